Source: an optimization exercise on an open RTL-to-GDS flow (aim: small area, a short achievable clock period and few clock cycles per item). Production flows keep margins and buffers that such runs may drop. At most, simulation tests tie the RTL to the original design; equivalence was not proved. Runs are listed by start time; runs that overlapped did not see each other's results, and the first one shown may already differ from the original design. Not every run is shown, and edits may drop behaviour that the tests do not exercise. Function not checked in runs 3, 4, 10 to 13, 21 to 23, 26, 28 and 33 to 39: the RTL went through the layout flow alone.

===== design/flow/design.v =====
module B2BCD_IP #(parameter WIDTH = 4, parameter DIGIT = 2)(
    Binary_code,
    BCD_code
);
input  [WIDTH-1: 0]   Binary_code;
output [4*DIGIT-1: 0]    BCD_code;
wire [4*DIGIT-1: 0] shift_result [2:WIDTH-1];
wire [4*DIGIT-1: 0]   add_result [2:WIDTH-2];
genvar i, j;
generate
    for(i=2; i<WIDTH; i=i+1)begin : loop_shift
        if(i==2)begin
            assign shift_result[i] = {{(4*DIGIT-3){1'b0}}, Binary_code[WIDTH-1 : WIDTH-3]};
        end
        else begin
            assign shift_result[i] = {add_result[i-1][4*DIGIT-2: 0], Binary_code[WIDTH-i-1]};
        end   
    end
    for(i=2; i<WIDTH-1; i=i+1)begin : loop_add1
        for(j=0; j<DIGIT; j=j+1)begin
            assign add_result[i][4*j+3:4*j] = (shift_result[i][4*j+3:4*j] > 4)? shift_result[i][4*j+3:4*j] + 3 : shift_result[i][4*j+3:4*j]; 
        end      
    end
endgenerate
assign BCD_code = shift_result[WIDTH-1];
endmodule
module UT_TOP (
    clk, 
    rst_n, 
    in_valid, 
    in_time,
    out_valid, 
    out_display, 
    out_day
);
input        clk, rst_n, in_valid;
input [30:0] in_time;
output reg       out_valid;
output reg [3:0] out_display;
output reg [2:0] out_day;
reg  [3:0]  current_state, next_state;
parameter IDLE       = 4'd0  ;
parameter INPUT      = 4'd1  ;
parameter CAL_16YEAR = 4'd2  ;
parameter CAL_4YEAR  = 4'd3  ;
parameter CAL_YEAR   = 4'd4  ;
parameter CAL_MONTH  = 4'd5  ;
parameter CAL_DAY    = 4'd6  ;
parameter CAL_4HOUR  = 4'd7  ;
parameter CAL_HOUR   = 4'd8  ;
parameter CAL_15MIN  = 4'd9  ;
parameter CAL_MIN    = 4'd10 ;
parameter CAL_SEC    = 4'd11 ;
parameter OUT        = 4'd12 ;
parameter time_16years      = 31'd504921600;   
parameter time_4years       = 31'd126230400;   
parameter time_common_years = 31'd31536000;    
parameter time_leap_years   = 31'd31622400;    
parameter time_odd_month    = 31'd2678400;     
parameter time_even_month   = 31'd2592000;     
parameter time_leap_month   = 31'd2505600;     
parameter time_com_month    = 31'd2419200;     
parameter time_day          = 31'd86400;       
parameter time_4hour        = 31'd14400;       
parameter time_hour         = 31'd3600;        
parameter time_15minute     = 31'd900;         
parameter time_minute       = 31'd60;          
reg [3:0] counter;
reg [30:0] in_time_reg;
reg leap;
reg [10:0] year;
reg [3:0]  month;
reg [4:0]  day;
reg [4:0]  hour;
reg [5:0]  minute;
reg [5:0]  second;
wire [10:0] temp_year;
wire [3:0]  temp_month;
wire [2:0]  week;
reg  [10:0] Binary_code;
wire [15:0] BCD_code;
assign temp_year =  (month < 3)? year-1 : year;
assign temp_month = (month < 3)? month + 12 : month;
assign week = (day + 2*temp_month + 3*(temp_month + 1)/5 + temp_year + temp_year/4 - temp_year/100 + temp_year/400 + 1) % 7;
B2BCD_IP #(11, 4) I_B2BCD_IP ( .Binary_code(Binary_code), .BCD_code(BCD_code) );
always @(*)begin
    case (counter)
        0 : Binary_code = year; 
        1 : Binary_code = year;
        2 : Binary_code = year;
        3 : Binary_code = year;
        4 : Binary_code = {7'b0, month};
        5 : Binary_code = {7'b0, month};
        6 : Binary_code = {6'b0, day};
        7 : Binary_code = {6'b0, day};
        8 : Binary_code = {6'b0, hour};
        9 : Binary_code = {6'b0, hour};
        10: Binary_code = {5'b0, minute};
        11: Binary_code = {5'b0, minute};
        12: Binary_code = {5'b0, second};
        13: Binary_code = {5'b0, second};  
        default: Binary_code = year;
    endcase
end
always @(*) begin
    leap = (year[1:0] == 2'b00)? 1: 0;
end
always @(posedge clk or negedge rst_n) begin
    if(!rst_n)begin
        in_time_reg <= 0;
    end
    else if(in_valid)begin
        in_time_reg <= in_time;
    end
    else if(next_state == CAL_16YEAR)begin
        in_time_reg <= (in_time_reg < time_16years)? in_time_reg : in_time_reg - time_16years;
    end
    else if(next_state == CAL_4YEAR)begin
        in_time_reg <= (in_time_reg < time_4years)? in_time_reg : in_time_reg - time_4years;
    end
    else if(next_state == CAL_YEAR)begin
        if(leap)
            in_time_reg <= (in_time_reg < time_leap_years)? in_time_reg : in_time_reg - time_leap_years;
        else
            in_time_reg <= (in_time_reg < time_common_years)? in_time_reg : in_time_reg - time_common_years;
    end
    else if(next_state == CAL_MONTH)begin
        if(month == 2 && leap) 
            in_time_reg <= (in_time_reg < time_leap_month)? in_time_reg: in_time_reg - time_leap_month;
        else if(month == 2 && !leap) 
            in_time_reg <= (in_time_reg < time_com_month)? in_time_reg: in_time_reg - time_com_month;
        else if(month == 1 || month == 3 || month == 5  || month == 7 || month == 8 || month == 10 || month == 12) 
            in_time_reg <= (in_time_reg < time_odd_month)? in_time_reg: in_time_reg - time_odd_month;
        else 
            in_time_reg <= (in_time_reg < time_even_month)? in_time_reg: in_time_reg - time_even_month;
    end
    else if(next_state == CAL_DAY)begin
        in_time_reg <= (in_time_reg < time_day)? in_time_reg: in_time_reg - time_day;
    end
    else if(next_state == CAL_4HOUR)begin
        in_time_reg <= (in_time_reg < time_4hour)? in_time_reg: in_time_reg - time_4hour;
    end
    else if(next_state == CAL_HOUR)begin
        in_time_reg <= (in_time_reg < time_hour)? in_time_reg: in_time_reg - time_hour;
    end
    else if(next_state == CAL_15MIN)begin
        in_time_reg <= (in_time_reg < time_15minute)? in_time_reg: in_time_reg - time_15minute;
    end
    else if(next_state == CAL_MIN)begin
        in_time_reg <= (in_time_reg < time_minute)? in_time_reg: in_time_reg - time_minute;
    end
end
always @(posedge clk or negedge rst_n) begin
    if(!rst_n)begin
        year <= 'd1970;
    end
    else if(next_state == CAL_16YEAR)begin
        year <= (in_time_reg < time_16years)? year: year + 'd16;
    end
    else if(next_state == CAL_4YEAR)begin
        year <= (in_time_reg < time_4years)? year: year + 'd4;
    end
    else if(next_state == CAL_YEAR)begin
        if(leap)
            year <= (in_time_reg < time_leap_years)? year: year + 'd1;
        else
            year <= (in_time_reg < time_common_years)? year: year + 'd1;
    end
    else if(next_state == IDLE)begin
        year <= 'd1970;
    end
end
always @(posedge clk or negedge rst_n) begin
    if(!rst_n)begin
        month <= 'd1;
    end
    else if(next_state == CAL_MONTH)begin
        if(month == 2 && leap) 
            month <= (in_time_reg < time_leap_month)? month: month + 'd1;
        else if(month == 2 && !leap) 
            month <= (in_time_reg < time_com_month)? month: month + 'd1;
        else if(month == 1 || month == 3 || month == 5  || month == 7 || month == 8 || month == 10 || month == 12)
            month <= (in_time_reg < time_odd_month)? month: month + 'd1;
        else 
            month <= (in_time_reg < time_even_month)? month: month + 'd1;
    end
    else if(next_state == IDLE)begin
        month <= 'd1;
    end
end
always @(posedge clk or negedge rst_n) begin
    if(!rst_n)begin
        day <= 'd1;
    end
    else if(next_state == CAL_DAY)begin
        day <= (in_time_reg < time_day)? day : day + 'd1;
    end
    else if(next_state == IDLE)begin
        day <= 'd1;
    end
end
always @(posedge clk or negedge rst_n) begin
    if(!rst_n)begin
        hour <= 'd0;
    end
    else if(next_state == CAL_4HOUR)begin
        hour <= (in_time_reg < time_4hour)? hour : hour + 'd4;
    end
    else if(next_state == CAL_HOUR)begin
        hour <= (in_time_reg < time_hour)? hour : hour + 'd1;
    end
    else if(next_state == IDLE)begin
        hour <= 'd0;
    end
end
always @(posedge clk or negedge rst_n) begin
    if(!rst_n)begin
        minute <= 'd0;
    end
    else if(next_state == CAL_15MIN)begin
        minute <= (in_time_reg < time_15minute)? minute : minute + 'd15;
    end
    else if(next_state == CAL_MIN)begin
        minute <= (in_time_reg < time_minute)? minute : minute + 'd1;
    end
    else if(next_state == IDLE)begin
        minute <= 'd0;
    end
end
always @(*)begin
    second = in_time_reg[5:0];
end
always @(posedge clk or negedge rst_n) begin
    if(!rst_n)begin
        counter <= 'd0;
    end
    else if(next_state == OUT)begin
        counter <= counter + 1;
    end
    else if(next_state == IDLE)begin
        counter <= 'd0;
    end
end
always@(posedge clk or negedge rst_n)begin
    if(!rst_n)begin
        current_state <= IDLE;
    end
    else begin
        current_state <= next_state;
    end
end
always@(*)begin
    if(!rst_n)
        next_state = IDLE ;
    else begin
        case(current_state)
        IDLE:
            next_state = (!in_valid)? IDLE : INPUT;
        INPUT:
            next_state = CAL_16YEAR;
        CAL_16YEAR:
            next_state = (in_time_reg < time_16years)? CAL_4YEAR : CAL_16YEAR;
        CAL_4YEAR:
            next_state = (in_time_reg < time_4years)? CAL_YEAR : CAL_4YEAR;
        CAL_YEAR:begin
            if(leap) 
                next_state = (in_time_reg < time_leap_years)? CAL_MONTH : CAL_YEAR;
            else 
                next_state = (in_time_reg < time_common_years)? CAL_MONTH : CAL_YEAR;
        end
        CAL_MONTH:begin
            if(month == 2 && leap) 
                next_state = (in_time_reg < time_leap_month)? CAL_DAY : CAL_MONTH;
            else if(month == 2 && !leap) 
                next_state = (in_time_reg < time_com_month)? CAL_DAY : CAL_MONTH;
            else if(month == 1 || month == 3 || month == 5  || month == 7 || month == 8 || month == 10 || month == 12) 
                next_state = (in_time_reg < time_odd_month)? CAL_DAY : CAL_MONTH;
            else 
                next_state = (in_time_reg < time_even_month)? CAL_DAY : CAL_MONTH;
        end 
        CAL_DAY:
            next_state = (in_time_reg < time_day)? CAL_4HOUR : CAL_DAY;  
        CAL_4HOUR:
            next_state = (in_time_reg < time_4hour)? CAL_HOUR : CAL_4HOUR;
        CAL_HOUR:
            next_state = (in_time_reg < time_hour)? CAL_15MIN : CAL_HOUR;
        CAL_15MIN:
            next_state = (in_time_reg < time_15minute)? CAL_MIN : CAL_15MIN;
        CAL_MIN:
            next_state = (in_time_reg < time_minute)? OUT : CAL_MIN;
        OUT:
            next_state = (counter == 14)? IDLE : OUT;
        default :
            next_state = IDLE ;
        endcase
    end
end
always @(posedge clk or negedge rst_n) begin
    if (!rst_n) out_valid <= 'd0;
    else if(next_state == OUT) out_valid <= 'd1;
	else out_valid <= 'd0; 
end
always @(posedge clk or negedge rst_n) begin
	if (!rst_n) out_display <= 'd0;
    else if(next_state == OUT)begin
        case (counter)
            0 : out_display <= BCD_code[15:12];
            1 : out_display <= BCD_code[11:8];
            2 : out_display <= BCD_code[7:4];
            3 : out_display <= BCD_code[3:0];
            4 : out_display <= BCD_code[7:4];
            5 : out_display <= BCD_code[3:0];
            6 : out_display <= BCD_code[7:4];
            7 : out_display <= BCD_code[3:0];
            8 : out_display <= BCD_code[7:4];
            9 : out_display <= BCD_code[3:0];
            10: out_display <= BCD_code[7:4];
            11: out_display <= BCD_code[3:0];
            12: out_display <= BCD_code[7:4];
            13: out_display <= BCD_code[3:0];
        endcase
    end 
	else out_display <= 'd0;
end
always @(posedge clk or negedge rst_n) begin
	if (!rst_n) out_day <= 'd0;
    else if(next_state == OUT) out_day <= week;
	else out_day <= 'd0;
end
endmodule

===== design/flow/run.sh =====
#!/bin/bash
# synth_recipe.tcl (not shown) runs the flow's synth.tcl, then flattens the netlist and writes it again
# the make line also repeats each setting of config.mk as NAME=value (left out here)
make -C /OpenROAD-flow-scripts/flow DESIGN_CONFIG=/design/flow/config.mk WORK_HOME=/design/flow/orfs CLKGATE_MAP_FILE= SYNTH_SCRIPT=/design/flow/synth_recipe.tcl finish

===== design/flow/config.mk =====
export PLATFORM = sky130hd
export DESIGN_NAME = UT_TOP
export DESIGN_NICKNAME = UT_TOP
export VERILOG_FILES = /design/flow/design.v
export SDC_FILE = /design/flow/constraint.sdc
export NUM_CORES = 4
export LEC_CHECK = 0
export CAP_MARGIN = 20
export CORE_MARGIN = 2
export CORE_UTILIZATION = 40
export SLEW_MARGIN = 20

===== design/flow/constraint.sdc =====
create_clock -name core_clock -period 15.0 [get_ports {clk}]
set_input_delay 3.0000 -clock core_clock [delete_from_list [all_inputs] [get_ports {clk}]]
set_output_delay 3.0000 -clock core_clock [all_outputs]
set_load 0.01 [all_outputs]

==> results of run 1 <==
## cell type report
| class | count | area, um^2 | area share (%) |
|---|---|---|---|
| repair buffers | 156 | 1330 | 7.63 |
| inverters | 119 | 447 | 2.57 |
| well taps | 468 | 586 | 3.37 |
| flip-flops and latches | 78 | 1960 | 11.3 |
| multi-input cells | 1763 | 12700 | 73.3 |
| clock buffers | 10 | 229 | 1.32 |
| clock inverters | 6 | 86.3 | 0.497 |
## how the worst min path moves through the flow
stage / endpoint / slack, ps / depth (start not counted)
final: minute[5]$_DFFE_PN0P_ / 480 / 1
after global routing: minute[5]$_DFFE_PN0P_ / 520 / 1
after CTS: minute[5]$_DFFE_PN0P_ / 490 / 1
after detailed placement: minute[5]$_DFFE_PN0P_ / 470 / 1
after global placement: minute[5]$_DFFE_PN0P_ / 470 / 1
after floorplan: minute[5]$_DFFE_PN0P_ / 440 / 1
## metrics by stage
step                      hold WS, ps  TNS (ps)  cell area (um^2)  instances
final                             479         0             17400       2600
after global routing              517      -205             17400       2600
after CTS                         486         0             16500       2570
after detailed placement          474      -817             16000       2548
after global placement            470         0             16000       2548
after floorplan                   442         0             15000       2087
## routing by layer
layer	vias to the layer above	wire, um	track usage [%]
met2	615	23800	42.9
met3	142	2920	3.71
li1	7858	-	-
met5	-	0	0
met1	7864	21600	32.3
met4	0	1710	9.94
## cells in the final DEF, fill, tap and decap left out, types with 39 or more instances in the layout
cell type        synthesis  routed
a21oi_1                183     173
buf_4                    4     108
clkdlybuf4s50_1          0      39
dfrtp_1                 69      68
ha_1                   132     126
inv_1                  115     109
nand2_1                195     191
nand3_1                 80      77
nor2_1                 194     192
nor3_1                  64      58
o21ai_0                166     162
xnor2_1                 56      44
## Yosys cell counts, types with 19 or more instances
cell / n
a211oi_1: 22
and3_1: 27
xor2_1: 25
xnor2_1: 56
dfrtp_1: 69
nand2b_1: 23
inv_1: 115
nor4_1: 19
clkbuf_1: 108
nor2b_1: 23
fa_1: 23
o21ai_0: 166
a21o_1: 21
nand2_1: 195
o211ai_1: 24
a31oi_1: 42
a21oi_1: 183
o22ai_1: 37
nor2_1: 194
ha_1: 132
mux2i_1: 38
nand3_1: 80
nor3_1: 64
mux2_2: 19
## logic make-up after synthesis
family / count (synthesis) / share of synthesized area, %
xor gates and xnor gates: 81 / 4.77
and+or+nand+nor: 710 / 22.7
AOI/OAI and AO/OA: 752 / 34.1
adders and majority gates: 163 / 14.7
buffers and inverters: 246 / 6.53
DFF: 78 / 13.2
muxes: 57 / 4.00
## worst max-delay path: cells and delay by family (launching register included)
| family | cells | cell delay (ps) |
|---|---|---|
| fa+ha+maj | 12 | 3580 |
| compound gates | 23 | 4580 |
| buf+inv | 17 | 1840 |
| flops | 1 | 410 |
| xor+xnor | 1 | 180 |
| simple gates | 16 | 3100 |
| mux | 3 | 690 |
## timing repair
| item | in CTS | in global routing |
|---|---|---|
| resized for setup | 28 | 114 |
| buffers inserted | 6 | 30 |
| setup endpoints to repair | 3 | 3 |
| pin swaps | 9 | 47 |
==> results by group, run 1 <==
Yosys
  • Post-synthesis register bit count: 78
  • Area contributors post-synth: dfrtp_1 (12%), ha_1 (11%), a21oi_1 (6.2%), o21ai_0 (5.6%), nand2_1 (4.9%)
  • Post-Syn Area: 0.0149 mm^2
  • Yosys warning count: 2
  • Register area share after synthesis: 13.2%
  • Synth Flop Type: dfrtp_1
  • Synth area leader: dfrtp_1
  • Post-synth top area share: 11.6%
  • Syn Inst Count: 2087
  • Synth async-reset ratio: 100%
  • Post-synth EDFFs: 0
  • Distinct cells, synth: 101
  • Avg Cell Area, Syn: 7.13 um^2

Finish
  • Layout cells sized above 1: 15.1%
  • Fill count: 3686
  • Largest register FFs: 31
  • Core Util, Final: 47.5%
  • Layout Area Growth over Synthesis: 16.8%
  • Antenna cell count: 0
  • # nets final: 2316

CTS
  • CTS Sinks: 78
  • CTS H-tree lvls: 3
  • Post-CTS Hold Buffers: 0
  • CTS max path bufs: 2
  • Clk pin slew, worst setup/hold paths: 70 ps
  • Clk latency of the worst-skew pair: 370 ps
  • Clock buffer count from CTS: 9
  • TritonCTS clock tree: built
  • Clock Tree Root: clkbuf_16

Global route
  • Initial antenna violation count: 0
  • Global-route wire length before repair: 80400 um
  • Grt ovf: 0
  • Largest net degree at the start of global routing: 56
  • Number of global-route vias before repair: 15.6k
  • Total GRT Usage: 25.3%

Hold path
  • Worst hold start: minute[5]$_DFFE_PN0P_
  • Worst Hold Class: flip-flop to flip-flop

Route
  • Routed Antenna Nets: 0
  • Final Routed Wirelength: 50000 um
  • DRC viols: 0
  • Iteration-0 DRC count of the detailed router: 1385
  • Drt first pass iters: 6
  • Routed WL per cell: 19.2 um
  • Total number of vias: 16.5k
  • Via density: 6.34

STA
  • Crit path time final: 14510 ps
  • Final hold vios: 0
  • Final Slew Violations: 0
  • Peak Freq: 68.9 MHz
  • Setup violations, final: 0
  • Clock Skews: 8.28 ps
  • Rel. slew slack: 19.8%
  • Worst-Margin Slew: 1200 ps
  • Final worst path period share: 96.8%
  • Setup ws final: 486 ps

Critical path
  • Worst setup EP type: flip-flop
  • CP Launch Type: flip-flop
  • Crit Path Class: flip-flop to flip-flop
  • Most used cell, CP: inv_2
  • Worst reg2reg setup slack: 490 ps
  • Critical Path RT: 15260 ps
  • Critical Path Max Stage Delay: 590 ps
  • Worst r2r src: month[2]$_DFFE_PN0P_
  • Critical R2R Capture: out_day[2]$_DFF_PN0_
  • Critical Path AT: 14770 ps
  • Crit path max fanout: 6
  • Setup crit start: month[2]$_DFFE_PN0P_
  • Cells on worst reg2reg path: 72
  • Critical Path Sink: out_day[2]$_DFF_PN0_
  • Cell at the slowest stage of the critical path: or4_4

Die
  • Row count: 70
  • Die X: 197 um
  • Area of the core: 0.0366 mm^2
  • Die height: 197 um
  • IO Pins: 42
  • Initial core utilization: 40.6%
  • Full die area: 0.0387 mm^2

Placement
  • Port Buf Inserts: 41
  • DPL Wire Length: 36700 um
  • Routability cong.: 0.954
  • Pre-CTS setup slack: -324 ps

Run status
  • Status: timing/DRC/antenna clean

Flow run
  • Max Cap Viol: 0
Testbench counts, summed over its fixed seeds: cycles 132,079, items 2,400.
Power of run 1 is not shown: default switching activity piles up to over one toggle a cycle in this logic, so the estimate is an artifact.
==> inputs of run 2 (changes only) <==
==> design/flow/design.v (replaced) <==
module UT_TOP (
    clk,
    rst_n,
    in_valid,
    in_time,
    out_valid,
    out_display,
    out_day
);
input        clk, rst_n, in_valid;
input [30:0] in_time;
output reg       out_valid;
output reg [3:0] out_display;
output reg [2:0] out_day;
localparam STEPS = 4;
localparam MAIN  = 16;                
localparam NCYC  = (MAIN + 12) / STEPS;   
localparam LW    = MAIN + 7;          
reg [9:0]    R;
reg [LW-1:0] L;
reg [10:0]   R2;
reg [4:0]    C;
reg [2:0]    W;
reg          busy;
reg [4:0]    k;
reg [9:0]    r_s  [0:STEPS];
reg [LW-1:0] l_s  [0:STEPS];
reg [10:0]   r2_s [0:STEPS];
reg [4:0]    c_s  [0:STEPS];
reg [2:0]    w_s  [0:STEPS];
reg [10:0]   t, t2, kk;
reg [3:0]    w2;
reg          q, q2;
integer      i, g;
always @(*) begin
    r_s[0]  = R;
    l_s[0]  = L;
    r2_s[0] = R2;
    c_s[0]  = C;
    w_s[0]  = W;
    for (i = 0; i < STEPS; i = i + 1) begin
        g = k * STEPS + i;
        if (g < MAIN)          kk = 11'd675;
        else if (g < MAIN + 5) kk = 11'd900;
        else                   kk = 11'd960;
        t = {r_s[i], l_s[i][LW-1]};
        q = (t >= kk);
        r_s[i+1] = q ? (t - kk) : t[9:0];
        l_s[i+1] = {l_s[i][LW-2:0], q};
        if (g < MAIN) begin
            t2 = {r2_s[i][9:0], q};
            q2 = r2_s[i][10] | (t2 >= 11'd1461);
            r2_s[i+1] = q2 ? (t2 - 11'd1461) : t2;
            c_s[i+1]  = {c_s[i][3:0], q2};
            w2 = {w_s[i], q};
            w_s[i+1] = (w2 >= 4'd7) ? w2 - 4'd7 : w2[2:0];
        end else begin
            r2_s[i+1] = r2_s[i];
            c_s[i+1]  = c_s[i];
            w_s[i+1]  = w_s[i];
        end
    end
end
always @(posedge clk) begin
    if (in_valid) begin
        R  <= {{(10-(31-LW)){1'b0}}, in_time[30:LW]};
        L  <= in_time[LW-1:0];
        R2 <= 11'd0;
        C  <= 5'd0;
        W  <= 3'd0;
    end else if (busy && k < NCYC) begin
        R  <= r_s[STEPS];
        L  <= l_s[STEPS];
        R2 <= r2_s[STEPS];
        C  <= c_s[STEPS];
        W  <= w_s[STEPS];
    end
end
always @(posedge clk or negedge rst_n) begin
    if (!rst_n) begin
        busy <= 1'b0;
        k    <= 5'd0;
    end else if (in_valid) begin
        busy <= 1'b1;
        k    <= 5'd0;
    end else if (busy) begin
        k    <= k + 5'd1;
        if (k == MAIN / STEPS + 13) busy <= 1'b0;
    end
end
reg  [1:0] yc;
reg  [8:0] doy, doyn, mstart;
reg        leap, feb29;
reg  [7:0] yr;
reg  [6:0] yy;
reg        y20;
reg  [3:0] mon;
reg  [4:0] dom;
always @(*) begin
    if (R2 >= 11'd1096)      begin yc = 2'd3; doy = R2 - 11'd1096; end
    else if (R2 >= 11'd730)  begin yc = 2'd2; doy = R2 - 11'd730;  end
    else if (R2 >= 11'd365)  begin yc = 2'd1; doy = R2 - 11'd365;  end
    else                     begin yc = 2'd0; doy = R2[8:0];       end
    leap  = (yc == 2'd2);
    feb29 = leap && (doy == 9'd59);
    doyn  = (leap && doy > 9'd59) ? doy - 9'd1 : doy;
    yr    = {1'b0, C, 2'b00} + yc + 8'd70;
    y20   = (yr >= 8'd100);
    yy    = y20 ? yr - 8'd100 : yr;
    if      (doyn >= 9'd334) begin mon = 4'd12; mstart = 9'd334; end
    else if (doyn >= 9'd304) begin mon = 4'd11; mstart = 9'd304; end
    else if (doyn >= 9'd273) begin mon = 4'd10; mstart = 9'd273; end
    else if (doyn >= 9'd243) begin mon = 4'd9;  mstart = 9'd243; end
    else if (doyn >= 9'd212) begin mon = 4'd8;  mstart = 9'd212; end
    else if (doyn >= 9'd181) begin mon = 4'd7;  mstart = 9'd181; end
    else if (doyn >= 9'd151) begin mon = 4'd6;  mstart = 9'd151; end
    else if (doyn >= 9'd120) begin mon = 4'd5;  mstart = 9'd120; end
    else if (doyn >= 9'd90)  begin mon = 4'd4;  mstart = 9'd90;  end
    else if (doyn >= 9'd59)  begin mon = 4'd3;  mstart = 9'd59;  end
    else if (doyn >= 9'd31)  begin mon = 4'd2;  mstart = 9'd31;  end
    else                     begin mon = 4'd1;  mstart = 9'd0;   end
    dom = doyn - mstart + 9'd1;
    if (feb29) begin mon = 4'd2; dom = 5'd29; end
end
wire [4:0] hour = L[11:7];
wire [5:0] minute = L[6:1];
wire [5:0] second = (L[0] ? 6'd30 : 6'd0) + R[9:5];
function [7:0] bcd2;    
    input [6:0] b;
    reg [3:0] tn;
    begin
        if      (b >= 7'd90) tn = 4'd9;
        else if (b >= 7'd80) tn = 4'd8;
        else if (b >= 7'd70) tn = 4'd7;
        else if (b >= 7'd60) tn = 4'd6;
        else if (b >= 7'd50) tn = 4'd5;
        else if (b >= 7'd40) tn = 4'd4;
        else if (b >= 7'd30) tn = 4'd3;
        else if (b >= 7'd20) tn = 4'd2;
        else if (b >= 7'd10) tn = 4'd1;
        else                 tn = 4'd0;
        bcd2 = {tn, b[3:0] - tn[3:0] * 4'd10};
    end
endfunction
wire [7:0] yy_b  = bcd2(yy);
wire [7:0] mon_b = bcd2({3'd0, mon});
wire [7:0] dom_b = bcd2({2'd0, dom});
wire [7:0] hr_b  = bcd2({2'd0, hour});
wire [7:0] mi_b  = bcd2({1'd0, minute});
wire [7:0] se_b  = bcd2({1'd0, second});
reg [3:0] digit;
always @(*) begin
    case (k - MAIN / STEPS)
        5'd0:  digit = y20 ? 4'd2 : 4'd1;
        5'd1:  digit = y20 ? 4'd0 : 4'd9;
        5'd2:  digit = yy_b[7:4];
        5'd3:  digit = yy_b[3:0];
        5'd4:  digit = mon_b[7:4];
        5'd5:  digit = mon_b[3:0];
        5'd6:  digit = dom_b[7:4];
        5'd7:  digit = dom_b[3:0];
        5'd8:  digit = hr_b[7:4];
        5'd9:  digit = hr_b[3:0];
        5'd10: digit = mi_b[7:4];
        5'd11: digit = mi_b[3:0];
        5'd12: digit = se_b[7:4];
        default: digit = se_b[3:0];
    endcase
end
wire outing = busy && !in_valid && (k >= MAIN / STEPS);
wire [2:0] wday = (W >= 3'd3) ? W - 3'd3 : W + 3'd4;    
always @(posedge clk or negedge rst_n) begin
    if (!rst_n) begin
        out_valid   <= 1'b0;
        out_display <= 4'd0;
        out_day     <= 3'd0;
    end else if (outing) begin
        out_valid   <= 1'b1;
        out_display <= digit;
        out_day     <= wday;
    end else begin
        out_valid   <= 1'b0;
        out_display <= 4'd0;
        out_day     <= 3'd0;
    end
end
endmodule
==> results by group, run 2 <==
Yosys
  • Yosys warning count: 6 (+4)
  • Syn Inst Count: 1475 (-29%)
  • Avg Cell Area, Syn: 7.39 um^2 (+3.7%)
  • Post-synth EDFFs: 31 (+31)
  • Synth Flop Type: edfxtp_1
  • Synth area leader: ha_1
  • Top-count cell post-synth: nand2_1
  • Area contributors post-synth: ha_1 (9.3%), edfxtp_1 (8.5%), a21oi_1 (5.1%), nand2_1 (5.1%), nor2_1 (4.8%)
  • Post-synth top area share: 9.30% (-2.3 points)
  • Synth async-reset ratio: 21.2% (-79 points)
  • Distinct cells, synth: 106 (+5.0%)
  • Register area share after synthesis: 15.6% (+2.4 points)
  • Synth top cells by count: nand2_1 (147), nor2_1 (138), a21oi_1 (111), o21ai_0 (88), ha_1 (81)
  • Post-Syn Area: 0.0109 mm^2 (-27%)
  • Post-synthesis register bit count: 66 (-15%)

Global route
  • Initial antenna violation count: 0 (unchanged)
  • Largest net degree at the start of global routing: 80 (+43%)
  • Number of global-route vias before repair: 10.3k (-34%)
  • Grt ovf: 0 (unchanged)
  • Global-route wire length before repair: 55000 um (-32%)
  • Total GRT Usage: 23.8% (-1.5 points)

STA
  • Setup ws final: 2190 ps (+1710 ps)
  • Setup violations, final: 0 (unchanged)
  • Peak Freq: 78.1 MHz (+13%)
  • Rel. slew slack: 31.1% (+11 points)
  • Final Slew Violations: 0 (unchanged)
  • Crit path time final: 12810 ps (-1710 ps)
  • Final worst path period share: 85.4% (-11 points)
  • Final hold vios: 0 (unchanged)
  • RSZ-0062 raised after global routing: no
  • Clock Skews: 8.11 ps (-0.169 ps)
  • Worst-Margin Slew: 1030 ps (-173 ps)
  • Setup TNS: 0 ps (unchanged)

Route
  • Iteration-0 DRC count of the detailed router: 1078 (-22%)
  • Final Routed Wirelength: 34700 um (-31%)
  • Total number of vias: 11.3k (-32%)
  • DRC viols: 0 (unchanged)
  • Routed Antenna Nets: 0 (unchanged)
  • Via density: 6.21 (-2.0%)
  • Routed WL per cell: 19.2 um (-0.31%)
  • Drt first pass iters: 5 (-1)

Critical path
  • Most used cell, CP: ha_1
  • Critical Path Max Stage Delay: 630 ps (+40 ps)
  • Crit path max fanout: 32 (+26)
  • Cell at the slowest stage of the critical path: dfrtp_1
  • Cells on worst reg2reg path: 43 (-40%)
  • Worst reg2reg setup slack: 2190 ps (+1710 ps)
  • Critical R2R Capture: R2[1]$_SDFFE_PP0P_
  • Crit Path Class: flip-flop to flip-flop
  • Worst r2r src: k[2]$_DFFE_PN0P_
  • Worst setup EP type: flip-flop
  • CP Launch Type: flip-flop
  • Critical Path RT: 15200 ps (-60 ps)
  • Critical Path AT: 13000 ps (-1770 ps)

Placement
  • Port Buf Inserts: 41 (unchanged)
  • Routability cong.: 0.932 (-2.3%)
  • DPL Wire Length: 26500 um (-28%)
  • Pre-CTS setup slack: 2460 ps (+2780 ps)
  • Placed cell area: 0.0115 mm^2 (-28%)

CTS
  • Post-CTS setup buffer count: 0 (-6)
  • CTS Sinks: 66 (-15%)
  • Clk pin slew, worst setup/hold paths: 70 ps (about the same)
  • Clock buffer count from CTS: 9 (unchanged)
  • Post-CTS Hold Buffers: 0 (unchanged)
  • Clk latency of the worst-skew pair: 350 ps (-20 ps)
  • CTS H-tree lvls: 3 (unchanged)
  • CTS max path bufs: 2 (unchanged)
  • CTS resizes: 0 (-100%)
  • Clock Tree Root: clkbuf_16
  • TritonCTS clock tree: built

Hold path
  • Worst hold start: L[14]$_DFFE_PP_
  • Worst Hold Class: flip-flop to flip-flop
  • Hold path endpoint: L[18]$_DFFE_PP_
  • WHS Path Cells: 1 (unchanged)

Die
  • Area of the core: 0.0269 mm^2 (-27%)
  • IO Pins: 42 (unchanged)
  • Die height: 169 um (-14%)
  • Row count: 60 (-14%)
  • Initial core utilization: 40.6% (-0.074 points)
  • Die X: 169 um (-14%)
  • Full die area: 0.0286 mm^2 (-26%)

Finish
  • Final Instance Area: 0.0118 mm^2 (-32%)
  • Most frequent cells in the layout: nand2_1 (147), nor2_1 (138), a21oi_1 (111)
  • Most common cell after layout, fill and taps aside: nand2_1
  • Layout cells sized above 1: 8.36% (-6.7 points)
  • Fill count: 2729 (-26%)
  • Largest register FFs: 23 (-26%)
  • Core Util, Final: 43.9% (-3.5 points)
  • Area of the multi-input gates: 0.00858 mm^2 (-33%)
  • Layout Area Growth over Synthesis: 8.32%
  • Antenna cell count: 0 (unchanged)
  • # nets final: 1590 (-31%)
  • Register area: 0.00170 mm^2 (-13%)

Flow run
  • Max Cap Viol: 0 (unchanged)

Run status
  • Status: timing/DRC/antenna clean
==> run 2: changes by cell type in the layout (fill, tap and decap cells not counted), sizes merged, moves of 38 or more <==
cell	delta
nor2	-56
o21ai	-75
buf	-103
a21oi	-68
inv	-38
ha	-51
nand2	-47
dfrtp	-55
==> run 2: logic make-up after synthesis <==
logic type                 after synthesis  share of synthesized area (%)
and+or+nand+nor                        543                           24.6
adders and majority gates               93                           11.2
xor gates and xnor gates                81                           6.58
AOI/OAI and AO/OA                      493                           31.4
muxes                                   49                           4.89
buffers and inverters                  150                           5.74
DFF                                     66                           15.6
==> run 2: per-stage QoR <==
| step | std cells | hold WS [ps] |
|---|---|---|
| after floorplan | 1475 | 507 |
| after global placement | 1796 | 529 |
| after detailed placement | 1796 | 537 |
| after CTS | 1812 | 554 |
| after global routing | 1812 | 571 |
| final | 1812 | 553 |
==> run 2: routing by layer <==
layer	global-route usage, %	up-vias	part of all wire [%]
li1	-	5470	-
met3	2.57	43	6.5
met2	37.8	404	44
met4	5.83	0	1.6
met5	0	-	0
met1	34.4	5334	47
==> run 2: cell type report <==
type,instances,share of cell area (%)
Clock inverter,7,0.699
Clock buffer,9,1.91
Multi-Input combinational cell,1259,72.7
Tap cell,341,3.61
Inverter,76,2.44
Sequential cell,66,14.4
Timing Repair Buffer,54,4.26
==> run 2: worst max-delay path by stage <==
stage	from	end	slack [ps]	cells after the start
floorplan	k[3]$_DFFE_PN0P_	R2[1]$_SDFFE_PP0P_	4400	51
detailed placement	k[2]$_DFFE_PN0P_	R2[1]$_SDFFE_PP0P_	2460	43
global route	k[2]$_DFFE_PN0P_	R2[1]$_SDFFE_PP0P_	1300	43
finish	k[2]$_DFFE_PN0P_	R2[1]$_SDFFE_PP0P_	2190	43
CTS	k[2]$_DFFE_PN0P_	R2[1]$_SDFFE_PP0P_	2450	43
global placement	k[2]$_DFFE_PN0P_	R2[1]$_SDFFE_PP0P_	2820	43
==> run 2: worst max-delay path, delay by kind of cell, from the launching register on <==
| kind | cells | cell delay, ps |
|---|---|---|
| and+or+nand+nor | 12 | 3220 |
| AOI/OAI and AO/OA | 15 | 3760 |
| xor gates and xnor gates | 1 | 230 |
| DFF | 1 | 630 |
| muxes | 3 | 890 |
| adders and majority gates | 5 | 1670 |
| buffers and inverters | 7 | 2190 |
Testbench counts for the RTL of run 2, summed over its fixed seeds: cycles 48,000, items 2,400.
Power of run 2 is left out for the same reason.
==> inputs of run 3 (changes only) <==
==> design/flow/design.v (replaced) <==
module UT_TOP (
    clk,
    rst_n,
    in_valid,
    in_time,
    out_valid,
    out_display,
    out_day
);
input        clk, rst_n, in_valid;
input [30:0] in_time;
output reg       out_valid;
output reg [3:0] out_display;
output reg [2:0] out_day;
reg [9:0]  R;      
reg [22:0] L;      
reg [10:0] R2;     
reg [7:0]  B;      
reg [3:0]  C2;     
reg [2:0]  W;      
reg        y20;    
reg        jf;     
reg        busy;
reg [4:0]  k;      
wire main_ph  = (k <= 5'd8);
wire date_ph  = (k <= 5'd9);
wire mon_ph   = (k == 5'd10) || (k == 5'd11);
wire eng_en   = busy && (k <= 5'd14);
wire div2_en  = busy && (k <= 5'd11);
wire hr0 = (k == 5'd9) || (k == 5'd10) || (k == 5'd11);
wire hr1 = (k == 5'd9) || (k == 5'd10);
function [11:0] step;    
    input [10:0] t;
    input [1:0]  m;      
    begin
        case (m)
            2'd0: step = (t >= 11'd675) ? {1'b1, t - 11'd675} : {1'b0, t};
            2'd1: step = (t >= 11'd900) ? {1'b1, t - 11'd900} : {1'b0, t};
            default: step = (t >= 11'd960) ? {1'b1, t - 11'd960} : {1'b0, t};
        endcase
    end
endfunction
wire [1:0] m0 = main_ph ? 2'd0 : hr0 ? 2'd1 : 2'd2;
wire [1:0] m1 = main_ph ? 2'd0 : hr1 ? 2'd1 : 2'd2;
wire [11:0] s0 = step({R, L[22]}, m0);
wire [9:0]  r1 = s0[9:0];
wire [21:0] l1 = L[21:0];
wire [11:0] s1 = step({r1, l1[21]}, m1);
wire        q0 = s0[11];
wire        q1 = s1[11];
function [11:0] step2;   
    input [11:0] t;
    input        mon;
    begin
        if (mon) step2 = (t >= 12'd1958) ? {1'b1, t[10:0] - 11'd1958} : {1'b0, t[10:0]};
        else     step2 = (t >= 12'd1461) ? {1'b1, t[10:0] - 11'd1461} : {1'b0, t[10:0]};
    end
endfunction
wire [10:0] r2i = (k == 5'd10) ? {R2[10:2], 2'b01} : R2;
wire        b0  = main_ph ? q0 : (k == 5'd9) || (k == 5'd10);
wire        b1  = main_ph ? q1 : (k == 5'd9);
wire [11:0] u0  = step2({r2i, b0}, mon_ph);
wire [11:0] u1  = step2({u0[10:0], b1}, mon_ph);
function [5:0] dbl_lo;   
    input [3:0] d;
    input       q;
    integer i, j;
    reg [1:0] c;
    reg [3:0] o;
    begin
        dbl_lo = 6'd0;
        for (i = 0; i < 10; i = i + 1)
            for (j = 0; j < 2; j = j + 1) begin
                c = (2 * i + j + 4) / 10;
                o = (2 * i + j + 4) % 10;
                if (d == i && q == j) dbl_lo = {c, o};
            end
    end
endfunction
function [3:0] dbl_hi;
    input [3:0] d;
    input [1:0] c;
    integer i, j;
    begin
        dbl_hi = 4'd0;
        for (i = 0; i < 10; i = i + 1)
            for (j = 0; j < 3; j = j + 1)
                if (d == i && c == j)
                    dbl_hi = ((2 * i + j) % 10) & 15;
    end
endfunction
wire [5:0] bl0 = dbl_lo(B[3:0], u0[11]);
wire [3:0] bh0 = dbl_hi(B[7:4], bl0[5:4]);
wire [5:0] bl1 = dbl_lo(bl0[3:0], u1[11]);
wire [3:0] bh1 = dbl_hi(bh0, bl1[5:4]);
function [2:0] mod7x2;   
    input [2:0] w;
    input       b;
    integer i, j;
    begin
        mod7x2 = 3'd0;
        for (i = 0; i < 7; i = i + 1)
            for (j = 0; j < 2; j = j + 1)
                if (w == i && b == j) mod7x2 = ((2 * i + j) % 7) & 7;
    end
endfunction
wire [2:0] w2 = mod7x2(mod7x2(W, q0), q1);
always @(posedge clk) begin
    if (in_valid) begin
        R  <= {2'b00, in_time[30:23]};
        L  <= in_time[22:0];
        R2 <= 11'd1304;
        B  <= 8'h96;
        W  <= 3'd0;
    end else begin
        if (eng_en) begin
            R <= s1[9:0];
            L <= {l1[20:0], q0, q1};
        end
        if (div2_en) R2 <= u1[10:0];
        if (busy && main_ph) W <= w2;
        if (busy && date_ph) B <= {bh1, bl1[3:0]};
        if (busy && mon_ph)  C2 <= {C2[1:0], u0[11], u1[11]};
        if (busy && k == 5'd1) y20 <= ({R, L} >= 33'd946684800);
        if (busy && k == 5'd10) jf <= (R2 >= 11'd1224);
    end
end
always @(posedge clk or negedge rst_n) begin
    if (!rst_n) begin
        busy <= 1'b0;
        k    <= 5'd0;
    end else if (in_valid) begin
        busy <= 1'b1;
        k    <= 5'd1;
    end else if (busy) begin
        k    <= k + 5'd1;
        if (k == 5'd21) busy <= 1'b0;
    end
end
wire       jfc = (k == 5'd10) ? (R2 >= 11'd1224) : jf;
wire       yc  = jfc && (B[3:0] == 4'd9);
wire [3:0] yt  = yc ? ((B[7:4] == 4'd9) ? 4'd0 : B[7:4] + 4'd1) : B[7:4];
wire [3:0] yo  = yc ? 4'd0 : B[3:0] + jfc;
function [3:0] mtab;     
    input [3:0] m;
    integer i;
    begin
        mtab = 4'd0;
        for (i = 0; i < 12; i = i + 1)
            if (m == i) mtab = (i < 10 ? i + 3 : i - 9) & 15;
    end
endfunction
wire [4:0] dom  = R2[10:6] + 5'd1;
wire [4:0] hour = L[11:7];
wire [5:0] mnt  = L[6:1];
reg [5:0] fld;
always @(*) begin
    case (k)
        5'd12, 5'd13: fld = {2'd0, mtab(C2)};
        5'd14, 5'd15: fld = {1'd0, dom};
        5'd16, 5'd17: fld = {1'd0, hour};
        5'd18, 5'd19: fld = mnt;
        default:      fld = {1'd0, R[9:5]};    
    endcase
end
function [6:0] bcd;      
    input [5:0] x;
    integer i;
    reg [2:0] tn;
    reg [3:0] on;
    begin
        bcd = 7'd0;
        for (i = 0; i < 64; i = i + 1) begin
            tn = i / 10;
            on = i % 10;
            if (x == i) bcd = {tn, on};
        end
    end
endfunction
wire [6:0] fb = bcd(fld);
wire       s30 = (k == 5'd20) && L[0];
wire [2:0] ft = s30 ? fb[6:4] + 3'd3 : fb[6:4];
reg [3:0] digit;
always @(*) begin
    case (k)
        5'd8:    digit = y20 ? 4'd2 : 4'd1;
        5'd9:    digit = y20 ? 4'd0 : 4'd9;
        5'd10:   digit = yt;
        5'd11:   digit = yo;
        default: digit = k[0] ? fb[3:0] : {1'b0, ft};
    endcase
end
wire [2:0] wd   = (k == 5'd8) ? w2 : W;
wire [2:0] wday = (wd >= 3'd3) ? wd - 3'd3 : wd + 3'd4;
wire outing = busy && !in_valid && (k >= 5'd8);
always @(posedge clk or negedge rst_n) begin
    if (!rst_n) begin
        out_valid   <= 1'b0;
        out_display <= 4'd0;
        out_day     <= 3'd0;
    end else if (outing) begin
        out_valid   <= 1'b1;
        out_display <= digit;
        out_day     <= wday;
    end else begin
        out_valid   <= 1'b0;
        out_display <= 4'd0;
        out_day     <= 3'd0;
    end
end
endmodule
--- a/design/flow/config.mk
+++ b/design/flow/config.mk
@@ -6,4 +6,5 @@
 export NUM_CORES = 4
 export LEC_CHECK = 0
+export ABC_AREA = 1
 export CAP_MARGIN = 20
 export CORE_MARGIN = 2
==> results by group, run 3 <==
Run status
  • Status: timing/DRC/antenna clean

Yosys
  • Synth area leader: nand2_1
  • Area contributors post-synth: nand2_1 (19%), edfxtp_1 (12%), inv_1 (7.7%), nor2_1 (6.3%), nand3_1 (5.9%)
  • Synth Flop Type: edfxtp_1
  • Synth top cells by count: nand2_1 (458), inv_1 (189), nor2_1 (154), nand3_1 (109), o21ai_0 (78)
  • Yosys warning count: 1 (-5)
  • Synthesized-area fraction occupied by xor and xnor cells: 2.36% (-4.2 points)
  • Post-synth top area share: 18.6% (+9.3 points)
  • Synth async-reset ratio: 18.7% (-2.5 points)
  • Avg Cell Area, Syn: 6.03 um^2 (-18%)
  • Simple-gate share of the synthesized area: 44.8% (+20 points)
  • Synth Area in Adders: 4.60% (-6.6 points)
  • Post-Syn Area: 0.00924 mm^2 (-15%)
  • Mux contribution to synthesized area: 0% (-4.9 points)
  • Syn Inst Count: 1531 (+3.8%)
  • Post-synth EDFFs: 37 (+19%)
  • Post-synthesis register bit count: 75 (+14%)
  • Distinct cells, synth: 63 (-41%)
  • Synth Area in Compound Gates: 16.4% (-15 points)
  • Largest family of logic cells by synthesized area: simple AND/OR/NAND/NOR gates
  • Register area share after synthesis: 21.0% (+5.4 points)
  • Top-count cell post-synth: nand2_1

STA
  • Rel. slew slack: 47.2% (+16 points)
  • Final Slew Violations: 0 (unchanged)
  • Clock Skews: 13.6 ps (+5.51 ps)
  • Setup violations, final: 0 (unchanged)
  • Final hold vios: 0 (unchanged)
  • Peak Freq: 201 MHz (+160%)
  • Setup TNS: 0 ps (unchanged)
  • Worst-Margin Slew: 791 ps (-234 ps)
  • Setup ws final: 10030 ps (+7830 ps)
  • RSZ-0062 raised after global routing: no
  • Crit path time final: 4970 ps (-7830 ps)
  • Final worst path period share: 33.2% (-52 points)

Global route
  • Initial antenna violation count: 0 (unchanged)
  • Grt ovf: 0 (unchanged)
  • Global-route wire length before repair: 47000 um (-15%)
  • Largest net degree at the start of global routing: 71 (-11%)
  • Number of global-route vias before repair: 9327 (-9.3%)
  • Total GRT Usage: 24.1% (+0.30 points)

CTS
  • Clock buffer count from CTS: 9 (unchanged)
  • Post-CTS setup buffer count: 0 (unchanged)
  • CTS max path bufs: 2 (unchanged)
  • CTS H-tree lvls: 3 (unchanged)
  • TritonCTS clock tree: built
  • CTS Sinks: 75 (+14%)
  • Post-CTS Hold Buffers: 0 (unchanged)
  • Clk pin slew, worst setup/hold paths: 70 ps (about the same)
  • CTS resizes: 0 (unchanged)
  • Clock Tree Root: clkbuf_16
  • Clk latency of the worst-skew pair: 360 ps (about the same)

Critical path
  • Critical Path Max Stage Delay: 460 ps (-170 ps)
  • Critical Path RT: 15260 ps (+60 ps)
  • Critical Path AT: 5230 ps (-7770 ps)
  • Worst setup EP type: flip-flop
  • Setup crit start: k[0]$_DFFE_PN0P_
  • Cell at the slowest stage of the critical path: dfrtp_1
  • Worst r2r src: k[0]$_DFFE_PN0P_
  • Crit path max fanout: 34 (+6.3%)
  • Crit Path Class: flip-flop to flip-flop
  • CP Launch Type: flip-flop
  • Most used cell, CP: nand2_1

Die
  • Die height: 156 um (-7.8%)
  • Die X: 156 um (-7.8%)
  • Row count: 55 (-8.3%)
  • IO Pins: 42 (unchanged)
  • Full die area: 0.0243 mm^2 (-15%)
  • Initial core utilization: 40.8% (+0.25 points)
  • Area of the core: 0.0226 mm^2 (-16%)

Route
  • Drt first pass iters: 5 (unchanged)
  • Final Routed Wirelength: 29200 um (-16%)
  • Iteration-0 DRC count of the detailed router: 716 (-34%)
  • DRC viols: 0 (unchanged)
  • Routed met1 length: 13100 um (-21%)
  • Via density: 5.45 (-12%)
  • Max Used Layer: met4
  • Routed WL per cell: 15.9 um (-17%)
  • Routed wl met3: 1620 um (-29%)
  • Routed Antenna Nets: 0 (unchanged)
  • Total number of vias: 10.0k (-11%)
  • Routed wl met2: 13700 um (-11%)

Finish
  • Fill count: 2396 (-12%)
  • Most frequent cells in the layout: nand2_1 (458), inv_1 (189), nor2_1 (154)
  • Layout Area Growth over Synthesis: 9.86%
  • # nets final: 1619 (+1.8%)
  • Register area: 0.00194 mm^2 (+14%)
  • Area of the multi-input gates: 0.00630 mm^2 (-27%)
  • Antenna cell count: 0 (unchanged)
  • Largest register FFs: 23 (unchanged)
  • Most common cell after layout, fill and taps aside: nand2_1
  • Layout cells sized above 1: 8.61% (+0.25 points)

Placement
  • Routability cong.: 0.938 (+0.63%)
  • Port Buf Inserts: 41 (unchanged)
  • DPL Wire Length: 22800 um (-14%)
  • Pre-CTS setup slack: 9670 ps (+7220 ps)

Flow run
  • Max Cap Viol: 0 (unchanged)

Hold path
  • Worst Hold Class: flip-flop to flip-flop
  • Worst hold start: C2[0]$_DFFE_PP_
## run 3: worst paths after layout
check                                endpoint  slack, ps  cells after the start
setup / recovery           R2[0]$_SDFFE_PP0P_      10030                     26
setup reg to reg           R2[0]$_SDFFE_PP0P_      10030                     26
hold reg to reg               C2[2]$_DFFE_PP_        500                      0
hold / removal                C2[2]$_DFFE_PP_        500                      0
max in group asynchronous    k[3]$_DFFE_PN0P_      11470                      1
min in group asynchronous    k[4]$_DFFE_PN0P_       3070                      1
## run 3: layout make-up
cell class / count / area share [%]
repair buffers: 43 / 4.14
clock buffers: 9 / 2.22
well taps: 285 / 3.51
inverters: 218 / 8.12
clock inverters: 7 / 0.814
multi-input cells: 1204 / 62.1
flip-flops and latches: 75 / 19.1
## run 3: critical path, delay by kind of cell, from the launching register on
family / cells / cell delay, ps
simple gates: 16 / 2660
fa+ha+maj: 3 / 810
compound gates: 3 / 590
flops: 1 / 460
buf+inv: 4 / 340
## run 3: kinds of logic after synthesis
| logic type | after synthesis |
|---|---|
| AND/OR/NAND/NOR | 894 |
| AO/OA/AOI/OAI | 252 |
| adder cells (fa/ha/maj) | 34 |
| buffers and inverters | 252 |
| flip-flops | 75 |
| XOR/XNOR | 24 |
## run 3: metrics by stage
| stage | area [um^2] | utilization (%) | hold slack (ps) | cells |
|---|---|---|---|---|
| 3_3_place_gp | 9840 | 43.4 | 473 | 1825 |
| 3_5_place_dp | 9840 | 43.4 | 486 | 1825 |
| 4_1_cts | 10100 | 44.8 | 502 | 1841 |
| 5_1_grt | 10100 | 44.8 | 523 | 1841 |
| 2_1_floorplan | 9240 | - | 452 | 1531 |
| 6_report | 10100 | 44.8 | 502 | 1841 |
## run 3: per-layer routing
metal	track usage (%)	up-vias
met5	0	-
met4	8.17	0
met3	2.83	56
met2	40.7	296
met1	31.9	4598
li1	-	5091
Power of run 3 is not shown: the default activity estimate is doubtful for this run.
==> inputs of run 4 (changes only) <==
--- a/design/flow/config.mk
+++ b/design/flow/config.mk
@@ -6,5 +6,4 @@
 export NUM_CORES = 4
 export LEC_CHECK = 0
-export ABC_AREA = 1
 export CAP_MARGIN = 20
 export CORE_MARGIN = 2
==> results by group, run 4 <==
Hold path
  • Worst Hold Class: flip-flop to flip-flop

Critical path
  • Crit Path Class: flip-flop to flip-flop
  • Critical Path Max Stage Delay: 730 ps (+270 ps)
  • Critical R2R Capture: out_day[0]$_DFF_PN0_
  • Critical Path RT: 15240 ps (-20 ps)
  • Worst reg2reg setup slack: 8550 ps (-1480 ps)
  • Crit path max fanout: 12 (-65%)
  • Setup crit start: R[1]$_DFFE_PP_
  • Critical Path AT: 6690 ps (+1460 ps)
  • Most used cell, CP: ha_1
  • CP Launch Type: flip-flop
  • Cell at the slowest stage of the critical path: o31ai_2
  • Critical Path Sink: out_day[0]$_DFF_PN0_
  • Worst r2r src: R[1]$_DFFE_PP_
  • Critical Path, Cell by Cell: inv_1 -> ha_1 -> and2_1 -> a31oi_2 -> a211oi_2 -> a22oi_1 -> xnor2_1 -> inv_1 -> ha_1 -> nand2_1 -> nor3_1 -> nor4b_2 -> o31ai_2 -> o22ai_2 -> o2111a_1 -> a31oi_1 -> a41oi_1 -> or2_1 -> ha_1 -> ha_1 -> inv_1 -> o2111ai_2 -> nor4b_1 -> a31o_1
  • Cells on worst reg2reg path: 24 (-7.7%)
  • Worst setup EP type: flip-flop

CTS
  • Clock buffer count from CTS: 9 (unchanged)
  • TritonCTS clock tree: built
  • Clock Tree Root: clkbuf_16
  • Clk latency of the worst-skew pair: 350 ps (about the same)
  • CTS Sinks: 75 (unchanged)
  • CTS max path bufs: 2 (unchanged)
  • CTS resizes: 0 (unchanged)
  • Clk pin slew, worst setup/hold paths: 70 ps (about the same)
  • Post-CTS Hold Buffers: 0 (unchanged)
  • CTS H-tree lvls: 3 (unchanged)
  • Post-CTS setup buffer count: 0 (unchanged)

STA
  • Worst-Margin Slew: 1030 ps (+236 ps)
  • Crit path time final: 6450 ps (+1480 ps)
  • Setup TNS: 0 ps (unchanged)
  • Clock Skews: 10.3 ps (-3.30 ps)
  • Final hold vios: 0 (unchanged)
  • RSZ-0062 raised after global routing: no
  • Rel. slew slack: 31.0% (-16 points)
  • Final worst path period share: 43.0% (+9.8 points)
  • Final Slew Violations: 0 (unchanged)
  • Setup violations, final: 0 (unchanged)
  • Peak Freq: 155 MHz (-23%)

Placement
  • Port Buf Inserts: 41 (unchanged)
  • Placed cells: 1274 (-30%)
  • DPL Wire Length: 17700 um (-23%)
  • Routability cong.: 0.948 (+1.1%)

Yosys
  • Register area share after synthesis: 24.0% (+3.0 points)
  • Post-synthesis register bit count: 75 (unchanged)
  • Top-count cell post-synth: nand2_1
  • Distinct cells, synth: 111 (+76%)
  • Syn Inst Count: 1014 (-34%)
  • Area contributors post-synth: edfxtp_1 (14%), dfxtp_1 (5.9%), ha_1 (5.3%), a21oi_1 (4.4%), dfrtp_1 (4.3%)
  • Yosys warning count: 1 (unchanged)
  • Post-synth EDFFs: 37 (unchanged)
  • Synth top cells by count: nand2_1 (92), nor2_1 (89), a21oi_1 (72), o21ai_0 (66), inv_1 (43)
  • Synth async-reset ratio: 18.7% (unchanged)
  • Synth area leader: edfxtp_1
  • Synth Flop Type: edfxtp_1
  • Avg Cell Area, Syn: 7.99 um^2 (+32%)
  • Post-synth top area share: 13.7% (-4.9 points)
  • Post-Syn Area: 0.00810 mm^2 (-12%)

Route
  • Total number of vias: 7934 (-21%)
  • Drt first pass iters: 5 (unchanged)
  • Final Routed Wirelength: 23900 um (-18%)
  • Iteration-0 DRC count of the detailed router: 716 (unchanged)
  • DRC viols: 0 (unchanged)
  • Routed WL per cell: 18.5 um (+17%)
  • Routed Antenna Nets: 0 (unchanged)
  • Via density: 6.15 (+13%)

Finish
  • Most common cell after layout, fill and taps aside: nand2_1
  • Fill count: 2057 (-14%)
  • # nets final: 1083 (-33%)
  • Core Util, Final: 44.7% (-0.13 points)
  • Layout cells sized above 1: 10.6% (+2.0 points)
  • Layout Area Growth over Synthesis: 10.6%
  • Largest register FFs: 23 (unchanged)
  • Most frequent cells in the layout: nand2_1 (92), nor2_1 (89), a21oi_1 (72)
  • Non-Filler Instances: 1291 (-30%)

Global route
  • Total GRT Usage: 22.3% (-1.8 points)
  • Initial antenna violation count: 0 (unchanged)
  • Grt ovf: 0 (unchanged)
  • Largest net degree at the start of global routing: 41 (-42%)
  • Global-route wire length before repair: 39100 um (-17%)
  • Number of global-route vias before repair: 7442 (-20%)

Die
  • IO Pins: 42 (unchanged)
  • Initial core utilization: 40.4% (-0.39 points)
  • Row count: 52 (-5.5%)
  • Area of the core: 0.0200 mm^2 (-11%)
  • Die height: 146 um (-6.2%)
  • Die X: 146 um (-6.2%)
  • Full die area: 0.0214 mm^2 (-12%)

Run status
  • Status: timing/DRC/antenna clean

Flow run
  • Max Cap Viol: 0 (unchanged)
==> run 4: critical path, delay by kind of cell, from the launching register on <==
kind / cells / cell delay [ps]
compound gates: 10 / 3100
xor+xnor: 1 / 360
fa+ha+maj: 4 / 810
buf+inv: 3 / 440
flops: 1 / 470
simple gates: 6 / 1140
==> run 4: area by class of cell <==
class,count,area (um^2),share of cell area [%]
antenna,1,2.50,0.0279
inverter,44,165,1.84
multi-input combinational,838,5740,64.0
sequential,75,1940,21.7
tap,270,338,3.77
clock inverter,7,98.8,1.10
clock buffer,9,225,2.51
timing repair buffer,47,450,5.03
==> run 4: routing by layer <==
layer,global-route usage (%),routed length (um),up-vias
li1,-,-,3835
met1,29.1,10700,3776
met2,35.8,11000,271
met3,3.41,1220,52
met4,11.4,1060,0
met5,0,0,-
==> run 4: metrics by stage <==
| step | instance area (um^2) | hold slack [ps] | setup slack, ps |
|---|---|---|---|
| final | 8960 | 583 | 8550 |
| after CTS | 8950 | 580 | 8630 |
| after detailed placement | 8630 | 569 | 8680 |
| after global routing | 8950 | 594 | 7920 |
| after floorplan | 8100 | 532 | 9620 |
| after global placement | 8630 | 564 | 8880 |
==> run 4: worst min-delay path by stage <==
| stage | start | cells past startpoint | endpoint |
|---|---|---|---|
| 6_report | L[13]$_DFFE_PP_ | 1 | L[15]$_DFFE_PP_ |
| 5_1_grt | L[13]$_DFFE_PP_ | 1 | L[15]$_DFFE_PP_ |
| 4_1_cts | L[13]$_DFFE_PP_ | 1 | L[15]$_DFFE_PP_ |
| 3_5_place_dp | L[13]$_DFFE_PP_ | 1 | L[15]$_DFFE_PP_ |
| 3_3_place_gp | L[13]$_DFFE_PP_ | 1 | L[15]$_DFFE_PP_ |
| 2_1_floorplan | C2[1]$_DFFE_PP_ | 0 | C2[3]$_DFFE_PP_ |
==> run 4: cells by family after synthesis <==
kind of cell	after synthesis	synth area share, %
simple gates	363	23.0
buf+inv	101	5.21
flops	75	24.0
fa+ha+maj	35	5.38
compound gates	346	31.0
xor+xnor	49	5.48
mux	45	5.96
Power of run 4 is not shown: the default activity estimate is doubtful for this run.
==> inputs of run 5 (changes only) <==
==> design/flow/design.v (replaced) <==
module UT_TOP (
    clk,
    rst_n,
    in_valid,
    in_time,
    out_valid,
    out_display,
    out_day
);
input        clk, rst_n, in_valid;
input [30:0] in_time;
output reg       out_valid;
output reg [3:0] out_display;
output reg [2:0] out_day;
reg [9:0]  R;      
reg [22:0] L;      
reg [10:0] R2;     
reg [7:0]  B;      
reg [3:0]  C2;     
reg [2:0]  W;      
reg        y20;    
reg        jf;     
reg        busy;
reg [4:0]  k;      
function ge11;       
    input [10:0] t;
    input [10:0] K;
    reg   [15:0] g, e;
    integer i, w;
    begin
        for (i = 0; i < 16; i = i + 1) begin
            g[i] = (i < 11) ? (t[i] & ~K[i]) : 1'b0;
            e[i] = (i < 11) ? ~(t[i] ^ K[i]) : 1'b1;
        end
        for (w = 1; w < 16; w = w * 2)
            for (i = 0; i < 16; i = i + 2 * w) begin
                g[i] = g[i + w] | (e[i + w] & g[i]);
                e[i] = e[i + w] & e[i];
            end
        ge11 = g[0] | e[0];
    end
endfunction
function ge24;       
    input [23:0] t;
    input [23:0] K;
    reg   [31:0] g, e;
    integer i, w;
    begin
        for (i = 0; i < 32; i = i + 1) begin
            g[i] = (i < 24) ? (t[i] & ~K[i]) : 1'b0;
            e[i] = (i < 24) ? ~(t[i] ^ K[i]) : 1'b1;
        end
        for (w = 1; w < 32; w = w * 2)
            for (i = 0; i < 32; i = i + 2 * w) begin
                g[i] = g[i + w] | (e[i + w] & g[i]);
                e[i] = e[i + w] & e[i];
            end
        ge24 = g[0] | e[0];
    end
endfunction
function [3:0] dd;   
    input [3:0] d;
    integer i;
    reg [3:0] v;
    begin
        dd = 4'd0;
        for (i = 0; i < 16; i = i + 1) begin
            v = (i >= 5) ? i + 3 : i;
            if (d == i) dd = v;
        end
    end
endfunction
function [6:0] bcd;      
    input [5:0] x;
    integer i;
    reg [2:0] tn;
    reg [3:0] on;
    begin
        bcd = 7'd0;
        for (i = 0; i < 64; i = i + 1) begin
            tn = i / 10;
            on = i % 10;
            if (x == i) bcd = {tn, on};
        end
    end
endfunction
function [2:0] m7;       
    input [2:0] w;
    input       b;
    integer i;
    reg [2:0] v;
    begin
        m7 = 3'd0;
        for (i = 0; i < 7; i = i + 1) begin
            v = (2 * i + b) % 7;
            if (w == i) m7 = v;
        end
    end
endfunction
function [2:0] wmap;     
    input [2:0] w;
    integer i;
    reg [2:0] v;
    begin
        wmap = 3'd0;
        for (i = 0; i < 7; i = i + 1) begin
            v = (i + 4) % 7;
            if (w == i) wmap = v;
        end
    end
endfunction
reg  f1, f8, f9, f10, pm, h0, n0, h1, n1, mon;
wire k8  = f8;
wire k9  = f9;
wire k10 = f10;
wire k1  = f1;
wire [4:0] kn = busy ? k + 5'd1 : 5'd1;       
always @(posedge clk) begin
    f1  <= (kn == 5'd1);
    f8  <= (kn == 5'd8);
    f9  <= (kn == 5'd9);
    f10 <= (kn == 5'd10);
    pm  <= (kn <= 5'd8);
    h0  <= (kn == 5'd9) || (kn == 5'd10) || (kn == 5'd11);    
    n0  <= (kn == 5'd12) || (kn == 5'd13) || (kn == 5'd14);   
    h1  <= (kn == 5'd9) || (kn == 5'd10);                     
    n1  <= (kn >= 5'd11) && (kn <= 5'd14);                    
    mon <= (kn == 5'd10) || (kn == 5'd11);                    
end
function [10:0] step;    
    input [10:0] t;
    input        m, h, n;
    reg          q6, q9, q96;
    reg   [10:0] d6, d9, d96;
    begin
        q6  = ge11(t, 11'd675);
        q9  = ge11(t, 11'd900);
        q96 = ge11(t, 11'd960);
        d6  = t - 11'd675;
        d9  = t - 11'd900;
        d96 = t - 11'd960;
        if (m && q6)       step = {1'b1, d6[9:0]};
        else if (h && q9)  step = {1'b1, d9[9:0]};
        else if (n && q96) step = {1'b1, d96[9:0]};
        else               step = {1'b0, t[9:0]};
    end
endfunction
wire [10:0] s0 = step({R, L[22]}, pm, h0, n0);
wire [10:0] s1 = step({s0[9:0], L[21]}, pm, h1, n1);
wire        q0 = s0[10];
wire        q1 = s1[10];
function [11:0] step2;   
    input [11:0] t;
    input        mo;
    reg          qa, qb;
    reg   [11:0] da, db;
    begin
        qa = ge11(t[11:1], 11'd730) & (t[0] | ~(t[11:1] == 11'd730));    
        qb = ge11(t[11:1], 11'd979);                                      
        da = t - 12'd1461;
        db = t - 12'd1958;
        if (!mo && qa)     step2 = {1'b1, da[10:0]};
        else if (mo && qb) step2 = {1'b1, db[10:0]};
        else               step2 = {1'b0, t[10:0]};
    end
endfunction
wire [10:0] r2i = k10 ? {R2[10:2], 2'b01} : R2;
wire        b0  = pm ? q0 : (k9 || k10);
wire        b1  = pm ? q1 : k9;
wire [11:0] u0  = step2({r2i, b0}, mon);
wire [11:0] u1a = step2({u0[10:0], 1'b1}, mon);
wire [11:0] u1b = step2({u0[10:0], 1'b0}, mon);
wire [11:0] u1  = b1 ? u1a : u1b;
wire [7:0] bb0 = {dd(B[7:4]), dd(B[3:0])};
wire [7:0] bb1 = {bb0[6:0], u0[11]};
wire [7:0] bb2 = {dd(bb1[7:4]), dd(bb1[3:0])};
wire [7:0] bb3 = {bb2[6:0], u1[11]};
wire [2:0] wa = q0 ? m7(W, 1'b1) : m7(W, 1'b0);
wire [2:0] w2 = q1 ? m7(wa, 1'b1) : m7(wa, 1'b0);
always @(posedge clk) begin
    if (!busy) begin
        R  <= {2'b00, in_time[30:23]};
        L  <= in_time[22:0];
        R2 <= 11'd1304;
        B  <= 8'h09;
        W  <= 3'd0;
    end else begin
        if (pm || h0 || n0) begin
            R <= s1[9:0];
            L <= {L[20:0], q0, q1};
        end
        if (pm || k9 || mon) R2 <= u1[10:0];
        if (pm || k9) B <= bb3;
        if (pm) W <= w2;
        if (mon) C2 <= {C2[1:0], u0[11], u1[11]};
        if (k1) y20 <= ge24({R[7:0], L[22:7]}, 24'd7395975);
        if (k10) jf <= ge11(R2, 11'd1224);
    end
end
always @(posedge clk or negedge rst_n) begin
    if (!rst_n) begin
        busy <= 1'b0;
        k    <= 5'd0;
    end else if (in_valid) begin
        busy <= 1'b1;
        k    <= 5'd1;
    end else if (busy) begin
        k    <= k + 5'd1;
        if (k == 5'd21) busy <= 1'b0;
    end
end
wire       jfc = k10 ? ge11(R2, 11'd1224) : jf;
wire       yc  = jfc && (B[3:0] == 4'd9);
wire [3:0] yt  = !yc ? B[7:4] : (B[7:4] == 4'd9) ? 4'd0 : B[7:4] + 4'd1;
wire [3:0] yo  = !jfc ? B[3:0] : yc ? 4'd0 : B[3:0] + 4'd1;
reg [3:0] mt, mo;
always @(*) begin
    case (C2)
        4'd7, 4'd8, 4'd9: begin mt = 4'd1; mo = C2 - 4'd7; end
        4'd10, 4'd11:     begin mt = 4'd0; mo = C2 - 4'd9; end
        default:          begin mt = 4'd0; mo = C2 + 4'd3; end
    endcase
end
reg [5:0] fld;
always @(*) begin
    if (k[4:1] == 4'd7)      fld = {1'b0, R2[10:6]};    
    else if (k[4:1] == 4'd8) fld = {1'b0, L[11:7]};     
    else if (k[4:1] == 4'd9) fld = L[6:1];              
    else                     fld = {1'b0, R[9:5]};      
end
wire [6:0] fb   = bcd(fld);
wire       dinc = (k[4:1] == 4'd7);                      
wire       s30  = (k[4:1] == 4'd10) && L[0];             
wire       o9   = (fb[3:0] == 4'd9);
wire [3:0] fo   = !dinc ? fb[3:0] : o9 ? 4'd0 : fb[3:0] + 4'd1;
wire [3:0] ft   = (dinc && o9) ? fb[6:4] + 4'd1 : s30 ? fb[6:4] + 4'd3 : {1'b0, fb[6:4]};
reg [3:0] digit;
always @(*) begin
    case (k)
        5'd8:    digit = y20 ? 4'd2 : 4'd1;
        5'd9:    digit = y20 ? 4'd0 : 4'd9;
        5'd10:   digit = yt;
        5'd11:   digit = yo;
        5'd12:   digit = mt;
        5'd13:   digit = mo;
        default: digit = k[0] ? fo : ft;
    endcase
end
wire [2:0] wday   = k8 ? wmap(w2) : wmap(W);
wire       outing = busy && (k >= 5'd8);
always @(posedge clk or negedge rst_n) begin
    if (!rst_n) begin
        out_valid   <= 1'b0;
        out_display <= 4'd0;
        out_day     <= 3'd0;
    end else if (outing) begin
        out_valid   <= 1'b1;
        out_display <= digit;
        out_day     <= wday;
    end else begin
        out_valid   <= 1'b0;
        out_display <= 4'd0;
        out_day     <= 3'd0;
    end
end
endmodule
==> results by group, run 5 <==
Global route
  • GR Util met1: 29.0% (-0.12 points)
  • Grt ovf: 0 (unchanged)
  • Grt peak-use layer: met2
  • Initial antenna violation count: 0 (unchanged)
  • Total GRT Usage: 20.7% (-1.6 points)
  • M2 GR Usage: 32.9% (-2.9 points)
  • Number of global-route vias before repair: 7135 (-4.1%)
  • Largest net degree at the start of global routing: 65 (+59%)
  • M3 GR Usage: 3.25% (-0.16 points)
  • Global-route wire length before repair: 36500 um (-6.5%)

Die
  • IO Pins: 42 (unchanged)
  • Area of the core: 0.0200 mm^2 (unchanged)
  • Row count: 52 (unchanged)
  • Full die area: 0.0214 mm^2 (about the same)
  • Die height: 146 um (about the same)
  • Initial core utilization: 40.4% (about the same)
  • Die X: 146 um (about the same)

STA
  • Setup violations, final: 0 (unchanged)
  • Worst-Margin Slew: 1020 ps (-5.48 ps)
  • Final Slew Violations: 0 (unchanged)
  • Crit path time final: 5650 ps (-797 ps)
  • Rel. slew slack: 31.7% (+0.75 points)
  • Peak Freq: 177 MHz (+14%)
  • Clock Skews: 14.0 ps (+3.71 ps)
  • Final hold vios: 0 (unchanged)
  • Final worst path period share: 37.7% (-5.3 points)
  • Worst hold slack: 533 ps (-50.7 ps)
  • Setup TNS: 0 ps (unchanged)
  • RSZ-0062 raised after global routing: no

CTS
  • CTS H-tree lvls: 3 (unchanged)
  • Post-CTS setup buffer count: 0 (unchanged)
  • Clk pin slew, worst setup/hold paths: 70 ps (about the same)
  • Post-CTS Hold Buffers: 0 (unchanged)
  • Clock buffer count from CTS: 9 (unchanged)
  • CTS Sinks: 85 (+13%)
  • Clk latency of the worst-skew pair: 360 ps (about the same)
  • CTS max path bufs: 2 (unchanged)
  • Clock Tree Root: clkbuf_16
  • TritonCTS clock tree: built
  • CTS resizes: 0 (unchanged)

Hold path
  • Hold path endpoint: R2[1]$_SDFFE_PN0P_
  • Worst hold start: R2[1]$_SDFFE_PN0P_
  • WHS Path Cells: 2 (+1)
  • Worst Hold Class: flip-flop to flip-flop

Yosys
  • Synth Flop Type: edfxtp_1
  • Post-synth EDFFs: 37 (unchanged)
  • Register area share after synthesis: 26.4% (+2.5 points)
  • Post-synth top area share: 13.7% (about the same)
  • Area contributors post-synth: edfxtp_1 (14%), dfxtp_1 (8.4%), ha_1 (5.6%), a21oi_1 (4.8%), nand2_1 (4.6%)
  • Distinct cells, synth: 101 (-9.0%)
  • Synth async-reset ratio: 16.5% (-2.2 points)
  • Synth top cells by count: nand2_1 (100), nor2_1 (98), a21oi_1 (77), o21ai_0 (72)
  • Top-count cell post-synth: nand2_1
  • Yosys warning count: 1 (unchanged)
  • Synth area leader: edfxtp_1
  • Post-synthesis register bit count: 85 (+13%)
  • Avg Cell Area, Syn: 7.93 um^2 (-0.71%)
  • Syn Inst Count: 1022 (+0.79%)
  • Post-Syn Area: 0.00811 mm^2 (about the same)

Route
  • Routed WL per cell: 17.3 um (-6.5%)
  • Iteration-0 DRC count of the detailed router: 663 (-7.4%)
  • Drt first pass iters: 6 (+1)
  • Final Routed Wirelength: 22400 um (-6.3%)
  • Routed Antenna Nets: 0 (unchanged)
  • Total number of vias: 7671 (-3.3%)
  • Via density: 5.93 (-3.5%)
  • DRC viols: 0 (unchanged)

Run status
  • Status: timing/DRC/antenna clean

Critical path
  • Critical Path AT: 5890 ps (-800 ps)
  • Crit path max fanout: 22 (+10)
  • Critical R2R Capture: out_day[2]$_DFF_PN0_
  • Worst r2r src: R[1]$_DFFE_PP_
  • Cells on worst reg2reg path: 20 (-17%)
  • Critical Path RT: 15230 ps (about the same)
  • CP Launch Type: flip-flop
  • Worst setup EP type: flip-flop
  • Crit Path Class: flip-flop to flip-flop
  • Worst reg2reg setup slack: 9350 ps (+800 ps)

Finish
  • Fill count: 2055 (-0.097%)
  • Area of the multi-input gates: 0.00553 mm^2 (-3.7%)
  • Layout cells sized above 1: 8.40% (-2.2 points)
  • Layout Area Growth over Synthesis: 9.82%
  • Register area: 0.00214 mm^2 (+10%)
  • Most frequent cells in the layout: nand2_1 (100), nor2_1 (98), a21oi_1 (77)
  • Antenna cell count: 0 (-1)
  • Most common cell after layout, fill and taps aside: nand2_1
  • Largest register FFs: 23 (unchanged)
  • # nets final: 1089 (+0.55%)
  • Core Util, Final: 44.4% (-0.28 points)

Placement
  • DPL Wire Length: 16300 um (-7.8%)
  • Port Buf Inserts: 41 (unchanged)
  • Routability cong.: 0.930 (-1.9%)

Flow run
  • Max Cap Viol: 0 (unchanged)
==> run 5: area by class of cell <==
class / count / share of cell area, %
tap: 270 / 3.80
inverter: 48 / 2.02
clock buffer: 9 / 2.53
sequential: 85 / 24.1
multi-input combinational: 831 / 62.1
clock inverter: 7 / 0.633
timing repair buffer: 44 / 4.86
==> run 5: logic make-up (layout without fill, tap and decap cells) <==
| family | count (synthesis) | in the layout | share of synthesized area [%] |
|---|---|---|---|
| and+or+nand+nor | 377 | 377 | 23.3 |
| AOI/OAI and AO/OA | 333 | 333 | 29.1 |
| buffers and inverters | 106 | 108 | 5.40 |
| DFF | 85 | 85 | 26.4 |
| muxes | 43 | 43 | 5.73 |
| xor gates and xnor gates | 42 | 42 | 4.54 |
| adders and majority gates | 36 | 36 | 5.56 |
==> run 5: per-layer routing <==
| metal | up-vias | wire [um] |
|---|---|---|
| met5 | - | 0 |
| met4 | 0 | 384 |
| met3 | 39 | 1150 |
| met2 | 250 | 10000 |
| met1 | 3572 | 10800 |
| li1 | 3810 | - |
==> run 5: worst max-delay path by stage <==
stage                   startpoint                   end  slack, ps  depth (start not counted)
global route        R[2]$_DFFE_PP_        R[4]$_DFFE_PP_       8930                         20
global placement    R[1]$_DFFE_PP_  out_day[2]$_DFF_PN0_       9540                         20
CTS                 R[1]$_DFFE_PP_  out_day[0]$_DFF_PN0_       9410                         20
finish              R[1]$_DFFE_PP_  out_day[2]$_DFF_PN0_       9350                         20
detailed placement  R[1]$_DFFE_PP_     W[0]$_SDFFE_PN0P_       9430                         20
floorplan           R[1]$_DFFE_PP_        R[6]$_DFFE_PP_      10050                         21
==> run 5: metrics by stage <==
step	cells	setup slack [ps]	area, um^2
global route	1294	8930	8900
floorplan	1022	10050	8110
CTS	1294	9410	8900
finish	1294	9350	8900
detailed placement	1278	9430	8620
global placement	1278	9540	8620
==> run 5: worst max-delay path: stages, from the launching register on <==
cell and delay (ps):
edfxtp_1 450, inv_1 140, ha_1 240, or3b_1 450
a21boi_4 290, nor2_1 230, nor2_1 240, a22oi_1 120
xnor2_1 400, inv_1 120, ha_1 280, and3b_1 190
a41o_1 190, a311o_1 290, a211o_1 340, a21o_1 170
nand2_1 510, nand3_1 340, a21oi_1 270, o221a_2 210
nor4_1 40
Testbench counts for the RTL of run 5, summed over its fixed seeds: cycles 55,200, items 2,400.
Power of run 5 is not shown: the default activity estimate is doubtful for this run.
==> inputs of run 6 (changes only) <==
--- a/design/flow/config.mk
+++ b/design/flow/config.mk
@@ -6,4 +6,5 @@
 export NUM_CORES = 4
 export LEC_CHECK = 0
+export ABC_AREA = 1
 export CAP_MARGIN = 20
 export CORE_MARGIN = 2
==> results by group, run 6 <==
STA
  • Final Slew Violations: 0 (unchanged)
  • Final worst path period share: 31.0% (-6.7 points)
  • Final hold vios: 0 (unchanged)
  • Peak Freq: 215 MHz (+22%)
  • Setup TNS: 0 ps (unchanged)
  • Clock Skews: 12.8 ps (-1.23 ps)
  • Rel. slew slack: 46.4% (+15 points)
  • Crit path time final: 4640 ps (-1010 ps)
  • Worst-Margin Slew: 805 ps (-217 ps)
  • Setup violations, final: 0 (unchanged)
  • RSZ-0062 raised after global routing: no

Route
  • Routed Antenna Nets: 0 (unchanged)
  • DRC viols: 0 (unchanged)
  • Routed wl met3: 974 um (-15%)
  • Routed WL per cell: 13.8 um (-20%)
  • Max Used Layer: met4
  • Total number of vias: 8815 (+15%)
  • Via density: 5.13 (-13%)
  • Final Routed Wirelength: 23800 um (+6.1%)
  • Drt first pass iters: 6 (unchanged)
  • Routed wl met2: 10400 um (+4.0%)
  • Routed met1 length: 12000 um (+11%)
  • Iteration-0 DRC count of the detailed router: 683 (+3.0%)

CTS
  • TritonCTS clock tree: built
  • Post-CTS Hold Buffers: 0 (unchanged)
  • Clock buffer count from CTS: 9 (unchanged)
  • Post-CTS setup buffer count: 0 (unchanged)
  • CTS resizes: 0 (unchanged)
  • Clk pin slew, worst setup/hold paths: 60 ps (about the same)
  • Clk latency of the worst-skew pair: 360 ps (about the same)
  • CTS max path bufs: 2 (unchanged)
  • Clock Tree Root: clkbuf_16
  • CTS H-tree lvls: 3 (unchanged)
  • CTS Sinks: 85 (unchanged)

Finish
  • Most common cell after layout, fill and taps aside: nand2_1
  • Layout Area Growth over Synthesis: 10.0%
  • Fill count: 2277 (+11%)
  • Antenna cell count: 0 (unchanged)
  • Most frequent cells in the layout: nand2_1 (420), inv_1 (201), nor2_1 (125)
  • Largest register FFs: 23 (unchanged)
  • Layout cells sized above 1: 7.35% (-1.1 points)
  • # nets final: 1508 (+38%)

Global route
  • Global-route wire length before repair: 38600 um (+5.7%)
  • Total GRT Usage: 21.0% (+0.37 points)
  • Grt ovf: 0 (unchanged)
  • Number of global-route vias before repair: 7896 (+11%)
  • Initial antenna violation count: 0 (unchanged)
  • Largest net degree at the start of global routing: 50 (-23%)

Yosys
  • Synth top cells by count: nand2_1 (420), inv_1 (202), nor2_1 (125), nand3_1 (100), o21ai_0 (97)
  • Top-count cell post-synth: nand2_1
  • Synth area leader: nand2_1
  • Synth Flop Type: edfxtp_1
  • Syn Inst Count: 1414 (+38%)
  • Post-Syn Area: 0.00870 mm^2 (+7.4%)
  • Post-synth EDFFs: 37 (unchanged)
  • Distinct cells, synth: 60 (-41%)
  • Post-synth top area share: 18.1% (+4.4 points)
  • Yosys warning count: 1 (unchanged)
  • Area contributors post-synth: nand2_1 (18%), edfxtp_1 (13%), inv_1 (8.7%), dfxtp_1 (7.8%), nand3_1 (5.7%)
  • Register area share after synthesis: 24.6% (-1.8 points)
  • Avg Cell Area, Syn: 6.16 um^2 (-22%)
  • Synth async-reset ratio: 16.5% (unchanged)
  • Post-synthesis register bit count: 85 (unchanged)

Critical path
  • Critical Path Max Stage Delay: 470 ps (-40 ps)
  • Worst setup EP type: flip-flop
  • Most used cell, CP: nand2_1
  • Critical Path RT: 15090 ps (-140 ps)
  • Crit Path Class: flip-flop to flip-flop
  • Cell at the slowest stage of the critical path: edfxtp_1
  • Crit path max fanout: 15 (-32%)
  • CP Launch Type: flip-flop
  • Critical Path AT: 4730 ps (-1160 ps)

Placement
  • Routability cong.: 0.949 (+2.0%)
  • Port Buf Inserts: 41 (unchanged)
  • DPL Wire Length: 18300 um (+12%)

Die
  • Row count: 53 (+1.9%)
  • IO Pins: 42 (unchanged)
  • Die X: 152 um (+3.5%)
  • Full die area: 0.0230 mm^2 (+7.2%)
  • Area of the core: 0.0212 mm^2 (+5.9%)
  • Die height: 152 um (+3.5%)
  • Initial core utilization: 41.0% (+0.57 points)

Flow run
  • Max Cap Viol: 0 (unchanged)

Run status
  • Status: timing/DRC/antenna clean

Hold path
  • Worst Hold Class: flip-flop to flip-flop
run 6: cell count changes in the layout (fill, tap and decap cells not counted), sizes merged, moves of 11 or more:
cell	change
xnor2	-25
inv	+178
xor2	+30
mux2i	-16
nand2b	-14
nand2	+352
nor2	+36
o21ai	+35
and2	-12
a21o	-15
a21oi	-11
mux2	-27
nand3	+79
or3	-15
run 6: area by class of cell:
cell class                 instances  area (um^2)  area share [%]
clock buffer                      10          230            2.40
multi-input combinational       1075         5540            57.8
sequential                        85         2140            22.4
inverter                         223          842            8.79
timing repair buffer              44          433            4.52
clock inverter                     6         52.6           0.549
tap                              275          344            3.59
run 6: logic make-up after synthesis:
logic type | share of synthesized area [%]
compound gates | 15.6
simple gates | 38.0
flops | 24.6
xor+xnor | 4.73
buf+inv | 11.8
fa+ha+maj | 5.17
run 6: through the flow:
stage | utilization (%) | instances | setup WS [ps] | hold slack [ps] | area, um^2
2_1_floorplan | - | 1414 | 11370 | 449 | 8700
3_3_place_gp | 43.8 | 1702 | 10560 | 500 | 9300
3_5_place_dp | 43.8 | 1702 | 10410 | 499 | 9300
4_1_cts | 45.1 | 1718 | 10380 | 510 | 9580
5_1_grt | 45.1 | 1718 | 9940 | 548 | 9580
6_report | 45.1 | 1718 | 10360 | 512 | 9580
run 6: per-layer routing:
layer | up-vias | global-route usage (%)
met1 | 3980 | 31.1
met5 | - | 0
met2 | 202 | 32.6
met4 | 0 | 5.32
li1 | 4608 | -
met3 | 25 | 2.37
run 6: final timing paths:
path,start,cells after the start,to,slack (ps)
max,R[1]$_DFFE_PP_,25,R[4]$_DFFE_PP_,10360
min,f1$_DFF_P_,2,y20$_DFFE_PP_,510
max reg2reg,R[1]$_DFFE_PP_,25,R[4]$_DFFE_PP_,10360
min reg2reg,f1$_DFF_P_,2,y20$_DFFE_PP_,510
max in group asynchronous,rst_n,1,busy$_DFF_PN0_,11430
min in group asynchronous,rst_n,1,out_day[1]$_DFF_PN0_,3090
run 6: critical path: cells and delay by family, from the launching register on:
kind / cells / cell delay (ps)
DFF: 1 / 470
buffers and inverters: 4 / 480
AOI/OAI and AO/OA: 5 / 440
xor gates and xnor gates: 2 / 550
and+or+nand+nor: 12 / 1960
adders and majority gates: 2 / 460
Power of run 6 is not shown: the default activity estimate is doubtful for this run.
==> inputs of run 7 (changes only) <==
==> design/flow/flow/run.sh (new file) <==
#!/bin/bash
# The standard layout, with timing repair aiming at 10.5 ns of setup slack
# (a 4.5 ns cycle) instead of 0; the clock and constraints stay the design's.
set -o pipefail
bash standard.sh SETUP_SLACK_MARGIN=10.5 finish > standard.log 2>&1
==> design/flow/standard.sh (new file) <==
#!/bin/bash
# synth_recipe.tcl (not shown) runs the flow's synth.tcl, then flattens the netlist and writes it again
# the make line also repeats each setting of config.mk as NAME=value (left out here)
make -C /OpenROAD-flow-scripts/flow DESIGN_CONFIG=/design/flow/config.mk WORK_HOME=/design/flow/orfs CLKGATE_MAP_FILE= SYNTH_SCRIPT=/design/flow/synth_recipe.tcl "${@:-finish}"
removed: design/flow/run.sh
==> results by group, run 7 <==
Critical path
  • CP Launch Type: flip-flop
  • Setup crit start: out_day[1]$_DFF_PN0_
  • Critical Path RT: 12000 ps (-3090 ps)
  • Critical Path Max Stage Delay: 530 ps (+60 ps)
  • Worst setup EP type: primary output
  • CP bufs+invs: 1 (-3)
  • Crit path max fanout: 1 (-14)
  • Cells on worst reg2reg path: 28 (+12%)
  • Critical Path Sink: out_day[1]
  • Top delay family on crit path: buffers and inverters
  • Worst r2r src: R[5]$_DFFE_PP_
  • Critical R2R Capture: B[0]$_SDFFE_PN1P_
  • Critical Path AT: 1230 ps (-3500 ps)
  • WP depth: 1 (-96%)
  • Crit Path Class: flip-flop to primary output
  • Worst reg2reg setup slack: 10860 ps (+500 ps)
  • Critical Path, Cell by Cell: clkdlybuf4s50_1
  • Cell at the slowest stage of the critical path: clkdlybuf4s50_1

Run status
  • Status: timing/DRC/antenna clean

CTS
  • Clk latency of the worst-skew pair: 360 ps (about the same)
  • CTS Sinks: 85 (unchanged)
  • TritonCTS clock tree: built
  • Clock Tree Root: clkbuf_16
  • CTS max path bufs: 2 (unchanged)
  • CTS H-tree lvls: 3 (unchanged)
  • Post-CTS Hold Buffers: 0 (unchanged)
  • Clock buffer count from CTS: 9 (unchanged)
  • Clk pin slew, worst setup/hold paths: 70 ps (about the same)

Global route
  • Number of global-route vias before repair: 7911 (+0.19%)
  • Initial antenna violation count: 0 (unchanged)
  • Total GRT Usage: 21.1% (+0.044 points)
  • Grt ovf: 0 (unchanged)
  • Global-route wire length before repair: 38700 um (+0.21%)
  • Largest net degree at the start of global routing: 50 (unchanged)

Die
  • Full die area: 0.0230 mm^2 (unchanged)
  • IO Pins: 42 (unchanged)
  • Die height: 152 um (unchanged)
  • Initial core utilization: 41.0% (unchanged)
  • Area of the core: 0.0212 mm^2 (unchanged)
  • Die X: 152 um (unchanged)
  • Row count: 53 (unchanged)

STA
  • Setup violations, final: 0 (unchanged)
  • Peak Freq: 237 MHz (+9.8%)
  • Final worst path period share: 28.2% (-2.8 points)
  • Clock Skews: 11.8 ps (-0.954 ps)
  • Setup TNS: 0 ps (unchanged)
  • Final Slew Violations: 0 (unchanged)
  • RSZ-0062 raised after global routing: no
  • Rel. slew slack: 44.8% (-1.6 points)
  • Final hold vios: 0 (unchanged)
  • Worst hold slack: 513 ps (+0.198 ps)
  • Worst-Margin Slew: 828 ps (+23.3 ps)
  • Crit path time final: 4230 ps (-416 ps)

Finish
  • # nets final: 1524 (+1.1%)
  • Most common cell after layout, fill and taps aside: nand2_1
  • Area of the multi-input gates: 0.00558 mm^2 (+0.75%)
  • Antenna cell count: 0 (unchanged)
  • Layout Area Growth over Synthesis: 11.9%
  • Fill count: 2265 (-0.53%)
  • Layout cells sized above 1: 8.84% (+1.5 points)
  • Most frequent cells in the layout: nand2_1 (419), inv_1 (199), nor2_1 (124)
  • Register area: 0.00214 mm^2 (unchanged)
  • Largest register FFs: 23 (unchanged)

Yosys
  • Top-count cell post-synth: nand2_1
  • Post-Syn Area: 0.00870 mm^2 (unchanged)
  • Post-synth EDFFs: 37 (unchanged)
  • Synth Flop Type: edfxtp_1
  • Area contributors post-synth: nand2_1 (18%), edfxtp_1 (13%), inv_1 (8.7%), dfxtp_1 (7.8%), nand3_1 (5.7%)
  • Syn Inst Count: 1414 (unchanged)
  • Distinct cells, synth: 60 (unchanged)
  • Post-synthesis register bit count: 85 (unchanged)
  • Register area share after synthesis: 24.6% (unchanged)
  • Avg Cell Area, Syn: 6.16 um^2 (unchanged)
  • Yosys warning count: 1 (unchanged)
  • Post-synth top area share: 18.1% (unchanged)
  • Synth area leader: nand2_1
  • Synth async-reset ratio: 16.5% (unchanged)
  • Synth top cells by count: nand2_1 (420), inv_1 (202), nor2_1 (125), nand3_1 (100), o21ai_0 (97)

Route
  • Via density: 5.14 (+0.17%)
  • Routed WL per cell: 13.9 um (+0.34%)
  • DRC viols: 0 (unchanged)
  • Total number of vias: 8912 (+1.1%)
  • Iteration-0 DRC count of the detailed router: 665 (-2.6%)
  • Drt first pass iters: 5 (-1)
  • Final Routed Wirelength: 24100 um (+1.3%)
  • Routed Antenna Nets: 0 (unchanged)

Hold path
  • Worst Hold Class: flip-flop to flip-flop

Flow run
  • Max Cap Viol: 0 (unchanged)

Placement
  • Routability cong.: 0.949 (unchanged)
  • DPL Wire Length: 18300 um (unchanged)
  • Port Buf Inserts: 41 (unchanged)
run 7: cell counts after synthesis:
Identical to the previous run, type by type.
run 7: kinds of logic after synthesis:
| family | count (synthesis) | share of synthesized area [%] |
|---|---|---|
| flip-flops | 85 | 24.6 |
| adder cells (fa/ha/maj) | 36 | 5.17 |
| XOR/XNOR | 47 | 4.73 |
| buffers and inverters | 254 | 11.8 |
| AO/OA/AOI/OAI | 237 | 15.6 |
| AND/OR/NAND/NOR | 755 | 38.0 |
run 7: what timing repair did:
item                                    in CTS  in global routing
endpoints found under the setup margin       7                 22
resized for setup                            1                 10
pin swaps                                    1                  1
hold endpoints to repair                     0                  0
setup buffers                                2                 14
run 7: area by class of cell:
cell class                      instances  share of cell area (%)
Multi-Input combinational cell       1075                    57.2
Sequential cell                        85                    22.0
Inverter                              223                    8.68
Timing Repair Buffer                   60                    5.68
Tap cell                              275                    3.53
Clock buffer                           10                    2.36
Clock inverter                          6                   0.539
run 7: worst min path at each step:
stage,start,endpoint,depth (start not counted)
after floorplan,busy$_DFF_PN0_,jf$_DFFE_PP_,0
after global placement,f1$_DFF_P_,y20$_DFFE_PP_,2
after detailed placement,R2[0]$_SDFFE_PN0P_,R2[0]$_SDFFE_PN0P_,2
after CTS,R2[0]$_SDFFE_PN0P_,R2[0]$_SDFFE_PN0P_,2
after global routing,f1$_DFF_P_,y20$_DFFE_PP_,2
final,f1$_DFF_P_,y20$_DFFE_PP_,2
run 7: worst reg2reg max path: cells and delay by family (launching register included):
kind / cells / cell delay [ps]
adders and majority gates: 2 / 480
xor gates and xnor gates: 1 / 180
buffers and inverters: 6 / 760
and+or+nand+nor: 14 / 1490
AOI/OAI and AO/OA: 5 / 700
DFF: 1 / 430
run 7: metal layers:
layer	vias to the layer above	track usage, %	wire (um)
met5	-	0	0
met4	0	5.32	341
met3	24	2.37	1050
met2	231	32.8	10600
met1	4010	31.1	12100
li1	4647	-	-
run 7: per-stage QoR:
step	util, %	instance area, um^2	cells	worst slack (ps)
final	45.9	9740	1734	10770
after detailed placement	43.8	9300	1702	10410
after CTS	45.2	9600	1720	10570
after floorplan	-	8700	1414	11370
after global routing	45.9	9740	1734	10520
after global placement	43.8	9300	1702	10560
Power of run 7 is not shown: the default activity estimate is doubtful for this run.
==> inputs of run 8 (changes only) <==
==> design/flow/flow/run.sh (replaced) <==
#!/bin/bash
# The standard layout, with timing repair aiming at 11.2 ns of setup slack
# (a 3.8000000000000007 ns cycle) instead of 0; the clock and constraints stay the design's.
set -o pipefail
bash standard.sh SETUP_SLACK_MARGIN=11.2 finish > standard.log 2>&1
==> results by group, run 8 <==
Run status
  • Status: timing/DRC/antenna clean

Critical path
  • Top delay family on crit path: flip-flops
  • Critical Path Max Stage Delay: 380 ps (-150 ps)
  • Crit Path Class: flip-flop to primary output
  • Critical Path AT: 870 ps (-360 ps)
  • Cell at the slowest stage of the critical path: dfrtp_1
  • Critical Path RT: 12000 ps (about the same)
  • CP Launch Type: flip-flop
  • CP bufs+invs: 1 (unchanged)
  • Critical Path, Cell by Cell: buf_2
  • Crit path max fanout: 1 (unchanged)
  • Worst setup EP type: primary output

CTS
  • TritonCTS clock tree: built
  • Clk latency of the worst-skew pair: 360 ps (about the same)
  • Post-CTS Hold Buffers: 0 (unchanged)
  • CTS Sinks: 85 (unchanged)
  • Clock Tree Root: clkbuf_16
  • CTS H-tree lvls: 3 (unchanged)
  • Clk pin slew, worst setup/hold paths: 70 ps (about the same)
  • Clock buffer count from CTS: 9 (unchanged)
  • CTS max path bufs: 2 (unchanged)

Yosys
  • Area contributors post-synth: nand2_1 (18%), edfxtp_1 (13%), inv_1 (8.7%), dfxtp_1 (7.8%), nand3_1 (5.7%)
  • Synth top cells by count: nand2_1 (420), inv_1 (202), nor2_1 (125), nand3_1 (100), o21ai_0 (97)
  • Synth Area in Adders: 5.17% (unchanged)
  • Largest family of logic cells by synthesized area: simple AND/OR/NAND/NOR gates
  • Top-count cell post-synth: nand2_1
  • Synth Area in Compound Gates: 15.6% (unchanged)
  • Simple-gate share of the synthesized area: 38.0% (unchanged)
  • Synth area leader: nand2_1
  • Avg Cell Area, Syn: 6.16 um^2 (unchanged)
  • Post-Syn Area: 0.00870 mm^2 (unchanged)
  • Distinct cells, synth: 60 (unchanged)
  • Mux contribution to synthesized area: 0% (unchanged)
  • Syn Inst Count: 1414 (unchanged)
  • Yosys warning count: 1 (unchanged)
  • Synthesized-area fraction occupied by xor and xnor cells: 4.73% (unchanged)
  • Post-synth top area share: 18.1% (unchanged)
  • Post-synthesis register bit count: 85 (unchanged)
  • Synth Flop Type: edfxtp_1
  • Post-synth EDFFs: 37 (unchanged)
  • Register area share after synthesis: 24.6% (unchanged)
  • Synth async-reset ratio: 16.5% (unchanged)

STA
  • Rel. slew slack: 48.8% (+4.0 points)
  • Worst-Margin Slew: 765 ps (-62.6 ps)
  • Final hold vios: 0 (unchanged)
  • Peak Freq: 259 MHz (+9.3%)
  • Final worst path period share: 25.8% (-2.4 points)
  • Crit path time final: 3870 ps (-360 ps)
  • Worst hold slack: 512 ps (-0.572 ps)
  • Clock Skews: 9.13 ps (-2.71 ps)
  • Setup TNS: 0 ps (unchanged)
  • Final Slew Violations: 0 (unchanged)
  • RSZ-0062 raised after global routing: yes
  • Setup violations, final: 0 (unchanged)

Finish
  • Largest register FFs: 23 (unchanged)
  • Layout cells sized above 1: 16.0% (+7.2 points)
  • Most common cell after layout, fill and taps aside: nand2_1
  • Core Util, Final: 48.8% (+2.9 points)
  • Layout Area Growth over Synthesis: 19.0%
  • Antenna cell count: 0 (unchanged)
  • Non-Filler Instances: 1778 (+2.5%)
  • Most frequent cells in the layout: nand2_1 (407), inv_1 (186), nor2_1 (116)
  • # nets final: 1568 (+2.9%)

Die
  • Area of the core: 0.0212 mm^2 (unchanged)
  • Initial core utilization: 41.0% (unchanged)
  • IO Pins: 42 (unchanged)
  • Row count: 53 (unchanged)
  • Die X: 152 um (unchanged)
  • Full die area: 0.0230 mm^2 (unchanged)
  • Die height: 152 um (unchanged)

Route
  • Routed Antenna Nets: 0 (unchanged)
  • Total number of vias: 9195 (+3.2%)
  • Routed WL per cell: 14.3 um (+3.0%)
  • DRC viols: 0 (unchanged)
  • Via density: 5.17 (+0.62%)
  • Final Routed Wirelength: 25400 um (+5.7%)
  • Drt first pass iters: 5 (unchanged)
  • Iteration-0 DRC count of the detailed router: 794 (+19%)

Global route
  • Number of global-route vias before repair: 8264 (+4.5%)
  • Total GRT Usage: 21.8% (+0.78 points)
  • Initial antenna violation count: 0 (unchanged)
  • Largest net degree at the start of global routing: 50 (unchanged)
  • Global-route wire length before repair: 40100 um (+3.6%)
  • Grt ovf: 0 (unchanged)

Placement
  • Routability cong.: 0.949 (unchanged)
  • Placed cells: 1702 (unchanged)
  • Port Buf Inserts: 41 (unchanged)
  • DPL Wire Length: 18300 um (unchanged)

Flow run
  • Max Cap Viol: 0 (unchanged)

Hold path
  • Worst Hold Class: flip-flop to flip-flop
-- run 8: cell count changes in the layout (fill, tap and decap cells not counted), sizes merged --
cell | before | now
clkdlybuf4s50 | 41 | 33
clkinvlp | 1 | 0
nand3 | 110 | 111
nand2 | 452 | 453
buf | 19 | 68
inv | 225 | 227
-- run 8: cells by family (layout without fill, tap and decap cells) --
logic type               after synthesis  after routing
AO/OA/AOI/OAI                        237            237
XOR/XNOR                              47             47
adder cells (fa/ha/maj)               36             36
buffers and inverters                254            341
flip-flops                            85             85
AND/OR/NAND/NOR                      755            757
-- run 8: final cells by class --
cell class / instances / area (um^2)
fill: 2200 / 10900
clock buffer: 10 / 230
inverter: 223 / 852
multi-input combinational: 1077 / 5900
timing repair buffer: 101 / 836
timing repair inverter: 1 / 3.75
clock inverter: 6 / 52.6
sequential: 85 / 2150
tap: 275 / 344
-- run 8: worst reg2reg max path, delay by kind of cell (launching register included) --
kind / cells / cell delay (ps)
adders and majority gates: 2 / 410
and+or+nand+nor: 21 / 2130
DFF: 1 / 530
xor gates and xnor gates: 1 / 150
buffers and inverters: 4 / 330
AOI/OAI and AO/OA: 1 / 170
-- run 8: per-stage QoR --
step	area [um^2]	setup WS [ps]
after floorplan	8700	11370
after global placement	9300	10560
after detailed placement	9300	10410
after CTS	9970	11120
after global routing	10400	10980
final	10400	11130
-- run 8: per-layer routing --
layer | vias to the layer above | GRT usage [%] | wire length [um]
met1 | 4160 | 31.2 | 12300
li1 | 4742 | - | -
met2 | 247 | 34.5 | 11300
met3 | 46 | 2.60 | 1310
met5 | - | 0 | 0
met4 | 0 | 6.85 | 517
-- run 8: worst paths after layout --
kind,startpoint,end,slack (ps),cells after the start
setup / recovery,out_day[1]$_DFF_PN0_,out_day[1],11130,1
hold / removal,f1$_DFF_P_,y20$_DFFE_PP_,510,2
setup reg to reg,R[6]$_DFFE_PP_,R2[10]$_SDFFE_PN1P_,11190,29
hold reg to reg,f1$_DFF_P_,y20$_DFFE_PP_,510,2
max in group asynchronous,rst_n,k[1]$_DFFE_PN0P_,11370,1
min in group asynchronous,rst_n,out_display[3]$_DFF_PN0_,3090,1
-- run 8: timing repair --
item / CTS / global route
pin swaps: 26 / 38
endpoints found under the setup margin: 38 / 36
gates cloned: 3 / 0
gates resized for setup: 77 / 59
setup buffers: 33 / 24
Power of run 8 is not shown: the default activity estimate is doubtful for this run.
==> inputs of run 9 (changes only) <==
==> design/flow/flow/run.sh (replaced) <==
#!/bin/bash
# The standard layout, with timing repair aiming at 11.2 ns of setup slack
# instead of 0; the clock and the constraints stay the design's.
set -o pipefail
bash standard.sh SETUP_SLACK_MARGIN=11.2 finish > standard.log 2>&1
--- a/design/flow/config.mk
+++ b/design/flow/config.mk
@@ -9,4 +9,4 @@
 export CAP_MARGIN = 20
 export CORE_MARGIN = 2
-export CORE_UTILIZATION = 40
+export CORE_UTILIZATION = 65
 export SLEW_MARGIN = 20
==> results by group, run 9 <==
Yosys
  • Post-synth EDFFs: 37 (unchanged)
  • Synth async-reset ratio: 16.5% (unchanged)
  • Top-count cell post-synth: nand2_1
  • Yosys warning count: 1 (unchanged)
  • Syn Inst Count: 1414 (unchanged)
  • Register area share after synthesis: 24.6% (unchanged)
  • Synth area leader: nand2_1
  • Post-synth top area share: 18.1% (unchanged)
  • Synth top cells by count: nand2_1 (420), inv_1 (202), nor2_1 (125), nand3_1 (100), o21ai_0 (97)
  • Area contributors post-synth: nand2_1 (18%), edfxtp_1 (13%), inv_1 (8.7%), dfxtp_1 (7.8%), nand3_1 (5.7%)
  • Post-Syn Area: 0.00870 mm^2 (unchanged)
  • Synth Flop Type: edfxtp_1
  • Distinct cells, synth: 60 (unchanged)
  • Avg Cell Area, Syn: 6.16 um^2 (unchanged)
  • Post-synthesis register bit count: 85 (unchanged)

Route
  • DRC viols: 0 (unchanged)
  • Routed Antenna Nets: 0 (unchanged)
  • Iteration-0 DRC count of the detailed router: 1236 (+56%)
  • Routed WL per cell: 16.4 um (+15%)
  • Drt first pass iters: 6 (+1)
  • Via density: 5.92 (+15%)
  • Total number of vias: 10.0k (+9.2%)
  • Final Routed Wirelength: 27800 um (+9.3%)

CTS
  • Post-CTS Hold Buffers: 0 (unchanged)
  • Clock Tree Root: clkbuf_16
  • Clk pin slew, worst setup/hold paths: 70 ps (about the same)
  • CTS H-tree lvls: 3 (unchanged)
  • CTS Sinks: 85 (unchanged)
  • Clk latency of the worst-skew pair: 360 ps (about the same)
  • TritonCTS clock tree: built
  • Clock buffer count from CTS: 9 (unchanged)
  • CTS max path bufs: 2 (unchanged)

Run status
  • Status: timing/DRC/antenna clean

Die
  • Full die area: 0.0143 mm^2 (-38%)
  • Area of the core: 0.0131 mm^2 (-38%)
  • Die height: 120 um (-21%)
  • IO Pins: 42 (unchanged)
  • Initial core utilization: 66.3% (+25 points)
  • Die X: 120 um (-21%)
  • Row count: 42 (-21%)

STA
  • Setup TNS: 0 ps (unchanged)
  • Final worst path period share: 26.4% (+0.65 points)
  • Worst-Margin Slew: 778 ps (+12.2 ps)
  • Final hold vios: 0 (unchanged)
  • Clock Skews: 11.4 ps (+2.25 ps)
  • RSZ-0062 raised after global routing: yes
  • Crit path time final: 3970 ps (+98.1 ps)
  • Setup violations, final: 0 (unchanged)
  • Final Slew Violations: 0 (unchanged)
  • Rel. slew slack: 48.0% (-0.81 points)
  • Peak Freq: 252 MHz (-2.5%)

Finish
  • # nets final: 1584 (+1.0%)
  • Core Util, Final: 80.5% (+32 points)
  • Largest register FFs: 23 (unchanged)
  • Most frequent cells in the layout: nand2_1 (401), inv_1 (187), nor2_1 (117)
  • Most common cell after layout, fill and taps aside: nand2_1
  • Non-Filler Instances: 1695 (-4.7%)
  • Layout cells sized above 1: 18.2% (+2.2 points)
  • Antenna cell count: 0 (unchanged)
  • Layout Area Growth over Synthesis: 21.5%
  • Final Instance Area: 0.0106 mm^2 (+2.1%)
  • Fill count: 943 (-57%)

Critical path
  • Cell at the slowest stage of the critical path: edfxtp_1
  • Crit path max fanout: 7 (+6)
  • Critical Path Max Stage Delay: 460 ps (+80 ps)
  • Worst setup EP type: flip-flop
  • CP Launch Type: flip-flop
  • Critical Path AT: 4220 ps (+3350 ps)
  • Crit Path Class: flip-flop to flip-flop
  • Most used cell, CP: nand2_1
  • Critical Path RT: 15250 ps (+3250 ps)

Global route
  • Total GRT Usage: 36.0% (+14 points)
  • Largest net degree at the start of global routing: 59 (+18%)
  • Global-route wire length before repair: 41700 um (+4.0%)
  • Initial antenna violation count: 0 (unchanged)
  • Grt ovf: 0 (unchanged)
  • Number of global-route vias before repair: 8883 (+7.5%)

Flow run
  • Max Cap Viol: 0 (unchanged)

Hold path
  • Worst Hold Class: flip-flop to flip-flop

Placement
  • Routability cong.: 0.991 (+4.4%)
  • Placed cells: 1603 (-5.8%)
  • DPL Wire Length: 18200 um (-0.75%)
  • Placed cell area: 0.00917 mm^2 (-1.3%)
  • Port Buf Inserts: 41 (unchanged)
==> run 9: cell counts after synthesis <==
Identical to the previous run, type by type.
==> run 9: layer usage <==
metal,vias to the layer above,part of all wire [%],wire (um),GRT usage (%)
met5,-,0,0,0
met4,0,4.9,1360,15.1
met3,142,8.9,2480,5.13
met2,651,46,12800,60.3
met1,4482,40,11100,46.5
li1,4762,-,-,-
==> run 9: worst max-delay path: cells and delay by family (launching register included) <==
family | cells | cell delay [ps]
adders and majority gates | 2 | 280
buffers and inverters | 7 | 750
DFF | 1 | 460
xor gates and xnor gates | 1 | 140
and+or+nand+nor | 17 | 1820
AOI/OAI and AO/OA | 3 | 420
==> run 9: cells by family (layout without fill, tap and decap cells) <==
logic type	Yosys count	count (layout)	share of synthesized area [%]
AOI/OAI and AO/OA	237	237	15.6
xor gates and xnor gates	47	47	4.73
adders and majority gates	36	36	5.17
buffers and inverters	254	357	11.8
DFF	85	85	24.6
and+or+nand+nor	755	757	38.0
==> run 9: through the flow <==
step,hold slack [ps],worst slack [ps]
finish,525,11030
global route,549,10880
CTS,528,11130
detailed placement,508,10400
global placement,492,10550
floorplan,449,11370
==> run 9: final timing paths <==
path | start | end | slack, ps | cells past startpoint
max | R[0]$_DFFE_PP_ | R2[4]$_SDFFE_PN1P_ | 11030 | 30
min | f1$_DFF_P_ | y20$_DFFE_PP_ | 520 | 2
max reg2reg | R[0]$_DFFE_PP_ | R2[4]$_SDFFE_PN1P_ | 11030 | 30
min reg2reg | f1$_DFF_P_ | y20$_DFFE_PP_ | 520 | 2
max in group asynchronous | rst_n | k[2]$_DFFE_PN0P_ | 11520 | 1
min in group asynchronous | rst_n | out_display[2]$_DFF_PN0_ | 3030 | 1
==> run 9: final cells by class <==
class                           instances  area (um^2)  share of cell area, %
Clock buffer                           12          269                   2.54
Clock inverter                          4         52.6                  0.497
Sequential cell                        85         2150                   20.3
Inverter                              223          870                   8.22
Multi-Input combinational cell       1077         6000                   56.7
Timing Repair Buffer                  117         1010                   9.59
Timing Repair inverter                  1         7.51                 0.0710
Tap cell                              176          220                   2.08
==> run 9: timing repair <==
action,in CTS,in global routing
setup endpoints to repair,38,38
pin swaps,29,47
gates resized for setup,90,85
buffers inserted,40,33
gates cloned,3,0
Power of run 9 is not shown: default switching activity piles up to over one toggle a cycle in this logic, so the estimate is an artifact.
==> inputs of run 10 (changes only) <==
--- a/design/flow/design.v
+++ b/design/flow/design.v
@@ -169,7 +169,5 @@
 wire        b1  = pm ? q1 : k9;
 wire [11:0] u0  = step2({r2i, b0}, mon);
-wire [11:0] u1a = step2({u0[10:0], 1'b1}, mon);
-wire [11:0] u1b = step2({u0[10:0], 1'b0}, mon);
-wire [11:0] u1  = b1 ? u1a : u1b;
+wire [11:0] u1  = step2({u0[10:0], b1}, mon);
 wire [7:0] bb0 = {dd(B[7:4]), dd(B[3:0])};
 wire [7:0] bb1 = {bb0[6:0], u0[11]};
--- a/design/flow/config.mk
+++ b/design/flow/config.mk
@@ -9,4 +9,4 @@
 export CAP_MARGIN = 20
 export CORE_MARGIN = 2
-export CORE_UTILIZATION = 65
+export CORE_UTILIZATION = 40
 export SLEW_MARGIN = 20
==> results by group, run 10 <==
Route
  • Final Routed Wirelength: 26100 um (-6.1%)
  • DRC viols: 0 (unchanged)
  • Routed wl met2: 12100 um (-5.2%)
  • Routed met1 length: 12300 um (+11%)
  • Routed Antenna Nets: 0 (unchanged)
  • Max Used Layer: met4
  • Drt first pass iters: 5 (-1)
  • Via density: 5.27 (-11%)
  • Routed WL per cell: 14.8 um (-9.8%)
  • Iteration-0 DRC count of the detailed router: 718 (-42%)
  • Routed wl met3: 1190 um (-52%)
  • Total number of vias: 9296 (-7.4%)

Global route
  • Initial antenna violation count: 0 (unchanged)
  • Largest net degree at the start of global routing: 57 (-3.4%)
  • Number of global-route vias before repair: 8404 (-5.4%)
  • Grt ovf: 0 (unchanged)
  • Total GRT Usage: 22.2% (-14 points)
  • Global-route wire length before repair: 40900 um (-2.1%)

Critical path
  • Critical R2R Capture: R2[10]$_SDFFE_PN1P_
  • Cell at the slowest stage of the critical path: dfrtp_1
  • Top delay family on crit path: flip-flops
  • CP Launch Type: flip-flop
  • CP bufs+invs: 1 (-6)
  • Worst r2r src: R[5]$_DFFE_PP_
  • Worst setup EP type: primary output
  • Crit Path Class: flip-flop to primary output
  • Cells on worst reg2reg path: 30 (unchanged)
  • Critical Path RT: 12000 ps (-3250 ps)
  • Worst reg2reg setup slack: 11250 ps (+220 ps)
  • Critical Path AT: 860 ps (-3360 ps)
  • Critical Path, Cell by Cell: buf_2
  • Crit path max fanout: 1 (-6)
  • Critical Path Max Stage Delay: 370 ps (-90 ps)

Finish
  • Most frequent cells in the layout: nand2_1 (388), inv_1 (182), nand3_1 (123)
  • # nets final: 1554 (-1.9%)
  • Area of the multi-input gates: 0.00598 mm^2 (-0.33%)
  • Largest register FFs: 23 (unchanged)
  • Fill count: 2140 (+130%)
  • Layout cells sized above 1: 17.0% (-1.3 points)
  • Most common cell after layout, fill and taps aside: nand2_1
  • Register area: 0.00214 mm^2 (-0.12%)
  • Layout Area Growth over Synthesis: 21.8%
  • Antenna cell count: 0 (unchanged)
  • Non-Filler Instances: 1765 (+4.1%)
  • Final Instance Area: 0.0105 mm^2 (-0.40%)

Die
  • Row count: 53 (+26%)
  • Initial core utilization: 40.9% (-25 points)
  • Die height: 151 um (+26%)
  • Die X: 151 um (+26%)
  • Area of the core: 0.0212 mm^2 (+61%)
  • Full die area: 0.0228 mm^2 (+59%)
  • IO Pins: 42 (unchanged)

Yosys
  • Synth Flop Type: edfxtp_1
  • Synth top cells by count: nand2_1 (408), inv_1 (198), nand3_1 (126), nor2_1 (104), o21ai_0 (104)
  • Distinct cells, synth: 59 (-1.7%)
  • Avg Cell Area, Syn: 6.20 um^2 (+0.63%)
  • Syn Inst Count: 1397 (-1.2%)
  • Register area share after synthesis: 24.8% (+0.14 points)
  • Synth area leader: nand2_1
  • Post-synthesis register bit count: 85 (unchanged)
  • Area contributors post-synth: nand2_1 (18%), edfxtp_1 (13%), inv_1 (8.6%), dfxtp_1 (7.9%), nand3_1 (7.3%)
  • Synth async-reset ratio: 16.5% (unchanged)
  • Post-synth EDFFs: 37 (unchanged)
  • Post-synth top area share: 17.7% (-0.42 points)
  • Yosys warning count: 1 (unchanged)
  • Post-Syn Area: 0.00865 mm^2 (-0.57%)
  • Top-count cell post-synth: nand2_1

Placement
  • Placed cells: 1684 (+5.1%)
  • Pre-CTS setup slack: 10590 ps (+193 ps)
  • Port Buf Inserts: 41 (unchanged)
  • Routability cong.: 0.950 (-4.1%)
  • DPL Wire Length: 18500 um (+1.7%)
  • Placed cell area: 0.00926 mm^2 (+0.97%)

STA
  • Peak Freq: 259 MHz (+2.7%)
  • Setup violations, final: 0 (unchanged)
  • Final hold vios: 0 (unchanged)
  • Rel. slew slack: 38.9% (-9.1 points)
  • Clock Skews: 7.59 ps (-3.79 ps)
  • Setup TNS: 0 ps (unchanged)
  • Setup ws final: 11140 ps (+105 ps)
  • RSZ-0062 raised after global routing: yes
  • Final worst path period share: 25.7% (-0.70 points)
  • Worst-Margin Slew: 917 ps (+140 ps)
  • Crit path time final: 3860 ps (-105 ps)
  • Final Slew Violations: 0 (unchanged)

CTS
  • CTS Sinks: 85 (unchanged)
  • CTS max path bufs: 2 (unchanged)
  • TritonCTS clock tree: built
  • Clk pin slew, worst setup/hold paths: 70 ps (about the same)
  • Clock buffer count from CTS: 9 (unchanged)
  • CTS H-tree lvls: 3 (unchanged)
  • Clock Tree Root: clkbuf_16
  • Clk latency of the worst-skew pair: 350 ps (about the same)

Hold path
  • WHS Path Cells: 1 (-1)
  • Worst hold start: f8$_DFF_P_
  • Worst Hold Class: flip-flop to flip-flop
  • Hold path endpoint: out_day[0]$_DFF_PN0_

Flow run
  • Max Cap Viol: 0 (unchanged)

Run status
  • Status: timing/DRC/antenna clean
==> run 10: through the flow <==
step / hold slack, ps / utilization, %
after floorplan: 446 / -
after global placement: 496 / 43.8
after detailed placement: 486 / 43.8
after CTS: 513 / 46.5
after global routing: 543 / 49.8
final: 512 / 49.8
==> run 10: worst max path at each step <==
stage | startpoint | end | slack [ps] | cells past startpoint
6_report | out_day[2]$_DFF_PN0_ | out_day[2] | 11140 | 1
2_1_floorplan | R[1]$_DFFE_PP_ | R2[10]$_SDFFE_PN1P_ | 11360 | 34
4_1_cts | out_day[1]$_DFF_PN0_ | out_day[1] | 11130 | 1
3_3_place_gp | R[5]$_DFFE_PP_ | C2[0]$_DFFE_PP_ | 10720 | 25
5_1_grt | R[2]$_DFFE_PP_ | R2[10]$_SDFFE_PN1P_ | 11050 | 34
3_5_place_dp | R[5]$_DFFE_PP_ | R2[7]$_SDFFE_PN0P_ | 10590 | 29
==> run 10: cells by family after synthesis <==
| logic type | Yosys count | share of synthesized area (%) |
|---|---|---|
| AO/OA/AOI/OAI | 228 | 15.0 |
| XOR/XNOR | 55 | 5.57 |
| flip-flops | 85 | 24.8 |
| adder cells (fa/ha/maj) | 35 | 5.06 |
| AND/OR/NAND/NOR | 739 | 37.9 |
| multiplexers | 1 | 0.116 |
| buffers and inverters | 254 | 11.6 |
==> run 10: final cells by class <==
| class | count | area share (%) |
|---|---|---|
| clock buffers | 11 | 2.51 |
| clock inverters | 5 | 0.606 |
| inverters | 222 | 8.09 |
| multi-input cells | 1060 | 56.7 |
| flip-flops and latches | 85 | 20.4 |
| well taps | 275 | 3.27 |
| repair buffers | 107 | 8.44 |
==> run 10: what timing repair did <==
action | 4_1_cts | 5_1_grt
endpoints found under the setup margin | 38 | 37
pin swaps | 7 | 49
hold buffers | 0 | 0
cloned | 0 | 2
gates resized for setup | 72 | 85
setup buffers | 22 | 41
==> run 10: layer usage <==
layer | global-route usage, % | up-vias
met5 | 0 | -
met4 | 5.98 | 0
met3 | 2.47 | 37
met2 | 36.9 | 288
met1 | 30.6 | 4272
li1 | - | 4699
Power of run 10 is not shown: the default activity estimate is doubtful for this run.
==> inputs of run 11 (changes only) <==
--- a/design/flow/design.v
+++ b/design/flow/design.v
@@ -71,18 +71,4 @@
     end
 endfunction
-function [6:0] bcd;      
-    input [5:0] x;
-    integer i;
-    reg [2:0] tn;
-    reg [3:0] on;
-    begin
-        bcd = 7'd0;
-        for (i = 0; i < 64; i = i + 1) begin
-            tn = i / 10;
-            on = i % 10;
-            if (x == i) bcd = {tn, on};
-        end
-    end
-endfunction
 function [2:0] m7;       
     input [2:0] w;
@@ -169,5 +155,7 @@
 wire        b1  = pm ? q1 : k9;
 wire [11:0] u0  = step2({r2i, b0}, mon);
-wire [11:0] u1  = step2({u0[10:0], b1}, mon);
+wire [11:0] u1a = step2({u0[10:0], 1'b1}, mon);
+wire [11:0] u1b = step2({u0[10:0], 1'b0}, mon);
+wire [11:0] u1  = b1 ? u1a : u1b;
 wire [7:0] bb0 = {dd(B[7:4]), dd(B[3:0])};
 wire [7:0] bb1 = {bb0[6:0], u0[11]};
@@ -210,14 +198,18 @@
 wire       jfc = k10 ? ge11(R2, 11'd1224) : jf;
 wire       yc  = jfc && (B[3:0] == 4'd9);
-wire [3:0] yt  = !yc ? B[7:4] : (B[7:4] == 4'd9) ? 4'd0 : B[7:4] + 4'd1;
-wire [3:0] yo  = !jfc ? B[3:0] : yc ? 4'd0 : B[3:0] + 4'd1;
-reg [3:0] mt, mo;
-always @(*) begin
-    case (C2)
-        4'd7, 4'd8, 4'd9: begin mt = 4'd1; mo = C2 - 4'd7; end
-        4'd10, 4'd11:     begin mt = 4'd0; mo = C2 - 4'd9; end
-        default:          begin mt = 4'd0; mo = C2 + 4'd3; end
-    endcase
-end
+wire [3:0] yt  = yc ? inc10(B[7:4]) : B[7:4];
+wire [3:0] yo  = jfc ? inc10(B[3:0]) : B[3:0];
+function [3:0] inc10;    
+    input [3:0] d;
+    begin
+        inc10 = (d == 4'd9) ? 4'd0 : {d[3] | (d[2] & d[1] & d[0]),
+                                     d[2] ^ (d[1] & d[0]),
+                                     d[1] ^ d[0],
+                                     ~d[0]};
+    end
+endfunction
+wire       mt = (C2 == 4'd7) || (C2 == 4'd8) || (C2 == 4'd9);
+wire [3:0] mo = (C2 == 4'd7) ? 4'd0 : (C2 == 4'd8) || (C2 == 4'd10) ? 4'd1 :
+                (C2 == 4'd9) || (C2 == 4'd11) ? 4'd2 : C2 + 4'd3;
 reg [5:0] fld;
 always @(*) begin
@@ -227,10 +219,19 @@
     else                     fld = {1'b0, R[9:5]};      
 end
-wire [6:0] fb   = bcd(fld);
+wire [3:0] dA   = dd({1'b0, fld[5:3]});
+wire [3:0] dB   = dd({dA[2:0], fld[2]});
+wire [3:0] dC   = dd({dB[2:0], fld[1]});
+wire [6:0] fb   = {dA[3], dB[3], dC[3], dC[2:0], fld[0]};
 wire       dinc = (k[4:1] == 4'd7);                      
 wire       s30  = (k[4:1] == 4'd10) && L[0];             
 wire       o9   = (fb[3:0] == 4'd9);
-wire [3:0] fo   = !dinc ? fb[3:0] : o9 ? 4'd0 : fb[3:0] + 4'd1;
-wire [3:0] ft   = (dinc && o9) ? fb[6:4] + 4'd1 : s30 ? fb[6:4] + 4'd3 : {1'b0, fb[6:4]};
+wire [3:0] fo   = dinc ? inc10(fb[3:0]) : fb[3:0];
+wire       tp1  = dinc && o9;                           
+reg  [2:0] ft;
+always @(*) begin
+    if (tp1)                ft = (fb[5:4] == 2'd0) ? 3'd1 : (fb[5:4] == 2'd1) ? 3'd2 : 3'd3;
+    else if (s30)           ft = (fb[5:4] == 2'd0) ? 3'd3 : (fb[5:4] == 2'd1) ? 3'd4 : 3'd5;
+    else                    ft = fb[6:4];
+end
 reg [3:0] digit;
 always @(*) begin
@@ -240,7 +241,7 @@
         5'd10:   digit = yt;
         5'd11:   digit = yo;
-        5'd12:   digit = mt;
+        5'd12:   digit = {3'b000, mt};
         5'd13:   digit = mo;
-        default: digit = k[0] ? fo : ft;
+        default: digit = k[0] ? fo : {1'b0, ft};
     endcase
 end
==> results by group, run 11 <==
Run status
  • Status: timing/DRC/antenna clean

Global route
  • Number of global-route vias before repair: 7616 (-9.4%)
  • Global-route wire length before repair: 37700 um (-7.6%)
  • Initial antenna violation count: 0 (unchanged)
  • Grt ovf: 0 (unchanged)
  • Largest net degree at the start of global routing: 60 (+5.3%)
  • Total GRT Usage: 22.9% (+0.73 points)

Critical path
  • Top delay family on crit path: flip-flops
  • Crit Path Class: flip-flop to primary output
  • CP bufs+invs: 1 (unchanged)
  • Critical Path, Cell by Cell: buf_2
  • Worst setup EP type: primary output
  • Cell at the slowest stage of the critical path: dfrtp_1
  • Critical Path AT: 860 ps (about the same)
  • CP Launch Type: flip-flop
  • Critical Path RT: 12000 ps (about the same)
  • Crit path max fanout: 1 (unchanged)
  • Critical Path Max Stage Delay: 370 ps (about the same)

Die
  • Initial core utilization: 40.7% (-0.21 points)
  • Area of the core: 0.0194 mm^2 (-8.3%)
  • Die height: 145 um (-4.4%)
  • IO Pins: 42 (unchanged)
  • Row count: 51 (-3.8%)
  • Die X: 145 um (-4.4%)
  • Full die area: 0.0209 mm^2 (-8.5%)

Yosys
  • Synth async-reset ratio: 16.5% (unchanged)
  • Top-count cell post-synth: nand2_1
  • Syn Inst Count: 1202 (-14%)
  • Register area share after synthesis: 27.1% (+2.4 points)
  • Post-Syn Area: 0.00790 mm^2 (-8.8%)
  • Synth Flop Type: edfxtp_1
  • Area contributors post-synth: nand2_1 (15%), edfxtp_1 (14%), dfxtp_1 (8.6%), inv_1 (7.9%), o21ai_0 (6.4%)
  • Post-synth top area share: 15.1% (-2.6 points)
  • Avg Cell Area, Syn: 6.57 um^2 (+6.0%)
  • Distinct cells, synth: 62 (+5.1%)
  • Post-synthesis register bit count: 85 (unchanged)
  • Yosys warning count: 1 (unchanged)
  • Synth area leader: nand2_1
  • Synth top cells by count: nand2_1 (317), inv_1 (166), o21ai_0 (101), nor2_1 (91), nand3_1 (82)
  • Post-synth EDFFs: 37 (unchanged)

Route
  • Routed Antenna Nets: 0 (unchanged)
  • Drt first pass iters: 5 (unchanged)
  • Routed wl met2: 11600 um (-4.7%)
  • Final Routed Wirelength: 24400 um (-6.7%)
  • Max Used Layer: met4
  • Routed WL per cell: 15.5 um (+4.9%)
  • Iteration-0 DRC count of the detailed router: 602 (-16%)
  • Routed met1 length: 11100 um (-10%)
  • DRC viols: 0 (unchanged)
  • Total number of vias: 8261 (-11%)
  • Via density: 5.26 (about the same)
  • Routed wl met3: 1090 um (-8.2%)

Placement
  • Placed cells: 1484 (-12%)
  • Routability cong.: 0.994 (+4.6%)
  • DPL Wire Length: 17500 um (-5.2%)
  • Port Buf Inserts: 41 (unchanged)

Finish
  • Non-Filler Instances: 1570 (-11%)
  • Layout cells sized above 1: 20.0% (+3.0 points)
  • Antenna cell count: 0 (unchanged)
  • Layout Area Growth over Synthesis: 24.4%
  • Most common cell after layout, fill and taps aside: nand2_1
  • Most frequent cells in the layout: nand2_1 (300), inv_1 (148), o21ai_0 (90)
  • # nets final: 1366 (-12%)
  • Largest register FFs: 23 (unchanged)
  • Core Util, Final: 50.7% (+0.84 points)

CTS
  • CTS Sinks: 85 (unchanged)
  • Clock Tree Root: clkbuf_16
  • Clk pin slew, worst setup/hold paths: 60 ps (about the same)
  • Clock buffer count from CTS: 9 (unchanged)
  • TritonCTS clock tree: built
  • Clk latency of the worst-skew pair: 360 ps (about the same)
  • CTS max path bufs: 2 (unchanged)
  • Post-CTS Hold Buffers: 0 (unchanged)
  • CTS H-tree lvls: 3 (unchanged)

STA
  • Crit path time final: 3860 ps (-3.70 ps)
  • Final worst path period share: 25.7% (about the same)
  • Setup violations, final: 0 (unchanged)
  • Peak Freq: 259 MHz (about the same)
  • Setup TNS: 0 ps (unchanged)
  • Final Slew Violations: 0 (unchanged)
  • Worst-Margin Slew: 640 ps (-277 ps)
  • Clock Skews: 10.4 ps (+2.85 ps)
  • RSZ-0062 raised after global routing: yes
  • Final hold vios: 0 (unchanged)
  • Rel. slew slack: 57.3% (+18 points)

Flow run
  • Max Cap Viol: 0 (unchanged)

Hold path
  • Worst Hold Class: flip-flop to flip-flop
-- run 11: cell types whose count changed in the layout (fill, tap and decap cells not counted), moves of 6 or more --
cell,previous run,this run
nor2_1,97,86
nor2_2,12,5
nand2_1,388,300
o21ai_1,8,22
xor2_1,47,36
inv_1,182,148
nand4_1,19,13
o21ai_0,100,90
nand3_1,123,73
o22ai_1,1,8
-- run 11: through the flow --
stage          area (um^2)  worst slack (ps)  hold WS, ps
2_1_floorplan         7900             11410          449
3_3_place_gp          8500             10510          507
3_5_place_dp          8500             10560          520
4_1_cts               9130             11120          529
5_1_grt               9830             10990          534
6_report              9830             11140          523
-- run 11: cells by family (layout without fill, tap and decap cells) --
family / Yosys count / after routing / share of synthesized area [%]
compound gates: 241 / 241 / 17.9
xor+xnor: 43 / 43 / 4.86
flops: 85 / 85 / 27.1
fa+ha+maj: 32 / 32 / 5.07
buf+inv: 214 / 317 / 11.1
simple gates: 587 / 587 / 34.0
-- run 11: worst paths after layout --
check / from / depth (start not counted) / slack, ps / endpoint
max: out_display[1]$_DFF_PN0_ / 1 / 11140 / out_display[1]
min in group asynchronous: rst_n / 1 / 3020 / out_day[1]$_DFF_PN0_
max reg2reg: R[6]$_DFFE_PP_ / 28 / 11150 / R2[4]$_SDFFE_PN1P_
min: f1$_DFF_P_ / 2 / 520 / y20$_DFFE_PP_
max in group asynchronous: rst_n / 1 / 11540 / k[1]$_DFFE_PN0P_
min reg2reg: f1$_DFF_P_ / 2 / 520 / y20$_DFFE_PP_
-- run 11: final cells by class --
class                           instances  area (um^2)
Tap cell                              265          332
Timing Repair Buffer                  114          970
Sequential cell                        85         2140
Fill cell                            1946         9570
Multi-Input combinational cell        903         5320
Clock inverter                          6          111
Inverter                              187          726
Clock buffer                           10          229
-- run 11: metal layers --
| layer | vias up | global-route usage, % |
|---|---|---|
| li1 | 4150 | - |
| met1 | 3811 | 30.0 |
| met3 | 48 | 3.61 |
| met4 | 0 | 6.29 |
| met2 | 252 | 39.3 |
| met5 | - | 0 |
-- run 11: what timing repair did --
action / CTS / global route
setup endpoints to repair: 32 / 36
resized for setup: 68 / 96
buffers inserted: 28 / 42
hold endpoints to repair: 0 / 0
gates cloned: 0 / 0
pin swaps: 16 / 58
Power of run 11 is not shown: default switching activity piles up to over one toggle a cycle in this logic, so the estimate is an artifact.
==> inputs of run 12 (changes only) <==
--- a/design/flow/design.v
+++ b/design/flow/design.v
@@ -117,17 +117,10 @@
     input [10:0] t;
     input        m, h, n;
-    reg          q6, q9, q96;
-    reg   [10:0] d6, d9, d96;
-    begin
-        q6  = ge11(t, 11'd675);
-        q9  = ge11(t, 11'd900);
-        q96 = ge11(t, 11'd960);
-        d6  = t - 11'd675;
-        d9  = t - 11'd900;
-        d96 = t - 11'd960;
-        if (m && q6)       step = {1'b1, d6[9:0]};
-        else if (h && q9)  step = {1'b1, d9[9:0]};
-        else if (n && q96) step = {1'b1, d96[9:0]};
-        else               step = {1'b0, t[9:0]};
+    reg   [10:0] kk;
+    reg   [11:0] d;
+    begin
+        kk = ({11{m}} & 11'd675) | ({11{h}} & 11'd900) | ({11{n}} & 11'd960);
+        d  = {1'b0, t} - {1'b0, kk};
+        step = d[11] ? {1'b0, t[9:0]} : {1'b1, d[9:0]};
     end
 endfunction
@@ -139,14 +132,8 @@
     input [11:0] t;
     input        mo;
-    reg          qa, qb;
-    reg   [11:0] da, db;
-    begin
-        qa = ge11(t[11:1], 11'd730) & (t[0] | ~(t[11:1] == 11'd730));    
-        qb = ge11(t[11:1], 11'd979);                                      
-        da = t - 12'd1461;
-        db = t - 12'd1958;
-        if (!mo && qa)     step2 = {1'b1, da[10:0]};
-        else if (mo && qb) step2 = {1'b1, db[10:0]};
-        else               step2 = {1'b0, t[10:0]};
+    reg   [12:0] d;
+    begin
+        d = {1'b0, t} - (mo ? 13'd1958 : 13'd1461);
+        step2 = d[12] ? {1'b0, t[10:0]} : {1'b1, d[10:0]};
     end
 endfunction
==> results by group, run 12 <==
Die
  • IO Pins: 42 (unchanged)
  • Full die area: 0.0203 mm^2 (-2.6%)
  • Area of the core: 0.0188 mm^2 (-3.3%)
  • Initial core utilization: 41.0% (+0.25 points)
  • Die X: 143 um (-1.3%)
  • Die height: 143 um (-1.3%)
  • Row count: 50 (-2.0%)

Critical path
  • Critical R2R Capture: R2[8]$_SDFFE_PN1P_
  • CP Launch Type: flip-flop
  • Worst setup EP type: flip-flop
  • Critical Path RT: 15290 ps (+3290 ps)
  • Critical Path AT: 4530 ps (+3670 ps)
  • Worst reg2reg setup slack: 10760 ps (-390 ps)
  • Most used cell, CP: nand2_1
  • Crit path max fanout: 4 (+3)
  • Critical Path Max Stage Delay: 390 ps (+20 ps)
  • Worst r2r src: pm$_DFF_P_
  • Crit Path Class: flip-flop to flip-flop
  • Cell at the slowest stage of the critical path: dfxtp_4
  • Cells on worst reg2reg path: 32 (+14%)

Finish
  • Most frequent cells in the layout: nand2_1 (346), inv_1 (154), nand3_1 (98)
  • Layout cells sized above 1: 19.4% (-0.63 points)
  • Register area: 0.00215 mm^2 (+0.29%)
  • # nets final: 1365 (-0.073%)
  • Antenna cell count: 0 (unchanged)
  • Largest register FFs: 23 (unchanged)
  • Most common cell after layout, fill and taps aside: nand2_1
  • Area of the multi-input gates: 0.00535 mm^2 (+0.68%)
  • Layout Area Growth over Synthesis: 25.9%
  • Fill count: 1873 (-3.8%)

Route
  • Routed Antenna Nets: 0 (unchanged)
  • DRC viols: 0 (unchanged)
  • Total number of vias: 8036 (-2.7%)
  • Via density: 5.25 (-0.18%)
  • Final Routed Wirelength: 23100 um (-5.1%)
  • Iteration-0 DRC count of the detailed router: 695 (+15%)
  • Routed WL per cell: 15.1 um (-2.6%)
  • Drt first pass iters: 5 (unchanged)

Hold path
  • Hold path endpoint: out_day[2]$_DFF_PN0_
  • WHS Path Cells: 1 (-1)
  • Worst Hold Class: flip-flop to flip-flop
  • Worst hold start: f8$_DFF_P_

CTS
  • Clk latency of the worst-skew pair: 360 ps (about the same)
  • CTS Sinks: 85 (unchanged)
  • CTS H-tree lvls: 3 (unchanged)
  • TritonCTS clock tree: built
  • Clock Tree Root: clkbuf_16
  • Clock buffer count from CTS: 9 (unchanged)
  • Clk pin slew, worst setup/hold paths: 60 ps (about the same)
  • CTS max path bufs: 2 (unchanged)

Global route
  • Total GRT Usage: 22.6% (-0.33 points)
  • Global-route wire length before repair: 36600 um (-3.1%)
  • Initial antenna violation count: 0 (unchanged)
  • Grt ovf: 0 (unchanged)
  • Largest net degree at the start of global routing: 53 (-12%)
  • Number of global-route vias before repair: 7266 (-4.6%)

Yosys
  • Syn Inst Count: 1202 (unchanged)
  • Register area share after synthesis: 27.9% (+0.74 points)
  • Yosys warning count: 1 (unchanged)
  • Avg Cell Area, Syn: 6.39 um^2 (-2.7%)
  • Synth Flop Type: edfxtp_1
  • Area contributors post-synth: nand2_1 (18%), edfxtp_1 (14%), dfxtp_1 (8.9%), inv_1 (8.2%), nand3_1 (6.9%)
  • Post-synth top area share: 18.4% (+3.3 points)
  • Synth top cells by count: nand2_1 (376), inv_1 (168), nand3_1 (106), nor2_1 (98), o21ai_0 (75)
  • Post-synthesis register bit count: 85 (unchanged)
  • Post-Syn Area: 0.00769 mm^2 (-2.7%)
  • Top-count cell post-synth: nand2_1
  • Post-synth EDFFs: 37 (unchanged)
  • Synth async-reset ratio: 16.5% (unchanged)
  • Distinct cells, synth: 52 (-16%)
  • Synth area leader: nand2_1

STA
  • Peak Freq: 236 MHz (-9.0%)
  • Rel. slew slack: 49.0% (-8.3 points)
  • Setup violations, final: 0 (unchanged)
  • Final worst path period share: 28.2% (+2.5 points)
  • Final hold vios: 0 (unchanged)
  • Worst hold slack: 464 ps (-58.4 ps)
  • Clock Skews: 11.4 ps (+0.921 ps)
  • RSZ-0062 raised after global routing: yes
  • Crit path time final: 4240 ps (+380 ps)
  • Setup TNS: 0 ps (unchanged)
  • Final Slew Violations: 0 (unchanged)
  • Worst-Margin Slew: 759 ps (+119 ps)

Placement
  • Port Buf Inserts: 41 (unchanged)
  • DPL Wire Length: 16200 um (-7.7%)
  • Routability cong.: 0.918 (-7.6%)

Run status
  • Status: timing/DRC/antenna clean

Flow run
  • Max Cap Viol: 0 (unchanged)
-- run 12: through the flow --
stage	cell area, um^2	utilization, %	std cells	worst slack, ps
5_1_grt	9680	51.6	1530	10570
6_report	9680	51.6	1530	10760
4_1_cts	9180	48.9	1504	10790
3_5_place_dp	8350	44.5	1453	9940
2_1_floorplan	7780	-	1202	10580
3_3_place_gp	8350	44.5	1453	10040
-- run 12: how the worst max path moves through the flow --
| stage | slack [ps] | from | endpoint | depth (start not counted) |
|---|---|---|---|---|
| floorplan | 10580 | pm$_DFF_P_ | R2[0]$_SDFFE_PN0P_ | 34 |
| global placement | 10040 | pm$_DFF_P_ | R2[2]$_SDFFE_PN0P_ | 32 |
| detailed placement | 9940 | pm$_DFF_P_ | R2[2]$_SDFFE_PN0P_ | 32 |
| CTS | 10790 | pm$_DFF_P_ | R2[7]$_SDFFE_PN0P_ | 32 |
| global route | 10570 | pm$_DFF_P_ | R2[10]$_SDFFE_PN1P_ | 32 |
| finish | 10760 | pm$_DFF_P_ | R2[8]$_SDFFE_PN1P_ | 32 |
-- run 12: logic make-up (layout without fill, tap and decap cells) --
| family | Yosys count | after routing | share of synthesized area, % |
|---|---|---|---|
| xor+xnor | 32 | 32 | 3.65 |
| buf+inv | 211 | 302 | 10.9 |
| compound gates | 185 | 185 | 14.1 |
| flops | 85 | 85 | 27.9 |
| fa+ha+maj | 40 | 40 | 6.71 |
| simple gates | 649 | 652 | 36.8 |
-- run 12: layer usage --
metal / share of wire [%] / global-route usage (%) / up-vias / routed length, um
met4: 1.4 / 5.05 / 0 / 324
met2: 45 / 35.2 / 266 / 10400
met5: 0 / 0 / - / 0
li1: - / - / 4088 / -
met1: 48 / 33.4 / 3652 / 11100
met3: 5.5 / 2.88 / 30 / 1280
-- run 12: what timing repair did --
item                       CTS  global route
hold buffers                 0             0
resized for setup          107            77
pin swaps                   37            27
gates cloned                 3             0
setup endpoints to repair   38            38
buffers inserted            32            26
-- run 12: worst max-delay path, delay by kind of cell (launching register included) --
family	cells	cell delay [ps]
flip-flops	1	390
AND/OR/NAND/NOR	18	1660
buffers and inverters	5	280
XOR/XNOR	2	330
adder cells (fa/ha/maj)	4	1150
AO/OA/AOI/OAI	3	360
-- run 12: layout make-up --
cell class / instances / share of cell area, %
Multi-Input combinational cell: 909 / 55.3
Sequential cell: 85 / 22.2
Timing Repair Buffer: 102 / 8.98
Inverter: 184 / 7.57
Tap cell: 234 / 3.02
Clock buffer: 12 / 2.58
Clock inverter: 4 / 0.336
Power of run 12 is left out for the same reason.
==> inputs of run 13 (changes only) <==
--- a/design/flow/design.v
+++ b/design/flow/design.v
@@ -117,10 +117,17 @@
     input [10:0] t;
     input        m, h, n;
-    reg   [10:0] kk;
-    reg   [11:0] d;
-    begin
-        kk = ({11{m}} & 11'd675) | ({11{h}} & 11'd900) | ({11{n}} & 11'd960);
-        d  = {1'b0, t} - {1'b0, kk};
-        step = d[11] ? {1'b0, t[9:0]} : {1'b1, d[9:0]};
+    reg          q6, q9, q96;
+    reg   [10:0] d6, d9, d96;
+    begin
+        q6  = ge11(t, 11'd675);
+        q9  = ge11(t, 11'd900);
+        q96 = ge11(t, 11'd960);
+        d6  = t - 11'd675;
+        d9  = t - 11'd900;
+        d96 = t - 11'd960;
+        if (m && q6)       step = {1'b1, d6[9:0]};
+        else if (h && q9)  step = {1'b1, d9[9:0]};
+        else if (n && q96) step = {1'b1, d96[9:0]};
+        else               step = {1'b0, t[9:0]};
     end
 endfunction
@@ -132,8 +139,14 @@
     input [11:0] t;
     input        mo;
-    reg   [12:0] d;
-    begin
-        d = {1'b0, t} - (mo ? 13'd1958 : 13'd1461);
-        step2 = d[12] ? {1'b0, t[10:0]} : {1'b1, d[10:0]};
+    reg          qa, qb;
+    reg   [11:0] da, db;
+    begin
+        qa = ge11(t[11:1], 11'd730) & (t[0] | ~(t[11:1] == 11'd730));    
+        qb = ge11(t[11:1], 11'd979);                                      
+        da = t - 12'd1461;
+        db = t - 12'd1958;
+        if (!mo && qa)     step2 = {1'b1, da[10:0]};
+        else if (mo && qb) step2 = {1'b1, db[10:0]};
+        else               step2 = {1'b0, t[10:0]};
     end
 endfunction
==> design/flow/flow/run.sh (replaced) <==
#!/bin/bash
# The standard layout, with timing repair aiming at 11.5 ns of setup slack
# instead of 0; the clock and the constraints stay the design's.
set -o pipefail
bash standard.sh SETUP_SLACK_MARGIN=11.5 finish > standard.log 2>&1
==> results by group, run 13 <==
Run status
  • Status: timing/DRC/antenna clean

Route
  • Routed Antenna Nets: 0 (unchanged)
  • DRC viols: 0 (unchanged)
  • Iteration-0 DRC count of the detailed router: 544 (-22%)
  • Final Routed Wirelength: 25700 um (+11%)
  • Total number of vias: 8536 (+6.2%)
  • Via density: 5.28 (+0.57%)
  • Drt first pass iters: 5 (unchanged)
  • Routed WL per cell: 15.9 um (+5.0%)

CTS
  • CTS Sinks: 85 (unchanged)
  • Clk pin slew, worst setup/hold paths: 70 ps (about the same)
  • CTS max path bufs: 2 (unchanged)
  • Clk latency of the worst-skew pair: 350 ps (about the same)
  • CTS H-tree lvls: 3 (unchanged)
  • Clock buffer count from CTS: 9 (unchanged)
  • TritonCTS clock tree: built
  • Clock Tree Root: clkbuf_16

Die
  • Row count: 51 (+2.0%)
  • IO Pins: 42 (unchanged)
  • Die X: 145 um (+1.3%)
  • Initial core utilization: 40.7% (-0.25 points)
  • Full die area: 0.0209 mm^2 (+2.7%)
  • Die height: 145 um (+1.3%)
  • Area of the core: 0.0194 mm^2 (+3.4%)

Finish
  • # nets final: 1412 (+3.4%)
  • Layout cells sized above 1: 28.2% (+8.8 points)
  • Antenna cell count: 0 (unchanged)
  • Register area: 0.00215 mm^2 (unchanged)
  • Layout Area Growth over Synthesis: 34.9%
  • Largest register FFs: 23 (unchanged)
  • Area of the multi-input gates: 0.00575 mm^2 (+7.4%)
  • Most common cell after layout, fill and taps aside: nand2_1
  • Most frequent cells in the layout: nand2_1 (284), inv_1 (139), buf_4 (97)
  • Fill count: 1818 (-2.9%)
  • Core Util, Final: 54.9% (+3.3 points)
  • Final Instance Area: 0.0107 mm^2 (+10%)

STA
  • Setup TNS: 0 ps (unchanged)
  • Setup violations, final: 0 (unchanged)
  • Final hold vios: 0 (unchanged)
  • Crit path time final: 3850 ps (-385 ps)
  • RSZ-0062 raised after global routing: yes
  • Setup ws final: 11150 ps (+385 ps)
  • Final Slew Violations: 0 (unchanged)
  • Worst-Margin Slew: 632 ps (-127 ps)
  • Clock Skews: 9.30 ps (-2.06 ps)
  • Rel. slew slack: 57.8% (+8.8 points)
  • Final worst path period share: 25.7% (-2.6 points)
  • Peak Freq: 260 MHz (+10%)

Yosys
  • Top-count cell post-synth: nand2_1
  • Syn Inst Count: 1202 (unchanged)
  • Post-synthesis register bit count: 85 (unchanged)
  • Synth area leader: nand2_1
  • Area contributors post-synth: nand2_1 (15%), edfxtp_1 (14%), dfxtp_1 (8.6%), inv_1 (7.9%), o21ai_0 (6.4%)
  • Post-synth top area share: 15.1% (-3.3 points)
  • Distinct cells, synth: 62 (+19%)
  • Avg Cell Area, Syn: 6.57 um^2 (+2.7%)
  • Synth top cells by count: nand2_1 (317), inv_1 (166), o21ai_0 (101), nor2_1 (91), nand3_1 (82)
  • Synth async-reset ratio: 16.5% (unchanged)
  • Yosys warning count: 1 (unchanged)
  • Register area share after synthesis: 27.1% (-0.74 points)
  • Post-synth EDFFs: 37 (unchanged)
  • Synth Flop Type: edfxtp_1
  • Post-Syn Area: 0.00790 mm^2 (+2.7%)

Placement
  • Placed cell area: 0.00850 mm^2 (+1.8%)
  • Port Buf Inserts: 41 (unchanged)
  • DPL Wire Length: 17500 um (+7.9%)
  • Routability cong.: 0.946 (+3.0%)
  • Pre-CTS setup slack: 10660 ps (+713 ps)

Global route
  • Largest net degree at the start of global routing: 51 (-3.8%)
  • Grt ovf: 0 (unchanged)
  • Grt peak-use layer: met2
  • Initial antenna violation count: 1 (+1)
  • Number of global-route vias before repair: 8186 (+13%)
  • M2 GR Usage: 41.8% (+6.6 points)
  • Total GRT Usage: 23.9% (+1.3 points)
  • Global-route wire length before repair: 39500 um (+8.0%)
  • M3 GR Usage: 2.98% (+0.096 points)
  • GR Util met1: 29.6% (-3.8 points)

Flow run
  • Max Cap Viol: 0 (unchanged)

Critical path
  • Top delay family on crit path: flip-flops
  • Worst setup EP type: primary output
  • Cell at the slowest stage of the critical path: dfrtp_1
  • CP Launch Type: flip-flop
  • Cells on worst reg2reg path: 27 (-16%)
  • Crit path max fanout: 1 (-3)
  • Critical Path RT: 12000 ps (-3290 ps)
  • Critical Path AT: 850 ps (-3680 ps)
  • Crit Path Class: flip-flop to primary output
  • CP bufs+invs: 1 (-4)
  • Critical Path Max Stage Delay: 360 ps (-30 ps)
  • WP depth: 1 (-97%)
  • Critical Path, Cell by Cell: buf_2

Hold path
  • WHS Path Cells: 2 (+1)
  • Worst Hold Class: flip-flop to flip-flop
-- run 13: cell count changes in the layout (fill, tap and decap cells not counted), moves of 8 or more --
cell / change
nand3_1: -31
buf_4: +47
inv_1: -15
inv_2: +15
nand2_4: +14
a21oi_2: +10
o21ai_1: +23
nand2_1: -62
xor2_1: +8
nor2_1: -11
-- run 13: repair_timing --
action | CTS | global route
setup buffers | 63 | 51
gates resized for setup | 153 | 159
gates cloned | 2 | 0
pin swaps | 69 | 89
hold buffers | 0 | 0
endpoints found under the setup margin | 39 | 66
hold endpoints to repair | 0 | 0
-- run 13: kinds of logic after synthesis --
| group | share of synthesized area [%] |
|---|---|
| fa+ha+maj | 5.07 |
| compound gates | 17.9 |
| flops | 27.1 |
| buf+inv | 11.1 |
| xor+xnor | 4.86 |
| simple gates | 34.0 |
-- run 13: final cells by class --
type	instances	share of cell area, %
Multi-Input combinational cell	905	54.0
Sequential cell	85	20.2
Clock inverter	4	0.435
Inverter	187	7.04
Clock buffer	12	2.42
Timing Repair Buffer	158	12.8
Tap cell	265	3.11
-- run 13: final timing paths --
| kind | start | endpoint | slack, ps |
|---|---|---|---|
| worst max-delay path | out_day[2]$_DFF_PN0_ | out_day[2] | 11150 |
| min in group asynchronous | rst_n | out_day[2]$_DFF_PN0_ | 2650 |
| worst max register to register | R[0]$_DFFE_PP_ | R2[4]$_SDFFE_PN1P_ | 11260 |
| max in group asynchronous | rst_n | k[2]$_DFFE_PN0P_ | 11900 |
| worst min register to register | f1$_DFF_P_ | y20$_DFFE_PP_ | 540 |
| worst min-delay path | f1$_DFF_P_ | y20$_DFFE_PP_ | 540 |
-- run 13: metal layers --
| metal | vias up | wire, um | share of wire (%) |
|---|---|---|---|
| met2 | 234 | 12500 | 49 |
| met4 | 2 | 893 | 3.5 |
| li1 | 4255 | - | - |
| met3 | 68 | 1210 | 4.7 |
| met1 | 3977 | 11000 | 43 |
| met5 | - | 15 | 0.058 |
-- run 13: stage by stage --
stage | hold WS (ps) | cells
2_1_floorplan | 449 | 1202
3_3_place_gp | 513 | 1484
3_5_place_dp | 532 | 1484
4_1_cts | 539 | 1565
5_1_grt | 548 | 1616
6_report | 538 | 1616
Power of run 13 is left out for the same reason.
==> inputs of run 14 (changes only) <==
--- a/design/flow/design.v
+++ b/design/flow/design.v
@@ -71,27 +71,16 @@
     end
 endfunction
-function [2:0] m7;       
+function [2:0] w4;       
     input [2:0] w;
-    input       b;
-    integer i;
+    input       a, b;
+    integer i, j;
     reg [2:0] v;
     begin
-        m7 = 3'd0;
-        for (i = 0; i < 7; i = i + 1) begin
-            v = (2 * i + b) % 7;
-            if (w == i) m7 = v;
-        end
-    end
-endfunction
-function [2:0] wmap;     
-    input [2:0] w;
-    integer i;
-    reg [2:0] v;
-    begin
-        wmap = 3'd0;
-        for (i = 0; i < 7; i = i + 1) begin
-            v = (i + 4) % 7;
-            if (w == i) wmap = v;
-        end
+        w4 = 3'd0;
+        for (i = 0; i < 7; i = i + 1)
+            for (j = 0; j < 4; j = j + 1) begin
+                v = (4 * i + j + 9) % 7;
+                if (w == i && {a, b} == j) w4 = v;
+            end
     end
 endfunction
@@ -162,6 +151,5 @@
 wire [7:0] bb2 = {dd(bb1[7:4]), dd(bb1[3:0])};
 wire [7:0] bb3 = {bb2[6:0], u1[11]};
-wire [2:0] wa = q0 ? m7(W, 1'b1) : m7(W, 1'b0);
-wire [2:0] w2 = q1 ? m7(wa, 1'b1) : m7(wa, 1'b0);
+wire [2:0] w2 = w4(W, q0, q1);
 always @(posedge clk) begin
     if (!busy) begin
@@ -170,5 +158,5 @@
         R2 <= 11'd1304;
         B  <= 8'h09;
-        W  <= 3'd0;
+        W  <= 3'd4;
     end else begin
         if (pm || h0 || n0) begin
@@ -246,5 +234,5 @@
     endcase
 end
-wire [2:0] wday   = k8 ? wmap(w2) : wmap(W);
+wire [2:0] wday   = k8 ? w2 : W;
 wire       outing = busy && (k >= 5'd8);
 always @(posedge clk or negedge rst_n) begin
==> design/flow/flow/run.sh (replaced) <==
#!/bin/bash
# The standard layout, with timing repair aiming at 11.2 ns of setup slack
# instead of 0; the clock and the constraints stay the design's.
set -o pipefail
bash standard.sh SETUP_SLACK_MARGIN=11.2 finish > standard.log 2>&1
==> results by group, run 14 <==
Run status
  • Status: timing/DRC/antenna clean

Global route
  • Largest net degree at the start of global routing: 58 (+14%)
  • Global-route wire length before repair: 37700 um (-4.5%)
  • Total GRT Usage: 21.6% (-2.3 points)
  • Number of global-route vias before repair: 7644 (-6.6%)
  • Grt ovf: 0 (unchanged)
  • Initial antenna violation count: 0 (-1)

CTS
  • CTS max path bufs: 2 (unchanged)
  • Clock buffer count from CTS: 9 (unchanged)
  • CTS Sinks: 85 (unchanged)
  • Post-CTS Hold Buffers: 0 (unchanged)
  • TritonCTS clock tree: built
  • Clk pin slew, worst setup/hold paths: 70 ps (about the same)
  • Clk latency of the worst-skew pair: 360 ps (about the same)
  • CTS H-tree lvls: 3 (unchanged)
  • Clock Tree Root: clkbuf_16

Die
  • Die height: 146 um (+0.88%)
  • Die X: 146 um (+0.88%)
  • Area of the core: 0.0196 mm^2 (+0.99%)
  • Initial core utilization: 41.0% (+0.34 points)
  • Row count: 51 (unchanged)
  • IO Pins: 42 (unchanged)
  • Full die area: 0.0213 mm^2 (+1.8%)

Route
  • Via density: 5.29 (about the same)
  • Final Routed Wirelength: 24400 um (-4.7%)
  • DRC viols: 0 (unchanged)
  • Total number of vias: 8391 (-1.7%)
  • Routed WL per cell: 15.4 um (-3.0%)
  • Drt first pass iters: 5 (unchanged)
  • Iteration-0 DRC count of the detailed router: 688 (+26%)
  • Routed Antenna Nets: 0 (unchanged)

STA
  • Worst-Margin Slew: 721 ps (+89.0 ps)
  • Setup violations, final: 0 (unchanged)
  • Rel. slew slack: 51.5% (-6.3 points)
  • Final worst path period share: 25.8% (+0.11 points)
  • Peak Freq: 259 MHz (-0.43%)
  • Clock Skews: 9.86 ps (+0.560 ps)
  • Final hold vios: 0 (unchanged)
  • Crit path time final: 3870 ps (+16.4 ps)
  • Final Slew Violations: 0 (unchanged)
  • RSZ-0062 raised after global routing: yes
  • Worst hold slack: 528 ps (-10.8 ps)
  • Setup TNS: 0 ps (unchanged)

Placement
  • Routability cong.: 0.936 (-1.1%)
  • Placed cells: 1506 (+1.5%)
  • DPL Wire Length: 17400 um (-0.37%)
  • Placed cell area: 0.00859 mm^2 (+1.1%)
  • Port Buf Inserts: 41 (unchanged)

Finish
  • Antenna cell count: 0 (unchanged)
  • Largest register FFs: 23 (unchanged)
  • Non-Filler Instances: 1587 (-1.8%)
  • Layout cells sized above 1: 20.4% (-7.8 points)
  • Most frequent cells in the layout: nand2_1 (328), inv_1 (133), nor2_1 (87)
  • Layout Area Growth over Synthesis: 22.4%
  • # nets final: 1384 (-2.0%)
  • Most common cell after layout, fill and taps aside: nand2_1
  • Final Instance Area: 0.00984 mm^2 (-7.6%)

Critical path
  • Worst setup EP type: primary output
  • Critical Path RT: 12000 ps (about the same)
  • Worst r2r src: R[0]$_DFFE_PP_
  • Critical Path Max Stage Delay: 370 ps (about the same)
  • CP Launch Type: flip-flop
  • Cells on worst reg2reg path: 27 (unchanged)
  • Top delay family on crit path: flip-flops
  • CP bufs+invs: 1 (unchanged)
  • Crit path max fanout: 1 (unchanged)
  • Cell at the slowest stage of the critical path: dfrtp_1
  • Crit Path Class: flip-flop to primary output
  • Setup crit start: out_display[1]$_DFF_PN0_
  • Critical Path, Cell by Cell: buf_2
  • Worst reg2reg setup slack: 11220 ps (-40 ps)
  • Critical Path AT: 870 ps (+20 ps)
  • Critical R2R Capture: R2[9]$_SDFFE_PN0P_

Yosys
  • Post-synth top area share: 16.1% (+1.0 points)
  • Synth Flop Type: edfxtp_1
  • Synth top cells by count: nand2_1 (345), inv_1 (149), nor2_1 (102), o21ai_0 (91), nand3_1 (71)
  • Synth area leader: nand2_1
  • Syn Inst Count: 1231 (+2.4%)
  • Avg Cell Area, Syn: 6.53 um^2 (-0.58%)
  • Post-Syn Area: 0.00804 mm^2 (+1.8%)
  • Post-synthesis register bit count: 85 (unchanged)
  • Register area share after synthesis: 26.6% (-0.49 points)
  • Yosys warning count: 1 (unchanged)
  • Post-synth EDFFs: 37 (unchanged)
  • Area contributors post-synth: nand2_1 (16%), edfxtp_1 (14%), dfxtp_1 (8.5%), inv_1 (7.0%), o21ai_0 (5.7%)
  • Distinct cells, synth: 59 (-4.8%)
  • Top-count cell post-synth: nand2_1
  • Synth async-reset ratio: 16.5% (unchanged)

Hold path
  • Worst hold start: f1$_DFF_P_
  • Hold path endpoint: y20$_DFFE_PP_
  • Worst Hold Class: flip-flop to flip-flop
  • WHS Path Cells: 2 (unchanged)

Flow run
  • Max Cap Viol: 0 (unchanged)
run 14: cell types whose count changed in the layout (fill, tap and decap cells not counted), sizes merged, moves of 8 or more:
cell,change
nand2,+29
nor2,+17
inv,-11
o21ai,-8
buf,-53
run 14: what timing repair did:
action,in CTS,in global routing
resized for setup,63,110
setup endpoints to repair,38,35
buffers inserted,10,51
cloned,1,3
pin swaps,6,50
run 14: area by class of cell:
| class | instances | area (um^2) |
|---|---|---|
| clock buffer | 9 | 225 |
| clock inverter | 7 | 56.3 |
| fill | 1916 | 9750 |
| inverter | 167 | 649 |
| multi-input combinational | 949 | 5540 |
| sequential | 85 | 2150 |
| tap | 265 | 332 |
| timing repair buffer | 105 | 893 |
run 14: logic make-up after synthesis:
family / share of synthesized area, %
AND/OR/NAND/NOR: 35.8
AO/OA/AOI/OAI: 16.5
buffers and inverters: 10.5
flip-flops: 26.6
XOR/XNOR: 5.45
adder cells (fa/ha/maj): 5.14
run 14: worst max-delay path by stage:
stage | endpoint | slack (ps) | depth (start not counted)
finish | out_display[1] | 11130 | 1
global route | R2[9]$_SDFFE_PN0P_ | 11020 | 27
CTS | out_display[1] | 11120 | 1
detailed placement | C2[0]$_DFFE_PP_ | 10570 | 25
global placement | out_day[2]$_DFF_PN0_ | 10640 | 29
floorplan | R2[3]$_SDFFE_PN1P_ | 11410 | 25
run 14: metrics by stage:
step / setup WS, ps / util (%)
after floorplan: 11410 / -
after global placement: 10640 / 43.9
after detailed placement: 10570 / 43.9
after CTS: 11120 / 46.0
after global routing: 11020 / 50.3
final: 11130 / 50.3
run 14: layer usage:
layer | up-vias | wire length, um | track usage, %
met3 | 39 | 1580 | 4.86
met2 | 268 | 10900 | 34.3
met4 | 0 | 544 | 5.64
li1 | 4232 | - | -
met5 | - | 0 | 0
met1 | 3852 | 11400 | 29.7
Testbench counts for the RTL of run 14, summed over its fixed seeds: cycles 55,200, items 2,400.
Power of run 14 is left out for the same reason.
==> inputs of run 15 (changes only) <==
==> design/flow/flow/run.sh (replaced) <==
#!/bin/bash
# The standard layout, with timing repair aiming at 10.9 ns of setup slack
# instead of 0; the clock and the constraints stay the design's.
set -o pipefail
bash standard.sh SETUP_SLACK_MARGIN=10.9 finish > standard.log 2>&1
==> results by group, run 15 <==
Global route
  • Initial antenna violation count: 0 (unchanged)
  • Total GRT Usage: 21.3% (-0.29 points)
  • Largest net degree at the start of global routing: 58 (unchanged)
  • Grt ovf: 0 (unchanged)
  • Global-route wire length before repair: 37200 um (-1.3%)
  • Number of global-route vias before repair: 7522 (-1.6%)

Yosys
  • Post-synth EDFFs: 37 (unchanged)
  • Distinct cells, synth: 59 (unchanged)
  • Post-synthesis register bit count: 85 (unchanged)
  • Yosys warning count: 1 (unchanged)
  • Synth Flop Type: edfxtp_1
  • Synth area leader: nand2_1
  • Synth top cells by count: nand2_1 (345), inv_1 (149), nor2_1 (102), o21ai_0 (91), nand3_1 (71)
  • Post-Syn Area: 0.00804 mm^2 (unchanged)
  • Post-synth top area share: 16.1% (unchanged)
  • Synth async-reset ratio: 16.5% (unchanged)
  • Syn Inst Count: 1231 (unchanged)
  • Area contributors post-synth: nand2_1 (16%), edfxtp_1 (14%), dfxtp_1 (8.5%), inv_1 (7.0%), o21ai_0 (5.7%)
  • Top-count cell post-synth: nand2_1
  • Register area share after synthesis: 26.6% (unchanged)
  • Avg Cell Area, Syn: 6.53 um^2 (unchanged)

Finish
  • Largest register FFs: 23 (unchanged)
  • Core Util, Final: 47.0% (-3.3 points)
  • Layout cells sized above 1: 12.5% (-8.0 points)
  • Most common cell after layout, fill and taps aside: nand2_1
  • Most frequent cells in the layout: nand2_1 (343), inv_1 (140), nor2_1 (96)
  • Layout Area Growth over Synthesis: 14.4%
  • Final Instance Area: 0.00920 mm^2 (-6.6%)
  • # nets final: 1338 (-3.3%)
  • Antenna cell count: 0 (unchanged)

CTS
  • Clock Tree Root: clkbuf_16
  • CTS max path bufs: 2 (unchanged)
  • Post-CTS Hold Buffers: 0 (unchanged)
  • Clock buffer count from CTS: 9 (unchanged)
  • CTS Sinks: 85 (unchanged)
  • Clk latency of the worst-skew pair: 360 ps (about the same)
  • TritonCTS clock tree: built
  • Clk pin slew, worst setup/hold paths: 70 ps (about the same)
  • CTS H-tree lvls: 3 (unchanged)

Critical path
  • Critical Path AT: 1010 ps (+140 ps)
  • Worst r2r src: R[6]$_DFFE_PP_
  • CP bufs+invs: 1 (unchanged)
  • Worst setup EP type: primary output
  • Setup crit start: out_display[1]$_DFF_PN0_
  • Crit Path Class: flip-flop to primary output
  • Crit path max fanout: 1 (unchanged)
  • Critical Path RT: 12000 ps (about the same)
  • Critical Path Max Stage Delay: 370 ps (about the same)
  • Cell at the slowest stage of the critical path: dfrtp_1
  • Critical Path, Cell by Cell: dlygate4sd2_1
  • CP Launch Type: flip-flop
  • Top delay family on crit path: flip-flops

STA
  • Final worst path period share: 26.7% (+0.94 points)
  • Worst-Margin Slew: 726 ps (+4.36 ps)
  • RSZ-0062 raised after global routing: no
  • Final Slew Violations: 0 (unchanged)
  • Rel. slew slack: 51.6% (+0.087 points)
  • Clock Skews: 10.9 ps (+1.01 ps)
  • Peak Freq: 249 MHz (-3.5%)
  • Setup TNS: 0 ps (unchanged)
  • Crit path time final: 4010 ps (+141 ps)
  • Final hold vios: 0 (unchanged)
  • Setup violations, final: 0 (unchanged)

Hold path
  • Worst Hold Class: flip-flop to flip-flop
  • Worst hold start: f1$_DFF_P_

Placement
  • Port Buf Inserts: 41 (unchanged)
  • DPL Wire Length: 17400 um (unchanged)
  • Routability cong.: 0.936 (unchanged)
  • Placed cell area: 0.00859 mm^2 (unchanged)

Flow run
  • Max Cap Viol: 0 (unchanged)

Route
  • Drt first pass iters: 5 (unchanged)
  • Routed Antenna Nets: 0 (unchanged)
  • Via density: 5.25 (-0.68%)
  • Total number of vias: 8092 (-3.6%)
  • Iteration-0 DRC count of the detailed router: 716 (+4.1%)
  • Routed WL per cell: 15.1 um (-2.2%)
  • Final Routed Wirelength: 23200 um (-5.1%)
  • DRC viols: 0 (unchanged)

Die
  • IO Pins: 42 (unchanged)
  • Full die area: 0.0213 mm^2 (unchanged)
  • Die X: 146 um (unchanged)
  • Area of the core: 0.0196 mm^2 (unchanged)
  • Row count: 51 (unchanged)
  • Die height: 146 um (unchanged)
  • Initial core utilization: 41.0% (unchanged)

Run status
  • Status: timing/DRC/antenna clean
[run 15: metal layers]
layer / GRT usage, % / vias up / routed length (um)
li1: - / 4136 / -
met2: 33.6 / 237 / 10200
met5: 0 / - / 0
met1: 29.6 / 3693 / 11200
met4: 5.20 / 0 / 325
met3: 4.92 / 26 / 1550
[run 15: kinds of logic after synthesis]
group / count (synthesis) / share of synthesized area (%)
xor+xnor: 50 / 5.45
simple gates: 638 / 35.8
flops: 85 / 26.6
fa+ha+maj: 33 / 5.14
buf+inv: 201 / 10.5
compound gates: 224 / 16.5
[run 15: path summary, 6_finish.rpt]
check / endpoint / slack [ps] / depth (start not counted)
min in group asynchronous: out_display[1]$_DFF_PN0_ / 3040 / 1
hold reg to reg: y20$_DFFE_PP_ / 530 / 2
setup reg to reg: R2[0]$_SDFFE_PN0P_ / 11070 / 25
setup / recovery: out_display[1] / 10990 / 1
hold / removal: y20$_DFFE_PP_ / 530 / 2
max in group asynchronous: busy$_DFF_PN0_ / 11520 / 1
[run 15: worst register-to-register path, cell delays in order, from the launching register on]
cell and delay, ps:
edfxtp_1 490, ha_1 270, nand2_1 60, o21bai_2 200, nand2_2 120, nand2_4 110, nand4_4 150, and2_1 180
inv_1 60, ha_1 230, o21ai_4 210, o21ai_2 90, o21ai_1 180, xor2_1 180, nand2_1 110, nand2_4 130
inv_2 60, nor2_1 110, nand4_1 120, nor2_2 150, nor2_4 80, nand3_4 130, buf_4 120, nand2_1 60
a21oi_1 170, nor2_1 60
[run 15: what timing repair did]
action,in CTS,in global routing
gates cloned,0,2
pin swaps,0,7
resized for setup,17,42
endpoints found under the setup margin,33,24
setup buffers,4,13
[run 15: stage by stage]
step	instances	hold slack [ps]	setup WS, ps
6_report	1541	526	10990
5_1_grt	1541	568	10880
4_1_cts	1526	533	10900
3_5_place_dp	1506	526	10570
3_3_place_gp	1506	495	10640
2_1_floorplan	1231	471	11410
[run 15: area by class of cell]
type | count | area (um^2)
Fill cell | 2000 | 10400
Multi-Input combinational cell | 947 | 5240
Sequential cell | 85 | 2140
Inverter | 167 | 633
Timing Repair Buffer | 61 | 563
Tap cell | 265 | 332
Clock buffer | 9 | 225
Clock inverter | 7 | 56.3
Power of run 15 is left out for the same reason.
==> inputs of run 16 (changes only) <==
--- a/design/flow/design.v
+++ b/design/flow/design.v
@@ -14,5 +14,5 @@
 output reg [2:0] out_day;
 reg [9:0]  R;      
-reg [22:0] L;      
+reg [21:0] L;      
 reg [10:0] R2;     
 reg [7:0]  B;      
@@ -71,4 +71,13 @@
     end
 endfunction
+function [3:0] inc10;    
+    input [3:0] d;
+    begin
+        inc10 = (d == 4'd9) ? 4'd0 : {d[3] | (d[2] & d[1] & d[0]),
+                                     d[2] ^ (d[1] & d[0]),
+                                     d[1] ^ d[0],
+                                     ~d[0]};
+    end
+endfunction
 function [2:0] w4;       
     input [2:0] w;
@@ -85,20 +94,32 @@
     end
 endfunction
-reg  f1, f8, f9, f10, pm, h0, n0, h1, n1, mon;
-wire k8  = f8;
-wire k9  = f9;
-wire k10 = f10;
-wire k1  = f1;
+function [2:0] w1;       
+    input [2:0] w;
+    input       a;
+    integer i, j;
+    reg [2:0] v;
+    begin
+        w1 = 3'd0;
+        for (i = 0; i < 7; i = i + 1)
+            for (j = 0; j < 2; j = j + 1) begin
+                v = (2 * i + j + 3) % 7;
+                if (w == i && a == j) w1 = v;
+            end
+    end
+endfunction
+reg  pm0, pm1, h0, n0, h1, n1, mon;           
+wire k1  = (k == 5'd1);
+wire k8  = (k == 5'd8);
+wire k9  = (k == 5'd9);
+wire k10 = (k == 5'd10);
+wire k11 = (k == 5'd11);
 wire [4:0] kn = busy ? k + 5'd1 : 5'd1;       
 always @(posedge clk) begin
-    f1  <= (kn == 5'd1);
-    f8  <= (kn == 5'd8);
-    f9  <= (kn == 5'd9);
-    f10 <= (kn == 5'd10);
-    pm  <= (kn <= 5'd8);
-    h0  <= (kn == 5'd9) || (kn == 5'd10) || (kn == 5'd11);    
-    n0  <= (kn == 5'd12) || (kn == 5'd13) || (kn == 5'd14);   
-    h1  <= (kn == 5'd9) || (kn == 5'd10);                     
-    n1  <= (kn >= 5'd11) && (kn <= 5'd14);                    
+    pm0 <= (kn <= 5'd8);                                      
+    pm1 <= (kn <= 5'd7);                                      
+    h0  <= (kn == 5'd9) || (kn == 5'd10);                     
+    h1  <= (kn == 5'd8) || (kn == 5'd9) || (kn == 5'd10);     
+    n0  <= (kn >= 5'd11) && (kn <= 5'd13);                    
+    n1  <= (kn >= 5'd11) && (kn <= 5'd13);
     mon <= (kn == 5'd10) || (kn == 5'd11);                    
 end
@@ -121,6 +142,6 @@
     end
 endfunction
-wire [10:0] s0 = step({R, L[22]}, pm, h0, n0);
-wire [10:0] s1 = step({s0[9:0], L[21]}, pm, h1, n1);
+wire [10:0] s0 = step({R, L[21]}, pm0, h0, n0);
+wire [10:0] s1 = step({s0[9:0], L[20]}, pm1, h1, n1);
 wire        q0 = s0[10];
 wire        q1 = s1[10];
@@ -140,33 +161,33 @@
     end
 endfunction
+wire        b0  = k1 ? 1'b0 : (pm0 && !k9) ? L[0] : (k9 || k10);
+wire        b1  = pm0 ? q0 : k9;
 wire [10:0] r2i = k10 ? {R2[10:2], 2'b01} : R2;
-wire        b0  = pm ? q0 : (k9 || k10);
-wire        b1  = pm ? q1 : k9;
 wire [11:0] u0  = step2({r2i, b0}, mon);
-wire [11:0] u1a = step2({u0[10:0], 1'b1}, mon);
-wire [11:0] u1b = step2({u0[10:0], 1'b0}, mon);
-wire [11:0] u1  = b1 ? u1a : u1b;
+wire [11:0] u1  = step2({u0[10:0], b1}, mon);
 wire [7:0] bb0 = {dd(B[7:4]), dd(B[3:0])};
 wire [7:0] bb1 = {bb0[6:0], u0[11]};
 wire [7:0] bb2 = {dd(bb1[7:4]), dd(bb1[3:0])};
 wire [7:0] bb3 = {bb2[6:0], u1[11]};
-wire [2:0] w2 = w4(W, q0, q1);
+wire [2:0] w2 = k8 ? w1(W, q0) : w4(W, q0, q1);
 always @(posedge clk) begin
     if (!busy) begin
-        R  <= {2'b00, in_time[30:23]};
-        L  <= in_time[22:0];
+        R  <= {1'b0, in_time[30:22]};
+        L  <= in_time[21:0];
         R2 <= 11'd1304;
         B  <= 8'h09;
         W  <= 3'd4;
     end else begin
-        if (pm || h0 || n0) begin
+        if (pm0 || h0 || n0) begin
             R <= s1[9:0];
-            L <= {L[20:0], q0, q1};
-        end
-        if (pm || k9 || mon) R2 <= u1[10:0];
-        if (pm || k9) B <= bb3;
-        if (pm) W <= w2;
+            L <= {L[19:0], q0, q1};
+        end
+        if (pm0 || k9 || mon) begin
+            R2 <= u1[10:0];
+            if (!mon) B <= bb3;
+        end
+        if (pm0) W <= w2;
         if (mon) C2 <= {C2[1:0], u0[11], u1[11]};
-        if (k1) y20 <= ge24({R[7:0], L[22:7]}, 24'd7395975);
+        if (k1) y20 <= ge24({R[8:0], L[21:7]}, 24'd7395975);
         if (k10) jf <= ge11(R2, 11'd1224);
     end
@@ -188,13 +209,4 @@
 wire [3:0] yt  = yc ? inc10(B[7:4]) : B[7:4];
 wire [3:0] yo  = jfc ? inc10(B[3:0]) : B[3:0];
-function [3:0] inc10;    
-    input [3:0] d;
-    begin
-        inc10 = (d == 4'd9) ? 4'd0 : {d[3] | (d[2] & d[1] & d[0]),
-                                     d[2] ^ (d[1] & d[0]),
-                                     d[1] ^ d[0],
-                                     ~d[0]};
-    end
-endfunction
 wire       mt = (C2 == 4'd7) || (C2 == 4'd8) || (C2 == 4'd9);
 wire [3:0] mo = (C2 == 4'd7) ? 4'd0 : (C2 == 4'd8) || (C2 == 4'd10) ? 4'd1 :
@@ -203,7 +215,7 @@
 always @(*) begin
     if (k[4:1] == 4'd7)      fld = {1'b0, R2[10:6]};    
-    else if (k[4:1] == 4'd8) fld = {1'b0, L[11:7]};     
-    else if (k[4:1] == 4'd9) fld = L[6:1];              
-    else                     fld = {1'b0, R[9:5]};      
+    else if (k[4:1] == 4'd8) fld = {1'b0, L[10:6]};     
+    else if (k[4:1] == 4'd9) fld = L[5:0];              
+    else                     fld = R[9:4];              
 end
 wire [3:0] dA   = dd({1'b0, fld[5:3]});
@@ -212,14 +224,7 @@
 wire [6:0] fb   = {dA[3], dB[3], dC[3], dC[2:0], fld[0]};
 wire       dinc = (k[4:1] == 4'd7);                      
-wire       s30  = (k[4:1] == 4'd10) && L[0];             
-wire       o9   = (fb[3:0] == 4'd9);
 wire [3:0] fo   = dinc ? inc10(fb[3:0]) : fb[3:0];
-wire       tp1  = dinc && o9;                           
-reg  [2:0] ft;
-always @(*) begin
-    if (tp1)                ft = (fb[5:4] == 2'd0) ? 3'd1 : (fb[5:4] == 2'd1) ? 3'd2 : 3'd3;
-    else if (s30)           ft = (fb[5:4] == 2'd0) ? 3'd3 : (fb[5:4] == 2'd1) ? 3'd4 : 3'd5;
-    else                    ft = fb[6:4];
-end
+wire       tp1  = dinc && (fb[3:0] == 4'd9);            
+wire [2:0] ft   = !tp1 ? fb[6:4] : (fb[5:4] == 2'd0) ? 3'd1 : (fb[5:4] == 2'd1) ? 3'd2 : 3'd3;
 reg [3:0] digit;
 always @(*) begin
==> design/flow/flow/run.sh (replaced) <==
#!/bin/bash
# The standard layout, with timing repair aiming at 11.2 ns of setup slack
# instead of 0; the clock and the constraints stay the design's.
set -o pipefail
bash standard.sh SETUP_SLACK_MARGIN=11.2 finish > standard.log 2>&1
==> results by group, run 16 <==
STA
  • Clock Skews: 7.03 ps (-3.84 ps)
  • Worst-Margin Slew: 664 ps (-61.7 ps)
  • RSZ-0062 raised after global routing: yes
  • Crit path time final: 3840 ps (-170 ps)
  • Peak Freq: 261 MHz (+4.4%)
  • Rel. slew slack: 55.6% (+4.1 points)
  • Setup TNS: 0 ps (unchanged)
  • Final Slew Violations: 0 (unchanged)
  • Setup violations, final: 0 (unchanged)
  • Final worst path period share: 25.6% (-1.1 points)
  • Final hold vios: 0 (unchanged)

Finish
  • # nets final: 1378 (+3.0%)
  • Most frequent cells in the layout: nand2_1 (388), inv_1 (150), o21ai_0 (97)
  • Final Instance Area: 0.00932 mm^2 (+1.3%)
  • Layout cells sized above 1: 15.7% (+3.2 points)
  • Most common cell after layout, fill and taps aside: nand2_1
  • Largest register FFs: 22 (-4.3%)
  • Layout Area Growth over Synthesis: 19.3%
  • Antenna cell count: 0 (unchanged)

Die
  • Die X: 144 um (-1.4%)
  • Die height: 144 um (-1.4%)
  • Area of the core: 0.0193 mm^2 (-1.3%)
  • Full die area: 0.0207 mm^2 (-2.8%)
  • Row count: 51 (unchanged)
  • IO Pins: 42 (unchanged)
  • Initial core utilization: 40.4% (-0.64 points)

Yosys
  • Synthesized-area fraction occupied by xor and xnor cells: 5.37% (-0.081 points)
  • Register area share after synthesis: 26.1% (-0.50 points)
  • Yosys warning count: 1 (unchanged)
  • Post-synth EDFFs: 37 (unchanged)
  • Syn Inst Count: 1245 (+1.1%)
  • Simple-gate share of the synthesized area: 36.3% (+0.48 points)
  • Avg Cell Area, Syn: 6.28 um^2 (-3.9%)
  • Mux contribution to synthesized area: 0% (unchanged)
  • Synth Area in Compound Gates: 16.1% (-0.34 points)
  • Post-synth top area share: 19.3% (+3.2 points)
  • Area contributors post-synth: nand2_1 (19%), edfxtp_1 (14%), inv_1 (7.8%), dfxtp_1 (7.4%), o21ai_0 (6.5%)
  • Synth area leader: nand2_1
  • Top-count cell post-synth: nand2_1
  • Synth async-reset ratio: 17.5% (+1.0 points)
  • Synth Flop Type: edfxtp_1
  • Post-synthesis register bit count: 80 (-5.9%)
  • Post-Syn Area: 0.00781 mm^2 (-2.8%)
  • Distinct cells, synth: 58 (-1.7%)
  • Largest family of logic cells by synthesized area: simple AND/OR/NAND/NOR gates
  • Synth Area in Adders: 4.96% (-0.17 points)
  • Synth top cells by count: nand2_1 (402), inv_1 (163), o21ai_0 (101), nor2_1 (88), nand3_1 (82)

Placement
  • Placed cell area: 0.00841 mm^2 (-2.2%)
  • Routability cong.: 0.892 (-4.6%)
  • DPL Wire Length: 15700 um (-9.5%)
  • Port Buf Inserts: 41 (unchanged)

CTS
  • CTS Sinks: 80 (-5.9%)
  • Clk pin slew, worst setup/hold paths: 60 ps (about the same)
  • Clk latency of the worst-skew pair: 350 ps (about the same)
  • Clock buffer count from CTS: 9 (unchanged)
  • TritonCTS clock tree: built
  • CTS max path bufs: 2 (unchanged)
  • Clock Tree Root: clkbuf_16
  • CTS H-tree lvls: 3 (unchanged)

Critical path
  • CP bufs+invs: 1 (unchanged)
  • Critical Path, Cell by Cell: buf_2
  • Critical Path AT: 840 ps (-170 ps)
  • Critical Path RT: 12000 ps (about the same)
  • Worst setup EP type: primary output
  • Crit path max fanout: 1 (unchanged)
  • Cell at the slowest stage of the critical path: dfrtp_1
  • Crit Path Class: flip-flop to primary output
  • CP Launch Type: flip-flop
  • Top delay family on crit path: flip-flops
  • Critical Path Max Stage Delay: 360 ps (about the same)

Route
  • DRC viols: 0 (unchanged)
  • Total number of vias: 8010 (-1.0%)
  • Iteration-0 DRC count of the detailed router: 592 (-17%)
  • Routed WL per cell: 13.8 um (-8.6%)
  • Drt first pass iters: 5 (unchanged)
  • Final Routed Wirelength: 21800 um (-6.1%)
  • Routed Antenna Nets: 0 (unchanged)
  • Via density: 5.06 (-3.6%)

Hold path
  • Worst Hold Class: flip-flop to flip-flop

Global route
  • Largest net degree at the start of global routing: 54 (-6.9%)
  • Initial antenna violation count: 0 (unchanged)
  • Grt ovf: 0 (unchanged)
  • Total GRT Usage: 21.1% (-0.27 points)
  • Global-route wire length before repair: 35200 um (-5.6%)
  • Number of global-route vias before repair: 7376 (-1.9%)

Flow run
  • Max Cap Viol: 0 (unchanged)

Run status
  • Status: timing/DRC/antenna clean
==> run 16: changes by cell type in the layout (fill, tap and decap cells not counted), sizes merged, moves of 8 or more <==
| cell | previous run | this run |
|---|---|---|
| buf | 20 | 54 |
| nand4 | 22 | 13 |
| nor3 | 23 | 9 |
| nor2 | 117 | 104 |
| dlygate4sd2 | 8 | 0 |
| inv | 168 | 181 |
| nand2 | 380 | 424 |
==> run 16: area by class of cell <==
cell class	count	area, um^2
clock buffer	9	225
clock inverter	7	61.3
fill	1992	10000
inverter	182	703
multi-input combinational	953	5210
sequential	80	2050
tap	265	332
timing repair buffer	87	738
==> run 16: logic make-up after synthesis <==
family	count (synthesis)
simple gates	650
compound gates	222
buf+inv	215
xor+xnor	47
fa+ha+maj	31
flops	80
==> run 16: layer usage <==
layer  global-route usage (%)  up-vias  part of all wire, %
li1                         -     4162                    -
met1                     26.9     3639                   46
met5                        0        -                    0
met3                     2.47       38                  2.7
met4                     6.40        0                  2.2
met2                     37.2      171                   49
==> run 16: timing repair <==
action,CTS,global route
endpoints found under the setup margin,35,39
pin swaps,6,24
cloned,1,2
setup buffers,5,37
hold buffers,0,0
gates resized for setup,56,71
endpoints found under the hold margin,0,0
==> run 16: final timing paths <==
path / startpoint / slack (ps) / to / cells past startpoint
min in group asynchronous: rst_n / 3040 / out_day[1]$_DFF_PN0_ / 1
max reg2reg: k[0]$_DFFE_PN0P_ / 11340 / R2[5]$_SDFFE_PN0P_ / 27
max in group asynchronous: rst_n / 11530 / k[4]$_DFFE_PN0P_ / 1
max: out_day[2]$_DFF_PN0_ / 11160 / out_day[2] / 1
min reg2reg: B[7]$_SDFFE_PN0P_ / 500 / B[7]$_SDFFE_PN0P_ / 2
min: B[7]$_SDFFE_PN0P_ / 500 / B[7]$_SDFFE_PN0P_ / 2
==> run 16: through the flow <==
step / hold slack [ps] / setup slack (ps) / util [%] / std cells
6_report: 498 / 11160 / 48.2 / 1583
5_1_grt: 531 / 11110 / 48.2 / 1583
4_1_cts: 509 / 11150 / 45.4 / 1544
3_5_place_dp: 500 / 10340 / 43.5 / 1522
3_3_place_gp: 499 / 10400 / 43.5 / 1522
2_1_floorplan: 449 / 11280 / - / 1245
Testbench counts for the RTL of run 16, summed over its fixed seeds: cycles 55,200, items 2,400.
Power of run 16 is not shown: the default activity estimate is doubtful for this run.
==> inputs of run 17 (changes only) <==
==> design/flow/flow/run.sh (replaced) <==
#!/bin/bash
# The standard layout, with timing repair aiming at 11.0 ns of setup slack
# instead of 0; the clock and the constraints stay the design's.
set -o pipefail
bash standard.sh SETUP_SLACK_MARGIN=11.0 finish > standard.log 2>&1
==> results by group, run 17 <==
Run status
  • Status: timing/DRC/antenna clean

Critical path
  • Cell at the slowest stage of the critical path: dfrtp_1
  • Top delay family on crit path: flip-flops
  • Critical Path AT: 940 ps (+100 ps)
  • Critical Path Max Stage Delay: 360 ps (about the same)
  • Critical Path, Cell by Cell: clkdlybuf4s15_1
  • Worst setup EP type: primary output
  • CP Launch Type: flip-flop
  • Crit Path Class: flip-flop to primary output
  • CP bufs+invs: 1 (unchanged)
  • Critical Path RT: 12000 ps (about the same)
  • Crit path max fanout: 1 (unchanged)

STA
  • Worst-Margin Slew: 657 ps (-6.41 ps)
  • Final Slew Violations: 0 (unchanged)
  • Crit path time final: 3940 ps (+100 ps)
  • Clock Skews: 6.20 ps (-0.830 ps)
  • Peak Freq: 254 MHz (-2.6%)
  • Rel. slew slack: 56.1% (+0.43 points)
  • Final worst path period share: 26.3% (+0.67 points)
  • RSZ-0062 raised after global routing: yes
  • Final hold vios: 0 (unchanged)
  • Setup violations, final: 0 (unchanged)
  • Setup TNS: 0 ps (unchanged)

Yosys
  • Avg Cell Area, Syn: 6.28 um^2 (unchanged)
  • Post-Syn Area: 0.00781 mm^2 (unchanged)
  • Register area share after synthesis: 26.1% (unchanged)
  • Post-synthesis register bit count: 80 (unchanged)
  • Synth async-reset ratio: 17.5% (unchanged)
  • Syn Inst Count: 1245 (unchanged)
  • Synth top cells by count: nand2_1 (402), inv_1 (163), o21ai_0 (101), nor2_1 (88), nand3_1 (82)
  • Area contributors post-synth: nand2_1 (19%), edfxtp_1 (14%), inv_1 (7.8%), dfxtp_1 (7.4%), o21ai_0 (6.5%)
  • Top-count cell post-synth: nand2_1
  • Post-synth EDFFs: 37 (unchanged)
  • Yosys warning count: 1 (unchanged)
  • Synth Flop Type: edfxtp_1
  • Synth area leader: nand2_1
  • Distinct cells, synth: 58 (unchanged)
  • Post-synth top area share: 19.3% (unchanged)

CTS
  • CTS max path bufs: 2 (unchanged)
  • CTS Sinks: 80 (unchanged)
  • Clk pin slew, worst setup/hold paths: 60 ps (about the same)
  • Clk latency of the worst-skew pair: 350 ps (about the same)
  • Clock buffer count from CTS: 9 (unchanged)
  • Clock Tree Root: clkbuf_16
  • CTS H-tree lvls: 3 (unchanged)
  • TritonCTS clock tree: built
  • Post-CTS Hold Buffers: 0 (unchanged)

Finish
  • Most frequent cells in the layout: nand2_1 (395), inv_1 (158), o21ai_0 (97)
  • Largest register FFs: 22 (unchanged)
  • Layout cells sized above 1: 11.6% (-4.1 points)
  • # nets final: 1361 (-1.2%)
  • Fill count: 2033 (+2.1%)
  • Layout Area Growth over Synthesis: 16.2%
  • Most common cell after layout, fill and taps aside: nand2_1
  • Non-Filler Instances: 1566 (-1.1%)
  • Antenna cell count: 0 (unchanged)

Die
  • Area of the core: 0.0193 mm^2 (unchanged)
  • IO Pins: 42 (unchanged)
  • Die height: 144 um (unchanged)
  • Row count: 51 (unchanged)
  • Initial core utilization: 40.4% (unchanged)
  • Full die area: 0.0207 mm^2 (unchanged)
  • Die X: 144 um (unchanged)

Placement
  • Port Buf Inserts: 41 (unchanged)
  • DPL Wire Length: 15700 um (unchanged)
  • Placed cells: 1522 (unchanged)
  • Routability cong.: 0.892 (unchanged)

Global route
  • Number of global-route vias before repair: 7400 (+0.33%)
  • Initial antenna violation count: 0 (unchanged)
  • Total GRT Usage: 21.1% (+0.062 points)
  • Global-route wire length before repair: 35300 um (+0.26%)
  • Grt ovf: 0 (unchanged)
  • Largest net degree at the start of global routing: 54 (unchanged)

Route
  • Routed WL per cell: 13.8 um (about the same)
  • Iteration-0 DRC count of the detailed router: 623 (+5.2%)
  • Via density: 5.00 (-1.1%)
  • DRC viols: 0 (unchanged)
  • Final Routed Wirelength: 21600 um (-1.0%)
  • Drt first pass iters: 5 (unchanged)
  • Routed Antenna Nets: 0 (unchanged)
  • Total number of vias: 7836 (-2.2%)

Flow run
  • Max Cap Viol: 0 (unchanged)

Hold path
  • Worst Hold Class: flip-flop to flip-flop
-- run 17: final cells by class --
| class | instances | area [um^2] | share of cell area [%] |
|---|---|---|---|
| clock inverter | 7 | 61.3 | 0.675 |
| timing repair buffer | 70 | 628 | 6.92 |
| tap | 265 | 332 | 3.65 |
| inverter | 182 | 702 | 7.73 |
| clock buffer | 9 | 225 | 2.48 |
| multi-input combinational | 953 | 5080 | 56.0 |
| sequential | 80 | 2050 | 22.5 |
-- run 17: cell families (layout without fill, tap and decap cells) --
group	Yosys count	after routing	synth area share, %
compound gates	222	222	16.1
flops	80	80	26.1
simple gates	650	653	36.3
xor+xnor	47	47	5.37
buf+inv	215	268	11.1
fa+ha+maj	31	31	4.96
-- run 17: path summary, 6_finish.rpt --
path | from | to | slack [ps] | depth (start not counted)
setup reg to reg | k[0]$_DFFE_PN0P_ | R2[5]$_SDFFE_PN0P_ | 11190 | 28
min in group asynchronous | rst_n | out_day[1]$_DFF_PN0_ | 3040 | 1
hold / removal | B[7]$_SDFFE_PN0P_ | B[7]$_SDFFE_PN0P_ | 500 | 2
max in group asynchronous | rst_n | k[1]$_DFFE_PN0P_ | 11530 | 1
setup / recovery | out_day[2]$_DFF_PN0_ | out_day[2] | 11060 | 1
hold reg to reg | B[7]$_SDFFE_PN0P_ | B[7]$_SDFFE_PN0P_ | 500 | 2
-- run 17: what timing repair did --
action / 4_1_cts / 5_1_grt
endpoints found under the setup margin: 34 / 36
cloned: 2 / 1
pin swaps: 5 / 10
resized for setup: 26 / 40
buffers inserted: 4 / 21
-- run 17: routing by layer --
metal	up-vias	part of all wire [%]	track usage, %
met5	-	0	0
met4	0	2.1	7.02
met3	35	2.7	2.43
met2	141	49	37.2
met1	3546	46	26.8
li1	4114	-	-
-- run 17: metrics by stage --
step                      area [um^2]  util (%)  setup WS (ps)  hold slack (ps)
after floorplan                  7810         -          11280              449
after global placement           8410      43.5          10400              499
after detailed placement         8410      43.5          10340              500
after CTS                        8790      45.5          11000              509
after global routing             9080      46.9          10970              531
final                            9080      46.9          11060              499
Power of run 17 is not shown: the default activity estimate is doubtful for this run.
==> inputs of run 18 (changes only) <==
==> design/flow/flow/run.sh (replaced) <==
#!/bin/bash
# The standard layout, with timing repair aiming at 10.9 ns of setup slack
# instead of 0; the clock and the constraints stay the design's.
set -o pipefail
bash standard.sh SETUP_SLACK_MARGIN=10.9 finish > standard.log 2>&1
--- a/design/flow/config.mk
+++ b/design/flow/config.mk
@@ -6,5 +6,4 @@
 export NUM_CORES = 4
 export LEC_CHECK = 0
-export ABC_AREA = 1
 export CAP_MARGIN = 20
 export CORE_MARGIN = 2
==> results by group, run 18 <==
Run status
  • Status: timing/DRC/antenna clean

Finish
  • Layout cells sized above 1: 25.1% (+13 points)
  • Most common cell after layout, fill and taps aside: buf_4
  • Antenna cell count: 0 (unchanged)
  • Layout Area Growth over Synthesis: 28.2%
  • Fill count: 1656 (-19%)
  • Most frequent cells in the layout: buf_4 (77), nand2_1 (75), nor2_1 (74)
  • Largest register FFs: 22 (unchanged)
  • # nets final: 1068 (-22%)

Yosys
  • Register area share after synthesis: 27.4% (+1.2 points)
  • Post-synth EDFFs: 37 (unchanged)
  • Synth async-reset ratio: 17.5% (unchanged)
  • Syn Inst Count: 938 (-25%)
  • Yosys warning count: 1 (unchanged)
  • Post-synth top area share: 14.9% (-4.4 points)
  • Post-Syn Area: 0.00746 mm^2 (-4.5%)
  • Synth top cells by count: nor2_1 (80), nand2_1 (77), a21oi_1 (72), o21ai_0 (70), clkbuf_1 (53)
  • Distinct cells, synth: 86 (+48%)
  • Top-count cell post-synth: nor2_1
  • Avg Cell Area, Syn: 7.95 um^2 (+27%)
  • Area contributors post-synth: edfxtp_1 (15%), dfxtp_1 (7.8%), ha_1 (5.2%), xnor2_1 (4.9%), a21oi_1 (4.8%)
  • Post-synthesis register bit count: 80 (unchanged)
  • Synth area leader: edfxtp_1
  • Synth Flop Type: edfxtp_1

STA
  • Final hold vios: 0 (unchanged)
  • Setup violations, final: 0 (unchanged)
  • Peak Freq: 226 MHz (-11%)
  • Clock Skews: 11.8 ps (+5.61 ps)
  • Setup TNS: 0 ps (unchanged)
  • Crit path time final: 4420 ps (+482 ps)
  • Final Slew Violations: 0 (unchanged)
  • Rel. slew slack: 30.7% (-25 points)
  • Worst-Margin Slew: 1040 ps (+381 ps)
  • Final worst path period share: 29.5% (+3.2 points)
  • RSZ-0062 raised after global routing: yes

Critical path
  • Worst setup EP type: flip-flop
  • CP Launch Type: flip-flop
  • Cells on worst reg2reg path: 20 (-29%)
  • Cell at the slowest stage of the critical path: or4_4
  • Most used cell, CP: ha_4
  • Crit Path Class: flip-flop to flip-flop
  • Critical Path, Cell by Cell: clkinv_4 -> ha_4 -> nand4bb_4 -> and2_4 -> ha_4 -> or4_4 -> a41oi_4 -> nor2b_4 -> nor4_4 -> o22ai_2 -> ha_4 -> nand2_2 -> a2111o_1 -> a311oi_4 -> buf_4 -> o21ai_4 -> nor3_2 -> nor4_4 -> mux2i_1 -> a31oi_1
  • Worst reg2reg setup slack: 10580 ps (-610 ps)
  • Critical Path Max Stage Delay: 540 ps (+180 ps)
  • Critical Path RT: 15200 ps (+3200 ps)
  • Critical Path AT: 4620 ps (+3680 ps)
  • Critical R2R Capture: R2[8]$_SDFFE_PN1P_
  • Worst r2r src: k[0]$_DFFE_PN0P_
  • Crit path max fanout: 4 (+3)

Placement
  • Routability cong.: 0.931 (+4.3%)
  • Port Buf Inserts: 41 (unchanged)
  • DPL Wire Length: 15000 um (-4.6%)

CTS
  • CTS max path bufs: 2 (unchanged)
  • CTS H-tree lvls: 3 (unchanged)
  • Post-CTS Hold Buffers: 0 (unchanged)
  • TritonCTS clock tree: built
  • Clk latency of the worst-skew pair: 360 ps (about the same)
  • Clock Tree Root: clkbuf_16
  • CTS Sinks: 80 (unchanged)
  • Clock buffer count from CTS: 9 (unchanged)
  • Clk pin slew, worst setup/hold paths: 70 ps (about the same)

Global route
  • Initial antenna violation count: 0 (unchanged)
  • Global-route wire length before repair: 36200 um (+2.8%)
  • Grt ovf: 0 (unchanged)
  • Largest net degree at the start of global routing: 62 (+15%)
  • Total GRT Usage: 22.6% (+1.5 points)
  • Number of global-route vias before repair: 7014 (-5.2%)

Route
  • Total number of vias: 7494 (-4.4%)
  • Via density: 6.06 (+21%)
  • Routed WL per cell: 18.8 um (+37%)
  • Drt first pass iters: 5 (unchanged)
  • Iteration-0 DRC count of the detailed router: 676 (+8.5%)
  • Final Routed Wirelength: 23200 um (+7.9%)
  • DRC viols: 0 (unchanged)
  • Routed Antenna Nets: 0 (unchanged)

Die
  • Initial core utilization: 41.1% (+0.71 points)
  • Area of the core: 0.0181 mm^2 (-6.1%)
  • Row count: 49 (-3.9%)
  • IO Pins: 42 (unchanged)
  • Die height: 141 um (-2.2%)
  • Die X: 141 um (-2.2%)
  • Full die area: 0.0198 mm^2 (-4.4%)

Hold path
  • WHS Path Cells: 0 (-2)
  • Worst Hold Class: flip-flop to flip-flop
  • Hold path endpoint: C2[3]$_DFFE_PP_
  • Worst hold start: C2[1]$_DFFE_PP_

Flow run
  • Max Cap Viol: 0 (unchanged)
[run 18: changes by cell type after synthesis, sizes merged, moves of 30 or more]
cell	change
inv	-136
mux2	+30
clkbuf	+37
nand3	-61
xnor2	+39
o21ai	-40
nand2	-346
[run 18: worst max path at each step]
stage / start / endpoint / depth (start not counted)
finish: k[0]$_DFFE_PN0P_ / R2[8]$_SDFFE_PN1P_ / 20
global route: k[0]$_DFFE_PN0P_ / R2[9]$_SDFFE_PN0P_ / 20
CTS: k[0]$_DFFE_PN0P_ / R2[8]$_SDFFE_PN1P_ / 20
detailed placement: k[1]$_DFFE_PN0P_ / R2[8]$_SDFFE_PN1P_ / 16
global placement: k[1]$_DFFE_PN0P_ / R2[8]$_SDFFE_PN1P_ / 16
floorplan: k[0]$_DFFE_PN0P_ / R2[8]$_SDFFE_PN1P_ / 21
[run 18: metrics by stage]
stage,cells,worst slack (ps),utilization [%],area (um^2),hold slack [ps]
2_1_floorplan,938,10660,-,7660,449
3_3_place_gp,1145,9960,44.7,8110,539
3_5_place_dp,1145,9870,44.7,8110,553
4_1_cts,1212,10630,50.0,9070,571
5_1_grt,1237,10360,52.7,9560,594
6_report,1237,10580,52.7,9560,571
[run 18: critical path: cells and delay by family (launching register included)]
family	cells	cell delay, ps
simple gates	8	1510
compound gates	6	1450
fa+ha+maj	3	460
flops	1	430
buf+inv	2	260
mux	1	160
[run 18: cell type report]
class,count,area [um^2],area share [%]
Clock buffer,12,289,3.02
Clock inverter,4,53.8,0.563
Inverter,44,176,1.84
Multi-Input combinational cell,745,5670,59.3
Sequential cell,80,2050,21.4
Tap cell,229,287,3.00
Timing Repair Buffer,123,1030,10.8
[run 18: metal layers]
layer / wire length [um] / vias to the layer above / track usage, % / share of wire, %
met5: 0 / - / 0 / 0
met4: 484 / 0 / 6.95 / 2.1
met3: 986 / 41 / 3.80 / 4.2
met2: 11500 / 210 / 38.8 / 49
met1: 10300 / 3633 / 29.3 / 44
li1: - / 3610 / - / -
[run 18: what timing repair did]
action	in CTS	in global routing
endpoints found under the setup margin	35	29
setup buffers	50	25
cloned	1	0
gates resized for setup	60	72
pin swaps	31	26
[run 18: cell families after synthesis]
group                    Yosys count  share of synthesized area (%)
buffers and inverters            114                           6.00
AND/OR/NAND/NOR                  313                           21.2
XOR/XNOR                          60                           7.04
flip-flops                        80                           27.4
multiplexers                      39                           5.74
AO/OA/AOI/OAI                    301                           27.4
adder cells (fa/ha/maj)           31                           5.20
Power of run 18 is not shown: the default activity estimate is doubtful for this run.
==> inputs of run 19 (changes only) <==
--- a/design/flow/config.mk
+++ b/design/flow/config.mk
@@ -6,4 +6,5 @@
 export NUM_CORES = 4
 export LEC_CHECK = 0
+export ABC_AREA = 1
 export CAP_MARGIN = 20
 export CORE_MARGIN = 2
==> results by group, run 19 <==
Finish
  • Layout Area Growth over Synthesis: 14.4%
  • Most frequent cells in the layout: nand2_1 (399), inv_1 (160), o21ai_0 (98)
  • Largest register FFs: 22 (unchanged)
  • Fill count: 2046 (+24%)
  • Layout cells sized above 1: 10.1% (-15 points)
  • Most common cell after layout, fill and taps aside: nand2_1
  • Non-Filler Instances: 1557 (+26%)
  • Register area: 0.00204 mm^2 (-0.24%)
  • # nets final: 1352 (+27%)
  • Area of the multi-input gates: 0.00502 mm^2 (-12%)
  • Antenna cell count: 0 (unchanged)

CTS
  • Clock Tree Root: clkbuf_16
  • CTS max path bufs: 2 (unchanged)
  • Clock buffer count from CTS: 9 (unchanged)
  • Post-CTS Hold Buffers: 0 (unchanged)
  • Clk latency of the worst-skew pair: 350 ps (about the same)
  • CTS Sinks: 80 (unchanged)
  • CTS H-tree lvls: 3 (unchanged)
  • Clk pin slew, worst setup/hold paths: 60 ps (about the same)
  • TritonCTS clock tree: built

Hold path
  • WHS Path Cells: 2 (+2)
  • Worst hold start: B[7]$_SDFFE_PN0P_
  • Worst Hold Class: flip-flop to flip-flop
  • Hold path endpoint: B[7]$_SDFFE_PN0P_

STA
  • Final worst path period share: 26.6% (-2.9 points)
  • Clock Skews: 5.31 ps (-6.50 ps)
  • Final Slew Violations: 0 (unchanged)
  • Worst hold slack: 499 ps (-72.0 ps)
  • Final hold vios: 0 (unchanged)
  • Setup TNS: 0 ps (unchanged)
  • RSZ-0062 raised after global routing: no
  • Peak Freq: 251 MHz (+11%)
  • Setup violations, final: 0 (unchanged)
  • Worst-Margin Slew: 661 ps (-377 ps)
  • Crit path time final: 3980 ps (-438 ps)
  • Rel. slew slack: 55.8% (+25 points)

Yosys
  • Area contributors post-synth: nand2_1 (19%), edfxtp_1 (14%), inv_1 (7.8%), dfxtp_1 (7.4%), o21ai_0 (6.5%)
  • Post-synth top area share: 19.3% (+4.4 points)
  • Yosys warning count: 1 (unchanged)
  • Post-synth EDFFs: 37 (unchanged)
  • Synth top cells by count: nand2_1 (402), inv_1 (163), o21ai_0 (101), nor2_1 (88), nand3_1 (82)
  • Distinct cells, synth: 58 (-33%)
  • Synth async-reset ratio: 17.5% (unchanged)
  • Syn Inst Count: 1245 (+33%)
  • Register area share after synthesis: 26.1% (-1.2 points)
  • Top-count cell post-synth: nand2_1
  • Synth Flop Type: edfxtp_1
  • Synth area leader: nand2_1
  • Avg Cell Area, Syn: 6.28 um^2 (-21%)
  • Post-synthesis register bit count: 80 (unchanged)
  • Post-Syn Area: 0.00781 mm^2 (+4.7%)

Route
  • Routed Antenna Nets: 0 (unchanged)
  • Iteration-0 DRC count of the detailed router: 572 (-15%)
  • Final Routed Wirelength: 21200 um (-8.8%)
  • Total number of vias: 7795 (+4.0%)
  • Routed WL per cell: 13.6 um (-28%)
  • DRC viols: 0 (unchanged)
  • Drt first pass iters: 5 (unchanged)
  • Via density: 5.01 (-17%)

Critical path
  • Worst setup EP type: primary output
  • Critical Path, Cell by Cell: dlygate4sd2_1
  • Worst reg2reg setup slack: 11150 ps (+570 ps)
  • Crit path max fanout: 1 (-3)
  • Critical Path AT: 980 ps (-3640 ps)
  • Critical Path RT: 12000 ps (-3200 ps)
  • CP bufs+invs: 1 (-1)
  • Worst r2r src: k[0]$_DFFE_PN0P_
  • Cell at the slowest stage of the critical path: dfrtp_1
  • Critical R2R Capture: C2[0]$_DFFE_PP_
  • Crit Path Class: flip-flop to primary output
  • Cells on worst reg2reg path: 21 (+5.0%)
  • Critical Path Max Stage Delay: 360 ps (-180 ps)
  • Top delay family on crit path: flip-flops
  • CP Launch Type: flip-flop

Flow run
  • Max Cap Viol: 0 (unchanged)

Placement
  • DPL Wire Length: 15700 um (+4.8%)
  • Placed cells: 1522 (+33%)
  • Routability cong.: 0.892 (-4.2%)
  • Port Buf Inserts: 41 (unchanged)

Die
  • Full die area: 0.0207 mm^2 (+4.6%)
  • Area of the core: 0.0193 mm^2 (+6.5%)
  • IO Pins: 42 (unchanged)
  • Initial core utilization: 40.4% (-0.71 points)
  • Row count: 51 (+4.1%)
  • Die X: 144 um (+2.3%)
  • Die height: 144 um (+2.3%)

Global route
  • Largest net degree at the start of global routing: 54 (-13%)
  • Initial antenna violation count: 0 (unchanged)
  • Global-route wire length before repair: 34900 um (-3.7%)
  • Number of global-route vias before repair: 7313 (+4.3%)
  • Grt ovf: 0 (unchanged)
  • Total GRT Usage: 20.9% (-1.7 points)

Run status
  • Status: timing/DRC/antenna clean
[run 19: repair_timing]
action | CTS | global route
gates resized for setup | 19 | 22
setup buffers | 2 | 16
cloned | 1 | 0
endpoints found under the setup margin | 31 | 28
pin swaps | 3 | 7
[run 19: worst max path at each step]
stage	cells past startpoint	end	slack [ps]	startpoint
after global placement	28	R2[5]$_SDFFE_PN0P_	10400	k[0]$_DFFE_PN0P_
after CTS	29	R2[4]$_SDFFE_PN1P_	10930	k[0]$_DFFE_PN0P_
after global routing	26	W[1]$_SDFFE_PN0P_	10870	R[2]$_DFFE_PP_
final	1	out_day[2]	11020	out_day[2]$_DFF_PN0_
after detailed placement	28	R2[5]$_SDFFE_PN0P_	10340	k[0]$_DFFE_PN0P_
after floorplan	25	C2[0]$_DFFE_PP_	11280	k[0]$_DFFE_PN0P_
[run 19: through the flow]
stage / setup WS [ps] / area, um^2 / utilization, %
final: 11020 / 8940 / 46.2
after global routing: 10870 / 8940 / 46.2
after CTS: 10930 / 8740 / 45.2
after detailed placement: 10340 / 8410 / 43.5
after global placement: 10400 / 8410 / 43.5
after floorplan: 11280 / 7810 / -
[run 19: area by class of cell]
type	count	share of cell area, %
timing repair buffer	63	6.33
clock buffer	9	2.52
multi-input combinational	951	56.1
inverter	182	7.79
tap	265	3.71
clock inverter	7	0.686
sequential	80	22.9
[run 19: per-layer routing]
metal	vias up	global-route usage, %	wire length (um)	part of all wire (%)
li1	4091	-	-	-
met1	3532	26.8	9940	47
met2	145	36.8	10300	49
met3	27	2.33	534	2.5
met4	0	6.45	387	1.8
met5	-	0	0	0
[run 19: cells by family after synthesis]
logic type	count (synthesis)	synth area share, %
AO/OA/AOI/OAI	222	16.1
XOR/XNOR	47	5.37
adder cells (fa/ha/maj)	31	4.96
buffers and inverters	215	11.1
flip-flops	80	26.1
AND/OR/NAND/NOR	650	36.3
[run 19: tightest hold or removal path, cell delays in order, from the launching register on]
cell,delay (ps)
dfxtp_1,330
nand2_1,70
a21oi_1,50
Power of run 19 is not shown: the default activity estimate is doubtful for this run.
==> inputs of run 20 (changes only) <==
--- a/design/flow/config.mk
+++ b/design/flow/config.mk
@@ -10,3 +10,4 @@
 export CORE_MARGIN = 2
 export CORE_UTILIZATION = 40
+export GPL_TIMING_DRIVEN = 1
 export SLEW_MARGIN = 20
==> results by group, run 20 <==
Global route
  • Largest net degree at the start of global routing: 54 (unchanged)
  • Total GRT Usage: 20.9% (unchanged)
  • Initial antenna violation count: 0 (unchanged)
  • Number of global-route vias before repair: 7313 (unchanged)
  • Global-route wire length before repair: 34900 um (unchanged)
  • Grt ovf: 0 (unchanged)

Critical path
  • Critical Path, Cell by Cell: dlygate4sd2_1
  • Crit Path Class: flip-flop to primary output
  • Critical Path AT: 980 ps (about the same)
  • Critical Path Max Stage Delay: 360 ps (about the same)
  • CP bufs+invs: 1 (unchanged)
  • Critical Path RT: 12000 ps (about the same)
  • Cell at the slowest stage of the critical path: dfrtp_1
  • CP Launch Type: flip-flop
  • Top delay family on crit path: flip-flops
  • Crit path max fanout: 1 (unchanged)
  • Worst setup EP type: primary output

STA
  • Final worst path period share: 26.6% (unchanged)
  • Setup TNS: 0 ps (unchanged)
  • RSZ-0062 raised after global routing: no
  • Worst-Margin Slew: 661 ps (unchanged)
  • Crit path time final: 3980 ps (unchanged)
  • Clock Skews: 5.31 ps (unchanged)
  • Peak Freq: 251 MHz (unchanged)
  • Final Slew Violations: 0 (unchanged)
  • Setup violations, final: 0 (unchanged)
  • Final hold vios: 0 (unchanged)
  • Rel. slew slack: 55.8% (unchanged)

Finish
  • Most frequent cells in the layout: nand2_1 (399), inv_1 (160), o21ai_0 (98)
  • Layout Area Growth over Synthesis: 14.4% (unchanged)
  • Non-Filler Instances: 1557 (unchanged)
  • Antenna cell count: 0 (unchanged)
  • Most common cell after layout, fill and taps aside: nand2_1
  • # nets final: 1352 (unchanged)
  • Largest register FFs: 22 (unchanged)
  • Layout cells sized above 1: 10.1% (unchanged)

Route
  • DRC viols: 0 (unchanged)
  • Routed WL per cell: 13.6 um (unchanged)
  • Via density: 5.01 (unchanged)
  • Drt first pass iters: 5 (unchanged)
  • Routed Antenna Nets: 0 (unchanged)
  • Iteration-0 DRC count of the detailed router: 572 (unchanged)
  • Total number of vias: 7795 (unchanged)
  • Final Routed Wirelength: 21200 um (unchanged)

CTS
  • CTS Sinks: 80 (unchanged)
  • Post-CTS Hold Buffers: 0 (unchanged)
  • Clock buffer count from CTS: 9 (unchanged)
  • Clk latency of the worst-skew pair: 350 ps (about the same)
  • TritonCTS clock tree: built
  • Clk pin slew, worst setup/hold paths: 60 ps (about the same)
  • CTS H-tree lvls: 3 (unchanged)
  • CTS max path bufs: 2 (unchanged)
  • Clock Tree Root: clkbuf_16

Yosys
  • Yosys warning count: 1 (unchanged)
  • Synth area leader: nand2_1
  • Avg Cell Area, Syn: 6.28 um^2 (unchanged)
  • Synth async-reset ratio: 17.5% (unchanged)
  • Area contributors post-synth: nand2_1 (19%), edfxtp_1 (14%), inv_1 (7.8%), dfxtp_1 (7.4%), o21ai_0 (6.5%)
  • Top-count cell post-synth: nand2_1
  • Post-synthesis register bit count: 80 (unchanged)
  • Synth Flop Type: edfxtp_1
  • Post-Syn Area: 0.00781 mm^2 (unchanged)
  • Syn Inst Count: 1245 (unchanged)
  • Register area share after synthesis: 26.1% (unchanged)
  • Post-synth top area share: 19.3% (unchanged)
  • Synth top cells by count: nand2_1 (402), inv_1 (163), o21ai_0 (101), nor2_1 (88), nand3_1 (82)
  • Post-synth EDFFs: 37 (unchanged)
  • Distinct cells, synth: 58 (unchanged)

Run status
  • Status: timing/DRC/antenna clean

Placement
  • Placed cells: 1522 (unchanged)
  • Routability cong.: 0.892 (unchanged)
  • DPL Wire Length: 15700 um (unchanged)
  • Port Buf Inserts: 41 (unchanged)

Die
  • Area of the core: 0.0193 mm^2 (unchanged)
  • Row count: 51 (unchanged)
  • Die height: 144 um (unchanged)
  • Initial core utilization: 40.4% (unchanged)
  • Die X: 144 um (unchanged)
  • Full die area: 0.0207 mm^2 (unchanged)
  • IO Pins: 42 (unchanged)

Flow run
  • Max Cap Viol: 0 (unchanged)

Hold path
  • Worst Hold Class: flip-flop to flip-flop
[run 20: worst reg2reg max path, stage by stage (launching register included)]
cell and delay (ps):
dfrtp_2 420, inv_2 120, ha_1 170, nand2_2 90, nor2_8 200, nor2_4 70
ha_1 250, inv_1 120, nand3_2 130, a21boi_2 170, nand2_1 80, nand2_2 150
inv_4 110, nand2_1 80, nand3_1 110, o21ai_4 140, ha_1 210, nor3b_2 220
nand3_2 150, nor2_4 200, nand3b_4 260, nand2_1 120
[run 20: final cells by class]
type / instances / area, um^2
sequential: 80 / 2040
fill: 2046 / 10400
timing repair buffer: 63 / 566
clock buffer: 9 / 225
multi-input combinational: 951 / 5020
tap: 265 / 332
clock inverter: 7 / 61.3
inverter: 182 / 697
[run 20: worst paths after layout]
check	startpoint	to	slack (ps)	cells past startpoint
worst max-delay path	out_day[2]$_DFF_PN0_	out_day[2]	11020	1
worst min-delay path	B[7]$_SDFFE_PN0P_	B[7]$_SDFFE_PN0P_	500	2
worst max register to register	k[0]$_DFFE_PN0P_	C2[0]$_DFFE_PP_	11150	21
worst min register to register	B[7]$_SDFFE_PN0P_	B[7]$_SDFFE_PN0P_	500	2
max in group asynchronous	rst_n	k[0]$_DFFE_PN0P_	11520	1
min in group asynchronous	rst_n	out_day[1]$_DFF_PN0_	3040	1
[run 20: through the flow]
step / worst slack, ps / hold slack (ps) / area, um^2 / utilization (%)
2_1_floorplan: 11280 / 449 / 7810 / -
3_3_place_gp: 10400 / 499 / 8410 / 43.5
3_5_place_dp: 10340 / 500 / 8410 / 43.5
4_1_cts: 10930 / 509 / 8740 / 45.2
5_1_grt: 10870 / 531 / 8940 / 46.2
6_report: 11020 / 499 / 8940 / 46.2
[run 20: logic make-up (layout without fill, tap and decap cells)]
group / Yosys count / after routing / synth area share, %
XOR/XNOR: 47 / 47 / 5.37
adder cells (fa/ha/maj): 31 / 31 / 4.96
buffers and inverters: 215 / 261 / 11.1
flip-flops: 80 / 80 / 26.1
AO/OA/AOI/OAI: 222 / 222 / 16.1
AND/OR/NAND/NOR: 650 / 651 / 36.3
[run 20: routing by layer]
metal,wire (um),vias to the layer above,part of all wire [%],global-route usage [%]
met4,387,0,1.8,6.45
met2,10300,145,49,36.8
met3,534,27,2.5,2.33
met5,0,-,0,0
li1,-,4091,-,-
met1,9940,3532,47,26.8
[run 20: repair_timing]
item / in CTS / in global routing
resized for setup: 19 / 22
buffers inserted: 2 / 16
endpoints found under the setup margin: 31 / 28
pin swaps: 3 / 7
cloned: 1 / 0
Power of run 20 is not shown: the default activity estimate is doubtful for this run.
==> inputs of run 21 (changes only) <==
--- a/design/flow/design.v
+++ b/design/flow/design.v
@@ -59,51 +59,38 @@
     end
 endfunction
-function [3:0] dd;   
-    input [3:0] d;
-    integer i;
-    reg [3:0] v;
-    begin
-        dd = 4'd0;
-        for (i = 0; i < 16; i = i + 1) begin
-            v = (i >= 5) ? i + 3 : i;
-            if (d == i) dd = v;
-        end
-    end
-endfunction
-function [3:0] inc10;    
-    input [3:0] d;
-    begin
-        inc10 = (d == 4'd9) ? 4'd0 : {d[3] | (d[2] & d[1] & d[0]),
-                                     d[2] ^ (d[1] & d[0]),
-                                     d[1] ^ d[0],
-                                     ~d[0]};
-    end
-endfunction
-function [2:0] w4;       
-    input [2:0] w;
+function [3:0] dd;
+    input [3:0] d;      
+    begin
+        dd[0] = (~d[3] & ~d[2] & d[0]) | (d[2] & d[1] & ~d[0]) | (d[3] & ~d[0]);
+        dd[1] = (~d[2] & d[1]) | (d[1] & d[0]) | (d[3] & ~d[0]);
+        dd[2] = (d[2] & ~d[1] & ~d[0]) | (d[3] & d[0]);
+        dd[3] = (d[2] & d[0]) | (d[2] & d[1]) | (d[3]);
+    end
+endfunction
+function [3:0] inc10;
+    input [3:0] d;      
+    begin
+        inc10[0] = (~d[0]);
+        inc10[1] = (~d[3] & ~d[1] & d[0]) | (d[1] & ~d[0]);
+        inc10[2] = (~d[2] & d[1] & d[0]) | (d[2] & ~d[1]) | (d[2] & ~d[0]);
+        inc10[3] = (d[2] & d[1] & d[0]) | (d[3] & ~d[0]);
+    end
+endfunction
+function [2:0] w4;
+    input [2:0] w;      
     input       a, b;
-    integer i, j;
-    reg [2:0] v;
-    begin
-        w4 = 3'd0;
-        for (i = 0; i < 7; i = i + 1)
-            for (j = 0; j < 4; j = j + 1) begin
-                v = (4 * i + j + 9) % 7;
-                if (w == i && {a, b} == j) w4 = v;
-            end
-    end
-endfunction
-function [2:0] w1;       
-    input [2:0] w;
+    begin
+        w4[0] = (~w[2] & ~w[1] & ~w[0] & b) | (~w[1] & w[0] & a & ~b) | (~w[2] & w[1] & ~w[0] & ~b) | (w[1] & w[0] & b) | (~w[1] & ~w[0] & ~a & b) | (w[2] & w[0] & ~b) | (w[2] & w[1] & a & b) | (w[2] & w[1] & ~a & ~b);
+        w4[1] = (~w[2] & ~w[1] & ~w[0] & ~a) | (~w[2] & ~w[1] & ~a & ~b) | (~w[2] & w[0] & a & b) | (~w[2] & ~w[0] & ~a & ~b) | (~w[2] & w[1] & a & b) | (w[1] & w[0] & a) | (w[2] & ~w[1] & a & ~b) | (w[2] & w[0] & ~a & b) | (w[2] & w[1] & ~a & b);
+        w4[2] = (~w[2] & ~w[0] & a) | (~w[2] & ~w[1] & w[0] & ~a & ~b) | (w[2] & ~w[0] & ~a) | (w[2] & w[0] & a & b) | (w[1] & ~w[0] & ~a & b) | (~w[1] & ~w[0] & a & ~b);
+    end
+endfunction
+function [2:0] w1;
+    input [2:0] w;      
     input       a;
-    integer i, j;
-    reg [2:0] v;
-    begin
-        w1 = 3'd0;
-        for (i = 0; i < 7; i = i + 1)
-            for (j = 0; j < 2; j = j + 1) begin
-                v = (2 * i + j + 3) % 7;
-                if (w == i && a == j) w1 = v;
-            end
+    begin
+        w1[0] = (~w[2] & ~w[1] & ~a) | (~w[2] & w[1] & a) | (w[2] & ~w[1] & ~w[0] & a) | (w[2] & w[1] & ~a);
+        w1[1] = (~w[2] & ~w[1] & ~w[0] & ~a) | (~w[2] & w[0] & a) | (w[1] & w[0]) | (w[2] & w[0] & ~a) | (w[2] & w[1] & a);
+        w1[2] = (~w[2] & ~w[1] & a) | (w[2] & ~w[1] & ~w[0]) | (~w[1] & w[0] & ~a);
     end
 endfunction
@@ -209,7 +196,17 @@
 wire [3:0] yt  = yc ? inc10(B[7:4]) : B[7:4];
 wire [3:0] yo  = jfc ? inc10(B[3:0]) : B[3:0];
-wire       mt = (C2 == 4'd7) || (C2 == 4'd8) || (C2 == 4'd9);
-wire [3:0] mo = (C2 == 4'd7) ? 4'd0 : (C2 == 4'd8) || (C2 == 4'd10) ? 4'd1 :
-                (C2 == 4'd9) || (C2 == 4'd11) ? 4'd2 : C2 + 4'd3;
+function [4:0] mbcd;
+    input [3:0] m;      
+    begin
+        mbcd[0] = (~m[0]);
+        mbcd[1] = (~m[3] & ~m[1] & ~m[0]) | (~m[2] & m[1] & m[0]) | (m[3] & m[0]);
+        mbcd[2] = (~m[3] & ~m[2] & m[0]) | (~m[3] & ~m[2] & m[1]) | (m[2] & ~m[1] & ~m[0]);
+        mbcd[3] = (m[2] & ~m[1] & m[0]) | (m[2] & m[1] & ~m[0]);
+        mbcd[4] = (m[2] & m[1] & m[0]) | (m[3] & ~m[1]);
+    end
+endfunction
+wire [4:0] mb = mbcd(C2);
+wire       mt = mb[4];
+wire [3:0] mo = mb[3:0];
 reg [5:0] fld;
 always @(*) begin
==> design/flow/flow/run.sh (replaced) <==
#!/bin/bash
# The standard layout, with timing repair aiming at 10.9 ns of setup slack
# instead of 0, and the port buffers made with buf_4 cells; the clock and the
# constraints stay the design's.
set -o pipefail
bash standard.sh SETUP_SLACK_MARGIN=10.9 "BUFFER_PORTS_ARGS=-buffer_cell sky130_fd_sc_hd__buf_4" finish > standard.log 2>&1
--- a/design/flow/config.mk
+++ b/design/flow/config.mk
@@ -10,4 +10,3 @@
 export CORE_MARGIN = 2
 export CORE_UTILIZATION = 40
-export GPL_TIMING_DRIVEN = 1
 export SLEW_MARGIN = 20
==> results by group, run 21 <==
Yosys
  • Top-count cell post-synth: nand2_1
  • Post-synth EDFFs: 37 (unchanged)
  • Syn Inst Count: 1251 (+0.48%)
  • Distinct cells, synth: 50 (-14%)
  • Synth async-reset ratio: 17.5% (unchanged)
  • Area contributors post-synth: nand2_1 (21%), edfxtp_1 (14%), dfxtp_1 (7.6%), inv_1 (7.4%), nand3_1 (6.8%)
  • Yosys warning count: 1 (unchanged)
  • Synth top cells by count: nand2_1 (437), inv_1 (152), nand3_1 (105), nor2_1 (90), o21ai_0 (76)
  • Synth Flop Type: edfxtp_1
  • Post-synthesis register bit count: 80 (unchanged)
  • Register area share after synthesis: 26.6% (+0.46 points)
  • Avg Cell Area, Syn: 6.14 um^2 (-2.2%)
  • Post-synth top area share: 21.4% (+2.1 points)
  • Synth area leader: nand2_1
  • Post-Syn Area: 0.00768 mm^2 (-1.7%)

STA
  • Rel. slew slack: 52.7% (-3.1 points)
  • Crit path time final: 3860 ps (-119 ps)
  • Worst hold slack: 521 ps (+21.4 ps)
  • Worst-Margin Slew: 704 ps (+42.8 ps)
  • Final hold vios: 0 (unchanged)
  • Setup TNS: 0 ps (unchanged)
  • Peak Freq: 259 MHz (+3.1%)
  • Clock Skews: 8.72 ps (+3.40 ps)
  • Setup ws final: 11140 ps (+119 ps)
  • Final Slew Violations: 0 (unchanged)
  • Final worst path period share: 25.8% (-0.79 points)
  • Setup violations, final: 0 (unchanged)
  • RSZ-0062 raised after global routing: yes

Finish
  • Layout cells sized above 1: 14.2% (+4.1 points)
  • Most frequent cells in the layout: nand2_1 (435), inv_1 (149), nand3_1 (103)
  • Antenna cell count: 0 (unchanged)
  • Most common cell after layout, fill and taps aside: nand2_1
  • Largest register FFs: 22 (unchanged)
  • Fill count: 1999 (-2.3%)
  • # nets final: 1355 (+0.22%)
  • Layout Area Growth over Synthesis: 14.0%

Critical path
  • Cells on worst reg2reg path: 27 (+29%)
  • Top delay family on crit path: flip-flops
  • Critical Path RT: 12000 ps (about the same)
  • Worst reg2reg setup slack: 11190 ps (+40 ps)
  • Worst setup EP type: primary output
  • Crit Path Class: flip-flop to primary output
  • CP Launch Type: flip-flop
  • Critical R2R Capture: B[0]$_SDFFE_PN1P_
  • Critical Path, Cell by Cell: buf_4
  • Critical Path AT: 860 ps (-120 ps)
  • Crit path max fanout: 1 (unchanged)
  • Critical Path Max Stage Delay: 380 ps (+20 ps)
  • Setup crit start: out_display[3]$_DFF_PN0_
  • Critical Path Sink: out_display[3]
  • Cell at the slowest stage of the critical path: dfrtp_1
  • Worst r2r src: k[0]$_DFFE_PN0P_
  • CP bufs+invs: 1 (unchanged)
  • WP depth: 1 (unchanged)

Global route
  • Global-route wire length before repair: 36700 um (+5.2%)
  • Number of global-route vias before repair: 7389 (+1.0%)
  • Largest net degree at the start of global routing: 47 (-13%)
  • Grt ovf: 0 (unchanged)
  • Total GRT Usage: 22.4% (+1.5 points)
  • Initial antenna violation count: 1 (+1)

CTS
  • CTS max path bufs: 2 (unchanged)
  • Post-CTS Hold Buffers: 0 (unchanged)
  • CTS Sinks: 80 (unchanged)
  • TritonCTS clock tree: built
  • Clock Tree Root: clkbuf_16
  • Clk pin slew, worst setup/hold paths: 60 ps (about the same)
  • Clk latency of the worst-skew pair: 350 ps (about the same)
  • CTS H-tree lvls: 3 (unchanged)
  • Clock buffer count from CTS: 9 (unchanged)

Die
  • IO Pins: 42 (unchanged)
  • Full die area: 0.0203 mm^2 (-1.7%)
  • Initial core utilization: 40.9% (+0.50 points)
  • Die X: 143 um (-0.85%)
  • Die height: 143 um (-0.85%)
  • Row count: 50 (-2.0%)
  • Area of the core: 0.0188 mm^2 (-2.9%)

Placement
  • Pre-CTS setup slack: 10500 ps (+164 ps)
  • Port Buf Inserts: 41 (unchanged)
  • DPL Wire Length: 16900 um (+7.5%)
  • Routability cong.: 0.890 (-0.32%)

Route
  • Drt first pass iters: 5 (unchanged)
  • Final Routed Wirelength: 22300 um (+5.1%)
  • DRC viols: 0 (unchanged)
  • Routed WL per cell: 14.5 um (+6.4%)
  • Via density: 5.27 (+5.3%)
  • Iteration-0 DRC count of the detailed router: 659 (+15%)
  • Total number of vias: 8104 (+4.0%)
  • Routed Antenna Nets: 0 (unchanged)

Hold path
  • Worst Hold Class: flip-flop to flip-flop
  • WHS Path Cells: 2 (unchanged)

Flow run
  • Max Cap Viol: 0 (unchanged)

Run status
  • Status: timing/DRC/antenna clean
[run 21: changes by cell type after synthesis, sizes merged, moves of 4 or more]
cell / change
nor3: +12
o22ai: -5
or2: -5
xor2: -11
a21oi: -4
inv: -9
nand3: +24
nand2: +46
a31oi: -4
o21ai: -18
nand3b: -4
ha: -8
[run 21: worst min-delay path by stage]
| stage | start | end |
|---|---|---|
| 2_1_floorplan | busy$_DFF_PN0_ | jf$_DFFE_PP_ |
| 4_1_cts | R[9]$_SDFFE_PN0P_ | R[9]$_SDFFE_PN0P_ |
| 6_report | R[9]$_SDFFE_PN0P_ | R[9]$_SDFFE_PN0P_ |
| 5_1_grt | R[9]$_SDFFE_PN0P_ | R[9]$_SDFFE_PN0P_ |
| 3_5_place_dp | R[9]$_SDFFE_PN0P_ | R[9]$_SDFFE_PN0P_ |
| 3_3_place_gp | R[9]$_SDFFE_PN0P_ | R[9]$_SDFFE_PN0P_ |
[run 21: final cells by class]
cell class                 instances  area, um^2  share of cell area, %
multi-input combinational        964        4880                   55.8
sequential                        80        2050                   23.4
inverter                         173         667                   7.62
timing repair buffer              70         538                   6.15
tap                              234         293                   3.34
clock buffer                       9         225                   2.57
clock inverter                     7         104                   1.19
[run 21: logic make-up after synthesis]
kind of cell	after synthesis	synth area share, %
compound gates	186	13.9
flops	80	26.6
simple gates	720	40.8
fa+ha+maj	23	3.75
xor+xnor	35	3.99
buf+inv	207	11.0
[run 21: metal layers]
layer	up-vias	global-route usage, %	wire, um
met3	36	2.73	1160
met1	3699	31.9	10800
met2	251	35.3	9920
li1	4116	-	-
met5	-	0	10
met4	2	6.93	410
[run 21: through the flow]
stage	cell area [um^2]	utilization, %	std cells
2_1_floorplan	7680	-	1251
3_3_place_gp	8120	43.3	1496
3_5_place_dp	8120	43.3	1496
4_1_cts	8470	45.1	1513
5_1_grt	8750	46.6	1537
6_report	8750	46.6	1537
[run 21: what timing repair did]
| action | CTS | global route |
|---|---|---|
| gates resized for setup | 7 | 24 |
| setup buffers | 1 | 24 |
| setup endpoints to repair | 27 | 27 |
| gates cloned | 0 | 0 |
| pin swaps | 1 | 4 |
Power of run 21 is not shown: the default activity estimate is doubtful for this run.
==> inputs of run 22 (changes only) <==
==> design/flow/flow/run.sh (replaced) <==
#!/bin/bash
# The standard layout, with timing repair aiming at 11.2 ns of setup slack
# instead of 0, and the port buffers made with buf_4 cells; the clock and the
# constraints stay the design's.
set -o pipefail
bash standard.sh SETUP_SLACK_MARGIN=11.2 "BUFFER_PORTS_ARGS=-buffer_cell sky130_fd_sc_hd__buf_4" finish > standard.log 2>&1
==> results by group, run 22 <==
Global route
  • Initial antenna violation count: 0 (-1)
  • Global-route wire length before repair: 35800 um (-2.4%)
  • Grt ovf: 0 (unchanged)
  • Number of global-route vias before repair: 7244 (-2.0%)
  • Largest net degree at the start of global routing: 47 (unchanged)
  • Total GRT Usage: 22.0% (-0.40 points)

STA
  • Crit path time final: 3860 ps (-6.00 ps)
  • Final worst path period share: 25.7% (-0.040 points)
  • Peak Freq: 259 MHz (+0.15%)
  • Rel. slew slack: 29.5% (-23 points)
  • RSZ-0062 raised after global routing: yes
  • Final hold vios: 0 (unchanged)
  • Setup violations, final: 0 (unchanged)
  • Worst-Margin Slew: 1050 ps (+344 ps)
  • Setup TNS: 0 ps (unchanged)
  • Clock Skews: 8.04 ps (-0.677 ps)
  • Final Slew Violations: 0 (unchanged)

Route
  • Drt first pass iters: 7 (+2)
  • Routed WL per cell: 14.6 um (+0.76%)
  • Iteration-0 DRC count of the detailed router: 575 (-13%)
  • Via density: 5.30 (+0.43%)
  • DRC viols: 0 (unchanged)
  • Routed Antenna Nets: 0 (unchanged)
  • Total number of vias: 8155 (+0.63%)
  • Final Routed Wirelength: 22500 um (+0.95%)

Die
  • Die X: 143 um (unchanged)
  • IO Pins: 42 (unchanged)
  • Die height: 143 um (unchanged)
  • Area of the core: 0.0188 mm^2 (unchanged)
  • Initial core utilization: 40.9% (unchanged)
  • Row count: 50 (unchanged)
  • Full die area: 0.0203 mm^2 (unchanged)

Yosys
  • Yosys warning count: 1 (unchanged)
  • Avg Cell Area, Syn: 6.14 um^2 (unchanged)
  • Synth top cells by count: nand2_1 (437), inv_1 (152), nand3_1 (105), nor2_1 (90), o21ai_0 (76)
  • Syn Inst Count: 1251 (unchanged)
  • Post-Syn Area: 0.00768 mm^2 (unchanged)
  • Synth Flop Type: edfxtp_1
  • Synth async-reset ratio: 17.5% (unchanged)
  • Distinct cells, synth: 50 (unchanged)
  • Top-count cell post-synth: nand2_1
  • Register area share after synthesis: 26.6% (unchanged)
  • Synth area leader: nand2_1
  • Post-synth top area share: 21.4% (unchanged)
  • Post-synth EDFFs: 37 (unchanged)
  • Post-synthesis register bit count: 80 (unchanged)
  • Area contributors post-synth: nand2_1 (21%), edfxtp_1 (14%), dfxtp_1 (7.6%), inv_1 (7.4%), nand3_1 (6.8%)

Critical path
  • Critical Path Max Stage Delay: 380 ps (about the same)
  • Top delay family on crit path: flip-flops
  • Critical Path RT: 12000 ps (about the same)
  • Cell at the slowest stage of the critical path: dfrtp_1
  • Worst reg2reg setup slack: 11360 ps (+170 ps)
  • Cells on worst reg2reg path: 26 (-3.7%)
  • Setup crit start: out_display[0]$_DFF_PN0_
  • CP Launch Type: flip-flop
  • Worst setup EP type: primary output
  • Crit path max fanout: 1 (unchanged)
  • WP depth: 1 (unchanged)
  • Worst r2r src: L[21]$_DFFE_PP_
  • Crit Path Class: flip-flop to primary output
  • Critical Path, Cell by Cell: buf_6
  • CP bufs+invs: 1 (unchanged)
  • Critical Path AT: 860 ps (about the same)

CTS
  • TritonCTS clock tree: built
  • Clk pin slew, worst setup/hold paths: 70 ps (about the same)
  • Clk latency of the worst-skew pair: 350 ps (about the same)
  • Clock Tree Root: clkbuf_16
  • CTS H-tree lvls: 3 (unchanged)
  • CTS Sinks: 80 (unchanged)
  • Clock buffer count from CTS: 9 (unchanged)
  • CTS max path bufs: 2 (unchanged)

Placement
  • Routability cong.: 0.915 (+2.9%)
  • DPL Wire Length: 16700 um (-1.5%)
  • Port Buf Inserts: 41 (unchanged)
  • Placed cells: 1496 (unchanged)

Finish
  • Layout Area Growth over Synthesis: 15.3%
  • Most frequent cells in the layout: nand2_1 (432), inv_1 (146), nand3_1 (103)
  • Most common cell after layout, fill and taps aside: nand2_1
  • Largest register FFs: 22 (unchanged)
  • Non-Filler Instances: 1540 (+0.20%)
  • # nets final: 1358 (+0.22%)
  • Layout cells sized above 1: 15.5% (+1.3 points)
  • Antenna cell count: 0 (unchanged)

Flow run
  • Max Cap Viol: 0 (unchanged)

Hold path
  • Worst hold start: R[9]$_SDFFE_PN0P_
  • WHS Path Cells: 2 (unchanged)
  • Worst Hold Class: flip-flop to flip-flop

Run status
  • Status: timing/DRC/antenna clean
## run 22: cell counts after synthesis
Identical to the previous run, type by type.
## run 22: layout make-up
type	instances	area, um^2
clock buffer	10	239
clock inverter	6	50.0
fill	1973	9910
inverter	173	673
multi-input combinational	966	4990
sequential	80	2050
tap	234	293
timing repair buffer	71	563
## run 22: logic make-up after synthesis
group,synth area share (%)
DFF,26.6
adders and majority gates,3.75
xor gates and xnor gates,3.99
buffers and inverters,11.0
AOI/OAI and AO/OA,13.9
and+or+nand+nor,40.8
## run 22: per-layer routing
layer	part of all wire, %	wire length, um	global-route usage (%)
met1	48	10700	31.2
met2	44	9910	34.2
met3	6.0	1340	2.99
met4	2.2	502	7.50
met5	0	0	0
## run 22: what timing repair did
item | 4_1_cts | 5_1_grt
setup buffers | 8 | 18
cloned | 0 | 2
endpoints found under the hold margin | 0 | 0
resized for setup | 22 | 44
pin swaps | 2 | 6
endpoints found under the setup margin | 35 | 35
hold buffers | 0 | 0
## run 22: worst paths after layout
kind / endpoint
min in group asynchronous: out_day[1]$_DFF_PN0_
min: R[9]$_SDFFE_PN0P_
max in group asynchronous: busy$_DFF_PN0_
max: out_display[0]
max reg2reg: R[0]$_DFFE_PP_
min reg2reg: R[9]$_SDFFE_PN0P_
## run 22: metrics by stage
stage                     worst slack [ps]  utilization (%)  area, um^2  hold slack [ps]
after global placement               10520             43.3        8120              513
final                                11140             47.2        8850              532
after global routing                 11120             47.2        8850              549
after CTS                            11130             45.5        8530              520
after floorplan                      11220                -        7680              470
after detailed placement             10490             43.3        8120              510
Power of run 22 is not shown: the default activity estimate is doubtful for this run.
==> inputs of run 23 (changes only) <==
--- a/design/flow/design.v
+++ b/design/flow/design.v
@@ -133,17 +133,37 @@
 wire        q0 = s0[10];
 wire        q1 = s1[10];
+function [11:0] rstep2;
+    input [11:0] t;
+    input [11:0] kk;
+    reg   [12:0] g, p;    
+    reg   [12:0] b;       
+    integer i, lvl, j;
+    reg   [12:0] G, P;
+    begin
+        for (i = 0; i < 12; i = i + 1) begin
+            g[i] = ~t[i] & kk[i];
+            p[i] = ~(t[i] ^ kk[i]);
+        end
+        g[12] = 1'b0; p[12] = 1'b0;
+        G = g; P = p;
+        for (lvl = 1; lvl < 16; lvl = lvl * 2)
+            for (i = 0; i < 12; i = i + 1)
+                if ((i / lvl) % 2 == 1) begin
+                    j = (i / lvl) * lvl - 1;
+                    G[i] = G[i] | (P[i] & G[j]);
+                    P[i] = P[i] & P[j];
+                end
+        b[0] = 1'b0;
+        for (i = 1; i < 13; i = i + 1) b[i] = G[i - 1];
+        rstep2[11] = ~b[12];
+        for (i = 0; i < 11; i = i + 1)
+            rstep2[i] = t[i] ^ (rstep2[11] & (kk[i] ^ b[i]));
+    end
+endfunction
 function [11:0] step2;   
     input [11:0] t;
     input        mo;
-    reg          qa, qb;
-    reg   [11:0] da, db;
-    begin
-        qa = ge11(t[11:1], 11'd730) & (t[0] | ~(t[11:1] == 11'd730));    
-        qb = ge11(t[11:1], 11'd979);                                      
-        da = t - 12'd1461;
-        db = t - 12'd1958;
-        if (!mo && qa)     step2 = {1'b1, da[10:0]};
-        else if (mo && qb) step2 = {1'b1, db[10:0]};
-        else               step2 = {1'b0, t[10:0]};
+    begin
+        step2 = rstep2(t, mo ? 12'd1958 : 12'd1461);
     end
 endfunction
==> design/flow/flow/run.sh (replaced) <==
#!/bin/bash
# The standard layout, with timing repair aiming at 11.0 ns of setup slack
# instead of 0, and the port buffers made with buf_4 cells; the clock and the
# constraints stay the design's.
set -o pipefail
bash standard.sh SETUP_SLACK_MARGIN=11.0 "BUFFER_PORTS_ARGS=-buffer_cell sky130_fd_sc_hd__buf_4" finish > standard.log 2>&1
==> results by group, run 23 <==
Run status
  • Status: timing/DRC/antenna clean

STA
  • Setup violations, final: 0 (unchanged)
  • Final hold vios: 0 (unchanged)
  • Peak Freq: 259 MHz (about the same)
  • Setup TNS: 0 ps (unchanged)
  • Final worst path period share: 25.7% (about the same)
  • Worst-Margin Slew: 935 ps (-113 ps)
  • Rel. slew slack: 37.1% (+7.6 points)
  • Crit path time final: 3860 ps (+1.80 ps)
  • Clock Skews: 7.86 ps (-0.176 ps)
  • Final Slew Violations: 0 (unchanged)
  • RSZ-0062 raised after global routing: no

Die
  • IO Pins: 42 (unchanged)
  • Area of the core: 0.0166 mm^2 (-11%)
  • Die X: 135 um (-5.5%)
  • Full die area: 0.0182 mm^2 (-11%)
  • Row count: 47 (-6.0%)
  • Die height: 135 um (-5.5%)
  • Initial core utilization: 41.1% (+0.19 points)

CTS
  • Clk pin slew, worst setup/hold paths: 60 ps (about the same)
  • TritonCTS clock tree: built
  • Clock buffer count from CTS: 9 (unchanged)
  • CTS Sinks: 80 (unchanged)
  • CTS H-tree lvls: 3 (unchanged)
  • CTS max path bufs: 2 (unchanged)
  • Post-CTS Hold Buffers: 0 (unchanged)
  • Clock Tree Root: clkbuf_16
  • Clk latency of the worst-skew pair: 350 ps (about the same)

Critical path
  • Worst reg2reg setup slack: 11240 ps (-120 ps)
  • Worst setup EP type: primary output
  • Crit path max fanout: 1 (unchanged)
  • Critical Path Max Stage Delay: 370 ps (about the same)
  • Critical Path AT: 860 ps (about the same)
  • CP bufs+invs: 1 (unchanged)
  • Top delay family on crit path: flip-flops
  • Critical Path, Cell by Cell: buf_4
  • Critical R2R Capture: R[5]$_DFFE_PP_
  • Cell at the slowest stage of the critical path: dfrtp_1
  • Crit Path Class: flip-flop to primary output
  • CP Launch Type: flip-flop
  • Cells on worst reg2reg path: 25 (-3.8%)
  • Worst r2r src: R[5]$_DFFE_PP_
  • Critical Path RT: 12000 ps (about the same)

Route
  • Total number of vias: 6782 (-17%)
  • Iteration-0 DRC count of the detailed router: 423 (-26%)
  • Drt first pass iters: 5 (-2)
  • Via density: 5.14 (-3.0%)
  • Routed WL per cell: 14.3 um (-2.0%)
  • Routed Antenna Nets: 0 (unchanged)
  • DRC viols: 0 (unchanged)
  • Final Routed Wirelength: 18900 um (-16%)

Placement
  • DPL Wire Length: 13700 um (-18%)
  • Port Buf Inserts: 41 (unchanged)
  • Routability cong.: 0.900 (-1.6%)

Hold path
  • Worst hold start: W[2]$_SDFFE_PN1P_
  • Hold path endpoint: W[2]$_SDFFE_PN1P_
  • WHS Path Cells: 2 (unchanged)
  • Worst Hold Class: flip-flop to flip-flop

Yosys
  • Yosys warning count: 1 (unchanged)
  • Post-synthesis register bit count: 80 (unchanged)
  • Top-count cell post-synth: nand2_1
  • Post-synth EDFFs: 37 (unchanged)
  • Synth top cells by count: nand2_1 (297), inv_1 (148), nor2_1 (86), o21ai_0 (69), nand3_1 (67)
  • Post-Syn Area: 0.00684 mm^2 (-11%)
  • Area contributors post-synth: nand2_1 (16%), edfxtp_1 (16%), dfxtp_1 (8.5%), inv_1 (8.1%), dfrtp_1 (5.1%)
  • Register area share after synthesis: 29.9% (+3.3 points)
  • Synth Flop Type: edfxtp_1
  • Avg Cell Area, Syn: 6.59 um^2 (+7.4%)
  • Syn Inst Count: 1038 (-17%)
  • Post-synth top area share: 16.3% (-5.1 points)
  • Distinct cells, synth: 60 (+20%)
  • Synth async-reset ratio: 17.5% (unchanged)
  • Synth area leader: nand2_1

Global route
  • Global-route wire length before repair: 30400 um (-15%)
  • Number of global-route vias before repair: 6272 (-13%)
  • Total GRT Usage: 21.0% (-0.97 points)
  • Largest net degree at the start of global routing: 55 (+17%)
  • Initial antenna violation count: 0 (unchanged)
  • Grt ovf: 0 (unchanged)

Finish
  • # nets final: 1151 (-15%)
  • Layout cells sized above 1: 15.3% (-0.19 points)
  • Largest register FFs: 22 (unchanged)
  • Antenna cell count: 0 (unchanged)
  • Layout Area Growth over Synthesis: 16.3%
  • Most common cell after layout, fill and taps aside: nand2_1
  • Fill count: 1703 (-14%)
  • Most frequent cells in the layout: nand2_1 (295), inv_1 (143), nor2_1 (84)

Flow run
  • Max Cap Viol: 0 (unchanged)
-- run 23: cell count changes after synthesis, sizes merged, moves of 4 or more --
cell / before / now
nand2: 469 / 315
nand3: 111 / 72
inv: 170 / 157
buf: 20 / 10
xor2: 33 / 24
a31oi: 9 / 15
o21ai: 99 / 93
nor2: 100 / 95
nand4: 14 / 18
-- run 23: worst max-delay path by stage --
stage | start | end | cells past startpoint
after floorplan | k[0]$_DFFE_PN0P_ | R2[1]$_SDFFE_PN0P_ | 31
final | out_display[3]$_DFF_PN0_ | out_display[3] | 1
after global routing | k[0]$_DFFE_PN0P_ | R2[1]$_SDFFE_PN0P_ | 30
after detailed placement | k[0]$_DFFE_PN0P_ | R2[7]$_SDFFE_PN0P_ | 30
after global placement | k[0]$_DFFE_PN0P_ | R2[5]$_SDFFE_PN0P_ | 30
after CTS | mon$_DFF_P_ | R2[1]$_SDFFE_PN0P_ | 22
-- run 23: repair_timing --
item | CTS | global route
gates resized for setup | 6 | 32
endpoints found under the setup margin | 14 | 26
pin swaps | 1 | 8
setup buffers | 2 | 24
cloned | 0 | 1
endpoints found under the hold margin | 0 | 0
-- run 23: layer usage --
layer  track usage (%)  vias to the layer above  part of all wire (%)
met5                 0                        -                     0
met4              7.19                        0                   2.0
met3              3.57                       36                   4.5
met2              33.3                      175                    45
met1              29.0                     3058                    49
li1                  -                     3513                     -
-- run 23: cell type report --
class	count	area, um^2	share of cell area [%]
Clock buffer	13	250	3.15
Multi-Input combinational cell	773	4180	52.6
Inverter	161	629	7.92
Timing Repair Buffer	70	526	6.61
Sequential cell	80	2050	25.7
Clock inverter	3	42.5	0.535
Tap cell	220	275	3.46
-- run 23: kinds of logic after synthesis --
family          share of synthesized area [%]
xor+xnor                                 3.31
flops                                    29.9
fa+ha+maj                                4.02
buf+inv                                  10.8
simple gates                             35.4
compound gates                           16.6
-- run 23: through the flow --
stage	worst slack (ps)	hold WS, ps	area (um^2)	util, %	instances
after floorplan	11100	449	6840	-	1038
after global routing	10990	556	7950	47.8	1320
final	11140	500	7950	47.8	1320
after detailed placement	10620	488	7310	44.0	1277
after global placement	10740	477	7310	44.0	1277
after CTS	11000	504	7630	45.9	1295
Power of run 23 is not shown: the default activity estimate is doubtful for this run.
==> inputs of run 24 (changes only) <==
--- a/design/flow/design.v
+++ b/design/flow/design.v
@@ -111,20 +111,37 @@
     mon <= (kn == 5'd10) || (kn == 5'd11);                    
 end
+function [10:0] rstep;
+    input [10:0] t;
+    input [10:0] kk;
+    reg   [11:0] g, p;    
+    reg   [11:0] b;       
+    integer i, lvl, j;
+    reg   [11:0] G, P;
+    begin
+        for (i = 0; i < 11; i = i + 1) begin
+            g[i] = ~t[i] & kk[i];
+            p[i] = ~(t[i] ^ kk[i]);
+        end
+        g[11] = 1'b0; p[11] = 1'b0;
+        G = g; P = p;
+        for (lvl = 1; lvl < 16; lvl = lvl * 2)
+            for (i = 0; i < 11; i = i + 1)
+                if ((i / lvl) % 2 == 1) begin
+                    j = (i / lvl) * lvl - 1;
+                    G[i] = G[i] | (P[i] & G[j]);
+                    P[i] = P[i] & P[j];
+                end
+        b[0] = 1'b0;
+        for (i = 1; i < 12; i = i + 1) b[i] = G[i - 1];
+        rstep[10] = ~b[11];
+        for (i = 0; i < 10; i = i + 1)
+            rstep[i] = t[i] ^ (rstep[10] & (kk[i] ^ b[i]));
+    end
+endfunction
 function [10:0] step;    
     input [10:0] t;
     input        m, h, n;
-    reg          q6, q9, q96;
-    reg   [10:0] d6, d9, d96;
-    begin
-        q6  = ge11(t, 11'd675);
-        q9  = ge11(t, 11'd900);
-        q96 = ge11(t, 11'd960);
-        d6  = t - 11'd675;
-        d9  = t - 11'd900;
-        d96 = t - 11'd960;
-        if (m && q6)       step = {1'b1, d6[9:0]};
-        else if (h && q9)  step = {1'b1, d9[9:0]};
-        else if (n && q96) step = {1'b1, d96[9:0]};
-        else               step = {1'b0, t[9:0]};
+    begin
+        step = rstep(t, ({11{m}} & 11'd675) | ({11{h}} & 11'd900) | ({11{n}} & 11'd960));
     end
 endfunction
==> results by group, run 24 <==
Die
  • IO Pins: 42 (unchanged)
  • Die height: 129 um (-4.1%)
  • Initial core utilization: 41.1% (+0.045 points)
  • Area of the core: 0.0153 mm^2 (-8.3%)
  • Die X: 129 um (-4.1%)
  • Full die area: 0.0167 mm^2 (-8.0%)
  • Row count: 45 (-4.3%)

STA
  • Clock Skews: 7.01 ps (-0.850 ps)
  • Setup TNS: 0 ps (unchanged)
  • Final Slew Violations: 0 (unchanged)
  • Rel. slew slack: 55.0% (+18 points)
  • Peak Freq: 259 MHz (+0.10%)
  • Crit path time final: 3860 ps (-4.00 ps)
  • Setup violations, final: 0 (unchanged)
  • Worst-Margin Slew: 670 ps (-265 ps)
  • RSZ-0062 raised after global routing: no
  • Final worst path period share: 25.7% (-0.027 points)
  • Final hold vios: 0 (unchanged)

Finish
  • Most common cell after layout, fill and taps aside: nand2_1
  • Most frequent cells in the layout: nand2_1 (237), inv_1 (130), nand3_1 (74), buf_4 (74), nor2_1 (63)
  • Layout cells sized above 1: 17.9% (+2.7 points)
  • Largest register FFs: 22 (unchanged)
  • Antenna cell count: 0 (unchanged)
  • # nets final: 1044 (-9.3%)
  • Layout Area Growth over Synthesis: 20.8%

Yosys
  • Synthesized-area fraction occupied by xor and xnor cells: 3.33% (+0.017 points)
  • Mux contribution to synthesized area: 0% (unchanged)
  • Largest family of logic cells by synthesized area: simple AND/OR/NAND/NOR gates
  • Post-synthesis register bit count: 80 (unchanged)
  • Synth Area in Adders: 4.58% (+0.56 points)
  • Post-synth top area share: 17.7% (+1.4 points)
  • Yosys warning count: 1 (unchanged)
  • Syn Inst Count: 924 (-11%)
  • Top-count cell post-synth: nand2_1
  • Register area share after synthesis: 32.5% (+2.7 points)
  • Synth top cells by count: nand2_1 (242), inv_1 (134), nand3_1 (77), nor2_1 (72), o21ai_0 (60)
  • Synth area leader: edfxtp_1
  • Post-Syn Area: 0.00628 mm^2 (-8.2%)
  • Synth async-reset ratio: 17.5% (unchanged)
  • Area contributors post-synth: edfxtp_1 (18%), nand2_1 (14%), dfxtp_1 (9.2%), inv_1 (8.0%), nand3_1 (6.1%)
  • Avg Cell Area, Syn: 6.79 um^2 (+3.1%)
  • Post-synth EDFFs: 37 (unchanged)
  • Synth Flop Type: edfxtp_1
  • Simple-gate share of the synthesized area: 32.0% (-3.4 points)
  • Distinct cells, synth: 52 (-13%)
  • Synth Area in Compound Gates: 16.7% (+0.052 points)

Route
  • Routed WL per cell: 13.8 um (-3.5%)
  • Final Routed Wirelength: 16600 um (-12%)
  • Iteration-0 DRC count of the detailed router: 487 (+15%)
  • DRC viols: 0 (unchanged)
  • Routed Antenna Nets: 0 (unchanged)
  • Via density: 5.10 (-0.66%)
  • Total number of vias: 6140 (-9.5%)
  • Drt first pass iters: 5 (unchanged)

Placement
  • DPL Wire Length: 11700 um (-15%)
  • Routability cong.: 0.877 (-2.6%)
  • Port Buf Inserts: 41 (unchanged)

Critical path
  • CP bufs+invs: 1 (unchanged)
  • Cell at the slowest stage of the critical path: dfrtp_1
  • Cells on worst reg2reg path: 25 (unchanged)
  • Critical Path AT: 860 ps (about the same)
  • Crit path max fanout: 1 (unchanged)
  • WP depth: 1 (unchanged)
  • Top delay family on crit path: flip-flops
  • Critical Path Max Stage Delay: 370 ps (about the same)
  • Crit Path Class: flip-flop to primary output
  • Worst reg2reg setup slack: 11190 ps (-50 ps)
  • Critical Path, Cell by Cell: buf_4
  • Worst setup EP type: primary output
  • Critical Path RT: 12000 ps (about the same)
  • CP Launch Type: flip-flop

CTS
  • CTS max path bufs: 2 (unchanged)
  • CTS Sinks: 80 (unchanged)
  • Clock buffer count from CTS: 9 (unchanged)
  • Clock Tree Root: clkbuf_16
  • Clk pin slew, worst setup/hold paths: 60 ps (about the same)
  • TritonCTS clock tree: built
  • Post-CTS Hold Buffers: 0 (unchanged)
  • Clk latency of the worst-skew pair: 350 ps (about the same)
  • CTS H-tree lvls: 3 (unchanged)

Hold path
  • WHS Path Cells: 2 (unchanged)
  • Worst Hold Class: flip-flop to flip-flop

Global route
  • Largest net degree at the start of global routing: 52 (-5.5%)
  • Initial antenna violation count: 0 (unchanged)
  • Grt ovf: 0 (unchanged)
  • Number of global-route vias before repair: 5574 (-11%)
  • Global-route wire length before repair: 26700 um (-12%)
  • Total GRT Usage: 19.9% (-1.1 points)

Flow run
  • Max Cap Viol: 0 (unchanged)

Run status
  • Status: timing/DRC/antenna clean
run 24: changes by cell type in the layout (fill, tap and decap cells not counted), moves of 8 or more:
cell / delta
nand2_1: -58
o21ai_0: -10
nor2_1: -21
xor2_1: -8
inv_1: -13
run 24: layout make-up:
cell class	instances	area [um^2]
Fill cell	1537	7680
Multi-Input combinational cell	671	3750
Sequential cell	80	2050
Timing Repair Buffer	77	607
Inverter	148	572
Tap cell	211	264
Clock buffer	10	229
Clock inverter	6	108
run 24: path summary, 6_finish.rpt:
kind,from,end
setup reg to reg,n0$_DFF_P_,R[8]$_DFFE_PP_
hold reg to reg,R2[4]$_SDFFE_PN1P_,R2[4]$_SDFFE_PN1P_
min in group asynchronous,rst_n,out_day[2]$_DFF_PN0_
max in group asynchronous,rst_n,k[0]$_DFFE_PN0P_
setup / recovery,out_day[0]$_DFF_PN0_,out_day[0]
hold / removal,R2[4]$_SDFFE_PN1P_,R2[4]$_SDFFE_PN1P_
run 24: repair_timing:
item,4_1_cts,5_1_grt
pin swaps,9,15
setup buffers,17,16
resized for setup,19,40
endpoints found under the setup margin,27,27
endpoints found under the hold margin,0,0
run 24: worst register-to-register path: stages (launching register included):
cell      delay [ps]
dfxtp_4          350
nor2_4           110
inv_2             60
nor2_4           110
inv_2             70
ha_4             230
nand2_2           80
inv_1             50
a221oi_2         200
nand2_1           90
buf_4            150
a21boi_4         200
nand3_2          110
xor2_2           160
inv_1             80
ha_1             310
nand2_1           70
inv_1             60
a221oi_2         270
o21ai_2          110
buf_4            150
buf_4            130
xor2_1           180
inv_1             60
nand3_1           70
a31oi_1           70
run 24: routing by layer:
metal  global-route usage [%]  vias up  wire length [um]
met5                        0        -                 0
met4                     6.59        0               288
met3                     2.56       23               652
met2                     30.5      143              7330
met1                     29.1     2797              8330
li1                         -     3177                 -
run 24: stage by stage:
stage               worst slack (ps)  utilization [%]  hold slack (ps)  instances  area [um^2]
floorplan                      11070                -              463        924         6280
global placement               10410             44.2              493       1154         6740
detailed placement             10230             44.2              483       1154         6740
CTS                            10990             47.8              498       1187         7300
global route                   10940             49.7              533       1203         7580
finish                         11140             49.7              493       1203         7580
run 24: cell families after synthesis:
| family | after synthesis |
|---|---|
| flip-flops | 80 |
| adder cells (fa/ha/maj) | 23 |
| AND/OR/NAND/NOR | 450 |
| AO/OA/AOI/OAI | 175 |
| XOR/XNOR | 23 |
| buffers and inverters | 173 |
Testbench counts for the RTL of run 24, summed over its fixed seeds: cycles 55,200, items 2,400.
Power of run 24 is not shown: the default activity estimate is doubtful for this run.
==> inputs of run 25 (changes only) <==
==> design/flow/flow/run.sh (replaced) <==
#!/bin/bash
# The standard layout, with timing repair aiming at 10.8 ns of setup slack
# instead of 0, and the port buffers made with buf_4 cells; the clock and the
# constraints stay the design's.
set -o pipefail
bash standard.sh SETUP_SLACK_MARGIN=10.8 "BUFFER_PORTS_ARGS=-buffer_cell sky130_fd_sc_hd__buf_4" finish > standard.log 2>&1
==> results by group, run 25 <==
Yosys
  • Post-synth top area share: 17.7% (unchanged)
  • Synth async-reset ratio: 17.5% (unchanged)
  • Register area share after synthesis: 32.5% (unchanged)
  • Synth top cells by count: nand2_1 (242), inv_1 (134), nand3_1 (77), nor2_1 (72), o21ai_0 (60)
  • Syn Inst Count: 924 (unchanged)
  • Synth area leader: edfxtp_1
  • Post-synthesis register bit count: 80 (unchanged)
  • Distinct cells, synth: 52 (unchanged)
  • Synth Flop Type: edfxtp_1
  • Area contributors post-synth: edfxtp_1 (18%), nand2_1 (14%), dfxtp_1 (9.2%), inv_1 (8.0%), nand3_1 (6.1%)
  • Avg Cell Area, Syn: 6.79 um^2 (unchanged)
  • Post-synth EDFFs: 37 (unchanged)
  • Post-Syn Area: 0.00628 mm^2 (unchanged)
  • Top-count cell post-synth: nand2_1
  • Yosys warning count: 1 (unchanged)

Finish
  • # nets final: 1030 (-1.3%)
  • Most common cell after layout, fill and taps aside: nand2_1
  • Core Util, Final: 48.6% (-1.1 points)
  • Antenna cell count: 0 (unchanged)
  • Layout cells sized above 1: 15.5% (-2.4 points)
  • Non-Filler Instances: 1189 (-1.2%)
  • Largest register FFs: 22 (unchanged)
  • Layout Area Growth over Synthesis: 18.2%
  • Most frequent cells in the layout: nand2_1 (238), inv_1 (131), nand3_1 (74)
  • Fill count: 1543 (+0.39%)

STA
  • Worst-Margin Slew: 663 ps (-6.16 ps)
  • Worst hold slack: 493 ps (+0.0340 ps)
  • RSZ-0062 raised after global routing: yes
  • Rel. slew slack: 55.4% (+0.41 points)
  • Peak Freq: 252 MHz (-2.9%)
  • Clock Skews: 7.13 ps (+0.112 ps)
  • Setup violations, final: 0 (unchanged)
  • Setup TNS: 0 ps (unchanged)
  • Final worst path period share: 26.5% (+0.78 points)
  • Final hold vios: 0 (unchanged)
  • Final Slew Violations: 0 (unchanged)
  • Crit path time final: 3970 ps (+117 ps)

Critical path
  • Critical Path AT: 4050 ps (+3190 ps)
  • CP Launch Type: flip-flop
  • Cell at the slowest stage of the critical path: dfxtp_4
  • Most used cell, CP: inv_1
  • Setup crit start: n0$_DFF_P_
  • Crit Path Class: flip-flop to flip-flop
  • Worst r2r src: n0$_DFF_P_
  • Critical Path Max Stage Delay: 370 ps (about the same)
  • Critical Path RT: 15080 ps (+3080 ps)
  • Worst setup EP type: flip-flop
  • Cells on worst reg2reg path: 25 (unchanged)
  • Crit path max fanout: 13 (+12)

Route
  • Routed Antenna Nets: 0 (unchanged)
  • Final Routed Wirelength: 16200 um (-2.3%)
  • Total number of vias: 6053 (-1.4%)
  • Routed WL per cell: 13.6 um (-1.1%)
  • Via density: 5.09 (-0.26%)
  • Iteration-0 DRC count of the detailed router: 415 (-15%)
  • Drt first pass iters: 6 (+1)
  • DRC viols: 0 (unchanged)

Global route
  • Number of global-route vias before repair: 5509 (-1.2%)
  • Grt ovf: 0 (unchanged)
  • Largest net degree at the start of global routing: 52 (unchanged)
  • Total GRT Usage: 19.7% (-0.23 points)
  • Initial antenna violation count: 0 (unchanged)
  • Global-route wire length before repair: 26400 um (-1.2%)

Die
  • Full die area: 0.0167 mm^2 (unchanged)
  • IO Pins: 42 (unchanged)
  • Row count: 45 (unchanged)
  • Initial core utilization: 41.1% (unchanged)
  • Area of the core: 0.0153 mm^2 (unchanged)
  • Die X: 129 um (unchanged)
  • Die height: 129 um (unchanged)

CTS
  • CTS H-tree lvls: 3 (unchanged)
  • CTS max path bufs: 2 (unchanged)
  • CTS Sinks: 80 (unchanged)
  • Clk pin slew, worst setup/hold paths: 60 ps (about the same)
  • TritonCTS clock tree: built
  • Clock buffer count from CTS: 9 (unchanged)
  • Post-CTS Hold Buffers: 0 (unchanged)
  • Clock Tree Root: clkbuf_16
  • Clk latency of the worst-skew pair: 350 ps (about the same)

Hold path
  • Worst hold start: R2[4]$_SDFFE_PN1P_
  • WHS Path Cells: 2 (unchanged)
  • Worst Hold Class: flip-flop to flip-flop

Flow run
  • Max Cap Viol: 0 (unchanged)

Run status
  • Status: timing/DRC/antenna clean

Placement
  • Routability cong.: 0.877 (unchanged)
  • DPL Wire Length: 11700 um (unchanged)
  • Placed cells: 1154 (unchanged)
  • Port Buf Inserts: 41 (unchanged)
## run 25: cell counts after synthesis
Identical to the previous run, type by type.
## run 25: cells by family (layout without fill, tap and decap cells)
group | after synthesis | in the layout | synth area share [%]
xor+xnor | 23 | 23 | 3.33
buf+inv | 173 | 227 | 10.9
flops | 80 | 80 | 32.5
simple gates | 450 | 450 | 32.0
compound gates | 175 | 175 | 16.7
fa+ha+maj | 23 | 23 | 4.58
## run 25: path summary, 6_finish.rpt
kind | to | slack, ps
max | R[1]$_DFFE_PP_ | 11030
min | R2[4]$_SDFFE_PN1P_ | 490
max reg2reg | R[1]$_DFFE_PP_ | 11030
min reg2reg | R2[4]$_SDFFE_PN1P_ | 490
max in group asynchronous | k[0]$_DFFE_PN0P_ | 12330
min in group asynchronous | out_day[2]$_DFF_PN0_ | 2490
## run 25: final cells by class
| type | instances | area [um^2] | area share, % |
|---|---|---|---|
| clock buffers | 10 | 229 | 3.09 |
| clock inverters | 6 | 108 | 1.45 |
| inverters | 148 | 574 | 7.74 |
| multi-input cells | 671 | 3710 | 50.0 |
| flip-flops and latches | 80 | 2050 | 27.6 |
| well taps | 211 | 264 | 3.56 |
| repair buffers | 63 | 489 | 6.59 |
## run 25: worst max-delay path, delay by kind of cell (launching register included)
family	cells	cell delay [ps]
simple gates	9	990
buf+inv	7	590
fa+ha+maj	2	510
flops	1	370
compound gates	5	900
xor+xnor	2	340
## run 25: through the flow
stage / setup slack [ps] / cell area (um^2)
floorplan: 11070 / 6280
global placement: 10410 / 6740
detailed placement: 10230 / 6740
CTS: 10760 / 7190
global route: 10700 / 7420
finish: 11030 / 7420
## run 25: routing by layer
layer | part of all wire [%] | global-route usage [%] | vias up
met5 | 0 | 0 | -
met1 | 50 | 29.0 | 2734
li1 | - | - | 3162
met2 | 44 | 30.0 | 137
met4 | 1.6 | 6.46 | 0
met3 | 4.0 | 2.52 | 20
## run 25: repair_timing
item / in CTS / in global routing
gates resized for setup: 12 / 32
pin swaps: 4 / 9
setup buffers: 7 / 12
setup endpoints to repair: 26 / 27
Power of run 25 is not shown: the default activity estimate is doubtful for this run.
==> inputs of run 26 (changes only) <==
--- a/design/flow/design.v
+++ b/design/flow/design.v
@@ -116,5 +116,5 @@
     reg   [11:0] g, p;    
     reg   [11:0] b;       
-    integer i, lvl, j;
+    integer i;
     reg   [11:0] G, P;
     begin
@@ -125,11 +125,8 @@
         g[11] = 1'b0; p[11] = 1'b0;
         G = g; P = p;
-        for (lvl = 1; lvl < 16; lvl = lvl * 2)
-            for (i = 0; i < 11; i = i + 1)
-                if ((i / lvl) % 2 == 1) begin
-                    j = (i / lvl) * lvl - 1;
-                    G[i] = G[i] | (P[i] & G[j]);
-                    P[i] = P[i] & P[j];
-                end
+        for (i = 1; i < 11; i = i + 1) begin
+            G[i] = G[i] | (P[i] & G[i - 1]);
+            P[i] = P[i] & P[i - 1];
+        end
         b[0] = 1'b0;
         for (i = 1; i < 12; i = i + 1) b[i] = G[i - 1];
@@ -155,5 +152,5 @@
     reg   [12:0] g, p;    
     reg   [12:0] b;       
-    integer i, lvl, j;
+    integer i;
     reg   [12:0] G, P;
     begin
@@ -164,11 +161,8 @@
         g[12] = 1'b0; p[12] = 1'b0;
         G = g; P = p;
-        for (lvl = 1; lvl < 16; lvl = lvl * 2)
-            for (i = 0; i < 12; i = i + 1)
-                if ((i / lvl) % 2 == 1) begin
-                    j = (i / lvl) * lvl - 1;
-                    G[i] = G[i] | (P[i] & G[j]);
-                    P[i] = P[i] & P[j];
-                end
+        for (i = 1; i < 12; i = i + 1) begin
+            G[i] = G[i] | (P[i] & G[i - 1]);
+            P[i] = P[i] & P[i - 1];
+        end
         b[0] = 1'b0;
         for (i = 1; i < 13; i = i + 1) b[i] = G[i - 1];
==> design/flow/flow/run.sh (replaced) <==
#!/bin/bash
# The standard layout, with timing repair aiming at 11.0 ns of setup slack
# instead of 0, and the port buffers made with buf_4 cells; the clock and the
# constraints stay the design's.
set -o pipefail
bash standard.sh SETUP_SLACK_MARGIN=11.0 "BUFFER_PORTS_ARGS=-buffer_cell sky130_fd_sc_hd__buf_4" finish > standard.log 2>&1
==> results by group, run 26 <==
Run status
  • Status: timing/DRC/antenna clean

CTS
  • Clk latency of the worst-skew pair: 340 ps (about the same)
  • CTS Sinks: 80 (unchanged)
  • Clock Tree Root: clkbuf_16
  • TritonCTS clock tree: built
  • Clock buffer count from CTS: 9 (unchanged)
  • CTS max path bufs: 2 (unchanged)
  • Clk pin slew, worst setup/hold paths: 60 ps (about the same)
  • CTS H-tree lvls: 3 (unchanged)
  • Post-CTS Hold Buffers: 0 (unchanged)

Critical path
  • WP depth: 32 (+28%)
  • Worst setup EP type: flip-flop
  • Crit Path Class: flip-flop to flip-flop
  • CP bufs+invs: 11 (+4)
  • Worst r2r src: R[0]$_DFFE_PP_
  • Setup crit start: R[0]$_DFFE_PP_
  • Most used cell, CP: buf_4
  • Critical Path RT: 15100 ps (+20 ps)
  • CP Launch Type: flip-flop
  • Critical Path AT: 4130 ps (+80 ps)
  • Critical R2R Capture: R[7]$_DFFE_PP_
  • Cells on worst reg2reg path: 32 (+28%)
  • Critical Path Max Stage Delay: 360 ps (about the same)
  • Critical Path Sink: R[7]$_DFFE_PP_
  • Top delay family on crit path: buffers and inverters
  • Crit path max fanout: 7 (-6)
  • Cell at the slowest stage of the critical path: edfxtp_1
  • Worst reg2reg setup slack: 10970 ps (-60 ps)

Global route
  • Grt ovf: 0 (unchanged)
  • Total GRT Usage: 19.6% (-0.10 points)
  • Initial antenna violation count: 0 (unchanged)
  • Number of global-route vias before repair: 5300 (-3.8%)
  • Largest net degree at the start of global routing: 54 (+3.8%)
  • Global-route wire length before repair: 25700 um (-2.5%)

Finish
  • Largest register FFs: 22 (unchanged)
  • Fill count: 1538 (-0.32%)
  • Most frequent cells in the layout: nand2_1 (213), inv_1 (136), buf_4 (88)
  • Layout Area Growth over Synthesis: 23.4%
  • # nets final: 1026 (-0.39%)
  • Register area: 0.00205 mm^2 (about the same)
  • Most common cell after layout, fill and taps aside: nand2_1
  • Antenna cell count: 0 (unchanged)
  • Layout cells sized above 1: 22.3% (+6.7 points)
  • Area of the multi-input gates: 0.00372 mm^2 (+0.27%)

Yosys
  • Synth top cells by count: nand2_1 (230), inv_1 (141), nor2_1 (71), nand3_1 (70), o21ai_0 (51)
  • Post-synth EDFFs: 37 (unchanged)
  • Syn Inst Count: 887 (-4.0%)
  • Distinct cells, synth: 55 (+5.8%)
  • Post-Syn Area: 0.00615 mm^2 (-2.1%)
  • Synth area leader: edfxtp_1
  • Area contributors post-synth: edfxtp_1 (18%), nand2_1 (14%), dfxtp_1 (9.4%), inv_1 (8.6%), dfrtp_1 (5.7%)
  • Post-synth top area share: 18.1% (+0.37 points)
  • Synth Flop Type: edfxtp_1
  • Post-synthesis register bit count: 80 (unchanged)
  • Synth async-reset ratio: 17.5% (unchanged)
  • Yosys warning count: 1 (unchanged)
  • Top-count cell post-synth: nand2_1
  • Register area share after synthesis: 33.2% (+0.69 points)
  • Avg Cell Area, Syn: 6.93 um^2 (+2.0%)

Die
  • Full die area: 0.0164 mm^2 (-2.0%)
  • IO Pins: 42 (unchanged)
  • Die height: 128 um (-1.0%)
  • Area of the core: 0.0151 mm^2 (-1.1%)
  • Die X: 128 um (-1.0%)
  • Row count: 45 (unchanged)
  • Initial core utilization: 40.7% (-0.40 points)

STA
  • Clock Skews: 5.99 ps (-1.14 ps)
  • Setup violations, final: 0 (unchanged)
  • Rel. slew slack: 40.5% (-15 points)
  • Final Slew Violations: 0 (unchanged)
  • Final worst path period share: 26.9% (+0.41 points)
  • Crit path time final: 4030 ps (+61.4 ps)
  • Setup TNS: 0 ps (unchanged)
  • Peak Freq: 248 MHz (-1.5%)
  • Worst-Margin Slew: 884 ps (+221 ps)
  • RSZ-0062 raised after global routing: yes
  • Final hold vios: 0 (unchanged)

Route
  • DRC viols: 0 (unchanged)
  • Total number of vias: 5918 (-2.2%)
  • Final Routed Wirelength: 16100 um (-0.75%)
  • Iteration-0 DRC count of the detailed router: 503 (+21%)
  • Routed WL per cell: 13.9 um (+1.6%)
  • Drt first pass iters: 5 (-1)
  • Routed Antenna Nets: 0 (unchanged)
  • Via density: 5.09 (about the same)

Placement
  • Port Buf Inserts: 41 (unchanged)
  • Routability cong.: 0.864 (-1.5%)
  • DPL Wire Length: 10900 um (-6.3%)

Flow run
  • Max Cap Viol: 0 (unchanged)

Hold path
  • Worst Hold Class: flip-flop to flip-flop
==> run 26: changes by cell type after synthesis, sizes merged, moves of 5 or more <==
| cell | delta |
|---|---|
| xor2 | +7 |
| o21ai | -17 |
| a21oi | -9 |
| nand2 | +6 |
| o22ai | -5 |
| o21bai | -5 |
| nand4 | -8 |
==> run 26: logic make-up after synthesis <==
group / after synthesis / synth area share (%)
flops: 80 / 33.2
fa+ha+maj: 23 / 4.68
xor+xnor: 28 / 3.99
compound gates: 137 / 13.1
buf+inv: 173 / 11.2
simple gates: 446 / 33.8
==> run 26: worst min-delay path by stage <==
stage,startpoint,endpoint,slack [ps],cells past startpoint
floorplan,R2[8]$_SDFFE_PN1P_,R2[8]$_SDFFE_PN1P_,440,2
global placement,R2[8]$_SDFFE_PN1P_,R2[8]$_SDFFE_PN1P_,460,2
detailed placement,R2[8]$_SDFFE_PN1P_,R2[8]$_SDFFE_PN1P_,460,2
CTS,R2[8]$_SDFFE_PN1P_,R2[8]$_SDFFE_PN1P_,480,2
global route,R2[8]$_SDFFE_PN1P_,R2[8]$_SDFFE_PN1P_,530,2
finish,R2[8]$_SDFFE_PN1P_,R2[8]$_SDFFE_PN1P_,470,2
==> run 26: timing repair <==
item                                   4_1_cts  5_1_grt
cloned                                       1        2
endpoints found under the hold margin        0        0
pin swaps                                   10       29
gates resized for setup                     23       43
setup endpoints to repair                   27       27
buffers inserted                            22       24
==> run 26: final cells by class <==
| class | instances | share of cell area [%] |
|---|---|---|
| multi-input cells | 637 | 49.0 |
| flip-flops and latches | 80 | 27.0 |
| repair buffers | 91 | 9.15 |
| inverters | 150 | 7.50 |
| well taps | 188 | 3.10 |
| clock buffers | 10 | 3.02 |
| clock inverters | 6 | 1.20 |
==> run 26: per-stage QoR <==
stage	hold slack, ps	setup slack (ps)	cells	area (um^2)	utilization (%)
after floorplan	442	11020	887	6160	-
after detailed placement	459	10370	1097	6610	43.8
after global placement	458	10480	1097	6610	43.8
after CTS	476	11000	1136	7200	47.7
final	472	10970	1162	7590	50.3
after global routing	532	10720	1162	7590	50.3
==> run 26: worst register-to-register path: cells and delay by family (launching register included) <==
family	cells	cell delay, ps
adder cells (fa/ha/maj)	2	550
flip-flops	1	360
XOR/XNOR	2	320
AND/OR/NAND/NOR	17	1260
buffers and inverters	11	1290
==> run 26: per-layer routing <==
layer | track usage [%] | share of wire (%) | up-vias
met1 | 27.9 | 49 | 2715
li1 | - | - | 3042
met2 | 31.1 | 45 | 137
met4 | 5.95 | 1.9 | 0
met5 | 0 | 0 | -
met3 | 2.63 | 4.3 | 24
Power of run 26 is not shown: the default activity estimate is doubtful for this run.
==> inputs of run 27 (changes only) <==
--- a/design/flow/design.v
+++ b/design/flow/design.v
@@ -116,5 +116,5 @@
     reg   [11:0] g, p;    
     reg   [11:0] b;       
-    integer i;
+    integer i, lvl, j;
     reg   [11:0] G, P;
     begin
@@ -125,8 +125,11 @@
         g[11] = 1'b0; p[11] = 1'b0;
         G = g; P = p;
-        for (i = 1; i < 11; i = i + 1) begin
-            G[i] = G[i] | (P[i] & G[i - 1]);
-            P[i] = P[i] & P[i - 1];
-        end
+        for (lvl = 1; lvl < 16; lvl = lvl * 2)
+            for (i = 0; i < 11; i = i + 1)
+                if ((i / lvl) % 2 == 1) begin
+                    j = (i / lvl) * lvl - 1;
+                    G[i] = G[i] | (P[i] & G[j]);
+                    P[i] = P[i] & P[j];
+                end
         b[0] = 1'b0;
         for (i = 1; i < 12; i = i + 1) b[i] = G[i - 1];
@@ -152,5 +155,5 @@
     reg   [12:0] g, p;    
     reg   [12:0] b;       
-    integer i;
+    integer i, lvl, j;
     reg   [12:0] G, P;
     begin
@@ -161,8 +164,11 @@
         g[12] = 1'b0; p[12] = 1'b0;
         G = g; P = p;
-        for (i = 1; i < 12; i = i + 1) begin
-            G[i] = G[i] | (P[i] & G[i - 1]);
-            P[i] = P[i] & P[i - 1];
-        end
+        for (lvl = 1; lvl < 16; lvl = lvl * 2)
+            for (i = 0; i < 12; i = i + 1)
+                if ((i / lvl) % 2 == 1) begin
+                    j = (i / lvl) * lvl - 1;
+                    G[i] = G[i] | (P[i] & G[j]);
+                    P[i] = P[i] & P[j];
+                end
         b[0] = 1'b0;
         for (i = 1; i < 13; i = i + 1) b[i] = G[i - 1];
==> design/flow/flow/run.sh (replaced) <==
#!/bin/bash
# The standard layout, with timing repair aiming at 11.2 ns of setup slack
# instead of 0, and the port buffers made with buf_4 cells; the clock and the
# constraints stay the design's.
set -o pipefail
bash standard.sh SETUP_SLACK_MARGIN=11.2 "BUFFER_PORTS_ARGS=-buffer_cell sky130_fd_sc_hd__buf_4" finish > standard.log 2>&1
==> results by group, run 27 <==
Yosys
  • Synthesized-area fraction occupied by xor and xnor cells: 3.33% (-0.66 points)
  • Syn Inst Count: 924 (+4.2%)
  • Post-synthesis register bit count: 80 (unchanged)
  • Post-synth EDFFs: 37 (unchanged)
  • Area contributors post-synth: edfxtp_1 (18%), nand2_1 (14%), dfxtp_1 (9.2%), inv_1 (8.0%), nand3_1 (6.1%)
  • Synth Area in Adders: 4.58% (-0.097 points)
  • Post-synth top area share: 17.7% (-0.37 points)
  • Post-Syn Area: 0.00628 mm^2 (+2.1%)
  • Synth async-reset ratio: 17.5% (unchanged)
  • Top-count cell post-synth: nand2_1
  • Synth Flop Type: edfxtp_1
  • Avg Cell Area, Syn: 6.79 um^2 (-2.0%)
  • Largest family of logic cells by synthesized area: simple AND/OR/NAND/NOR gates
  • Mux contribution to synthesized area: 0% (unchanged)
  • Simple-gate share of the synthesized area: 32.0% (-1.8 points)
  • Synth top cells by count: nand2_1 (242), inv_1 (134), nand3_1 (77), nor2_1 (72), o21ai_0 (60)
  • Distinct cells, synth: 52 (-5.5%)
  • Yosys warning count: 1 (unchanged)
  • Synth area leader: edfxtp_1
  • Synth Area in Compound Gates: 16.7% (+3.5 points)
  • Register area share after synthesis: 32.5% (-0.69 points)

STA
  • Setup violations, final: 0 (unchanged)
  • Setup TNS: 0 ps (unchanged)
  • RSZ-0062 raised after global routing: yes
  • Clock Skews: 5.19 ps (-0.801 ps)
  • Peak Freq: 260 MHz (+5.0%)
  • Final worst path period share: 25.6% (-1.3 points)
  • Crit path time final: 3840 ps (-192 ps)
  • Final hold vios: 0 (unchanged)
  • Final Slew Violations: 0 (unchanged)
  • Rel. slew slack: 35.8% (-4.7 points)
  • Worst hold slack: 512 ps (+39.9 ps)
  • Worst-Margin Slew: 957 ps (+73.3 ps)
  • Setup ws final: 11160 ps (+192 ps)

Critical path
  • Crit Path Class: flip-flop to primary output
  • CP bufs+invs: 1 (-10)
  • Critical Path AT: 840 ps (-3290 ps)
  • Critical Path Max Stage Delay: 370 ps (about the same)
  • Top delay family on crit path: flip-flops
  • Crit path max fanout: 1 (-6)
  • Critical Path RT: 12000 ps (-3100 ps)
  • CP Launch Type: flip-flop
  • Critical Path, Cell by Cell: buf_6
  • Cell at the slowest stage of the critical path: dfrtp_1
  • Worst setup EP type: primary output

Placement
  • Port Buf Inserts: 41 (unchanged)
  • Routability cong.: 0.887 (+2.6%)
  • DPL Wire Length: 11900 um (+8.7%)
  • Pre-CTS setup slack: 10380 ps (+7.30 ps)

CTS
  • CTS max path bufs: 2 (unchanged)
  • Post-CTS Hold Buffers: 0 (unchanged)
  • Clk latency of the worst-skew pair: 360 ps (+20 ps)
  • Clock buffer count from CTS: 9 (unchanged)
  • TritonCTS clock tree: built
  • CTS H-tree lvls: 3 (unchanged)
  • Clk pin slew, worst setup/hold paths: 60 ps (about the same)
  • CTS Sinks: 80 (unchanged)
  • Clock Tree Root: clkbuf_16

Route
  • Drt first pass iters: 5 (unchanged)
  • Via density: 5.17 (+1.5%)
  • Total number of vias: 6351 (+7.3%)
  • DRC viols: 0 (unchanged)
  • Routed Antenna Nets: 0 (unchanged)
  • Routed WL per cell: 14.1 um (+1.5%)
  • Final Routed Wirelength: 17300 um (+7.3%)
  • Iteration-0 DRC count of the detailed router: 526 (+4.6%)

Finish
  • Area of the multi-input gates: 0.00389 mm^2 (+4.6%)
  • Most frequent cells in the layout: nand2_1 (231), inv_1 (123), buf_4 (87)
  • Layout Area Growth over Synthesis: 26.3%
  • # nets final: 1070 (+4.3%)
  • Fill count: 1490 (-3.1%)
  • Antenna cell count: 0 (unchanged)
  • Register area: 0.00206 mm^2 (+0.30%)
  • Layout cells sized above 1: 22.4% (+0.12 points)
  • Most common cell after layout, fill and taps aside: nand2_1
  • Largest register FFs: 22 (unchanged)

Die
  • Area of the core: 0.0153 mm^2 (+1.1%)
  • Initial core utilization: 41.1% (+0.40 points)
  • Die X: 129 um (+1.0%)
  • IO Pins: 42 (unchanged)
  • Full die area: 0.0167 mm^2 (+2.1%)
  • Row count: 45 (unchanged)
  • Die height: 129 um (+1.0%)

Global route
  • Total GRT Usage: 21.1% (+1.5 points)
  • Grt ovf: 0 (unchanged)
  • Initial antenna violation count: 0 (unchanged)
  • Largest net degree at the start of global routing: 52 (-3.7%)
  • Number of global-route vias before repair: 5873 (+11%)
  • Global-route wire length before repair: 28000 um (+8.7%)

Hold path
  • Worst Hold Class: flip-flop to flip-flop

Run status
  • Status: timing/DRC/antenna clean

Flow run
  • Max Cap Viol: 0 (unchanged)
-- run 27: cell count changes after synthesis, sizes merged, moves of 5 or more --
cell / previous run / this run
a21oi: 40 / 49
nand2: 259 / 253
nand4: 4 / 12
o21ai: 54 / 71
o21bai: 1 / 6
o22ai: 3 / 8
xor2: 28 / 21
-- run 27: final cells by class --
cell class,instances,area share [%]
Tap cell,211,3.33
Multi-Input combinational cell,672,49.1
Timing Repair inverter,1,0.0789
Sequential cell,80,26.0
Clock buffer,13,3.60
Timing Repair Buffer,101,10.5
Clock inverter,3,0.253
Inverter,148,7.25
-- run 27: repair_timing --
action | CTS | global route
pin swaps | 14 | 49
endpoints found under the setup margin | 35 | 35
setup buffers | 31 | 26
hold endpoints to repair | 0 | 0
gates cloned | 2 | 0
resized for setup | 45 | 60
-- run 27: cells by family (layout without fill, tap and decap cells) --
logic type                 Yosys count  after routing
buffers and inverters              173            266
DFF                                 80             80
adders and majority gates           23             23
xor gates and xnor gates            23             23
AOI/OAI and AO/OA                  175            175
and+or+nand+nor                    450            451
-- run 27: worst paths after layout --
check                                              start                        to  slack [ps]  depth (start not counted)
worst min register to register        R2[4]$_SDFFE_PN1P_        R2[4]$_SDFFE_PN1P_         510                          2
worst max-delay path            out_display[2]$_DFF_PN0_            out_display[2]       11160                          1
worst max register to register                n0$_DFF_P_            R[1]$_DFFE_PP_       11170                         28
min in group asynchronous                          rst_n  out_display[0]$_DFF_PN0_        2480                          1
max in group asynchronous                          rst_n          k[0]$_DFFE_PN0P_       12350                          1
worst min-delay path                  R2[4]$_SDFFE_PN1P_        R2[4]$_SDFFE_PN1P_         510                          2
-- run 27: per-layer routing --
metal | GRT usage (%) | routed length, um
met3 | 3.06 | 747
met2 | 32.9 | 7620
met5 | 0 | 0
met4 | 8.89 | 386
met1 | 29.4 | 8530
-- run 27: through the flow --
step	std cells	area (um^2)	util (%)
2_1_floorplan	924	6290	-
3_3_place_gp	1154	6750	44.3
3_5_place_dp	1154	6750	44.3
4_1_cts	1203	7490	49.1
5_1_grt	1229	7930	51.9
6_report	1229	7930	51.9
Testbench counts for the RTL of run 27, summed over its fixed seeds: cycles 55,200, items 2,400.
Power of run 27 is not shown: the default activity estimate is doubtful for this run.
==> inputs of run 28 (changes only) <==
--- a/design/flow/design.v
+++ b/design/flow/design.v
@@ -77,4 +77,26 @@
     end
 endfunction
+function [5:0] bq_lo;
+    input [3:0] o;      
+    input       a, b;
+    begin
+        bq_lo[0] = (b);
+        bq_lo[1] = (~o[3] & ~o[2] & ~o[1] & a) | (~o[2] & o[1] & o[0] & ~a) | (o[2] & ~o[1] & ~o[0] & ~a) | (o[2] & o[1] & ~o[0] & a) | (o[3] & ~a) | (o[2] & ~o[1] & o[0] & a);
+        bq_lo[2] = (o[2] & ~o[0] & ~a) | (o[2] & o[1] & ~o[0]) | (o[3] & ~o[0] & a) | (~o[2] & ~o[1] & o[0] & ~a) | (~o[3] & ~o[2] & o[0] & a);
+        bq_lo[3] = (~o[2] & o[1] & ~o[0] & ~a) | (o[2] & ~o[1] & ~o[0] & a) | (o[2] & o[1] & o[0] & ~a) | (o[3] & o[0] & a);
+        bq_lo[4] = (~o[2] & o[1] & a) | (~o[2] & o[1] & o[0]) | (o[2] & ~o[1] & ~o[0]) | (o[1] & o[0] & a) | (o[3]);
+        bq_lo[5] = (o[2] & o[0]) | (o[2] & o[1]) | (o[3]);
+    end
+endfunction
+function [3:0] bq_hi;
+    input [3:0] t;      
+    input [1:0] c;
+    begin
+        bq_hi[0] = (c[0]);
+        bq_hi[1] = (~t[3] & ~t[2] & ~t[1] & c[1]) | (~t[2] & t[1] & t[0] & ~c[1]) | (t[2] & ~t[1] & ~t[0] & ~c[1]) | (t[2] & t[1] & ~t[0] & c[1]) | (t[3] & ~c[1]) | (t[2] & ~t[1] & t[0] & c[1]);
+        bq_hi[2] = (t[2] & ~t[0] & ~c[1]) | (t[2] & t[1] & ~t[0]) | (t[3] & ~t[0] & c[1]) | (~t[2] & ~t[1] & t[0] & ~c[1]) | (~t[3] & ~t[2] & t[0] & c[1]);
+        bq_hi[3] = (~t[2] & t[1] & ~t[0] & ~c[1]) | (t[2] & ~t[1] & ~t[0] & c[1]) | (t[2] & t[1] & t[0] & ~c[1]) | (t[3] & t[0] & c[1]);
+    end
+endfunction
 function [2:0] w4;
     input [2:0] w;      
@@ -95,5 +117,5 @@
     end
 endfunction
-reg  pm0, pm1, h0, n0, h1, n1, mon;           
+reg  pm0, pm1, h0, h1, n, mon;                
 wire k1  = (k == 5'd1);
 wire k8  = (k == 5'd8);
@@ -107,6 +129,5 @@
     h0  <= (kn == 5'd9) || (kn == 5'd10);                     
     h1  <= (kn == 5'd8) || (kn == 5'd9) || (kn == 5'd10);     
-    n0  <= (kn >= 5'd11) && (kn <= 5'd13);                    
-    n1  <= (kn >= 5'd11) && (kn <= 5'd13);
+    n   <= (kn >= 5'd11) && (kn <= 5'd13);                    
     mon <= (kn == 5'd10) || (kn == 5'd11);                    
 end
@@ -146,6 +167,6 @@
     end
 endfunction
-wire [10:0] s0 = step({R, L[21]}, pm0, h0, n0);
-wire [10:0] s1 = step({s0[9:0], L[20]}, pm1, h1, n1);
+wire [10:0] s0 = step({R, L[21]}, pm0, h0, n);
+wire [10:0] s1 = step({s0[9:0], L[20]}, pm1, h1, n);
 wire        q0 = s0[10];
 wire        q1 = s1[10];
@@ -190,8 +211,6 @@
 wire [11:0] u0  = step2({r2i, b0}, mon);
 wire [11:0] u1  = step2({u0[10:0], b1}, mon);
-wire [7:0] bb0 = {dd(B[7:4]), dd(B[3:0])};
-wire [7:0] bb1 = {bb0[6:0], u0[11]};
-wire [7:0] bb2 = {dd(bb1[7:4]), dd(bb1[3:0])};
-wire [7:0] bb3 = {bb2[6:0], u1[11]};
+wire [5:0] blo = bq_lo(B[3:0], u0[11], u1[11]);
+wire [7:0] bb3 = {bq_hi(B[7:4], blo[5:4]), blo[3:0]};
 wire [2:0] w2 = k8 ? w1(W, q0) : w4(W, q0, q1);
 always @(posedge clk) begin
@@ -203,5 +222,5 @@
         W  <= 3'd4;
     end else begin
-        if (pm0 || h0 || n0) begin
+        if (pm0 || h0 || n) begin
             R <= s1[9:0];
             L <= {L[19:0], q0, q1};
==> design/flow/flow/run.sh (replaced) <==
#!/bin/bash
# The standard layout, with timing repair aiming at 11.0 ns of setup slack
# instead of 0, and the port buffers made with buf_4 cells; the clock and the
# constraints stay the design's.
set -o pipefail
bash standard.sh SETUP_SLACK_MARGIN=11.0 "BUFFER_PORTS_ARGS=-buffer_cell sky130_fd_sc_hd__buf_4" finish > standard.log 2>&1
==> results by group, run 28 <==
Run status
  • Status: timing/DRC/antenna clean

Placement
  • Port Buf Inserts: 41 (unchanged)
  • Routability cong.: 0.890 (+0.39%)
  • Placed cell area: 0.00686 mm^2 (+1.6%)
  • DPL Wire Length: 12500 um (+5.7%)

Die
  • Area of the core: 0.0158 mm^2 (+3.4%)
  • Die height: 131 um (+0.97%)
  • Die X: 131 um (+0.97%)
  • IO Pins: 42 (unchanged)
  • Full die area: 0.0170 mm^2 (+2.0%)
  • Row count: 46 (+2.2%)
  • Initial core utilization: 40.6% (-0.53 points)

STA
  • Final hold vios: 0 (unchanged)
  • Final Slew Violations: 0 (unchanged)
  • Clock Skews: 9.07 ps (+3.88 ps)
  • RSZ-0062 raised after global routing: no
  • Peak Freq: 259 MHz (-0.41%)
  • Setup TNS: 0 ps (unchanged)
  • Rel. slew slack: 37.9% (+2.1 points)
  • Crit path time final: 3860 ps (+15.8 ps)
  • Setup violations, final: 0 (unchanged)
  • Worst-Margin Slew: 923 ps (-34.3 ps)
  • Final worst path period share: 25.7% (+0.11 points)

Route
  • DRC viols: 0 (unchanged)
  • Final Routed Wirelength: 17800 um (+2.7%)
  • Via density: 5.15 (-0.33%)
  • Iteration-0 DRC count of the detailed router: 409 (-22%)
  • Total number of vias: 6320 (-0.49%)
  • Routed Antenna Nets: 0 (unchanged)
  • Routed WL per cell: 14.5 um (+2.9%)
  • Drt first pass iters: 5 (unchanged)

Hold path
  • Worst hold start: R2[4]$_SDFFE_PN1P_
  • Worst Hold Class: flip-flop to flip-flop

Yosys
  • Mux contribution to synthesized area: 0% (unchanged)
  • Post-Syn Area: 0.00640 mm^2 (+2.0%)
  • Synth Area in Compound Gates: 16.3% (-0.41 points)
  • Syn Inst Count: 936 (+1.3%)
  • Top-count cell post-synth: nand2_1
  • Post-synth top area share: 17.4% (-0.35 points)
  • Synth area leader: edfxtp_1
  • Distinct cells, synth: 56 (+7.7%)
  • Synth async-reset ratio: 17.5% (unchanged)
  • Register area share after synthesis: 31.9% (-0.64 points)
  • Area contributors post-synth: edfxtp_1 (17%), nand2_1 (14%), dfxtp_1 (9.1%), inv_1 (7.8%), nand3_1 (6.4%)
  • Synth Area in Adders: 4.49% (-0.090 points)
  • Yosys warning count: 1 (unchanged)
  • Simple-gate share of the synthesized area: 33.5% (+1.6 points)
  • Largest family of logic cells by synthesized area: simple AND/OR/NAND/NOR gates
  • Synthesized-area fraction occupied by xor and xnor cells: 3.13% (-0.20 points)
  • Avg Cell Area, Syn: 6.84 um^2 (+0.71%)
  • Post-synth EDFFs: 37 (unchanged)
  • Synth Flop Type: edfxtp_1
  • Synth top cells by count: nand2_1 (245), inv_1 (133), nand3_1 (82), nor2_1 (75), o21ai_0 (64)
  • Post-synthesis register bit count: 80 (unchanged)

Critical path
  • Critical Path AT: 860 ps (+20 ps)
  • Setup crit start: out_display[1]$_DFF_PN0_
  • Critical Path RT: 12000 ps (about the same)
  • Cell at the slowest stage of the critical path: dfrtp_1
  • Crit path max fanout: 1 (unchanged)
  • Worst setup EP type: primary output
  • Crit Path Class: flip-flop to primary output
  • CP Launch Type: flip-flop
  • Critical Path, Cell by Cell: buf_4
  • Critical Path Max Stage Delay: 370 ps (about the same)
  • Top delay family on crit path: flip-flops
  • CP bufs+invs: 1 (unchanged)
  • Worst r2r src: n$_DFF_P_

Global route
  • Global-route wire length before repair: 28300 um (+1.3%)
  • Grt ovf: 0 (unchanged)
  • Total GRT Usage: 21.2% (+0.038 points)
  • Largest net degree at the start of global routing: 55 (+5.8%)
  • Initial antenna violation count: 0 (unchanged)
  • Number of global-route vias before repair: 5756 (-2.0%)

Finish
  • Antenna cell count: 0 (unchanged)
  • Most frequent cells in the layout: nand2_1 (241), inv_1 (129), nand3_1 (81), buf_4 (81), nor2_1 (70)
  • Final Instance Area: 0.00770 mm^2 (-2.9%)
  • Layout cells sized above 1: 19.0% (-3.4 points)
  • Largest register FFs: 22 (unchanged)
  • # nets final: 1063 (-0.65%)
  • Most common cell after layout, fill and taps aside: nand2_1
  • Layout Area Growth over Synthesis: 20.2%

CTS
  • Clk pin slew, worst setup/hold paths: 60 ps (about the same)
  • CTS Sinks: 80 (unchanged)
  • Clk latency of the worst-skew pair: 360 ps (about the same)
  • Clock Tree Root: clkbuf_16
  • Clock buffer count from CTS: 9 (unchanged)
  • CTS max path bufs: 2 (unchanged)
  • CTS H-tree lvls: 3 (unchanged)
  • TritonCTS clock tree: built

Flow run
  • Max Cap Viol: 0 (unchanged)
-- run 28: cells by family (layout without fill, tap and decap cells) --
logic type	after synthesis	count (layout)
compound gates	170	170
buf+inv	168	242
fa+ha+maj	23	23
flops	80	80
xor+xnor	22	22
simple gates	473	474
-- run 28: worst paths after layout --
path                                        to  slack [ps]  depth (start not counted)
setup / recovery                out_display[1]       11140                          1
hold / removal              R2[4]$_SDFFE_PN1P_         510                          2
setup reg to reg                R[2]$_DFFE_PP_       11200                         25
hold reg to reg             R2[4]$_SDFFE_PN1P_         510                          2
max in group asynchronous       busy$_DFF_PN0_       12340                          1
min in group asynchronous  out_valid$_DFF_PN0_        2480                          1
-- run 28: area by class of cell --
cell class | instances | area (um^2)
multi-input cells | 689 | 3890
fillers | 1654 | 8070
clock inverters | 6 | 36.3
flip-flops and latches | 80 | 2050
clock buffers | 10 | 229
well taps | 216 | 270
inverters | 143 | 566
repair buffers | 83 | 648
-- run 28: metal layers --
metal / global-route usage [%] / up-vias / part of all wire, %
li1: - / 3254 / -
met2: 31.9 / 157 / 43
met1: 30.4 / 2876 / 49
met4: 7.76 / 0 / 2.6
met5: 0 / - / 0
met3: 3.87 / 33 / 5.3
-- run 28: tightest hold or removal path, cell delays in order (launching register included) --
cell	delay [ps]
dfxtp_1	320
nand2_1	70
nand3_1	70
-- run 28: repair_timing --
| item | CTS | global route |
|---|---|---|
| buffers inserted | 17 | 22 |
| setup endpoints to repair | 27 | 27 |
| cloned | 0 | 1 |
| pin swaps | 7 | 17 |
| hold buffers | 0 | 0 |
| resized for setup | 25 | 35 |
-- run 28: through the flow --
step,setup WS [ps],util (%),std cells,hold WS (ps)
final,11140,48.8,1227,514
after global routing,10940,48.8,1227,522
after CTS,11000,46.6,1204,506
after detailed placement,10230,43.5,1171,493
after global placement,10340,43.5,1171,491
after floorplan,11040,-,936,449
Power of run 28 is not shown: the default activity estimate is doubtful for this run.
==> inputs of run 29 (changes only) <==
==> design/flow/design.v: back to that of run 24 <==
==> design/flow/flow/run.sh (replaced) <==
#!/bin/bash
# The standard layout, with timing repair aiming at 11.0 ns of setup slack
# instead of 0, and the port buffers made with buf_2 cells; the clock and the
# constraints stay the design's.
set -o pipefail
bash standard.sh SETUP_SLACK_MARGIN=11.0 "BUFFER_PORTS_ARGS=-buffer_cell sky130_fd_sc_hd__buf_2" finish > standard.log 2>&1
==> results by group, run 29 <==
Route
  • Total number of vias: 6138 (-2.9%)
  • Iteration-0 DRC count of the detailed router: 483 (+18%)
  • Final Routed Wirelength: 16600 um (-6.7%)
  • Routed Antenna Nets: 0 (unchanged)
  • Drt first pass iters: 5 (unchanged)
  • Routed WL per cell: 13.7 um (-5.3%)
  • Via density: 5.08 (-1.4%)
  • DRC viols: 0 (unchanged)

Critical path
  • Critical R2R Capture: R[1]$_DFFE_PP_
  • Critical Path AT: 860 ps (about the same)
  • CP Launch Type: flip-flop
  • Cells on worst reg2reg path: 25 (unchanged)
  • Crit Path Class: flip-flop to primary output
  • Crit path max fanout: 1 (unchanged)
  • Cell at the slowest stage of the critical path: dfrtp_1
  • Worst r2r src: n0$_DFF_P_
  • Critical Path RT: 12000 ps (about the same)
  • Worst reg2reg setup slack: 11200 ps (about the same)
  • CP bufs+invs: 1 (unchanged)
  • Critical Path, Cell by Cell: buf_2
  • Critical Path Max Stage Delay: 370 ps (about the same)
  • Worst setup EP type: primary output
  • Setup crit start: out_day[2]$_DFF_PN0_
  • Top delay family on crit path: flip-flops

Yosys
  • Yosys warning count: 1 (unchanged)
  • Synth Flop Type: edfxtp_1
  • Synth area leader: edfxtp_1
  • Post-Syn Area: 0.00628 mm^2 (-2.0%)
  • Area contributors post-synth: edfxtp_1 (18%), nand2_1 (14%), dfxtp_1 (9.2%), inv_1 (8.0%), nand3_1 (6.1%)
  • Post-synth top area share: 17.7% (+0.35 points)
  • Syn Inst Count: 924 (-1.3%)
  • Synth top cells by count: nand2_1 (242), inv_1 (134), nand3_1 (77), nor2_1 (72), o21ai_0 (60)
  • Post-synthesis register bit count: 80 (unchanged)
  • Distinct cells, synth: 52 (-7.1%)
  • Synth async-reset ratio: 17.5% (unchanged)
  • Register area share after synthesis: 32.5% (+0.64 points)
  • Top-count cell post-synth: nand2_1
  • Post-synth EDFFs: 37 (unchanged)
  • Avg Cell Area, Syn: 6.79 um^2 (-0.70%)

Finish
  • Area of the multi-input gates: 0.00378 mm^2 (-3.0%)
  • Most common cell after layout, fill and taps aside: nand2_1
  • Register area: 0.00205 mm^2 (-0.18%)
  • # nets final: 1049 (-1.3%)
  • Fill count: 1548 (-6.4%)
  • Most frequent cells in the layout: nand2_1 (234), inv_1 (130), nand3_1 (74)
  • Layout cells sized above 1: 18.2% (-0.84 points)
  • Final Instance Area: 0.00748 mm^2 (-2.8%)
  • Layout Area Growth over Synthesis: 19.2%
  • Largest register FFs: 22 (unchanged)
  • Antenna cell count: 0 (unchanged)

CTS
  • CTS H-tree lvls: 3 (unchanged)
  • Clk latency of the worst-skew pair: 350 ps (about the same)
  • CTS max path bufs: 2 (unchanged)
  • Clk pin slew, worst setup/hold paths: 60 ps (about the same)
  • TritonCTS clock tree: built
  • Clock Tree Root: clkbuf_16
  • CTS Sinks: 80 (unchanged)
  • Clock buffer count from CTS: 9 (unchanged)

Hold path
  • Worst Hold Class: flip-flop to flip-flop
  • Hold path endpoint: R2[4]$_SDFFE_PN1P_
  • Worst hold start: R2[4]$_SDFFE_PN1P_
  • WHS Path Cells: 2 (unchanged)

STA
  • Worst-Margin Slew: 636 ps (-287 ps)
  • Final hold vios: 0 (unchanged)
  • Final Slew Violations: 0 (unchanged)
  • Final worst path period share: 25.7% (about the same)
  • Rel. slew slack: 57.3% (+19 points)
  • Setup TNS: 0 ps (unchanged)
  • RSZ-0062 raised after global routing: no
  • Peak Freq: 259 MHz (about the same)
  • Crit path time final: 3860 ps (+0.400 ps)
  • Setup violations, final: 0 (unchanged)
  • Clock Skews: 8.09 ps (-0.973 ps)

Die
  • Initial core utilization: 41.1% (+0.53 points)
  • IO Pins: 42 (unchanged)
  • Area of the core: 0.0153 mm^2 (-3.2%)
  • Row count: 45 (-2.2%)
  • Die height: 129 um (-0.96%)
  • Full die area: 0.0167 mm^2 (-1.9%)
  • Die X: 129 um (-0.96%)

Global route
  • Grt ovf: 0 (unchanged)
  • Global-route wire length before repair: 27400 um (-3.4%)
  • Initial antenna violation count: 0 (unchanged)
  • Total GRT Usage: 20.6% (-0.63 points)
  • Largest net degree at the start of global routing: 52 (-5.5%)
  • Number of global-route vias before repair: 5703 (-0.92%)

Run status
  • Status: timing/DRC/antenna clean

Placement
  • Placed cell area: 0.00664 mm^2 (-3.2%)
  • DPL Wire Length: 11700 um (-7.1%)
  • Routability cong.: 0.866 (-2.7%)
  • Port Buf Inserts: 41 (unchanged)

Flow run
  • Max Cap Viol: 0 (unchanged)
-- run 29: cell types whose count changed after synthesis, sizes merged, moves of 5 or more --
cell,change
nor2,-9
o22ai,+5
nand2,-9
nand3,-6
-- run 29: per-layer routing --
| metal | track usage, % | vias up | wire (um) |
|---|---|---|---|
| li1 | - | 3190 | - |
| met1 | 29.7 | 2749 | 8100 |
| met2 | 31.0 | 172 | 7210 |
| met3 | 2.93 | 27 | 875 |
| met4 | 8.06 | 0 | 368 |
| met5 | 0 | - | 0 |
-- run 29: cell families after synthesis --
kind of cell | Yosys count | share of synthesized area (%)
buffers and inverters | 173 | 10.9
XOR/XNOR | 23 | 3.33
AO/OA/AOI/OAI | 175 | 16.7
adder cells (fa/ha/maj) | 23 | 4.58
AND/OR/NAND/NOR | 450 | 32.0
flip-flops | 80 | 32.5
-- run 29: how the worst max path moves through the flow --
stage,endpoint,cells past startpoint,slack [ps]
2_1_floorplan,R[7]$_DFFE_PP_,25,11070
3_3_place_gp,R[1]$_DFFE_PP_,24,10420
3_5_place_dp,R[1]$_DFFE_PP_,24,10240
4_1_cts,R[1]$_DFFE_PP_,22,11000
5_1_grt,W[1]$_SDFFE_PN0P_,25,10980
6_report,out_day[2],1,11140
-- run 29: through the flow --
step,std cells,setup slack [ps],util (%),hold slack [ps]
floorplan,924,11070,-,463
CTS,1188,11000,46.9,510
global route,1208,10980,49.0,540
finish,1208,11140,49.0,509
global placement,1154,10420,43.5,490
detailed placement,1154,10240,43.5,490
-- run 29: cell type report --
cell class              instances  area share [%]
flip-flops and latches         80            27.4
multi-input cells             672            50.5
clock inverters                 3           0.568
repair buffers                 81            7.09
well taps                     211            3.53
inverters                     148            7.71
clock buffers                  13            3.21
-- run 29: repair_timing --
item,in CTS,in global routing
setup buffers,17,20
pin swaps,10,18
setup endpoints to repair,27,27
cloned,1,0
hold buffers,0,0
resized for setup,28,35
Testbench counts for the RTL of run 29, summed over its fixed seeds: cycles 55,200, items 2,400.
Power of run 29 is not shown: the default activity estimate is doubtful for this run.
==> inputs of run 30 (changes only) <==
==> design/flow/flow/run.sh (replaced) <==
#!/bin/bash
# The standard layout, with timing repair aiming at 11.0 ns of setup slack
# instead of 0, and the port buffers made with buf_1 cells; placement not routability driven.
# The clock and the constraints stay the design's.
set -o pipefail
bash standard.sh SETUP_SLACK_MARGIN=11.0 "BUFFER_PORTS_ARGS=-buffer_cell sky130_fd_sc_hd__buf_1"  finish > standard.log 2>&1
--- a/design/flow/config.mk
+++ b/design/flow/config.mk
@@ -10,3 +10,4 @@
 export CORE_MARGIN = 2
 export CORE_UTILIZATION = 40
+export GPL_ROUTABILITY_DRIVEN = 0
 export SLEW_MARGIN = 20
==> results by group, run 30 <==
Critical path
  • Worst setup EP type: primary output
  • CP Launch Type: flip-flop
  • Cell at the slowest stage of the critical path: dfrtp_1
  • Cells on worst reg2reg path: 23 (-8.0%)
  • Critical R2R Capture: R[1]$_DFFE_PP_
  • Worst reg2reg setup slack: 11200 ps (about the same)
  • Critical Path, Cell by Cell: buf_1
  • Worst r2r src: h0$_DFF_P_
  • Crit Path Class: flip-flop to primary output
  • CP bufs+invs: 1 (unchanged)
  • Setup crit start: out_day[2]$_DFF_PN0_
  • Critical Path AT: 840 ps (-20 ps)
  • Crit path max fanout: 1 (unchanged)
  • Critical Path RT: 12000 ps (about the same)
  • Critical Path Max Stage Delay: 360 ps (about the same)
  • Top delay family on crit path: flip-flops

Route
  • Routed WL per cell: 13.6 um (-0.89%)
  • Total number of vias: 6189 (+0.83%)
  • Via density: 5.14 (+1.1%)
  • Drt first pass iters: 5 (unchanged)
  • Routed Antenna Nets: 0 (unchanged)
  • Iteration-0 DRC count of the detailed router: 528 (+9.3%)
  • DRC viols: 0 (unchanged)
  • Final Routed Wirelength: 16400 um (-1.1%)

Yosys
  • Top-count cell post-synth: nand2_1
  • Mux contribution to synthesized area: 0% (unchanged)
  • Synth area leader: edfxtp_1
  • Synth Area in Adders: 4.58% (unchanged)
  • Synth top cells by count: nand2_1 (242), inv_1 (134), nand3_1 (77), nor2_1 (72), o21ai_0 (60)
  • Post-Syn Area: 0.00628 mm^2 (unchanged)
  • Distinct cells, synth: 52 (unchanged)
  • Area contributors post-synth: edfxtp_1 (18%), nand2_1 (14%), dfxtp_1 (9.2%), inv_1 (8.0%), nand3_1 (6.1%)
  • Register area share after synthesis: 32.5% (unchanged)
  • Synth Flop Type: edfxtp_1
  • Yosys warning count: 1 (unchanged)
  • Post-synth top area share: 17.7% (unchanged)
  • Synthesized-area fraction occupied by xor and xnor cells: 3.33% (unchanged)
  • Simple-gate share of the synthesized area: 32.0% (unchanged)
  • Synth Area in Compound Gates: 16.7% (unchanged)
  • Avg Cell Area, Syn: 6.79 um^2 (unchanged)
  • Post-synth EDFFs: 37 (unchanged)
  • Post-synthesis register bit count: 80 (unchanged)
  • Synth async-reset ratio: 17.5% (unchanged)
  • Largest family of logic cells by synthesized area: simple AND/OR/NAND/NOR gates
  • Syn Inst Count: 924 (unchanged)

Die
  • Row count: 45 (unchanged)
  • Die height: 129 um (unchanged)
  • Area of the core: 0.0153 mm^2 (unchanged)
  • IO Pins: 42 (unchanged)
  • Die X: 129 um (unchanged)
  • Initial core utilization: 41.1% (unchanged)
  • Full die area: 0.0167 mm^2 (unchanged)

STA
  • Final hold vios: 0 (unchanged)
  • Peak Freq: 261 MHz (+0.53%)
  • Final worst path period share: 25.6% (-0.14 points)
  • Setup TNS: 0 ps (unchanged)
  • Final Slew Violations: 0 (unchanged)
  • Rel. slew slack: 50.0% (-7.2 points)
  • Worst-Margin Slew: 750 ps (+113 ps)
  • Clock Skews: 9.46 ps (+1.36 ps)
  • Crit path time final: 3840 ps (-20.5 ps)
  • Setup violations, final: 0 (unchanged)
  • RSZ-0062 raised after global routing: no

Global route
  • Grt ovf: 0 (unchanged)
  • Initial antenna violation count: 0 (unchanged)
  • Global-route wire length before repair: 27000 um (-1.5%)
  • Total GRT Usage: 20.2% (-0.33 points)
  • Largest net degree at the start of global routing: 52 (unchanged)
  • Number of global-route vias before repair: 5542 (-2.8%)

Finish
  • Most frequent cells in the layout: nand2_1 (235), inv_1 (130), nand3_1 (75)
  • Fill count: 1571 (+1.5%)
  • Most common cell after layout, fill and taps aside: nand2_1
  • Core Util, Final: 48.3% (-0.75 points)
  • Area of the multi-input gates: 0.00372 mm^2 (-1.5%)
  • Register area: 0.00205 mm^2 (+0.24%)
  • # nets final: 1046 (-0.29%)
  • Layout cells sized above 1: 13.5% (-4.7 points)
  • Largest register FFs: 22 (unchanged)
  • Antenna cell count: 0 (unchanged)
  • Layout Area Growth over Synthesis: 17.4%

Hold path
  • Worst Hold Class: flip-flop to flip-flop
  • Worst hold start: R2[4]$_SDFFE_PN1P_
  • WHS Path Cells: 2 (unchanged)
  • Hold path endpoint: R2[4]$_SDFFE_PN1P_

CTS
  • Post-CTS Hold Buffers: 0 (unchanged)
  • CTS H-tree lvls: 3 (unchanged)
  • Clock buffer count from CTS: 9 (unchanged)
  • CTS max path bufs: 2 (unchanged)
  • TritonCTS clock tree: built
  • Clk pin slew, worst setup/hold paths: 70 ps (about the same)
  • Clock Tree Root: clkbuf_16
  • Clk latency of the worst-skew pair: 350 ps (about the same)
  • CTS Sinks: 80 (unchanged)

Flow run
  • Max Cap Viol: 0 (unchanged)

Run status
  • Status: timing/DRC/antenna clean

Placement
  • DPL Wire Length: 11700 um (about the same)
  • Port Buf Inserts: 41 (unchanged)
run 30: cell counts after synthesis:
Identical to the previous run, type by type.
run 30: how the worst max path moves through the flow:
stage	slack [ps]	endpoint	depth (start not counted)
3_3_place_gp	10410	R[1]$_DFFE_PP_	24
3_5_place_dp	10220	R[1]$_DFFE_PP_	24
5_1_grt	10900	R[1]$_DFFE_PP_	23
4_1_cts	10990	R[1]$_DFFE_PP_	24
6_report	11160	out_day[2]	1
2_1_floorplan	11070	R[7]$_DFFE_PP_	25
run 30: cell families (layout without fill, tap and decap cells):
| kind of cell | after synthesis | count (layout) |
|---|---|---|
| AND/OR/NAND/NOR | 450 | 450 |
| AO/OA/AOI/OAI | 175 | 175 |
| buffers and inverters | 173 | 243 |
| flip-flops | 80 | 80 |
| adder cells (fa/ha/maj) | 23 | 23 |
| XOR/XNOR | 23 | 23 |
run 30: metrics by stage:
| stage | instances | hold WS (ps) | setup slack (ps) | area, um^2 |
|---|---|---|---|---|
| 2_1_floorplan | 924 | 463 | 11070 | 6280 |
| 3_3_place_gp | 1154 | 487 | 10410 | 6590 |
| 3_5_place_dp | 1154 | 487 | 10220 | 6590 |
| 4_1_cts | 1184 | 507 | 10990 | 7070 |
| 5_1_grt | 1205 | 519 | 10900 | 7370 |
| 6_report | 1205 | 502 | 11160 | 7370 |
run 30: timing repair:
item                       in CTS  in global routing
gates resized for setup        22                 35
buffers inserted               14                 21
cloned                          0                  0
pin swaps                       7                 17
setup endpoints to repair      27                 27
run 30: metal layers:
metal  track usage [%]  vias to the layer above  part of all wire (%)
met4              7.42                        0                   2.1
met3              2.85                       25                   4.8
met1              29.4                     2819                    50
li1                  -                     3193                     -
met5                 0                        -                     0
met2              30.5                      152                    43
run 30: area by class of cell:
class                   instances  area share [%]
flip-flops and latches         80            27.9
clock buffers                  12            3.63
multi-input cells             671            50.5
well taps                     211            3.58
repair buffers                 79            6.18
clock inverters                 4           0.340
inverters                     148            7.86
Power of run 30 is not shown: the default activity estimate is doubtful for this run.
==> inputs of run 31 (changes only) <==
==> design/flow/flow/run.sh (replaced) <==
#!/bin/bash
# The standard layout, with timing repair aiming at 11.0 ns of setup slack
# instead of 0, and the port buffers made with buf_1 cells; no gate cloning in repair.
# The clock and the constraints stay the design's.
set -o pipefail
bash standard.sh SETUP_SLACK_MARGIN=11.0 "BUFFER_PORTS_ARGS=-buffer_cell sky130_fd_sc_hd__buf_1" SKIP_GATE_CLONING=1 finish > standard.log 2>&1
--- a/design/flow/config.mk
+++ b/design/flow/config.mk
@@ -10,4 +10,3 @@
 export CORE_MARGIN = 2
 export CORE_UTILIZATION = 40
-export GPL_ROUTABILITY_DRIVEN = 0
 export SLEW_MARGIN = 20
==> results by group, run 31 <==
Run status
  • Status: timing/DRC/antenna clean

CTS
  • CTS max path bufs: 2 (unchanged)
  • CTS H-tree lvls: 3 (unchanged)
  • Clk latency of the worst-skew pair: 350 ps (about the same)
  • CTS Sinks: 80 (unchanged)
  • Clk pin slew, worst setup/hold paths: 70 ps (about the same)
  • TritonCTS clock tree: built
  • Clock Tree Root: clkbuf_16
  • Post-CTS Hold Buffers: 0 (unchanged)
  • Clock buffer count from CTS: 9 (unchanged)

Yosys
  • Syn Inst Count: 924 (unchanged)
  • Synth top cells by count: nand2_1 (242), inv_1 (134), nand3_1 (77), nor2_1 (72), o21ai_0 (60)
  • Synth Area in Adders: 4.58% (unchanged)
  • Synth area leader: edfxtp_1
  • Post-Syn Area: 0.00628 mm^2 (unchanged)
  • Largest family of logic cells by synthesized area: simple AND/OR/NAND/NOR gates
  • Simple-gate share of the synthesized area: 32.0% (unchanged)
  • Synthesized-area fraction occupied by xor and xnor cells: 3.33% (unchanged)
  • Top-count cell post-synth: nand2_1
  • Post-synthesis register bit count: 80 (unchanged)
  • Distinct cells, synth: 52 (unchanged)
  • Avg Cell Area, Syn: 6.79 um^2 (unchanged)
  • Post-synth top area share: 17.7% (unchanged)
  • Register area share after synthesis: 32.5% (unchanged)
  • Post-synth EDFFs: 37 (unchanged)
  • Synth Flop Type: edfxtp_1
  • Area contributors post-synth: edfxtp_1 (18%), nand2_1 (14%), dfxtp_1 (9.2%), inv_1 (8.0%), nand3_1 (6.1%)
  • Yosys warning count: 1 (unchanged)
  • Synth Area in Compound Gates: 16.7% (unchanged)
  • Synth async-reset ratio: 17.5% (unchanged)
  • Mux contribution to synthesized area: 0% (unchanged)

Route
  • Total number of vias: 6190 (+0.016%)
  • Drt first pass iters: 5 (unchanged)
  • Final Routed Wirelength: 16500 um (+0.93%)
  • Routed WL per cell: 13.7 um (+0.76%)
  • Routed Antenna Nets: 0 (unchanged)
  • Iteration-0 DRC count of the detailed router: 520 (-1.5%)
  • Via density: 5.13 (-0.15%)
  • DRC viols: 0 (unchanged)

STA
  • Peak Freq: 261 MHz (about the same)
  • Setup TNS: 0 ps (unchanged)
  • Rel. slew slack: 50.3% (+0.26 points)
  • Clock Skews: 7.63 ps (-1.82 ps)
  • Final hold vios: 0 (unchanged)
  • Worst-Margin Slew: 746 ps (-3.87 ps)
  • RSZ-0062 raised after global routing: no
  • Setup violations, final: 0 (unchanged)
  • Crit path time final: 3840 ps (+0.400 ps)
  • Final worst path period share: 25.6% (about the same)
  • Final Slew Violations: 0 (unchanged)

Die
  • IO Pins: 42 (unchanged)
  • Die height: 129 um (unchanged)
  • Full die area: 0.0167 mm^2 (unchanged)
  • Row count: 45 (unchanged)
  • Initial core utilization: 41.1% (unchanged)
  • Die X: 129 um (unchanged)
  • Area of the core: 0.0153 mm^2 (unchanged)

Finish
  • Largest register FFs: 22 (unchanged)
  • Layout Area Growth over Synthesis: 17.7%
  • Most common cell after layout, fill and taps aside: nand2_1
  • Antenna cell count: 0 (unchanged)
  • # nets final: 1048 (+0.19%)
  • Most frequent cells in the layout: nand2_1 (235), inv_1 (129), nand3_1 (75)
  • Core Util, Final: 48.4% (+0.12 points)
  • Layout cells sized above 1: 13.8% (+0.27 points)

Placement
  • Port Buf Inserts: 41 (unchanged)
  • Routability cong.: 0.865
  • DPL Wire Length: 11700 um (unchanged)

Critical path
  • Critical Path AT: 840 ps (about the same)
  • Critical Path Max Stage Delay: 360 ps (about the same)
  • Crit Path Class: flip-flop to primary output
  • Worst setup EP type: primary output
  • Top delay family on crit path: flip-flops
  • Critical Path RT: 12000 ps (about the same)
  • CP Launch Type: flip-flop
  • Cell at the slowest stage of the critical path: dfrtp_1
  • Crit path max fanout: 1 (unchanged)
  • CP bufs+invs: 1 (unchanged)
  • Critical Path, Cell by Cell: buf_1

Global route
  • Number of global-route vias before repair: 5542 (unchanged)
  • Largest net degree at the start of global routing: 52 (unchanged)
  • Initial antenna violation count: 0 (unchanged)
  • Total GRT Usage: 20.2% (unchanged)
  • Grt ovf: 0 (unchanged)
  • Global-route wire length before repair: 27000 um (unchanged)

Flow run
  • Max Cap Viol: 0 (unchanged)

Hold path
  • Worst Hold Class: flip-flop to flip-flop
run 31: cell types whose count changed in the layout (fill, tap and decap cells not counted), sizes merged:
cell,change
buf,+2
run 31: kinds of logic (layout without fill, tap and decap cells):
| kind of cell | after synthesis | after routing |
|---|---|---|
| XOR/XNOR | 23 | 23 |
| AND/OR/NAND/NOR | 450 | 450 |
| buffers and inverters | 173 | 245 |
| AO/OA/AOI/OAI | 175 | 175 |
| flip-flops | 80 | 80 |
| adder cells (fa/ha/maj) | 23 | 23 |
run 31: worst paths after layout:
kind	start	end	slack (ps)	cells after the start
max	out_day[2]$_DFF_PN0_	out_day[2]	11160	1
min	R2[4]$_SDFFE_PN1P_	R2[4]$_SDFFE_PN1P_	500	2
max reg2reg	h0$_DFF_P_	R[1]$_DFFE_PP_	11180	23
min reg2reg	R2[4]$_SDFFE_PN1P_	R2[4]$_SDFFE_PN1P_	500	2
max in group asynchronous	rst_n	k[1]$_DFFE_PN0P_	11790	1
min in group asynchronous	rst_n	out_valid$_DFF_PN0_	2690	1
run 31: worst reg2reg max path: cells and delay by family, from the launching register on:
family / cells / cell delay, ps
buf+inv: 7 / 670
simple gates: 8 / 980
xor+xnor: 3 / 530
compound gates: 3 / 490
flops: 1 / 360
fa+ha+maj: 2 / 540
run 31: through the flow:
| stage | cells | setup slack [ps] | hold WS [ps] | area [um^2] |
|---|---|---|---|---|
| finish | 1207 | 11160 | 504 | 7390 |
| CTS | 1184 | 10990 | 507 | 7070 |
| global route | 1207 | 10900 | 519 | 7390 |
| global placement | 1154 | 10410 | 487 | 6590 |
| floorplan | 924 | 11070 | 463 | 6280 |
| detailed placement | 1154 | 10220 | 487 | 6590 |
run 31: area by class of cell:
type,count,area [um^2]
fill,1566,7870
multi-input combinational,671,3720
sequential,80,2050
inverter,148,579
timing repair buffer,81,474
clock buffer,12,268
tap,211,264
clock inverter,4,25.0
run 31: repair_timing:
item                                    4_1_cts  5_1_grt
gates resized for setup                      22       38
pin swaps                                     7       18
buffers inserted                             14       23
endpoints found under the hold margin         0        0
cloned                                        0        0
endpoints found under the setup margin       27       27
run 31: metal layers:
layer | GRT usage [%] | wire length, um | vias up
met2 | 30.5 | 7200 | 159
li1 | - | - | 3192
met3 | 2.85 | 762 | 24
met1 | 29.4 | 8220 | 2815
met4 | 7.42 | 342 | 0
met5 | 0 | 0 | -
Power of run 31 is not shown: the default activity estimate is doubtful for this run.
==> inputs of run 32 (changes only) <==
==> design/flow/flow/run.sh (replaced) <==
#!/bin/bash
# The standard layout, with timing repair aiming at 11.0 ns of setup slack
# instead of 0, and the port buffers made with buf_1 cells; the clock and the
# constraints stay the design's.
set -o pipefail
bash standard.sh SETUP_SLACK_MARGIN=11.0 "BUFFER_PORTS_ARGS=-buffer_cell sky130_fd_sc_hd__buf_1" finish > standard.log 2>&1
==> results by group, run 32 <==
Die
  • IO Pins: 42 (unchanged)
  • Area of the core: 0.0153 mm^2 (unchanged)
  • Full die area: 0.0167 mm^2 (unchanged)
  • Row count: 45 (unchanged)
  • Die height: 129 um (unchanged)
  • Die X: 129 um (unchanged)
  • Initial core utilization: 41.1% (unchanged)

Critical path
  • Worst reg2reg setup slack: 11200 ps (+20 ps)
  • Worst setup EP type: primary output
  • Critical Path Sink: out_day[2]
  • Critical R2R Capture: R[1]$_DFFE_PP_
  • Critical Path RT: 12000 ps (about the same)
  • Critical Path Max Stage Delay: 360 ps (about the same)
  • Cells on worst reg2reg path: 23 (unchanged)
  • Top delay family on crit path: flip-flops
  • Critical Path AT: 840 ps (about the same)
  • Setup crit start: out_day[2]$_DFF_PN0_
  • Worst r2r src: h0$_DFF_P_
  • Cell at the slowest stage of the critical path: dfrtp_1
  • WP depth: 1 (unchanged)
  • Critical Path, Cell by Cell: buf_1
  • Crit path max fanout: 1 (unchanged)
  • Crit Path Class: flip-flop to primary output
  • CP bufs+invs: 1 (unchanged)
  • CP Launch Type: flip-flop

STA
  • Setup TNS: 0 ps (unchanged)
  • Worst-Margin Slew: 750 ps (+3.87 ps)
  • Rel. slew slack: 50.0% (-0.26 points)
  • Crit path time final: 3840 ps (-0.400 ps)
  • Final hold vios: 0 (unchanged)
  • Clock Skews: 9.46 ps (+1.82 ps)
  • Final worst path period share: 25.6% (about the same)
  • Setup violations, final: 0 (unchanged)
  • Peak Freq: 261 MHz (about the same)
  • Final Slew Violations: 0 (unchanged)
  • RSZ-0062 raised after global routing: no

Finish
  • Area of the multi-input gates: 0.00372 mm^2 (unchanged)
  • Register area: 0.00205 mm^2 (unchanged)
  • # nets final: 1046 (-0.19%)
  • Most frequent cells in the layout: nand2_1 (235), inv_1 (130), nand3_1 (75)
  • Most common cell after layout, fill and taps aside: nand2_1
  • Layout cells sized above 1: 13.5% (-0.27 points)
  • Layout Area Growth over Synthesis: 17.4%
  • Antenna cell count: 0 (unchanged)
  • Fill count: 1571 (+0.32%)
  • Largest register FFs: 22 (unchanged)

Yosys
  • Register area share after synthesis: 32.5% (unchanged)
  • Post-synth top area share: 17.7% (unchanged)
  • Post-synthesis register bit count: 80 (unchanged)
  • Distinct cells, synth: 52 (unchanged)
  • Synth area leader: edfxtp_1
  • Mux contribution to synthesized area: 0% (unchanged)
  • Simple-gate share of the synthesized area: 32.0% (unchanged)
  • Synthesized-area fraction occupied by xor and xnor cells: 3.33% (unchanged)
  • Syn Inst Count: 924 (unchanged)
  • Synth Area in Adders: 4.58% (unchanged)
  • Post-synth EDFFs: 37 (unchanged)
  • Synth Flop Type: edfxtp_1
  • Avg Cell Area, Syn: 6.79 um^2 (unchanged)
  • Top-count cell post-synth: nand2_1
  • Largest family of logic cells by synthesized area: simple AND/OR/NAND/NOR gates
  • Synth async-reset ratio: 17.5% (unchanged)
  • Synth top cells by count: nand2_1 (242), inv_1 (134), nand3_1 (77), nor2_1 (72), o21ai_0 (60)
  • Area contributors post-synth: edfxtp_1 (18%), nand2_1 (14%), dfxtp_1 (9.2%), inv_1 (8.0%), nand3_1 (6.1%)
  • Yosys warning count: 1 (unchanged)
  • Post-Syn Area: 0.00628 mm^2 (unchanged)
  • Synth Area in Compound Gates: 16.7% (unchanged)

CTS
  • Clock buffer count from CTS: 9 (unchanged)
  • Clock Tree Root: clkbuf_16
  • TritonCTS clock tree: built
  • Clk pin slew, worst setup/hold paths: 70 ps (about the same)
  • Clk latency of the worst-skew pair: 350 ps (about the same)
  • CTS H-tree lvls: 3 (unchanged)
  • CTS Sinks: 80 (unchanged)
  • CTS max path bufs: 2 (unchanged)
  • Post-CTS Hold Buffers: 0 (unchanged)

Placement
  • Port Buf Inserts: 41 (unchanged)
  • DPL Wire Length: 11700 um (unchanged)
  • Routability cong.: 0.865 (unchanged)

Global route
  • Total GRT Usage: 20.2% (unchanged)
  • Global-route wire length before repair: 27000 um (unchanged)
  • Number of global-route vias before repair: 5542 (unchanged)
  • Initial antenna violation count: 0 (unchanged)
  • Grt ovf: 0 (unchanged)
  • Largest net degree at the start of global routing: 52 (unchanged)

Route
  • Via density: 5.14 (+0.15%)
  • Routed WL per cell: 13.6 um (-0.76%)
  • Iteration-0 DRC count of the detailed router: 528 (+1.5%)
  • Routed Antenna Nets: 0 (unchanged)
  • DRC viols: 0 (unchanged)
  • Drt first pass iters: 5 (unchanged)
  • Final Routed Wirelength: 16400 um (-0.92%)
  • Total number of vias: 6189 (-0.016%)

Hold path
  • Worst Hold Class: flip-flop to flip-flop

Flow run
  • Max Cap Viol: 0 (unchanged)

Run status
  • Status: timing/DRC/antenna clean
[run 32: through the flow]
step	hold slack (ps)	instances	setup WS [ps]	utilization [%]	cell area, um^2
2_1_floorplan	463	924	11070	-	6280
3_3_place_gp	487	1154	10410	43.2	6590
3_5_place_dp	487	1154	10220	43.2	6590
4_1_cts	507	1184	10990	46.4	7070
5_1_grt	519	1205	10900	48.3	7370
6_report	502	1205	11160	48.3	7370
[run 32: logic make-up (layout without fill, tap and decap cells)]
kind of cell             after synthesis  after routing
AND/OR/NAND/NOR                      450            450
AO/OA/AOI/OAI                        175            175
buffers and inverters                173            243
flip-flops                            80             80
adder cells (fa/ha/maj)               23             23
XOR/XNOR                              23             23
[run 32: cell type report]
class                           count  share of cell area [%]
Multi-Input combinational cell    671                    50.5
Clock buffer                       12                    3.63
Tap cell                          211                    3.58
Clock inverter                      4                   0.340
Inverter                          148                    7.86
Sequential cell                    80                    27.9
Timing Repair Buffer               79                    6.18
[run 32: routing by layer]
layer	routed length [um]	part of all wire, %	GRT usage (%)	vias up
li1	-	-	-	3193
met2	7100	43	30.5	152
met1	8140	50	29.4	2819
met4	350	2.1	7.42	0
met3	783	4.8	2.85	25
met5	0	0	0	-
[run 32: worst register-to-register path: stages (launching register included)]
cell and delay [ps]:
dfxtp_4 360, nor2_4 130, inv_2 60, nor2_4 140, inv_2 80, ha_4 220, nand2_1 80, inv_1 60
a221oi_2 250, nand2_2 130, buf_4 160, buf_4 130, xor2_1 150, nor2_2 120, xor2_1 200, inv_1 90
ha_1 320, a21oi_1 170, or2_1 180, nand2_4 110, clkinv_8 90, nand3_1 100, xor2_1 180, o21ai_1 60
[run 32: what timing repair did]
action                     in CTS  in global routing
gates resized for setup        22                 35
pin swaps                       7                 17
buffers inserted               14                 21
setup endpoints to repair      27                 27
[run 32: worst min-delay path by stage]
stage	cells after the start	from	slack [ps]	endpoint
2_1_floorplan	2	R2[4]$_SDFFE_PN1P_	460	R2[4]$_SDFFE_PN1P_
3_3_place_gp	2	R2[4]$_SDFFE_PN1P_	490	R2[4]$_SDFFE_PN1P_
3_5_place_dp	2	R2[4]$_SDFFE_PN1P_	490	R2[4]$_SDFFE_PN1P_
4_1_cts	2	R2[4]$_SDFFE_PN1P_	510	R2[4]$_SDFFE_PN1P_
5_1_grt	2	R2[4]$_SDFFE_PN1P_	520	R2[4]$_SDFFE_PN1P_
6_report	2	R2[4]$_SDFFE_PN1P_	500	R2[4]$_SDFFE_PN1P_
Power of run 32 is not shown: the default activity estimate is doubtful for this run.
==> inputs of run 33 (changes only) <==
==> design/flow/design.v: back to that of run 28 <==
==> results by group, run 33 <==
Die
  • Initial core utilization: 40.6% (-0.53 points)
  • Area of the core: 0.0158 mm^2 (+3.4%)
  • IO Pins: 42 (unchanged)
  • Full die area: 0.0170 mm^2 (+2.0%)
  • Row count: 46 (+2.2%)
  • Die X: 131 um (+0.97%)
  • Die height: 131 um (+0.97%)

CTS
  • CTS max path bufs: 2 (unchanged)
  • Clock Tree Root: clkbuf_16
  • Post-CTS Hold Buffers: 0 (unchanged)
  • TritonCTS clock tree: built
  • Clk pin slew, worst setup/hold paths: 60 ps (about the same)
  • Clk latency of the worst-skew pair: 350 ps (about the same)
  • Clock buffer count from CTS: 9 (unchanged)
  • CTS Sinks: 80 (unchanged)
  • CTS H-tree lvls: 3 (unchanged)

Critical path
  • Cell at the slowest stage of the critical path: dfxtp_4
  • Critical Path AT: 4120 ps (+3280 ps)
  • Critical Path Max Stage Delay: 350 ps (about the same)
  • Critical Path RT: 15280 ps (+3280 ps)
  • Most used cell, CP: nand2_1
  • Crit path max fanout: 10 (+9)
  • Crit Path Class: flip-flop to flip-flop
  • CP Launch Type: flip-flop
  • Worst setup EP type: flip-flop

Flow run
  • Max Cap Viol: 0 (unchanged)

Yosys
  • Avg Cell Area, Syn: 6.84 um^2 (+0.71%)
  • Syn Inst Count: 936 (+1.3%)
  • Yosys warning count: 1 (unchanged)
  • Synth Flop Type: edfxtp_1
  • Synth async-reset ratio: 17.5% (unchanged)
  • Top-count cell post-synth: nand2_1
  • Register area share after synthesis: 31.9% (-0.64 points)
  • Synth top cells by count: nand2_1 (245), inv_1 (133), nand3_1 (82), nor2_1 (75), o21ai_0 (64)
  • Post-synthesis register bit count: 80 (unchanged)
  • Area contributors post-synth: edfxtp_1 (17%), nand2_1 (14%), dfxtp_1 (9.1%), inv_1 (7.8%), nand3_1 (6.4%)
  • Post-Syn Area: 0.00640 mm^2 (+2.0%)
  • Distinct cells, synth: 56 (+7.7%)
  • Post-synth top area share: 17.4% (-0.35 points)
  • Post-synth EDFFs: 37 (unchanged)
  • Synth area leader: edfxtp_1

STA
  • Setup TNS: 0 ps (unchanged)
  • Final Slew Violations: 0 (unchanged)
  • Worst hold slack: 504 ps (+1.86 ps)
  • Clock Skews: 8.97 ps (-0.491 ps)
  • Final worst path period share: 25.6% (about the same)
  • Rel. slew slack: 29.6% (-20 points)
  • Peak Freq: 260 MHz (about the same)
  • RSZ-0062 raised after global routing: no
  • Worst-Margin Slew: 1060 ps (+307 ps)
  • Setup violations, final: 0 (unchanged)
  • Final hold vios: 0 (unchanged)
  • Crit path time final: 3840 ps (+1.30 ps)

Global route
  • Number of global-route vias before repair: 5577 (+0.63%)
  • Global-route wire length before repair: 27500 um (+2.0%)
  • Initial antenna violation count: 0 (unchanged)
  • Total GRT Usage: 20.5% (+0.24 points)
  • Largest net degree at the start of global routing: 55 (+5.8%)
  • Grt ovf: 0 (unchanged)

Route
  • Routed WL per cell: 14.1 um (+3.6%)
  • Iteration-0 DRC count of the detailed router: 455 (-14%)
  • DRC viols: 0 (unchanged)
  • Drt first pass iters: 5 (unchanged)
  • Final Routed Wirelength: 17100 um (+4.5%)
  • Via density: 5.13 (-0.22%)
  • Routed Antenna Nets: 0 (unchanged)
  • Total number of vias: 6232 (+0.69%)

Placement
  • DPL Wire Length: 12100 um (+3.6%)
  • Routability cong.: 0.904 (+4.6%)
  • Port Buf Inserts: 41 (unchanged)

Finish
  • # nets final: 1052 (+0.57%)
  • Largest register FFs: 22 (unchanged)
  • Most common cell after layout, fill and taps aside: nand2_1
  • Most frequent cells in the layout: nand2_1 (241), inv_1 (129), nand3_1 (80)
  • Antenna cell count: 0 (unchanged)
  • Core Util, Final: 47.5% (-0.75 points)
  • Layout Area Growth over Synthesis: 17.1%
  • Layout cells sized above 1: 13.9% (+0.42 points)

Hold path
  • Worst Hold Class: flip-flop to flip-flop

Run status
  • Status: timing/DRC/antenna clean
-- run 33: worst paths after layout --
kind,startpoint,endpoint,slack [ps],depth (start not counted)
worst max-delay path,n$_DFF_P_,W[1]$_SDFFE_PN0P_,11160,29
worst min-delay path,R2[4]$_SDFFE_PN1P_,R2[4]$_SDFFE_PN1P_,500,2
worst max register to register,n$_DFF_P_,W[1]$_SDFFE_PN0P_,11160,29
worst min register to register,R2[4]$_SDFFE_PN1P_,R2[4]$_SDFFE_PN1P_,500,2
max in group asynchronous,rst_n,busy$_DFF_PN0_,11790,1
min in group asynchronous,rst_n,out_day[2]$_DFF_PN0_,2690,1
-- run 33: critical path, delay by kind of cell (launching register included) --
family	cells	cell delay, ps
adder cells (fa/ha/maj)	2	510
AO/OA/AOI/OAI	3	620
flip-flops	1	350
AND/OR/NAND/NOR	14	1360
buffers and inverters	9	750
XOR/XNOR	1	160
-- run 33: cells by family (layout without fill, tap and decap cells) --
group           Yosys count  after routing  share of synthesized area (%)
xor+xnor                 22             22                           3.13
flops                    80             80                           31.9
fa+ha+maj                23             23                           4.49
compound gates          170            170                           16.3
buf+inv                 168            231                           10.7
simple gates            473            474                           33.5
-- run 33: layout make-up --
| cell class | instances | area (um^2) |
|---|---|---|
| sequential | 80 | 2050 |
| inverter | 143 | 566 |
| multi-input combinational | 689 | 3890 |
| clock inverter | 7 | 95.1 |
| clock buffer | 9 | 225 |
| tap | 216 | 270 |
| fill | 1636 | 8270 |
| timing repair buffer | 72 | 394 |
-- run 33: repair_timing --
action,4_1_cts,5_1_grt
cloned,1,0
resized for setup,27,37
hold endpoints to repair,0,0
pin swaps,5,13
setup buffers,10,19
setup endpoints to repair,27,27
-- run 33: metrics by stage --
| stage | instances | instance area, um^2 | setup WS [ps] |
|---|---|---|---|
| 4_1_cts | 1197 | 7200 | 11010 |
| 2_1_floorplan | 936 | 6400 | 11040 |
| 3_5_place_dp | 1170 | 6700 | 10260 |
| 6_report | 1216 | 7500 | 11160 |
| 5_1_grt | 1216 | 7500 | 10960 |
| 3_3_place_gp | 1170 | 6700 | 10390 |
-- run 33: per-layer routing --
layer / wire length, um / share of wire (%) / GRT usage [%]
met4: 230 / 1.3 / 5.44
met3: 892 / 5.2 / 3.99
met2: 7480 / 44 / 31.1
met5: 0 / 0 / 0
met1: 8510 / 50 / 29.8
Power of run 33 is not shown: the default activity estimate is doubtful for this run.
==> inputs of run 34 (changes only) <==
--- a/design/flow/design.v
+++ b/design/flow/design.v
@@ -222,16 +222,20 @@
         W  <= 3'd4;
     end else begin
+        R[3:0]   <= s1[3:0];
+        L[21:11] <= L[19:9];
+        R2[5:0]  <= u1[5:0];
         if (pm0 || h0 || n) begin
-            R <= s1[9:0];
-            L <= {L[19:0], q0, q1};
+            R[9:4]  <= s1[9:4];                   
+            L[10:0] <= {L[8:0], q0, q1};          
         end
+        B[7:4] <= bb3[7:4];                       
         if (pm0 || k9 || mon) begin
-            R2 <= u1[10:0];
-            if (!mon) B <= bb3;
+            R2[10:6] <= u1[10:6];                 
+            if (!mon) B[3:0] <= bb3[3:0];
         end
         if (pm0) W <= w2;
         if (mon) C2 <= {C2[1:0], u0[11], u1[11]};
         if (k1) y20 <= ge24({R[8:0], L[21:7]}, 24'd7395975);
-        if (k10) jf <= ge11(R2, 11'd1224);
+        jf <= ge11(R2, 11'd1224);                 
     end
 end
==> results by group, run 34 <==
Run status
  • Status: timing/DRC/antenna clean

STA
  • Clock Skews: 8.26 ps (-0.706 ps)
  • Final worst path period share: 25.8% (+0.21 points)
  • Setup violations, final: 0 (unchanged)
  • Rel. slew slack: 50.3% (+21 points)
  • Worst-Margin Slew: 740 ps (-317 ps)
  • Crit path time final: 3870 ps (+30.9 ps)
  • Setup TNS: 0 ps (unchanged)
  • Peak Freq: 258 MHz (-0.80%)
  • RSZ-0062 raised after global routing: yes
  • Final Slew Violations: 0 (unchanged)
  • Final hold vios: 0 (unchanged)

Yosys
  • Post-synth top area share: 15.5% (-1.9 points)
  • Syn Inst Count: 909 (-2.9%)
  • Synth Flop Type: dfxtp_1
  • Synth async-reset ratio: 17.5% (unchanged)
  • Distinct cells, synth: 51 (-8.9%)
  • Post-Syn Area: 0.00599 mm^2 (-6.5%)
  • Yosys warning count: 1 (unchanged)
  • Avg Cell Area, Syn: 6.58 um^2 (-3.7%)
  • Synth top cells by count: nand2_1 (247), inv_1 (132), nor2_1 (77), nand3_1 (74), o21ai_0 (58)
  • Synth area leader: nand2_1
  • Post-synthesis register bit count: 80 (unchanged)
  • Register area share after synthesis: 31.6% (-0.28 points)
  • Top-count cell post-synth: nand2_1
  • Post-synth EDFFs: 22 (-41%)
  • Area contributors post-synth: nand2_1 (15%), dfxtp_1 (15%), edfxtp_1 (11%), inv_1 (8.3%), nand3_1 (6.2%)

CTS
  • TritonCTS clock tree: built
  • Clk latency of the worst-skew pair: 350 ps (about the same)
  • CTS H-tree lvls: 3 (unchanged)
  • Post-CTS Hold Buffers: 0 (unchanged)
  • Clk pin slew, worst setup/hold paths: 60 ps (about the same)
  • CTS max path bufs: 2 (unchanged)
  • CTS Sinks: 80 (unchanged)
  • Clock buffer count from CTS: 9 (unchanged)
  • Clock Tree Root: clkbuf_16

Die
  • IO Pins: 42 (unchanged)
  • Die height: 126 um (-3.2%)
  • Initial core utilization: 41.0% (+0.42 points)
  • Row count: 44 (-4.3%)
  • Area of the core: 0.0146 mm^2 (-7.5%)
  • Die X: 126 um (-3.2%)
  • Full die area: 0.0160 mm^2 (-6.3%)

Route
  • Routed WL per cell: 13.5 um (-4.1%)
  • Iteration-0 DRC count of the detailed router: 448 (-1.5%)
  • Routed Antenna Nets: 0 (unchanged)
  • DRC viols: 0 (unchanged)
  • Via density: 5.08 (-0.94%)
  • Final Routed Wirelength: 15700 um (-8.4%)
  • Total number of vias: 5894 (-5.4%)
  • Drt first pass iters: 4 (-1)

Flow run
  • Max Cap Viol: 0 (unchanged)

Finish
  • # nets final: 1029 (-2.2%)
  • Register area: 0.00190 mm^2 (-7.3%)
  • Layout Area Growth over Synthesis: 17.4%
  • Core Util, Final: 48.2% (+0.63 points)
  • Most common cell after layout, fill and taps aside: nand2_1
  • Antenna cell count: 0 (unchanged)
  • Largest register FFs: 22 (unchanged)
  • Layout cells sized above 1: 12.6% (-1.3 points)
  • Most frequent cells in the layout: nand2_1 (245), inv_1 (129), nand3_1 (72)
  • Final Instance Area: 0.00703 mm^2 (-6.3%)
  • Fill count: 1498 (-8.4%)
  • Area of the multi-input gates: 0.00362 mm^2 (-7.0%)

Global route
  • Number of global-route vias before repair: 5391 (-3.3%)
  • Global-route wire length before repair: 25900 um (-5.8%)
  • Total GRT Usage: 19.9% (-0.58 points)
  • Grt ovf: 0 (unchanged)
  • Initial antenna violation count: 0 (unchanged)
  • Largest net degree at the start of global routing: 50 (-9.1%)

Placement
  • DPL Wire Length: 11300 um (-6.6%)
  • Placed cell area: 0.00629 mm^2 (-6.1%)
  • Routability cong.: 0.888 (-1.8%)
  • Port Buf Inserts: 41 (unchanged)

Hold path
  • WHS Path Cells: 2 (unchanged)
  • Worst hold start: L[19]$_DFF_P_
  • Worst Hold Class: flip-flop to flip-flop
  • Hold path endpoint: L[21]$_DFF_P_

Critical path
  • Critical Path AT: 3960 ps (-160 ps)
  • Critical Path RT: 15090 ps (-190 ps)
  • Cells on worst reg2reg path: 26 (-10%)
  • Crit Path Class: flip-flop to flip-flop
  • Crit path max fanout: 8 (-2)
  • Worst reg2reg setup slack: 11130 ps (-30 ps)
  • CP Launch Type: flip-flop
  • Worst setup EP type: flip-flop
  • Critical R2R Capture: R[5]$_DFFE_PP_
  • Worst r2r src: n$_DFF_P_
[run 34: layout make-up]
cell class	count	area share, %
clock buffer	12	3.97
clock inverter	4	0.676
inverter	140	7.87
multi-input combinational	670	51.5
sequential	80	27.1
tap	184	3.28
timing repair buffer	71	5.62
[run 34: how the worst max path moves through the flow]
stage               from  cells past startpoint  slack [ps]             end
5_1_grt        n$_DFF_P_                     26       10900  R[5]$_DFFE_PP_
4_1_cts        n$_DFF_P_                     26       10980  R[5]$_DFFE_PP_
3_5_place_dp   n$_DFF_P_                     26       10480  R[5]$_DFFE_PP_
3_3_place_gp   n$_DFF_P_                     26       10630  R[5]$_DFFE_PP_
2_1_floorplan  n$_DFF_P_                     26       11100  R[6]$_DFFE_PP_
6_report       n$_DFF_P_                     26       11130  R[5]$_DFFE_PP_
[run 34: repair_timing]
action,in CTS,in global routing
buffers inserted,6,22
pin swaps,2,17
resized for setup,16,35
cloned,0,1
setup endpoints to repair,27,27
[run 34: stage by stage]
step / setup WS (ps) / hold WS (ps) / cells
after global routing: 10900 / 478 / 1161
after detailed placement: 10480 / 441 / 1116
after CTS: 10980 / 449 / 1138
final: 11130 / 447 / 1161
after floorplan: 11100 / 426 / 909
after global placement: 10630 / 442 / 1116
[run 34: kinds of logic (layout without fill, tap and decap cells)]
family	after synthesis	after routing	synth area share, %
adder cells (fa/ha/maj)	23	23	4.81
AND/OR/NAND/NOR	464	465	34.2
XOR/XNOR	23	23	3.37
flip-flops	80	80	31.6
AO/OA/AOI/OAI	159	159	15.5
buffers and inverters	160	227	10.5
[run 34: routing by layer]
metal / share of wire [%] / vias to the layer above / track usage, %
li1: - / 3103 / -
met4: 1.5 / 0 / 6.01
met5: 0 / - / 0
met3: 5.0 / 16 / 4.30
met1: 51 / 2618 / 28.6
met2: 43 / 157 / 29.9
[run 34: worst max-delay path, cell delays in order (launching register included)]
cell and delay [ps]:
dfxtp_4 360, nor2_4 130, inv_2 60, nor2_4 160, inv_2 80, ha_1 290, nand2_1 90, inv_1 40
a221oi_1 230, nand2_1 130, nand2_2 120, nand2_4 80, inv_8 90, nand3_1 120, xor2_2 190, inv_1 100
ha_4 230, nand2_1 60, inv_1 70, a221oi_2 280, nand2_2 130, nand2_4 130, nand2_8 90, clkinv_8 80
nand2_2 60, xnor2_2 130, o21ai_1 70
Power of run 34 is not shown: the default activity estimate is doubtful for this run.
==> inputs of run 35 (changes only) <==
==> design/flow/flow/run.sh (replaced) <==
#!/bin/bash
# The standard layout, with timing repair aiming at 10.9 ns of setup slack
# instead of 0, and the port buffers made with buf_1 cells; the clock and the
# constraints stay the design's.
set -o pipefail
bash standard.sh SETUP_SLACK_MARGIN=10.9 "BUFFER_PORTS_ARGS=-buffer_cell sky130_fd_sc_hd__buf_1" finish > standard.log 2>&1
==> results by group, run 35 <==
Route
  • Via density: 5.07 (about the same)
  • Routed WL per cell: 13.4 um (-0.96%)
  • DRC viols: 0 (unchanged)
  • Iteration-0 DRC count of the detailed router: 415 (-7.4%)
  • Drt first pass iters: 5 (+1)
  • Total number of vias: 5884 (-0.17%)
  • Routed Antenna Nets: 0 (unchanged)
  • Final Routed Wirelength: 15500 um (-1.0%)

Die
  • IO Pins: 42 (unchanged)
  • Die height: 126 um (unchanged)
  • Row count: 44 (unchanged)
  • Die X: 126 um (unchanged)
  • Initial core utilization: 41.0% (unchanged)
  • Area of the core: 0.0146 mm^2 (unchanged)
  • Full die area: 0.0160 mm^2 (unchanged)

STA
  • Final hold vios: 0 (unchanged)
  • Setup violations, final: 0 (unchanged)
  • Peak Freq: 253 MHz (-2.0%)
  • RSZ-0062 raised after global routing: no
  • Rel. slew slack: 49.0% (-1.3 points)
  • Crit path time final: 3950 ps (+77.4 ps)
  • Clock Skews: 9.93 ps (+1.67 ps)
  • Final worst path period share: 26.3% (+0.52 points)
  • Worst-Margin Slew: 759 ps (+19.9 ps)
  • Setup TNS: 0 ps (unchanged)
  • Setup ws final: 11050 ps (-77.4 ps)
  • Final Slew Violations: 0 (unchanged)

Global route
  • Grt ovf: 0 (unchanged)
  • Global-route wire length before repair: 25800 um (-0.42%)
  • Number of global-route vias before repair: 5355 (-0.67%)
  • Largest net degree at the start of global routing: 50 (unchanged)
  • Total GRT Usage: 19.8% (-0.080 points)
  • Initial antenna violation count: 0 (unchanged)

Placement
  • Pre-CTS setup slack: 10480 ps (unchanged)
  • DPL Wire Length: 11300 um (unchanged)
  • Port Buf Inserts: 41 (unchanged)
  • Routability cong.: 0.888 (unchanged)

Yosys
  • Register area share after synthesis: 31.6% (unchanged)
  • Post-synth top area share: 15.5% (unchanged)
  • Synth Flop Type: dfxtp_1
  • Synth area leader: nand2_1
  • Top-count cell post-synth: nand2_1
  • Distinct cells, synth: 51 (unchanged)
  • Post-synth EDFFs: 22 (unchanged)
  • Post-Syn Area: 0.00599 mm^2 (unchanged)
  • Area contributors post-synth: nand2_1 (15%), dfxtp_1 (15%), edfxtp_1 (11%), inv_1 (8.3%), nand3_1 (6.2%)
  • Avg Cell Area, Syn: 6.58 um^2 (unchanged)
  • Synth async-reset ratio: 17.5% (unchanged)
  • Post-synthesis register bit count: 80 (unchanged)
  • Synth top cells by count: nand2_1 (247), inv_1 (132), nor2_1 (77), nand3_1 (74), o21ai_0 (58)
  • Yosys warning count: 1 (unchanged)
  • Syn Inst Count: 909 (unchanged)

CTS
  • Clk latency of the worst-skew pair: 350 ps (about the same)
  • CTS H-tree lvls: 3 (unchanged)
  • Post-CTS Hold Buffers: 0 (unchanged)
  • CTS max path bufs: 2 (unchanged)
  • Clock Tree Root: clkbuf_16
  • TritonCTS clock tree: built
  • Clk pin slew, worst setup/hold paths: 70 ps (about the same)
  • Clock buffer count from CTS: 9 (unchanged)
  • CTS Sinks: 80 (unchanged)

Critical path
  • Critical Path RT: 15090 ps (about the same)
  • Critical Path AT: 4040 ps (+80 ps)
  • Crit Path Class: flip-flop to flip-flop
  • Cell at the slowest stage of the critical path: dfxtp_4
  • Crit path max fanout: 8 (unchanged)
  • Worst setup EP type: flip-flop
  • CP bufs+invs: 7 (unchanged)
  • Top delay family on crit path: simple AND/OR/NAND/NOR gates
  • CP Launch Type: flip-flop
  • Critical Path Max Stage Delay: 370 ps (about the same)

Finish
  • Layout cells sized above 1: 12.1% (-0.50 points)
  • Antenna cell count: 0 (unchanged)
  • Area of the multi-input gates: 0.00358 mm^2 (-1.1%)
  • Most frequent cells in the layout: nand2_1 (245), inv_1 (129), nand3_1 (73)
  • Fill count: 1501 (+0.20%)
  • Register area: 0.00191 mm^2 (+0.13%)
  • Largest register FFs: 22 (unchanged)
  • # nets final: 1028 (-0.097%)
  • Layout Area Growth over Synthesis: 16.5%
  • Most common cell after layout, fill and taps aside: nand2_1

Run status
  • Status: timing/DRC/antenna clean

Flow run
  • Max Cap Viol: 0 (unchanged)

Hold path
  • Worst Hold Class: flip-flop to flip-flop
[run 35: cell counts after synthesis]
No cell type changed its count.
[run 35: cell families (layout without fill, tap and decap cells)]
group / Yosys count / after routing / share of synthesized area (%)
buffers and inverters: 160 / 226 / 10.5
AND/OR/NAND/NOR: 464 / 465 / 34.2
AO/OA/AOI/OAI: 159 / 159 / 15.5
adder cells (fa/ha/maj): 23 / 23 / 4.81
XOR/XNOR: 23 / 23 / 3.37
flip-flops: 80 / 80 / 31.6
[run 35: metrics by stage]
step	cells	utilization, %	cell area (um^2)	hold slack, ps
4_1_cts	1136	45.9	6700	449
5_1_grt	1160	47.8	6980	478
6_report	1160	47.8	6980	444
3_5_place_dp	1116	43.1	6290	441
2_1_floorplan	909	-	5990	426
3_3_place_gp	1116	43.1	6290	442
[run 35: final timing paths]
| check | from | endpoint | slack, ps | cells past startpoint |
|---|---|---|---|---|
| setup / recovery | h0$_DFF_P_ | R[5]$_DFFE_PP_ | 11050 | 26 |
| hold / removal | L[19]$_DFF_P_ | L[21]$_DFF_P_ | 440 | 2 |
| setup reg to reg | h0$_DFF_P_ | R[5]$_DFFE_PP_ | 11050 | 26 |
| hold reg to reg | L[19]$_DFF_P_ | L[21]$_DFF_P_ | 440 | 2 |
| max in group asynchronous | rst_n | busy$_DFF_PN0_ | 11800 | 1 |
| min in group asynchronous | rst_n | out_day[1]$_DFF_PN0_ | 2690 | 1 |
[run 35: repair_timing]
action | 4_1_cts | 5_1_grt
buffers inserted | 4 | 23
resized for setup | 12 | 30
setup endpoints to repair | 25 | 27
cloned | 0 | 1
pin swaps | 1 | 14
[run 35: area by class of cell]
class,count,area share [%]
Inverter,140,7.82
Sequential cell,80,27.3
Clock buffer,12,4.00
Tap cell,184,3.30
Multi-Input combinational cell,670,51.3
Clock inverter,4,0.682
Timing Repair Buffer,70,5.56
[run 35: tightest hold or removal path: cells and delay by family (launching register included)]
kind	cells	cell delay (ps)
and+or+nand+nor	2	100
DFF	1	310
[run 35: layer usage]
layer / routed length, um / global-route usage, % / part of all wire (%)
met1: 7830 / 28.5 / 51
met2: 6630 / 29.9 / 43
met5: 0 / 0 / 0
met4: 207 / 5.69 / 1.3
met3: 834 / 4.30 / 5.4
Power of run 35 is not shown: the default activity estimate is doubtful for this run.
==> inputs of run 36 (changes only) <==
==> design/flow/flow/run.sh (replaced) <==
#!/bin/bash
# The standard layout, with timing repair aiming at 11.1 ns of setup slack
# instead of 0, and the port buffers made with buf_1 cells; the clock and the
# constraints stay the design's.
set -o pipefail
bash standard.sh SETUP_SLACK_MARGIN=11.1 "BUFFER_PORTS_ARGS=-buffer_cell sky130_fd_sc_hd__buf_1" finish > standard.log 2>&1
==> results by group, run 36 <==
Yosys
  • Avg Cell Area, Syn: 6.58 um^2 (unchanged)
  • Syn Inst Count: 909 (unchanged)
  • Area contributors post-synth: nand2_1 (15%), dfxtp_1 (15%), edfxtp_1 (11%), inv_1 (8.3%), nand3_1 (6.2%)
  • Post-synthesis register bit count: 80 (unchanged)
  • Distinct cells, synth: 51 (unchanged)
  • Top-count cell post-synth: nand2_1
  • Yosys warning count: 1 (unchanged)
  • Synth area leader: nand2_1
  • Synth top cells by count: nand2_1 (247), inv_1 (132), nor2_1 (77), nand3_1 (74), o21ai_0 (58)
  • Synth async-reset ratio: 17.5% (unchanged)
  • Synth Flop Type: dfxtp_1
  • Post-synth top area share: 15.5% (unchanged)
  • Register area share after synthesis: 31.6% (unchanged)
  • Post-synth EDFFs: 22 (unchanged)
  • Post-Syn Area: 0.00599 mm^2 (unchanged)

Critical path
  • CP Launch Type: flip-flop
  • Worst r2r src: n$_DFF_P_
  • Crit Path Class: flip-flop to primary output
  • Worst reg2reg setup slack: 11280 ps (+230 ps)
  • Worst setup EP type: primary output
  • CP bufs+invs: 1 (-6)
  • Top delay family on crit path: flip-flops
  • Critical Path RT: 12000 ps (-3090 ps)
  • Critical Path Max Stage Delay: 360 ps (about the same)
  • Critical R2R Capture: R[5]$_DFFE_PP_
  • Critical Path AT: 830 ps (-3210 ps)
  • Crit path max fanout: 1 (-7)
  • Critical Path, Cell by Cell: buf_1
  • Cell at the slowest stage of the critical path: dfrtp_1
  • Cells on worst reg2reg path: 25 (-3.8%)

Hold path
  • Hold path endpoint: L[19]$_DFF_P_
  • Worst Hold Class: flip-flop to flip-flop
  • Worst hold start: L[17]$_DFF_P_
  • WHS Path Cells: 2 (unchanged)

Placement
  • Port Buf Inserts: 41 (unchanged)
  • Pre-CTS setup slack: 10500 ps (+19.6 ps)
  • DPL Wire Length: 11200 um (-0.71%)
  • Placed cells: 1116 (unchanged)
  • Routability cong.: 0.880 (-0.84%)

Finish
  • Register area: 0.00190 mm^2 (-0.20%)
  • # nets final: 1029 (+0.097%)
  • Largest register FFs: 22 (unchanged)
  • Area of the multi-input gates: 0.00369 mm^2 (+3.1%)
  • Antenna cell count: 0 (unchanged)
  • Most common cell after layout, fill and taps aside: nand2_1
  • Fill count: 1466 (-2.3%)
  • Most frequent cells in the layout: nand2_1 (244), inv_1 (128), nand3_1 (72)
  • Layout cells sized above 1: 13.5% (+1.4 points)
  • Non-Filler Instances: 1161 (+0.086%)
  • Layout Area Growth over Synthesis: 18.9%

STA
  • Final worst path period share: 25.5% (-0.79 points)
  • Peak Freq: 261 MHz (+3.1%)
  • Clock Skews: 8.81 ps (-1.12 ps)
  • Setup TNS: 0 ps (unchanged)
  • Final Slew Violations: 0 (unchanged)
  • Final hold vios: 0 (unchanged)
  • Setup ws final: 11170 ps (+118 ps)
  • RSZ-0062 raised after global routing: no
  • Worst-Margin Slew: 742 ps (-16.9 ps)
  • Rel. slew slack: 50.5% (+1.5 points)
  • Setup violations, final: 0 (unchanged)
  • Crit path time final: 3830 ps (-118 ps)

Die
  • Area of the core: 0.0146 mm^2 (unchanged)
  • Full die area: 0.0160 mm^2 (unchanged)
  • Die X: 126 um (unchanged)
  • Initial core utilization: 41.0% (unchanged)
  • IO Pins: 42 (unchanged)
  • Row count: 44 (unchanged)
  • Die height: 126 um (unchanged)

CTS
  • Post-CTS Hold Buffers: 0 (unchanged)
  • Clk pin slew, worst setup/hold paths: 60 ps (about the same)
  • Clock buffer count from CTS: 9 (unchanged)
  • CTS H-tree lvls: 3 (unchanged)
  • TritonCTS clock tree: built
  • Clk latency of the worst-skew pair: 350 ps (about the same)
  • CTS Sinks: 80 (unchanged)
  • Clock Tree Root: clkbuf_16
  • CTS max path bufs: 2 (unchanged)

Route
  • DRC viols: 0 (unchanged)
  • Drt first pass iters: 6 (+1)
  • Routed WL per cell: 13.6 um (+1.5%)
  • Via density: 5.13 (+1.1%)
  • Iteration-0 DRC count of the detailed router: 460 (+11%)
  • Final Routed Wirelength: 15700 um (+1.6%)
  • Total number of vias: 5951 (+1.1%)
  • Routed Antenna Nets: 0 (unchanged)

Global route
  • Largest net degree at the start of global routing: 50 (unchanged)
  • Number of global-route vias before repair: 5402 (+0.88%)
  • Initial antenna violation count: 0 (unchanged)
  • Total GRT Usage: 20.0% (+0.18 points)
  • Grt ovf: 0 (unchanged)
  • Global-route wire length before repair: 26100 um (+1.3%)

Flow run
  • Max Cap Viol: 0 (unchanged)

Run status
  • Status: timing/DRC/antenna clean
-- run 36: repair_timing --
item	CTS	global route
pin swaps	5	14
resized for setup	22	40
setup endpoints to repair	27	27
setup buffers	17	12
-- run 36: layout make-up --
cell class / count / area share (%)
Multi-Input combinational cell: 669 / 51.9
Sequential cell: 80 / 26.7
Inverter: 140 / 7.66
Timing Repair Buffer: 72 / 5.71
Tap cell: 184 / 3.23
Clock buffer: 9 / 3.16
Clock inverter: 7 / 1.65
-- run 36: tightest hold or removal path, stage by stage, from the launching register on --
cell,delay (ps)
dfxtp_1,310
nand2_1,60
nand2_1,50
-- run 36: cell families after synthesis --
group	share of synthesized area, %
AOI/OAI and AO/OA	15.5
buffers and inverters	10.5
DFF	31.6
and+or+nand+nor	34.2
xor gates and xnor gates	3.37
adders and majority gates	4.81
-- run 36: stage by stage --
step           hold WS [ps]  area (um^2)  util [%]
2_1_floorplan           426         5990         -
5_1_grt                 483         7120      48.8
4_1_cts                 455         6850      47.0
6_report                454         7120      48.8
3_5_place_dp            443         6290      43.1
3_3_place_gp            443         6290      43.1
-- run 36: worst max path at each step --
stage / from / slack (ps) / depth (start not counted) / to
2_1_floorplan: n$_DFF_P_ / 11180 / 26 / R[6]$_DFFE_PP_
3_3_place_gp: n$_DFF_P_ / 10600 / 26 / R[5]$_DFFE_PP_
3_5_place_dp: n$_DFF_P_ / 10500 / 26 / R[5]$_DFFE_PP_
4_1_cts: n$_DFF_P_ / 11090 / 25 / R[5]$_DFFE_PP_
5_1_grt: mon$_DFF_P_ / 11070 / 21 / R2[9]$_SDFFE_PN0P_
6_report: out_display[2]$_DFF_PN0_ / 11170 / 1 / out_display[2]
-- run 36: layer usage --
layer  vias up  wire length (um)  GRT usage (%)
met2       142              6840           30.6
met5         -                 0              0
li1       3092                 -              -
met3        11               763           3.80
met4         0               172           4.78
met1      2706              7970           29.2
Power of run 36 is not shown: the default activity estimate is doubtful for this run.
==> inputs of run 37 (changes only) <==
==> design/flow/flow/run.sh (replaced) <==
#!/bin/bash
# The standard layout, with timing repair aiming at 11.2 ns of setup slack
# instead of 0, and the port buffers made with buf_1 cells; the clock and the
# constraints stay the design's.
set -o pipefail
bash standard.sh SETUP_SLACK_MARGIN=11.2 "BUFFER_PORTS_ARGS=-buffer_cell sky130_fd_sc_hd__buf_1" finish > standard.log 2>&1
==> results by group, run 37 <==
Critical path
  • Critical Path AT: 830 ps (about the same)
  • Cells on worst reg2reg path: 28 (+12%)
  • Worst setup EP type: primary output
  • Critical Path Max Stage Delay: 370 ps (about the same)
  • Critical R2R Capture: W[2]$_SDFFE_PN1P_
  • Worst reg2reg setup slack: 11290 ps (about the same)
  • Critical Path, Cell by Cell: clkbuf_2
  • Crit path max fanout: 1 (unchanged)
  • Cell at the slowest stage of the critical path: dfrtp_1
  • Worst r2r src: n$_DFF_P_
  • Top delay family on crit path: flip-flops
  • Crit Path Class: flip-flop to primary output
  • Critical Path RT: 12000 ps (about the same)
  • CP Launch Type: flip-flop
  • CP bufs+invs: 1 (unchanged)

STA
  • Rel. slew slack: 51.6% (+1.1 points)
  • Setup TNS: 0 ps (unchanged)
  • Crit path time final: 3830 ps (+4.30 ps)
  • Peak Freq: 261 MHz (-0.11%)
  • Final worst path period share: 25.6% (+0.029 points)
  • Clock Skews: 9.75 ps (+0.945 ps)
  • Final hold vios: 0 (unchanged)
  • RSZ-0062 raised after global routing: yes
  • Setup violations, final: 0 (unchanged)
  • Worst-Margin Slew: 726 ps (-16.4 ps)
  • Final Slew Violations: 0 (unchanged)

Yosys
  • Synth async-reset ratio: 17.5% (unchanged)
  • Register area share after synthesis: 31.6% (unchanged)
  • Yosys warning count: 1 (unchanged)
  • Mux contribution to synthesized area: 0% (unchanged)
  • Area contributors post-synth: nand2_1 (15%), dfxtp_1 (15%), edfxtp_1 (11%), inv_1 (8.3%), nand3_1 (6.2%)
  • Synth Flop Type: dfxtp_1
  • Avg Cell Area, Syn: 6.58 um^2 (unchanged)
  • Synth Area in Compound Gates: 15.5% (unchanged)
  • Largest family of logic cells by synthesized area: simple AND/OR/NAND/NOR gates
  • Post-synthesis register bit count: 80 (unchanged)
  • Synthesized-area fraction occupied by xor and xnor cells: 3.37% (unchanged)
  • Distinct cells, synth: 51 (unchanged)
  • Post-synth EDFFs: 22 (unchanged)
  • Syn Inst Count: 909 (unchanged)
  • Simple-gate share of the synthesized area: 34.2% (unchanged)
  • Post-synth top area share: 15.5% (unchanged)
  • Synth Area in Adders: 4.81% (unchanged)
  • Post-Syn Area: 0.00599 mm^2 (unchanged)
  • Top-count cell post-synth: nand2_1
  • Synth top cells by count: nand2_1 (247), inv_1 (132), nor2_1 (77), nand3_1 (74), o21ai_0 (58)
  • Synth area leader: nand2_1

Hold path
  • Worst Hold Class: flip-flop to flip-flop
  • WHS Path Cells: 2 (unchanged)
  • Worst hold start: L[14]$_DFF_P_
  • Hold path endpoint: L[16]$_DFF_P_

Die
  • Full die area: 0.0160 mm^2 (unchanged)
  • IO Pins: 42 (unchanged)
  • Initial core utilization: 41.0% (unchanged)
  • Row count: 44 (unchanged)
  • Die height: 126 um (unchanged)
  • Die X: 126 um (unchanged)
  • Area of the core: 0.0146 mm^2 (unchanged)

Flow run
  • Max Cap Viol: 0 (unchanged)

CTS
  • TritonCTS clock tree: built
  • Clock Tree Root: clkbuf_16
  • Clk latency of the worst-skew pair: 360 ps (about the same)
  • Clk pin slew, worst setup/hold paths: 60 ps (about the same)
  • CTS Sinks: 80 (unchanged)
  • CTS H-tree lvls: 3 (unchanged)
  • Post-CTS Hold Buffers: 0 (unchanged)
  • Clock buffer count from CTS: 9 (unchanged)
  • CTS max path bufs: 2 (unchanged)

Finish
  • Layout Area Growth over Synthesis: 21.6%
  • Antenna cell count: 0 (unchanged)
  • Most frequent cells in the layout: nand2_1 (244), inv_1 (128), nand3_1 (70)
  • Layout cells sized above 1: 16.4% (+2.9 points)
  • Largest register FFs: 22 (unchanged)
  • Most common cell after layout, fill and taps aside: nand2_1
  • # nets final: 1043 (+1.4%)
  • Fill count: 1406 (-4.1%)

Route
  • Routed Antenna Nets: 0 (unchanged)
  • Iteration-0 DRC count of the detailed router: 443 (-3.7%)
  • Final Routed Wirelength: 16200 um (+2.9%)
  • Via density: 5.12 (-0.13%)
  • DRC viols: 0 (unchanged)
  • Drt first pass iters: 5 (-1)
  • Routed WL per cell: 13.8 um (+1.7%)
  • Total number of vias: 6015 (+1.1%)

Placement
  • DPL Wire Length: 11200 um (about the same)
  • Port Buf Inserts: 41 (unchanged)
  • Routability cong.: 0.857 (-2.7%)

Global route
  • Global-route wire length before repair: 26100 um (about the same)
  • Total GRT Usage: 20.1% (+0.18 points)
  • Initial antenna violation count: 0 (unchanged)
  • Largest net degree at the start of global routing: 50 (unchanged)
  • Grt ovf: 0 (unchanged)
  • Number of global-route vias before repair: 5452 (+0.93%)

Run status
  • Status: timing/DRC/antenna clean
run 37: worst reg2reg max path: cells and delay by family, from the launching register on:
family	cells	cell delay, ps
buffers and inverters	7	570
flip-flops	1	360
XOR/XNOR	1	200
adder cells (fa/ha/maj)	2	510
AO/OA/AOI/OAI	3	430
AND/OR/NAND/NOR	15	1540
run 37: worst max path at each step:
stage | start | end | slack, ps | depth (start not counted)
3_5_place_dp | n$_DFF_P_ | R[5]$_DFFE_PP_ | 10550 | 26
6_report | out_display[1]$_DFF_PN0_ | out_display[1] | 11170 | 1
5_1_grt | n$_DFF_P_ | R[7]$_DFFE_PP_ | 11060 | 23
4_1_cts | out_display[1]$_DFF_PN0_ | out_display[1] | 11150 | 1
2_1_floorplan | k[0]$_DFFE_PN0P_ | R2[4]$_SDFF_PN1_ | 11210 | 29
3_3_place_gp | n$_DFF_P_ | R[5]$_DFFE_PP_ | 10620 | 26
run 37: final cells by class:
| class | count | area (um^2) | share of cell area, % |
|---|---|---|---|
| clock inverters | 7 | 93.8 | 1.29 |
| multi-input cells | 670 | 3760 | 51.7 |
| well taps | 184 | 230 | 3.16 |
| flip-flops and latches | 80 | 1910 | 26.2 |
| clock buffers | 9 | 225 | 3.10 |
| repair buffers | 85 | 510 | 7.02 |
| inverters | 140 | 548 | 7.53 |
run 37: logic make-up (layout without fill, tap and decap cells):
family,after synthesis,count (layout)
xor+xnor,23,23
fa+ha+maj,23,23
simple gates,464,465
flops,80,80
compound gates,159,159
buf+inv,160,241
run 37: repair_timing:
| item | 4_1_cts | 5_1_grt |
|---|---|---|
| gates cloned | 1 | 0 |
| setup buffers | 24 | 18 |
| hold endpoints to repair | 0 | 0 |
| endpoints found under the setup margin | 35 | 35 |
| pin swaps | 11 | 18 |
| resized for setup | 39 | 44 |
run 37: metal layers:
layer / wire, um / track usage, %
met1: 8000 / 29.1
met5: 0 / 0
met4: 178 / 5.04
met2: 7060 / 30.3
met3: 969 / 4.93
run 37: metrics by stage:
stage               util [%]  hold WS, ps  instances  cell area, um^2  setup slack (ps)
CTS                     47.5          457       1157             6940             11150
detailed placement      43.1          444       1116             6290             10550
global placement        43.1          440       1116             6290             10620
global route            49.9          477       1175             7280             11060
floorplan                  -          426        909             5990             11210
finish                  49.9          455       1175             7280             11170
Power of run 37 is not shown: the default activity estimate is doubtful for this run.
==> inputs of run 38 (changes only) <==
==> design/flow/flow/run.sh (replaced) <==
#!/bin/bash
# The standard layout, with timing repair aiming at 11.1 ns of setup slack
# instead of 0, and the port buffers made with buf_1 cells; the clock and the
# constraints stay the design's.
set -o pipefail
bash standard.sh SETUP_SLACK_MARGIN=11.1 "BUFFER_PORTS_ARGS=-buffer_cell sky130_fd_sc_hd__buf_1" finish > standard.log 2>&1
--- a/design/flow/config.mk
+++ b/design/flow/config.mk
@@ -10,3 +10,5 @@
 export CORE_MARGIN = 2
 export CORE_UTILIZATION = 40
+export CTS_CLUSTER_DIAMETER = 200
+export CTS_CLUSTER_SIZE = 30
 export SLEW_MARGIN = 20
==> results by group, run 38 <==
STA
  • Setup violations, final: 0 (unchanged)
  • Final Slew Violations: 0 (unchanged)
  • Worst-Margin Slew: 742 ps (+16.4 ps)
  • RSZ-0062 raised after global routing: no
  • Final worst path period share: 25.5% (-0.029 points)
  • Final hold vios: 0 (unchanged)
  • Clock Skews: 8.81 ps (-0.945 ps)
  • Crit path time final: 3830 ps (-4.30 ps)
  • Worst hold slack: 454 ps (-0.420 ps)
  • Setup TNS: 0 ps (unchanged)
  • Rel. slew slack: 50.5% (-1.1 points)
  • Peak Freq: 261 MHz (+0.11%)

Yosys
  • Register area share after synthesis: 31.6% (unchanged)
  • Synth Flop Type: dfxtp_1
  • Top-count cell post-synth: nand2_1
  • Synth async-reset ratio: 17.5% (unchanged)
  • Avg Cell Area, Syn: 6.58 um^2 (unchanged)
  • Post-synth top area share: 15.5% (unchanged)
  • Area contributors post-synth: nand2_1 (15%), dfxtp_1 (15%), edfxtp_1 (11%), inv_1 (8.3%), nand3_1 (6.2%)
  • Post-synthesis register bit count: 80 (unchanged)
  • Synth top cells by count: nand2_1 (247), inv_1 (132), nor2_1 (77), nand3_1 (74), o21ai_0 (58)
  • Synth area leader: nand2_1
  • Syn Inst Count: 909 (unchanged)
  • Yosys warning count: 1 (unchanged)
  • Post-Syn Area: 0.00599 mm^2 (unchanged)
  • Distinct cells, synth: 51 (unchanged)
  • Post-synth EDFFs: 22 (unchanged)

Finish
  • Layout Area Growth over Synthesis: 18.9%
  • Most common cell after layout, fill and taps aside: nand2_1
  • Layout cells sized above 1: 13.5% (-2.9 points)
  • Most frequent cells in the layout: nand2_1 (244), inv_1 (128), nand3_1 (72)
  • # nets final: 1029 (-1.3%)
  • Largest register FFs: 22 (unchanged)
  • Final Instance Area: 0.00712 mm^2 (-2.2%)
  • Core Util, Final: 48.8% (-1.1 points)
  • Antenna cell count: 0 (unchanged)

Critical path
  • Cell at the slowest stage of the critical path: dfrtp_1
  • Worst setup EP type: primary output
  • Critical Path RT: 12000 ps (about the same)
  • Cells on worst reg2reg path: 25 (-11%)
  • CP bufs+invs: 1 (unchanged)
  • Critical Path Max Stage Delay: 360 ps (about the same)
  • Critical Path AT: 830 ps (about the same)
  • Crit path max fanout: 1 (unchanged)
  • CP Launch Type: flip-flop
  • Critical Path, Cell by Cell: buf_1
  • WP depth: 1 (unchanged)
  • Crit Path Class: flip-flop to primary output
  • Top delay family on crit path: flip-flops

CTS
  • CTS max path bufs: 2 (unchanged)
  • Clk pin slew, worst setup/hold paths: 60 ps (about the same)
  • CTS H-tree lvls: 3 (unchanged)
  • Clk latency of the worst-skew pair: 350 ps (about the same)
  • TritonCTS clock tree: built
  • CTS Sinks: 80 (unchanged)
  • Clock buffer count from CTS: 9 (unchanged)
  • Post-CTS Hold Buffers: 0 (unchanged)
  • Clock Tree Root: clkbuf_16

Global route
  • Grt peak-use layer: met2
  • GR Util met1: 29.2% (+0.068 points)
  • Grt ovf: 0 (unchanged)
  • Number of global-route vias before repair: 5402 (-0.92%)
  • M2 GR Usage: 30.6% (+0.28 points)
  • Largest net degree at the start of global routing: 50 (unchanged)
  • Initial antenna violation count: 0 (unchanged)
  • Global-route wire length before repair: 26100 um (about the same)
  • Total GRT Usage: 20.0% (-0.18 points)
  • M3 GR Usage: 3.80% (-1.1 points)

Route
  • Routed Antenna Nets: 0 (unchanged)
  • Iteration-0 DRC count of the detailed router: 460 (+3.8%)
  • Drt first pass iters: 6 (+1)
  • Routed WL per cell: 13.6 um (-1.7%)
  • Via density: 5.13 (+0.13%)
  • Total number of vias: 5951 (-1.1%)
  • DRC viols: 0 (unchanged)
  • Final Routed Wirelength: 15700 um (-2.9%)

Die
  • Initial core utilization: 41.0% (unchanged)
  • Area of the core: 0.0146 mm^2 (unchanged)
  • Row count: 44 (unchanged)
  • IO Pins: 42 (unchanged)
  • Die X: 126 um (unchanged)
  • Die height: 126 um (unchanged)
  • Full die area: 0.0160 mm^2 (unchanged)

Placement
  • Routability cong.: 0.880 (+2.8%)
  • Placed cell area: 0.00629 mm^2 (about the same)
  • Port Buf Inserts: 41 (unchanged)
  • DPL Wire Length: 11200 um (about the same)

Hold path
  • Worst Hold Class: flip-flop to flip-flop
  • WHS Path Cells: 2 (unchanged)

Flow run
  • Max Cap Viol: 0 (unchanged)

Run status
  • Status: timing/DRC/antenna clean
-- run 38: final timing paths --
kind,from,endpoint,slack [ps]
setup / recovery,out_display[2]$_DFF_PN0_,out_display[2],11170
hold / removal,L[17]$_DFF_P_,L[19]$_DFF_P_,450
setup reg to reg,n$_DFF_P_,R[5]$_DFFE_PP_,11280
hold reg to reg,L[17]$_DFF_P_,L[19]$_DFF_P_,450
min in group asynchronous,rst_n,k[1]$_DFFE_PN0P_,2690
max in group asynchronous,rst_n,busy$_DFF_PN0_,11790
-- run 38: through the flow --
step | setup WS, ps | std cells
final | 11170 | 1161
after global routing | 11070 | 1161
after CTS | 11090 | 1149
after detailed placement | 10500 | 1116
after global placement | 10600 | 1116
after floorplan | 11180 | 909
-- run 38: cell type report --
cell class                      count  area (um^2)
Multi-Input combinational cell    669         3690
Tap cell                          184          230
Clock inverter                      7          118
Timing Repair Buffer               72          407
Clock buffer                        9          225
Sequential cell                    80         1900
Fill cell                        1466         7470
Inverter                          140          546
-- run 38: what timing repair did --
action                     in CTS  in global routing
setup endpoints to repair      27                 27
resized for setup              22                 40
pin swaps                       5                 14
setup buffers                  17                 12
gates cloned                    0                  0
-- run 38: routing by layer --
layer | up-vias | wire length, um
met4 | 0 | 172
met5 | - | 0
li1 | 3092 | -
met1 | 2706 | 7970
met3 | 11 | 763
met2 | 142 | 6840
-- run 38: cells by family (layout without fill, tap and decap cells) --
logic type | Yosys count | after routing | share of synthesized area, %
AOI/OAI and AO/OA | 159 | 159 | 15.5
xor gates and xnor gates | 23 | 23 | 3.37
adders and majority gates | 23 | 23 | 4.81
buffers and inverters | 160 | 228 | 10.5
DFF | 80 | 80 | 31.6
and+or+nand+nor | 464 | 464 | 34.2
Power of run 38 is not shown: the default activity estimate is doubtful for this run.
==> inputs of run 39 (changes only) <==
--- a/design/flow/design.v
+++ b/design/flow/design.v
@@ -20,5 +20,4 @@
 reg [2:0]  W;      
 reg        y20;    
-reg        jf;     
 reg        busy;
 reg [4:0]  k;      
@@ -99,13 +98,4 @@
     end
 endfunction
-function [2:0] w4;
-    input [2:0] w;      
-    input       a, b;
-    begin
-        w4[0] = (~w[2] & ~w[1] & ~w[0] & b) | (~w[1] & w[0] & a & ~b) | (~w[2] & w[1] & ~w[0] & ~b) | (w[1] & w[0] & b) | (~w[1] & ~w[0] & ~a & b) | (w[2] & w[0] & ~b) | (w[2] & w[1] & a & b) | (w[2] & w[1] & ~a & ~b);
-        w4[1] = (~w[2] & ~w[1] & ~w[0] & ~a) | (~w[2] & ~w[1] & ~a & ~b) | (~w[2] & w[0] & a & b) | (~w[2] & ~w[0] & ~a & ~b) | (~w[2] & w[1] & a & b) | (w[1] & w[0] & a) | (w[2] & ~w[1] & a & ~b) | (w[2] & w[0] & ~a & b) | (w[2] & w[1] & ~a & b);
-        w4[2] = (~w[2] & ~w[0] & a) | (~w[2] & ~w[1] & w[0] & ~a & ~b) | (w[2] & ~w[0] & ~a) | (w[2] & w[0] & a & b) | (w[1] & ~w[0] & ~a & b) | (~w[1] & ~w[0] & a & ~b);
-    end
-endfunction
 function [2:0] w1;
     input [2:0] w;      
@@ -213,5 +203,6 @@
 wire [5:0] blo = bq_lo(B[3:0], u0[11], u1[11]);
 wire [7:0] bb3 = {bq_hi(B[7:4], blo[5:4]), blo[3:0]};
-wire [2:0] w2 = k8 ? w1(W, q0) : w4(W, q0, q1);
+wire [2:0] wa = w1(W, q0);
+wire [2:0] w2 = k8 ? wa : w1(wa, q1);
 always @(posedge clk) begin
     if (!busy) begin
@@ -233,27 +224,21 @@
             R2[10:6] <= u1[10:6];                 
             if (!mon) B[3:0] <= bb3[3:0];
+            else if (k10) B[3:0] <= yo;          
         end
         if (pm0) W <= w2;
         if (mon) C2 <= {C2[1:0], u0[11], u1[11]};
         if (k1) y20 <= ge24({R[8:0], L[21:7]}, 24'd7395975);
-        jf <= ge11(R2, 11'd1224);                 
     end
 end
 always @(posedge clk or negedge rst_n) begin
-    if (!rst_n) begin
-        busy <= 1'b0;
-        k    <= 5'd0;
-    end else if (in_valid) begin
-        busy <= 1'b1;
-        k    <= 5'd1;
-    end else if (busy) begin
-        k    <= k + 5'd1;
-        if (k == 5'd21) busy <= 1'b0;
-    end
+    if (!rst_n)                 busy <= 1'b0;
+    else if (in_valid)          busy <= 1'b1;
+    else if (busy && k == 5'd21) busy <= 1'b0;
 end
-wire       jfc = k10 ? ge11(R2, 11'd1224) : jf;
-wire       yc  = jfc && (B[3:0] == 4'd9);
+always @(posedge clk) k <= kn;
+wire       jf  = ge11(R2, 11'd1224);
+wire       yc  = jf && (B[3:0] == 4'd9);
 wire [3:0] yt  = yc ? inc10(B[7:4]) : B[7:4];
-wire [3:0] yo  = jfc ? inc10(B[3:0]) : B[3:0];
+wire [3:0] yo  = jf ? inc10(B[3:0]) : B[3:0];
 function [4:0] mbcd;
     input [3:0] m;      
@@ -290,5 +275,5 @@
         5'd9:    digit = y20 ? 4'd0 : 4'd9;
         5'd10:   digit = yt;
-        5'd11:   digit = yo;
+        5'd11:   digit = B[3:0];
         5'd12:   digit = {3'b000, mt};
         5'd13:   digit = mo;
--- a/design/flow/config.mk
+++ b/design/flow/config.mk
@@ -10,5 +10,3 @@
 export CORE_MARGIN = 2
 export CORE_UTILIZATION = 40
-export CTS_CLUSTER_DIAMETER = 200
-export CTS_CLUSTER_SIZE = 30
 export SLEW_MARGIN = 20
==> results by group, run 39 <==
Run status
  • Status: timing/DRC/antenna clean

Global route
  • Number of global-route vias before repair: 5250 (-2.8%)
  • Initial antenna violation count: 0 (unchanged)
  • Largest net degree at the start of global routing: 53 (+6.0%)
  • Global-route wire length before repair: 25800 um (-1.2%)
  • Grt ovf: 0 (unchanged)
  • Total GRT Usage: 20.3% (+0.32 points)

Finish
  • # nets final: 1027 (-0.19%)
  • Fill count: 1473 (+0.48%)
  • Most common cell after layout, fill and taps aside: nand2_1
  • Layout cells sized above 1: 14.2% (+0.64 points)
  • Most frequent cells in the layout: nand2_1 (233), inv_1 (129), nand3_1 (79)
  • Layout Area Growth over Synthesis: 19.6%
  • Largest register FFs: 22 (unchanged)
  • Antenna cell count: 0 (unchanged)

CTS
  • Clock buffer count from CTS: 9 (unchanged)
  • TritonCTS clock tree: built
  • CTS Sinks: 79 (-1.3%)
  • CTS H-tree lvls: 3 (unchanged)
  • Clk pin slew, worst setup/hold paths: 70 ps (about the same)
  • Clk latency of the worst-skew pair: 350 ps (about the same)
  • CTS max path bufs: 2 (unchanged)
  • Clock Tree Root: clkbuf_16

Placement
  • Port Buf Inserts: 41 (unchanged)
  • Pre-CTS setup slack: 10400 ps (-107 ps)
  • DPL Wire Length: 11500 um (+2.9%)
  • Routability cong.: 0.909 (+3.3%)

Critical path
  • Cells on worst reg2reg path: 26 (+4.0%)
  • Critical Path AT: 850 ps (+20 ps)
  • CP Launch Type: flip-flop
  • Critical Path, Cell by Cell: buf_1
  • Crit path max fanout: 1 (unchanged)
  • Worst setup EP type: primary output
  • Cell at the slowest stage of the critical path: dfrtp_1
  • Critical Path Max Stage Delay: 370 ps (about the same)
  • CP bufs+invs: 1 (unchanged)
  • WP depth: 1 (unchanged)
  • Crit Path Class: flip-flop to primary output
  • Critical Path RT: 12000 ps (about the same)
  • Top delay family on crit path: flip-flops

Die
  • Area of the core: 0.0144 mm^2 (-1.1%)
  • Initial core utilization: 40.6% (-0.47 points)
  • Row count: 44 (unchanged)
  • Full die area: 0.0156 mm^2 (-2.2%)
  • Die height: 125 um (-1.1%)
  • Die X: 125 um (-1.1%)
  • IO Pins: 42 (unchanged)

STA
  • Worst hold slack: 455 ps (+0.827 ps)
  • Peak Freq: 260 MHz (-0.43%)
  • Final Slew Violations: 0 (unchanged)
  • Rel. slew slack: 44.8% (-5.7 points)
  • Worst-Margin Slew: 822 ps (+79.9 ps)
  • Setup TNS: 0 ps (unchanged)
  • RSZ-0062 raised after global routing: yes
  • Setup violations, final: 0 (unchanged)
  • Crit path time final: 3850 ps (+16.3 ps)
  • Setup ws final: 11150 ps (-16.3 ps)
  • Final hold vios: 0 (unchanged)
  • Final worst path period share: 25.6% (+0.11 points)
  • Clock Skews: 8.99 ps (+0.179 ps)

Yosys
  • Post-Syn Area: 0.00585 mm^2 (-2.3%)
  • Synth Flop Type: dfxtp_1
  • Synth area leader: dfxtp_1
  • Post-synth EDFFs: 21 (-4.5%)
  • Distinct cells, synth: 50 (-2.0%)
  • Post-synthesis register bit count: 79 (-1.3%)
  • Syn Inst Count: 891 (-2.0%)
  • Synth top cells by count: nand2_1 (241), inv_1 (133), nand3_1 (82), nor2_1 (75), dfxtp_1 (49)
  • Area contributors post-synth: dfxtp_1 (17%), nand2_1 (15%), edfxtp_1 (11%), inv_1 (8.5%), nand3_1 (7.0%)
  • Top-count cell post-synth: nand2_1
  • Yosys warning count: 1 (unchanged)
  • Register area share after synthesis: 31.4% (-0.21 points)
  • Synth async-reset ratio: 11.4% (-6.1 points)
  • Post-synth top area share: 16.8% (+1.3 points)
  • Avg Cell Area, Syn: 6.57 um^2 (-0.28%)

Route
  • Drt first pass iters: 5 (-1)
  • Routed Antenna Nets: 0 (unchanged)
  • Iteration-0 DRC count of the detailed router: 408 (-11%)
  • Final Routed Wirelength: 16000 um (+1.4%)
  • Routed WL per cell: 13.8 um (+1.6%)
  • Via density: 5.03 (-1.9%)
  • Total number of vias: 5829 (-2.1%)
  • DRC viols: 0 (unchanged)

Hold path
  • WHS Path Cells: 2 (unchanged)
  • Worst Hold Class: flip-flop to flip-flop

Flow run
  • Max Cap Viol: 0 (unchanged)
-- run 39: cell types whose count changed in the layout (fill, tap and decap cells not counted), moves of 4 or more --
cell,change
o21ai_0,-14
buf_4,+13
nand2_1,-11
nand3_1,+7
o21bai_1,+6
nor3_1,+5
a211oi_1,-4
nand4_1,-4
-- run 39: worst paths after layout --
kind	slack [ps]	startpoint	to
min reg2reg	460	L[17]$_DFF_P_	L[19]$_DFF_P_
min	460	L[17]$_DFF_P_	L[19]$_DFF_P_
max reg2reg	11250	h0$_DFF_P_	R[7]$_DFFE_PP_
max in group asynchronous	11950	rst_n	out_display[1]$_DFF_PN0_
min in group asynchronous	2640	rst_n	out_valid$_DFF_PN0_
max	11150	out_valid$_DFF_PN0_	out_valid
-- run 39: what timing repair did --
action,4_1_cts,5_1_grt
buffers inserted,14,26
endpoints found under the setup margin,27,26
pin swaps,11,26
cloned,0,1
resized for setup,27,24
hold buffers,0,0
-- run 39: layout make-up --
type / count / area [um^2] / area share (%)
clock buffers: 9 / 225 / 3.22
clock inverters: 7 / 60.1 / 0.858
inverters: 143 / 553 / 7.90
multi-input cells: 653 / 3570 / 51.1
flip-flops and latches: 79 / 1850 / 26.5
well taps: 184 / 230 / 3.29
repair buffers: 84 / 502 / 7.17
-- run 39: per-layer routing --
metal  part of all wire, %  track usage, %  up-vias
li1                      -               -     3075
met1                    48            28.1     2596
met2                    46            32.7      133
met3                   4.2            3.77       25
met4                   2.0            5.62        0
met5                     0               0        -
-- run 39: through the flow --
step	instances	util, %	cell area (um^2)
2_1_floorplan	891	-	5870
3_3_place_gp	1102	42.9	6190
3_5_place_dp	1102	42.9	6190
4_1_cts	1132	46.3	6680
5_1_grt	1159	48.5	7000
6_report	1159	48.5	7000
-- run 39: logic make-up (layout without fill, tap and decap cells) --
family,after synthesis,after routing,synth area share (%)
AO/OA/AOI/OAI,150,150,15.2
XOR/XNOR,23,23,3.44
adder cells (fa/ha/maj),23,23,4.92
buffers and inverters,160,243,10.6
flip-flops,79,79,31.4
AND/OR/NAND/NOR,456,457,34.5
Power of run 39 is left out: the tool's default activity adds up to more than one toggle a clock period on the data nets, which glitch-free logic cannot reach.
==> inputs of run 40 (changes only) <==
--- a/design/flow/design.v
+++ b/design/flow/design.v
@@ -20,4 +20,5 @@
 reg [2:0]  W;      
 reg        y20;    
+reg        jf;     
 reg        busy;
 reg [4:0]  k;      
@@ -98,4 +99,13 @@
     end
 endfunction
+function [2:0] w4;
+    input [2:0] w;      
+    input       a, b;
+    begin
+        w4[0] = (~w[2] & ~w[1] & ~w[0] & b) | (~w[1] & w[0] & a & ~b) | (~w[2] & w[1] & ~w[0] & ~b) | (w[1] & w[0] & b) | (~w[1] & ~w[0] & ~a & b) | (w[2] & w[0] & ~b) | (w[2] & w[1] & a & b) | (w[2] & w[1] & ~a & ~b);
+        w4[1] = (~w[2] & ~w[1] & ~w[0] & ~a) | (~w[2] & ~w[1] & ~a & ~b) | (~w[2] & w[0] & a & b) | (~w[2] & ~w[0] & ~a & ~b) | (~w[2] & w[1] & a & b) | (w[1] & w[0] & a) | (w[2] & ~w[1] & a & ~b) | (w[2] & w[0] & ~a & b) | (w[2] & w[1] & ~a & b);
+        w4[2] = (~w[2] & ~w[0] & a) | (~w[2] & ~w[1] & w[0] & ~a & ~b) | (w[2] & ~w[0] & ~a) | (w[2] & w[0] & a & b) | (w[1] & ~w[0] & ~a & b) | (~w[1] & ~w[0] & a & ~b);
+    end
+endfunction
 function [2:0] w1;
     input [2:0] w;      
@@ -203,6 +213,5 @@
 wire [5:0] blo = bq_lo(B[3:0], u0[11], u1[11]);
 wire [7:0] bb3 = {bq_hi(B[7:4], blo[5:4]), blo[3:0]};
-wire [2:0] wa = w1(W, q0);
-wire [2:0] w2 = k8 ? wa : w1(wa, q1);
+wire [2:0] w2 = k8 ? w1(W, q0) : w4(W, q0, q1);
 always @(posedge clk) begin
     if (!busy) begin
@@ -224,9 +233,9 @@
             R2[10:6] <= u1[10:6];                 
             if (!mon) B[3:0] <= bb3[3:0];
-            else if (k10) B[3:0] <= yo;          
         end
         if (pm0) W <= w2;
         if (mon) C2 <= {C2[1:0], u0[11], u1[11]};
         if (k1) y20 <= ge24({R[8:0], L[21:7]}, 24'd7395975);
+        jf <= ge11(R2, 11'd1224);                 
     end
 end
@@ -237,8 +246,8 @@
 end
 always @(posedge clk) k <= kn;
-wire       jf  = ge11(R2, 11'd1224);
-wire       yc  = jf && (B[3:0] == 4'd9);
+wire       jfc = k10 ? ge11(R2, 11'd1224) : jf;
+wire       yc  = jfc && (B[3:0] == 4'd9);
 wire [3:0] yt  = yc ? inc10(B[7:4]) : B[7:4];
-wire [3:0] yo  = jf ? inc10(B[3:0]) : B[3:0];
+wire [3:0] yo  = jfc ? inc10(B[3:0]) : B[3:0];
 function [4:0] mbcd;
     input [3:0] m;      
@@ -275,5 +284,5 @@
         5'd9:    digit = y20 ? 4'd0 : 4'd9;
         5'd10:   digit = yt;
-        5'd11:   digit = B[3:0];
+        5'd11:   digit = yo;
         5'd12:   digit = {3'b000, mt};
         5'd13:   digit = mo;
==> results by group, run 40 <==
CTS
  • Clock Tree Root: clkbuf_16
  • CTS max path bufs: 2 (unchanged)
  • Clock buffer count from CTS: 9 (unchanged)
  • Clk latency of the worst-skew pair: 360 ps (about the same)
  • CTS H-tree lvls: 3 (unchanged)
  • Clk pin slew, worst setup/hold paths: 70 ps (about the same)
  • Post-CTS Hold Buffers: 0 (unchanged)
  • CTS Sinks: 80 (+1.3%)
  • TritonCTS clock tree: built

Route
  • Routed wl met2: 6530 um (-11%)
  • Max Used Layer: met4
  • DRC viols: 0 (unchanged)
  • Final Routed Wirelength: 15700 um (-1.8%)
  • Via density: 5.15 (+2.3%)
  • Routed Antenna Nets: 0 (unchanged)
  • Routed wl met3: 879 um (+31%)
  • Total number of vias: 5862 (+0.57%)
  • Drt first pass iters: 7 (+2)
  • Routed met1 length: 7810 um (+2.1%)
  • Iteration-0 DRC count of the detailed router: 412 (+0.98%)
  • Routed WL per cell: 13.8 um (about the same)

Placement
  • Port Buf Inserts: 41 (unchanged)
  • DPL Wire Length: 11400 um (-0.91%)
  • Routability cong.: 0.912 (+0.24%)
  • Placed cell area: 0.00625 mm^2 (+1.0%)

Finish
  • Antenna cell count: 0 (unchanged)
  • Final Instance Area: 0.00693 mm^2 (-1.0%)
  • # nets final: 1007 (-1.9%)
  • Most common cell after layout, fill and taps aside: nand2_1
  • Register area: 0.00188 mm^2 (+1.3%)
  • Fill count: 1492 (+1.3%)
  • Largest register FFs: 22 (unchanged)
  • Core Util, Final: 47.8% (-0.68 points)
  • Area of the multi-input gates: 0.00360 mm^2 (+0.77%)
  • Layout Area Growth over Synthesis: 17.0%
  • Most frequent cells in the layout: nand2_1 (219), inv_1 (134), nor2_1 (80)
  • Layout cells sized above 1: 12.0% (-2.1 points)

Yosys
  • Post-synthesis register bit count: 80 (+1.3%)
  • Distinct cells, synth: 52 (+4.0%)
  • Synth async-reset ratio: 11.3% (-0.14 points)
  • Synth top cells by count: nand2_1 (224), inv_1 (136), nor2_1 (89), nand3_1 (67), o21ai_0 (54)
  • Avg Cell Area, Syn: 6.65 um^2 (+1.3%)
  • Synth Flop Type: dfxtp_1
  • Area contributors post-synth: dfxtp_1 (17%), nand2_1 (14%), edfxtp_1 (11%), inv_1 (8.6%), nand3_1 (5.7%)
  • Post-synth top area share: 16.6% (-0.20 points)
  • Register area share after synthesis: 31.5% (+0.14 points)
  • Yosys warning count: 1 (unchanged)
  • Top-count cell post-synth: nand2_1
  • Synth area leader: dfxtp_1
  • Post-Syn Area: 0.00592 mm^2 (+1.2%)
  • Post-synth EDFFs: 22 (+4.8%)
  • Syn Inst Count: 890 (-0.11%)

Die
  • Area of the core: 0.0145 mm^2 (+0.38%)
  • Initial core utilization: 40.9% (+0.33 points)
  • Full die area: 0.0158 mm^2 (+1.2%)
  • Die X: 126 um (+0.58%)
  • Die height: 126 um (+0.58%)
  • Row count: 44 (unchanged)
  • IO Pins: 42 (unchanged)

Hold path
  • Hold path endpoint: L[21]$_DFF_P_
  • Worst hold start: L[19]$_DFF_P_
  • WHS Path Cells: 2 (unchanged)
  • Worst Hold Class: flip-flop to flip-flop

Critical path
  • Worst setup EP type: primary output
  • WP depth: 1 (unchanged)
  • Worst r2r src: n$_DFF_P_
  • Critical Path, Cell by Cell: buf_1
  • Cell at the slowest stage of the critical path: dfrtp_1
  • Critical Path Max Stage Delay: 360 ps (about the same)
  • Cells on worst reg2reg path: 25 (-3.8%)
  • Critical Path RT: 12000 ps (about the same)
  • Crit Path Class: flip-flop to primary output
  • Crit path max fanout: 1 (unchanged)
  • Critical R2R Capture: R[6]$_DFFE_PP_
  • CP bufs+invs: 1 (unchanged)
  • Worst reg2reg setup slack: 11310 ps (+60 ps)
  • CP Launch Type: flip-flop
  • Top delay family on crit path: flip-flops
  • Critical Path AT: 850 ps (about the same)

Global route
  • Number of global-route vias before repair: 5423 (+3.3%)
  • Largest net degree at the start of global routing: 44 (-17%)
  • Total GRT Usage: 20.3% (about the same)
  • Initial antenna violation count: 0 (unchanged)
  • Global-route wire length before repair: 26000 um (+0.77%)
  • Grt ovf: 0 (unchanged)

STA
  • Final Slew Violations: 0 (unchanged)
  • RSZ-0062 raised after global routing: no
  • Peak Freq: 260 MHz (about the same)
  • Final worst path period share: 25.6% (about the same)
  • Final hold vios: 0 (unchanged)
  • Setup violations, final: 0 (unchanged)
  • Crit path time final: 3850 ps (-0.800 ps)
  • Rel. slew slack: 46.5% (+1.7 points)
  • Worst-Margin Slew: 797 ps (-25.5 ps)
  • Setup TNS: 0 ps (unchanged)
  • Clock Skews: 11.5 ps (+2.47 ps)

Flow run
  • Max Cap Viol: 0 (unchanged)

Run status
  • Status: timing/DRC/antenna clean
run 40: cell count changes in the layout (fill, tap and decap cells not counted), sizes merged, moves of 8 or more:
cell / change
buf: -22
nand3: -15
nand2: -14
nor2: +8
o21ai: +8
run 40: what timing repair did:
action	4_1_cts	5_1_grt
setup buffers	4	15
gates resized for setup	18	33
endpoints found under the setup margin	26	27
gates cloned	0	1
pin swaps	3	12
run 40: per-stage QoR:
stage                     hold slack [ps]  instances  setup slack (ps)
after floorplan                       426        890             11100
after CTS                             455       1123             11070
final                                 453       1139             11150
after detailed placement              442       1103             10600
after global placement                438       1103             10780
after global routing                  470       1139             11060
run 40: worst max path at each step:
| stage | start | endpoint | slack [ps] |
|---|---|---|---|
| 2_1_floorplan | n$_DFF_P_ | R[6]$_DFFE_PP_ | 11100 |
| 3_3_place_gp | n$_DFF_P_ | R[5]$_DFFE_PP_ | 10780 |
| 3_5_place_dp | n$_DFF_P_ | R[5]$_DFFE_PP_ | 10600 |
| 4_1_cts | n$_DFF_P_ | R[5]$_DFFE_PP_ | 11070 |
| 5_1_grt | n$_DFF_P_ | R[7]$_DFFE_PP_ | 11060 |
| 6_report | out_day[0]$_DFF_PN0_ | out_day[0] | 11150 |
run 40: layer usage:
metal,vias up,GRT usage [%]
met1,2616,28.6
met5,-,0
met3,33,3.53
met2,171,30.0
li1,3042,-
met4,0,10.0
run 40: area by class of cell:
cell class                 instances  share of cell area, %
multi-input combinational        650                   52.0
sequential                        80                   27.1
inverter                         147                   8.20
timing repair buffer              62                   4.50
tap                              184                   3.32
clock buffer                      10                   3.31
clock inverter                     6                   1.55
run 40: cells by family after synthesis:
logic type | Yosys count | share of synthesized area (%)
XOR/XNOR | 23 | 3.40
AND/OR/NAND/NOR | 442 | 33.2
flip-flops | 80 | 31.5
buffers and inverters | 161 | 10.5
AO/OA/AOI/OAI | 161 | 16.5
adder cells (fa/ha/maj) | 23 | 4.86
Testbench counts for the RTL of run 40, summed over its fixed seeds: cycles 55,200, items 2,400.
Power of run 40 is left out for the same reason.
==> inputs of run 41 (changes only) <==
--- a/design/flow/config.mk
+++ b/design/flow/config.mk
@@ -6,5 +6,4 @@
 export NUM_CORES = 4
 export LEC_CHECK = 0
-export ABC_AREA = 1
 export CAP_MARGIN = 20
 export CORE_MARGIN = 2
==> results by group, run 41 <==
Die
  • IO Pins: 42 (unchanged)
  • Area of the core: 0.0152 mm^2 (+5.0%)
  • Initial core utilization: 41.0% (+0.12 points)
  • Die height: 129 um (+2.5%)
  • Row count: 45 (+2.3%)
  • Full die area: 0.0166 mm^2 (+5.1%)
  • Die X: 129 um (+2.5%)

STA
  • Final Slew Violations: 0 (unchanged)
  • Crit path time final: 4310 ps (+466 ps)
  • Rel. slew slack: 40.3% (-6.2 points)
  • Clock Skews: 11.1 ps (-0.303 ps)
  • Setup violations, final: 0 (unchanged)
  • Final worst path period share: 28.7% (+3.1 points)
  • RSZ-0062 raised after global routing: yes
  • Final hold vios: 0 (unchanged)
  • Worst-Margin Slew: 896 ps (+99.3 ps)
  • Peak Freq: 232 MHz (-11%)
  • Setup TNS: 0 ps (unchanged)

Global route
  • M2 GR Usage: 34.5% (+4.5 points)
  • Number of global-route vias before repair: 5682 (+4.8%)
  • M3 GR Usage: 3.45% (-0.075 points)
  • Total GRT Usage: 21.3% (+1.0 points)
  • GR Util met1: 29.9% (+1.3 points)
  • Global-route wire length before repair: 28200 um (+8.3%)
  • Initial antenna violation count: 0 (unchanged)
  • Grt peak-use layer: met2
  • Grt ovf: 0 (unchanged)
  • Largest net degree at the start of global routing: 67 (+52%)

Critical path
  • Critical Path RT: 15230 ps (+3230 ps)
  • Worst setup EP type: flip-flop
  • Critical Path, Cell by Cell: or2_4 -> nor2_4 -> inv_4 -> ha_4 -> a211oi_2 -> o32a_1 -> and2_4 -> buf_4 -> nand3_1 -> xnor2_2 -> ha_1 -> a21o_4 -> nand3_1 -> o211ai_1 -> a31o_2 -> a21oi_4 -> buf_4 -> or3_4 -> a32oi_2 -> nor3_2 -> a311o_1
  • CP Launch Type: flip-flop
  • Crit path max fanout: 4 (+3)
  • Critical Path Max Stage Delay: 360 ps (about the same)
  • Crit Path Class: flip-flop to flip-flop
  • Cell at the slowest stage of the critical path: dfxtp_4
  • Critical Path AT: 4540 ps (+3690 ps)

Finish
  • Final Instance Area: 0.00775 mm^2 (+12%)
  • Most common cell after layout, fill and taps aside: nand2_1
  • # nets final: 892 (-11%)
  • Layout Area Growth over Synthesis: 24.4%
  • Largest register FFs: 22 (unchanged)
  • Non-Filler Instances: 1028 (-9.7%)
  • Most frequent cells in the layout: nand2_1 (78), nor2_1 (69), buf_4 (48)
  • Antenna cell count: 0 (unchanged)
  • Layout cells sized above 1: 24.5% (+12 points)

Route
  • Final Routed Wirelength: 17800 um (+14%)
  • Total number of vias: 6007 (+2.5%)
  • DRC viols: 0 (unchanged)
  • Routed WL per cell: 17.3 um (+26%)
  • Routed Antenna Nets: 0 (unchanged)
  • Iteration-0 DRC count of the detailed router: 373 (-9.5%)
  • Via density: 5.84 (+14%)
  • Drt first pass iters: 5 (-2)

Yosys
  • Synth async-reset ratio: 11.3% (unchanged)
  • Avg Cell Area, Syn: 8.09 um^2 (+22%)
  • Post-synth top area share: 15.7% (-0.83 points)
  • Synth area leader: dfxtp_1
  • Syn Inst Count: 771 (-13%)
  • Top-count cell post-synth: nand2_1
  • Post-synth EDFFs: 22 (unchanged)
  • Post-synthesis register bit count: 80 (unchanged)
  • Register area share after synthesis: 29.9% (-1.6 points)
  • Distinct cells, synth: 81 (+56%)
  • Yosys warning count: 1 (unchanged)
  • Area contributors post-synth: dfxtp_1 (16%), edfxtp_1 (11%), mux2_2 (5.8%), xnor2_1 (5.2%), nand2_1 (5.0%)
  • Post-Syn Area: 0.00623 mm^2 (+5.3%)
  • Synth top cells by count: nand2_1 (83), nor2_1 (80), a21oi_1 (52), dfxtp_1 (49), o21ai_0 (44)
  • Synth Flop Type: dfxtp_1

Placement
  • DPL Wire Length: 12200 um (+7.2%)
  • Placed cells: 959 (-13%)
  • Port Buf Inserts: 41 (unchanged)
  • Routability cong.: 0.884 (-3.0%)
  • Placed cell area: 0.00668 mm^2 (+6.9%)

CTS
  • TritonCTS clock tree: built
  • CTS max path bufs: 2 (unchanged)
  • Clock buffer count from CTS: 9 (unchanged)
  • CTS Sinks: 80 (unchanged)
  • Clk latency of the worst-skew pair: 350 ps (about the same)
  • Clk pin slew, worst setup/hold paths: 70 ps (about the same)
  • CTS H-tree lvls: 3 (unchanged)
  • Clock Tree Root: clkbuf_16
  • Post-CTS Hold Buffers: 0 (unchanged)

Run status
  • Status: timing/DRC/antenna clean

Hold path
  • Worst Hold Class: flip-flop to flip-flop

Flow run
  • Max Cap Viol: 0 (unchanged)
-- run 41: cell types whose count changed after synthesis, moves of 13 or more --
| cell | previous run | this run |
|---|---|---|
| nand2_1 | 224 | 83 |
| nand3_1 | 67 | 20 |
| and2_1 | 1 | 14 |
| xnor2_1 | 4 | 37 |
| inv_1 | 136 | 30 |
| clkbuf_1 | 11 | 34 |
| mux2_2 | 0 | 32 |
-- run 41: final cells by class --
| type | instances | area [um^2] |
|---|---|---|
| well taps | 188 | 235 |
| multi-input cells | 617 | 4550 |
| inverters | 33 | 155 |
| repair buffers | 94 | 581 |
| flip-flops and latches | 80 | 1890 |
| clock buffers | 10 | 229 |
| fillers | 1451 | 7450 |
| clock inverters | 6 | 115 |
-- run 41: per-layer routing --
metal,up-vias,wire (um)
met3,24,714
met2,172,8270
met1,2872,8580
met5,-,0
met4,0,247
li1,2939,-
-- run 41: timing repair --
action                                  CTS  global route
buffers inserted                         39            13
gates resized for setup                  35            38
pin swaps                                33            26
cloned                                    1             0
endpoints found under the setup margin   27            28
-- run 41: logic make-up after synthesis --
kind of cell    share of synthesized area (%)
compound gates                           22.3
xor+xnor                                 7.59
fa+ha+maj                                4.94
buf+inv                                  4.76
flops                                    29.9
mux                                      7.06
simple gates                             23.4
-- run 41: path summary, 6_finish.rpt --
kind	slack (ps)	from	depth (start not counted)	to
max	10690	h0$_DFF_P_	21	W[0]$_SDFFE_PN0P_
min	480	L[17]$_DFF_P_	1	L[19]$_DFF_P_
max reg2reg	10690	h0$_DFF_P_	21	W[0]$_SDFFE_PN0P_
min reg2reg	480	L[17]$_DFF_P_	1	L[19]$_DFF_P_
max in group asynchronous	12090	rst_n	1	busy$_DFFE_PN0P_
min in group asynchronous	2570	rst_n	1	out_display[0]$_DFF_PN0_
-- run 41: worst max-delay path: cells and delay by family, from the launching register on --
kind	cells	cell delay, ps
AO/OA/AOI/OAI	8	1650
AND/OR/NAND/NOR	7	1200
adder cells (fa/ha/maj)	2	470
flip-flops	1	360
buffers and inverters	3	340
XOR/XNOR	1	180
-- run 41: stage by stage --
stage	hold WS [ps]	setup WS (ps)	utilization, %
final	484	10690	51.0
after floorplan	456	10820	-
after global placement	466	9640	43.9
after CTS	489	10700	49.2
after detailed placement	474	9540	43.9
after global routing	503	10530	51.0
Power of run 41 is left out for the same reason.
==> inputs of run 42 (changes only) <==
--- a/design/flow/config.mk
+++ b/design/flow/config.mk
@@ -6,6 +6,8 @@
 export NUM_CORES = 4
 export LEC_CHECK = 0
+export ABC_AREA = 1
 export CAP_MARGIN = 20
 export CORE_MARGIN = 2
 export CORE_UTILIZATION = 40
+export CTS_BUF_LIST = sky130_fd_sc_hd__clkbuf_8 sky130_fd_sc_hd__clkbuf_16
 export SLEW_MARGIN = 20
==> results by group, run 42 <==
Run status
  • Status: timing/DRC/antenna clean

Hold path
  • Worst Hold Class: flip-flop to flip-flop
  • Worst hold start: L[19]$_DFF_P_
  • Hold path endpoint: L[21]$_DFF_P_
  • WHS Path Cells: 2 (+1)

Critical path
  • Worst setup EP type: primary output
  • Cells on worst reg2reg path: 25 (+19%)
  • Crit path max fanout: 1 (-3)
  • Top delay family on crit path: flip-flops
  • CP bufs+invs: 1 (-2)
  • CP Launch Type: flip-flop
  • Critical Path AT: 840 ps (-3700 ps)
  • Critical Path RT: 12000 ps (-3230 ps)
  • Crit Path Class: flip-flop to primary output
  • Cell at the slowest stage of the critical path: dfrtp_1
  • Critical Path, Cell by Cell: buf_1
  • Critical R2R Capture: R[6]$_DFFE_PP_
  • Critical Path Max Stage Delay: 360 ps (about the same)
  • WP depth: 1 (-95%)
  • Worst reg2reg setup slack: 11310 ps (+620 ps)
  • Worst r2r src: n$_DFF_P_

Route
  • Iteration-0 DRC count of the detailed router: 420 (+13%)
  • Routed WL per cell: 13.8 um (-21%)
  • Total number of vias: 5882 (-2.1%)
  • DRC viols: 0 (unchanged)
  • Via density: 5.16 (-12%)
  • Drt first pass iters: 7 (+2)
  • Routed Antenna Nets: 0 (unchanged)
  • Final Routed Wirelength: 15700 um (-12%)

STA
  • Rel. slew slack: 46.3% (+6.0 points)
  • Final hold vios: 0 (unchanged)
  • Crit path time final: 3840 ps (-466 ps)
  • RSZ-0062 raised after global routing: no
  • Final Slew Violations: 0 (unchanged)
  • Peak Freq: 260 MHz (+12%)
  • Setup TNS: 0 ps (unchanged)
  • Worst-Margin Slew: 800 ps (-96.2 ps)
  • Clock Skews: 11.2 ps (+0.0556 ps)
  • Worst hold slack: 453 ps (-31.5 ps)
  • Setup violations, final: 0 (unchanged)
  • Final worst path period share: 25.6% (-3.1 points)

Yosys
  • Post-Syn Area: 0.00592 mm^2 (-5.0%)
  • Yosys warning count: 1 (unchanged)
  • Post-synth top area share: 16.6% (+0.83 points)
  • Post-synthesis register bit count: 80 (unchanged)
  • Distinct cells, synth: 52 (-36%)
  • Synth Flop Type: dfxtp_1
  • Synth async-reset ratio: 11.3% (unchanged)
  • Synth area leader: dfxtp_1
  • Syn Inst Count: 890 (+15%)
  • Register area share after synthesis: 31.5% (+1.6 points)
  • Post-synth EDFFs: 22 (unchanged)
  • Top-count cell post-synth: nand2_1
  • Area contributors post-synth: dfxtp_1 (17%), nand2_1 (14%), edfxtp_1 (11%), inv_1 (8.6%), nand3_1 (5.7%)
  • Avg Cell Area, Syn: 6.65 um^2 (-18%)
  • Synth top cells by count: nand2_1 (224), inv_1 (136), nor2_1 (89), nand3_1 (67), o21ai_0 (54)

Placement
  • Placed cells: 1103 (+15%)
  • DPL Wire Length: 11400 um (-6.7%)
  • Routability cong.: 0.912 (+3.1%)
  • Port Buf Inserts: 41 (unchanged)

CTS
  • Clock buffer count from CTS: 9 (unchanged)
  • CTS max path bufs: 2 (unchanged)
  • Clk pin slew, worst setup/hold paths: 70 ps (about the same)
  • Clock Tree Root: clkbuf_16
  • Post-CTS Hold Buffers: 0 (unchanged)
  • CTS Sinks: 80 (unchanged)
  • TritonCTS clock tree: built
  • Clk latency of the worst-skew pair: 360 ps (about the same)
  • CTS H-tree lvls: 3 (unchanged)

Global route
  • Global-route wire length before repair: 26000 um (-7.7%)
  • Grt ovf: 0 (unchanged)
  • Grt peak-use layer: met2
  • M2 GR Usage: 30.0% (-4.5 points)
  • Largest net degree at the start of global routing: 44 (-34%)
  • Number of global-route vias before repair: 5423 (-4.6%)
  • Total GRT Usage: 20.3% (-1.0 points)
  • M3 GR Usage: 3.53% (+0.075 points)
  • GR Util met1: 28.6% (-1.3 points)
  • Initial antenna violation count: 0 (unchanged)

Die
  • IO Pins: 42 (unchanged)
  • Full die area: 0.0158 mm^2 (-4.9%)
  • Row count: 44 (-2.2%)
  • Initial core utilization: 40.9% (-0.12 points)
  • Die height: 126 um (-2.5%)
  • Die X: 126 um (-2.5%)
  • Area of the core: 0.0145 mm^2 (-4.8%)

Finish
  • Most common cell after layout, fill and taps aside: nand2_1
  • Layout cells sized above 1: 12.0% (-12 points)
  • # nets final: 1007 (+13%)
  • Layout Area Growth over Synthesis: 17.0%
  • Fill count: 1492 (+2.8%)
  • Most frequent cells in the layout: nand2_1 (219), inv_1 (135), nor2_1 (80)
  • Non-Filler Instances: 1139 (+11%)
  • Register area: 0.00188 mm^2 (-0.79%)
  • Largest register FFs: 22 (unchanged)
  • Antenna cell count: 0 (unchanged)
  • Area of the multi-input gates: 0.00360 mm^2 (-21%)

Flow run
  • Max Cap Viol: 0 (unchanged)
-- run 42: changes by cell type in the layout (fill, tap and decap cells not counted), sizes merged, moves of 16 or more --
cell	change
mux2	-32
and2	-16
o21ai	+17
buf	-31
inv	+114
nand2	+156
xnor2	-33
nand3	+53
-- run 42: timing repair --
item | 4_1_cts | 5_1_grt
buffers inserted | 4 | 15
cloned | 0 | 1
pin swaps | 3 | 12
setup endpoints to repair | 26 | 27
resized for setup | 18 | 33
-- run 42: worst max-delay path by stage --
stage                          from             end  slack [ps]
2_1_floorplan             n$_DFF_P_  R[6]$_DFFE_PP_       11100
3_3_place_gp              n$_DFF_P_  R[5]$_DFFE_PP_       10780
3_5_place_dp              n$_DFF_P_  R[5]$_DFFE_PP_       10600
4_1_cts                   n$_DFF_P_  R[5]$_DFFE_PP_       11070
5_1_grt                   n$_DFF_P_  R[7]$_DFFE_PP_       11060
6_report       out_day[0]$_DFF_PN0_      out_day[0]       11160
-- run 42: kinds of logic (layout without fill, tap and decap cells) --
group	Yosys count	after routing	synth area share, %
and+or+nand+nor	442	442	33.2
AOI/OAI and AO/OA	161	162	16.5
buffers and inverters	161	225	10.5
DFF	80	80	31.5
adders and majority gates	23	23	4.86
xor gates and xnor gates	23	23	3.40
-- run 42: layout make-up --
class / instances / area share, %
clock buffers: 9 / 3.25
clock inverters: 7 / 1.61
inverters: 147 / 8.20
multi-input cells: 650 / 52.0
flip-flops and latches: 80 / 27.1
well taps: 184 / 3.32
repair buffers: 62 / 4.50
-- run 42: through the flow --
step	utilization [%]	instance area (um^2)	setup WS [ps]
6_report	47.8	6930	11160
5_1_grt	47.8	6930	11060
4_1_cts	46.2	6690	11070
3_5_place_dp	43.2	6250	10600
3_3_place_gp	43.2	6250	10780
2_1_floorplan	-	5920	11100
-- run 42: routing by layer --
layer | vias up | wire length [um]
li1 | 3043 | -
met1 | 2631 | 7790
met2 | 174 | 6520
met3 | 34 | 896
met4 | 0 | 474
met5 | - | 0
Power of run 42 is left out for the same reason.
==> inputs of run 43 (changes only) <==
==> design/flow/flow/run.sh (replaced) <==
#!/bin/bash
# The standard layout, with timing repair aiming at 11.2 ns of setup slack
# instead of 0, and the port buffers made with buf_1 cells; the clock and the
# constraints stay the design's.
set -o pipefail
bash standard.sh SETUP_SLACK_MARGIN=11.2 "BUFFER_PORTS_ARGS=-buffer_cell sky130_fd_sc_hd__buf_1" finish > standard.log 2>&1
--- a/design/flow/config.mk
+++ b/design/flow/config.mk
@@ -10,4 +10,4 @@
 export CORE_MARGIN = 2
 export CORE_UTILIZATION = 40
-export CTS_BUF_LIST = sky130_fd_sc_hd__clkbuf_8 sky130_fd_sc_hd__clkbuf_16
+export CTS_BUF_LIST = sky130_fd_sc_hd__clkbuf_8
 export SLEW_MARGIN = 20
==> results by group, run 43 <==
Run status
  • Status: timing/DRC/antenna clean

Placement
  • Port Buf Inserts: 41 (unchanged)
  • Placed cells: 1103 (unchanged)
  • DPL Wire Length: 11400 um (-0.55%)
  • Routability cong.: 0.858 (-5.9%)

CTS
  • CTS H-tree lvls: 3 (unchanged)
  • Clock buffer count from CTS: 9 (unchanged)
  • CTS Sinks: 80 (unchanged)
  • TritonCTS clock tree: built
  • Clk pin slew, worst setup/hold paths: 100 ps (+30 ps)
  • Post-CTS Hold Buffers: 0 (unchanged)
  • CTS max path bufs: 2 (unchanged)
  • Clock Tree Root: clkbuf_8
  • Clk latency of the worst-skew pair: 380 ps (+20 ps)

Global route
  • Number of global-route vias before repair: 5476 (+0.98%)
  • Initial antenna violation count: 0 (unchanged)
  • Grt ovf: 0 (unchanged)
  • Global-route wire length before repair: 25900 um (-0.58%)
  • Grt peak-use layer: met2
  • Total GRT Usage: 19.9% (-0.38 points)
  • M2 GR Usage: 30.8% (+0.83 points)
  • GR Util met1: 28.6% (-0.053 points)
  • M3 GR Usage: 2.72% (-0.81 points)
  • Largest net degree at the start of global routing: 44 (unchanged)

Die
  • Row count: 44 (unchanged)
  • Area of the core: 0.0145 mm^2 (unchanged)
  • Die height: 126 um (unchanged)
  • Die X: 126 um (unchanged)
  • Initial core utilization: 40.9% (unchanged)
  • IO Pins: 42 (unchanged)
  • Full die area: 0.0158 mm^2 (unchanged)

Route
  • DRC viols: 0 (unchanged)
  • Routed WL per cell: 13.7 um (-0.32%)
  • Drt first pass iters: 5 (-2)
  • Via density: 5.16 (-0.14%)
  • Total number of vias: 5910 (+0.48%)
  • Final Routed Wirelength: 15700 um (+0.29%)
  • Iteration-0 DRC count of the detailed router: 463 (+10%)
  • Routed Antenna Nets: 0 (unchanged)

STA
  • Worst hold slack: 456 ps (+3.18 ps)
  • RSZ-0062 raised after global routing: yes
  • Setup violations, final: 0 (unchanged)
  • Final Slew Violations: 0 (unchanged)
  • Crit path time final: 3860 ps (+18.2 ps)
  • Rel. slew slack: 42.4% (-3.8 points)
  • Peak Freq: 259 MHz (-0.47%)
  • Final hold vios: 0 (unchanged)
  • Worst-Margin Slew: 857 ps (+56.9 ps)
  • Clock Skews: 16.5 ps (+5.25 ps)
  • Setup TNS: 0 ps (unchanged)
  • Final worst path period share: 25.8% (+0.12 points)

Yosys
  • Distinct cells, synth: 52 (unchanged)
  • Synth async-reset ratio: 11.3% (unchanged)
  • Avg Cell Area, Syn: 6.65 um^2 (unchanged)
  • Yosys warning count: 1 (unchanged)
  • Post-synth EDFFs: 22 (unchanged)
  • Synth top cells by count: nand2_1 (224), inv_1 (136), nor2_1 (89), nand3_1 (67), o21ai_0 (54)
  • Syn Inst Count: 890 (unchanged)
  • Area contributors post-synth: dfxtp_1 (17%), nand2_1 (14%), edfxtp_1 (11%), inv_1 (8.6%), nand3_1 (5.7%)
  • Post-synth top area share: 16.6% (unchanged)
  • Post-synthesis register bit count: 80 (unchanged)
  • Register area share after synthesis: 31.5% (unchanged)
  • Post-Syn Area: 0.00592 mm^2 (unchanged)
  • Synth Flop Type: dfxtp_1
  • Synth area leader: dfxtp_1
  • Top-count cell post-synth: nand2_1

Finish
  • Layout Area Growth over Synthesis: 16.0%
  • Core Util, Final: 47.5% (-0.39 points)
  • Non-Filler Instances: 1146 (+0.61%)
  • Most common cell after layout, fill and taps aside: nand2_1
  • Largest register FFs: 22 (unchanged)
  • Layout cells sized above 1: 13.8% (+1.8 points)
  • # nets final: 1014 (+0.70%)
  • Most frequent cells in the layout: nand2_1 (220), inv_1 (133), nor2_1 (80)
  • Antenna cell count: 0 (unchanged)

Critical path
  • Critical Path Max Stage Delay: 370 ps (about the same)
  • Crit path max fanout: 1 (unchanged)
  • Crit Path Class: flip-flop to primary output
  • CP bufs+invs: 1 (unchanged)
  • Top delay family on crit path: flip-flops
  • Critical Path RT: 12000 ps (about the same)
  • CP Launch Type: flip-flop
  • Critical Path, Cell by Cell: clkbuf_2
  • Critical Path AT: 860 ps (+20 ps)
  • Cell at the slowest stage of the critical path: dfrtp_1
  • Worst setup EP type: primary output

Flow run
  • Max Cap Viol: 0 (unchanged)

Hold path
  • Worst Hold Class: flip-flop to flip-flop
[run 43: logic make-up after synthesis]
family	Yosys count	synth area share [%]
adder cells (fa/ha/maj)	23	4.86
XOR/XNOR	23	3.40
buffers and inverters	161	10.5
AND/OR/NAND/NOR	442	33.2
AO/OA/AOI/OAI	161	16.5
flip-flops	80	31.5
[run 43: worst paths after layout]
check | startpoint | slack, ps | cells after the start | to
min in group asynchronous | rst_n | 2530 | 1 | out_day[2]$_DFF_PN0_
worst max register to register | h0$_DFF_P_ | 11400 | 26 | R[5]$_DFFE_PP_
worst max-delay path | out_day[0]$_DFF_PN0_ | 11140 | 1 | out_day[0]
worst min-delay path | L[14]$_DFF_P_ | 460 | 2 | L[16]$_DFF_P_
worst min register to register | L[14]$_DFF_P_ | 460 | 2 | L[16]$_DFF_P_
max in group asynchronous | rst_n | 12140 | 1 | busy$_DFFE_PN0P_
[run 43: area by class of cell]
type	instances	area (um^2)
clock buffers	9	124
clock inverters	7	62.6
fillers	1506	7610
inverters	147	571
multi-input cells	649	3600
flip-flops and latches	80	1880
well taps	184	230
repair buffers	70	402
[run 43: stage by stage]
| stage | setup slack (ps) | area (um^2) |
|---|---|---|
| global route | 11090 | 6870 |
| detailed placement | 10720 | 6260 |
| global placement | 10810 | 6260 |
| finish | 11140 | 6870 |
| floorplan | 11220 | 5930 |
| CTS | 11110 | 6620 |
[run 43: repair_timing]
| action | in CTS | in global routing |
|---|---|---|
| pin swaps | 5 | 15 |
| gates resized for setup | 21 | 43 |
| setup buffers | 11 | 16 |
| setup endpoints to repair | 35 | 35 |
[run 43: per-layer routing]
metal / wire, um / share of wire, %
met1: 7920 / 50
met5: 0 / 0
met3: 719 / 4.6
met2: 6780 / 43
met4: 313 / 2.0
Power of run 43 is left out for the same reason.
==> inputs of run 44 (changes only) <==
==> design/flow/flow/run.sh (replaced) <==
#!/bin/bash
# The standard layout, with timing repair aiming at 11.1 ns of setup slack
# instead of 0, and the port buffers made with buf_1 cells; the clock and the
# constraints stay the design's.
set -o pipefail
bash standard.sh SETUP_SLACK_MARGIN=11.1 "BUFFER_PORTS_ARGS=-buffer_cell sky130_fd_sc_hd__buf_1" finish > standard.log 2>&1
==> results by group, run 44 <==
Run status
  • Status: timing/DRC/antenna clean

STA
  • Worst-Margin Slew: 800 ps (-56.5 ps)
  • Setup violations, final: 0 (unchanged)
  • Clock Skews: 11.9 ps (-4.52 ps)
  • Final hold vios: 0 (unchanged)
  • Peak Freq: 259 MHz (about the same)
  • Setup TNS: 0 ps (unchanged)
  • Final worst path period share: 25.7% (about the same)
  • Crit path time final: 3860 ps (-2.30 ps)
  • Final Slew Violations: 0 (unchanged)
  • Rel. slew slack: 46.2% (+3.8 points)
  • Worst hold slack: 456 ps (-0.0720 ps)
  • RSZ-0062 raised after global routing: yes

Yosys
  • Post-synth EDFFs: 22 (unchanged)
  • Synth async-reset ratio: 11.3% (unchanged)
  • Post-synth top area share: 16.6% (unchanged)
  • Top-count cell post-synth: nand2_1
  • Synth Flop Type: dfxtp_1
  • Register area share after synthesis: 31.5% (unchanged)
  • Avg Cell Area, Syn: 6.65 um^2 (unchanged)
  • Synth top cells by count: nand2_1 (224), inv_1 (136), nor2_1 (89), nand3_1 (67), o21ai_0 (54)
  • Distinct cells, synth: 52 (unchanged)
  • Syn Inst Count: 890 (unchanged)
  • Synth area leader: dfxtp_1
  • Area contributors post-synth: dfxtp_1 (17%), nand2_1 (14%), edfxtp_1 (11%), inv_1 (8.6%), nand3_1 (5.7%)
  • Yosys warning count: 1 (unchanged)
  • Post-Syn Area: 0.00592 mm^2 (unchanged)
  • Post-synthesis register bit count: 80 (unchanged)

Route
  • Via density: 5.17 (+0.30%)
  • Final Routed Wirelength: 15700 um (-0.15%)
  • Routed Antenna Nets: 0 (unchanged)
  • Iteration-0 DRC count of the detailed router: 452 (-2.4%)
  • Drt first pass iters: 5 (unchanged)
  • Total number of vias: 5881 (-0.49%)
  • DRC viols: 0 (unchanged)
  • Routed WL per cell: 13.8 um (+0.64%)

Critical path
  • Setup crit start: out_day[0]$_DFF_PN0_
  • Cells on worst reg2reg path: 25 (-3.8%)
  • Critical Path Max Stage Delay: 370 ps (about the same)
  • Top delay family on crit path: flip-flops
  • Crit Path Class: flip-flop to primary output
  • Critical R2R Capture: R[6]$_DFFE_PP_
  • Worst reg2reg setup slack: 11320 ps (-80 ps)
  • WP depth: 1 (unchanged)
  • CP Launch Type: flip-flop
  • Critical Path, Cell by Cell: clkbuf_2
  • Critical Path AT: 860 ps (about the same)
  • Worst setup EP type: primary output
  • Cell at the slowest stage of the critical path: dfrtp_1
  • Crit path max fanout: 1 (unchanged)
  • Worst r2r src: n$_DFF_P_
  • Critical Path Sink: out_day[0]
  • Critical Path RT: 12000 ps (about the same)
  • CP bufs+invs: 1 (unchanged)

Finish
  • Final Instance Area: 0.00683 mm^2 (-0.62%)
  • Most frequent cells in the layout: nand2_1 (218), inv_1 (133), nor2_1 (80)
  • Largest register FFs: 22 (unchanged)
  • Layout cells sized above 1: 12.5% (-1.3 points)
  • Antenna cell count: 0 (unchanged)
  • Layout Area Growth over Synthesis: 15.3%
  • Most common cell after layout, fill and taps aside: nand2_1
  • Core Util, Final: 47.2% (-0.29 points)
  • # nets final: 1005 (-0.89%)

CTS
  • Clock Tree Root: clkbuf_8
  • TritonCTS clock tree: built
  • Clk latency of the worst-skew pair: 370 ps (about the same)
  • Post-CTS Hold Buffers: 0 (unchanged)
  • Clk pin slew, worst setup/hold paths: 90 ps (about the same)
  • CTS H-tree lvls: 3 (unchanged)
  • CTS max path bufs: 2 (unchanged)
  • Clock buffer count from CTS: 9 (unchanged)
  • CTS Sinks: 80 (unchanged)

Die
  • Die height: 126 um (unchanged)
  • Die X: 126 um (unchanged)
  • Initial core utilization: 40.9% (unchanged)
  • Row count: 44 (unchanged)
  • IO Pins: 42 (unchanged)
  • Full die area: 0.0158 mm^2 (unchanged)
  • Area of the core: 0.0145 mm^2 (unchanged)

Global route
  • Number of global-route vias before repair: 5428 (-0.88%)
  • Initial antenna violation count: 0 (unchanged)
  • Largest net degree at the start of global routing: 44 (unchanged)
  • Grt ovf: 0 (unchanged)
  • Global-route wire length before repair: 25900 um (+0.27%)
  • Total GRT Usage: 20.1% (+0.18 points)

Placement
  • Port Buf Inserts: 41 (unchanged)
  • Routability cong.: 0.912 (+6.2%)
  • DPL Wire Length: 11400 um (+0.55%)
  • Placed cell area: 0.00625 mm^2 (-0.12%)

Flow run
  • Max Cap Viol: 0 (unchanged)

Hold path
  • Worst Hold Class: flip-flop to flip-flop
-- run 44: cell counts after synthesis --
Identical to the previous run, type by type.
-- run 44: cells by family after synthesis --
kind of cell / share of synthesized area, %
AOI/OAI and AO/OA: 16.5
xor gates and xnor gates: 3.40
adders and majority gates: 4.86
and+or+nand+nor: 33.2
buffers and inverters: 10.5
DFF: 31.5
-- run 44: layer usage --
layer,track usage (%),wire length [um],up-vias
met2,30.3,6660,185
met3,3.48,964,34
met5,0,0,-
met4,8.17,405,0
li1,-,-,3050
met1,28.6,7680,2612
-- run 44: worst min path at each step --
stage                  startpoint            end  slack [ps]  depth (start not counted)
floorplan           L[19]$_DFF_P_  L[21]$_DFF_P_         430                          2
global placement    L[19]$_DFF_P_  L[21]$_DFF_P_         440                          2
detailed placement  L[17]$_DFF_P_  L[19]$_DFF_P_         440                          2
CTS                 L[19]$_DFF_P_  L[21]$_DFF_P_         460                          2
global route        L[17]$_DFF_P_  L[19]$_DFF_P_         470                          2
finish              L[19]$_DFF_P_  L[21]$_DFF_P_         460                          2
-- run 44: metrics by stage --
step	worst slack [ps]	std cells
after floorplan	11100	890
after global placement	10780	1103
after detailed placement	10600	1103
after CTS	11070	1123
after global routing	11060	1137
final	11140	1137
-- run 44: final cells by class --
cell class	instances	area, um^2
Clock buffer	9	124
Clock inverter	7	111
Fill cell	1502	7650
Inverter	147	567
Multi-Input combinational cell	650	3620
Sequential cell	80	1880
Tap cell	184	230
Timing Repair Buffer	60	300
-- run 44: repair_timing --
item / in CTS / in global routing
resized for setup: 18 / 40
cloned: 0 / 1
pin swaps: 3 / 10
setup buffers: 4 / 13
setup endpoints to repair: 26 / 30
Power of run 44 is left out for the same reason.
==> inputs of run 45 (changes only) <==
==> design/flow/flow/run.sh (replaced) <==
#!/bin/bash
# The standard layout, with timing repair aiming at 11.1 ns of setup slack
# instead of 0, and the port buffers made with buf_1 cells; repair only resizes and swaps gates.
# The clock and the constraints stay the design's.
set -o pipefail
bash standard.sh SETUP_SLACK_MARGIN=11.1 "BUFFER_PORTS_ARGS=-buffer_cell sky130_fd_sc_hd__buf_1" SETUP_MOVE_SEQUENCE=unbuffer,sizeup,swap finish > standard.log 2>&1
==> results by group, run 45 <==
Global route
  • Grt ovf: 0 (unchanged)
  • Global-route wire length before repair: 25900 um (about the same)
  • Total GRT Usage: 20.1% (about the same)
  • Initial antenna violation count: 0 (unchanged)
  • Number of global-route vias before repair: 5417 (-0.20%)
  • Largest net degree at the start of global routing: 44 (unchanged)

Finish
  • Core Util, Final: 48.1% (+0.96 points)
  • Largest register FFs: 22 (unchanged)
  • Layout Area Growth over Synthesis: 17.7%
  • Most common cell after layout, fill and taps aside: nand2_1
  • # nets final: 987 (-1.8%)
  • Antenna cell count: 0 (unchanged)
  • Non-Filler Instances: 1119 (-1.6%)
  • Most frequent cells in the layout: nand2_1 (215), inv_1 (128), nor2_1 (80)
  • Layout cells sized above 1: 13.5% (+0.99 points)

Route
  • Final Routed Wirelength: 15800 um (+0.66%)
  • Routed WL per cell: 14.1 um (+2.3%)
  • Via density: 5.21 (+0.81%)
  • Iteration-0 DRC count of the detailed router: 454 (+0.44%)
  • Routed Antenna Nets: 0 (unchanged)
  • DRC viols: 0 (unchanged)
  • Drt first pass iters: 4 (-1)
  • Total number of vias: 5835 (-0.78%)

Yosys
  • Post-synth EDFFs: 22 (unchanged)
  • Yosys warning count: 1 (unchanged)
  • Distinct cells, synth: 52 (unchanged)
  • Register area share after synthesis: 31.5% (unchanged)
  • Post-synth top area share: 16.6% (unchanged)
  • Avg Cell Area, Syn: 6.65 um^2 (unchanged)
  • Post-synthesis register bit count: 80 (unchanged)
  • Synth Area in Compound Gates: 16.5% (unchanged)
  • Mux contribution to synthesized area: 0% (unchanged)
  • Simple-gate share of the synthesized area: 33.2% (unchanged)
  • Top-count cell post-synth: nand2_1
  • Synth top cells by count: nand2_1 (224), inv_1 (136), nor2_1 (89), nand3_1 (67), o21ai_0 (54)
  • Synthesized-area fraction occupied by xor and xnor cells: 3.40% (unchanged)
  • Synth Flop Type: dfxtp_1
  • Post-Syn Area: 0.00592 mm^2 (unchanged)
  • Syn Inst Count: 890 (unchanged)
  • Largest family of logic cells by synthesized area: simple AND/OR/NAND/NOR gates
  • Synth async-reset ratio: 11.3% (unchanged)
  • Synth Area in Adders: 4.86% (unchanged)
  • Area contributors post-synth: dfxtp_1 (17%), nand2_1 (14%), edfxtp_1 (11%), inv_1 (8.6%), nand3_1 (5.7%)
  • Synth area leader: dfxtp_1

CTS
  • Clk latency of the worst-skew pair: 380 ps (about the same)
  • Clk pin slew, worst setup/hold paths: 90 ps (about the same)
  • CTS Sinks: 80 (unchanged)
  • TritonCTS clock tree: built
  • CTS max path bufs: 2 (unchanged)
  • Post-CTS Hold Buffers: 0 (unchanged)
  • Clock Tree Root: clkbuf_8
  • CTS H-tree lvls: 3 (unchanged)
  • Clock buffer count from CTS: 9 (unchanged)

Critical path
  • Critical Path Max Stage Delay: 370 ps (about the same)
  • Top delay family on crit path: flip-flops
  • Cell at the slowest stage of the critical path: dfrtp_1
  • Worst setup EP type: primary output
  • Crit path max fanout: 1 (unchanged)
  • Cells on worst reg2reg path: 26 (+4.0%)
  • Critical Path, Cell by Cell: clkbuf_2
  • CP bufs+invs: 1 (unchanged)
  • Critical Path RT: 12000 ps (about the same)
  • CP Launch Type: flip-flop
  • Critical Path AT: 860 ps (about the same)
  • Crit Path Class: flip-flop to primary output
  • WP depth: 1 (unchanged)

STA
  • Worst-Margin Slew: 792 ps (-8.03 ps)
  • RSZ-0062 raised after global routing: yes
  • Clock Skews: 13.6 ps (+1.71 ps)
  • Final Slew Violations: 0 (unchanged)
  • Rel. slew slack: 46.8% (+0.54 points)
  • Final worst path period share: 25.8% (+0.028 points)
  • Setup violations, final: 0 (unchanged)
  • Setup TNS: 0 ps (unchanged)
  • Final hold vios: 0 (unchanged)
  • Crit path time final: 3860 ps (+4.20 ps)
  • Worst hold slack: 456 ps (+0.265 ps)
  • Peak Freq: 259 MHz (-0.11%)

Placement
  • Routability cong.: 0.912 (unchanged)
  • DPL Wire Length: 11400 um (unchanged)
  • Port Buf Inserts: 41 (unchanged)
  • Placed cells: 1103 (unchanged)

Die
  • Full die area: 0.0158 mm^2 (unchanged)
  • Row count: 44 (unchanged)
  • IO Pins: 42 (unchanged)
  • Area of the core: 0.0145 mm^2 (unchanged)
  • Die height: 126 um (unchanged)
  • Initial core utilization: 40.9% (unchanged)
  • Die X: 126 um (unchanged)

Hold path
  • WHS Path Cells: 2 (unchanged)
  • Worst Hold Class: flip-flop to flip-flop

Run status
  • Status: timing/DRC/antenna clean

Flow run
  • Max Cap Viol: 0 (unchanged)
==> run 45: cell counts after synthesis <==
Identical to the previous run, type by type.
==> run 45: what timing repair did <==
item | in CTS | in global routing
buffers inserted | 0 | 0
endpoints found under the hold margin | 0 | 0
setup endpoints to repair | 26 | 30
pin swaps | 10 | 31
resized for setup | 28 | 83
==> run 45: kinds of logic after synthesis <==
group                      Yosys count
AOI/OAI and AO/OA                  161
buffers and inverters              161
and+or+nand+nor                    442
adders and majority gates           23
xor gates and xnor gates            23
DFF                                 80
==> run 45: layout make-up <==
type                    count  area (um^2)
clock inverters             7          111
well taps                 184          230
flip-flops and latches     80         1890
multi-input cells         649         3850
fillers                  1469         7510
inverters                 147          588
repair buffers             43          173
clock buffers               9          124
==> run 45: path summary, 6_finish.rpt <==
kind / slack, ps / startpoint / endpoint
max reg2reg: 11290 / n$_DFF_P_ / R[5]$_DFFE_PP_
min: 460 / L[19]$_DFF_P_ / L[21]$_DFF_P_
max in group asynchronous: 12150 / rst_n / out_display[1]$_DFF_PN0_
min in group asynchronous: 2530 / rst_n / out_day[2]$_DFF_PN0_
max: 11140 / out_day[0]$_DFF_PN0_ / out_day[0]
min reg2reg: 460 / L[19]$_DFF_P_ / L[21]$_DFF_P_
==> run 45: metal layers <==
layer,part of all wire (%),GRT usage [%],wire (um),vias up
li1,-,-,-,3003
met1,50,28.6,7840,2646
met2,43,30.6,6820,156
met3,4.7,3.48,751,30
met4,2.5,7.71,403,0
met5,0,0,0,-
==> run 45: stage by stage <==
stage | instance area, um^2 | setup WS, ps
global placement | 6250 | 10780
global route | 6970 | 11040
finish | 6970 | 11140
floorplan | 5920 | 11100
CTS | 6600 | 11070
detailed placement | 6250 | 10600
Power of run 45 is left out for the same reason.
==> inputs of run 46 (changes only) <==
--- a/design/flow/design.v
+++ b/design/flow/design.v
@@ -99,13 +99,4 @@
     end
 endfunction
-function [2:0] w4;
-    input [2:0] w;      
-    input       a, b;
-    begin
-        w4[0] = (~w[2] & ~w[1] & ~w[0] & b) | (~w[1] & w[0] & a & ~b) | (~w[2] & w[1] & ~w[0] & ~b) | (w[1] & w[0] & b) | (~w[1] & ~w[0] & ~a & b) | (w[2] & w[0] & ~b) | (w[2] & w[1] & a & b) | (w[2] & w[1] & ~a & ~b);
-        w4[1] = (~w[2] & ~w[1] & ~w[0] & ~a) | (~w[2] & ~w[1] & ~a & ~b) | (~w[2] & w[0] & a & b) | (~w[2] & ~w[0] & ~a & ~b) | (~w[2] & w[1] & a & b) | (w[1] & w[0] & a) | (w[2] & ~w[1] & a & ~b) | (w[2] & w[0] & ~a & b) | (w[2] & w[1] & ~a & b);
-        w4[2] = (~w[2] & ~w[0] & a) | (~w[2] & ~w[1] & w[0] & ~a & ~b) | (w[2] & ~w[0] & ~a) | (w[2] & w[0] & a & b) | (w[1] & ~w[0] & ~a & b) | (~w[1] & ~w[0] & a & ~b);
-    end
-endfunction
 function [2:0] w1;
     input [2:0] w;      
@@ -213,5 +204,6 @@
 wire [5:0] blo = bq_lo(B[3:0], u0[11], u1[11]);
 wire [7:0] bb3 = {bq_hi(B[7:4], blo[5:4]), blo[3:0]};
-wire [2:0] w2 = k8 ? w1(W, q0) : w4(W, q0, q1);
+wire [2:0] wa = w1(W, q0);
+wire [2:0] w2 = k8 ? wa : w1(wa, q1);
 always @(posedge clk) begin
     if (!busy) begin
==> design/flow/flow/run.sh (replaced) <==
#!/bin/bash
# The standard layout, with timing repair aiming at 11.1 ns of setup slack
# instead of 0, and the port buffers made with buf_1 cells; the clock and the
# constraints stay the design's.
set -o pipefail
bash standard.sh SETUP_SLACK_MARGIN=11.1 "BUFFER_PORTS_ARGS=-buffer_cell sky130_fd_sc_hd__buf_1" finish > standard.log 2>&1
==> results by group, run 46 <==
Yosys
  • Largest family of logic cells by synthesized area: simple AND/OR/NAND/NOR gates
  • Avg Cell Area, Syn: 6.64 um^2 (-0.24%)
  • Register area share after synthesis: 31.8% (+0.26 points)
  • Post-synth EDFFs: 22 (unchanged)
  • Synth async-reset ratio: 11.3% (unchanged)
  • Mux contribution to synthesized area: 0% (unchanged)
  • Post-synthesis register bit count: 80 (unchanged)
  • Synth Flop Type: dfxtp_1
  • Syn Inst Count: 885 (-0.56%)
  • Distinct cells, synth: 54 (+3.8%)
  • Simple-gate share of the synthesized area: 34.3% (+1.1 points)
  • Post-Syn Area: 0.00587 mm^2 (-0.80%)
  • Top-count cell post-synth: nand2_1
  • Yosys warning count: 1 (unchanged)
  • Area contributors post-synth: dfxtp_1 (17%), nand2_1 (16%), edfxtp_1 (11%), inv_1 (7.9%), nand3_1 (6.4%)
  • Synthesized-area fraction occupied by xor and xnor cells: 3.83% (+0.43 points)
  • Synth area leader: dfxtp_1
  • Synth top cells by count: nand2_1 (244), inv_1 (123), nor2_1 (77), nand3_1 (75), o21ai_0 (63)
  • Synth Area in Adders: 4.90% (+0.039 points)
  • Synth Area in Compound Gates: 15.4% (-1.1 points)
  • Post-synth top area share: 16.7% (+0.13 points)

Route
  • DRC viols: 0 (unchanged)
  • Final Routed Wirelength: 15000 um (-5.2%)
  • Drt first pass iters: 5 (+1)
  • Iteration-0 DRC count of the detailed router: 363 (-20%)
  • Total number of vias: 5692 (-2.5%)
  • Routed Antenna Nets: 0 (unchanged)
  • Via density: 4.99 (-4.3%)
  • Routed met1 length: 7830 um (-0.15%)
  • Routed WL per cell: 13.1 um (-7.0%)
  • Routed wl met3: 470 um (-37%)
  • Routed wl met2: 6490 um (-4.8%)
  • Max Used Layer: met4

Die
  • Area of the core: 0.0144 mm^2 (-0.38%)
  • Initial core utilization: 40.7% (-0.17 points)
  • Full die area: 0.0157 mm^2 (-0.78%)
  • Die X: 125 um (-0.39%)
  • IO Pins: 42 (unchanged)
  • Row count: 44 (unchanged)
  • Die height: 125 um (-0.39%)

Finish
  • Layout cells sized above 1: 13.7% (+0.21 points)
  • Largest register FFs: 22 (unchanged)
  • Core Util, Final: 47.5% (-0.65 points)
  • Non-Filler Instances: 1141 (+2.0%)
  • # nets final: 1009 (+2.2%)
  • Layout Area Growth over Synthesis: 16.6%
  • Most common cell after layout, fill and taps aside: nand2_1
  • Antenna cell count: 0 (unchanged)
  • Most frequent cells in the layout: nand2_1 (237), inv_1 (120), nor2_1 (73)
  • Final Instance Area: 0.00685 mm^2 (-1.7%)
  • Fill count: 1504 (+2.4%)

STA
  • Final worst path period share: 25.7% (-0.11 points)
  • Setup violations, final: 0 (unchanged)
  • Crit path time final: 3850 ps (-17.1 ps)
  • Setup TNS: 0 ps (unchanged)
  • Final Slew Violations: 0 (unchanged)
  • RSZ-0062 raised after global routing: yes
  • Worst-Margin Slew: 724 ps (-68.1 ps)
  • Rel. slew slack: 51.6% (+4.8 points)
  • Final hold vios: 0 (unchanged)
  • Clock Skews: 17.9 ps (+4.29 ps)
  • Peak Freq: 260 MHz (+0.45%)

Critical path
  • Critical Path RT: 12000 ps (about the same)
  • Critical R2R Capture: R[7]$_DFFE_PP_
  • Critical Path, Cell by Cell: buf_1
  • Worst setup EP type: primary output
  • CP Launch Type: flip-flop
  • Setup crit start: out_display[1]$_DFF_PN0_
  • Cells on worst reg2reg path: 26 (unchanged)
  • WP depth: 1 (unchanged)
  • Crit path max fanout: 1 (unchanged)
  • CP bufs+invs: 1 (unchanged)
  • Worst r2r src: h0$_DFF_P_
  • Critical Path Sink: out_display[1]
  • Crit Path Class: flip-flop to primary output
  • Cell at the slowest stage of the critical path: dfrtp_1
  • Worst reg2reg setup slack: 11250 ps (-40 ps)
  • Top delay family on crit path: flip-flops
  • Critical Path AT: 850 ps (about the same)
  • Critical Path Max Stage Delay: 360 ps (about the same)

Flow run
  • Max Cap Viol: 0 (unchanged)

Placement
  • DPL Wire Length: 10900 um (-4.8%)
  • Placed cell area: 0.00620 mm^2 (-0.84%)
  • Routability cong.: 0.854 (-6.3%)
  • Port Buf Inserts: 41 (unchanged)
  • Placed cells: 1097 (-0.54%)

CTS
  • TritonCTS clock tree: built
  • CTS Sinks: 80 (unchanged)
  • Clk latency of the worst-skew pair: 380 ps (about the same)
  • Clock Tree Root: clkbuf_8
  • CTS H-tree lvls: 3 (unchanged)
  • CTS max path bufs: 2 (unchanged)
  • Clk pin slew, worst setup/hold paths: 80 ps (about the same)
  • Clock buffer count from CTS: 9 (unchanged)

Global route
  • Grt ovf: 0 (unchanged)
  • Initial antenna violation count: 0 (unchanged)
  • Total GRT Usage: 19.0% (-1.1 points)
  • Largest net degree at the start of global routing: 51 (+16%)
  • Global-route wire length before repair: 24500 um (-5.7%)
  • Number of global-route vias before repair: 5082 (-6.2%)

Hold path
  • Worst Hold Class: flip-flop to flip-flop
  • Worst hold start: L[19]$_DFF_P_

Run status
  • Status: timing/DRC/antenna clean
==> run 46: cell count changes after synthesis, sizes merged, moves of 6 or more <==
| cell | before | now |
|---|---|---|
| nand2 | 239 | 258 |
| inv | 146 | 132 |
| a21oi | 49 | 38 |
| nand3 | 73 | 83 |
| nor2 | 91 | 82 |
| o21ai | 64 | 70 |
==> run 46: how the worst min path moves through the flow <==
| stage | end | depth (start not counted) |
|---|---|---|
| after CTS | L[21]$_DFF_P_ | 2 |
| after global placement | L[21]$_DFF_P_ | 2 |
| after global routing | L[21]$_DFF_P_ | 2 |
| final | L[21]$_DFF_P_ | 2 |
| after detailed placement | L[21]$_DFF_P_ | 2 |
| after floorplan | L[16]$_DFF_P_ | 2 |
==> run 46: cell type report <==
class	count	area, um^2	share of cell area (%)
Clock buffer	10	138	2.01
Clock inverter	6	58.8	0.859
Inverter	133	513	7.49
Multi-Input combinational cell	658	3640	53.1
Sequential cell	80	1880	27.5
Tap cell	184	230	3.36
Timing Repair Buffer	70	387	5.65
==> run 46: layer usage <==
metal  vias up  global-route usage, %
met1      2546                   27.7
li1       3035                      -
met5         -                      0
met4         0                   5.23
met3        15                   3.85
met2        96                   28.5
==> run 46: kinds of logic (layout without fill, tap and decap cells) <==
kind of cell / count (synthesis) / after routing
adders and majority gates: 23 / 23
DFF: 80 / 80
buffers and inverters: 148 / 219
xor gates and xnor gates: 24 / 24
and+or+nand+nor: 458 / 459
AOI/OAI and AO/OA: 152 / 152
==> run 46: per-stage QoR <==
stage	hold WS (ps)	setup WS [ps]
floorplan	425	11130
global placement	440	10370
detailed placement	443	10290
CTS	457	11120
global route	482	10990
finish	453	11150
==> run 46: timing repair <==
action                     4_1_cts  5_1_grt
pin swaps                        8       23
hold buffers                     0        0
gates cloned                     0        1
setup endpoints to repair       27       29
setup buffers                   10       17
resized for setup               30       31
Testbench counts for the RTL of run 46, summed over its fixed seeds: cycles 55,200, items 2,400.
Power of run 46 is left out for the same reason.
==> inputs of run 47 (changes only) <==
--- a/design/flow/config.mk
+++ b/design/flow/config.mk
@@ -11,3 +11,4 @@
 export CORE_UTILIZATION = 40
 export CTS_BUF_LIST = sky130_fd_sc_hd__clkbuf_8
+export PLACE_DENSITY = 0.4
 export SLEW_MARGIN = 20
==> results by group, run 47 <==
Run status
  • Status: timing/DRC/antenna clean

Route
  • DRC viols: 0 (unchanged)
  • Final Routed Wirelength: 16700 um (+12%)
  • Total number of vias: 5916 (+3.9%)
  • Via density: 5.15 (+3.3%)
  • Routed WL per cell: 14.6 um (+11%)
  • Iteration-0 DRC count of the detailed router: 292 (-20%)
  • Drt first pass iters: 4 (-1)
  • Routed Antenna Nets: 0 (unchanged)

Critical path
  • CP bufs+invs: 1 (unchanged)
  • Critical Path RT: 12000 ps (about the same)
  • Worst setup EP type: primary output
  • Crit Path Class: flip-flop to primary output
  • Cell at the slowest stage of the critical path: dfrtp_1
  • Crit path max fanout: 1 (unchanged)
  • Critical Path Max Stage Delay: 370 ps (about the same)
  • Top delay family on crit path: flip-flops
  • Critical Path, Cell by Cell: clkbuf_2
  • CP Launch Type: flip-flop
  • Critical Path AT: 860 ps (about the same)

Finish
  • Layout Area Growth over Synthesis: 19.9%
  • Non-Filler Instances: 1148 (+0.61%)
  • Final Instance Area: 0.00704 mm^2 (+2.9%)
  • Core Util, Final: 48.8% (+1.4 points)
  • Fill count: 1482 (-1.5%)
  • Largest register FFs: 22 (unchanged)
  • # nets final: 1016 (+0.69%)
  • Layout cells sized above 1: 15.7% (+2.0 points)
  • Most frequent cells in the layout: nand2_1 (234), inv_1 (121), nor2_1 (71)
  • Most common cell after layout, fill and taps aside: nand2_1
  • Antenna cell count: 0 (unchanged)

Placement
  • Port Buf Inserts: 41 (unchanged)
  • Routability cong.: 0.852 (-0.25%)
  • Placed cell area: 0.00621 mm^2 (+0.12%)
  • Placed cells: 1098 (+0.091%)
  • DPL Wire Length: 12300 um (+13%)

STA
  • Final hold vios: 0 (unchanged)
  • Worst-Margin Slew: 787 ps (+63.2 ps)
  • Setup violations, final: 0 (unchanged)
  • Final worst path period share: 25.8% (+0.11 points)
  • Crit path time final: 3860 ps (+16.7 ps)
  • RSZ-0062 raised after global routing: yes
  • Rel. slew slack: 47.4% (-4.2 points)
  • Final Slew Violations: 0 (unchanged)
  • Setup TNS: 0 ps (unchanged)
  • Clock Skews: 16.5 ps (-1.45 ps)
  • Peak Freq: 259 MHz (-0.43%)

Yosys
  • Synth top cells by count: nand2_1 (244), inv_1 (123), nor2_1 (77), nand3_1 (75), o21ai_0 (63)
  • Register area share after synthesis: 31.8% (unchanged)
  • Area contributors post-synth: dfxtp_1 (17%), nand2_1 (16%), edfxtp_1 (11%), inv_1 (7.9%), nand3_1 (6.4%)
  • Syn Inst Count: 885 (unchanged)
  • Avg Cell Area, Syn: 6.64 um^2 (unchanged)
  • Synth Flop Type: dfxtp_1
  • Post-synth top area share: 16.7% (unchanged)
  • Distinct cells, synth: 54 (unchanged)
  • Top-count cell post-synth: nand2_1
  • Synth async-reset ratio: 11.3% (unchanged)
  • Yosys warning count: 1 (unchanged)
  • Post-synth EDFFs: 22 (unchanged)
  • Post-synthesis register bit count: 80 (unchanged)
  • Post-Syn Area: 0.00587 mm^2 (unchanged)
  • Synth area leader: dfxtp_1

CTS
  • Clk latency of the worst-skew pair: 370 ps (about the same)
  • CTS H-tree lvls: 3 (unchanged)
  • CTS max path bufs: 2 (unchanged)
  • TritonCTS clock tree: built
  • CTS Sinks: 80 (unchanged)
  • Clock buffer count from CTS: 9 (unchanged)
  • Clk pin slew, worst setup/hold paths: 90 ps (about the same)
  • Clock Tree Root: clkbuf_8

Die
  • Full die area: 0.0157 mm^2 (unchanged)
  • IO Pins: 42 (unchanged)
  • Die height: 125 um (unchanged)
  • Initial core utilization: 40.7% (unchanged)
  • Row count: 44 (unchanged)
  • Die X: 125 um (unchanged)
  • Area of the core: 0.0144 mm^2 (unchanged)

Global route
  • Total GRT Usage: 21.4% (+2.4 points)
  • Number of global-route vias before repair: 5662 (+11%)
  • Global-route wire length before repair: 27300 um (+12%)
  • Largest net degree at the start of global routing: 50 (-2.0%)
  • Grt ovf: 0 (unchanged)
  • Initial antenna violation count: 0 (unchanged)

Hold path
  • Worst Hold Class: flip-flop to flip-flop

Flow run
  • Max Cap Viol: 0 (unchanged)
==> run 47: cell counts after synthesis <==
No cell type changed its count.
==> run 47: worst register-to-register path: stages, from the launching register on <==
cell and delay (ps):
dfxtp_4 360, nor2_4 110, inv_2 60, nor2_4 110, inv_4 60, ha_4 220
nand2_2 70, inv_1 50, a221oi_2 240, nand2_2 120, nand2_4 130, nand3_4 120
xor2_4 190, ha_4 280, a31o_4 150, a21o_1 130, nand4_1 160, o21ai_1 240
nand2_1 110, nand3_1 110, nand3_2 90, or2_1 250, nand3_2 60, nand2_1 50
==> run 47: cells by family (layout without fill, tap and decap cells) <==
family / Yosys count / count (layout) / share of synthesized area, %
DFF: 80 / 80 / 31.8
and+or+nand+nor: 458 / 459 / 34.3
adders and majority gates: 23 / 23 / 4.90
buffers and inverters: 148 / 226 / 9.76
AOI/OAI and AO/OA: 152 / 152 / 15.4
xor gates and xnor gates: 24 / 24 / 3.83
==> run 47: area by class of cell <==
type	instances	area [um^2]	share of cell area (%)
sequential	80	1880	26.8
multi-input combinational	658	3750	53.2
timing repair buffer	77	440	6.25
inverter	133	520	7.39
clock buffer	10	138	1.95
clock inverter	6	81.3	1.15
tap	184	230	3.27
==> run 47: worst paths after layout <==
path | slack, ps | to | start | depth (start not counted)
setup / recovery | 11140 | out_valid | out_valid$_DFF_PN0_ | 1
hold / removal | 470 | L[21]$_DFF_P_ | L[19]$_DFF_P_ | 2
setup reg to reg | 11290 | R[7]$_DFFE_PP_ | h0$_DFF_P_ | 23
hold reg to reg | 470 | L[21]$_DFF_P_ | L[19]$_DFF_P_ | 2
max in group asynchronous | 12100 | out_display[3]$_DFF_PN0_ | rst_n | 1
min in group asynchronous | 2560 | busy$_DFFE_PN0P_ | rst_n | 1
==> run 47: stage by stage <==
step | worst slack [ps] | hold slack, ps
floorplan | 11130 | 425
finish | 11140 | 466
CTS | 11100 | 470
detailed placement | 10210 | 451
global placement | 10340 | 439
global route | 11070 | 485
==> run 47: metal layers <==
layer	vias to the layer above	track usage, %	wire length [um]
li1	3038	-	-
met5	-	0	0
met4	0	10.9	566
met2	119	36.5	8150
met3	36	2.91	562
met1	2723	26.4	7450
==> run 47: timing repair <==
item,CTS,global route
endpoints found under the setup margin,27,29
endpoints found under the hold margin,0,0
pin swaps,12,22
setup buffers,15,18
cloned,0,1
hold buffers,0,0
gates resized for setup,34,48
Power of run 47 is left out for the same reason.
==> inputs of run 48 (changes only) <==
--- a/design/flow/config.mk
+++ b/design/flow/config.mk
@@ -11,4 +11,4 @@
 export CORE_UTILIZATION = 40
 export CTS_BUF_LIST = sky130_fd_sc_hd__clkbuf_8
-export PLACE_DENSITY = 0.4
+export PLACE_DENSITY = 0.8
 export SLEW_MARGIN = 20
==> results by group, run 48 <==
Finish
  • Most common cell after layout, fill and taps aside: nand2_1
  • Layout Area Growth over Synthesis: 15.5%
  • Most frequent cells in the layout: nand2_1 (240), inv_1 (120), nor2_1 (74)
  • # nets final: 1005 (-1.1%)
  • Largest register FFs: 22 (unchanged)
  • Layout cells sized above 1: 12.9% (-2.8 points)
  • Final Instance Area: 0.00678 mm^2 (-3.7%)
  • Antenna cell count: 0 (unchanged)
  • Fill count: 1409 (-4.9%)

Route
  • Drt first pass iters: 6 (+2)
  • Iteration-0 DRC count of the detailed router: 350 (+20%)
  • Final Routed Wirelength: 15100 um (-9.7%)
  • DRC viols: 0 (unchanged)
  • Routed Antenna Nets: 0 (unchanged)
  • Routed WL per cell: 13.3 um (-8.8%)
  • Total number of vias: 5970 (+0.91%)
  • Via density: 5.25 (+1.9%)

Global route
  • Global-route wire length before repair: 24300 um (-11%)
  • Grt ovf: 0 (unchanged)
  • Initial antenna violation count: 0 (unchanged)
  • Number of global-route vias before repair: 5313 (-6.2%)
  • Largest net degree at the start of global routing: 50 (unchanged)
  • Total GRT Usage: 18.8% (-2.6 points)

Critical path
  • Critical Path AT: 880 ps (+20 ps)
  • Top delay family on crit path: flip-flops
  • Critical Path, Cell by Cell: clkbuf_2
  • Crit Path Class: flip-flop to primary output
  • Critical Path RT: 12000 ps (about the same)
  • Crit path max fanout: 1 (unchanged)
  • Critical Path Max Stage Delay: 380 ps (about the same)
  • Cell at the slowest stage of the critical path: dfrtp_1
  • CP Launch Type: flip-flop
  • Worst setup EP type: primary output
  • CP bufs+invs: 1 (unchanged)

Placement
  • Port Buf Inserts: 41 (unchanged)
  • Routability cong.: 0.900 (+5.6%)
  • DPL Wire Length: 10800 um (-12%)
  • Placed cell area: 0.00620 mm^2 (-0.12%)

STA
  • Crit path time final: 3880 ps (+13.7 ps)
  • Final Slew Violations: 0 (unchanged)
  • Peak Freq: 258 MHz (-0.35%)
  • Setup violations, final: 0 (unchanged)
  • RSZ-0062 raised after global routing: yes
  • Final worst path period share: 25.9% (+0.091 points)
  • Setup TNS: 0 ps (unchanged)
  • Worst-Margin Slew: 792 ps (+4.56 ps)
  • Final hold vios: 0 (unchanged)
  • Clock Skews: 15.8 ps (-0.664 ps)
  • Rel. slew slack: 47.1% (-0.30 points)

Die
  • Initial core utilization: 40.7% (unchanged)
  • Die height: 125 um (unchanged)
  • Die X: 125 um (unchanged)
  • IO Pins: 42 (unchanged)
  • Area of the core: 0.0144 mm^2 (unchanged)
  • Full die area: 0.0157 mm^2 (unchanged)
  • Row count: 44 (unchanged)

Yosys
  • Post-synth top area share: 16.7% (unchanged)
  • Post-synth EDFFs: 22 (unchanged)
  • Area contributors post-synth: dfxtp_1 (17%), nand2_1 (16%), edfxtp_1 (11%), inv_1 (7.9%), nand3_1 (6.4%)
  • Distinct cells, synth: 54 (unchanged)
  • Synth async-reset ratio: 11.3% (unchanged)
  • Post-synthesis register bit count: 80 (unchanged)
  • Synth Flop Type: dfxtp_1
  • Register area share after synthesis: 31.8% (unchanged)
  • Yosys warning count: 1 (unchanged)
  • Post-Syn Area: 0.00587 mm^2 (unchanged)
  • Syn Inst Count: 885 (unchanged)
  • Synth area leader: dfxtp_1
  • Avg Cell Area, Syn: 6.64 um^2 (unchanged)
  • Top-count cell post-synth: nand2_1
  • Synth top cells by count: nand2_1 (244), inv_1 (123), nor2_1 (77), nand3_1 (75), o21ai_0 (63)

CTS
  • Clock buffer count from CTS: 9 (unchanged)
  • CTS Sinks: 80 (unchanged)
  • CTS max path bufs: 2 (unchanged)
  • Post-CTS Hold Buffers: 0 (unchanged)
  • TritonCTS clock tree: built
  • Clk pin slew, worst setup/hold paths: 100 ps (about the same)
  • Clock Tree Root: clkbuf_8
  • Clk latency of the worst-skew pair: 380 ps (about the same)
  • CTS H-tree lvls: 3 (unchanged)

Hold path
  • Worst Hold Class: flip-flop to flip-flop

Run status
  • Status: timing/DRC/antenna clean

Flow run
  • Max Cap Viol: 0 (unchanged)
==> run 48: cell count changes in the layout (fill, tap and decap cells not counted), moves of 3 or more <==
cell and change:
nor2_1 +3, nand2_2 -5, nor2_2 -3, clkinv_4 +3
nand3_4 -3, buf_4 -10, nand2_1 +6
==> run 48: cells by family (layout without fill, tap and decap cells) <==
logic type | Yosys count | count (layout) | synth area share [%]
DFF | 80 | 80 | 31.8
buffers and inverters | 148 | 215 | 9.76
xor gates and xnor gates | 24 | 24 | 3.83
adders and majority gates | 23 | 23 | 4.90
AOI/OAI and AO/OA | 152 | 152 | 15.4
and+or+nand+nor | 458 | 459 | 34.3
==> run 48: final timing paths <==
kind                                      start              endpoint  slack [ps]  cells after the start
max                        out_day[1]$_DFF_PN0_            out_day[1]       11120                      1
min                               L[19]$_DFF_P_         L[21]$_DFF_P_         440                      2
max reg2reg                          h0$_DFF_P_        R[7]$_DFFE_PP_       11260                     26
min reg2reg                       L[19]$_DFF_P_         L[21]$_DFF_P_         440                      2
max in group asynchronous                 rst_n      busy$_DFFE_PN0P_       12160                      1
min in group asynchronous                 rst_n  out_day[0]$_DFF_PN0_        2530                      1
==> run 48: area by class of cell <==
type / instances / area, um^2 / area share [%]
clock inverter: 6 / 76.3 / 1.13
clock buffer: 10 / 138 / 2.03
sequential: 80 / 1880 / 27.8
timing repair buffer: 66 / 345 / 5.09
multi-input combinational: 658 / 3600 / 53.0
inverter: 133 / 513 / 7.56
tap: 184 / 230 / 3.39
==> run 48: routing by layer <==
layer	wire length, um	global-route usage (%)
met5	0	0
met4	461	7.91
met3	799	2.44
met2	6720	30.4
met1	7120	25.4
==> run 48: timing repair <==
item                       CTS  global route
setup buffers                5            18
resized for setup           19            33
setup endpoints to repair   27            29
gates cloned                 0             1
pin swaps                    3            13
==> run 48: metrics by stage <==
stage	hold slack [ps]	setup slack, ps	cells	util [%]
floorplan	425	11130	885	-
global placement	434	10740	1097	43.0
detailed placement	440	10550	1097	43.0
CTS	448	11080	1118	45.2
global route	475	11010	1137	47.0
finish	441	11120	1137	47.0
Power of run 48 is left out for the same reason.
==> inputs of run 49 (changes only) <==
==> design/flow/run.sh (new file) <==
#!/bin/bash
# synth_recipe.tcl (not shown) runs the flow's synth.tcl, then flattens the netlist and writes it again
# the make line also repeats each setting of config.mk as NAME=value (left out here)
make -C /OpenROAD-flow-scripts/flow DESIGN_CONFIG=/design/flow/config.mk WORK_HOME=/design/flow/orfs CLKGATE_MAP_FILE= SYNTH_SCRIPT=/design/flow/synth_recipe.tcl finish
--- a/design/flow/config.mk
+++ b/design/flow/config.mk
@@ -12,3 +12,4 @@
 export CTS_BUF_LIST = sky130_fd_sc_hd__clkbuf_8
 export PLACE_DENSITY = 0.8
+export SETUP_SLACK_MARGIN = 5
 export SLEW_MARGIN = 20
removed: design/flow/flow/run.sh
removed: design/flow/standard.sh
==> results by group, run 49 <==
Run status
  • Status: timing/DRC/antenna clean

CTS
  • Clock Tree Root: clkbuf_8
  • TritonCTS clock tree: built
  • CTS Sinks: 80 (unchanged)
  • CTS max path bufs: 2 (unchanged)
  • Post-CTS Hold Buffers: 0 (unchanged)
  • Clock buffer count from CTS: 9 (unchanged)
  • Clk latency of the worst-skew pair: 370 ps (about the same)
  • Clk pin slew, worst setup/hold paths: 90 ps (about the same)
  • Post-CTS setup buffer count: 0 (-5)
  • CTS resizes: 0 (-19)
  • CTS H-tree lvls: 3 (unchanged)

Yosys
  • Avg Cell Area, Syn: 6.64 um^2 (unchanged)
  • Synth top cells by count: nand2_1 (244), inv_1 (123), nor2_1 (77), nand3_1 (75), o21ai_0 (63)
  • Register area share after synthesis: 31.8% (unchanged)
  • Distinct cells, synth: 54 (unchanged)
  • Top-count cell post-synth: nand2_1
  • Syn Inst Count: 885 (unchanged)
  • Post-synth top area share: 16.7% (unchanged)
  • Synth Flop Type: dfxtp_1
  • Synth area leader: dfxtp_1
  • Area contributors post-synth: dfxtp_1 (17%), nand2_1 (16%), edfxtp_1 (11%), inv_1 (7.9%), nand3_1 (6.4%)
  • Post-Syn Area: 0.00587 mm^2 (unchanged)
  • Yosys warning count: 1 (unchanged)
  • Post-synthesis register bit count: 80 (unchanged)
  • Synth async-reset ratio: 11.3% (unchanged)
  • Post-synth EDFFs: 22 (unchanged)

Route
  • Via density: 5.12 (-2.4%)
  • Iteration-0 DRC count of the detailed router: 356 (+1.7%)
  • Total number of vias: 5704 (-4.5%)
  • Final Routed Wirelength: 14100 um (-6.9%)
  • DRC viols: 0 (unchanged)
  • Routed Antenna Nets: 0 (unchanged)
  • Drt first pass iters: 5 (-1)
  • Routed WL per cell: 12.6 um (-4.9%)

Placement
  • Port Buf Inserts: 41 (unchanged)
  • Placed cell area: 0.00645 mm^2 (+4.1%)
  • Routability cong.: 0.917 (+1.9%)
  • DPL Wire Length: 10700 um (-0.62%)
  • Placed cells: 1097 (unchanged)

Critical path
  • CP Launch Type: flip-flop
  • Crit Path Class: flip-flop to flip-flop
  • Critical Path AT: 4640 ps (+3760 ps)
  • Critical Path Max Stage Delay: 500 ps (+120 ps)
  • Cell at the slowest stage of the critical path: o21ai_0
  • Crit path max fanout: 10 (+9)
  • CP bufs+invs: 4 (+3)
  • Top delay family on crit path: simple AND/OR/NAND/NOR gates
  • Critical Path RT: 15130 ps (+3130 ps)
  • Worst setup EP type: flip-flop
  • Most used cell, CP: nand2_1
  • Critical Path, Cell by Cell: nor2_1 -> inv_1 -> nor2_1 -> inv_1 -> ha_1 -> nand2_1 -> inv_1 -> o21ai_0 -> nand3_1 -> xor2_1 -> ha_1 -> a31o_2 -> nand3_1 -> nand2_1 -> nand2_1 -> nand2_1 -> nand2_1 -> nand2_2 -> inv_2 -> nand3_1 -> or2_1 -> nand3_1 -> nand2_1

STA
  • Final Slew Violations: 0 (unchanged)
  • Rel. slew slack: 50.1% (+3.0 points)
  • Final worst path period share: 30.1% (+4.2 points)
  • Clock Skews: 14.3 ps (-1.48 ps)
  • Crit path time final: 4510 ps (+635 ps)
  • Setup violations, final: 0 (unchanged)
  • Final hold vios: 0 (unchanged)
  • Peak Freq: 222 MHz (-14%)
  • RSZ-0062 raised after global routing: no
  • Worst-Margin Slew: 729 ps (-62.7 ps)
  • Worst hold slack: 458 ps (+16.9 ps)
  • Setup TNS: 0 ps (unchanged)

Finish
  • Most common cell after layout, fill and taps aside: nand2_1
  • Final Instance Area: 0.00666 mm^2 (-1.9%)
  • Antenna cell count: 0 (unchanged)
  • Layout Area Growth over Synthesis: 13.3%
  • Fill count: 1487 (+5.5%)
  • Most frequent cells in the layout: nand2_1 (244), inv_1 (123), nor2_1 (77)
  • Layout cells sized above 1: 7.21% (-5.7 points)
  • Non-Filler Instances: 1113 (-2.1%)
  • Area of the multi-input gates: 0.00343 mm^2 (-4.6%)
  • # nets final: 981 (-2.4%)
  • Register area: 0.00187 mm^2 (-0.86%)
  • Largest register FFs: 22 (unchanged)

Die
  • Initial core utilization: 40.7% (unchanged)
  • Full die area: 0.0157 mm^2 (unchanged)
  • Die height: 125 um (unchanged)
  • Row count: 44 (unchanged)
  • Die X: 125 um (unchanged)
  • Area of the core: 0.0144 mm^2 (unchanged)
  • IO Pins: 42 (unchanged)

Global route
  • Global-route wire length before repair: 24200 um (-0.43%)
  • Number of global-route vias before repair: 5326 (+0.24%)
  • Initial antenna violation count: 0 (unchanged)
  • Total GRT Usage: 18.5% (-0.28 points)
  • Grt ovf: 0 (unchanged)
  • Largest net degree at the start of global routing: 51 (+2.0%)

Flow run
  • Max Cap Viol: 0 (unchanged)

Hold path
  • Worst Hold Class: flip-flop to flip-flop
run 49: cell types whose count changed in the layout (fill, tap and decap cells not counted), moves of 4 or more:
cell             previous run  this run
clkdlybuf4s50_1             0        41
buf_1                      38         0
buf_4                      25         2
dfxtp_1                    44        49
xor2_1                     12        17
xor2_2                      7         2
dfxtp_4                     4         0
nand2_1                   240       244
nand2_4                     5         1
run 49: kinds of logic (layout without fill, tap and decap cells):
group / after synthesis / count (layout) / synth area share (%)
XOR/XNOR: 24 / 24 / 3.83
AND/OR/NAND/NOR: 458 / 458 / 34.3
flip-flops: 80 / 80 / 31.8
AO/OA/AOI/OAI: 152 / 152 / 15.4
adder cells (fa/ha/maj): 23 / 23 / 4.90
buffers and inverters: 148 / 192 / 9.76
run 49: cell type report:
type	instances	area share (%)
Multi-Input combinational cell	657	51.6
Clock inverter	7	1.17
Sequential cell	80	28.0
Inverter	133	7.50
Timing Repair Buffer	43	6.39
Clock buffer	9	1.86
Tap cell	184	3.46
run 49: path summary, 6_finish.rpt:
path                                from                  endpoint  slack [ps]  cells after the start
max                            n$_DFF_P_            R[7]$_DFFE_PP_       10490                     23
min                        L[11]$_DFF_P_             L[13]$_DFF_P_         460                      2
max reg2reg                    n$_DFF_P_            R[7]$_DFFE_PP_       10490                     23
min reg2reg                L[11]$_DFF_P_             L[13]$_DFF_P_         460                      2
max in group asynchronous          rst_n  out_display[1]$_DFF_PN0_       11810                      1
min in group asynchronous          rst_n       out_valid$_DFF_PN0_        2910                      1
run 49: layer usage:
metal	up-vias	track usage, %	wire length, um
met4	0	6.08	269
li1	2988	-	-
met1	2538	25.4	6750
met2	154	30.1	6290
met5	-	0	0
met3	24	2.74	746
run 49: through the flow:
stage               utilization (%)  worst slack, ps
floorplan                         -            11130
global placement               44.8            10740
detailed placement             44.8            10610
CTS                            46.1            10570
global route                   46.1            10040
finish                         46.1            10490
run 49: worst register-to-register path: cells and delay by family, from the launching register on:
kind / cells / cell delay (ps)
simple gates: 14 / 1770
fa+ha+maj: 2 / 580
xor+xnor: 1 / 280
flops: 1 / 380
compound gates: 2 / 770
buf+inv: 4 / 440
Power of run 49 is left out for the same reason.
==> inputs of run 50 (changes only) <==
==> design/flow/flow/run.sh (new file) <==
#!/bin/bash
# The standard layout, with timing repair aiming at 11.1 ns of setup slack
# instead of 0, and the port buffers made with buf_1 cells, without the buffers that synthesis put in; the clock and the
# constraints stay the design's.
set -o pipefail
bash standard.sh SETUP_SLACK_MARGIN=11.1 "BUFFER_PORTS_ARGS=-buffer_cell sky130_fd_sc_hd__buf_1" REMOVE_ABC_BUFFERS=1 finish > standard.log 2>&1
==> design/flow/standard.sh (new file) <==
#!/bin/bash
# synth_recipe.tcl (not shown) runs the flow's synth.tcl, then flattens the netlist and writes it again
# the make line also repeats each setting of config.mk as NAME=value (left out here)
make -C /OpenROAD-flow-scripts/flow DESIGN_CONFIG=/design/flow/config.mk WORK_HOME=/design/flow/orfs CLKGATE_MAP_FILE= SYNTH_SCRIPT=/design/flow/synth_recipe.tcl "${@:-finish}"
--- a/design/flow/config.mk
+++ b/design/flow/config.mk
@@ -12,4 +12,3 @@
 export CTS_BUF_LIST = sky130_fd_sc_hd__clkbuf_8
 export PLACE_DENSITY = 0.8
-export SETUP_SLACK_MARGIN = 5
 export SLEW_MARGIN = 20
removed: design/flow/run.sh
==> results by group, run 50 <==
Yosys
  • Top-count cell post-synth: nand2_1
  • Synth async-reset ratio: 11.3% (unchanged)
  • Post-synthesis register bit count: 80 (unchanged)
  • Register area share after synthesis: 31.8% (unchanged)
  • Area contributors post-synth: dfxtp_1 (17%), nand2_1 (16%), edfxtp_1 (11%), inv_1 (7.9%), nand3_1 (6.4%)
  • Syn Inst Count: 885 (unchanged)
  • Post-Syn Area: 0.00587 mm^2 (unchanged)
  • Yosys warning count: 1 (unchanged)
  • Distinct cells, synth: 54 (unchanged)
  • Avg Cell Area, Syn: 6.64 um^2 (unchanged)
  • Post-synth EDFFs: 22 (unchanged)
  • Post-synth top area share: 16.7% (unchanged)
  • Synth Flop Type: dfxtp_1
  • Synth top cells by count: nand2_1 (244), inv_1 (123), nor2_1 (77), nand3_1 (75), o21ai_0 (63)
  • Synth area leader: dfxtp_1

Global route
  • M3 GR Usage: 2.10% (-0.64 points)
  • Largest net degree at the start of global routing: 50 (-2.0%)
  • M2 GR Usage: 32.2% (+2.2 points)
  • Initial antenna violation count: 0 (unchanged)
  • Number of global-route vias before repair: 5435 (+2.0%)
  • Grt ovf: 0 (unchanged)
  • Global-route wire length before repair: 24400 um (+0.85%)
  • GR Util met1: 24.1% (-1.3 points)
  • Total GRT Usage: 18.6% (+0.055 points)
  • Grt peak-use layer: met2

Placement
  • DPL Wire Length: 10900 um (+1.9%)
  • Port Buf Inserts: 41 (unchanged)
  • Routability cong.: 0.882 (-3.8%)

Route
  • Total number of vias: 6038 (+5.9%)
  • Final Routed Wirelength: 15400 um (+9.8%)
  • Drt first pass iters: 6 (+1)
  • Via density: 5.28 (+3.1%)
  • DRC viols: 0 (unchanged)
  • Routed Antenna Nets: 0 (unchanged)
  • Routed WL per cell: 13.5 um (+7.0%)
  • Iteration-0 DRC count of the detailed router: 477 (+34%)

STA
  • Rel. slew slack: 39.2% (-11 points)
  • Final worst path period share: 26.2% (-3.8 points)
  • Final hold vios: 0 (unchanged)
  • Worst-Margin Slew: 911 ps (+182 ps)
  • Setup TNS: 0 ps (unchanged)
  • Clock Skews: 6.87 ps (-7.47 ps)
  • Crit path time final: 3940 ps (-577 ps)
  • Peak Freq: 254 MHz (+15%)
  • Final Slew Violations: 0 (unchanged)
  • Setup violations, final: 0 (unchanged)
  • RSZ-0062 raised after global routing: yes

Die
  • Initial core utilization: 40.7% (unchanged)
  • Full die area: 0.0157 mm^2 (unchanged)
  • Area of the core: 0.0144 mm^2 (unchanged)
  • Die X: 125 um (unchanged)
  • Die height: 125 um (unchanged)
  • IO Pins: 42 (unchanged)
  • Row count: 44 (unchanged)

Critical path
  • Crit path max fanout: 6 (-4)
  • Crit Path Class: flip-flop to flip-flop
  • Worst r2r src: h0$_DFF_P_
  • CP bufs+invs: 6 (+2)
  • Critical Path AT: 4050 ps (-590 ps)
  • Critical Path, Cell by Cell: nor2_4 -> inv_2 -> nor2_4 -> inv_4 -> ha_1 -> nand2_1 -> inv_1 -> o21ai_2 -> nand2_4 -> inv_6 -> nand3_4 -> xor2_2 -> ha_1 -> buf_6 -> a211oi_2 -> nand2_1 -> nand2_2 -> nand2_4 -> buf_4 -> nor3_1 -> nand3b_1 -> nand2_1
  • CP Launch Type: flip-flop
  • Worst reg2reg setup slack: 11060 ps (+580 ps)
  • Worst setup EP type: flip-flop
  • Top delay family on crit path: simple AND/OR/NAND/NOR gates
  • Cells on worst reg2reg path: 22 (-4.3%)
  • Cell at the slowest stage of the critical path: dfxtp_4
  • Critical Path Max Stage Delay: 360 ps (-140 ps)
  • Critical Path RT: 15110 ps (-20 ps)
  • Setup crit start: h0$_DFF_P_
  • Critical R2R Capture: R[6]$_DFFE_PP_
  • Most used cell, CP: nand2_1

CTS
  • Clock Tree Root: clkbuf_8
  • Clk latency of the worst-skew pair: 360 ps (about the same)
  • Post-CTS Hold Buffers: 0 (unchanged)
  • CTS H-tree lvls: 3 (unchanged)
  • CTS max path bufs: 2 (unchanged)
  • Clock buffer count from CTS: 9 (unchanged)
  • CTS Sinks: 80 (unchanged)
  • TritonCTS clock tree: built
  • Clk pin slew, worst setup/hold paths: 70 ps (-20 ps)

Finish
  • Core Util, Final: 47.6% (+1.4 points)
  • Most frequent cells in the layout: nand2_1 (239), inv_1 (123), nor2_1 (73)
  • # nets final: 1011 (+3.1%)
  • Layout cells sized above 1: 13.3% (+6.1 points)
  • Antenna cell count: 0 (unchanged)
  • Fill count: 1422 (-4.4%)
  • Most common cell after layout, fill and taps aside: nand2_1
  • Largest register FFs: 22 (unchanged)
  • Layout Area Growth over Synthesis: 16.8%

Flow run
  • Max Cap Viol: 0 (unchanged)

Hold path
  • Worst hold start: L[18]$_DFF_P_
  • Worst Hold Class: flip-flop to flip-flop
  • WHS Path Cells: 2 (unchanged)
  • Hold path endpoint: L[20]$_DFF_P_

Run status
  • Status: timing/DRC/antenna clean
run 50: logic make-up (layout without fill, tap and decap cells):
| kind of cell | count (synthesis) | after routing | synth area share (%) |
|---|---|---|---|
| flip-flops | 80 | 80 | 31.8 |
| AND/OR/NAND/NOR | 458 | 459 | 34.3 |
| buffers and inverters | 148 | 221 | 9.76 |
| XOR/XNOR | 24 | 24 | 3.83 |
| AO/OA/AOI/OAI | 152 | 152 | 15.4 |
| adder cells (fa/ha/maj) | 23 | 23 | 4.90 |
run 50: timing repair:
action / 4_1_cts / 5_1_grt
pin swaps: 4 / 18
setup endpoints to repair: 27 / 27
gates cloned: 0 / 1
buffers inserted: 6 / 23
gates resized for setup: 21 / 39
endpoints found under the hold margin: 0 / 0
run 50: how the worst max path moves through the flow:
| stage | cells past startpoint | slack, ps | end |
|---|---|---|---|
| global placement | 23 | 10710 | R[7]$_DFFE_PP_ |
| floorplan | 26 | 11110 | R[7]$_DFFE_PP_ |
| finish | 22 | 11060 | R[6]$_DFFE_PP_ |
| global route | 25 | 10930 | R[6]$_DFFE_PP_ |
| detailed placement | 23 | 10520 | R[7]$_DFFE_PP_ |
| CTS | 26 | 11100 | R[7]$_DFFE_PP_ |
run 50: final cells by class:
cell class	count	area (um^2)	area share, %
repair buffers	72	403	5.87
clock buffers	10	138	2.01
well taps	184	230	3.36
flip-flops and latches	80	1880	27.5
inverters	133	515	7.52
clock inverters	6	53.8	0.784
multi-input cells	658	3630	53.0
run 50: stage by stage:
step / hold slack, ps / area [um^2] / cells / setup slack, ps
floorplan: 425 / 5800 / 870 / 11110
global placement: 440 / 6200 / 1097 / 10710
detailed placement: 441 / 6200 / 1097 / 10520
CTS: 458 / 6520 / 1119 / 11100
global route: 483 / 6860 / 1143 / 10930
finish: 454 / 6860 / 1143 / 11060
run 50: worst reg2reg max path, stage by stage (launching register included):
cell	delay, ps
dfxtp_4	360
nor2_4	130
inv_2	60
nor2_4	170
inv_4	70
ha_1	300
nand2_1	80
inv_1	60
o21ai_2	320
nand2_4	140
inv_6	120
nand3_4	80
xor2_2	160
ha_1	350
buf_6	130
a211oi_2	250
nand2_1	130
nand2_2	120
nand2_4	80
buf_4	160
nor3_1	210
nand3b_1	170
nand2_1	70
run 50: per-layer routing:
layer	part of all wire, %	up-vias
li1	-	3037
met5	0	-
met2	50	207
met3	5.3	22
met4	2.0	0
met1	43	2772
Power of run 50 is left out for the same reason.

-- static timing again, ports no longer ideal --
Ports are ideal in the flow. The routed layouts listed here were re-timed in OpenROAD. Step 1 sets driving cells, clkbuf_16 on the clock port and buf_2 on the other inputs (assumed; they add their load-dependent delay and slew). Step 2 moves the port delays by t, midway between the first and last clock arrival at a register: inputs arrive t later, outputs are due t later. That takes back most of the time a late clock gives input paths. Three values: no drivers, after step 1, after step 2; two values: the first two.
run	shift t [ns]	slack for setup (ns)	slew at the worst register clock pin (ns)
run 1	0.424	0.486 / 0.486 / 0.486	0.07 / 0.07
run 2	0.392	2.193 / 2.193 / 2.193	0.07 / 0.07
run 3	0.394	10.027 / 10.027 / 9.664	0.07 / 0.07
run 4	0.389	8.551 / 8.551 / 8.551	0.07 / 0.07
run 5	0.401	9.348 / 9.348 / 9.348	0.08 / 0.08
run 6	0.394	10.357 / 10.357 / 10.357	0.07 / 0.07
run 7	0.394	10.772 / 10.728 / 10.859	0.07 / 0.07
run 8	0.397	11.133 / 11.086 / 10.997	0.07 / 0.07
run 9	0.392	11.035 / 11.035 / 11.014	0.07 / 0.07
run 10	0.391	11.140 / 11.098 / 10.992	0.07 / 0.07
run 11	0.401	11.144 / 11.099 / 11.050	0.07 / 0.07
run 12	0.389	10.764 / 10.764 / 10.764	0.07 / 0.07
run 13	0.394	11.149 / 11.104 / 11.122	0.07 / 0.07
run 14	0.400	11.133 / 11.088 / 11.115	0.07 / 0.07
run 15	0.396	10.992 / 10.948 / 11.075	0.07 / 0.07
run 16	0.388	11.162 / 11.121 / 11.093	0.07 / 0.07
run 17	0.390	11.061 / 11.019 / 11.098	0.06 / 0.06
run 18	0.402	10.579 / 10.579 / 10.579	0.07 / 0.07
run 19	0.387	11.017 / 10.974 / 11.098	0.06 / 0.06
run 20	0.387	11.017 / 10.974 / 11.098	0.06 / 0.06
run 21	0.394	11.136 / 11.090 / 11.194	0.07 / 0.07
run 22	0.392	11.142 / 11.098 / 11.345	0.07 / 0.07
run 23	0.389	11.140 / 11.098 / 11.235	0.06 / 0.06
run 24	0.385	11.144 / 11.105 / 11.193	0.07 / 0.07
run 25	0.383	11.027 / 11.027 / 11.027	0.06 / 0.06
run 26	0.383	10.966 / 10.966 / 10.966	0.07 / 0.07
run 27	0.400	11.157 / 11.112 / 11.169	0.06 / 0.06
run 28	0.392	11.142 / 11.101 / 11.199	0.07 / 0.07
run 29	0.392	11.141 / 11.096 / 11.201	0.06 / 0.06
run 30	0.387	11.162 / 11.119 / 11.198	0.07 / 0.07
run 31	0.389	11.161 / 11.118 / 11.182	0.07 / 0.07
run 32	0.387	11.162 / 11.119 / 11.198	0.07 / 0.07
run 33	0.392	11.160 / 11.117 / 11.160	0.07 / 0.07
run 34	0.389	11.130 / 11.130 / 11.130	0.06 / 0.06
run 35	0.389	11.052 / 11.052 / 11.052	0.07 / 0.07
run 36	0.391	11.170 / 11.126 / 11.285	0.07 / 0.07
run 37	0.391	11.166 / 11.126 / 11.286	0.07 / 0.07
run 38	0.391	11.170 / 11.126 / 11.285	0.07 / 0.07
run 39	0.388	11.154 / 11.110 / 11.252	0.07 / 0.07
run 40	0.395	11.155 / 11.115 / 11.313	0.07 / 0.07
run 41	0.385	10.689 / 10.689 / 10.689	0.07 / 0.07
run 42	0.395	11.155 / 11.116 / 11.311	0.07 / 0.07
run 43	0.405	11.137 / 11.100 / 11.398	0.10 / 0.10
run 44	0.405	11.139 / 11.102 / 11.319	0.09 / 0.09
run 45	0.407	11.135 / 11.097 / 11.286	0.09 / 0.09
run 46	0.405	11.152 / 11.118 / 11.252	0.09 / 0.09
run 47	0.400	11.136 / 11.099 / 11.294	0.09 / 0.09
run 48	0.413	11.122 / 11.085 / 11.260	0.10 / 0.10
run 49	0.400	10.487 / 10.487 / 10.487	0.09 / 0.09
run 50	0.392	11.065 / 11.065 / 11.065	0.08 / 0.08
After both steps setup and hold are still met in every run listed. The setup slack of run 3, which loses most, moves by 0.000 ns with the drivers and by -0.363 ns with both steps. The worst setup slack also covers recovery checks on asynchronous resets.
